This design comes from an exercise in tuning for small area, a short achievable clock period and few clock cycles on the open sky130 flow, not from production work.
Where RTL was checked, it was by simulation tests only, not by an equivalence proof against the original.
Runs are listed by start time; runs that overlapped did not see each other's results, and the first one shown may already differ from the original design.
The series may have gaps, and a smaller design here may also do less where the tests do not look.
The RTL of runs 1 to 15, 19, 21, 28 and 36 was laid out without a check of its function.
Power figures rest on the tool's default switching activity, not on a simulated workload.

==> flow/run.sh <==
#!/bin/bash
# synth_recipe.tcl (not shown) runs the flow's synth.tcl, then flattens the netlist and writes it again
# the make line also repeats each setting of config.mk as NAME=value (left out here)
make -C /OpenROAD-flow-scripts/flow DESIGN_CONFIG=/design/flow/config.mk WORK_HOME=/design/flow/orfs CLKGATE_MAP_FILE= SYNTH_SCRIPT=/design/flow/synth_recipe.tcl finish
==> flow/config.mk <==
export PLATFORM = sky130hd
export DESIGN_NAME = DCT
export DESIGN_NICKNAME = DCT
export VERILOG_FILES = /design/flow/design.v
export SDC_FILE = /design/flow/constraint.sdc
export NUM_CORES = 4
export LEC_CHECK = 0
export CAP_MARGIN = 20
export CORE_MARGIN = 2
export CORE_UTILIZATION = 40
export SLEW_MARGIN = 20
==> flow/constraint.sdc <==
create_clock -name core_clock -period 10.5 [get_ports {clk}]
set_input_delay 2.1000 -clock core_clock [delete_from_list [all_inputs] [get_ports {clk}]]
set_output_delay 2.1000 -clock core_clock [all_outputs]
set_load 0.01 [all_outputs]
==> flow/design.v <==
module DCT(
	clk,
	rst_n,
	in_valid,
	in_data,
	out_valid,
	out_data
);
input        clk, rst_n, in_valid;
input signed [7:0]in_data;
output logic out_valid;
output logic signed[9:0]out_data;
integer i, j, m, n;
parameter [2:0] IDLE   = 3'd0, 
				INPUT  = 3'd1, 
				MUL1   = 3'd2, 
				MUL2   = 3'd3, 
				OUTPUT = 3'd4;
logic signed [7:0] dctmtx    [0:3][0:3];
logic signed [7:0] inbuffer  [0:3][0:3];
logic signed [9:0] tmpbuffer [0:3][0:3];
logic signed [9:0] outbuffer [0:3][0:3];
logic signed [9:0] buffer_next;
logic signed [31:0] mac [0:3];
logic [3:0] input_cnt, output_cnt;
logic [3:0] mul_cnt;
logic [2:0] state, next_state;
assign dctmtx[0][0] = 8'b01000000;
assign dctmtx[0][1] = 8'b01000000;
assign dctmtx[0][2] = 8'b01000000;
assign dctmtx[0][3] = 8'b01000000;
assign dctmtx[1][0] = 8'b01010011;
assign dctmtx[1][1] = 8'b00100010;
assign dctmtx[1][2] = 8'b11011110;
assign dctmtx[1][3] = 8'b10101101;
assign dctmtx[2][0] = 8'b01000000;
assign dctmtx[2][1] = 8'b11000000;
assign dctmtx[2][2] = 8'b11000000;
assign dctmtx[2][3] = 8'b01000000;
assign dctmtx[3][0] = 8'b00100010;
assign dctmtx[3][1] = 8'b10101101;
assign dctmtx[3][2] = 8'b01010011;
assign dctmtx[3][3] = 8'b11011110;
always_ff @(posedge clk or negedge rst_n) begin
	if(!rst_n)
		state <= IDLE;
	else
		state <= next_state;
end
always_comb begin
	case(state)
		default: 
			next_state = IDLE;
		IDLE: 
			next_state = (in_valid) ? INPUT : IDLE;
		INPUT:
			next_state = (input_cnt == 4'd15) ?  MUL1 : INPUT;
		MUL1:
			next_state = (mul_cnt == 4'd15) ? MUL2 : MUL1;
		MUL2:
			next_state = (mul_cnt == 4'd15) ? OUTPUT : MUL2;
		OUTPUT: 
			next_state = (output_cnt == 4'd15) ? IDLE : OUTPUT;
	endcase
end
always_ff @(posedge clk or negedge rst_n) begin
	if(!rst_n)
		input_cnt <= 4'd0;
	else if(in_valid)
		input_cnt <= input_cnt + 4'd1;
	else
		input_cnt <= 4'd0;
end
always_ff @(posedge clk or negedge rst_n) begin
	if(!rst_n) begin
		for(i = 0; i < 4; i = i + 1)
			for(j = 0; j < 4; j = j + 1)
				inbuffer[i][j] <= 8'd0;
	end
	else if(in_valid)
		inbuffer[input_cnt[3:2]][input_cnt[1:0]] <= in_data;
end
always_ff @(posedge clk or negedge rst_n) begin
	if(!rst_n) begin
		out_valid <= 1'b0;
		out_data  <= 10'd0;
	end
	else if(state == OUTPUT) begin
		out_valid <= 1'b1;
		out_data  <= outbuffer[output_cnt[3:2]][output_cnt[1:0]];
	end
	else begin
		out_valid <= 1'b0;
		out_data  <= 10'd0;
	end
end
always_ff @(posedge clk or negedge rst_n) begin
	if(!rst_n)
		output_cnt <= 4'd0;
	else if(state == OUTPUT)
		output_cnt <= output_cnt + 4'd1;
	else
		output_cnt <= 4'd0;
end
always_ff @(posedge clk or negedge rst_n) begin
	if(!rst_n) begin
		for(m = 0; m < 4; m = m + 1) begin
			for(n = 0; n < 4; n = n + 1) begin
				tmpbuffer[m][n] <= 10'd0;
				outbuffer[m][n] <= 10'd0;
			end
		end
	end
	else begin
		if(state == MUL1)
			tmpbuffer[mul_cnt[3:2]][mul_cnt[1:0]] <= buffer_next;
		else if(state == MUL2)
			outbuffer[mul_cnt[3:2]][mul_cnt[1:0]] <= buffer_next;
	end
end
always_ff @(posedge clk or negedge rst_n) begin
	if(!rst_n)
		mul_cnt <= 4'd0;
	else if(state == MUL1 || state == MUL2)
		mul_cnt <= mul_cnt + 4'd1;
	else
		mul_cnt <= 4'd0;
end
always_comb begin
	mac[0] = 32'sd0;
	mac[1] = 32'sd0;
	mac[2] = 32'sd0;
	mac[3] = 32'sd0;
	if(state == MUL1) begin
		mac[0] = dctmtx[mul_cnt[3:2]][0] * inbuffer[0][mul_cnt[1:0]];
		mac[1] = dctmtx[mul_cnt[3:2]][1] * inbuffer[1][mul_cnt[1:0]];
		mac[2] = dctmtx[mul_cnt[3:2]][2] * inbuffer[2][mul_cnt[1:0]];
		mac[3] = dctmtx[mul_cnt[3:2]][3] * inbuffer[3][mul_cnt[1:0]];
		buffer_next = (mac[0] + mac[1] + mac[2] + mac[3]) / 128;
	end
	else if(state == MUL2) begin
		mac[0] = tmpbuffer[mul_cnt[3:2]][0] * dctmtx[mul_cnt[1:0]][0];
		mac[1] = tmpbuffer[mul_cnt[3:2]][1] * dctmtx[mul_cnt[1:0]][1];
		mac[2] = tmpbuffer[mul_cnt[3:2]][2] * dctmtx[mul_cnt[1:0]][2];
		mac[3] = tmpbuffer[mul_cnt[3:2]][3] * dctmtx[mul_cnt[1:0]][3];
		buffer_next = (mac[0] + mac[1] + mac[2] + mac[3]) / 128;
	end
	else
		buffer_next = 0;
end
endmodule
==> key figures, run 1 <==
Synth
  • Post-synth EDFFs: 0
  • Top_reg_cell synth: dfrtp_1
  • Sequential fraction of the synthesis area: 0.282
  • Synth cell types: 73
  • Netlist Area Pre-Place: ~0.042 mm^2
  • Syn avg cell area: 10.1 um^2
  • Ys async rst share: 1.00
  • Post-Syn Nets: around 5000
  • Synth warn: 6
  • Synth Register Bits: around 470
  • Cells after synthesis: a little over 4000

Power
  • Static leakage: ~24 nW
  • Worst vdd ir: approximately 0.00032 V
  • Pwr Density: approximately 170 mW/mm^2

Worst setup path
  • Crit path capture type: flip-flop
  • Worst setup path start: mul_cnt[2]$_DFF_PN0_
  • Worst r2r src: mul_cnt[2]$_DFF_PN0_
  • WP data required: roughly 11 ns
  • Crit Path Category: reg -> reg
  • Most used cell, CP: fa_1
  • Worst path arrival time: ~11 ns
  • Worst stage delay on the critical path: a little over 0.5 ns
  • Critical Path Source Type: flip-flop
  • Reg-to-reg slack, setup: 0.22 ns
  • Max FO, Critical Path: 8
  • Worst path slowest cell: fa_1

Clocking
  • Clock-pin transition on the worst setup and hold timing paths: around 0.060 ns
  • CTS Root Cell: clkbuf_16
  • H-tree depth: 2
  • TritonCTS Buffers: 48
  • Clk buf depth: 3
  • Worst-skew pair later-pin latency: roughly 0.61 ns
  • Post-CTS Hold Fix Bufs: 0
  • Clock sink total: 474
  • CTS tree: built

Placement
  • Placed cells: approximately 5600
  • GPL Wtd Cong: roughly 0.9
  • Hpwl dp: about 85 mm
  • Area after DPL: roughly 0.046 mm^2
  • Number of port buffers: 21

Flow run
  • Max_cap viols: 0

STA
  • Final hold viol count: 0
  • TNS Setup: 0 ns
  • Finish-stage setup viols: 0
  • Clk_skew: about 0.031 ns
  • Max Freq: a little under 100 MHz
  • Worst-Margin Slew: approximately 1.1 ns
  • Slew Viols, Final: 0
  • Period utilization: 0.979
  • Minimum clock period after layout: between 10 and 15 ns
  • Slew headroom: 0.262
  • Final hold slack: 0.477 ns

Cells and area
  • Reg area: ~0.012 mm^2
  • Fin util: 0.458
  • Footprint of the multi-input gates: between 0.02 and 0.03 mm^2
  • Layout Cells excl Fill: around 5700
  • Final net count: just over 5000
  • Share of cells above drive strength 1: 0.148
  • Filler Cells Inserted: about 9900
  • Area grow syn2layout: 13.3%
  • Fin area: about 0.048 mm^2

Run status
  • Run status: complete, no violations

Global route
  • First-pass GRT wire length: between 150 and 200 mm
  • Initial antenna violation count: 0
  • Total grt overflow: 0
  • Largest net degree at the start of global routing: approximately 180
  • Vias in the first global route: 30300
  • Total GRT Usage: 0.210

Floorplanning
  • Ports: 22
  • Core Area: 0.104 mm^2
  • DIE HEIGHT: between 300 and 400 um
  • Die extent in x: between 300 and 400 um
  • Starting Density: 0.405
  • # rows: around 120
  • DIE AREA: about 0.11 mm^2

Hold path
  • HP Start: outbuffer[11][2]$_DFFE_PN0P_
  • Worst Hold Class: reg -> reg

Detailed routing
  • 1st-pass router iterations: 5
  • Final ANT Viol Nets: 0
  • DR DRC count: 0
  • Final wirelength: approximately 110 mm
  • WL per Instance: around 19 um
  • Vias post-DR: ~29000
  • Via/cell ratio: ~5.1
  • DRT iter0 DRCs: 1952
-- through the flow --
step	setup slack, ns	power, W
after floorplan	0.0905	0.00436
after global placement	-0.0751	0.00658
after detailed placement	-0.236	0.00660
after CTS	0.0322	0.00829
after global routing	-0.0154	0.00883
final	0.216	0.00831
-- registers in the layout (all words and copies together), names as in the netlist --
register,cells
mul_cnt,4
state,3
out_data,10
output_cnt,4
outbuffer,160
out_valid,1
inbuffer,128
tmpbuffer,160
input_cnt,4
-- area by class of cell --
class | instances | share of cell area
Sequential cell | 474 | 0.249
Clock buffer | 71 | 0.0291
Timing Repair Buffer | 291 | 0.0546
Antenna cell | 3 | 0.000158
Clock inverter | 14 | 0.00210
Multi-Input combinational cell | 2672 | 0.564
Tap cell | 1380 | 0.0362
Inverter | 818 | 0.0645
-- cells in the final DEF, fill, tap and decap left out, types with 11 or more instances in the layout --
cell / count
inv_1: 810
clkdlybuf4s50_1: 20
mux2_2: 176
nand2_1: 424
a31oi_1: 46
nand3_1: 60
buf_4: 243
and2_1: 117
buf_12: 23
o21ai_0: 296
or2_2: 19
a222oi_1: 13
a21oi_1: 38
clkbuf_1: 13
xnor2_1: 52
nand2b_1: 24
xor2_1: 17
dfrtp_1: 471
a22oi_1: 146
clkinv_2: 11
ha_1: 283
clkbuf_16: 52
fa_1: 577
nor2_1: 121
mux2i_1: 54
a31oi_2: 17
nor2b_1: 14
-- metal layers --
layer / part of all wire / wire, um / vias up / global-route usage
met3: 0.047 / 5210 / 125 / 0.0249
met4: 0.023 / 2510 / 0 / 0.0514
met2: 0.47 / 52400 / 610 / 0.343
li1: - / - / 13500 / -
met5: 0 / 0 / - / 0
met1: 0.46 / 50300 / 14800 / 0.299
-- power breakdown --
group	leakage, nW	internal, W	switching, W
sequential	5.35	0.00190	0.0000404
clock	0.743	0.000917	0.000734
combinational	18.1	0.00185	0.00287
-- path summary, 6_finish.rpt --
| kind | cells after the start | endpoint |
|---|---|---|
| max in group asynchronous | 2 | mul_cnt[2]$_DFF_PN0_ |
| max reg2reg | 34 | outbuffer[0][9]$_DFFE_PN0P_ |
| min reg2reg | 2 | outbuffer[11][2]$_DFFE_PN0P_ |
| max | 34 | outbuffer[0][9]$_DFFE_PN0P_ |
| min | 2 | outbuffer[11][2]$_DFFE_PN0P_ |
| min in group asynchronous | 1 | out_data[8]$_DFF_PN0_ |
-- logic make-up after synthesis --
kind of cell    Yosys count  share of synthesized area
compound gates          631                     0.0926
other cells               1                  0.0000892
flops                   474                      0.282
buf+inv                1001                     0.0899
simple gates            855                     0.0930
mux                     238                     0.0628
xor+xnor                 74                     0.0166
fa+ha+maj               873                      0.363
-- worst max-delay path: cells and delay by family (launching register included) --
family | cells | cell delay [ns]
multiplexers | 1 | 0.26
XOR/XNOR | 1 | 0.22
AO/OA/AOI/OAI | 6 | 1.63
AND/OR/NAND/NOR | 9 | 2.37
buffers and inverters | 6 | 0.66
adder cells (fa/ha/maj) | 11 | 4.52
flip-flops | 1 | 0.46
-- timing repair --
action / 4_1_cts / 5_1_grt
endpoints found under the hold margin: 0 / 0
gates resized for setup: 8 / 81
setup buffers: 1 / 11
endpoints found under the setup margin: 64 / 319
gates cloned: 0 / 4
pin swaps: 1 / 34
-- Yosys cell counts (5+ instances only) --
master	instances	area share
nand2_1	426	0.038
or3_1	8	0.0012
and2_1	121	0.018
buf_1	20	0.0018
mux2i_1	57	0.014
a31oi_1	67	0.010
a222oi_1	13	0.0031
a21o_1	8	0.0014
nor2_1	136	0.012
nor2b_1	15	0.0022
a22oi_1	146	0.026
a22o_1	7	0.0015
nand2b_1	24	0.0036
xor2_1	17	0.0035
o21ai_0	297	0.035
and3_1	11	0.0016
nor3_1	10	0.0012
nand3_1	60	0.0071
mux2_2	177	0.047
ha_1	295	0.088
xnor2_1	52	0.011
a21oi_1	43	0.0051
clkbuf_1	156	0.014
a221oi_1	5	0.0010
a211oi_1	5	0.00089
inv_1	817	0.073
dfrtp_1	474	0.28
or2_2	20	0.0030
fa_1	578	0.28
==> run 2, diff against run 1 <==
==> flow/design.v (replaced) <==
module DCT(
	input                     clk,
	input                     rst_n,
	input                     in_valid,
	input  signed       [7:0] in_data,
	output logic              out_valid,
	output logic signed [9:0] out_data
);
function signed [9:0] half;
	input signed [10:0] s;
	reg signed [10:0] t;
	begin
		t = s + {10'd0, s[10] & s[0]};
		half = t[10:1];
	end
endfunction
function signed [9:0] odd;
	input signed [10:0] p;
	input signed [10:0] q;
	reg signed [17:0] pp, qq, x, t;
	begin
		pp = p;
		qq = q;
		x = pp * 18'sd83 + qq * 18'sd34;
		t = x + (x[17] ? 18'sd127 : 18'sd0);
		odd = t[16:7];
	end
endfunction
logic [5:0] cnt;
logic [7:0] sr [0:15];
logic signed [8:0] tq [0:2];
logic signed [8:0] bank [0:3];
logic [1:0] trow, ycol;
logic       rot, bank_ld;
always_ff @(posedge clk or negedge rst_n) begin
	if (!rst_n)
		cnt <= 6'd0;
	else if (cnt == 6'd0)
		cnt <= in_valid ? 6'd1 : 6'd0;
	else if (cnt == 6'd32)
		cnt <= 6'd0;
	else
		cnt <= cnt + 6'd1;
end
always_ff @(posedge clk or negedge rst_n) begin
	if (!rst_n)
		out_valid <= 1'b0;
	else
		out_valid <= (cnt >= 6'd17) && (cnt <= 6'd32);
end
logic [5:0] cm12;
assign cm12 = cnt - 6'd12;
always_ff @(posedge clk) begin
	trow    <= cm12[3:2];
	ycol    <= cnt[1:0];
	rot     <= (cnt >= 6'd15) && (cnt <= 6'd27);
	bank_ld <= (cnt == 6'd15) || (cnt == 6'd19) || (cnt == 6'd23) || (cnt == 6'd27);
end
integer j;
always_ff @(posedge clk) begin
	sr[0] <= rot ? sr[15] : in_data;
	for (j = 1; j < 16; j = j + 1)
		sr[j] <= sr[j-1];
end
logic signed [10:0] ta, tb, tc, td, te, tf, tu, tv;
logic signed [9:0] tnew;
assign ta = $signed(sr[0]);
assign tb = $signed(sr[4]);
assign tc = $signed(sr[8]);
assign td = $signed(sr[12]);
assign te = ta + td;
assign tf = tb + tc;
assign tu = ta - tb;
assign tv = td - tc;
always_comb begin
	case (trow)
		2'd0: tnew = half(tf + te);
		2'd1: tnew = odd(tu, tv);
		2'd2: tnew = half(tf - te);
		default: tnew = odd(tu, -tv);
	endcase
end
always_ff @(posedge clk) begin
	tq[0] <= tnew[8:0];
	tq[1] <= tq[0];
	tq[2] <= tq[1];
	if (bank_ld) begin
		bank[0] <= tq[2];
		bank[1] <= tq[1];
		bank[2] <= tq[0];
		bank[3] <= tnew[8:0];
	end
end
logic signed [10:0] e0, e1, o0, o1;
logic signed [9:0] ynew;
assign e0 = bank[0] + bank[3];
assign e1 = bank[1] + bank[2];
assign o0 = bank[0] - bank[3];
assign o1 = bank[1] - bank[2];
always_comb begin
	case (ycol)
		2'd0: ynew = half(e0 + e1);
		2'd1: ynew = odd(o0, o1);
		2'd2: ynew = half(e0 - e1);
		default: ynew = odd(-o1, o0);
	endcase
end
always_ff @(posedge clk)
	out_data <= ynew;
endmodule
==> key figures, run 2 <==
Synth
  • Post-synthesis adder-cell area fraction: 0.329
  • Cells after synthesis: roughly 2200
  • Netlist Area Pre-Place: 0.0202 mm^2
  • Main combinational cell family by area after synthesis: adder cells
  • Top_reg_cell synth: dfxtp_1
  • Post-Syn Nets: ~2700
  • Post-synthesis xor/xnor area fraction: 0.107
  • Syn avg cell area: 9.19 um^2
  • Post-synth EDFFs: 36
  • Sequential fraction of the synthesis area: 0.231
  • Most common cell in the netlist: ha_1
  • Ys async rst share: 0.0327
  • Multiplexer share of the synthesized area: 0.00927
  • Top cells by count, synth: ha_1 (378), inv_1 (329), dfxtp_1 (171), xnor2_1 (171), nor2_1 (153)
  • Synth warn: 4
  • Synth Area in Compound Gates: 0.149
  • Ranking of synthesized cells by area: ha_1 (23%), dfxtp_1 (17%), fa_1 (9.5%), xnor2_1 (7.4%), inv_1 (6.1%)
  • Synth Register Bits: roughly 210
  • Synth cell types: slightly below 90
  • Top-area cell type share of the netlist area: 0.234
  • Simple-Gate Fraction of Synth Area: 0.108
  • Area leader, netlist: ha_1

STA
  • RSZ-0062 raised after global routing: no
  • Final hold viol count: 0
  • PnR worst setup slack: about 0.89 ns
  • Max Freq: 104 MHz
  • Worst-Margin Slew: ~0.95 ns
  • Slew headroom: 0.366
  • Clk_skew: around 0.019 ns
  • Finish-stage setup viols: 0
  • TNS Setup: 0 ns
  • Slew Viols, Final: 0
  • Period utilization: 0.915
  • Minimum clock period after layout: around 9.6 ns

Cells and area
  • Inserted Diodes: 0
  • Most frequent cells in the layout: ha_1 (378), inv_1 (329), dfxtp_1 (171), xnor2_1 (170), nor2_1 (153)
  • Top Registers: sr: 128 flops, bank: 36 flops, tq: 27 flops
  • Largest Register: sr
  • Largest register FFs: 128
  • Fin area: ~0.022 mm^2
  • Layout Cells excl Fill: between 2000 and 3000
  • Final net count: between 2000 and 3000
  • Most common cell after layout, fill and taps aside: ha_1
  • Share of cells above drive strength 1: 0.0379
  • Area grow syn2layout: 8.14%

Placement
  • GPL Wtd Cong: a little under 0.9
  • Number of port buffers: 21
  • Placed cells: around 2900
  • Area after DPL: around 0.021 mm^2
  • DP Worst Slack: about 0.76 ns
  • Hpwl dp: 38.9 mm

Worst setup path
  • WP data required: between 10 and 15 ns
  • Crit path capture type: flip-flop
  • Reg-to-reg slack, setup: approximately 0.89 ns
  • Worst path arrival time: 10.01 ns
  • Worst path slowest cell: fa_1
  • Worst stage delay on the critical path: ~0.48 ns
  • Reg2Reg Capture Point: out_data[6]$_DFF_P_
  • Critical Path Source Type: flip-flop
  • Worst r2r src: bank[0][0]$_DFFE_PP_
  • Most used cell, CP: ha_1
  • Max FO, Critical Path: 7
  • FF-to-FF path depth: 41
  • Crit Path Category: reg -> reg

Global route
  • Total GRT Usage: 0.173
  • Largest net degree at the start of global routing: 37
  • Vias in the first global route: 14700
  • Initial antenna violation count: 0
  • Total grt overflow: 0
  • First-pass GRT wire length: approximately 74 mm

Detailed routing
  • WL per Instance: 15.7 um
  • DRT iter0 DRCs: 690
  • Via/cell ratio: between 5 and 6
  • Vias post-DR: 14700
  • Final wirelength: 45.8 mm
  • DR DRC count: 0
  • Final ANT Viol Nets: 0
  • 1st-pass router iterations: 5

Floorplanning
  • Die extent in x: ~230 um
  • Ports: 22
  • DIE HEIGHT: approximately 230 um
  • DIE AREA: between 0.05 and 0.06 mm^2
  • Core Area: 0.0501 mm^2
  • # rows: 82
  • Starting Density: 0.404

Hold path
  • Endpoint of the worst hold path: sr[12][2]$_DFF_P_
  • HP Start: sr[11][2]$_DFF_P_
  • Worst Hold Class: reg -> reg
  • Hold Path Stages: 0

Clocking
  • CTS Root Cell: clkbuf_16
  • CTS tree: built
  • H-tree depth: 1
  • Clk buf depth: 3
  • Clock-pin transition on the worst setup and hold timing paths: 0.07 ns
  • Clock sink total: ~210
  • Worst-skew pair later-pin latency: ~0.52 ns
  • TritonCTS Buffers: 21

Flow run
  • Max_cap viols: 0

Run status
  • Run status: complete, no violations
## run 2: cell families after synthesis
family | Yosys count
AO/OA/AOI/OAI | 459
multiplexers | 15
adder cells (fa/ha/maj) | 474
XOR/XNOR | 243
AND/OR/NAND/NOR | 441
buffers and inverters | 356
flip-flops | 214
## run 2: what timing repair did
item	4_1_cts	5_1_grt
resized for setup	0	1
buffers inserted	0	0
endpoints found under the setup margin	0	2
hold buffers	0	0
## run 2: how the worst max path moves through the flow
stage	from	endpoint	slack, ns
floorplan	bank[0][0]$_DFFE_PP_	out_data[7]$_DFF_P_	1.66
global route	bank[0][0]$_DFFE_PP_	out_data[6]$_DFF_P_	0.17
global placement	bank[0][0]$_DFFE_PP_	out_data[6]$_DFF_P_	0.94
CTS	bank[0][0]$_DFFE_PP_	out_data[6]$_DFF_P_	0.69
detailed placement	bank[0][0]$_DFFE_PP_	out_data[6]$_DFF_P_	0.76
finish	bank[0][0]$_DFFE_PP_	out_data[6]$_DFF_P_	0.89
## run 2: area by class of cell
| class | count | area (um^2) |
|---|---|---|
| Fill cell | 4948 | 28200 |
| Inverter | 331 | 1240 |
| Tap cell | 672 | 841 |
| Multi-Input combinational cell | 1632 | 14200 |
| Clock inverter | 8 | 72.6 |
| Sequential cell | 214 | 4680 |
| Clock buffer | 30 | 591 |
| Timing Repair Buffer | 27 | 255 |
## run 2: worst max-delay path: cells and delay by family, from the launching register on
family          cells  cell delay (ns)
compound gates     13             2.80
xor+xnor            4             0.93
fa+ha+maj          11             3.88
buf+inv             6             0.45
flops               1             0.39
simple gates        7             1.05
## run 2: stage by stage
stage	util	hold slack (ns)
2_1_floorplan	-	0.310
3_3_place_gp	0.424	0.310
3_5_place_dp	0.424	0.312
4_1_cts	0.437	0.322
5_1_grt	0.437	0.329
6_report	0.437	0.320
## run 2: metal layers
layer	vias to the layer above	routed length, um	track usage
met5	-	0	0
met4	0	1770	0.0625
li1	7540	-	-
met2	184	22600	0.315
met3	73	1320	0.0219
met1	6881	20000	0.208
Power of run 2 is left out: the tool's default activity adds up to more than one toggle a clock period on the data nets, which glitch-free logic cannot reach.
==> run 3, diff against run 2 <==
==> flow/design.v (replaced) <==
module DCT(
	input                     clk,
	input                     rst_n,
	input                     in_valid,
	input  signed       [7:0] in_data,
	output logic              out_valid,
	output logic signed [9:0] out_data
);
logic [5:0] cnt;
always_ff @(posedge clk or negedge rst_n) begin
	if (!rst_n)
		cnt <= 6'd0;
	else if (cnt == 6'd0)
		cnt <= in_valid ? 6'd1 : 6'd0;
	else if (cnt == 6'd34)
		cnt <= 6'd0;
	else
		cnt <= cnt + 6'd1;
end
always_ff @(posedge clk or negedge rst_n) begin
	if (!rst_n)
		out_valid <= 1'b0;
	else
		out_valid <= (cnt >= 6'd19) && (cnt <= 6'd34);
end
logic [5:0] cm12;
logic [1:0] trow;      
logic       rot, bank_ld;
logic [1:0] ysel;      
assign cm12 = cnt - 6'd12;
always_ff @(posedge clk) begin
	trow    <= cm12[3:2];
	rot     <= (cnt >= 6'd15) && (cnt <= 6'd27);
	bank_ld <= (cnt == 6'd17) || (cnt == 6'd21) || (cnt == 6'd25) || (cnt == 6'd29);
	ysel    <= cnt[1:0] + 2'd2;
end
logic signed [7:0] sr [0:15];
integer j;
always_ff @(posedge clk) begin
	sr[0] <= rot ? sr[15] : in_data;
	for (j = 1; j < 16; j = j + 1)
		sr[j] <= sr[j-1];
end
logic signed [7:0] ta, tb, tc, td;
logic signed [7:0] pa, pb, qa, qb;
logic              psub, qsub;
logic signed [8:0] p1, q1;
assign ta = sr[0];
assign tb = sr[4];
assign tc = sr[8];
assign td = sr[12];
always_comb begin
	psub = (trow != 2'd0);
	qsub = (trow != 2'd0);
	pa = (trow == 2'd2) ? tb : ta;
	pb = (trow == 2'd0) ? td : (trow == 2'd2) ? ta : tb;
	qa = (trow == 2'd0) ? tb : (trow == 2'd1) ? td : tc;
	qb = (trow == 2'd0) ? tc : (trow == 2'd1) ? tc : td;
end
logic [9:0] p1w, q1w;
assign p1w = {pa[7], pa, 1'b1} + {pb[7] ^ psub, pb ^ {8{psub}}, psub};
assign q1w = {qa[7], qa, 1'b1} + {qb[7] ^ qsub, qb ^ {8{qsub}}, qsub};
assign p1 = p1w[9:1];
assign q1 = q1w[9:1];
logic signed [8:0] tp, tqv;
logic              teven;
always_ff @(posedge clk) begin
	tp    <= p1;
	tqv   <= q1;
	teven <= ~trow[0];
end
logic signed [15:0] xp, xq, xt1, xt2, xt3, xt4, xt5, xt6, tx;
logic signed [8:0]  ty;
logic               tcb;
assign xp  = tp;
assign xq  = tqv;
assign xt1 = xp <<< 6;
assign xt2 = teven ? (xq <<< 6) : (xq <<< 5);
assign xt3 = teven ? 16'sd0 : (xp <<< 4);
assign xt4 = teven ? 16'sd0 : (xp <<< 1);
assign xt5 = teven ? 16'sd0 : xp;
assign xt6 = teven ? 16'sd0 : (xq <<< 1);
assign tx  = xt1 + xt2 + xt3 + xt4 + xt5 + xt6;
assign ty  = tx[15:7];
assign tcb = tx[15] & (tx[6:0] != 7'd0);
logic signed [8:0] yq [0:3];
logic              cq [0:3];
always_ff @(posedge clk) begin
	yq[0] <= ty;  cq[0] <= tcb;
	yq[1] <= yq[0]; cq[1] <= cq[0];
	yq[2] <= yq[1]; cq[2] <= cq[1];
	yq[3] <= yq[2]; cq[3] <= cq[2];
end
logic signed [10:0] e0, e1, o0, o1, y0s, y2s;
assign e0 = 11'(yq[3]) + 11'(yq[0]) + 11'(cq[3]) + 11'(cq[0]);
assign e1 = 11'(yq[2]) + 11'(yq[1]) + 11'(cq[2]) + 11'(cq[1]);
assign o0 = 11'(yq[3]) - 11'(yq[0]) + 11'(cq[3]) - 11'(cq[0]);
assign o1 = 11'(yq[2]) - 11'(yq[1]) + 11'(cq[2]) - 11'(cq[1]);
logic [12:0] y0w, y2w;
assign y0w = {e0[10], e0, 1'b1} + {e1[10], e1, 1'b0};
assign y2w = {e0[10], e0, 1'b1} + {~e1[10], ~e1, 1'b1};
logic signed [9:0] y0r, y2r, o0r, o1r;
logic              y0f, y2f;
always_ff @(posedge clk) begin
	y0r <= y0w[11:2];
	y0f <= y0w[12] & y0w[1];
	if (bank_ld) begin
		y2r <= y2w[11:2];
		y2f <= y2w[12] & y2w[1];
		o0r <= o0[9:0];
		o1r <= o1[9:0];
	end
end
logic               yodd1;
logic signed [9:0]  m1, m2;
logic signed [16:0] zm1, zm2, z;
assign yodd1 = (ysel[1] == 1'b0);
assign m1 = yodd1 ? o0r : ~o1r;
assign m2 = yodd1 ? o1r : o0r;
assign zm1 = m1;
assign zm2 = m2;
assign z = (zm1 <<< 6) + (zm1 <<< 4) + (zm1 <<< 1) + zm1 + (zm2 <<< 5) + (zm2 <<< 1)
         + (yodd1 ? 17'sd0 : 17'sd83);
logic signed [9:0] zh;
logic              zf;
always_ff @(posedge clk) begin
	zh <= z[16:7];
	zf <= z[16] & (z[6:0] != 7'd0);
end
logic signed [9:0] om;
logic              of;
always_comb begin
	case (ysel)
		2'd0: begin om = y0r; of = y0f; end
		2'd2: begin om = y2r; of = y2f; end
		default: begin om = zh; of = zf; end
	endcase
end
always_ff @(posedge clk)
	out_data <= om + 10'(of);
endmodule
--- a/flow/config.mk
+++ b/flow/config.mk
@@ -8,4 +8,5 @@
 export CAP_MARGIN = 20
 export CORE_MARGIN = 2
 export CORE_UTILIZATION = 40
+export SETUP_SLACK_MARGIN = 5
 export SLEW_MARGIN = 20
==> key figures, run 3 <==
Worst setup path
  • Max FO, Critical Path: 37
  • Reg-to-reg slack, setup: ~5.4 ns
  • Critical Path Source Type: flip-flop
  • WP data required: 10.94 ns
  • Capture point of the worst path: zh[8]$_DFF_P_
  • Worst r2r src: ysel[1]$_DFF_P_
  • Worst setup path start: ysel[1]$_DFF_P_
  • Crit path capture type: flip-flop
  • FF-to-FF path depth: 16
  • Crit Path Category: reg -> reg
  • Worst path arrival time: about 5.5 ns
  • Reg2Reg Capture Point: zh[8]$_DFF_P_

Detailed routing
  • DR DRC count: 0
  • Final ANT Viol Nets: 0
  • 1st-pass router iterations: 4
  • Final wirelength: 27.8 mm
  • Via/cell ratio: between 4 and 5
  • DRT iter0 DRCs: approximately 380
  • Vias post-DR: slightly below 10000
  • WL per Instance: 13.6 um

Cells and area
  • Top Registers: sr: 128 flops, yq: 36 flops
  • Filler Cells Inserted: between 3000 and 4000
  • Share of cells above drive strength 1: 0.0668
  • Inserted Diodes: 0
  • Largest register FFs: between 100 and 150
  • Layout Cells excl Fill: roughly 2000
  • Most frequent cells in the layout: dfxtp_1 (225), inv_1 (207), ha_1 (196), nor2_1 (85), fa_1 (77)
  • Most common cell after layout, fill and taps aside: dfxtp_1
  • Final net count: 1791
  • Area grow syn2layout: 10.7%
  • Largest Register: sr

Clocking
  • Worst-skew pair later-pin latency: 0.55 ns
  • Cells resized by post-CTS repair: 0
  • Clk buf depth: 3
  • Post-CTS Hold Fix Bufs: 0
  • Clock-pin transition on the worst setup and hold timing paths: about 0.06 ns
  • CTS Root Cell: clkbuf_16
  • CTS tree: built
  • H-tree depth: 1
  • TritonCTS Buffers: 28
  • Clock sink total: about 260
  • Post-CTS Setup Bufs: 0

STA
  • TNS Setup: 0 ns
  • RSZ-0062 raised after global routing: no
  • Slew headroom: 0.367
  • Max Freq: between 150 and 200 MHz
  • Slew Viols, Final: 0
  • Period utilization: 0.484
  • Minimum clock period after layout: around 5.1 ns
  • Final hold viol count: 0
  • Clk_skew: approximately 0.018 ns
  • Final hold slack: approximately 0.32 ns
  • Worst-Margin Slew: about 0.95 ns
  • Finish-stage setup viols: 0

Synth
  • Cells after synthesis: around 1500
  • Ranking of synthesized cells by area: dfxtp_1 (30%), ha_1 (16%), fa_1 (10%), edfxtp_1 (6.1%), inv_1 (5.1%)
  • Synth warn: 4
  • Ys async rst share: 0.0266
  • Sequential fraction of the synthesis area: 0.368
  • Top-area cell type share of the netlist area: 0.295
  • Synth Register Bits: 263
  • Synth cell types: 82
  • Netlist Area Pre-Place: 0.0153 mm^2
  • Post-Syn Nets: around 1800
  • Post-synth EDFFs: 31
  • Most common cell in the netlist: dfxtp_1
  • Area leader, netlist: dfxtp_1
  • Top cells by count, synth: dfxtp_1 (225), inv_1 (207), ha_1 (196), nor2_1 (85), fa_1 (77)
  • Top_reg_cell synth: dfxtp_1
  • Syn avg cell area: just over 10 um^2

Floorplanning
  • Die extent in x: between 150 and 200 um
  • Ports: 22
  • DIE AREA: 0.0397 mm^2
  • DIE HEIGHT: roughly 200 um
  • Starting Density: 0.405
  • # rows: between 70 and 80
  • Core Area: around 0.038 mm^2

Placement
  • Number of port buffers: 21
  • Hpwl dp: around 22 mm
  • GPL Wtd Cong: between 0.8 and 0.9
  • Placed cells: between 1500 and 2000

Hold path
  • Worst Hold Class: reg -> reg

Global route
  • Total grt overflow: 0
  • Largest net degree at the start of global routing: a little under 50
  • Total GRT Usage: 0.145
  • First-pass GRT wire length: 47.0 mm
  • Initial antenna violation count: 0
  • Vias in the first global route: between 9000 and 10000

Run status
  • Run status: complete, no violations

Flow run
  • Max_cap viols: 0
[run 3: changes by cell type in the layout (fill, tap and decap cells not counted), sizes merged, moves of 40 or more]
cell and change:
a21oi -75, nor2 -68, xnor2 -110, a21o -45, xor2 -40, inv -121
ha -182, dfxtp +54
[run 3: cell families (layout without fill, tap and decap cells)]
logic type                 after synthesis  after routing  share of synthesized area
and+or+nand+nor                        302            302                      0.101
DFF                                    263            263                      0.368
buffers and inverters                  241            284                     0.0614
adders and majority gates              273            273                      0.262
muxes                                   73             73                     0.0519
AOI/OAI and AO/OA                      240            240                      0.103
xor gates and xnor gates                93             93                     0.0543
[run 3: how the worst min path moves through the flow]
stage	startpoint	end	slack (ns)	cells past startpoint
floorplan	sr[9][0]$_DFF_P_	sr[10][0]$_DFF_P_	0.31	0
detailed placement	sr[14][7]$_DFF_P_	sr[15][7]$_DFF_P_	0.31	0
global placement	sr[7][5]$_DFF_P_	sr[8][5]$_DFF_P_	0.31	0
finish	sr[6][2]$_DFF_P_	sr[7][2]$_DFF_P_	0.32	0
global route	sr[2][3]$_DFF_P_	sr[3][3]$_DFF_P_	0.33	0
CTS	sr[10][1]$_DFF_P_	sr[11][1]$_DFF_P_	0.32	0
[run 3: final cells by class]
type / instances / area (um^2) / share of cell area
Inverter: 208 / 781 / 0.0462
Timing Repair Buffer: 25 / 240 / 0.0142
Sequential cell: 263 / 5610 / 0.332
Clock buffer: 35 / 779 / 0.0461
Tap cell: 511 / 639 / 0.0378
Multi-Input combinational cell: 981 / 8720 / 0.516
Clock inverter: 16 / 134 / 0.00792
[run 3: metal layers]
layer / routed length (um) / track usage / vias up
met5: 0 / 0 / -
met4: 903 / 0.0494 / 0
met3: 731 / 0.0197 / 49
met2: 12700 / 0.249 / 110
met1: 13400 / 0.188 / 4615
li1: - / - / 5073
[run 3: critical path, stage by stage, from the launching register on]
cell     delay (ns)
dfxtp_1        0.31
buf_4          0.42
mux2i_1        0.62
inv_1          0.13
fa_1           0.41
inv_1          0.08
fa_1           0.45
fa_1           0.54
inv_1          0.05
fa_1           0.49
inv_1          0.04
ha_1           0.33
nand2_1        0.07
o21ai_1        0.23
o22ai_2        0.18
and4b_1        0.22
or3_1          0.35
[run 3: stage by stage]
step                worst slack (ns)   util  instance area, um^2
floorplan                       5.55      -                15300
global placement                5.44  0.424                16000
CTS                             5.37  0.449                16900
finish                          5.42  0.449                16900
global route                    5.09  0.449                16900
detailed placement              5.38  0.424                16000
Power of run 3 is left out for the same reason.
==> run 4, diff against run 3 <==
--- a/flow/config.mk
+++ b/flow/config.mk
@@ -8,5 +8,4 @@
 export CAP_MARGIN = 20
 export CORE_MARGIN = 2
 export CORE_UTILIZATION = 40
-export SETUP_SLACK_MARGIN = 5
 export SLEW_MARGIN = 20
==> key figures, run 4 <==
Run status
  • Run status: complete, no violations

Clocking
  • Post-CTS Hold Fix Bufs: 0
  • H-tree depth: 1
  • Post-CTS Setup Bufs: 0
  • Clock sink total: approximately 260
  • Worst-skew pair later-pin latency: approximately 0.55 ns
  • TritonCTS Buffers: 28
  • CTS Root Cell: clkbuf_16
  • Clk buf depth: 3
  • Clock-pin transition on the worst setup and hold timing paths: about 0.060 ns
  • Cells resized by post-CTS repair: 0
  • CTS tree: built

STA
  • Period utilization: 0.484
  • Minimum clock period after layout: between 5 and 6 ns
  • Slew headroom: 0.367
  • Final hold viol count: 0
  • Slew Viols, Final: 0
  • Clk_skew: ~0.018 ns
  • Max Freq: ~200 MHz
  • TNS Setup: 0 ns
  • RSZ-0062 raised after global routing: no
  • Finish-stage setup viols: 0
  • Worst-Margin Slew: 0.948 ns

Worst setup path
  • Worst path arrival time: around 5.5 ns
  • WP data required: 10.94 ns
  • Max FO, Critical Path: 37
  • Reg-to-reg slack, setup: ~5.4 ns
  • Critical Path Source Type: flip-flop
  • Crit path capture type: flip-flop
  • Reg2Reg Capture Point: zh[8]$_DFF_P_
  • Worst r2r src: ysel[1]$_DFF_P_
  • FF-to-FF path depth: 16
  • Crit Path Category: reg -> reg

Global route
  • Total GRT Usage: 0.145
  • Total grt overflow: 0
  • First-pass GRT wire length: approximately 47 mm
  • Largest net degree at the start of global routing: 49
  • Initial antenna violation count: 0
  • Vias in the first global route: slightly below 10000

Flow run
  • Max_cap viols: 0

Cells and area
  • Most frequent cells in the layout: dfxtp_1 (225), inv_1 (207), ha_1 (196), nor2_1 (85), fa_1 (77)
  • Final net count: 1791
  • Largest Register: sr
  • Most common cell after layout, fill and taps aside: dfxtp_1
  • Area grow syn2layout: 10.7%
  • Largest register FFs: approximately 130
  • Inserted Diodes: 0
  • Top Registers: sr: 128 flops, yq: 36 flops
  • Share of cells above drive strength 1: 0.0668

Synth
  • Most common cell in the netlist: dfxtp_1
  • Synth warn: 4
  • Post-Syn Nets: 1769
  • Top cells by count, synth: dfxtp_1 (225), inv_1 (207), ha_1 (196), nor2_1 (85), fa_1 (77)
  • Synth Register Bits: ~260
  • Post-synth EDFFs: 31
  • Synth cell types: a little over 80
  • Ranking of synthesized cells by area: dfxtp_1 (30%), ha_1 (16%), fa_1 (10%), edfxtp_1 (6.1%), inv_1 (5.1%)
  • Top-area cell type share of the netlist area: 0.295
  • Cells after synthesis: 1485
  • Area leader, netlist: dfxtp_1
  • Netlist Area Pre-Place: 0.0153 mm^2
  • Top_reg_cell synth: dfxtp_1
  • Syn avg cell area: 10.3 um^2
  • Ys async rst share: 0.0266
  • Sequential fraction of the synthesis area: 0.368

Floorplanning
  • Core Area: 0.0377 mm^2
  • DIE HEIGHT: between 150 and 200 um
  • Ports: 22
  • DIE AREA: 0.0397 mm^2
  • Starting Density: 0.405
  • # rows: between 70 and 80
  • Die extent in x: between 150 and 200 um

Detailed routing
  • Final wirelength: about 28 mm
  • Final ANT Viol Nets: 0
  • Vias post-DR: between 9000 and 10000
  • Via/cell ratio: between 4 and 5
  • DR DRC count: 0
  • 1st-pass router iterations: 4
  • WL per Instance: 13.6 um
  • DRT iter0 DRCs: between 300 and 400

Placement
  • Number of port buffers: 21
  • GPL Wtd Cong: 0.817
  • Hpwl dp: 21.8 mm

Hold path
  • HP Start: sr[6][2]$_DFF_P_
  • Worst Hold Class: reg -> reg
  • Endpoint of the worst hold path: sr[7][2]$_DFF_P_
  • Hold Path Stages: 0
[run 4: logic make-up (layout without fill, tap and decap cells)]
| kind of cell | after synthesis | count (layout) | synth area share |
|---|---|---|---|
| DFF | 263 | 263 | 0.368 |
| and+or+nand+nor | 302 | 302 | 0.101 |
| buffers and inverters | 241 | 284 | 0.0614 |
| xor gates and xnor gates | 93 | 93 | 0.0543 |
| AOI/OAI and AO/OA | 240 | 240 | 0.103 |
| adders and majority gates | 273 | 273 | 0.262 |
| muxes | 73 | 73 | 0.0519 |
[run 4: how the worst max path moves through the flow]
stage | startpoint | to | slack [ns]
5_1_grt | ysel[1]$_DFF_P_ | zh[8]$_DFF_P_ | 5.09
3_3_place_gp | ysel[1]$_DFF_P_ | zh[8]$_DFF_P_ | 5.44
4_1_cts | ysel[1]$_DFF_P_ | zh[8]$_DFF_P_ | 5.37
2_1_floorplan | ysel[1]$_DFF_P_ | zh[8]$_DFF_P_ | 5.55
3_5_place_dp | ysel[1]$_DFF_P_ | zh[8]$_DFF_P_ | 5.38
6_report | ysel[1]$_DFF_P_ | zh[8]$_DFF_P_ | 5.42
[run 4: routing by layer]
| metal | up-vias | part of all wire | routed length (um) | GRT usage |
|---|---|---|---|---|
| li1 | 5073 | - | - | - |
| met1 | 4615 | 0.48 | 13400 | 0.188 |
| met2 | 110 | 0.46 | 12700 | 0.249 |
| met3 | 49 | 0.026 | 731 | 0.0197 |
| met4 | 0 | 0.032 | 903 | 0.0494 |
| met5 | - | 0 | 0 | 0 |
[run 4: area by class of cell]
cell class	count	area [um^2]
Sequential cell	263	5610
Inverter	208	781
Clock buffer	35	779
Tap cell	511	639
Timing Repair Buffer	25	240
Clock inverter	16	134
Fill cell	3584	20800
Multi-Input combinational cell	981	8720
[run 4: worst max-delay path: stages, from the launching register on]
cell and delay, ns:
dfxtp_1 0.31, buf_4 0.42, mux2i_1 0.62, inv_1 0.13, fa_1 0.41, inv_1 0.08, fa_1 0.45, fa_1 0.54
inv_1 0.05, fa_1 0.49, inv_1 0.04, ha_1 0.33, nand2_1 0.07, o21ai_1 0.23, o22ai_2 0.18, and4b_1 0.22
or3_1 0.35
[run 4: stage by stage]
step | util | worst slack [ns] | std cells | instance area (um^2) | hold WS [ns]
detailed placement | 0.424 | 5.38 | 1988 | 16000 | 0.312
global placement | 0.424 | 5.44 | 1988 | 16000 | 0.310
floorplan | - | 5.55 | 1485 | 15300 | 0.310
finish | 0.449 | 5.42 | 2039 | 16900 | 0.321
CTS | 0.449 | 5.37 | 2039 | 16900 | 0.323
global route | 0.449 | 5.09 | 2039 | 16900 | 0.329
Power of run 4 is left out for the same reason.
==> run 5, diff against run 4 <==
==> flow/design.v (replaced) <==
module DCT(
	input                     clk,
	input                     rst_n,
	input                     in_valid,
	input  signed       [7:0] in_data,
	output logic              out_valid,
	output logic signed [9:0] out_data
);
function [31:0] csa16;
	input [15:0] a, b, c;
	reg [15:0] s, k;
	begin
		s = a ^ b ^ c;
		k = (a & b) | (a & c) | (b & c);
		csa16 = {k[14:0], 1'b0, s};
	end
endfunction
function [33:0] csa17;
	input [16:0] a, b, c;
	reg [16:0] s, k;
	begin
		s = a ^ b ^ c;
		k = (a & b) | (a & c) | (b & c);
		csa17 = {k[15:0], 1'b0, s};
	end
endfunction
logic [5:0] cnt;
always_ff @(posedge clk or negedge rst_n) begin
	if (!rst_n)
		cnt <= 6'd0;
	else if (cnt == 6'd0)
		cnt <= in_valid ? 6'd1 : 6'd0;
	else if (cnt == 6'd35)
		cnt <= 6'd0;
	else
		cnt <= cnt + 6'd1;
end
always_ff @(posedge clk or negedge rst_n) begin
	if (!rst_n)
		out_valid <= 1'b0;
	else
		out_valid <= (cnt >= 6'd20) && (cnt <= 6'd35);
end
logic [5:0] cm12;
logic [1:0] trow;      
logic       rot, bank_ld, m_rot, kf;
logic [1:0] osel;      
assign cm12 = cnt - 6'd12;
always_ff @(posedge clk) begin
	trow    <= cm12[3:2];
	rot     <= (cnt >= 6'd15) && (cnt <= 6'd27);
	bank_ld <= (cnt == 6'd18) || (cnt == 6'd22) || (cnt == 6'd26) || (cnt == 6'd30);
	m_rot   <= (cnt == 6'd20) || (cnt == 6'd24) || (cnt == 6'd28) || (cnt == 6'd32);
	kf      <= (cnt == 6'd21) || (cnt == 6'd25) || (cnt == 6'd29) || (cnt == 6'd33);
	osel    <= cnt[1:0] + 2'd1;
end
logic signed [7:0] sr [0:15];
integer j;
always_ff @(posedge clk) begin
	sr[0] <= rot ? sr[15] : in_data;
	for (j = 1; j < 16; j = j + 1)
		sr[j] <= sr[j-1];
end
logic signed [7:0] ta, tb, tc, td;
logic signed [7:0] pa, pb, qa, qb;
logic              psub, qsub;
assign ta = sr[0];
assign tb = sr[4];
assign tc = sr[8];
assign td = sr[12];
always_comb begin
	psub = (trow != 2'd0);
	qsub = (trow != 2'd0);
	pa = (trow == 2'd2) ? tb : ta;
	pb = (trow == 2'd0) ? td : (trow == 2'd2) ? ta : tb;
	qa = (trow == 2'd0) ? tb : (trow == 2'd1) ? td : tc;
	qb = (trow == 2'd0) ? tc : (trow == 2'd1) ? tc : td;
end
logic [9:0] p1w, q1w;
assign p1w = {pa[7], pa, 1'b1} + {pb[7] ^ psub, pb ^ {8{psub}}, psub};
assign q1w = {qa[7], qa, 1'b1} + {qb[7] ^ qsub, qb ^ {8{qsub}}, qsub};
logic signed [8:0] tp, tqv;
logic              teven;
always_ff @(posedge clk) begin
	tp    <= p1w[9:1];
	tqv   <= q1w[9:1];
	teven <= ~trow[0];
end
logic [15:0] xp, xq, xt1, xt2, xt3, xt4, xt5, xt6;
logic [15:0] xs1, xc1, xs2, xc2, xs3, xc3, xs, xc;
logic [7:0]  xlo;
assign xp  = {{7{tp[8]}}, tp};
assign xq  = {{7{tqv[8]}}, tqv};
assign xt1 = xp << 6;
assign xt2 = teven ? (xq << 6) : (xq << 5);
assign xt3 = teven ? 16'd0 : (xp << 4);
assign xt4 = teven ? 16'd0 : (xp << 1);
assign xt5 = teven ? 16'd0 : xp;
assign xt6 = teven ? 16'd0 : (xq << 1);
assign {xc1, xs1} = csa16(xt1, xt2, xt3);
assign {xc2, xs2} = csa16(xt4, xt5, xt6);
assign {xc3, xs3} = csa16(xs1, xc1, xs2);
assign {xc,  xs}  = csa16(xs3, xc3, xc2);
assign xlo = {1'b0, xs[6:0]} + {1'b0, xc[6:0]};
logic [8:0] ts, tc2;
logic       tc7, tnz;
always_ff @(posedge clk) begin
	ts  <= xs[15:7];
	tc2 <= xc[15:7];
	tc7 <= xlo[7];
	tnz <= (xlo[6:0] != 7'd0);
end
logic [8:0] ty;
assign ty = ts + tc2 + {8'd0, tc7};
logic signed [8:0] yq [0:3];
logic              cq [0:3];
always_ff @(posedge clk) begin
	yq[0] <= ty;  cq[0] <= ty[8] & tnz;
	yq[1] <= yq[0]; cq[1] <= cq[0];
	yq[2] <= yq[1]; cq[2] <= cq[1];
	yq[3] <= yq[2]; cq[3] <= cq[2];
end
logic signed [11:0] s0, s2;
logic signed [10:0] o0, o1;
assign s0 = 12'(yq[3]) + 12'(yq[2]) + 12'(yq[1]) + 12'(yq[0])
          + 12'(cq[3]) + 12'(cq[2]) + 12'(cq[1]) + 12'(cq[0]);
assign s2 = 12'(yq[3]) - 12'(yq[2]) - 12'(yq[1]) + 12'(yq[0])
          + 12'(cq[3]) - 12'(cq[2]) - 12'(cq[1]) + 12'(cq[0]);
assign o0 = 11'(yq[3]) - 11'(yq[0]) + 11'(cq[3]) - 11'(cq[0]);
assign o1 = 11'(yq[2]) - 11'(yq[1]) + 11'(cq[2]) - 11'(cq[1]);
logic signed [9:0] y0r, y2r, m1, m2;
logic              y0f, y2f;
always_ff @(posedge clk) begin
	y0r <= s0[10:1];
	y0f <= s0[11] & s0[0];
	if (bank_ld) begin
		y2r <= s2[10:1];
		y2f <= s2[11] & s2[0];
	end
	if (bank_ld) begin
		m1 <= o0[9:0];
		m2 <= o1[9:0];
	end else if (m_rot) begin
		m1 <= ~m2;
		m2 <= m1;
	end
end
logic [16:0] zm1, zm2;
logic [16:0] zs1, zc1, zs2, zc2, zs3, zc3, zs, zc;
logic [8:0]  zlo;
assign zm1 = {{7{m1[9]}}, m1};
assign zm2 = {{7{m2[9]}}, m2};
assign {zc1, zs1} = csa17(zm1 << 6, zm1 << 4, zm1 << 1);
assign {zc2, zs2} = csa17(zm1, zm2 << 5, zm2 << 1);
assign {zc3, zs3} = csa17(zs1, zc1, zs2);
assign {zc,  zs}  = csa17(zs3, zc3, zc2);
assign zlo = {2'b0, zs[6:0]} + {2'b0, zc[6:0]} + (kf ? 9'd83 : 9'd0);
logic [9:0] zsh, zch;
logic [1:0] zc7;
logic       znz;
always_ff @(posedge clk) begin
	zsh <= zs[16:7];
	zch <= zc[16:7];
	zc7 <= zlo[8:7];
	znz <= (zlo[6:0] != 7'd0);
end
logic [9:0] zh;
logic [9:0] om;
logic       of;
assign zh = zsh + zch + {8'd0, zc7};
always_comb begin
	case (osel)
		2'd0: begin om = y0r; of = y0f; end
		2'd2: begin om = y2r; of = y2f; end
		default: begin om = zh; of = zh[9] & znz; end
	endcase
end
always_ff @(posedge clk)
	out_data <= om + {9'd0, of};
endmodule
==> key figures, run 5 <==
Run status
  • Run status: complete, no violations

Synth
  • Ys async rst share: 0.0236
  • Ranking of synthesized cells by area: dfxtp_1 (32%), fa_1 (16%), ha_1 (14%), edfxtp_1 (5.8%), inv_1 (5.2%)
  • Top cells by count, synth: dfxtp_1 (259), inv_1 (222), ha_1 (185), fa_1 (130), nand2_1 (63)
  • Sequential fraction of the synthesis area: 0.394
  • Post-synth EDFFs: 31
  • Netlist Area Pre-Place: between 0.015 and 0.02 mm^2
  • Most common cell in the netlist: dfxtp_1
  • Top_reg_cell synth: dfxtp_1
  • Synth cell types: between 70 and 80
  • Cells after synthesis: between 1000 and 1500
  • Synth Register Bits: between 200 and 300
  • Top-area cell type share of the netlist area: 0.324
  • Synth warn: 4
  • Post-Syn Nets: 1759
  • Area leader, netlist: dfxtp_1
  • Syn avg cell area: around 11 um^2

Clocking
  • Clock-pin transition on the worst setup and hold timing paths: around 0.06 ns
  • CTS tree: built
  • TritonCTS Buffers: 31
  • Post-CTS Setup Bufs: 0
  • Clock sink total: roughly 300
  • Clk buf depth: 3
  • Worst-skew pair later-pin latency: between 0.5 and 0.6 ns
  • Cells resized by post-CTS repair: 0
  • Post-CTS Hold Fix Bufs: 0
  • H-tree depth: 1
  • CTS Root Cell: clkbuf_16

Worst setup path
  • Crit-path cells: inv_1 -> fa_1 -> fa_1 -> inv_1 -> fa_1 -> fa_1 -> inv_1 -> ha_1 -> a21oi_1 -> o211ai_1 -> o41ai_1 -> o21ai_0 -> xnor2_1 -> and2_1
  • WP data required: 10.83 ns
  • Crit Path Category: reg -> reg
  • Critical Path Source Type: flip-flop
  • Crit-path leading delay family: adder cells
  • Worst path slowest cell: fa_1
  • Worst stage delay on the critical path: around 0.53 ns
  • Worst path arrival time: roughly 4.5 ns
  • Max FO, Critical Path: 4
  • Buf+Inv Stages, Crit Path: 3
  • Crit path capture type: flip-flop
  • Most used cell, CP: fa_1

Placement
  • GPL Wtd Cong: between 0.8 and 0.9
  • Hpwl dp: 22.2 mm
  • Number of port buffers: 21

Flow run
  • Max_cap viols: 0

Global route
  • Vias in the first global route: just under 10000
  • Total grt overflow: 0
  • Initial antenna violation count: 0
  • Largest net degree at the start of global routing: just under 60
  • First-pass GRT wire length: ~48 mm
  • Total GRT Usage: 0.143

Detailed routing
  • Vias post-DR: roughly 9500
  • Via/cell ratio: between 4 and 5
  • 1st-pass router iterations: 5
  • Final ANT Viol Nets: 0
  • DRT iter0 DRCs: approximately 310
  • DR DRC count: 0
  • Final wirelength: between 20 and 30 mm
  • WL per Instance: approximately 14 um

Cells and area
  • Share of cells above drive strength 1: 0.0645
  • Most frequent cells in the layout: dfxtp_1 (257), inv_1 (222), ha_1 (185), fa_1 (130), nand2_1 (63)
  • Inserted Diodes: 0
  • Filler Cells Inserted: about 3600
  • Top Registers: sr: 128 flops, yq: 36 flops
  • Final net count: around 1800
  • Area grow syn2layout: 11.3%
  • Largest Register: sr
  • Fin util: 0.450
  • Most common cell after layout, fill and taps aside: dfxtp_1
  • Largest register FFs: ~130

Floorplanning
  • Starting Density: 0.404
  • # rows: 73
  • DIE AREA: slightly above 0.04 mm^2
  • Die extent in x: ~200 um
  • Core Area: between 0.03 and 0.04 mm^2
  • Ports: 22
  • DIE HEIGHT: 204 um

STA
  • Final hold viol count: 0
  • Slew Viols, Final: 0
  • Worst-Margin Slew: roughly 0.91 ns
  • Slew headroom: 0.394
  • Period utilization: 0.399
  • TNS Setup: 0 ns
  • RSZ-0062 raised after global routing: no
  • Finish-stage setup viols: 0
  • Max Freq: 239 MHz
  • Minimum clock period after layout: about 4.2 ns
  • Clk_skew: around 0.015 ns

Hold path
  • Worst Hold Class: reg -> reg
## run 5: kinds of logic (layout without fill, tap and decap cells)
family | count (synthesis) | in the layout | share of synthesized area
and+or+nand+nor | 238 | 238 | 0.0756
AOI/OAI and AO/OA | 197 | 197 | 0.0811
adders and majority gates | 315 | 315 | 0.308
muxes | 47 | 47 | 0.0323
xor gates and xnor gates | 91 | 91 | 0.0499
DFF | 297 | 297 | 0.394
buffers and inverters | 248 | 303 | 0.0597
## run 5: routing by layer
metal  track usage  part of all wire
met4        0.0472             0.031
met2         0.246              0.47
met5             0                 0
met1         0.185              0.47
met3        0.0206             0.027
## run 5: layout make-up
cell class / instances / area (um^2) / share of cell area
multi-input cells: 888 / 8730 / 0.491
flip-flops and latches: 297 / 6290 / 0.354
clock buffers: 43 / 882 / 0.0496
inverters: 223 / 837 / 0.0471
well taps: 525 / 657 / 0.0369
repair buffers: 24 / 233 / 0.0131
clock inverters: 13 / 148 / 0.00830
## run 5: path summary, 6_finish.rpt
kind / start / endpoint / depth (start not counted) / slack [ns]
max in group asynchronous: rst_n / cnt[1]$_DFF_PN0_ / 1 / 8.45
worst min-delay path: sr[14][3]$_DFF_P_ / sr[15][3]$_DFF_P_ / 0 / 0.32
worst max-delay path: yq[1][0]$_DFF_P_ / y2f$_DFFE_PP_ / 14 / 6.31
worst max register to register: yq[1][0]$_DFF_P_ / y2f$_DFFE_PP_ / 14 / 6.31
worst min register to register: sr[14][3]$_DFF_P_ / sr[15][3]$_DFF_P_ / 0 / 0.32
min in group asynchronous: rst_n / cnt[4]$_DFF_PN0_ / 1 / 1.79
## run 5: per-stage QoR
stage | cell area (um^2) | hold WS [ns] | setup slack [ns] | std cells
2_1_floorplan | 16000 | 0.310 | 6.59 | 1433
3_5_place_dp | 16800 | 0.312 | 6.32 | 1957
6_report | 17800 | 0.324 | 6.31 | 2013
5_1_grt | 17800 | 0.330 | 6.05 | 2013
3_3_place_gp | 16800 | 0.310 | 6.40 | 1957
4_1_cts | 17800 | 0.323 | 6.31 | 2013
Power of run 5 is left out for the same reason.
==> run 6, diff against run 5 <==
==> flow/design.v (replaced) <==
module DCT(
	input                     clk,
	input                     rst_n,
	input                     in_valid,
	input  signed       [7:0] in_data,
	output logic              out_valid,
	output logic signed [9:0] out_data
);
function [31:0] csa16;
	input [15:0] a, b, c;
	reg [15:0] s, k;
	begin
		s = a ^ b ^ c;
		k = (a & b) | (a & c) | (b & c);
		csa16 = {k[14:0], 1'b0, s};
	end
endfunction
function [33:0] csa17;
	input [16:0] a, b, c;
	reg [16:0] s, k;
	begin
		s = a ^ b ^ c;
		k = (a & b) | (a & c) | (b & c);
		csa17 = {k[15:0], 1'b0, s};
	end
endfunction
logic [5:0] cnt;
always_ff @(posedge clk or negedge rst_n) begin
	if (!rst_n)
		cnt <= 6'd0;
	else if (cnt == 6'd0)
		cnt <= in_valid ? 6'd1 : 6'd0;
	else if (cnt == 6'd35)
		cnt <= 6'd0;
	else
		cnt <= cnt + 6'd1;
end
always_ff @(posedge clk or negedge rst_n) begin
	if (!rst_n)
		out_valid <= 1'b0;
	else
		out_valid <= (cnt >= 6'd20) && (cnt <= 6'd35);
end
logic [5:0] cm12;
logic [1:0] trow;      
logic       t1odd, s_pa, s_pbd, s_pba, s_qab, s_qad, s_qbc, t_add;
logic       rot, m2_ld, bank_ld, m_rot, kf;
logic [1:0] osel;      
assign cm12 = cnt - 6'd12;
assign trow = cm12[3:2];
always_ff @(posedge clk) begin
	t1odd   <= trow[0];
	s_pa    <= (trow == 2'd2);
	s_pbd   <= (trow == 2'd0);
	s_pba   <= (trow == 2'd2);
	s_qab   <= (trow == 2'd0);
	s_qad   <= (trow == 2'd1);
	s_qbc   <= (trow == 2'd0) || (trow == 2'd1);
	t_add   <= (trow == 2'd0);
	rot     <= (cnt >= 6'd15) && (cnt <= 6'd27);
	m2_ld   <= (cnt == 6'd17) || (cnt == 6'd21) || (cnt == 6'd25) || (cnt == 6'd29);
	bank_ld <= (cnt == 6'd18) || (cnt == 6'd22) || (cnt == 6'd26) || (cnt == 6'd30);
	m_rot   <= (cnt == 6'd20) || (cnt == 6'd24) || (cnt == 6'd28) || (cnt == 6'd32);
	kf      <= (cnt == 6'd21) || (cnt == 6'd25) || (cnt == 6'd29) || (cnt == 6'd33);
	osel    <= cnt[1:0] + 2'd1;
end
logic signed [7:0] sr [0:15];
integer j;
always_ff @(posedge clk) begin
	sr[0] <= rot ? sr[15] : in_data;
	for (j = 1; j < 16; j = j + 1)
		sr[j] <= sr[j-1];
end
logic [7:0] ta, tb, tc, td;
logic [7:0] pa, pb, qa, qb;
assign ta = sr[0];
assign tb = sr[4];
assign tc = sr[8];
assign td = sr[12];
assign pa = s_pa ? tb : ta;
assign pb = s_pbd ? td : s_pba ? ta : tb;
assign qa = s_qab ? tb : s_qad ? td : tc;
assign qb = s_qbc ? tc : td;
logic [9:0] p1w, q1w;
assign p1w = {pa[7], pa, 1'b1} + {pb[7] ^ ~t_add, pb ^ {8{~t_add}}, ~t_add};
assign q1w = {qa[7], qa, 1'b1} + {qb[7] ^ ~t_add, qb ^ {8{~t_add}}, ~t_add};
logic [8:0] tp, tqv;
logic       teven;
always_ff @(posedge clk) begin
	tp    <= p1w[9:1];
	tqv   <= q1w[9:1];
	teven <= ~t1odd;
end
logic [15:0] xp, xq, xt1, xt2, xt3, xt4, xt5, xt6;
logic [15:0] xs1, xc1, xs2, xc2, xs3, xc3, xs, xc;
assign xp  = {{7{tp[8]}}, tp};
assign xq  = {{7{tqv[8]}}, tqv};
assign xt1 = xp << 6;
assign xt2 = teven ? (xq << 6) : (xq << 5);
assign xt3 = teven ? 16'd0 : (xp << 4);
assign xt4 = teven ? 16'd0 : (xp << 1);
assign xt5 = teven ? 16'd0 : xp;
assign xt6 = teven ? 16'd0 : (xq << 1);
assign {xc1, xs1} = csa16(xt1, xt2, xt3);
assign {xc2, xs2} = csa16(xt4, xt5, xt6);
assign {xc3, xs3} = csa16(xs1, xc1, xs2);
assign {xc,  xs}  = csa16(xs3, xc3, xc2);
logic [15:0] ts, tc2;
always_ff @(posedge clk) begin
	ts  <= xs;
	tc2 <= xc;
end
logic [15:0] tx;
assign tx = ts + tc2;
logic [8:0] yq [0:3];
logic       cq [0:3];
always_ff @(posedge clk) begin
	yq[0] <= tx[15:7];
	cq[0] <= tx[15] & (tx[6:0] != 7'd0);
	yq[1] <= yq[0]; cq[1] <= cq[0];
	yq[2] <= yq[1]; cq[2] <= cq[1];
	yq[3] <= yq[2]; cq[3] <= cq[2];
end
logic signed [10:0] y0e, y1e, y2e, y3e;
assign y0e = {{2{yq[0][8]}}, yq[0]};
assign y1e = {{2{yq[1][8]}}, yq[1]};
assign y3e = {{2{yq[3][8]}}, yq[3]};
logic signed [10:0] e1n, o1n, o0n;
assign e1n = y1e + y0e + 11'(cq[1]) + 11'(cq[0]);
assign o1n = y1e - y0e + 11'(cq[1]) - 11'(cq[0]);
assign o0n = y3e - y0e + 11'(cq[3]) - 11'(cq[0]);
logic signed [10:0] e1r;
always_ff @(posedge clk)
	e1r <= e1n;
logic signed [11:0] s0, s2;
assign s0 = 12'(y3e) + 12'(y0e) + 12'(e1r) + 12'(cq[3]) + 12'(cq[0]);
assign s2 = 12'(y3e) + 12'(y0e) - 12'(e1r) + 12'(cq[3]) + 12'(cq[0]);
logic [9:0] y0r, y2r, m1, m2;
logic       y0f, y2f;
always_ff @(posedge clk) begin
	y0r <= s0[10:1];
	y0f <= s0[11] & s0[0];
	if (bank_ld) begin
		y2r <= s2[10:1];
		y2f <= s2[11] & s2[0];
	end
	if (bank_ld)
		m1 <= o0n[9:0];
	else if (m_rot)
		m1 <= ~m2;
	if (m2_ld)
		m2 <= o1n[9:0];
	else if (m_rot)
		m2 <= m1;
end
logic [16:0] zm1, zm2, zk;
logic [16:0] zs1, zc1, zs2, zc2, zs3, zc3, zs4, zc4, zs, zc;
assign zm1 = {{7{m1[9]}}, m1};
assign zm2 = {{7{m2[9]}}, m2};
assign zk  = kf ? 17'd83 : 17'd0;
assign {zc1, zs1} = csa17(zm1 << 6, zm1 << 4, zm1 << 1);
assign {zc2, zs2} = csa17(zm1, zm2 << 5, zm2 << 1);
assign {zc3, zs3} = csa17(zs1, zc1, zs2);
assign {zc4, zs4} = csa17(zs3, zc3, zc2);
assign {zc,  zs}  = csa17(zs4, zc4, zk);
logic [16:0] zsr, zcr;
always_ff @(posedge clk) begin
	zsr <= zs;
	zcr <= zc;
end
logic [16:0] z;
logic [9:0]  om;
logic        of;
assign z = zsr + zcr;
always_comb begin
	case (osel)
		2'd0: begin om = y0r; of = y0f; end
		2'd2: begin om = y2r; of = y2f; end
		default: begin om = z[16:7]; of = z[16] & (z[6:0] != 7'd0); end
	endcase
end
always_ff @(posedge clk)
	out_data <= om + {9'd0, of};
endmodule
==> key figures, run 6 <==
Run status
  • Run status: complete, no violations

Worst setup path
  • Worst setup path start: yq[0][0]$_DFF_P_
  • Worst path arrival time: roughly 4.2 ns
  • Max FO, Critical Path: 6
  • Critical Path Source Type: flip-flop
  • WP data required: between 10 and 15 ns
  • Crit path capture type: flip-flop
  • Crit Path Category: reg -> reg
  • Worst r2r src: yq[0][0]$_DFF_P_

Cells and area
  • Final net count: between 1500 and 2000
  • Fin area: 0.0186 mm^2
  • Area grow syn2layout: 12.6%
  • Most frequent cells in the layout: dfxtp_1 (292), inv_1 (222), ha_1 (201), fa_1 (89), o21ai_0 (71)
  • Filler Cells Inserted: ~3800
  • Most common cell after layout, fill and taps aside: dfxtp_1
  • Share of cells above drive strength 1: 0.0729
  • Top Registers: sr: 128 flops, yq: 36 flops, zsr: 17 flops
  • Largest register FFs: about 130
  • Layout Cells excl Fill: 2109
  • Largest Register: sr
  • Inserted Diodes: 0

Synth
  • Post-synth EDFFs: 31
  • Most common cell in the netlist: dfxtp_1
  • Top_reg_cell synth: dfxtp_1
  • Syn avg cell area: roughly 11 um^2
  • Top cells by count, synth: dfxtp_1 (292), inv_1 (222), ha_1 (201), fa_1 (89), o21ai_0 (71)
  • Ranking of synthesized cells by area: dfxtp_1 (35%), ha_1 (15%), fa_1 (11%), edfxtp_1 (5.6%), inv_1 (5.0%)
  • Sequential fraction of the synthesis area: 0.421
  • Post-Syn Nets: 1812
  • Cells after synthesis: ~1500
  • Synth Register Bits: between 300 and 400
  • Synth cell types: 70
  • Top-area cell type share of the netlist area: 0.354
  • Area leader, netlist: dfxtp_1
  • Netlist Area Pre-Place: about 0.017 mm^2
  • Synth warn: 4
  • Ys async rst share: 0.0212

Detailed routing
  • DRT iter0 DRCs: 374
  • Final ANT Viol Nets: 0
  • 1st-pass router iterations: 4
  • WL per Instance: ~14 um
  • Vias post-DR: between 9000 and 10000
  • Via/cell ratio: around 4.7
  • DR DRC count: 0
  • Final wirelength: roughly 29 mm

Global route
  • Vias in the first global route: 10200
  • Initial antenna violation count: 0
  • Largest net degree at the start of global routing: 47
  • Total GRT Usage: 0.140
  • Total grt overflow: 0
  • First-pass GRT wire length: between 40 and 50 mm

Floorplanning
  • Die extent in x: a little over 200 um
  • Starting Density: 0.405
  • # rows: 74
  • DIE AREA: 0.0430 mm^2
  • Core Area: just over 0.04 mm^2
  • Ports: 22
  • DIE HEIGHT: 207 um

Placement
  • GPL Wtd Cong: approximately 0.85
  • Number of port buffers: 21
  • Area after DPL: roughly 0.017 mm^2
  • Placed cells: slightly above 2000
  • Hpwl dp: 22.5 mm

STA
  • RSZ-0062 raised after global routing: no
  • Slew headroom: 0.444
  • Slew Viols, Final: 0
  • Period utilization: 0.368
  • Finish-stage setup viols: 0
  • Max Freq: 259 MHz
  • Worst-Margin Slew: 0.833 ns
  • Clk_skew: approximately 0.015 ns
  • Final hold viol count: 0
  • TNS Setup: 0 ns
  • Minimum clock period after layout: a little under 4 ns

Clocking
  • CTS Root Cell: clkbuf_16
  • TritonCTS Buffers: 36
  • Clock-pin transition on the worst setup and hold timing paths: 0.06 ns
  • Clock sink total: 330
  • Worst-skew pair later-pin latency: 0.56 ns
  • Post-CTS Setup Bufs: 0
  • Post-CTS Hold Fix Bufs: 0
  • Cells resized by post-CTS repair: 0
  • H-tree depth: 2
  • Clk buf depth: 3
  • CTS tree: built

Hold path
  • Worst Hold Class: reg -> reg
  • HP Start: sr[3][3]$_DFF_P_

Flow run
  • Max_cap viols: 0
==> run 6: stage by stage <==
stage | util | setup WS (ns) | hold slack, ns
2_1_floorplan | - | 6.99 | 0.310
3_3_place_gp | 0.425 | 6.71 | 0.310
3_5_place_dp | 0.425 | 6.64 | 0.312
4_1_cts | 0.456 | 6.61 | 0.322
5_1_grt | 0.456 | 6.24 | 0.328
6_report | 0.456 | 6.63 | 0.321
==> run 6: final cells by class <==
cell class / count / area [um^2] / share of cell area
Tap cell: 532 / 666 / 0.0358
Clock inverter: 15 / 221 / 0.0119
Clock buffer: 50 / 1050 / 0.0567
Inverter: 222 / 833 / 0.0448
Sequential cell: 330 / 6950 / 0.373
Timing Repair Buffer: 24 / 233 / 0.0125
Multi-Input combinational cell: 936 / 8660 / 0.465
==> run 6: worst max-delay path, cell delays in order (launching register included) <==
cell      delay [ns]
dfxtp_1         0.39
ha_1            0.20
inv_1           0.06
fa_1            0.40
o21bai_1        0.15
a21oi_1         0.11
o21bai_1        0.14
a21o_1          0.17
a21oi_1         0.07
nor2_1          0.09
nor2_1          0.06
xnor2_1         0.21
ha_1            0.29
ha_1            0.38
and3_1          0.17
a21oi_1         0.10
o21ai_0         0.13
o41ai_1         0.35
mux2i_1         0.13
==> run 6: metal layers <==
layer / GRT usage / part of all wire / wire (um)
met4: 0.0596 / 0.037 / 1060
met5: 0 / 0 / 0
met3: 0.0218 / 0.025 / 721
met2: 0.245 / 0.48 / 13900
met1: 0.170 / 0.45 / 13100
==> run 6: logic make-up (layout without fill, tap and decap cells) <==
logic type	count (synthesis)	in the layout	share of synthesized area
flip-flops	330	330	0.421
adder cells (fa/ha/maj)	290	290	0.260
XOR/XNOR	98	98	0.0519
multiplexers	63	63	0.0405
buffers and inverters	245	311	0.0557
AO/OA/AOI/OAI	228	228	0.0902
AND/OR/NAND/NOR	257	257	0.0812
==> run 6: path summary, 6_finish.rpt <==
check                                   endpoint  slack, ns  depth (start not counted)
worst max-delay path               y2f$_DFFE_PP_       6.63                         18
worst min-delay path            sr[4][3]$_DFF_P_       0.32                          0
worst max register to register     y2f$_DFFE_PP_       6.63                         18
worst min register to register  sr[4][3]$_DFF_P_       0.32                          0
max in group asynchronous       cnt[0]$_DFF_PN0_       8.44                          1
min in group asynchronous       cnt[1]$_DFF_PN0_       1.81                          1
Power of run 6 is left out for the same reason.
==> run 7, diff against run 6 <==
==> flow/design.v (replaced) <==
module DCT(
	input                     clk,
	input                     rst_n,
	input                     in_valid,
	input  signed       [7:0] in_data,
	output logic              out_valid,
	output logic signed [9:0] out_data
);
function [35:0] csa;
	input [17:0] a, b, c;
	reg [17:0] s, k;
	begin
		s = a ^ b ^ c;
		k = (a & b) | (a & c) | (b & c);
		csa = {k[16:0], 1'b0, s};
	end
endfunction
function [17:0] padd;
	input [17:0] a, b;
	input        cin;
	reg [17:0] p, g, gg, pp, c;
	integer l, i, m;
	begin
		p = a ^ b;
		g = a & b;
		g[0] = g[0] | (p[0] & cin);
		gg = g;
		pp = p;
		for (l = 0; l < 5; l = l + 1)
			for (i = 0; i < 18; i = i + 1)
				if ((i >> l) & 1) begin
					m = ((i >> l) << l) - 1;
					gg[i] = gg[i] | (pp[i] & gg[m]);
					pp[i] = pp[i] & pp[m];
				end
		c = {gg[16:0], cin};
		padd = p ^ c;
	end
endfunction
logic [5:0] cnt;
always_ff @(posedge clk or negedge rst_n) begin
	if (!rst_n)
		cnt <= 6'd0;
	else if (cnt == 6'd0)
		cnt <= in_valid ? 6'd1 : 6'd0;
	else if (cnt == 6'd35)
		cnt <= 6'd0;
	else
		cnt <= cnt + 6'd1;
end
always_ff @(posedge clk or negedge rst_n) begin
	if (!rst_n)
		out_valid <= 1'b0;
	else
		out_valid <= (cnt >= 6'd20) && (cnt <= 6'd35);
end
logic [5:0] cm12;
logic [1:0] trow;      
logic       t1odd, s_pa, s_pbd, s_pba, s_qab, s_qad, s_qbc, t_add;
logic       rot, m2_ld, bank_ld, m_rot, kf;
logic [1:0] osel;      
assign cm12 = cnt - 6'd12;
assign trow = cm12[3:2];
always_ff @(posedge clk) begin
	t1odd   <= trow[0];
	s_pa    <= (trow == 2'd2);
	s_pbd   <= (trow == 2'd0);
	s_pba   <= (trow == 2'd2);
	s_qab   <= (trow == 2'd0);
	s_qad   <= (trow == 2'd1);
	s_qbc   <= (trow == 2'd0) || (trow == 2'd1);
	t_add   <= (trow == 2'd0);
	rot     <= (cnt >= 6'd15) && (cnt <= 6'd27);
	m2_ld   <= (cnt == 6'd17) || (cnt == 6'd21) || (cnt == 6'd25) || (cnt == 6'd29);
	bank_ld <= (cnt == 6'd18) || (cnt == 6'd22) || (cnt == 6'd26) || (cnt == 6'd30);
	m_rot   <= (cnt == 6'd20) || (cnt == 6'd24) || (cnt == 6'd28) || (cnt == 6'd32);
	kf      <= (cnt == 6'd21) || (cnt == 6'd25) || (cnt == 6'd29) || (cnt == 6'd33);
	osel    <= cnt[1:0] + 2'd1;
end
logic signed [7:0] sr [0:15];
integer j;
always_ff @(posedge clk) begin
	sr[0] <= rot ? sr[15] : in_data;
	for (j = 1; j < 16; j = j + 1)
		sr[j] <= sr[j-1];
end
logic [7:0] ta, tb, tc, td;
logic [7:0] pa, pb, qa, qb;
logic       tsub;
assign ta = sr[0];
assign tb = sr[4];
assign tc = sr[8];
assign td = sr[12];
assign pa = s_pa ? tb : ta;
assign pb = s_pbd ? td : s_pba ? ta : tb;
assign qa = s_qab ? tb : s_qad ? td : tc;
assign qb = s_qbc ? tc : td;
assign tsub = ~t_add;
logic [17:0] p1w, q1w;
assign p1w = padd({{10{pa[7]}}, pa}, {{10{pb[7] ^ tsub}}, pb ^ {8{tsub}}}, tsub);
assign q1w = padd({{10{qa[7]}}, qa}, {{10{qb[7] ^ tsub}}, qb ^ {8{tsub}}}, tsub);
logic [8:0] tp, tqv;
logic       teven;
always_ff @(posedge clk) begin
	tp    <= p1w[8:0];
	tqv   <= q1w[8:0];
	teven <= ~t1odd;
end
logic [17:0] xp, xq, xt1, xt2, xt3, xt4, xt5, xt6;
logic [17:0] xs1, xc1, xs2, xc2, xs3, xc3, xs, xc;
assign xp  = {{9{tp[8]}}, tp};
assign xq  = {{9{tqv[8]}}, tqv};
assign xt1 = xp << 6;
assign xt2 = teven ? (xq << 6) : (xq << 5);
assign xt3 = teven ? 18'd0 : (xp << 4);
assign xt4 = teven ? 18'd0 : (xp << 1);
assign xt5 = teven ? 18'd0 : xp;
assign xt6 = teven ? 18'd0 : (xq << 1);
assign {xc1, xs1} = csa(xt1, xt2, xt3);
assign {xc2, xs2} = csa(xt4, xt5, xt6);
assign {xc3, xs3} = csa(xs1, xc1, xs2);
assign {xc,  xs}  = csa(xs3, xc3, xc2);
logic [15:0] ts, tc2;
always_ff @(posedge clk) begin
	ts  <= xs[15:0];
	tc2 <= xc[15:0];
end
logic [17:0] tx, tt;
assign tx = padd({2'd0, ts}, {2'd0, tc2}, 1'b0);
assign tt = padd({9'd0, tx[15:7]}, 18'd0, tx[15] & (tx[6:0] != 7'd0));
logic [8:0] tq [0:3];
always_ff @(posedge clk) begin
	tq[0] <= tt[8:0];
	tq[1] <= tq[0];
	tq[2] <= tq[1];
	tq[3] <= tq[2];
end
logic [17:0] t0e, t1e, t2e, t3e;
assign t3e = {{9{tq[0][8]}}, tq[0]};
assign t2e = t3e;
assign t1e = {{9{tq[1][8]}}, tq[1]};
assign t0e = {{9{tq[3][8]}}, tq[3]};
logic [17:0] e1n, o1n, o0n;
assign e1n = padd(t1e, t2e, 1'b0);
assign o1n = padd(t1e, ~t2e, 1'b1);
assign o0n = padd(t0e, ~t3e, 1'b1);
logic [10:0] e1r;
always_ff @(posedge clk)
	e1r <= e1n[10:0];
logic [17:0] e1x, as0, ac0, as2, ac2, s0, s2;
assign e1x = {{7{e1r[10]}}, e1r};
assign {ac0, as0} = csa(t0e, t3e, e1x);
assign {ac2, as2} = csa(t0e, t3e, ~e1x);
assign s0 = padd(as0, ac0, 1'b0);
assign s2 = padd(as2, ac2, 1'b1);
logic [9:0] y0r, y2r, m1, m2;
logic       y0f, y2f;
always_ff @(posedge clk) begin
	y0r <= s0[10:1];
	y0f <= s0[11] & s0[0];
	if (bank_ld) begin
		y2r <= s2[10:1];
		y2f <= s2[11] & s2[0];
	end
	if (bank_ld)
		m1 <= o0n[9:0];
	else if (m_rot)
		m1 <= ~m2;
	if (m2_ld)
		m2 <= o1n[9:0];
	else if (m_rot)
		m2 <= m1;
end
logic [17:0] zm1, zm2, zk;
logic [17:0] zs1, zc1, zs2, zc2, zs3, zc3, zs4, zc4, zs, zc;
assign zm1 = {{8{m1[9]}}, m1};
assign zm2 = {{8{m2[9]}}, m2};
assign zk  = kf ? 18'd83 : 18'd0;
assign {zc1, zs1} = csa(zm1 << 6, zm1 << 4, zm1 << 1);
assign {zc2, zs2} = csa(zm1, zm2 << 5, zm2 << 1);
assign {zc3, zs3} = csa(zs1, zc1, zs2);
assign {zc4, zs4} = csa(zs3, zc3, zc2);
assign {zc,  zs}  = csa(zs4, zc4, zk);
logic [16:0] zsr, zcr;
always_ff @(posedge clk) begin
	zsr <= zs[16:0];
	zcr <= zc[16:0];
end
logic [17:0] z, od;
logic [9:0]  om;
logic        of;
assign z = padd({1'b0, zsr}, {1'b0, zcr}, 1'b0);
always_comb begin
	case (osel)
		2'd0: begin om = y0r; of = y0f; end
		2'd2: begin om = y2r; of = y2f; end
		default: begin om = z[16:7]; of = z[16] & (z[6:0] != 7'd0); end
	endcase
end
assign od = padd({8'd0, om}, 18'd0, of);
always_ff @(posedge clk)
	out_data <= od[9:0];
endmodule
==> key figures, run 7 <==
Synth
  • Ranking of synthesized cells by area: dfxtp_1 (38%), fa_1 (17%), ha_1 (11%), edfxtp_1 (6.1%), inv_1 (5.2%)
  • Syn avg cell area: around 12 um^2
  • Top-area cell type share of the netlist area: 0.377
  • Cells after synthesis: about 1300
  • Post-Syn Nets: between 1500 and 2000
  • Top_reg_cell synth: dfxtp_1
  • Netlist Area Pre-Place: roughly 0.015 mm^2
  • Area leader, netlist: dfxtp_1
  • Post-synth EDFFs: 31
  • Synth Register Bits: between 300 and 400
  • Ys async rst share: 0.0215
  • Most common cell in the netlist: dfxtp_1
  • Synth warn: 3
  • Sequential fraction of the synthesis area: 0.449
  • Top cells by count, synth: dfxtp_1 (287), inv_1 (213), ha_1 (131), fa_1 (128), nor2_1 (47)
  • Synth cell types: between 60 and 70

Detailed routing
  • WL per Instance: 12.8 um
  • Vias post-DR: around 8400
  • DR DRC count: 0
  • Final wirelength: about 24 mm
  • DRT iter0 DRCs: 270
  • Via/cell ratio: 4.48
  • 1st-pass router iterations: 4
  • Final ANT Viol Nets: 0

Floorplanning
  • Core Area: between 0.03 and 0.04 mm^2
  • Starting Density: 0.406
  • # rows: 71
  • Ports: 22
  • Die extent in x: 199 um
  • DIE HEIGHT: between 150 and 200 um
  • DIE AREA: approximately 0.040 mm^2

STA
  • Max Freq: roughly 270 MHz
  • Worst-Margin Slew: roughly 0.94 ns
  • Finish-stage setup viols: 0
  • Clk_skew: between 0.02 and 0.03 ns
  • Period utilization: 0.356
  • Slew headroom: 0.375
  • RSZ-0062 raised after global routing: no
  • TNS Setup: 0 ns
  • Final hold viol count: 0
  • Minimum clock period after layout: roughly 3.7 ns
  • Slew Viols, Final: 0

Global route
  • Largest net degree at the start of global routing: 47
  • Total grt overflow: 0
  • Initial antenna violation count: 0
  • Vias in the first global route: 8882
  • First-pass GRT wire length: ~42 mm
  • Total GRT Usage: 0.131

Worst setup path
  • Critical Path Source Type: flip-flop
  • Crit path capture type: flip-flop
  • Crit Path Category: reg -> reg
  • Worst path arrival time: 4.19 ns
  • Max FO, Critical Path: 5
  • WP data required: 10.95 ns

Clocking
  • CTS Root Cell: clkbuf_16
  • Cells resized by post-CTS repair: 0
  • Post-CTS Hold Fix Bufs: 0
  • H-tree depth: 2
  • Clock-pin transition on the worst setup and hold timing paths: 0.06 ns
  • Clock sink total: ~330
  • Post-CTS Setup Bufs: 0
  • CTS tree: built
  • TritonCTS Buffers: 35
  • Worst-skew pair later-pin latency: approximately 0.54 ns
  • Clk buf depth: 3

Cells and area
  • Fin util: 0.457
  • Filler Cells Inserted: 3512
  • Largest register FFs: 128
  • Largest Register: sr
  • Inserted Diodes: 0
  • Share of cells above drive strength 1: 0.0687
  • Area grow syn2layout: 12.6%
  • Final net count: approximately 1600
  • Most common cell after layout, fill and taps aside: dfxtp_1
  • Most frequent cells in the layout: dfxtp_1 (287), inv_1 (213), ha_1 (131), fa_1 (128), nor2_1 (47)
  • Top Registers: sr: 128 flops, tq: 36 flops, zsr: 17 flops

Placement
  • Hpwl dp: 18.8 mm
  • GPL Wtd Cong: just under 0.8
  • Number of port buffers: 21

Hold path
  • Worst Hold Class: reg -> reg

Run status
  • Run status: complete, no violations

Flow run
  • Max_cap viols: 0
[run 7: critical path, cell delays in order (launching register included)]
cell,delay (ns)
dfxtp_1,0.30
ha_1,0.38
nand3_1,0.15
o221ai_2,0.18
a41o_1,0.32
nor4_4,0.05
nor3_2,0.32
a21oi_1,0.13
xnor2_1,0.15
a31oi_1,0.16
ha_1,0.17
ha_1,0.18
nand3_1,0.10
nor3_1,0.26
nand4_2,0.21
a2111oi_2,0.43
xor2_1,0.17
[run 7: kinds of logic (layout without fill, tap and decap cells)]
logic type	after synthesis	count (layout)	share of synthesized area
AOI/OAI and AO/OA	158	158	0.0675
buffers and inverters	237	301	0.0583
adders and majority gates	259	259	0.275
xor gates and xnor gates	82	82	0.0471
muxes	56	56	0.0388
DFF	325	325	0.449
and+or+nand+nor	188	188	0.0639
[run 7: final timing paths]
path | startpoint | end | slack (ns) | depth (start not counted)
max | ts[6]$_DFF_P_ | tq[0][8]$_DFF_P_ | 6.76 | 16
min | sr[7][4]$_DFF_P_ | sr[8][4]$_DFF_P_ | 0.31 | 0
max reg2reg | ts[6]$_DFF_P_ | tq[0][8]$_DFF_P_ | 6.76 | 16
min reg2reg | sr[7][4]$_DFF_P_ | sr[8][4]$_DFF_P_ | 0.31 | 0
max in group asynchronous | rst_n | cnt[1]$_DFF_PN0_ | 8.43 | 1
min in group asynchronous | rst_n | cnt[3]$_DFF_PN0_ | 1.82 | 1
[run 7: per-layer routing]
layer	track usage	share of wire	routed length, um
met5	0	0	0
met4	0.0379	0.019	448
met3	0.0241	0.027	659
met2	0.241	0.51	12400
met1	0.157	0.44	10700
[run 7: area by class of cell]
type                       count  area (um^2)  share of cell area
inverter                     213          800              0.0465
tap                          511          639              0.0372
clock inverter                17          185              0.0108
multi-input combinational    743         7520               0.437
sequential                   325         6850               0.399
clock buffer                  46          948              0.0552
timing repair buffer          25          240              0.0140
[run 7: stage by stage]
stage	hold WS, ns	setup WS [ns]	area [um^2]	std cells
after floorplan	0.310	7.11	15300	1305
after global placement	0.310	6.80	16000	1817
after detailed placement	0.312	6.75	16000	1817
after CTS	0.308	6.72	17200	1880
after global routing	0.313	6.39	17200	1880
final	0.313	6.76	17200	1880
Power of run 7 is left out for the same reason.
==> run 8, diff against run 7 <==
--- a/flow/design.v
+++ b/flow/design.v
@@ -57,7 +57,7 @@
 logic [5:0] cm12;
 logic [1:0] trow;      
 logic       t1odd, s_pa, s_pbd, s_pba, s_qab, s_qad, s_qbc, t_add;
-logic       rot, m2_ld, bank_ld, m_rot, kf;
+logic       rot, m2_ld, bank_ld, y2_ld, m_rot, kf;
 logic [1:0] osel;      
 assign cm12 = cnt - 6'd12;
 assign trow = cm12[3:2];
@@ -73,6 +73,7 @@
 	rot     <= (cnt >= 6'd15) && (cnt <= 6'd27);
 	m2_ld   <= (cnt == 6'd17) || (cnt == 6'd21) || (cnt == 6'd25) || (cnt == 6'd29);
 	bank_ld <= (cnt == 6'd18) || (cnt == 6'd22) || (cnt == 6'd26) || (cnt == 6'd30);
+	y2_ld   <= (cnt == 6'd19) || (cnt == 6'd23) || (cnt == 6'd27) || (cnt == 6'd31);
 	m_rot   <= (cnt == 6'd20) || (cnt == 6'd24) || (cnt == 6'd28) || (cnt == 6'd32);
 	kf      <= (cnt == 6'd21) || (cnt == 6'd25) || (cnt == 6'd29) || (cnt == 6'd33);
 	osel    <= cnt[1:0] + 2'd1;
@@ -125,9 +126,11 @@
 	ts  <= xs[15:0];
 	tc2 <= xc[15:0];
 end
-logic [17:0] tx, tt;
+logic [17:0] tx, txb, tsb, tcb, tt;
 assign tx = padd({2'd0, ts}, {2'd0, tc2}, 1'b0);
-assign tt = padd({9'd0, tx[15:7]}, 18'd0, tx[15] & (tx[6:0] != 7'd0));
+assign {tcb, tsb} = csa({2'd0, ts}, {2'd0, tc2}, 18'd127);
+assign txb = padd(tsb, tcb, 1'b0);
+assign tt = tx[15] ? {9'd0, txb[15:7]} : {9'd0, tx[15:7]};
 logic [8:0] tq [0:3];
 always_ff @(posedge clk) begin
 	tq[0] <= tt[8:0];
@@ -153,14 +156,16 @@
 assign {ac2, as2} = csa(t0e, t3e, ~e1x);
 assign s0 = padd(as0, ac0, 1'b0);
 assign s2 = padd(as2, ac2, 1'b1);
-logic [9:0] y0r, y2r, m1, m2;
-logic       y0f, y2f;
-always_ff @(posedge clk) begin
-	y0r <= s0[10:1];
-	y0f <= s0[11] & s0[0];
-	if (bank_ld) begin
-		y2r <= s2[10:1];
-		y2f <= s2[11] & s2[0];
+logic [9:0] y0r, y2a, y2r, m1, m2;
+logic       y0f, y2af, y2f;
+always_ff @(posedge clk) begin
+	y0r  <= s0[10:1];
+	y0f  <= s0[11] & s0[0];
+	y2a  <= s2[10:1];
+	y2af <= s2[11] & s2[0];
+	if (y2_ld) begin
+		y2r <= y2a;
+		y2f <= y2af;
 	end
 	if (bank_ld)
 		m1 <= o0n[9:0];
==> key figures, run 8 <==
Run status
  • Run status: complete, no violations

Cells and area
  • Inserted Diodes: 0
  • Share of cells above drive strength 1: 0.0639
  • Fin util: 0.456
  • Largest register FFs: between 100 and 150
  • Most frequent cells in the layout: dfxtp_1 (299), inv_1 (229), ha_1 (144), fa_1 (131), xnor2_1 (52)
  • Area grow syn2layout: 11.7%
  • Largest Register: sr
  • Most common cell after layout, fill and taps aside: dfxtp_1
  • Final net count: 1687
  • Top Registers: sr: 128 flops, tq: 36 flops, zsr: 17 flops

Detailed routing
  • WL per Instance: 13.5 um
  • Final ANT Viol Nets: 0
  • DRT iter0 DRCs: around 260
  • DR DRC count: 0
  • 1st-pass router iterations: 4
  • Final wirelength: approximately 26 mm
  • Via/cell ratio: around 4.5
  • Vias post-DR: 8687

Clocking
  • CTS Root Cell: clkbuf_16
  • CTS tree: built
  • H-tree depth: 2
  • Post-CTS Setup Bufs: 0
  • Clock sink total: 337
  • Post-CTS Hold Fix Bufs: 0
  • Clock-pin transition on the worst setup and hold timing paths: about 0.050 ns
  • Worst-skew pair later-pin latency: between 0.5 and 0.6 ns
  • Clk buf depth: 3
  • TritonCTS Buffers: 37
  • Cells resized by post-CTS repair: 0

Floorplanning
  • # rows: slightly above 70
  • Core Area: 0.0389 mm^2
  • Starting Density: 0.408
  • DIE HEIGHT: approximately 200 um
  • Die extent in x: ~200 um
  • DIE AREA: just over 0.04 mm^2
  • Ports: 22

Synth
  • Post-synthesis adder-cell area fraction: 0.279
  • Cells after synthesis: around 1400
  • Synth warn: 3
  • Simple-Gate Fraction of Synth Area: 0.0626
  • Ranking of synthesized cells by area: dfxtp_1 (38%), fa_1 (17%), ha_1 (11%), edfxtp_1 (5.9%), inv_1 (5.4%)
  • Synth Register Bits: around 340
  • Netlist Area Pre-Place: ~0.016 mm^2
  • Top_reg_cell synth: dfxtp_1
  • Top cells by count, synth: dfxtp_1 (299), inv_1 (229), ha_1 (144), fa_1 (131), xnor2_1 (52)
  • Most common cell in the netlist: dfxtp_1
  • Top-area cell type share of the netlist area: 0.377
  • Syn avg cell area: about 12 um^2
  • Area leader, netlist: dfxtp_1
  • Synth Area in Compound Gates: 0.0715
  • Multiplexer share of the synthesized area: 0.0363
  • Sequential fraction of the synthesis area: 0.447
  • Post-Syn Nets: between 1500 and 2000
  • Post-synth EDFFs: 31
  • Ys async rst share: 0.0208
  • Synth cell types: 68
  • Post-synthesis xor/xnor area fraction: 0.0446
  • Main combinational cell family by area after synthesis: adder cells

Worst setup path
  • Crit-path leading delay family: simple AND/OR/NAND/NOR gates
  • Max FO, Critical Path: 2
  • Worst path arrival time: roughly 4.3 ns
  • Worst path slowest cell: nor4_1
  • Worst stage delay on the critical path: roughly 0.61 ns
  • Crit Path Category: reg -> reg
  • Crit path capture type: flip-flop
  • WP data required: roughly 11 ns
  • Buf+Inv Stages, Crit Path: 0
  • Most used cell, CP: ha_1
  • Crit-path cells: ha_1 -> a21o_1 -> nand2_1 -> fa_1 -> or4b_2 -> nor4_1 -> a221oi_1 -> ha_1 -> ha_1 -> nand2_1 -> nor2_1 -> nand4_1 -> nor2_1 -> ha_1 -> xnor2_1
  • Critical Path Source Type: flip-flop

Placement
  • GPL Wtd Cong: approximately 0.78
  • Number of port buffers: 21
  • DP Worst Slack: approximately 6.7 ns
  • Hpwl dp: 20.6 mm

Global route
  • Initial antenna violation count: 0
  • Largest net degree at the start of global routing: 39
  • Total GRT Usage: 0.137
  • Total grt overflow: 0
  • First-pass GRT wire length: 45.9 mm
  • Vias in the first global route: 9655

STA
  • Finish-stage setup viols: 0
  • Period utilization: 0.366
  • PnR worst setup slack: ~6.7 ns
  • Slew headroom: 0.417
  • Slew Viols, Final: 0
  • Final hold viol count: 0
  • Minimum clock period after layout: 3.84 ns
  • TNS Setup: 0 ns
  • Clk_skew: around 0.0095 ns
  • Max Freq: 260 MHz
  • Worst-Margin Slew: slightly below 0.9 ns
  • RSZ-0062 raised after global routing: no

Flow run
  • Max_cap viols: 0

Hold path
  • Worst Hold Class: reg -> reg
run 8: changes by cell type after synthesis, moves of 4 or more:
cell	change
nor3_1	-4
nand2_1	+9
a211oi_1	-5
o31ai_1	+5
inv_1	+16
o21ai_0	+5
nor2b_1	-6
dfxtp_1	+12
a21o_1	+4
xnor2_1	+8
xor2_1	-11
ha_1	+13
clkbuf_1	-6
run 8: final timing paths:
check / start / end / slack [ns] / cells past startpoint
hold reg to reg: tq[2][4]$_DFF_P_ / tq[3][4]$_DFF_P_ / 0.32 / 0
setup reg to reg: zsr[2]$_DFF_P_ / out_data[9]$_DFF_P_ / 6.66 / 15
max in group asynchronous: rst_n / cnt[3]$_DFF_PN0_ / 8.42 / 1
hold / removal: tq[2][4]$_DFF_P_ / tq[3][4]$_DFF_P_ / 0.32 / 0
min in group asynchronous: rst_n / cnt[4]$_DFF_PN0_ / 1.83 / 1
setup / recovery: zsr[2]$_DFF_P_ / out_data[9]$_DFF_P_ / 6.66 / 15
run 8: layer usage:
layer,vias to the layer above,part of all wire,GRT usage
met5,-,0,0
li1,4449,-,-
met4,0,0.038,0.0581
met3,61,0.032,0.0244
met1,4089,0.44,0.157
met2,88,0.49,0.251
run 8: cell type report:
class                           count  area [um^2]
Fill cell                        3593        21200
Multi-Input combinational cell    773         7840
Sequential cell                   337         7090
Clock buffer                       52         1000
Inverter                          230          863
Tap cell                          518          648
Timing Repair Buffer               22          218
Clock inverter                      9         73.8
run 8: logic make-up (layout without fill, tap and decap cells):
family	Yosys count	in the layout
AO/OA/AOI/OAI	168	168
AND/OR/NAND/NOR	195	195
buffers and inverters	251	313
multiplexers	55	55
XOR/XNOR	80	80
adder cells (fa/ha/maj)	275	275
flip-flops	337	337
run 8: worst register-to-register path: stages (launching register included):
cell and delay (ns):
dfxtp_1 0.33, ha_1 0.28, a21o_1 0.13, nand2_1 0.08, fa_1 0.48, or4b_2 0.58, nor4_1 0.61, a221oi_1 0.18
ha_1 0.25, ha_1 0.18, nand2_1 0.09, nor2_1 0.05, nand4_1 0.12, nor2_1 0.05, ha_1 0.19, xnor2_1 0.12
run 8: through the flow:
stage / area [um^2] / instances / hold WS (ns)
after detailed placement: 16700 / 1880 / 0.312
after CTS: 17700 / 1941 / 0.323
final: 17700 / 1941 / 0.320
after floorplan: 15900 / 1361 / 0.310
after global placement: 16700 / 1880 / 0.310
after global routing: 17700 / 1941 / 0.322
Power of run 8 is left out for the same reason.
==> run 9, diff against run 8 <==
--- a/flow/design.v
+++ b/flow/design.v
@@ -156,16 +156,17 @@
 assign {ac2, as2} = csa(t0e, t3e, ~e1x);
 assign s0 = padd(as0, ac0, 1'b0);
 assign s2 = padd(as2, ac2, 1'b1);
-logic [9:0] y0r, y2a, y2r, m1, m2;
-logic       y0f, y2af, y2f;
+logic [9:0]  y0r, y2a, y2r, m1, m2;
+logic        y0f, y2af;
+logic [17:0] y2i;
+assign y2i = padd({8'd0, y2a}, 18'd0, y2af);
 always_ff @(posedge clk) begin
 	y0r  <= s0[10:1];
 	y0f  <= s0[11] & s0[0];
 	y2a  <= s2[10:1];
 	y2af <= s2[11] & s2[0];
 	if (y2_ld) begin
-		y2r <= y2a;
-		y2f <= y2af;
+		y2r <= y2i[9:0];
 	end
 	if (bank_ld)
 		m1 <= o0n[9:0];
@@ -191,18 +192,18 @@
 	zsr <= zs[16:0];
 	zcr <= zc[16:0];
 end
-logic [17:0] z, od;
-logic [9:0]  om;
-logic        of;
+logic [17:0] z, zb, zsb, zcb, y0i;
+logic [9:0]  zt;
 assign z = padd({1'b0, zsr}, {1'b0, zcr}, 1'b0);
-always_comb begin
+assign {zcb, zsb} = csa({1'b0, zsr}, {1'b0, zcr}, 18'd127);
+assign zb = padd(zsb, zcb, 1'b0);
+assign zt = z[16] ? zb[16:7] : z[16:7];
+assign y0i = padd({8'd0, y0r}, 18'd0, y0f);
+always_ff @(posedge clk) begin
 	case (osel)
-		2'd0: begin om = y0r; of = y0f; end
-		2'd2: begin om = y2r; of = y2f; end
-		default: begin om = z[16:7]; of = z[16] & (z[6:0] != 7'd0); end
+		2'd0: out_data <= y0i[9:0];
+		2'd2: out_data <= y2r;
+		default: out_data <= zt;
 	endcase
 end
-assign od = padd({8'd0, om}, 18'd0, of);
-always_ff @(posedge clk)
-	out_data <= od[9:0];
 endmodule
==> key figures, run 9 <==
Global route
  • Largest net degree at the start of global routing: 39
  • Total GRT Usage: 0.138
  • First-pass GRT wire length: approximately 49 mm
  • Vias in the first global route: slightly above 10000
  • Met2 usage: 0.254
  • GR Util met3: 0.0248
  • Total grt overflow: 0
  • Initial antenna violation count: 0
  • Gr busiest metal: met2
  • Met1 global-route usage: 0.160

Cells and area
  • Inserted Diodes: 0
  • Footprint of the multi-input gates: between 0.008 and 0.009 mm^2
  • Share of cells above drive strength 1: 0.0584
  • Largest Register: sr
  • Area grow syn2layout: 11.6%
  • Largest register FFs: 128
  • Top Registers: sr: 128 flops, tq: 36 flops, zsr: 17 flops
  • Final net count: ~1900
  • Layout Cells excl Fill: 2114
  • Reg area: 0.00706 mm^2
  • Filler Cells Inserted: approximately 4000
  • Most frequent cells in the layout: dfxtp_1 (298), inv_1 (288), ha_1 (168), fa_1 (134), xnor2_1 (62)
  • Most common cell after layout, fill and taps aside: dfxtp_1

Worst setup path
  • Crit Path Category: reg -> out
  • Crit path capture type: output port
  • FF-to-FF path depth: 10
  • Worst stage delay on the critical path: between 0.5 and 0.6 ns
  • Crit-path leading delay family: buffers and inverters
  • Buf+Inv Stages, Crit Path: 1
  • Worst path arrival time: 1.36 ns
  • WP data required: between 8 and 9 ns
  • Worst setup path start: out_valid$_DFF_PN0_
  • Crit-path cells: clkdlybuf4s50_1
  • Worst path slowest cell: clkdlybuf4s50_1
  • Max FO, Critical Path: 1
  • Critical Path Source Type: flip-flop
  • Worst r2r src: tq[0][1]$_DFF_P_
  • Levels on crit path: 1

Clocking
  • CTS tree: built
  • Post-CTS Setup Bufs: 0
  • Cells resized by post-CTS repair: 0
  • Clock-pin transition on the worst setup and hold timing paths: approximately 0.050 ns
  • CTS Root Cell: clkbuf_16
  • TritonCTS Buffers: 37
  • Post-CTS Hold Fix Bufs: 0
  • Clk buf depth: 3
  • Worst-skew pair later-pin latency: between 0.5 and 0.6 ns
  • H-tree depth: 2
  • Clock sink total: 336

Placement
  • Hpwl dp: 22.6 mm
  • GPL Wtd Cong: approximately 0.85
  • DP Worst Slack: approximately 7.0 ns
  • Placed cells: 2049
  • Number of port buffers: 21

Floorplanning
  • DIE HEIGHT: 209 um
  • Core Area: roughly 0.042 mm^2
  • Starting Density: 0.403
  • Ports: 22
  • Die extent in x: 209 um
  • DIE AREA: ~0.044 mm^2
  • # rows: 75

Synth
  • Top-area cell type share of the netlist area: 0.356
  • Cells after synthesis: between 1500 and 2000
  • Post-Syn Nets: 1825
  • Most common cell in the netlist: dfxtp_1
  • Top_reg_cell synth: dfxtp_1
  • Area leader, netlist: dfxtp_1
  • Synth Register Bits: 336
  • Post-synth EDFFs: 30
  • Synth cell types: 63
  • Synth warn: 3
  • Syn avg cell area: approximately 11 um^2
  • Top cells by count, synth: dfxtp_1 (299), inv_1 (288), ha_1 (168), fa_1 (134), xnor2_1 (62)
  • Ranking of synthesized cells by area: dfxtp_1 (36%), fa_1 (16%), ha_1 (13%), inv_1 (6.4%), edfxtp_1 (5.4%)
  • Netlist Area Pre-Place: around 0.017 mm^2
  • Ys async rst share: 0.0208
  • Sequential fraction of the synthesis area: 0.420

STA
  • Final hold viol count: 0
  • Slew Viols, Final: 0
  • TNS Setup: 0 ns
  • Worst-Margin Slew: 0.841 ns
  • RSZ-0062 raised after global routing: no
  • Slew headroom: 0.439
  • Max Freq: approximately 290 MHz
  • Clk_skew: approximately 0.018 ns
  • Period utilization: 0.329
  • Finish-stage setup viols: 0
  • Minimum clock period after layout: between 3 and 4 ns
  • PnR worst setup slack: roughly 7.0 ns

Hold path
  • Hold Path Stages: 0
  • Worst Hold Class: reg -> reg
  • HP Start: tq[2][8]$_DFF_P_

Detailed routing
  • Final wirelength: 28.3 mm
  • DRT iter0 DRCs: 390
  • DR DRC count: 0
  • Vias post-DR: 9590
  • Via/cell ratio: between 4 and 5
  • Final ANT Viol Nets: 0
  • 1st-pass router iterations: 7
  • WL per Instance: between 10 and 15 um

Run status
  • Run status: complete, no violations

Flow run
  • Max_cap viols: 0
==> run 9: layer usage <==
layer | vias to the layer above | share of wire
li1 | 4915 | -
met2 | 113 | 0.50
met3 | 56 | 0.031
met5 | - | 0
met1 | 4506 | 0.44
met4 | 0 | 0.030
==> run 9: area by class of cell <==
| class | count | area share |
|---|---|---|
| flip-flops and latches | 336 | 0.376 |
| repair buffers | 21 | 0.0112 |
| multi-input cells | 865 | 0.457 |
| clock inverters | 14 | 0.00787 |
| inverters | 288 | 0.0576 |
| clock buffers | 51 | 0.0538 |
| well taps | 539 | 0.0359 |
==> run 9: worst paths after layout <==
check                                    to  slack, ns
max                               out_valid       7.04
min                        tq[3][8]$_DFF_P_       0.32
max reg2reg                  y2a[8]$_DFF_P_       7.23
min reg2reg                tq[3][8]$_DFF_P_       0.32
max in group asynchronous  cnt[4]$_DFF_PN0_       8.41
min in group asynchronous  cnt[3]$_DFF_PN0_       1.83
==> run 9: logic make-up (layout without fill, tap and decap cells) <==
family                   count (synthesis)  count (layout)  share of synthesized area
AND/OR/NAND/NOR                        221             221                     0.0649
multiplexers                            53              53                     0.0333
buffers and inverters                  311             374                     0.0695
XOR/XNOR                                92              92                     0.0491
adder cells (fa/ha/maj)                302             302                      0.285
flip-flops                             336             336                      0.420
AO/OA/AOI/OAI                          197             197                     0.0783
==> run 9: through the flow <==
| stage | hold WS, ns | util | instance area (um^2) |
|---|---|---|---|
| after global placement | 0.310 | 0.422 | 17600 |
| final | 0.324 | 0.450 | 18800 |
| after floorplan | 0.310 | - | 16800 |
| after CTS | 0.324 | 0.450 | 18800 |
| after global routing | 0.327 | 0.450 | 18800 |
| after detailed placement | 0.312 | 0.422 | 17600 |
Power of run 9 is left out for the same reason.
==> run 10, diff against run 9 <==
--- a/flow/design.v
+++ b/flow/design.v
@@ -109,8 +109,8 @@
 end
 logic [17:0] xp, xq, xt1, xt2, xt3, xt4, xt5, xt6;
 logic [17:0] xs1, xc1, xs2, xc2, xs3, xc3, xs, xc;
-assign xp  = {{9{tp[8]}}, tp};
-assign xq  = {{9{tqv[8]}}, tqv};
+assign xp  = {9'd0, ~tp[8], tp[7:0]};
+assign xq  = {9'd0, ~tqv[8], tqv[7:0]};
 assign xt1 = xp << 6;
 assign xt2 = teven ? (xq << 6) : (xq << 5);
 assign xt3 = teven ? 18'd0 : (xp << 4);
@@ -122,15 +122,20 @@
 assign {xc3, xs3} = csa(xs1, xc1, xs2);
 assign {xc,  xs}  = csa(xs3, xc3, xc2);
 logic [15:0] ts, tc2;
-always_ff @(posedge clk) begin
-	ts  <= xs[15:0];
-	tc2 <= xc[15:0];
-end
-logic [17:0] tx, txb, tsb, tcb, tt;
-assign tx = padd({2'd0, ts}, {2'd0, tc2}, 1'b0);
-assign {tcb, tsb} = csa({2'd0, ts}, {2'd0, tc2}, 18'd127);
+logic        teven2;
+always_ff @(posedge clk) begin
+	ts     <= xs[15:0];
+	tc2    <= xc[15:0];
+	teven2 <= teven;
+end
+logic [17:0] tk, tkb, tsa, tca, tsb, tcb, tx, txb, tt;
+assign tk  = teven2 ? 18'h08000 : 18'h08B00;
+assign tkb = teven2 ? 18'h0807F : 18'h08B7F;
+assign {tca, tsa} = csa({2'd0, ts}, {2'd0, tc2}, tk);
+assign {tcb, tsb} = csa({2'd0, ts}, {2'd0, tc2}, tkb);
+assign tx  = padd(tsa, tca, 1'b0);
 assign txb = padd(tsb, tcb, 1'b0);
-assign tt = tx[15] ? {9'd0, txb[15:7]} : {9'd0, tx[15:7]};
+assign tt  = tx[15] ? {9'd0, txb[15:7]} : {9'd0, tx[15:7]};
 logic [8:0] tq [0:3];
 always_ff @(posedge clk) begin
 	tq[0] <= tt[8:0];
@@ -177,25 +182,29 @@
 	else if (m_rot)
 		m2 <= m1;
 end
-logic [17:0] zm1, zm2, zk;
-logic [17:0] zs1, zc1, zs2, zc2, zs3, zc3, zs4, zc4, zs, zc;
-assign zm1 = {{8{m1[9]}}, m1};
-assign zm2 = {{8{m2[9]}}, m2};
-assign zk  = kf ? 18'd83 : 18'd0;
+logic [17:0] zm1, zm2;
+logic [17:0] zs1, zc1, zs2, zc2, zs3, zc3, zs, zc;
+assign zm1 = {8'd0, ~m1[9], m1[8:0]};
+assign zm2 = {8'd0, ~m2[9], m2[8:0]};
 assign {zc1, zs1} = csa(zm1 << 6, zm1 << 4, zm1 << 1);
 assign {zc2, zs2} = csa(zm1, zm2 << 5, zm2 << 1);
 assign {zc3, zs3} = csa(zs1, zc1, zs2);
-assign {zc4, zs4} = csa(zs3, zc3, zc2);
-assign {zc,  zs}  = csa(zs4, zc4, zk);
+assign {zc,  zs}  = csa(zs3, zc3, zc2);
 logic [16:0] zsr, zcr;
+logic        kf2;
 always_ff @(posedge clk) begin
 	zsr <= zs[16:0];
 	zcr <= zc[16:0];
+	kf2 <= kf;
 end
 logic [17:0] z, zb, zsb, zcb, y0i;
 logic [9:0]  zt;
-assign z = padd({1'b0, zsr}, {1'b0, zcr}, 1'b0);
-assign {zcb, zsb} = csa({1'b0, zsr}, {1'b0, zcr}, 18'd127);
+logic [17:0] zka, zkb, zsa, zca;
+assign zka = kf2 ? 18'h11653 : 18'h11600;
+assign zkb = kf2 ? 18'h116D2 : 18'h1167F;
+assign {zca, zsa} = csa({1'b0, zsr}, {1'b0, zcr}, zka);
+assign {zcb, zsb} = csa({1'b0, zsr}, {1'b0, zcr}, zkb);
+assign z  = padd(zsa, zca, 1'b0);
 assign zb = padd(zsb, zcb, 1'b0);
 assign zt = z[16] ? zb[16:7] : z[16:7];
 assign y0i = padd({8'd0, y0r}, 18'd0, y0f);
==> key figures, run 10 <==
Run status
  • Run status: complete, no violations

Synth
  • Synth warn: 3
  • Post-Syn Nets: around 1600
  • Synth cell types: 66
  • Post-synthesis adder-cell area fraction: 0.282
  • Cells after synthesis: ~1400
  • Top cells by count, synth: dfxtp_1 (299), inv_1 (219), ha_1 (169), fa_1 (116)
  • Ranking of synthesized cells by area: dfxtp_1 (38%), fa_1 (15%), ha_1 (13%), edfxtp_1 (5.7%), inv_1 (5.2%)
  • Simple-Gate Fraction of Synth Area: 0.0567
  • Multiplexer share of the synthesized area: 0.0393
  • Main combinational cell family by area after synthesis: adder cells
  • Top-area cell type share of the netlist area: 0.380
  • Syn avg cell area: between 10 and 15 um^2
  • Synth Area in Compound Gates: 0.0744
  • Netlist Area Pre-Place: ~0.016 mm^2
  • Ys async rst share: 0.0208
  • Most common cell in the netlist: dfxtp_1
  • Area leader, netlist: dfxtp_1
  • Post-synth EDFFs: 30
  • Sequential fraction of the synthesis area: 0.449
  • Post-synthesis xor/xnor area fraction: 0.0406
  • Synth Register Bits: around 340
  • Top_reg_cell synth: dfxtp_1

Placement
  • Hpwl dp: a little over 20 mm
  • DP Worst Slack: between 7 and 8 ns
  • Area after DPL: around 0.017 mm^2
  • Number of port buffers: 21
  • GPL Wtd Cong: 0.814

Clocking
  • TritonCTS Buffers: 37
  • CTS tree: built
  • Clk buf depth: 3
  • Worst-skew pair later-pin latency: 0.55 ns
  • CTS Root Cell: clkbuf_16
  • Cells resized by post-CTS repair: 0
  • Post-CTS Hold Fix Bufs: 0
  • Clock sink total: 336
  • Post-CTS Setup Bufs: 0
  • H-tree depth: 2
  • Clock-pin transition on the worst setup and hold timing paths: about 0.070 ns

STA
  • Slew Viols, Final: 0
  • Period utilization: 0.333
  • Final hold viol count: 0
  • TNS Setup: 0 ns
  • RSZ-0062 raised after global routing: no
  • Finish-stage setup viols: 0
  • Slew headroom: 0.433
  • Minimum clock period after layout: 3.49 ns
  • Worst-Margin Slew: about 0.85 ns
  • Clk_skew: 0.0183 ns
  • Max Freq: between 200 and 300 MHz
  • PnR worst setup slack: 7.01 ns
  • Final hold slack: ~0.32 ns

Floorplanning
  • Die extent in x: slightly above 200 um
  • Core Area: between 0.03 and 0.04 mm^2
  • DIE AREA: around 0.041 mm^2
  • Starting Density: 0.406
  • Ports: 22
  • # rows: slightly above 70
  • DIE HEIGHT: approximately 200 um

Cells and area
  • Top Registers: sr: 128 flops, tq: 36 flops
  • Filler Cells Inserted: 3553
  • Inserted Diodes: 0
  • Most common cell after layout, fill and taps aside: dfxtp_1
  • Fin area: ~0.018 mm^2
  • Most frequent cells in the layout: dfxtp_1 (299), inv_1 (219), ha_1 (169), fa_1 (116)
  • Share of cells above drive strength 1: 0.0713
  • Largest register FFs: around 130
  • Area grow syn2layout: 12.8%
  • Final net count: between 1500 and 2000
  • Largest Register: sr

Worst setup path
  • Reg2Reg Capture Point: y2a[8]$_DFF_P_
  • Worst r2r src: tq[0][0]$_DFF_P_
  • Worst path slowest cell: clkdlybuf4s50_1
  • Crit Path Category: reg -> out
  • Max FO, Critical Path: 1
  • WP data required: roughly 8.4 ns
  • Crit-path cells: clkdlybuf4s50_1
  • FF-to-FF path depth: 11
  • Crit-path leading delay family: buffers and inverters
  • Worst stage delay on the critical path: 0.53 ns
  • Worst path arrival time: between 1 and 1.5 ns
  • Reg-to-reg slack, setup: between 7 and 8 ns
  • Critical Path Source Type: flip-flop
  • Buf+Inv Stages, Crit Path: 1
  • Crit path capture type: output port

Detailed routing
  • Final wirelength: roughly 26 mm
  • Vias post-DR: around 8800
  • Final ANT Viol Nets: 0
  • Via/cell ratio: about 4.5
  • DRT iter0 DRCs: around 260
  • WL per Instance: 13.5 um
  • 1st-pass router iterations: 4
  • DR DRC count: 0

Global route
  • First-pass GRT wire length: about 45 mm
  • Initial antenna violation count: 0
  • Vias in the first global route: around 9100
  • Largest net degree at the start of global routing: 48
  • Total grt overflow: 0
  • Total GRT Usage: 0.136

Hold path
  • HP Start: sr[3][1]$_DFF_P_
  • Worst Hold Class: reg -> reg
  • Endpoint of the worst hold path: sr[4][1]$_DFF_P_
  • Hold Path Stages: 0

Flow run
  • Max_cap viols: 0
run 10: worst max-delay path by stage:
stage	from	end	slack, ns	cells after the start
2_1_floorplan	tq[0][1]$_DFF_P_	y2a[8]$_DFF_P_	7.43	11
3_3_place_gp	tq[0][2]$_DFF_P_	y0r[8]$_DFF_P_	7.23	12
3_5_place_dp	tq[0][1]$_DFF_P_	y2a[8]$_DFF_P_	7.19	11
4_1_cts	out_valid$_DFF_PN0_	out_valid	6.97	1
5_1_grt	tq[0][1]$_DFF_P_	y2a[8]$_DFF_P_	6.93	11
6_report	out_valid$_DFF_PN0_	out_valid	7.01	1
run 10: final cells by class:
class	count	area, um^2	area share
Tap cell	518	648	0.0365
Timing Repair Buffer	22	218	0.0123
Inverter	219	822	0.0463
Sequential cell	336	7060	0.398
Multi-Input combinational cell	773	7760	0.437
Clock inverter	23	251	0.0142
Clock buffer	44	1000	0.0565
run 10: worst reg2reg max path, delay by kind of cell, from the launching register on:
kind | cells | cell delay, ns
DFF | 1 | 0.41
xor gates and xnor gates | 1 | 0.16
buffers and inverters | 1 | 0.12
AOI/OAI and AO/OA | 6 | 1.11
adders and majority gates | 3 | 1.39
run 10: cell families (layout without fill, tap and decap cells):
kind of cell / Yosys count / count (layout)
AOI/OAI and AO/OA: 176 / 176
xor gates and xnor gates: 73 / 73
buffers and inverters: 242 / 308
adders and majority gates: 285 / 285
DFF: 336 / 336
muxes: 59 / 59
and+or+nand+nor: 180 / 180
run 10: per-layer routing:
| metal | up-vias | global-route usage | share of wire | routed length (um) |
|---|---|---|---|---|
| met5 | - | 0 | 0 | 0 |
| met4 | 0 | 0.0472 | 0.030 | 776 |
| met3 | 48 | 0.0229 | 0.028 | 740 |
| met2 | 90 | 0.241 | 0.49 | 12800 |
| met1 | 4147 | 0.166 | 0.45 | 11900 |
| li1 | 4467 | - | - | - |
run 10: per-stage QoR:
stage,util,std cells
floorplan,-,1351
global placement,0.426,1868
detailed placement,0.426,1868
CTS,0.459,1935
global route,0.459,1935
finish,0.459,1935
Power of run 10 is left out for the same reason.
==> run 11, diff against run 10 <==
--- a/flow/design.v
+++ b/flow/design.v
@@ -128,39 +128,39 @@
 	tc2    <= xc[15:0];
 	teven2 <= teven;
 end
-logic [17:0] tk, tkb, tsa, tca, tsb, tcb, tx, txb, tt;
+logic [17:0] tk, tsa, tca, tx;
 assign tk  = teven2 ? 18'h08000 : 18'h08B00;
-assign tkb = teven2 ? 18'h0807F : 18'h08B7F;
 assign {tca, tsa} = csa({2'd0, ts}, {2'd0, tc2}, tk);
-assign {tcb, tsb} = csa({2'd0, ts}, {2'd0, tc2}, tkb);
 assign tx  = padd(tsa, tca, 1'b0);
-assign txb = padd(tsb, tcb, 1'b0);
-assign tt  = tx[15] ? {9'd0, txb[15:7]} : {9'd0, tx[15:7]};
-logic [8:0] tq [0:3];
-always_ff @(posedge clk) begin
-	tq[0] <= tt[8:0];
-	tq[1] <= tq[0];
+logic [8:0]  yn;
+logic        cn;
+logic [8:0]  tq [1:3];
+logic [17:0] ynext;
+assign ynext = padd({9'd0, yn}, 18'd0, cn);
+always_ff @(posedge clk) begin
+	yn    <= tx[15:7];
+	cn    <= tx[15] & (tx[6:0] != 7'd0);
+	tq[1] <= ynext[8:0];
 	tq[2] <= tq[1];
 	tq[3] <= tq[2];
 end
-logic [17:0] t0e, t1e, t2e, t3e;
-assign t3e = {{9{tq[0][8]}}, tq[0]};
-assign t2e = t3e;
+logic [17:0] t0e, t1e, yne;
+assign yne = {{9{yn[8]}}, yn};
 assign t1e = {{9{tq[1][8]}}, tq[1]};
 assign t0e = {{9{tq[3][8]}}, tq[3]};
 logic [17:0] e1n, o1n, o0n;
-assign e1n = padd(t1e, t2e, 1'b0);
-assign o1n = padd(t1e, ~t2e, 1'b1);
-assign o0n = padd(t0e, ~t3e, 1'b1);
+assign e1n = padd(t1e, yne, cn);
+assign o1n = padd(t1e, ~yne, ~cn);
+assign o0n = padd(t0e, ~yne, ~cn);
 logic [10:0] e1r;
 always_ff @(posedge clk)
 	e1r <= e1n[10:0];
 logic [17:0] e1x, as0, ac0, as2, ac2, s0, s2;
 assign e1x = {{7{e1r[10]}}, e1r};
-assign {ac0, as0} = csa(t0e, t3e, e1x);
-assign {ac2, as2} = csa(t0e, t3e, ~e1x);
-assign s0 = padd(as0, ac0, 1'b0);
-assign s2 = padd(as2, ac2, 1'b1);
+assign {ac0, as0} = csa(t0e, yne, e1x);
+assign {ac2, as2} = csa(t0e, yne, ~e1x);
+assign s0 = padd(as0, ac0, cn);
+assign s2 = padd(as2, {ac2[17:1], cn}, 1'b1);
 logic [9:0]  y0r, y2a, y2r, m1, m2;
 logic        y0f, y2af;
 logic [17:0] y2i;
--- a/flow/config.mk
+++ b/flow/config.mk
@@ -8,4 +8,6 @@
 export CAP_MARGIN = 20
 export CORE_MARGIN = 2
 export CORE_UTILIZATION = 40
+export CTS_CLUSTER_DIAMETER = 100
+export CTS_CLUSTER_SIZE = 30
 export SLEW_MARGIN = 20
==> key figures, run 11 <==
Global route
  • First-pass GRT wire length: between 40 and 50 mm
  • Initial antenna violation count: 0
  • Vias in the first global route: between 8000 and 9000
  • Total grt overflow: 0
  • Largest net degree at the start of global routing: between 40 and 50
  • Total GRT Usage: 0.136

Synth
  • Synth Register Bits: ~340
  • Area leader, netlist: dfxtp_1
  • Sequential fraction of the synthesis area: 0.452
  • Ranking of synthesized cells by area: dfxtp_1 (38%), fa_1 (15%), ha_1 (13%), edfxtp_1 (5.7%), inv_1 (5.1%)
  • Ys async rst share: 0.0208
  • Top-area cell type share of the netlist area: 0.383
  • Most common cell in the netlist: dfxtp_1
  • Post-synth EDFFs: 30
  • Synth warn: 3
  • Post-Syn Nets: 1625
  • Syn avg cell area: around 12 um^2
  • Synth cell types: 66
  • Netlist Area Pre-Place: about 0.016 mm^2
  • Top cells by count, synth: dfxtp_1 (300), inv_1 (212), ha_1 (161), fa_1 (119), nand2_1 (46)
  • Top_reg_cell synth: dfxtp_1
  • Cells after synthesis: ~1300

Cells and area
  • Fin area: roughly 0.017 mm^2
  • Most frequent cells in the layout: dfxtp_1 (300), inv_1 (212), ha_1 (161), fa_1 (119), nand2_1 (46)
  • Filler Cells Inserted: ~3500
  • Share of cells above drive strength 1: 0.0464
  • Area grow syn2layout: 8.09%
  • Final net count: ~1600
  • Inserted Diodes: 0
  • Most common cell after layout, fill and taps aside: dfxtp_1
  • Largest Register: sr
  • Top Registers: sr: 128 flops, tq: 27 flops
  • Largest register FFs: between 100 and 150

Clocking
  • Clock-pin transition on the worst setup and hold timing paths: about 0.11 ns
  • TritonCTS Buffers: 16
  • Post-CTS Hold Fix Bufs: 0
  • CTS Root Cell: clkbuf_16
  • H-tree depth: 1
  • Cells resized by post-CTS repair: 0
  • Worst-skew pair later-pin latency: a little over 0.5 ns
  • CTS tree: built
  • Post-CTS Setup Bufs: 0
  • Clock sink total: 337
  • Clk buf depth: 3

STA
  • Finish-stage setup viols: 0
  • Max Freq: ~280 MHz
  • Slew headroom: 0.376
  • TNS Setup: 0 ns
  • Minimum clock period after layout: around 3.5 ns
  • Worst-Margin Slew: slightly above 0.9 ns
  • RSZ-0062 raised after global routing: no
  • Clk_skew: 0.0303 ns
  • Slew Viols, Final: 0
  • Final hold viol count: 0
  • Period utilization: 0.335

Worst setup path
  • Crit-path cells: clkdlybuf4s50_1
  • Worst path slowest cell: clkdlybuf4s50_1
  • Buf+Inv Stages, Crit Path: 1
  • Crit-path leading delay family: buffers and inverters
  • Crit Path Category: reg -> out
  • Worst path arrival time: roughly 1.4 ns
  • WP data required: ~8.4 ns
  • Crit path capture type: output port
  • Worst stage delay on the critical path: 0.54 ns
  • Critical Path Source Type: flip-flop
  • Max FO, Critical Path: 1

Detailed routing
  • WL per Instance: about 14 um
  • Final wirelength: 26.4 mm
  • Final ANT Viol Nets: 0
  • Via/cell ratio: roughly 4.6
  • 1st-pass router iterations: 4
  • DR DRC count: 0
  • Vias post-DR: ~8600
  • DRT iter0 DRCs: roughly 290

Flow run
  • Max_cap viols: 0

Placement
  • GPL Wtd Cong: around 0.8
  • Hpwl dp: about 21 mm
  • Number of port buffers: 21
  • Area after DPL: 0.0164 mm^2

Floorplanning
  • Core Area: 0.0386 mm^2
  • DIE AREA: approximately 0.041 mm^2
  • Die extent in x: between 200 and 250 um
  • # rows: 72
  • DIE HEIGHT: 202 um
  • Starting Density: 0.405
  • Ports: 22

Hold path
  • Worst Hold Class: reg -> reg

Run status
  • Run status: complete, no violations
==> run 11: cell type report <==
| class | count | area [um^2] | area share |
|---|---|---|---|
| Clock buffer | 20 | 437 | 0.0258 |
| Clock inverter | 5 | 66.3 | 0.00391 |
| Inverter | 212 | 796 | 0.0470 |
| Multi-Input combinational cell | 762 | 7690 | 0.454 |
| Sequential cell | 337 | 7080 | 0.418 |
| Tap cell | 518 | 648 | 0.0383 |
| Timing Repair Buffer | 22 | 218 | 0.0129 |
==> run 11: per-layer routing <==
metal  global-route usage  vias up  share of wire
met5                    0        -              0
met2                0.231       76           0.46
li1                     -     4345              -
met4               0.0310        0          0.022
met1                0.185     4178           0.49
met3               0.0160       30          0.024
==> run 11: worst paths after layout <==
check / from / to / slack (ns) / cells past startpoint
setup / recovery: out_data[7]$_DFF_P_ / out_data[7] / 6.99 / 1
hold / removal: sr[11][6]$_DFF_P_ / sr[12][6]$_DFF_P_ / 0.30 / 0
setup reg to reg: yn[1]$_DFF_P_ / y0r[8]$_DFF_P_ / 7.02 / 12
hold reg to reg: sr[11][6]$_DFF_P_ / sr[12][6]$_DFF_P_ / 0.30 / 0
max in group asynchronous: rst_n / cnt[2]$_DFF_PN0_ / 8.39 / 1
min in group asynchronous: rst_n / cnt[1]$_DFF_PN0_ / 1.85 / 1
==> run 11: cell families (layout without fill, tap and decap cells) <==
group	count (synthesis)	count (layout)	synth area share
AOI/OAI and AO/OA	165	165	0.0708
xor gates and xnor gates	72	72	0.0402
adders and majority gates	280	280	0.281
buffers and inverters	235	259	0.0572
DFF	337	337	0.452
muxes	54	54	0.0362
and+or+nand+nor	191	191	0.0631
==> run 11: per-stage QoR <==
step           utilization  hold slack (ns)  worst slack (ns)  cells
2_1_floorplan            -            0.310              7.26   1334
3_3_place_gp         0.425            0.310              7.05   1851
3_5_place_dp         0.425            0.312              7.01   1851
4_1_cts              0.438            0.295              6.92   1876
5_1_grt              0.438            0.296              6.69   1876
6_report             0.438            0.298              6.99   1876
Power of run 11 is left out for the same reason.
==> run 12, diff against run 11 <==
--- a/flow/config.mk
+++ b/flow/config.mk
@@ -8,6 +8,6 @@
 export CAP_MARGIN = 20
 export CORE_MARGIN = 2
 export CORE_UTILIZATION = 40
-export CTS_CLUSTER_DIAMETER = 100
-export CTS_CLUSTER_SIZE = 30
+export CTS_CLUSTER_DIAMETER = 70
+export CTS_CLUSTER_SIZE = 20
 export SLEW_MARGIN = 20
==> key figures, run 12 <==
Worst setup path
  • Worst path slowest cell: clkdlybuf4s50_1
  • Worst setup path start: out_data[7]$_DFF_P_
  • Reg-to-reg slack, setup: between 7 and 8 ns
  • Crit-path cells: clkdlybuf4s50_1
  • Critical Path Source Type: flip-flop
  • Max FO, Critical Path: 1
  • Reg2Reg Capture Point: y0r[8]$_DFF_P_
  • WP data required: about 8.4 ns
  • Worst stage delay on the critical path: roughly 0.54 ns
  • FF-to-FF path depth: 12
  • Crit path capture type: output port
  • Crit-path leading delay family: buffers and inverters
  • Buf+Inv Stages, Crit Path: 1
  • Crit Path Category: reg -> out
  • Worst path arrival time: between 1 and 1.5 ns
  • Worst r2r src: yn[1]$_DFF_P_

STA
  • Slew headroom: 0.373
  • Period utilization: 0.336
  • Worst-Margin Slew: about 0.94 ns
  • TNS Setup: 0 ns
  • Max Freq: roughly 280 MHz
  • Final hold viol count: 0
  • Finish-stage setup viols: 0
  • Minimum clock period after layout: ~3.5 ns
  • RSZ-0062 raised after global routing: no
  • Clk_skew: about 0.021 ns
  • Slew Viols, Final: 0

Detailed routing
  • Final wirelength: between 20 and 30 mm
  • Vias post-DR: between 8000 and 9000
  • DR DRC count: 0
  • WL per Instance: 14.0 um
  • Final ANT Viol Nets: 0
  • DRT iter0 DRCs: roughly 330
  • 1st-pass router iterations: 4
  • Via/cell ratio: 4.58

Synth
  • Syn avg cell area: approximately 12 um^2
  • Top-area cell type share of the netlist area: 0.383
  • Post-synth EDFFs: 30
  • Sequential fraction of the synthesis area: 0.452
  • Netlist Area Pre-Place: roughly 0.016 mm^2
  • Cells after synthesis: about 1300
  • Area leader, netlist: dfxtp_1
  • Synth cell types: 66
  • Ys async rst share: 0.0208
  • Top_reg_cell synth: dfxtp_1
  • Ranking of synthesized cells by area: dfxtp_1 (38%), fa_1 (15%), ha_1 (13%), edfxtp_1 (5.7%), inv_1 (5.1%)
  • Post-Syn Nets: 1625
  • Synth warn: 3
  • Top cells by count, synth: dfxtp_1 (300), inv_1 (212), ha_1 (161), fa_1 (119), nand2_1 (46)
  • Most common cell in the netlist: dfxtp_1
  • Synth Register Bits: roughly 340

Clocking
  • Clock sink total: between 300 and 400
  • CTS Root Cell: clkbuf_16
  • Clk buf depth: 3
  • TritonCTS Buffers: 24
  • Post-CTS Hold Fix Bufs: 0
  • Cells resized by post-CTS repair: 0
  • H-tree depth: 1
  • CTS tree: built
  • Worst-skew pair later-pin latency: between 0.5 and 0.6 ns
  • Clock-pin transition on the worst setup and hold timing paths: ~0.080 ns
  • Post-CTS Setup Bufs: 0

Placement
  • GPL Wtd Cong: between 0.7 and 0.8
  • Number of port buffers: 21
  • Placed cells: 1851
  • Hpwl dp: between 20 and 25 mm

Hold path
  • HP Start: tq[2][3]$_DFF_P_
  • Hold Path Stages: 0
  • Endpoint of the worst hold path: tq[3][3]$_DFF_P_
  • Worst Hold Class: reg -> reg

Global route
  • Total GRT Usage: 0.136
  • First-pass GRT wire length: ~45 mm
  • Largest net degree at the start of global routing: 47
  • Initial antenna violation count: 0
  • Vias in the first global route: ~9000
  • Total grt overflow: 0

Floorplanning
  • Starting Density: 0.405
  • Ports: 22
  • Die extent in x: about 200 um
  • DIE HEIGHT: between 200 and 250 um
  • DIE AREA: approximately 0.041 mm^2
  • # rows: a little over 70
  • Core Area: between 0.03 and 0.04 mm^2

Cells and area
  • Inserted Diodes: 0
  • Top Registers: sr: 128 flops, tq: 27 flops
  • Largest Register: sr
  • Largest register FFs: around 130
  • Area grow syn2layout: 9.79%
  • Final net count: 1650
  • Fin util: 0.445
  • Layout Cells excl Fill: roughly 1900
  • Most common cell after layout, fill and taps aside: dfxtp_1
  • Share of cells above drive strength 1: 0.0568
  • Most frequent cells in the layout: dfxtp_1 (300), inv_1 (212), ha_1 (161), fa_1 (119), nand2_1 (46)

Flow run
  • Max_cap viols: 0

Run status
  • Run status: complete, no violations
run 12: final cells by class:
cell class,instances,area (um^2)
Inverter,212,796
Timing Repair Buffer,22,218
Tap cell,518,648
Clock buffer,31,668
Fill cell,3509,21400
Clock inverter,10,101
Multi-Input combinational cell,762,7690
Sequential cell,337,7080
run 12: cells by family (layout without fill, tap and decap cells):
group / count (synthesis) / count (layout) / share of synthesized area
AND/OR/NAND/NOR: 191 / 191 / 0.0631
XOR/XNOR: 72 / 72 / 0.0402
flip-flops: 337 / 337 / 0.452
buffers and inverters: 235 / 275 / 0.0572
adder cells (fa/ha/maj): 280 / 280 / 0.281
multiplexers: 54 / 54 / 0.0362
AO/OA/AOI/OAI: 165 / 165 / 0.0708
run 12: worst max path at each step:
| stage | end | slack [ns] | depth (start not counted) |
|---|---|---|---|
| after floorplan | y0r[8]$_DFF_P_ | 7.26 | 12 |
| after global placement | y0r[8]$_DFF_P_ | 7.05 | 12 |
| after detailed placement | y0r[8]$_DFF_P_ | 7.01 | 12 |
| after CTS | out_data[7] | 6.92 | 1 |
| after global routing | y2af$_DFF_P_ | 6.72 | 11 |
| final | out_data[7] | 6.97 | 1 |
run 12: worst reg2reg max path: cells and delay by family, from the launching register on:
kind            cells  cell delay, ns
flops               1            0.49
compound gates      6            1.07
xor+xnor            1            0.15
buf+inv             2            0.22
fa+ha+maj           3            1.42
run 12: layer usage:
layer,vias up,global-route usage,share of wire
met4,0,0.0341,0.024
met5,-,0,0
met3,35,0.0173,0.027
met2,85,0.229,0.46
li1,4370,-,-
met1,4179,0.186,0.48
run 12: through the flow:
stage	hold WS [ns]	instance area, um^2	setup WS (ns)
floorplan	0.310	15700	7.26
global placement	0.310	16400	7.05
detailed placement	0.312	16400	7.01
CTS	0.322	17200	6.92
global route	0.330	17200	6.72
finish	0.312	17200	6.97
Power of run 12 is left out for the same reason.
==> run 13, diff against run 12 <==
--- a/flow/config.mk
+++ b/flow/config.mk
@@ -7,7 +7,7 @@
 export LEC_CHECK = 0
 export CAP_MARGIN = 20
 export CORE_MARGIN = 2
-export CORE_UTILIZATION = 40
-export CTS_CLUSTER_DIAMETER = 70
-export CTS_CLUSTER_SIZE = 20
+export CORE_UTILIZATION = 60
+export CTS_CLUSTER_DIAMETER = 100
+export CTS_CLUSTER_SIZE = 30
 export SLEW_MARGIN = 20
==> key figures, run 13 <==
Detailed routing
  • DRT iter0 DRCs: 419
  • WL per Instance: between 15 and 20 um
  • Final wirelength: approximately 26 mm
  • Vias post-DR: between 8000 and 9000
  • DR DRC count: 0
  • Via/cell ratio: 5.04
  • Final ANT Viol Nets: 0
  • 1st-pass router iterations: 4

Global route
  • Total grt overflow: 0
  • Largest net degree at the start of global routing: 47
  • First-pass GRT wire length: about 44 mm
  • Initial antenna violation count: 0
  • Total GRT Usage: 0.200
  • Vias in the first global route: 8804

Floorplanning
  • Ports: 22
  • Core Area: approximately 0.026 mm^2
  • Starting Density: 0.607
  • DIE HEIGHT: around 170 um
  • DIE AREA: 0.0274 mm^2
  • Die extent in x: 166 um
  • # rows: 59

Synth
  • Synth warn: 3
  • Syn avg cell area: 11.7 um^2
  • Ys async rst share: 0.0208
  • Area leader, netlist: dfxtp_1
  • Ranking of synthesized cells by area: dfxtp_1 (38%), fa_1 (15%), ha_1 (13%), edfxtp_1 (5.7%), inv_1 (5.1%)
  • Netlist Area Pre-Place: 0.0157 mm^2
  • Most common cell in the netlist: dfxtp_1
  • Post-synth EDFFs: 30
  • Top_reg_cell synth: dfxtp_1
  • Top-area cell type share of the netlist area: 0.383
  • Synth Register Bits: between 300 and 400
  • Top cells by count, synth: dfxtp_1 (300), inv_1 (212), ha_1 (161), fa_1 (119), nand2_1 (46)
  • Post-Syn Nets: between 1500 and 2000
  • Synth cell types: 66
  • Cells after synthesis: around 1300
  • Sequential fraction of the synthesis area: 0.452

Worst setup path
  • Worst stage delay on the critical path: 0.54 ns
  • Max FO, Critical Path: 1
  • Crit Path Category: reg -> out
  • Crit-path cells: clkdlybuf4s50_1
  • Crit-path leading delay family: buffers and inverters
  • Crit path capture type: output port
  • Worst path arrival time: ~1.4 ns
  • Worst path slowest cell: clkdlybuf4s50_1
  • Critical Path Source Type: flip-flop
  • WP data required: 8.40 ns
  • Buf+Inv Stages, Crit Path: 1

Clocking
  • H-tree depth: 1
  • Cells resized by post-CTS repair: 0
  • Worst-skew pair later-pin latency: between 0.5 and 0.6 ns
  • Post-CTS Hold Fix Bufs: 0
  • TritonCTS Buffers: 15
  • CTS Root Cell: clkbuf_16
  • Post-CTS Setup Bufs: 0
  • Clk buf depth: 3
  • Clock sink total: 337
  • CTS tree: built
  • Clock-pin transition on the worst setup and hold timing paths: approximately 0.11 ns

Cells and area
  • Largest Register: sr
  • Most frequent cells in the layout: dfxtp_1 (300), inv_1 (212), ha_1 (161), fa_1 (119), nand2_1 (46)
  • Inserted Diodes: 0
  • Largest register FFs: 128
  • Final net count: between 1500 and 2000
  • Most common cell after layout, fill and taps aside: dfxtp_1
  • Top Registers: sr: 128 flops, tq: 27 flops
  • Area grow syn2layout: 6.16%
  • Share of cells above drive strength 1: 0.0442

Run status
  • Run status: complete, no violations

STA
  • Final hold viol count: 0
  • Max Freq: 287 MHz
  • Minimum clock period after layout: roughly 3.5 ns
  • Slew headroom: 0.352
  • Worst-Margin Slew: roughly 0.97 ns
  • Slew Viols, Final: 0
  • Period utilization: 0.332
  • RSZ-0062 raised after global routing: no
  • Finish-stage setup viols: 0
  • Clk_skew: approximately 0.028 ns
  • TNS Setup: 0 ns

Placement
  • Hpwl dp: between 20 and 25 mm
  • GPL Wtd Cong: roughly 0.84
  • Number of port buffers: 21

Flow run
  • Max_cap viols: 0

Hold path
  • Worst Hold Class: reg -> reg
## run 13: cell types whose count changed in the layout (fill, tap and decap cells not counted), sizes merged
cell and change:
clkbuf -12, clkinv -3, inv -2, clkinvlp -1
## run 13: layer usage
layer	routed length, um	GRT usage	vias up
met5	0	0	-
met4	370	0.0393	0
met3	576	0.0205	25
met2	12800	0.343	69
met1	12600	0.279	4093
li1	-	-	4338
## run 13: stage by stage
stage,hold slack [ns],std cells,setup WS [ns],utilization,instance area [um^2]
finish,0.323,1691,7.02,0.644,16600
global route,0.334,1691,6.73,0.644,16600
CTS,0.329,1691,6.97,0.644,16600
global placement,0.310,1668,7.11,0.627,16200
floorplan,0.310,1334,7.26,-,15700
detailed placement,0.312,1668,7.01,0.627,16200
## run 13: logic make-up (layout without fill, tap and decap cells)
kind of cell               count (synthesis)  after routing  share of synthesized area
DFF                                      337            337                      0.452
adders and majority gates                280            280                      0.281
buffers and inverters                    235            257                     0.0572
and+or+nand+nor                          191            191                     0.0631
AOI/OAI and AO/OA                        165            165                     0.0708
xor gates and xnor gates                  72             72                     0.0402
muxes                                     54             54                     0.0362
## run 13: final cells by class
class,count,area [um^2]
inverters,212,796
clock inverters,4,40.0
well taps,335,419
multi-input cells,762,7690
repair buffers,22,218
clock buffers,19,390
flip-flops and latches,337,7080
fillers,2082,9200
## run 13: worst paths after layout
path,from,endpoint,slack (ns),depth (start not counted)
min,sr[7][6]$_DFF_P_,sr[8][6]$_DFF_P_,0.32,0
max reg2reg,yn[1]$_DFF_P_,y0r[8]$_DFF_P_,7.04,12
min reg2reg,sr[7][6]$_DFF_P_,sr[8][6]$_DFF_P_,0.32,0
min in group asynchronous,rst_n,cnt[3]$_DFF_PN0_,1.83,1
max,out_data[6]$_DFF_P_,out_data[6],7.02,1
max in group asynchronous,rst_n,cnt[0]$_DFF_PN0_,8.43,1
Power of run 13 is left out for the same reason.
==> run 14, diff against run 13 <==
--- a/flow/design.v
+++ b/flow/design.v
@@ -37,6 +37,27 @@
 		padd = p ^ c;
 	end
 endfunction
+function [35:0] paddc;
+	input [17:0] a, b;
+	reg [17:0] p, g, gg, pp, c0, c1;
+	integer l, i, m;
+	begin
+		p = a ^ b;
+		g = a & b;
+		gg = g;
+		pp = p;
+		for (l = 0; l < 5; l = l + 1)
+			for (i = 0; i < 18; i = i + 1)
+				if ((i >> l) & 1) begin
+					m = ((i >> l) << l) - 1;
+					gg[i] = gg[i] | (pp[i] & gg[m]);
+					pp[i] = pp[i] & pp[m];
+				end
+		c0 = {gg[16:0], 1'b0};
+		c1 = {gg[16:0] | pp[16:0], 1'b1};
+		paddc = {p ^ c1, p ^ c0};
+	end
+endfunction
 logic [5:0] cnt;
 always_ff @(posedge clk or negedge rst_n) begin
 	if (!rst_n)
@@ -190,23 +211,25 @@
 assign {zc2, zs2} = csa(zm1, zm2 << 5, zm2 << 1);
 assign {zc3, zs3} = csa(zs1, zc1, zs2);
 assign {zc,  zs}  = csa(zs3, zc3, zc2);
-logic [16:0] zsr, zcr;
-logic        kf2;
-always_ff @(posedge clk) begin
-	zsr <= zs[16:0];
-	zcr <= zc[16:0];
-	kf2 <= kf;
-end
-logic [17:0] z, zb, zsb, zcb, y0i;
+logic [8:0] zlo;
+assign zlo = {2'd0, zs[6:0]} + {2'd0, zc[6:0]} + (kf ? 9'd83 : 9'd0);
+logic [9:0] zsh, zch;
+logic [1:0] zc7;
+logic       znz;
+always_ff @(posedge clk) begin
+	zsh <= zs[16:7];
+	zch <= zc[16:7];
+	zc7 <= zlo[8:7];
+	znz <= (zlo[6:0] != 7'd0);
+end
+logic [17:0] uk, us, uc;
+logic [35:0] uu;
 logic [9:0]  zt;
-logic [17:0] zka, zkb, zsa, zca;
-assign zka = kf2 ? 18'h11653 : 18'h11600;
-assign zkb = kf2 ? 18'h116D2 : 18'h1167F;
-assign {zca, zsa} = csa({1'b0, zsr}, {1'b0, zcr}, zka);
-assign {zcb, zsb} = csa({1'b0, zsr}, {1'b0, zcr}, zkb);
-assign z  = padd(zsa, zca, 1'b0);
-assign zb = padd(zsb, zcb, 1'b0);
-assign zt = z[16] ? zb[16:7] : z[16:7];
+assign uk = {8'd0, 10'h22C | {8'd0, zc7}};
+assign {uc, us} = csa({8'd0, zsh}, {8'd0, zch}, uk);
+assign uu = paddc(us, uc);
+assign zt = (uu[9] & znz) ? uu[27:18] : uu[9:0];
+logic [17:0] y0i;
 assign y0i = padd({8'd0, y0r}, 18'd0, y0f);
 always_ff @(posedge clk) begin
 	case (osel)
--- a/flow/config.mk
+++ b/flow/config.mk
@@ -7,7 +7,7 @@
 export LEC_CHECK = 0
 export CAP_MARGIN = 20
 export CORE_MARGIN = 2
-export CORE_UTILIZATION = 60
+export CORE_UTILIZATION = 40
 export CTS_CLUSTER_DIAMETER = 100
 export CTS_CLUSTER_SIZE = 30
 export SLEW_MARGIN = 20
==> key figures, run 14 <==
Run status
  • Run status: complete, no violations

Synth
  • Post-synth EDFFs: 30
  • Ys async rst share: 0.0213
  • Sequential fraction of the synthesis area: 0.451
  • Netlist Area Pre-Place: approximately 0.015 mm^2
  • Cells after synthesis: approximately 1300
  • Top-area cell type share of the netlist area: 0.380
  • Post-Syn Nets: approximately 1600
  • Top cells by count, synth: dfxtp_1 (291), inv_1 (205), ha_1 (151), fa_1 (121)
  • Top_reg_cell synth: dfxtp_1
  • Area leader, netlist: dfxtp_1
  • Synth warn: 3
  • Ranking of synthesized cells by area: dfxtp_1 (38%), fa_1 (16%), ha_1 (12%), edfxtp_1 (5.9%), inv_1 (5.0%)
  • Syn avg cell area: about 12 um^2
  • Synth Register Bits: 328
  • Synth cell types: between 60 and 70
  • Most common cell in the netlist: dfxtp_1

Cells and area
  • Area grow syn2layout: 7.87%
  • Layout Cells excl Fill: 1841
  • Most common cell after layout, fill and taps aside: dfxtp_1
  • Final net count: roughly 1600
  • Largest Register: sr
  • Largest register FFs: between 100 and 150
  • Inserted Diodes: 0
  • Top Registers: sr: 128 flops, tq: 27 flops, ts: 16 flops
  • Fin util: 0.439
  • Most frequent cells in the layout: dfxtp_1 (291), inv_1 (205), ha_1 (151), fa_1 (121)
  • Share of cells above drive strength 1: 0.0376

Global route
  • Initial antenna violation count: 0
  • Vias in the first global route: between 8000 and 9000
  • Largest net degree at the start of global routing: 47
  • Total GRT Usage: 0.138
  • First-pass GRT wire length: about 44 mm
  • Total grt overflow: 0

Worst setup path
  • Critical Path Source Type: flip-flop
  • Max FO, Critical Path: 11
  • Worst path arrival time: 4.32 ns
  • WP data required: approximately 11 ns
  • FF-to-FF path depth: 13
  • Crit path capture type: flip-flop
  • Worst path slowest cell: mux2i_1
  • Worst stage delay on the critical path: ~0.74 ns
  • Worst r2r src: zsh[1]$_DFF_P_
  • Crit-path cells: fa_1 -> ha_1 -> nand3_1 -> a21oi_1 -> o21ai_0 -> nand2b_1 -> a21oi_1 -> fa_1 -> nand2b_1 -> mux2i_1 -> a211oi_2 -> a311oi_1 -> o211ai_1
  • Reg2Reg Capture Point: out_data[7]$_DFF_P_
  • Crit Path Category: reg -> reg
  • Reg-to-reg slack, setup: about 6.5 ns

STA
  • RSZ-0062 raised after global routing: no
  • Clk_skew: approximately 0.027 ns
  • Finish-stage setup viols: 0
  • Max Freq: roughly 250 MHz
  • Period utilization: 0.377
  • Slew headroom: 0.320
  • Final hold viol count: 0
  • TNS Setup: 0 ns
  • Minimum clock period after layout: 3.95 ns
  • Slew Viols, Final: 0
  • Worst-Margin Slew: ~1 ns
  • PnR worst setup slack: 6.55 ns

Clocking
  • Cells resized by post-CTS repair: 0
  • Clock-pin transition on the worst setup and hold timing paths: ~0.11 ns
  • Clock sink total: approximately 330
  • CTS Root Cell: clkbuf_16
  • H-tree depth: 1
  • TritonCTS Buffers: 15
  • Clk buf depth: 3
  • Worst-skew pair later-pin latency: around 0.5 ns
  • Post-CTS Hold Fix Bufs: 0
  • Post-CTS Setup Bufs: 0
  • CTS tree: built

Placement
  • GPL Wtd Cong: slightly above 0.8
  • Number of port buffers: 21
  • DP Worst Slack: about 6.6 ns
  • Placed cells: approximately 1800
  • Hpwl dp: a little over 20 mm

Floorplanning
  • Starting Density: 0.407
  • DIE HEIGHT: between 150 and 200 um
  • Die extent in x: 200 um
  • DIE AREA: 0.0399 mm^2
  • # rows: 71
  • Core Area: 0.0377 mm^2
  • Ports: 22

Detailed routing
  • 1st-pass router iterations: 4
  • Via/cell ratio: 4.61
  • DRT iter0 DRCs: approximately 350
  • Final ANT Viol Nets: 0
  • WL per Instance: around 14 um
  • Final wirelength: between 20 and 30 mm
  • DR DRC count: 0
  • Vias post-DR: approximately 8500

Flow run
  • Max_cap viols: 0

Hold path
  • Hold Path Stages: 0
  • HP Start: sr[9][2]$_DFF_P_
  • Endpoint of the worst hold path: sr[10][2]$_DFF_P_
  • Worst Hold Class: reg -> reg
==> run 14: changes by cell type after synthesis, sizes merged, moves of 5 or more <==
cell    delta
a211oi     -5
a21oi     +12
dfxtp      -9
ha        -10
inv        -7
nor2       -6
nor2b      +8
o211ai     +6
o21a       -5
o21bai     -9
==> run 14: how the worst max path moves through the flow <==
stage                     from                   to  cells after the start
3_3_place_gp    zsh[1]$_DFF_P_  out_data[7]$_DFF_P_                     13
2_1_floorplan  m1[5]$_DFFE_PP_          znz$_DFF_P_                     11
6_report        zsh[1]$_DFF_P_  out_data[7]$_DFF_P_                     13
4_1_cts         zsh[1]$_DFF_P_  out_data[7]$_DFF_P_                     13
3_5_place_dp    zsh[1]$_DFF_P_  out_data[7]$_DFF_P_                     13
5_1_grt         zsh[1]$_DFF_P_  out_data[7]$_DFF_P_                     13
==> run 14: layout make-up <==
| type | instances | area (um^2) |
|---|---|---|
| Clock buffer | 19 | 400 |
| Tap cell | 511 | 639 |
| Clock inverter | 4 | 36.3 |
| Sequential cell | 328 | 6900 |
| Inverter | 205 | 769 |
| Fill cell | 3553 | 21100 |
| Multi-Input combinational cell | 752 | 7550 |
| Timing Repair Buffer | 22 | 218 |
==> run 14: per-stage QoR <==
| step | area, um^2 | hold slack (ns) |
|---|---|---|
| after floorplan | 15300 | 0.310 |
| after global placement | 16100 | 0.311 |
| after detailed placement | 16100 | 0.312 |
| after CTS | 16500 | 0.315 |
| after global routing | 16500 | 0.326 |
| final | 16500 | 0.324 |
==> run 14: cells by family after synthesis <==
group,share of synthesized area
XOR/XNOR,0.0451
flip-flops,0.451
multiplexers,0.0359
AND/OR/NAND/NOR,0.0637
AO/OA/AOI/OAI,0.0671
buffers and inverters,0.0560
adder cells (fa/ha/maj),0.282
==> run 14: routing by layer <==
metal	part of all wire	global-route usage
met5	0	0
met4	0.023	0.0370
met3	0.023	0.0176
met2	0.49	0.249
met1	0.46	0.173
==> run 14: worst max-delay path: cells and delay by family, from the launching register on <==
family / cells / cell delay [ns]
AO/OA/AOI/OAI: 6 / 1.07
adder cells (fa/ha/maj): 3 / 1.30
flip-flops: 1 / 0.33
multiplexers: 1 / 0.74
AND/OR/NAND/NOR: 3 / 0.37
Power of run 14 is left out for the same reason.
==> run 15, diff against run 14 <==
--- a/flow/design.v
+++ b/flow/design.v
@@ -37,34 +37,13 @@
 		padd = p ^ c;
 	end
 endfunction
-function [35:0] paddc;
-	input [17:0] a, b;
-	reg [17:0] p, g, gg, pp, c0, c1;
-	integer l, i, m;
-	begin
-		p = a ^ b;
-		g = a & b;
-		gg = g;
-		pp = p;
-		for (l = 0; l < 5; l = l + 1)
-			for (i = 0; i < 18; i = i + 1)
-				if ((i >> l) & 1) begin
-					m = ((i >> l) << l) - 1;
-					gg[i] = gg[i] | (pp[i] & gg[m]);
-					pp[i] = pp[i] & pp[m];
-				end
-		c0 = {gg[16:0], 1'b0};
-		c1 = {gg[16:0] | pp[16:0], 1'b1};
-		paddc = {p ^ c1, p ^ c0};
-	end
-endfunction
 logic [5:0] cnt;
 always_ff @(posedge clk or negedge rst_n) begin
 	if (!rst_n)
 		cnt <= 6'd0;
 	else if (cnt == 6'd0)
 		cnt <= in_valid ? 6'd1 : 6'd0;
-	else if (cnt == 6'd35)
+	else if (cnt == 6'd33)
 		cnt <= 6'd0;
 	else
 		cnt <= cnt + 6'd1;
@@ -73,31 +52,29 @@
 	if (!rst_n)
 		out_valid <= 1'b0;
 	else
-		out_valid <= (cnt >= 6'd20) && (cnt <= 6'd35);
-end
-logic [5:0] cm12;
+		out_valid <= (cnt >= 6'd18) && (cnt <= 6'd33);
+end
+logic [5:0] cm10;
 logic [1:0] trow;      
-logic       t1odd, s_pa, s_pbd, s_pba, s_qab, s_qad, s_qbc, t_add;
-logic       rot, m2_ld, bank_ld, y2_ld, m_rot, kf;
+logic       t1even, s_p, s_qa, s_qb1, s_qb2;
+logic       r0sel, rot, m2_ld, bank_ld, y2_ld, m_rot, kf;
 logic [1:0] osel;      
-assign cm12 = cnt - 6'd12;
-assign trow = cm12[3:2];
-always_ff @(posedge clk) begin
-	t1odd   <= trow[0];
-	s_pa    <= (trow == 2'd2);
-	s_pbd   <= (trow == 2'd0);
-	s_pba   <= (trow == 2'd2);
-	s_qab   <= (trow == 2'd0);
-	s_qad   <= (trow == 2'd1);
-	s_qbc   <= (trow == 2'd0) || (trow == 2'd1);
-	t_add   <= (trow == 2'd0);
-	rot     <= (cnt >= 6'd15) && (cnt <= 6'd27);
-	m2_ld   <= (cnt == 6'd17) || (cnt == 6'd21) || (cnt == 6'd25) || (cnt == 6'd29);
-	bank_ld <= (cnt == 6'd18) || (cnt == 6'd22) || (cnt == 6'd26) || (cnt == 6'd30);
-	y2_ld   <= (cnt == 6'd19) || (cnt == 6'd23) || (cnt == 6'd27) || (cnt == 6'd31);
-	m_rot   <= (cnt == 6'd20) || (cnt == 6'd24) || (cnt == 6'd28) || (cnt == 6'd32);
-	kf      <= (cnt == 6'd21) || (cnt == 6'd25) || (cnt == 6'd29) || (cnt == 6'd33);
-	osel    <= cnt[1:0] + 2'd1;
+assign cm10 = cnt - 6'd10;
+assign trow = cm10[3:2];
+always_ff @(posedge clk) begin
+	t1even  <= (trow == 2'd2);
+	s_p     <= (trow == 2'd2);
+	s_qa    <= (trow == 2'd1);
+	s_qb1   <= (trow == 2'd1);
+	s_qb2   <= (trow == 2'd2);
+	r0sel   <= (cnt >= 6'd12) && (cnt <= 6'd15);
+	rot     <= (cnt >= 6'd15) && (cnt <= 6'd25);
+	m2_ld   <= (cnt == 6'd15) || (cnt == 6'd19) || (cnt == 6'd23) || (cnt == 6'd27);
+	bank_ld <= (cnt == 6'd16) || (cnt == 6'd20) || (cnt == 6'd24) || (cnt == 6'd28);
+	y2_ld   <= (cnt == 6'd17) || (cnt == 6'd21) || (cnt == 6'd25) || (cnt == 6'd29);
+	m_rot   <= (cnt == 6'd18) || (cnt == 6'd22) || (cnt == 6'd26) || (cnt == 6'd30);
+	kf      <= (cnt == 6'd19) || (cnt == 6'd23) || (cnt == 6'd27) || (cnt == 6'd31);
+	osel    <= cnt[1:0] + 2'd3;
 end
 logic signed [7:0] sr [0:15];
 integer j;
@@ -106,27 +83,33 @@
 	for (j = 1; j < 16; j = j + 1)
 		sr[j] <= sr[j-1];
 end
+logic [17:0] r0a, r0b, r0c, r0d, r0s1, r0c1, r0s2, r0c2, r0s;
+assign r0a = {{10{sr[0][7]}}, sr[0]};
+assign r0b = {{10{sr[4][7]}}, sr[4]};
+assign r0c = {{10{sr[8][7]}}, sr[8]};
+assign r0d = {{10{sr[12][7]}}, sr[12]};
+assign {r0c1, r0s1} = csa(r0a, r0b, r0c);
+assign {r0c2, r0s2} = csa(r0s1, r0c1, r0d);
+assign r0s = padd(r0s2, r0c2, 1'b0);
 logic [7:0] ta, tb, tc, td;
 logic [7:0] pa, pb, qa, qb;
-logic       tsub;
-assign ta = sr[0];
-assign tb = sr[4];
-assign tc = sr[8];
-assign td = sr[12];
-assign pa = s_pa ? tb : ta;
-assign pb = s_pbd ? td : s_pba ? ta : tb;
-assign qa = s_qab ? tb : s_qad ? td : tc;
-assign qb = s_qbc ? tc : td;
-assign tsub = ~t_add;
+assign ta = sr[2];
+assign tb = sr[6];
+assign tc = sr[10];
+assign td = sr[14];
+assign pa = s_p ? ta : td;
+assign pb = s_p ? tc : ta;
+assign qa = s_qa ? tc : tb;
+assign qb = s_qb1 ? tb : s_qb2 ? td : tc;
 logic [17:0] p1w, q1w;
-assign p1w = padd({{10{pa[7]}}, pa}, {{10{pb[7] ^ tsub}}, pb ^ {8{tsub}}}, tsub);
-assign q1w = padd({{10{qa[7]}}, qa}, {{10{qb[7] ^ tsub}}, qb ^ {8{tsub}}}, tsub);
+assign p1w = padd({{10{pa[7]}}, pa}, ~{{10{pb[7]}}, pb}, 1'b1);
+assign q1w = padd({{10{qa[7]}}, qa}, ~{{10{qb[7]}}, qb}, 1'b1);
 logic [8:0] tp, tqv;
 logic       teven;
 always_ff @(posedge clk) begin
 	tp    <= p1w[8:0];
 	tqv   <= q1w[8:0];
-	teven <= ~t1odd;
+	teven <= t1even;
 end
 logic [17:0] xp, xq, xt1, xt2, xt3, xt4, xt5, xt6;
 logic [17:0] xs1, xc1, xs2, xc2, xs3, xc3, xs, xc;
@@ -159,8 +142,13 @@
 logic [17:0] ynext;
 assign ynext = padd({9'd0, yn}, 18'd0, cn);
 always_ff @(posedge clk) begin
-	yn    <= tx[15:7];
-	cn    <= tx[15] & (tx[6:0] != 7'd0);
+	if (r0sel) begin
+		yn <= r0s[9:1];
+		cn <= r0s[9] & r0s[0];
+	end else begin
+		yn <= tx[15:7];
+		cn <= tx[15] & (tx[6:0] != 7'd0);
+	end
 	tq[1] <= ynext[8:0];
 	tq[2] <= tq[1];
 	tq[3] <= tq[2];
@@ -211,25 +199,23 @@
 assign {zc2, zs2} = csa(zm1, zm2 << 5, zm2 << 1);
 assign {zc3, zs3} = csa(zs1, zc1, zs2);
 assign {zc,  zs}  = csa(zs3, zc3, zc2);
-logic [8:0] zlo;
-assign zlo = {2'd0, zs[6:0]} + {2'd0, zc[6:0]} + (kf ? 9'd83 : 9'd0);
-logic [9:0] zsh, zch;
-logic [1:0] zc7;
-logic       znz;
-always_ff @(posedge clk) begin
-	zsh <= zs[16:7];
-	zch <= zc[16:7];
-	zc7 <= zlo[8:7];
-	znz <= (zlo[6:0] != 7'd0);
-end
-logic [17:0] uk, us, uc;
-logic [35:0] uu;
+logic [16:0] zsr, zcr;
+logic        kf2;
+always_ff @(posedge clk) begin
+	zsr <= zs[16:0];
+	zcr <= zc[16:0];
+	kf2 <= kf;
+end
+logic [17:0] z, zb, zsb, zcb, y0i;
 logic [9:0]  zt;
-assign uk = {8'd0, 10'h22C | {8'd0, zc7}};
-assign {uc, us} = csa({8'd0, zsh}, {8'd0, zch}, uk);
-assign uu = paddc(us, uc);
-assign zt = (uu[9] & znz) ? uu[27:18] : uu[9:0];
-logic [17:0] y0i;
+logic [17:0] zka, zkb, zsa, zca;
+assign zka = kf2 ? 18'h11653 : 18'h11600;
+assign zkb = kf2 ? 18'h116D2 : 18'h1167F;
+assign {zca, zsa} = csa({1'b0, zsr}, {1'b0, zcr}, zka);
+assign {zcb, zsb} = csa({1'b0, zsr}, {1'b0, zcr}, zkb);
+assign z  = padd(zsa, zca, 1'b0);
+assign zb = padd(zsb, zcb, 1'b0);
+assign zt = z[16] ? zb[16:7] : z[16:7];
 assign y0i = padd({8'd0, y0r}, 18'd0, y0f);
 always_ff @(posedge clk) begin
 	case (osel)
--- a/flow/config.mk
+++ b/flow/config.mk
@@ -7,7 +7,7 @@
 export LEC_CHECK = 0
 export CAP_MARGIN = 20
 export CORE_MARGIN = 2
-export CORE_UTILIZATION = 40
+export CORE_UTILIZATION = 60
 export CTS_CLUSTER_DIAMETER = 100
 export CTS_CLUSTER_SIZE = 30
 export SLEW_MARGIN = 20
==> key figures, run 15 <==
Cells and area
  • Footprint of the multi-input gates: just over 0.008 mm^2
  • Final net count: approximately 1700
  • Inserted Diodes: 0
  • Filler Cells Inserted: around 2100
  • Largest Register: sr
  • Most common cell after layout, fill and taps aside: dfxtp_1
  • Share of cells above drive strength 1: 0.0376
  • Reg area: about 0.007 mm^2
  • Area grow syn2layout: 6.14%
  • Largest register FFs: 128
  • Most frequent cells in the layout: dfxtp_1 (298), inv_1 (213), ha_1 (170), fa_1 (138), nor2_1 (49)
  • Top Registers: sr: 128 flops, tq: 27 flops

Worst setup path
  • Max FO, Critical Path: 2
  • Crit path capture type: flip-flop
  • Crit Path Category: reg -> reg
  • WP data required: about 11 ns
  • Critical Path Source Type: flip-flop
  • Worst path arrival time: between 4 and 5 ns

Floorplanning
  • Die extent in x: between 150 and 200 um
  • Starting Density: 0.614
  • Ports: 22
  • # rows: 59
  • DIE HEIGHT: ~170 um
  • Core Area: 0.0262 mm^2
  • DIE AREA: 0.0281 mm^2

Placement
  • GPL Wtd Cong: ~0.85
  • Number of port buffers: 21
  • Hpwl dp: approximately 23 mm

STA
  • Period utilization: 0.342
  • Final hold viol count: 0
  • Clk_skew: around 0.020 ns
  • RSZ-0062 raised after global routing: no
  • Slew Viols, Final: 0
  • Finish-stage setup viols: 0
  • Worst-Margin Slew: 0.921 ns
  • Slew headroom: 0.385
  • Minimum clock period after layout: 3.59 ns
  • TNS Setup: 0 ns
  • Max Freq: about 280 MHz

Synth
  • Ys async rst share: 0.0209
  • Synth Register Bits: around 340
  • Top cells by count, synth: dfxtp_1 (298), inv_1 (213), ha_1 (170), fa_1 (138), nor2_1 (49)
  • Post-synth EDFFs: 30
  • Synth warn: 3
  • Area leader, netlist: dfxtp_1
  • Sequential fraction of the synthesis area: 0.438
  • Most common cell in the netlist: dfxtp_1
  • Ranking of synthesized cells by area: dfxtp_1 (37%), fa_1 (17%), ha_1 (13%), edfxtp_1 (5.6%), inv_1 (5.0%)
  • Netlist Area Pre-Place: about 0.016 mm^2
  • Top-area cell type share of the netlist area: 0.371
  • Syn avg cell area: 11.8 um^2
  • Cells after synthesis: approximately 1400
  • Top_reg_cell synth: dfxtp_1
  • Post-Syn Nets: between 1500 and 2000
  • Synth cell types: 63

Clocking
  • Clock-pin transition on the worst setup and hold timing paths: about 0.11 ns
  • Clock sink total: between 300 and 400
  • Post-CTS Hold Fix Bufs: 0
  • CTS tree: built
  • Post-CTS Setup Bufs: 0
  • Worst-skew pair later-pin latency: roughly 0.5 ns
  • TritonCTS Buffers: 15
  • H-tree depth: 1
  • CTS Root Cell: clkbuf_16
  • Clk buf depth: 3
  • Cells resized by post-CTS repair: 0

Flow run
  • Max_cap viols: 0

Global route
  • Vias in the first global route: 9088
  • First-pass GRT wire length: 45.7 mm
  • Initial antenna violation count: 1
  • Total GRT Usage: 0.207
  • Total grt overflow: 0
  • Largest net degree at the start of global routing: 32

Detailed routing
  • Via/cell ratio: roughly 5.1
  • 1st-pass router iterations: 4
  • WL per Instance: around 16 um
  • Vias post-DR: ~8800
  • Final ANT Viol Nets: 0
  • Final wirelength: between 20 and 30 mm
  • DRT iter0 DRCs: between 400 and 500
  • DR DRC count: 0

Hold path
  • Worst Hold Class: reg -> reg

Run status
  • Run status: complete, no violations
-- run 15: layout make-up --
cell class	count	share of cell area
clock inverters	3	0.00191
well taps	335	0.0245
clock buffers	20	0.0231
flip-flops and latches	335	0.412
multi-input cells	789	0.478
inverters	214	0.0470
repair buffers	22	0.0127
-- run 15: cell families after synthesis --
group,count (synthesis),share of synthesized area
AOI/OAI and AO/OA,171,0.0729
xor gates and xnor gates,66,0.0359
adders and majority gates,308,0.304
buffers and inverters,234,0.0546
DFF,335,0.438
muxes,53,0.0346
and+or+nand+nor,191,0.0604
-- run 15: per-layer routing --
layer,part of all wire,GRT usage,routed length (um),up-vias
met5,0,0,0,-
met4,0.025,0.0567,701,0
met3,0.025,0.0232,697,35
met2,0.52,0.389,14500,94
met1,0.43,0.252,11800,4191
li1,-,-,-,4449
-- run 15: critical path, stage by stage (launching register included) --
cell,delay (ns)
dfxtp_1,0.34
fa_1,0.56
fa_1,0.44
ha_1,0.31
a21o_1,0.18
a21oi_1,0.22
o21bai_1,0.10
a21o_1,0.21
a21o_1,0.21
a21o_1,0.19
fa_1,0.37
xnor2_1,0.20
nand3_1,0.10
o21ai_0,0.10
-- run 15: path summary, 6_finish.rpt --
path	from	end	slack [ns]	depth (start not counted)
worst max register to register	sr[0][2]$_DFF_P_	cn$_DFF_P_	6.91	13
worst min-delay path	sr[3][3]$_DFF_P_	sr[4][3]$_DFF_P_	0.33	0
min in group asynchronous	rst_n	cnt[0]$_DFF_PN0_	1.85	1
worst min register to register	sr[3][3]$_DFF_P_	sr[4][3]$_DFF_P_	0.33	0
max in group asynchronous	rst_n	cnt[2]$_DFF_PN0_	8.39	1
worst max-delay path	sr[0][2]$_DFF_P_	cn$_DFF_P_	6.91	13
-- run 15: through the flow --
step | hold slack [ns] | area [um^2] | std cells | utilization | setup slack [ns]
5_1_grt | 0.331 | 17100 | 1718 | 0.652 | 6.73
3_5_place_dp | 0.312 | 16600 | 1695 | 0.635 | 6.91
2_1_floorplan | 0.310 | 16100 | 1358 | - | 7.13
3_3_place_gp | 0.310 | 16600 | 1695 | 0.635 | 6.97
4_1_cts | 0.329 | 17100 | 1718 | 0.652 | 6.89
6_report | 0.329 | 17100 | 1718 | 0.652 | 6.91
Power of run 15 is left out for the same reason.
==> run 16, diff against run 15 <==
--- a/flow/design.v
+++ b/flow/design.v
@@ -35,6 +35,27 @@
 				end
 		c = {gg[16:0], cin};
 		padd = p ^ c;
+	end
+endfunction
+function [35:0] paddc;
+	input [17:0] a, b;
+	reg [17:0] p, g, gg, pp, c0, c1;
+	integer l, i, m;
+	begin
+		p = a ^ b;
+		g = a & b;
+		gg = g;
+		pp = p;
+		for (l = 0; l < 5; l = l + 1)
+			for (i = 0; i < 18; i = i + 1)
+				if ((i >> l) & 1) begin
+					m = ((i >> l) << l) - 1;
+					gg[i] = gg[i] | (pp[i] & gg[m]);
+					pp[i] = pp[i] & pp[m];
+				end
+		c0 = {gg[16:0], 1'b0};
+		c1 = {gg[16:0] | pp[16:0], 1'b1};
+		paddc = {p ^ c1, p ^ c0};
 	end
 endfunction
 logic [5:0] cnt;
@@ -199,23 +220,25 @@
 assign {zc2, zs2} = csa(zm1, zm2 << 5, zm2 << 1);
 assign {zc3, zs3} = csa(zs1, zc1, zs2);
 assign {zc,  zs}  = csa(zs3, zc3, zc2);
-logic [16:0] zsr, zcr;
-logic        kf2;
-always_ff @(posedge clk) begin
-	zsr <= zs[16:0];
-	zcr <= zc[16:0];
-	kf2 <= kf;
-end
-logic [17:0] z, zb, zsb, zcb, y0i;
+logic [8:0] zlo;
+assign zlo = {2'd0, zs[6:0]} + {2'd0, zc[6:0]} + (kf ? 9'd83 : 9'd0);
+logic [9:0] zsh, zch;
+logic [1:0] zc7;
+logic       znz;
+always_ff @(posedge clk) begin
+	zsh <= zs[16:7];
+	zch <= zc[16:7];
+	zc7 <= zlo[8:7];
+	znz <= (zlo[6:0] != 7'd0);
+end
+logic [17:0] uk, us, uc;
+logic [35:0] uu;
 logic [9:0]  zt;
-logic [17:0] zka, zkb, zsa, zca;
-assign zka = kf2 ? 18'h11653 : 18'h11600;
-assign zkb = kf2 ? 18'h116D2 : 18'h1167F;
-assign {zca, zsa} = csa({1'b0, zsr}, {1'b0, zcr}, zka);
-assign {zcb, zsb} = csa({1'b0, zsr}, {1'b0, zcr}, zkb);
-assign z  = padd(zsa, zca, 1'b0);
-assign zb = padd(zsb, zcb, 1'b0);
-assign zt = z[16] ? zb[16:7] : z[16:7];
+assign uk = {8'd0, 10'h22C | {8'd0, zc7}};
+assign {uc, us} = csa({8'd0, zsh}, {8'd0, zch}, uk);
+assign uu = paddc(us, uc);
+assign zt = (uu[9] & znz) ? uu[27:18] : uu[9:0];
+logic [17:0] y0i;
 assign y0i = padd({8'd0, y0r}, 18'd0, y0f);
 always_ff @(posedge clk) begin
 	case (osel)
==> key figures, run 16 <==
Cells and area
  • Area grow syn2layout: 6.40%
  • Final net count: between 1500 and 2000
  • Largest Register: sr
  • Inserted Diodes: 0
  • Share of cells above drive strength 1: 0.0422
  • Top Registers: sr: 128 flops, tq: 27 flops, ts: 16 flops
  • Largest register FFs: around 130
  • Most frequent cells in the layout: dfxtp_1 (289), inv_1 (210), ha_1 (160), fa_1 (140), xnor2_1 (57)
  • Most common cell after layout, fill and taps aside: dfxtp_1

Synth
  • Netlist Area Pre-Place: about 0.016 mm^2
  • Synth cell types: 54
  • Syn avg cell area: between 10 and 15 um^2
  • Ys async rst share: 0.0215
  • Top_reg_cell synth: dfxtp_1
  • Synth warn: 3
  • Area leader, netlist: dfxtp_1
  • Sequential fraction of the synthesis area: 0.436
  • Top-area cell type share of the netlist area: 0.368
  • Post-synth EDFFs: 30
  • Post-Syn Nets: 1637
  • Ranking of synthesized cells by area: dfxtp_1 (37%), fa_1 (18%), ha_1 (13%), edfxtp_1 (5.7%), inv_1 (5.0%)
  • Cells after synthesis: about 1300
  • Top cells by count, synth: dfxtp_1 (289), inv_1 (210), ha_1 (160), fa_1 (140), xnor2_1 (57)
  • Most common cell in the netlist: dfxtp_1
  • Synth Register Bits: ~330

Worst setup path
  • Crit-path leading delay family: adder cells
  • Crit Path Category: reg -> reg
  • Most used cell, CP: fa_1
  • Worst path slowest cell: fa_1
  • Worst stage delay on the critical path: about 0.56 ns
  • Crit path capture type: flip-flop
  • Critical Path Source Type: flip-flop
  • Buf+Inv Stages, Crit Path: 0
  • WP data required: 10.93 ns
  • Worst path arrival time: approximately 4 ns
  • Max FO, Critical Path: 2
  • Crit-path cells: fa_1 -> fa_1 -> ha_1 -> a211oi_1 -> o21bai_1 -> a21oi_1 -> o21bai_1 -> a21o_1 -> fa_1 -> xnor2_1 -> xnor2_1 -> nand3_1 -> o21ai_0

STA
  • Max Freq: approximately 280 MHz
  • RSZ-0062 raised after global routing: no
  • TNS Setup: 0 ns
  • Worst-Margin Slew: between 0.8 and 0.9 ns
  • Minimum clock period after layout: roughly 3.6 ns
  • Clk_skew: 0.0165 ns
  • Slew Viols, Final: 0
  • Period utilization: 0.342
  • Finish-stage setup viols: 0
  • Slew headroom: 0.421
  • Final hold viol count: 0

Clocking
  • CTS Root Cell: clkbuf_16
  • CTS tree: built
  • TritonCTS Buffers: 15
  • Clk buf depth: 3
  • Post-CTS Setup Bufs: 0
  • Clock sink total: roughly 330
  • Cells resized by post-CTS repair: 0
  • Clock-pin transition on the worst setup and hold timing paths: 0.10 ns
  • Post-CTS Hold Fix Bufs: 0
  • H-tree depth: 1
  • Worst-skew pair later-pin latency: roughly 0.51 ns

Global route
  • Total grt overflow: 0
  • First-pass GRT wire length: 44.7 mm
  • Vias in the first global route: about 9000
  • Initial antenna violation count: 0
  • Total GRT Usage: 0.204
  • Largest net degree at the start of global routing: 32

Floorplanning
  • Ports: 22
  • DIE HEIGHT: approximately 170 um
  • DIE AREA: 0.0275 mm^2
  • # rows: 59
  • Starting Density: 0.607
  • Core Area: between 0.02 and 0.03 mm^2
  • Die extent in x: between 150 and 200 um

Detailed routing
  • Via/cell ratio: roughly 5
  • DRT iter0 DRCs: between 200 and 300
  • Vias post-DR: between 8000 and 9000
  • Final wirelength: roughly 27 mm
  • WL per Instance: 15.8 um
  • Final ANT Viol Nets: 0
  • 1st-pass router iterations: 5
  • DR DRC count: 0

Placement
  • GPL Wtd Cong: around 0.85
  • Hpwl dp: around 22 mm
  • Number of port buffers: 21

Hold path
  • Worst Hold Class: reg -> reg

Run status
  • Run status: complete, no violations

Flow run
  • Max_cap viols: 0
run 16: cell types whose count changed after synthesis, moves of 5 or more:
| cell | previous run | this run |
|---|---|---|
| nand2_1 | 41 | 48 |
| mux2i_1 | 32 | 38 |
| nor2_1 | 49 | 43 |
| xor2_1 | 18 | 24 |
| or3_1 | 6 | 1 |
| ha_1 | 170 | 160 |
| o21a_1 | 15 | 7 |
| and2_1 | 15 | 9 |
| a21o_1 | 24 | 16 |
| o21ai_0 | 35 | 42 |
| dfxtp_1 | 298 | 289 |
| xnor2_1 | 48 | 57 |
run 16: logic make-up (layout without fill, tap and decap cells):
kind of cell,after synthesis,after routing,share of synthesized area
simple gates,178,178,0.0564
fa+ha+maj,300,300,0.306
compound gates,146,146,0.0577
flops,326,326,0.436
xor+xnor,82,82,0.0467
mux,62,62,0.0416
buf+inv,232,256,0.0555
run 16: layout make-up:
type / count / area (um^2)
clock buffer: 19 / 400
clock inverter: 4 / 45.0
fill: 2035 / 9190
inverter: 210 / 788
multi-input combinational: 768 / 7990
sequential: 326 / 6860
tap: 335 / 419
timing repair buffer: 23 / 225
run 16: through the flow:
stage                     utilization  instances  setup WS (ns)  hold slack (ns)  area, um^2
after global routing            0.646       1685           6.62            0.333       16700
after global placement          0.628       1662           7.01            0.310       16300
after CTS                       0.646       1685           6.91            0.326       16700
after detailed placement        0.628       1662           6.95            0.312       16300
after floorplan                     -       1326           7.13            0.310       15700
final                           0.646       1685           6.91            0.325       16700
run 16: per-layer routing:
layer | track usage | up-vias | share of wire
li1 | - | 4276 | -
met1 | 0.239 | 4043 | 0.42
met2 | 0.392 | 67 | 0.53
met3 | 0.0219 | 32 | 0.017
met4 | 0.0586 | 0 | 0.029
met5 | 0 | - | 0
run 16: worst paths after layout:
kind / depth (start not counted) / endpoint / slack (ns) / start
min in group asynchronous: 1 / cnt[5]$_DFF_PN0_ / 1.84 / rst_n
max: 13 / cn$_DFF_P_ / 6.91 / sr[0][2]$_DFF_P_
min reg2reg: 0 / sr[4][3]$_DFF_P_ / 0.32 / sr[3][3]$_DFF_P_
min: 0 / sr[4][3]$_DFF_P_ / 0.32 / sr[3][3]$_DFF_P_
max in group asynchronous: 1 / cnt[3]$_DFF_PN0_ / 8.42 / rst_n
max reg2reg: 13 / cn$_DFF_P_ / 6.91 / sr[0][2]$_DFF_P_
Testbench counts for the RTL of run 16, summed over its fixed seeds: cycles 8,704.
Power of run 16 is left out for the same reason.
==> run 17, diff against run 16 <==
--- a/flow/design.v
+++ b/flow/design.v
@@ -78,7 +78,7 @@
 logic [5:0] cm10;
 logic [1:0] trow;      
 logic       t1even, s_p, s_qa, s_qb1, s_qb2;
-logic       r0sel, rot, m2_ld, bank_ld, y2_ld, m_rot, kf;
+logic       r0sel, rot, m2_ld, bank_ld, y2_ld, m_rot;
 logic [1:0] osel;      
 assign cm10 = cnt - 6'd10;
 assign trow = cm10[3:2];
@@ -94,7 +94,6 @@
 	bank_ld <= (cnt == 6'd16) || (cnt == 6'd20) || (cnt == 6'd24) || (cnt == 6'd28);
 	y2_ld   <= (cnt == 6'd17) || (cnt == 6'd21) || (cnt == 6'd25) || (cnt == 6'd29);
 	m_rot   <= (cnt == 6'd18) || (cnt == 6'd22) || (cnt == 6'd26) || (cnt == 6'd30);
-	kf      <= (cnt == 6'd19) || (cnt == 6'd23) || (cnt == 6'd27) || (cnt == 6'd31);
 	osel    <= cnt[1:0] + 2'd3;
 end
 logic signed [7:0] sr [0:15];
@@ -104,14 +103,15 @@
 	for (j = 1; j < 16; j = j + 1)
 		sr[j] <= sr[j-1];
 end
-logic [17:0] r0a, r0b, r0c, r0d, r0s1, r0c1, r0s2, r0c2, r0s;
-assign r0a = {{10{sr[0][7]}}, sr[0]};
-assign r0b = {{10{sr[4][7]}}, sr[4]};
-assign r0c = {{10{sr[8][7]}}, sr[8]};
-assign r0d = {{10{sr[12][7]}}, sr[12]};
+logic [17:0] r0a, r0b, r0c, r0d, r0s1, r0c1, r0s2, r0c2, r0u, r0s;
+assign r0a = {10'd0, ~sr[0][7], sr[0][6:0]};
+assign r0b = {10'd0, ~sr[4][7], sr[4][6:0]};
+assign r0c = {10'd0, ~sr[8][7], sr[8][6:0]};
+assign r0d = {10'd0, ~sr[12][7], sr[12][6:0]};
 assign {r0c1, r0s1} = csa(r0a, r0b, r0c);
 assign {r0c2, r0s2} = csa(r0s1, r0c1, r0d);
-assign r0s = padd(r0s2, r0c2, 1'b0);
+assign r0u = padd(r0s2, r0c2, 1'b0);
+assign r0s = {8'd0, ~r0u[9], r0u[8:0]};
 logic [7:0] ta, tb, tc, td;
 logic [7:0] pa, pb, qa, qb;
 assign ta = sr[2];
@@ -193,8 +193,9 @@
 assign s2 = padd(as2, {ac2[17:1], cn}, 1'b1);
 logic [9:0]  y0r, y2a, y2r, m1, m2;
 logic        y0f, y2af;
-logic [17:0] y2i;
+logic [17:0] y2i, m2n;
 assign y2i = padd({8'd0, y2a}, 18'd0, y2af);
+assign m2n = padd({8'd0, ~m2}, 18'd0, 1'b1);
 always_ff @(posedge clk) begin
 	y0r  <= s0[10:1];
 	y0f  <= s0[11] & s0[0];
@@ -206,35 +207,36 @@
 	if (bank_ld)
 		m1 <= o0n[9:0];
 	else if (m_rot)
-		m1 <= ~m2;
+		m1 <= m2n[9:0];
 	if (m2_ld)
 		m2 <= o1n[9:0];
 	else if (m_rot)
 		m2 <= m1;
 end
 logic [17:0] zm1, zm2;
-logic [17:0] zs1, zc1, zs2, zc2, zs3, zc3, zs, zc;
+logic [17:0] zs1, zc1, zs2, zc2, zs3, zc3, zs, zc, zlo;
+logic [6:0]  zor;
 assign zm1 = {8'd0, ~m1[9], m1[8:0]};
 assign zm2 = {8'd0, ~m2[9], m2[8:0]};
 assign {zc1, zs1} = csa(zm1 << 6, zm1 << 4, zm1 << 1);
 assign {zc2, zs2} = csa(zm1, zm2 << 5, zm2 << 1);
 assign {zc3, zs3} = csa(zs1, zc1, zs2);
 assign {zc,  zs}  = csa(zs3, zc3, zc2);
-logic [8:0] zlo;
-assign zlo = {2'd0, zs[6:0]} + {2'd0, zc[6:0]} + (kf ? 9'd83 : 9'd0);
+assign zlo = padd({11'd0, zs[6:0]}, {11'd0, zc[6:0]}, 1'b0);
+assign zor = {zs[5:0] | zc[5:0], 1'b0};
 logic [9:0] zsh, zch;
-logic [1:0] zc7;
+logic       zc7;
 logic       znz;
 always_ff @(posedge clk) begin
 	zsh <= zs[16:7];
 	zch <= zc[16:7];
-	zc7 <= zlo[8:7];
-	znz <= (zlo[6:0] != 7'd0);
+	zc7 <= zlo[7];
+	znz <= ((zs[6:0] ^ zc[6:0]) != zor);
 end
 logic [17:0] uk, us, uc;
 logic [35:0] uu;
 logic [9:0]  zt;
-assign uk = {8'd0, 10'h22C | {8'd0, zc7}};
+assign uk = {8'd0, 10'h22C | {9'd0, zc7}};
 assign {uc, us} = csa({8'd0, zsh}, {8'd0, zch}, uk);
 assign uu = paddc(us, uc);
 assign zt = (uu[9] & znz) ? uu[27:18] : uu[9:0];
==> key figures, run 17 <==
Run status
  • Run status: complete, no violations

Worst setup path
  • Worst path arrival time: around 1.4 ns
  • Levels on crit path: 1
  • Worst r2r src: zsh[2]$_DFF_P_
  • Crit path capture type: output port
  • WP data required: roughly 8.4 ns
  • Reg2Reg Capture Point: out_data[7]$_DFF_P_
  • Critical Path Source Type: flip-flop
  • Worst setup path start: out_data[3]$_DFF_P_
  • Max FO, Critical Path: 1
  • Crit-path cells: clkdlybuf4s50_1
  • Worst stage delay on the critical path: 0.54 ns
  • Reg-to-reg slack, setup: 7.11 ns
  • Capture point of the worst path: out_data[3]
  • FF-to-FF path depth: 16
  • Crit-path leading delay family: buffers and inverters
  • Buf+Inv Stages, Crit Path: 1
  • Worst path slowest cell: clkdlybuf4s50_1
  • Crit Path Category: reg -> out

Detailed routing
  • Final wirelength: 26.7 mm
  • DRT iter0 DRCs: around 320
  • DR DRC count: 0
  • WL met2: 13.9 mm
  • Via/cell ratio: roughly 4.9
  • WL per Instance: about 16 um
  • Final ANT Viol Nets: 0
  • 1st-pass router iterations: 4
  • Max layer used: met4
  • Metal-1 WL: between 10 and 15 mm
  • Met3 WL: 482 um
  • Vias post-DR: 8354

Floorplanning
  • Core Area: 0.0258 mm^2
  • Ports: 22
  • # rows: 59
  • DIE HEIGHT: ~170 um
  • Starting Density: 0.605
  • Die extent in x: roughly 170 um
  • DIE AREA: between 0.02 and 0.03 mm^2

Synth
  • Cells after synthesis: about 1300
  • Netlist Area Pre-Place: roughly 0.016 mm^2
  • Ys async rst share: 0.0216
  • Sequential fraction of the synthesis area: 0.436
  • Post-Syn Nets: about 1600
  • Simple-Gate Fraction of Synth Area: 0.0582
  • Most common cell in the netlist: dfxtp_1
  • Post-synthesis xor/xnor area fraction: 0.0464
  • Main combinational cell family by area after synthesis: adder cells
  • Synth Area in Compound Gates: 0.0605
  • Syn avg cell area: between 10 and 15 um^2
  • Ranking of synthesized cells by area: dfxtp_1 (37%), fa_1 (17%), ha_1 (13%), edfxtp_1 (5.8%), inv_1 (5.4%)
  • Area leader, netlist: dfxtp_1
  • Synth cell types: 58
  • Post-synthesis adder-cell area fraction: 0.304
  • Post-synth EDFFs: 30
  • Top_reg_cell synth: dfxtp_1
  • Synth Register Bits: between 300 and 400
  • Multiplexer share of the synthesized area: 0.0347
  • Synth warn: 3
  • Top-area cell type share of the netlist area: 0.368
  • Top cells by count, synth: dfxtp_1 (287), inv_1 (223), ha_1 (164), fa_1 (135), nor2_1 (53)

Clocking
  • Worst-skew pair later-pin latency: between 0.5 and 0.6 ns
  • TritonCTS Buffers: 15
  • Clock sink total: around 320
  • Clock-pin transition on the worst setup and hold timing paths: 0.11 ns
  • CTS tree: built
  • Post-CTS Hold Fix Bufs: 0
  • H-tree depth: 1
  • Clk buf depth: 3
  • Cells resized by post-CTS repair: 0
  • CTS Root Cell: clkbuf_16
  • Post-CTS Setup Bufs: 0

Cells and area
  • Most common cell after layout, fill and taps aside: dfxtp_1
  • Top Registers: sr: 128 flops, tq: 27 flops, ts: 16 flops
  • Inserted Diodes: 0
  • Area grow syn2layout: 6.40%
  • Most frequent cells in the layout: dfxtp_1 (287), inv_1 (223), ha_1 (164), fa_1 (135), nor2_1 (53)
  • Largest register FFs: between 100 and 150
  • Share of cells above drive strength 1: 0.0487
  • Filler Cells Inserted: ~2100
  • Largest Register: sr
  • Final net count: 1659

STA
  • Period utilization: 0.333
  • Minimum clock period after layout: 3.50 ns
  • Max Freq: ~290 MHz
  • Final hold viol count: 0
  • RSZ-0062 raised after global routing: no
  • TNS Setup: 0 ns
  • Slew Viols, Final: 0
  • Worst-Margin Slew: about 0.87 ns
  • Finish-stage setup viols: 0
  • Slew headroom: 0.422
  • Clk_skew: 0.0163 ns

Placement
  • Number of port buffers: 21
  • Hpwl dp: 21.9 mm
  • GPL Wtd Cong: between 0.8 and 0.9

Flow run
  • Max_cap viols: 0

Global route
  • First-pass GRT wire length: between 40 and 50 mm
  • Largest net degree at the start of global routing: 32
  • Total grt overflow: 0
  • Total GRT Usage: 0.207
  • Initial antenna violation count: 0
  • Vias in the first global route: about 8600

Hold path
  • Worst Hold Class: reg -> reg
[run 17: area by class of cell]
cell class,count,area (um^2),share of cell area
repair buffers,23,225,0.0135
clock buffers,18,397,0.0239
multi-input cells,762,7880,0.474
clock inverters,5,52.6,0.00316
inverters,223,837,0.0503
well taps,335,419,0.0252
flip-flops and latches,324,6820,0.410
[run 17: layer usage]
metal / up-vias / global-route usage
met5: - / 0
met4: 0 / 0.0517
met3: 33 / 0.0215
met2: 77 / 0.399
met1: 3966 / 0.247
li1: 4278 / -
[run 17: cells by family after synthesis]
group	Yosys count
AND/OR/NAND/NOR	181
AO/OA/AOI/OAI	150
multiplexers	51
flip-flops	324
XOR/XNOR	81
buffers and inverters	247
adder cells (fa/ha/maj)	299
[run 17: how the worst min path moves through the flow]
stage	depth (start not counted)	slack, ns	from	to
2_1_floorplan	0	0.31	sr[9][0]$_DFF_P_	sr[10][0]$_DFF_P_
3_3_place_gp	0	0.31	tq[2][0]$_DFF_P_	tq[3][0]$_DFF_P_
3_5_place_dp	0	0.31	sr[1][1]$_DFF_P_	sr[2][1]$_DFF_P_
4_1_cts	0	0.33	sr[7][5]$_DFF_P_	sr[8][5]$_DFF_P_
5_1_grt	0	0.33	sr[7][5]$_DFF_P_	sr[8][5]$_DFF_P_
6_report	0	0.33	sr[7][5]$_DFF_P_	sr[8][5]$_DFF_P_
[run 17: metrics by stage]
stage	std cells	cell area, um^2	hold slack, ns	util	setup slack, ns
2_1_floorplan	1333	15600	0.310	-	7.36
6_report	1690	16600	0.329	0.644	7.00
3_5_place_dp	1667	16200	0.312	0.626	7.11
4_1_cts	1690	16600	0.333	0.644	6.94
5_1_grt	1690	16600	0.334	0.644	6.90
3_3_place_gp	1667	16200	0.310	0.626	7.21
Testbench counts for the RTL of run 17, summed over its fixed seeds: cycles 8,704.
Power of run 17 is left out for the same reason.
==> run 18, diff against run 17 <==
==> flow/flow/run.sh (new file) <==
#!/bin/bash
# Layout: the standard flow (standard.sh, all steps), except that the
# buffers ORFS puts on the input and output ports are buf_2 cells
# (buffer_ports -buffer_cell) instead of its default choice.
# make's full output goes to flow.log here; each step's own log is under orfs/logs/.
set -euo pipefail
export BUFFER_PORTS_ARGS="-buffer_cell sky130_fd_sc_hd__buf_2"
bash standard.sh > flow.log 2>&1
==> flow/standard.sh (new file) <==
#!/bin/bash
# synth_recipe.tcl (not shown) runs the flow's synth.tcl, then flattens the netlist and writes it again
# the make line also repeats each setting of config.mk as NAME=value (left out here)
make -C /OpenROAD-flow-scripts/flow DESIGN_CONFIG=/design/flow/config.mk WORK_HOME=/design/flow/orfs CLKGATE_MAP_FILE= SYNTH_SCRIPT=/design/flow/synth_recipe.tcl "${@:-finish}"
removed: flow/run.sh
==> key figures, run 18 <==
STA
  • Slew Viols, Final: 0
  • Minimum clock period after layout: approximately 3.4 ns
  • TNS Setup: 0 ns
  • RSZ-0062 raised after global routing: no
  • Clk_skew: roughly 0.027 ns
  • Worst-Margin Slew: ~0.87 ns
  • Final hold viol count: 0
  • Slew headroom: 0.418
  • Finish-stage setup viols: 0
  • Final hold slack: between 0.3 and 0.4 ns
  • Max Freq: ~300 MHz
  • Period utilization: 0.326

Floorplanning
  • Core Area: roughly 0.026 mm^2
  • DIE AREA: between 0.02 and 0.03 mm^2
  • # rows: 59
  • Die extent in x: roughly 170 um
  • DIE HEIGHT: 165 um
  • Starting Density: 0.605
  • Ports: 22

Clocking
  • CTS tree: built
  • Worst-skew pair later-pin latency: slightly above 0.5 ns
  • Post-CTS Setup Bufs: 0
  • Clk buf depth: 3
  • TritonCTS Buffers: 15
  • CTS Root Cell: clkbuf_16
  • Clock-pin transition on the worst setup and hold timing paths: 0.10 ns
  • Clock sink total: ~320
  • H-tree depth: 1
  • Cells resized by post-CTS repair: 0
  • Post-CTS Hold Fix Bufs: 0

Worst setup path
  • Crit-path leading delay family: compound AO/OA/AOI/OAI gates
  • Crit path capture type: flip-flop
  • Worst stage delay on the critical path: approximately 0.49 ns
  • Max FO, Critical Path: 5
  • Worst path slowest cell: xor3_2
  • Crit-path cells: inv_1 -> ha_1 -> inv_1 -> ha_1 -> a21oi_1 -> a21o_1 -> nand2_1 -> a21o_1 -> a21oi_1 -> fa_1 -> xor3_2 -> nand4_2 -> nand3_2 -> a21oi_2 -> xnor2_1 -> mux2_4
  • Crit Path Category: reg -> reg
  • Critical Path Source Type: flip-flop
  • WP data required: between 10 and 15 ns
  • Worst path arrival time: 3.82 ns
  • Buf+Inv Stages, Crit Path: 2

Synth
  • Synth Register Bits: 324
  • Netlist Area Pre-Place: about 0.016 mm^2
  • Ys async rst share: 0.0216
  • Top-area cell type share of the netlist area: 0.368
  • Area leader, netlist: dfxtp_1
  • Ranking of synthesized cells by area: dfxtp_1 (37%), fa_1 (17%), ha_1 (13%), edfxtp_1 (5.8%), inv_1 (5.4%)
  • Most common cell in the netlist: dfxtp_1
  • Synth cell types: between 50 and 60
  • Sequential fraction of the synthesis area: 0.436
  • Post-synth EDFFs: 30
  • Synth warn: 3
  • Top cells by count, synth: dfxtp_1 (287), inv_1 (223), ha_1 (164), fa_1 (135), nor2_1 (53)
  • Syn avg cell area: roughly 12 um^2
  • Post-Syn Nets: approximately 1600
  • Cells after synthesis: between 1000 and 1500
  • Top_reg_cell synth: dfxtp_1

Detailed routing
  • DR DRC count: 0
  • 1st-pass router iterations: 4
  • DRT iter0 DRCs: 321
  • Final wirelength: 26.3 mm
  • WL per Instance: 15.5 um
  • Via/cell ratio: 4.95
  • Final ANT Viol Nets: 0
  • Vias post-DR: 8354

Global route
  • First-pass GRT wire length: about 43 mm
  • Vias in the first global route: approximately 8500
  • Total grt overflow: 0
  • Initial antenna violation count: 0
  • Total GRT Usage: 0.204
  • Largest net degree at the start of global routing: 32

Cells and area
  • Top Registers: sr: 128 flops, tq: 27 flops, ts: 16 flops
  • Filler Cells Inserted: between 2000 and 2500
  • Most common cell after layout, fill and taps aside: dfxtp_1
  • Inserted Diodes: 0
  • Most frequent cells in the layout: dfxtp_1 (287), inv_1 (223), ha_1 (164), fa_1 (135), nor2_1 (53)
  • Area grow syn2layout: 5.68%
  • Share of cells above drive strength 1: 0.0620
  • Largest register FFs: approximately 130
  • Footprint of the multi-input gates: about 0.0079 mm^2
  • Final net count: 1659
  • Largest Register: sr
  • Reg area: between 0.006 and 0.007 mm^2

Flow run
  • Max_cap viols: 0

Placement
  • Hpwl dp: 21.5 mm
  • GPL Wtd Cong: 0.838
  • Number of port buffers: 21

Run status
  • Run status: complete, no violations

Hold path
  • Worst Hold Class: reg -> reg
-- run 18: cell counts after synthesis --
No cell type changed its count.
-- run 18: worst paths after layout --
check	start	to	slack (ns)	depth (start not counted)
min	sr[7][3]$_DFF_P_	sr[8][3]$_DFF_P_	0.30	0
max	zch[3]$_DFF_P_	out_data[7]$_DFF_P_	7.07	16
min in group asynchronous	rst_n	cnt[3]$_DFF_PN0_	1.40	1
min reg2reg	sr[7][3]$_DFF_P_	sr[8][3]$_DFF_P_	0.30	0
max reg2reg	zch[3]$_DFF_P_	out_data[7]$_DFF_P_	7.07	16
max in group asynchronous	rst_n	cnt[0]$_DFF_PN0_	8.95	1
-- run 18: routing by layer --
metal,share of wire,vias up,wire length [um],track usage
met5,0,-,0,0
met4,0.033,0,870,0.0600
met2,0.52,74,13600,0.379
met1,0.43,3966,11200,0.249
met3,0.021,39,541,0.0262
li1,-,4275,-,-
-- run 18: cell type report --
| class | count | share of cell area |
|---|---|---|
| multi-input combinational | 762 | 0.477 |
| sequential | 324 | 0.413 |
| inverter | 223 | 0.0507 |
| tap | 335 | 0.0254 |
| clock buffer | 19 | 0.0236 |
| timing repair buffer | 23 | 0.00727 |
| clock inverter | 3 | 0.00303 |
-- run 18: stage by stage --
| stage | area (um^2) | std cells | utilization | setup slack, ns |
|---|---|---|---|---|
| final | 16500 | 1689 | 0.639 | 7.07 |
| after CTS | 16500 | 1689 | 0.639 | 7.09 |
| after global routing | 16500 | 1689 | 0.639 | 6.87 |
| after global placement | 16100 | 1667 | 0.622 | 7.21 |
| after detailed placement | 16100 | 1667 | 0.622 | 7.10 |
| after floorplan | 15600 | 1333 | - | 7.36 |
-- run 18: kinds of logic after synthesis --
group,count (synthesis),synth area share
xor+xnor,81,0.0464
flops,324,0.436
compound gates,150,0.0605
mux,51,0.0347
fa+ha+maj,299,0.304
buf+inv,247,0.0595
simple gates,181,0.0582
Power of run 18 is left out for the same reason.
==> run 19, diff against run 18 <==
--- a/flow/design.v
+++ b/flow/design.v
@@ -16,6 +16,26 @@
 	end
 endfunction
 function [17:0] padd;
+	input [17:0] a, b;
+	input        cin;
+	reg [17:0] p, g, gg, pp, c;
+	integer d, i;
+	begin
+		p = a ^ b;
+		g = a & b;
+		g[0] = g[0] | (p[0] & cin);
+		gg = g;
+		pp = p;
+		for (d = 1; d < 18; d = d * 2)
+			for (i = 17; i >= d; i = i - 1) begin
+				gg[i] = gg[i] | (pp[i] & gg[i-d]);
+				pp[i] = pp[i] & pp[i-d];
+			end
+		c = {gg[16:0], cin};
+		padd = p ^ c;
+	end
+endfunction
+function [17:0] padds;
 	input [17:0] a, b;
 	input        cin;
 	reg [17:0] p, g, gg, pp, c;
@@ -34,25 +54,23 @@
 					pp[i] = pp[i] & pp[m];
 				end
 		c = {gg[16:0], cin};
-		padd = p ^ c;
+		padds = p ^ c;
 	end
 endfunction
 function [35:0] paddc;
 	input [17:0] a, b;
 	reg [17:0] p, g, gg, pp, c0, c1;
-	integer l, i, m;
+	integer d, i;
 	begin
 		p = a ^ b;
 		g = a & b;
 		gg = g;
 		pp = p;
-		for (l = 0; l < 5; l = l + 1)
-			for (i = 0; i < 18; i = i + 1)
-				if ((i >> l) & 1) begin
-					m = ((i >> l) << l) - 1;
-					gg[i] = gg[i] | (pp[i] & gg[m]);
-					pp[i] = pp[i] & pp[m];
-				end
+		for (d = 1; d < 18; d = d * 2)
+			for (i = 17; i >= d; i = i - 1) begin
+				gg[i] = gg[i] | (pp[i] & gg[i-d]);
+				pp[i] = pp[i] & pp[i-d];
+			end
 		c0 = {gg[16:0], 1'b0};
 		c1 = {gg[16:0] | pp[16:0], 1'b1};
 		paddc = {p ^ c1, p ^ c0};
@@ -103,14 +121,17 @@
 	for (j = 1; j < 16; j = j + 1)
 		sr[j] <= sr[j-1];
 end
-logic [17:0] r0a, r0b, r0c, r0d, r0s1, r0c1, r0s2, r0c2, r0u, r0s;
-assign r0a = {10'd0, ~sr[0][7], sr[0][6:0]};
-assign r0b = {10'd0, ~sr[4][7], sr[4][6:0]};
-assign r0c = {10'd0, ~sr[8][7], sr[8][6:0]};
-assign r0d = {10'd0, ~sr[12][7], sr[12][6:0]};
+logic [17:0] r0a, r0b, r0c, r0d, r0s1, r0c1, r0pn, r0u, r0s;
+assign r0a = {10'd0, ~sr[3][7], sr[3][6:0]};
+assign r0b = {10'd0, ~sr[7][7], sr[7][6:0]};
+assign r0c = {10'd0, ~sr[11][7], sr[11][6:0]};
 assign {r0c1, r0s1} = csa(r0a, r0b, r0c);
-assign {r0c2, r0s2} = csa(r0s1, r0c1, r0d);
-assign r0u = padd(r0s2, r0c2, 1'b0);
+assign r0pn = padd(r0s1, r0c1, 1'b0);
+logic [9:0] r0p;
+always_ff @(posedge clk)
+	r0p <= r0pn[9:0];
+assign r0d = {10'd0, ~sr[0][7], sr[0][6:0]};
+assign r0u = padd({8'd0, r0p}, r0d, 1'b0);
 assign r0s = {8'd0, ~r0u[9], r0u[8:0]};
 logic [7:0] ta, tb, tc, td;
 logic [7:0] pa, pb, qa, qb;
@@ -123,8 +144,8 @@
 assign qa = s_qa ? tc : tb;
 assign qb = s_qb1 ? tb : s_qb2 ? td : tc;
 logic [17:0] p1w, q1w;
-assign p1w = padd({{10{pa[7]}}, pa}, ~{{10{pb[7]}}, pb}, 1'b1);
-assign q1w = padd({{10{qa[7]}}, qa}, ~{{10{qb[7]}}, qb}, 1'b1);
+assign p1w = padds({{10{pa[7]}}, pa}, ~{{10{pb[7]}}, pb}, 1'b1);
+assign q1w = padds({{10{qa[7]}}, qa}, ~{{10{qb[7]}}, qb}, 1'b1);
 logic [8:0] tp, tqv;
 logic       teven;
 always_ff @(posedge clk) begin
@@ -161,7 +182,7 @@
 logic        cn;
 logic [8:0]  tq [1:3];
 logic [17:0] ynext;
-assign ynext = padd({9'd0, yn}, 18'd0, cn);
+assign ynext = padds({9'd0, yn}, 18'd0, cn);
 always_ff @(posedge clk) begin
 	if (r0sel) begin
 		yn <= r0s[9:1];
@@ -194,8 +215,8 @@
 logic [9:0]  y0r, y2a, y2r, m1, m2;
 logic        y0f, y2af;
 logic [17:0] y2i, m2n;
-assign y2i = padd({8'd0, y2a}, 18'd0, y2af);
-assign m2n = padd({8'd0, ~m2}, 18'd0, 1'b1);
+assign y2i = padds({8'd0, y2a}, 18'd0, y2af);
+assign m2n = padds({8'd0, ~m2}, 18'd0, 1'b1);
 always_ff @(posedge clk) begin
 	y0r  <= s0[10:1];
 	y0f  <= s0[11] & s0[0];
@@ -222,7 +243,7 @@
 assign {zc2, zs2} = csa(zm1, zm2 << 5, zm2 << 1);
 assign {zc3, zs3} = csa(zs1, zc1, zs2);
 assign {zc,  zs}  = csa(zs3, zc3, zc2);
-assign zlo = padd({11'd0, zs[6:0]}, {11'd0, zc[6:0]}, 1'b0);
+assign zlo = padds({11'd0, zs[6:0]}, {11'd0, zc[6:0]}, 1'b0);
 assign zor = {zs[5:0] | zc[5:0], 1'b0};
 logic [9:0] zsh, zch;
 logic       zc7;
@@ -235,18 +256,15 @@
 end
 logic [17:0] uk, us, uc;
 logic [35:0] uu;
-logic [9:0]  zt;
 assign uk = {8'd0, 10'h22C | {9'd0, zc7}};
 assign {uc, us} = csa({8'd0, zsh}, {8'd0, zch}, uk);
 assign uu = paddc(us, uc);
-assign zt = (uu[9] & znz) ? uu[27:18] : uu[9:0];
 logic [17:0] y0i;
-assign y0i = padd({8'd0, y0r}, 18'd0, y0f);
-always_ff @(posedge clk) begin
-	case (osel)
-		2'd0: out_data <= y0i[9:0];
-		2'd2: out_data <= y2r;
-		default: out_data <= zt;
-	endcase
-end
+logic [9:0]  obase;
+logic        zsel;
+assign y0i   = padds({8'd0, y0r}, 18'd0, y0f);
+assign obase = osel[0] ? uu[9:0] : osel[1] ? y2r : y0i[9:0];
+assign zsel  = osel[0] & znz & uu[9];
+always_ff @(posedge clk)
+	out_data <= zsel ? uu[27:18] : obase;
 endmodule
==> key figures, run 19 <==
Run status
  • Run status: complete, no violations

Floorplanning
  • DIE AREA: 0.0287 mm^2
  • Ports: 22
  • Core Area: about 0.027 mm^2
  • # rows: 60
  • Die extent in x: between 150 and 200 um
  • DIE HEIGHT: about 170 um
  • Starting Density: 0.611

Clocking
  • Clock sink total: 335
  • CTS tree: built
  • CTS Root Cell: clkbuf_16
  • Worst-skew pair later-pin latency: roughly 0.5 ns
  • Cells resized by post-CTS repair: 0
  • Post-CTS Setup Bufs: 0
  • Clock-pin transition on the worst setup and hold timing paths: 0.11 ns
  • Clk buf depth: 3
  • TritonCTS Buffers: 15
  • H-tree depth: 1
  • Post-CTS Hold Fix Bufs: 0

Worst setup path
  • Worst path slowest cell: fa_1
  • Most used cell, CP: o21ai_0
  • Crit path capture type: flip-flop
  • Critical Path Source Type: flip-flop
  • Worst path arrival time: around 3.7 ns
  • Buf+Inv Stages, Crit Path: 2
  • Crit-path cells: inv_1 -> fa_1 -> inv_1 -> fa_1 -> nor2b_1 -> o21ai_0 -> a21boi_0 -> o21ai_0 -> a21oi_1 -> o21ai_0 -> o311ai_0
  • Worst stage delay on the critical path: around 0.66 ns
  • Crit Path Category: reg -> reg
  • Max FO, Critical Path: 6
  • WP data required: ~11 ns
  • Crit-path leading delay family: compound AO/OA/AOI/OAI gates

Placement
  • Area after DPL: ~0.017 mm^2
  • GPL Wtd Cong: roughly 0.86
  • DP Worst Slack: roughly 7.2 ns
  • Hpwl dp: between 20 and 25 mm
  • Number of port buffers: 21

Cells and area
  • Most common cell after layout, fill and taps aside: dfxtp_1
  • Largest register FFs: 128
  • Filler Cells Inserted: 2204
  • Most frequent cells in the layout: dfxtp_1 (298), inv_1 (246), ha_1 (179), fa_1 (109), a21oi_1 (77)
  • Final net count: around 1800
  • Fin area: 0.0173 mm^2
  • Top Registers: sr: 128 flops, tq: 27 flops, ts: 16 flops
  • Inserted Diodes: 0
  • Reg area: a little over 0.007 mm^2
  • Largest Register: sr
  • Share of cells above drive strength 1: 0.0512
  • Footprint of the multi-input gates: between 0.008 and 0.009 mm^2
  • Area grow syn2layout: 5.40%

Global route
  • Total grt overflow: 0
  • Total GRT Usage: 0.213
  • Vias in the first global route: 10000
  • Initial antenna violation count: 1
  • Largest net degree at the start of global routing: 32
  • First-pass GRT wire length: 48.3 mm

Synth
  • Post-synthesis adder-cell area fraction: 0.269
  • Post-synth EDFFs: 30
  • Most common cell in the netlist: dfxtp_1
  • Top-area cell type share of the netlist area: 0.363
  • Multiplexer share of the synthesized area: 0.0368
  • Post-synthesis xor/xnor area fraction: 0.0511
  • Cells after synthesis: between 1500 and 2000
  • Post-Syn Nets: 1800
  • Sequential fraction of the synthesis area: 0.429
  • Main combinational cell family by area after synthesis: adder cells
  • Ranking of synthesized cells by area: dfxtp_1 (36%), ha_1 (14%), fa_1 (13%), inv_1 (5.6%), edfxtp_1 (5.5%)
  • Netlist Area Pre-Place: 0.0164 mm^2
  • Area leader, netlist: dfxtp_1
  • Simple-Gate Fraction of Synth Area: 0.0707
  • Ys async rst share: 0.0209
  • Synth cell types: 54
  • Synth warn: 3
  • Top_reg_cell synth: dfxtp_1
  • Synth Register Bits: 335
  • Synth Area in Compound Gates: 0.0813
  • Syn avg cell area: between 10 and 15 um^2
  • Top cells by count, synth: dfxtp_1 (298), inv_1 (246), ha_1 (179), fa_1 (109), a21oi_1 (77)

Detailed routing
  • Vias post-DR: about 9500
  • 1st-pass router iterations: 5
  • WL per Instance: between 15 and 20 um
  • Final ANT Viol Nets: 0
  • Final wirelength: about 29 mm
  • DR DRC count: 0
  • Via/cell ratio: 5.11
  • DRT iter0 DRCs: 370

STA
  • Slew Viols, Final: 0
  • TNS Setup: 0 ns
  • Minimum clock period after layout: between 3 and 4 ns
  • Period utilization: 0.317
  • PnR worst setup slack: ~7.2 ns
  • Final hold viol count: 0
  • Slew headroom: 0.375
  • Max Freq: between 300 and 400 MHz
  • Worst-Margin Slew: approximately 0.94 ns
  • Clk_skew: approximately 0.02 ns
  • RSZ-0062 raised after global routing: no
  • Finish-stage setup viols: 0

Hold path
  • Worst Hold Class: reg -> reg

Flow run
  • Max_cap viols: 0
==> run 19: layer usage <==
metal	up-vias	share of wire	wire [um]	global-route usage
met3	49	0.021	592	0.0222
li1	4891	-	-	-
met5	-	0.00046	13	0
met2	87	0.52	14800	0.405
met1	4490	0.42	12000	0.247
met4	2	0.038	1080	0.0769
==> run 19: per-stage QoR <==
| step | utilization | std cells | hold WS, ns |
|---|---|---|---|
| after global routing | 0.644 | 1863 | 0.318 |
| after CTS | 0.644 | 1863 | 0.322 |
| after floorplan | - | 1501 | 0.310 |
| after detailed placement | 0.628 | 1840 | 0.312 |
| after global placement | 0.628 | 1840 | 0.310 |
| final | 0.644 | 1863 | 0.321 |
==> run 19: kinds of logic after synthesis <==
| logic type | Yosys count |
|---|---|
| adders and majority gates | 288 |
| and+or+nand+nor | 235 |
| xor gates and xnor gates | 95 |
| DFF | 335 |
| buffers and inverters | 270 |
| muxes | 57 |
| AOI/OAI and AO/OA | 221 |
==> run 19: final cells by class <==
class	instances	area share
Multi-Input combinational cell	896	0.483
Clock inverter	3	0.00195
Inverter	246	0.0534
Timing Repair Buffer	22	0.00651
Clock buffer	20	0.0234
Tap cell	341	0.0247
Sequential cell	335	0.407
==> run 19: worst paths after layout <==
kind,from,end,slack [ns],cells after the start
worst max-delay path,yn[1]$_DFF_P_,y2a[9]$_DFF_P_,7.18,11
worst min-delay path,sr[5][3]$_DFF_P_,sr[6][3]$_DFF_P_,0.32,0
worst max register to register,yn[1]$_DFF_P_,y2a[9]$_DFF_P_,7.18,11
worst min register to register,sr[5][3]$_DFF_P_,sr[6][3]$_DFF_P_,0.32,0
max in group asynchronous,rst_n,cnt[4]$_DFF_PN0_,8.95,1
min in group asynchronous,rst_n,cnt[0]$_DFF_PN0_,1.39,1
Power of run 19 is left out for the same reason.
==> run 20, diff against run 19 <==
--- a/flow/design.v
+++ b/flow/design.v
@@ -121,17 +121,14 @@
 	for (j = 1; j < 16; j = j + 1)
 		sr[j] <= sr[j-1];
 end
-logic [17:0] r0a, r0b, r0c, r0d, r0s1, r0c1, r0pn, r0u, r0s;
-assign r0a = {10'd0, ~sr[3][7], sr[3][6:0]};
-assign r0b = {10'd0, ~sr[7][7], sr[7][6:0]};
-assign r0c = {10'd0, ~sr[11][7], sr[11][6:0]};
+logic [17:0] r0a, r0b, r0c, r0d, r0s1, r0c1, r0s2, r0c2, r0u, r0s;
+assign r0a = {10'd0, ~sr[0][7], sr[0][6:0]};
+assign r0b = {10'd0, ~sr[4][7], sr[4][6:0]};
+assign r0c = {10'd0, ~sr[8][7], sr[8][6:0]};
+assign r0d = {10'd0, ~sr[12][7], sr[12][6:0]};
 assign {r0c1, r0s1} = csa(r0a, r0b, r0c);
-assign r0pn = padd(r0s1, r0c1, 1'b0);
-logic [9:0] r0p;
-always_ff @(posedge clk)
-	r0p <= r0pn[9:0];
-assign r0d = {10'd0, ~sr[0][7], sr[0][6:0]};
-assign r0u = padd({8'd0, r0p}, r0d, 1'b0);
+assign {r0c2, r0s2} = csa(r0s1, r0c1, r0d);
+assign r0u = padd(r0s2, r0c2, 1'b0);
 assign r0s = {8'd0, ~r0u[9], r0u[8:0]};
 logic [7:0] ta, tb, tc, td;
 logic [7:0] pa, pb, qa, qb;
@@ -256,15 +253,18 @@
 end
 logic [17:0] uk, us, uc;
 logic [35:0] uu;
+logic [9:0]  zt;
 assign uk = {8'd0, 10'h22C | {9'd0, zc7}};
 assign {uc, us} = csa({8'd0, zsh}, {8'd0, zch}, uk);
 assign uu = paddc(us, uc);
+assign zt = (uu[9] & znz) ? uu[27:18] : uu[9:0];
 logic [17:0] y0i;
-logic [9:0]  obase;
-logic        zsel;
-assign y0i   = padds({8'd0, y0r}, 18'd0, y0f);
-assign obase = osel[0] ? uu[9:0] : osel[1] ? y2r : y0i[9:0];
-assign zsel  = osel[0] & znz & uu[9];
-always_ff @(posedge clk)
-	out_data <= zsel ? uu[27:18] : obase;
+assign y0i = padds({8'd0, y0r}, 18'd0, y0f);
+always_ff @(posedge clk) begin
+	case (osel)
+		2'd0: out_data <= y0i[9:0];
+		2'd2: out_data <= y2r;
+		default: out_data <= zt;
+	endcase
+end
 endmodule
==> key figures, run 20 <==
Run status
  • Run status: complete, no violations

Cells and area
  • Most frequent cells in the layout: dfxtp_1 (288), inv_1 (212), ha_1 (174), fa_1 (115), nor2_1 (70)
  • Area grow syn2layout: 5.46%
  • Final net count: 1758
  • Most common cell after layout, fill and taps aside: dfxtp_1
  • Largest register FFs: 128
  • Top Registers: sr: 128 flops, tq: 27 flops, ts: 16 flops
  • Layout Cells excl Fill: around 1800
  • Footprint of the multi-input gates: roughly 0.0084 mm^2
  • Reg area: ~0.0068 mm^2
  • Largest Register: sr
  • Share of cells above drive strength 1: 0.0533
  • Fin util: 0.639
  • Filler Cells Inserted: 2157
  • Inserted Diodes: 0

Global route
  • First-pass GRT wire length: ~48 mm
  • Initial antenna violation count: 0
  • Vias in the first global route: 9583
  • Largest net degree at the start of global routing: 32
  • Total GRT Usage: 0.217
  • Total grt overflow: 0

Clocking
  • Clock-pin transition on the worst setup and hold timing paths: between 0.1 and 0.15 ns
  • TritonCTS Buffers: 15
  • Worst-skew pair later-pin latency: ~0.51 ns
  • H-tree depth: 1
  • CTS tree: built
  • Post-CTS Hold Fix Bufs: 0
  • CTS Root Cell: clkbuf_16
  • Post-CTS Setup Bufs: 0
  • Clk buf depth: 3
  • Clock sink total: 325
  • Cells resized by post-CTS repair: 0

STA
  • Minimum clock period after layout: ~3.3 ns
  • Clk_skew: between 0.015 and 0.02 ns
  • Finish-stage setup viols: 0
  • RSZ-0062 raised after global routing: no
  • Final hold slack: approximately 0.32 ns
  • Slew headroom: 0.367
  • Period utilization: 0.313
  • Max Freq: ~300 MHz
  • Final hold viol count: 0
  • Worst-Margin Slew: around 0.95 ns
  • Slew Viols, Final: 0
  • TNS Setup: 0 ns

Hold path
  • Worst Hold Class: reg -> reg
  • Hold Path Stages: 0
  • HP Start: sr[9][6]$_DFF_P_
  • Endpoint of the worst hold path: sr[10][6]$_DFF_P_

Synth
  • Cells after synthesis: approximately 1400
  • Ys async rst share: 0.0215
  • Syn avg cell area: 11.2 um^2
  • Post-Syn Nets: around 1700
  • Top_reg_cell synth: dfxtp_1
  • Most common cell in the netlist: dfxtp_1
  • Sequential fraction of the synthesis area: 0.424
  • Synth warn: 3
  • Netlist Area Pre-Place: ~0.016 mm^2
  • Ranking of synthesized cells by area: dfxtp_1 (36%), fa_1 (14%), ha_1 (13%), edfxtp_1 (5.6%), inv_1 (4.9%)
  • Top-area cell type share of the netlist area: 0.357
  • Post-synth EDFFs: 30
  • Area leader, netlist: dfxtp_1
  • Top cells by count, synth: dfxtp_1 (288), inv_1 (212), ha_1 (174), fa_1 (115), nor2_1 (70)
  • Synth Register Bits: 325
  • Synth cell types: 66

Flow run
  • Max_cap viols: 0

Worst setup path
  • Worst path slowest cell: fa_1
  • Crit Path Category: reg -> reg
  • Worst path arrival time: 3.63 ns
  • Buf+Inv Stages, Crit Path: 1
  • WP data required: around 11 ns
  • Worst stage delay on the critical path: approximately 0.63 ns
  • Reg-to-reg slack, setup: roughly 7.2 ns
  • Worst r2r src: yn[1]$_DFF_P_
  • Critical Path Source Type: flip-flop
  • Max FO, Critical Path: 6
  • Most used cell, CP: fa_1
  • Crit-path leading delay family: compound AO/OA/AOI/OAI gates
  • Crit-path cells: inv_1 -> fa_1 -> fa_1 -> a21o_1 -> a21oi_1 -> nor2b_1 -> o21a_1 -> o41ai_2 -> o311ai_0
  • Crit path capture type: flip-flop
  • FF-to-FF path depth: 9
  • Reg2Reg Capture Point: y2a[9]$_DFF_P_

Detailed routing
  • DRT iter0 DRCs: roughly 340
  • Final ANT Viol Nets: 0
  • WL per Instance: around 16 um
  • Final wirelength: 29.6 mm
  • Via/cell ratio: 5.15
  • DR DRC count: 0
  • Vias post-DR: just over 9000
  • 1st-pass router iterations: 4

Placement
  • GPL Wtd Cong: 0.842
  • Hpwl dp: roughly 24 mm
  • Number of port buffers: 21
  • Placed cells: about 1800

Floorplanning
  • Starting Density: 0.606
  • Die extent in x: between 150 and 200 um
  • Core Area: about 0.027 mm^2
  • DIE AREA: roughly 0.028 mm^2
  • DIE HEIGHT: 168 um
  • Ports: 22
  • # rows: 60
-- run 20: metrics by stage --
step                      worst slack (ns)  area, um^2
after global routing                  6.98       17000
final                                 7.22       17000
after floorplan                       7.49       16100
after detailed placement              7.23       16600
after CTS                             7.17       17000
after global placement                7.30       16600
-- run 20: how the worst max path moves through the flow --
stage	start	end	cells after the start
after floorplan	sr[0][1]$_DFF_P_	cn$_DFF_P_	11
after global placement	yn[1]$_DFF_P_	y2a[9]$_DFF_P_	9
after CTS	yn[1]$_DFF_P_	y2a[9]$_DFF_P_	9
after detailed placement	yn[1]$_DFF_P_	y2a[9]$_DFF_P_	9
final	yn[1]$_DFF_P_	y2a[9]$_DFF_P_	9
after global routing	yn[1]$_DFF_P_	y0r[8]$_DFF_P_	11
-- run 20: layer usage --
metal	global-route usage	wire, um	up-vias
met1	0.257	12500	4435
met4	0.0503	600	0
met3	0.0190	446	28
li1	-	-	4764
met5	0	0	-
met2	0.425	16000	67
-- run 20: cells by family after synthesis --
logic type,share of synthesized area
flops,0.424
xor+xnor,0.0477
buf+inv,0.0551
mux,0.0346
compound gates,0.0869
simple gates,0.0743
fa+ha+maj,0.277
-- run 20: cell type report --
cell class / instances / share of cell area
Multi-Input combinational cell: 882 / 0.494
Sequential cell: 325 / 0.402
Inverter: 212 / 0.0467
Tap cell: 341 / 0.0251
Clock buffer: 18 / 0.0227
Timing Repair Buffer: 22 / 0.00661
Clock inverter: 5 / 0.00294
Testbench counts for the RTL of run 20, summed over its fixed seeds: cycles 8,704.
Power of run 20 is left out for the same reason.
==> run 21, diff against run 20 <==
--- a/flow/design.v
+++ b/flow/design.v
@@ -121,14 +121,17 @@
 	for (j = 1; j < 16; j = j + 1)
 		sr[j] <= sr[j-1];
 end
-logic [17:0] r0a, r0b, r0c, r0d, r0s1, r0c1, r0s2, r0c2, r0u, r0s;
-assign r0a = {10'd0, ~sr[0][7], sr[0][6:0]};
-assign r0b = {10'd0, ~sr[4][7], sr[4][6:0]};
-assign r0c = {10'd0, ~sr[8][7], sr[8][6:0]};
-assign r0d = {10'd0, ~sr[12][7], sr[12][6:0]};
+logic [17:0] r0a, r0b, r0c, r0d, r0s1, r0c1, r0pn, r0u, r0s;
+assign r0a = {10'd0, ~sr[3][7], sr[3][6:0]};
+assign r0b = {10'd0, ~sr[7][7], sr[7][6:0]};
+assign r0c = {10'd0, ~sr[11][7], sr[11][6:0]};
 assign {r0c1, r0s1} = csa(r0a, r0b, r0c);
-assign {r0c2, r0s2} = csa(r0s1, r0c1, r0d);
-assign r0u = padd(r0s2, r0c2, 1'b0);
+assign r0pn = padds(r0s1, r0c1, 1'b0);
+logic [9:0] r0p;
+always_ff @(posedge clk)
+	r0p <= r0pn[9:0];
+assign r0d = {10'd0, ~sr[0][7], sr[0][6:0]};
+assign r0u = padds({8'd0, r0p}, r0d, 1'b0);
 assign r0s = {8'd0, ~r0u[9], r0u[8:0]};
 logic [7:0] ta, tb, tc, td;
 logic [7:0] pa, pb, qa, qb;
@@ -174,32 +177,35 @@
 logic [17:0] tk, tsa, tca, tx;
 assign tk  = teven2 ? 18'h08000 : 18'h08B00;
 assign {tca, tsa} = csa({2'd0, ts}, {2'd0, tc2}, tk);
-assign tx  = padd(tsa, tca, 1'b0);
-logic [8:0]  yn;
+assign tx  = padds(tsa, tca, 1'b0);
+logic [8:0]  yn, ynn;    
 logic        cn;
 logic [8:0]  tq [1:3];
 logic [17:0] ynext;
 assign ynext = padds({9'd0, yn}, 18'd0, cn);
 always_ff @(posedge clk) begin
 	if (r0sel) begin
-		yn <= r0s[9:1];
+		yn  <= r0s[9:1];
+		ynn <= ~r0s[9:1];
 		cn <= r0s[9] & r0s[0];
 	end else begin
-		yn <= tx[15:7];
+		yn  <= tx[15:7];
+		ynn <= ~tx[15:7];
 		cn <= tx[15] & (tx[6:0] != 7'd0);
 	end
 	tq[1] <= ynext[8:0];
 	tq[2] <= tq[1];
 	tq[3] <= tq[2];
 end
-logic [17:0] t0e, t1e, yne;
+logic [17:0] t0e, t1e, yne, ynne;
 assign yne = {{9{yn[8]}}, yn};
+assign ynne = {{9{ynn[8]}}, ynn};
 assign t1e = {{9{tq[1][8]}}, tq[1]};
 assign t0e = {{9{tq[3][8]}}, tq[3]};
 logic [17:0] e1n, o1n, o0n;
-assign e1n = padd(t1e, yne, cn);
-assign o1n = padd(t1e, ~yne, ~cn);
-assign o0n = padd(t0e, ~yne, ~cn);
+assign e1n = padds(t1e, yne, cn);
+assign o1n = padds(t1e, ynne, ~cn);
+assign o0n = padds(t0e, ynne, ~cn);
 logic [10:0] e1r;
 always_ff @(posedge clk)
 	e1r <= e1n[10:0];
@@ -207,7 +213,7 @@
 assign e1x = {{7{e1r[10]}}, e1r};
 assign {ac0, as0} = csa(t0e, yne, e1x);
 assign {ac2, as2} = csa(t0e, yne, ~e1x);
-assign s0 = padd(as0, ac0, cn);
+assign s0 = padd(as0, {ac0[17:1], cn}, 1'b0);
 assign s2 = padd(as2, {ac2[17:1], cn}, 1'b1);
 logic [9:0]  y0r, y2a, y2r, m1, m2;
 logic        y0f, y2af;
@@ -253,18 +259,15 @@
 end
 logic [17:0] uk, us, uc;
 logic [35:0] uu;
-logic [9:0]  zt;
 assign uk = {8'd0, 10'h22C | {9'd0, zc7}};
 assign {uc, us} = csa({8'd0, zsh}, {8'd0, zch}, uk);
 assign uu = paddc(us, uc);
-assign zt = (uu[9] & znz) ? uu[27:18] : uu[9:0];
 logic [17:0] y0i;
-assign y0i = padds({8'd0, y0r}, 18'd0, y0f);
-always_ff @(posedge clk) begin
-	case (osel)
-		2'd0: out_data <= y0i[9:0];
-		2'd2: out_data <= y2r;
-		default: out_data <= zt;
-	endcase
-end
+logic [9:0]  obase;
+logic        zsel;
+assign y0i   = padds({8'd0, y0r}, 18'd0, y0f);
+assign obase = osel[0] ? uu[9:0] : osel[1] ? y2r : y0i[9:0];
+assign zsel  = osel[0] & znz & uu[9];
+always_ff @(posedge clk)
+	out_data <= zsel ? uu[27:18] : obase;
 endmodule
==> key figures, run 21 <==
Run status
  • Run status: complete, no violations

Synth
  • Cells after synthesis: roughly 1400
  • Post-synth EDFFs: 30
  • Sequential fraction of the synthesis area: 0.433
  • Synth Register Bits: about 340
  • Ranking of synthesized cells by area: dfxtp_1 (37%), fa_1 (15%), ha_1 (13%), edfxtp_1 (5.4%), inv_1 (5.2%)
  • Syn avg cell area: between 10 and 15 um^2
  • Most common cell in the netlist: dfxtp_1
  • Synth warn: 3
  • Post-Syn Nets: 1753
  • Netlist Area Pre-Place: approximately 0.017 mm^2
  • Top-area cell type share of the netlist area: 0.369
  • Synth cell types: 68
  • Top cells by count, synth: dfxtp_1 (306), inv_1 (231), ha_1 (175), fa_1 (124), a21oi_1 (60)
  • Ys async rst share: 0.0204
  • Top_reg_cell synth: dfxtp_1
  • Area leader, netlist: dfxtp_1

Cells and area
  • Top Registers: sr: 128 flops, tq: 27 flops, ts: 16 flops
  • Inserted Diodes: 0
  • Area grow syn2layout: 5.32%
  • Most common cell after layout, fill and taps aside: dfxtp_1
  • Largest Register: sr
  • Final net count: 1765
  • Largest register FFs: 128
  • Most frequent cells in the layout: dfxtp_1 (306), inv_1 (231), ha_1 (175), fa_1 (124), a21oi_1 (60)
  • Share of cells above drive strength 1: 0.0610
  • Fin util: 0.646
  • Filler Cells Inserted: about 2200

Detailed routing
  • DR DRC count: 0
  • DRT iter0 DRCs: ~400
  • Final wirelength: approximately 28 mm
  • Via/cell ratio: approximately 5.0
  • Final ANT Viol Nets: 0
  • WL per Instance: between 15 and 20 um
  • Vias post-DR: 9181
  • 1st-pass router iterations: 4

Clocking
  • Clk buf depth: 3
  • TritonCTS Buffers: 15
  • Post-CTS Setup Bufs: 0
  • Post-CTS Hold Fix Bufs: 0
  • Clock sink total: 343
  • CTS Root Cell: clkbuf_16
  • CTS tree: built
  • Worst-skew pair later-pin latency: between 0.5 and 0.6 ns
  • H-tree depth: 1
  • Cells resized by post-CTS repair: 0
  • Clock-pin transition on the worst setup and hold timing paths: around 0.12 ns

Global route
  • Initial antenna violation count: 0
  • Total GRT Usage: 0.209
  • Total grt overflow: 0
  • Vias in the first global route: roughly 9500
  • First-pass GRT wire length: between 40 and 50 mm
  • Largest net degree at the start of global routing: 32

Placement
  • Number of port buffers: 21
  • Hpwl dp: 23.1 mm
  • GPL Wtd Cong: around 0.8

Worst setup path
  • Buf+Inv Stages, Crit Path: 1
  • WP data required: 10.78 ns
  • Crit path capture type: flip-flop
  • Crit-path leading delay family: adder cells
  • Crit Path Category: reg -> reg
  • Worst path slowest cell: fa_1
  • Max FO, Critical Path: 5
  • Most used cell, CP: fa_1
  • Critical Path Source Type: flip-flop
  • Worst stage delay on the critical path: about 0.44 ns
  • Crit-path cells: inv_1 -> fa_1 -> fa_1 -> a21o_1 -> a21oi_1 -> o21ai_0 -> o211ai_1 -> o21bai_1 -> fa_1 -> mux2_2
  • Worst path arrival time: 3.47 ns

STA
  • RSZ-0062 raised after global routing: no
  • Period utilization: 0.304
  • Worst-Margin Slew: approximately 0.99 ns
  • Max Freq: 314 MHz
  • Minimum clock period after layout: about 3.2 ns
  • Final hold viol count: 0
  • TNS Setup: 0 ns
  • Slew headroom: 0.340
  • Clk_skew: approximately 0.019 ns
  • Slew Viols, Final: 0
  • Finish-stage setup viols: 0

Floorplanning
  • Ports: 22
  • Die extent in x: about 170 um
  • DIE AREA: approximately 0.029 mm^2
  • Core Area: roughly 0.027 mm^2
  • Starting Density: 0.613
  • DIE HEIGHT: approximately 170 um
  • # rows: 60

Hold path
  • Worst Hold Class: reg -> reg

Flow run
  • Max_cap viols: 0
-- run 21: worst paths after layout --
| check | from | endpoint | slack, ns | depth (start not counted) |
|---|---|---|---|---|
| min in group asynchronous | rst_n | out_valid$_DFF_PN0_ | 1.39 | 1 |
| max in group asynchronous | rst_n | cnt[4]$_DFF_PN0_ | 8.95 | 1 |
| worst max register to register | cn$_DFF_P_ | m1[8]$_DFFE_PP_ | 7.31 | 10 |
| worst min-delay path | sr[9][1]$_DFF_P_ | sr[10][1]$_DFF_P_ | 0.32 | 0 |
| worst min register to register | sr[9][1]$_DFF_P_ | sr[10][1]$_DFF_P_ | 0.32 | 0 |
| worst max-delay path | cn$_DFF_P_ | m1[8]$_DFFE_PP_ | 7.31 | 10 |
-- run 21: metrics by stage --
stage | hold slack [ns] | cell area, um^2 | worst slack [ns] | std cells
2_1_floorplan | 0.310 | 16600 | 7.54 | 1443
3_3_place_gp | 0.310 | 17100 | 7.35 | 1810
3_5_place_dp | 0.312 | 17100 | 7.29 | 1810
4_1_cts | 0.324 | 17500 | 7.29 | 1832
5_1_grt | 0.331 | 17500 | 7.03 | 1832
6_report | 0.320 | 17500 | 7.31 | 1832
-- run 21: routing by layer --
metal / routed length, um / vias up / global-route usage
met5: 0 / - / 0
met4: 594 / 0 / 0.0494
met3: 605 / 31 / 0.0205
met2: 14700 / 70 / 0.394
met1: 12400 / 4382 / 0.256
li1: - / 4698 / -
-- run 21: worst register-to-register path: cells and delay by family (launching register included) --
| family | cells | cell delay, ns |
|---|---|---|
| adder cells (fa/ha/maj) | 3 | 1.26 |
| multiplexers | 1 | 0.27 |
| flip-flops | 1 | 0.41 |
| AO/OA/AOI/OAI | 5 | 0.87 |
| buffers and inverters | 1 | 0.16 |
-- run 21: area by class of cell --
cell class,count,area [um^2],share of cell area
clock inverters,2,20.0,0.00114
flip-flops and latches,343,7200,0.411
multi-input cells,841,8430,0.482
inverters,231,867,0.0495
repair buffers,23,120,0.00686
clock buffers,20,398,0.0227
well taps,372,465,0.0266
-- run 21: cells by family after synthesis --
family,count (synthesis),synth area share
flops,343,0.433
fa+ha+maj,299,0.281
buf+inv,259,0.0593
simple gates,198,0.0620
compound gates,191,0.0757
xor+xnor,90,0.0486
mux,63,0.0401
Power of run 21 is left out for the same reason.
==> run 22, diff against run 21 <==
--- a/flow/design.v
+++ b/flow/design.v
@@ -178,34 +178,31 @@
 assign tk  = teven2 ? 18'h08000 : 18'h08B00;
 assign {tca, tsa} = csa({2'd0, ts}, {2'd0, tc2}, tk);
 assign tx  = padds(tsa, tca, 1'b0);
-logic [8:0]  yn, ynn;    
+logic [8:0]  yn;
 logic        cn;
 logic [8:0]  tq [1:3];
 logic [17:0] ynext;
 assign ynext = padds({9'd0, yn}, 18'd0, cn);
 always_ff @(posedge clk) begin
 	if (r0sel) begin
-		yn  <= r0s[9:1];
-		ynn <= ~r0s[9:1];
+		yn <= r0s[9:1];
 		cn <= r0s[9] & r0s[0];
 	end else begin
-		yn  <= tx[15:7];
-		ynn <= ~tx[15:7];
+		yn <= tx[15:7];
 		cn <= tx[15] & (tx[6:0] != 7'd0);
 	end
 	tq[1] <= ynext[8:0];
 	tq[2] <= tq[1];
 	tq[3] <= tq[2];
 end
-logic [17:0] t0e, t1e, yne, ynne;
+logic [17:0] t0e, t1e, yne;
 assign yne = {{9{yn[8]}}, yn};
-assign ynne = {{9{ynn[8]}}, ynn};
 assign t1e = {{9{tq[1][8]}}, tq[1]};
 assign t0e = {{9{tq[3][8]}}, tq[3]};
 logic [17:0] e1n, o1n, o0n;
 assign e1n = padds(t1e, yne, cn);
-assign o1n = padds(t1e, ynne, ~cn);
-assign o0n = padds(t0e, ynne, ~cn);
+assign o1n = padds(t1e, ~yne, ~cn);
+assign o0n = padds(t0e, ~yne, ~cn);
 logic [10:0] e1r;
 always_ff @(posedge clk)
 	e1r <= e1n[10:0];
@@ -213,7 +210,7 @@
 assign e1x = {{7{e1r[10]}}, e1r};
 assign {ac0, as0} = csa(t0e, yne, e1x);
 assign {ac2, as2} = csa(t0e, yne, ~e1x);
-assign s0 = padd(as0, {ac0[17:1], cn}, 1'b0);
+assign s0 = padd(as0, ac0, cn);
 assign s2 = padd(as2, {ac2[17:1], cn}, 1'b1);
 logic [9:0]  y0r, y2a, y2r, m1, m2;
 logic        y0f, y2af;
==> key figures, run 22 <==
Run status
  • Run status: complete, no violations

Floorplanning
  • Die extent in x: 168 um
  • # rows: 60
  • DIE AREA: ~0.028 mm^2
  • DIE HEIGHT: approximately 170 um
  • Core Area: 0.0267 mm^2
  • Starting Density: 0.605
  • Ports: 22

Flow run
  • Max_cap viols: 0

Cells and area
  • Largest Register: sr
  • Fin area: 0.0171 mm^2
  • Top Registers: sr: 128 flops, tq: 27 flops, ts: 16 flops
  • Area grow syn2layout: 5.53%
  • Share of cells above drive strength 1: 0.0579
  • Inserted Diodes: 0
  • Most frequent cells in the layout: dfxtp_1 (297), inv_1 (228), ha_1 (174), fa_1 (122), xnor2_1 (58)
  • Most common cell after layout, fill and taps aside: dfxtp_1
  • Largest register FFs: approximately 130
  • Final net count: approximately 1700

Detailed routing
  • Vias post-DR: between 9000 and 10000
  • WL per Instance: 16.0 um
  • 1st-pass router iterations: 4
  • DRT iter0 DRCs: 340
  • Final wirelength: about 28 mm
  • Final ANT Viol Nets: 0
  • DR DRC count: 0
  • Via/cell ratio: approximately 5.2

Global route
  • Largest net degree at the start of global routing: 32
  • First-pass GRT wire length: approximately 47 mm
  • Total grt overflow: 0
  • Initial antenna violation count: 1
  • Total GRT Usage: 0.211
  • Vias in the first global route: between 9000 and 10000

Synth
  • Synth cell types: 63
  • Post-Syn Nets: 1719
  • Netlist Area Pre-Place: around 0.016 mm^2
  • Simple-Gate Fraction of Synth Area: 0.0631
  • Sequential fraction of the synthesis area: 0.434
  • Post-synthesis adder-cell area fraction: 0.286
  • Most common cell in the netlist: dfxtp_1
  • Ranking of synthesized cells by area: dfxtp_1 (37%), fa_1 (15%), ha_1 (13%), edfxtp_1 (5.6%), inv_1 (5.3%)
  • Post-synth EDFFs: 30
  • Cells after synthesis: between 1000 and 1500
  • Top-area cell type share of the netlist area: 0.368
  • Main combinational cell family by area after synthesis: adder cells
  • Ys async rst share: 0.0210
  • Synth Register Bits: 334
  • Synth warn: 3
  • Top_reg_cell synth: dfxtp_1
  • Post-synthesis xor/xnor area fraction: 0.0482
  • Area leader, netlist: dfxtp_1
  • Top cells by count, synth: dfxtp_1 (297), inv_1 (228), ha_1 (174), fa_1 (122), xnor2_1 (58)
  • Synth Area in Compound Gates: 0.0734
  • Syn avg cell area: ~11 um^2
  • Multiplexer share of the synthesized area: 0.0361

Hold path
  • Worst Hold Class: reg -> reg

STA
  • Period utilization: 0.305
  • Final hold viol count: 0
  • TNS Setup: 0 ns
  • Worst-Margin Slew: about 0.95 ns
  • Clk_skew: between 0.02 and 0.03 ns
  • Finish-stage setup viols: 0
  • RSZ-0062 raised after global routing: no
  • Slew Viols, Final: 0
  • Max Freq: between 300 and 400 MHz
  • Minimum clock period after layout: approximately 3.2 ns
  • Slew headroom: 0.369

Placement
  • GPL Wtd Cong: ~0.85
  • Number of port buffers: 21
  • Area after DPL: between 0.015 and 0.02 mm^2
  • Hpwl dp: 23.1 mm

Worst setup path
  • Crit path capture type: flip-flop
  • Worst path arrival time: ~3.7 ns
  • Crit-path cells: inv_1 -> fa_1 -> inv_1 -> fa_1 -> a21oi_1 -> o21ai_0 -> a2111oi_0 -> o31ai_1 -> a21oi_1 -> xnor2_1
  • Worst stage delay on the critical path: 0.63 ns
  • Worst path slowest cell: fa_1
  • Critical Path Source Type: flip-flop
  • Max FO, Critical Path: 5
  • Crit Path Category: reg -> reg
  • WP data required: approximately 11 ns

Clocking
  • Clock sink total: approximately 330
  • H-tree depth: 1
  • Post-CTS Setup Bufs: 0
  • Cells resized by post-CTS repair: 0
  • Clock-pin transition on the worst setup and hold timing paths: roughly 0.10 ns
  • Worst-skew pair later-pin latency: between 0.5 and 0.6 ns
  • TritonCTS Buffers: 15
  • CTS Root Cell: clkbuf_16
  • Post-CTS Hold Fix Bufs: 0
  • Clk buf depth: 3
  • CTS tree: built
==> run 22: cell types whose count changed in the layout (fill, tap and decap cells not counted), moves of 5 or more <==
cell,change
o21ai_1,+6
mux2i_1,-6
a21o_1,-8
xnor2_1,+8
dfxtp_1,-9
o211ai_1,-5
xor2_1,-8
==> run 22: path summary, 6_finish.rpt <==
path | start | end | slack, ns | cells past startpoint
min in group asynchronous | rst_n | out_valid$_DFF_PN0_ | 1.38 | 1
max in group asynchronous | rst_n | cnt[2]$_DFF_PN0_ | 8.97 | 1
max reg2reg | yn[1]$_DFF_P_ | y0r[9]$_DFF_P_ | 7.30 | 10
min | sr[12][2]$_DFF_P_ | sr[13][2]$_DFF_P_ | 0.33 | 0
min reg2reg | sr[12][2]$_DFF_P_ | sr[13][2]$_DFF_P_ | 0.33 | 0
max | yn[1]$_DFF_P_ | y0r[9]$_DFF_P_ | 7.30 | 10
==> run 22: layer usage <==
layer	GRT usage	wire, um	part of all wire	up-vias
met5	0	13	0.00046	-
met4	0.0705	925	0.033	2
met3	0.0202	561	0.020	49
met2	0.420	15300	0.54	81
met1	0.235	11600	0.41	4428
li1	-	-	-	4608
==> run 22: worst max-delay path, delay by kind of cell, from the launching register on <==
kind / cells / cell delay, ns
buffers and inverters: 2 / 0.25
flip-flops: 1 / 0.50
XOR/XNOR: 1 / 0.13
AO/OA/AOI/OAI: 5 / 1.18
adder cells (fa/ha/maj): 2 / 1.09
==> run 22: cells by family (layout without fill, tap and decap cells) <==
| logic type | after synthesis | in the layout |
|---|---|---|
| adders and majority gates | 296 | 296 |
| xor gates and xnor gates | 89 | 89 |
| buffers and inverters | 253 | 274 |
| AOI/OAI and AO/OA | 184 | 184 |
| muxes | 55 | 55 |
| DFF | 334 | 334 |
| and+or+nand+nor | 201 | 201 |
==> run 22: layout make-up <==
type,instances,area (um^2)
clock buffer,21,419
timing repair buffer,22,113
tap,341,427
sequential,334,7020
clock inverter,3,33.8
multi-input combinational,825,8190
fill,2147,9670
inverter,228,856
==> run 22: through the flow <==
step	utilization	hold slack [ns]	cells	worst slack (ns)
final	0.638	0.335	1774	7.30
after floorplan	-	0.310	1412	7.53
after CTS	0.638	0.337	1774	7.29
after detailed placement	0.621	0.312	1750	7.30
after global routing	0.638	0.341	1774	7.05
after global placement	0.621	0.310	1750	7.30
Testbench counts for the RTL of run 22, summed over its fixed seeds: cycles 8,704.
Power of run 22 is left out for the same reason.
==> run 23, diff against run 22 <==
==> flow/flow/run.sh (replaced) <==
#!/bin/bash
# Layout: the standard flow (standard.sh, all steps), except that the
# buffers ORFS puts on the input and output ports are buf_2 cells
# (buffer_ports -buffer_cell), and timing repair aims for 7.4 ns of setup slack.
# make's full output goes to flow.log here; each step's own log is under orfs/logs/.
set -euo pipefail
export BUFFER_PORTS_ARGS="-buffer_cell sky130_fd_sc_hd__buf_2"
export SETUP_SLACK_MARGIN=7.4
bash standard.sh > flow.log 2>&1
==> key figures, run 23 <==
Run status
  • Run status: complete, no violations

Worst setup path
  • Max FO, Critical Path: 1
  • Critical Path Source Type: flip-flop
  • Crit path capture type: output port
  • Crit Path Category: reg -> out
  • Buf+Inv Stages, Crit Path: 1
  • Crit-path leading delay family: flip-flops
  • Crit-path cells: buf_2
  • Worst path slowest cell: dfrtp_1
  • Worst stage delay on the critical path: ~0.37 ns
  • Worst path arrival time: ~1 ns
  • WP data required: about 8.4 ns

Global route
  • Total grt overflow: 0
  • Largest net degree at the start of global routing: 32
  • Vias in the first global route: between 9000 and 10000
  • Initial antenna violation count: 1
  • Total GRT Usage: 0.211
  • First-pass GRT wire length: 47.3 mm

STA
  • Worst-Margin Slew: approximately 0.82 ns
  • PnR worst setup slack: ~7.4 ns
  • Slew Viols, Final: 0
  • TNS Setup: 0 ns
  • Minimum clock period after layout: approximately 3.1 ns
  • Clk_skew: between 0.02 and 0.025 ns
  • Period utilization: 0.298
  • RSZ-0062 raised after global routing: yes
  • Slew headroom: 0.452
  • Finish-stage setup viols: 0
  • Max Freq: ~320 MHz
  • Final hold viol count: 0

Synth
  • Synth Register Bits: 334
  • Synth warn: 3
  • Sequential fraction of the synthesis area: 0.434
  • Area leader, netlist: dfxtp_1
  • Synth cell types: 63
  • Top-area cell type share of the netlist area: 0.368
  • Syn avg cell area: ~11 um^2
  • Ranking of synthesized cells by area: dfxtp_1 (37%), fa_1 (15%), ha_1 (13%), edfxtp_1 (5.6%), inv_1 (5.3%)
  • Post-Syn Nets: around 1700
  • Netlist Area Pre-Place: between 0.015 and 0.02 mm^2
  • Top_reg_cell synth: dfxtp_1
  • Ys async rst share: 0.0210
  • Top cells by count, synth: dfxtp_1 (297), inv_1 (228), ha_1 (174), fa_1 (122), xnor2_1 (58)
  • Cells after synthesis: 1412
  • Most common cell in the netlist: dfxtp_1
  • Post-synth EDFFs: 30

Cells and area
  • Share of cells above drive strength 1: 0.0682
  • Fin area: roughly 0.017 mm^2
  • Area grow syn2layout: 5.87%
  • Largest register FFs: 128
  • Most frequent cells in the layout: dfxtp_1 (289), inv_1 (227), ha_1 (174), fa_1 (122), xnor2_1 (58)
  • Top Registers: sr: 128 flops, tq: 27 flops, ts: 16 flops
  • Largest Register: sr
  • Fin util: 0.640
  • Inserted Diodes: 0
  • Most common cell after layout, fill and taps aside: dfxtp_1
  • Final net count: between 1500 and 2000

Hold path
  • Worst Hold Class: reg -> reg

Clocking
  • Clk buf depth: 3
  • CTS tree: built
  • TritonCTS Buffers: 15
  • Worst-skew pair later-pin latency: approximately 0.53 ns
  • Clock-pin transition on the worst setup and hold timing paths: roughly 0.12 ns
  • H-tree depth: 1
  • Clock sink total: between 300 and 400
  • Post-CTS Hold Fix Bufs: 0
  • CTS Root Cell: clkbuf_16

Detailed routing
  • Final ANT Viol Nets: 0
  • Via/cell ratio: 5.16
  • DR DRC count: 0
  • 1st-pass router iterations: 4
  • Vias post-DR: 9163
  • DRT iter0 DRCs: between 300 and 400
  • WL per Instance: between 15 and 20 um
  • Final wirelength: 28.6 mm

Placement
  • Number of port buffers: 21
  • Hpwl dp: ~23 mm
  • Area after DPL: ~0.017 mm^2
  • DP Worst Slack: about 7.3 ns
  • GPL Wtd Cong: 0.849

Floorplanning
  • # rows: 60
  • Die extent in x: approximately 170 um
  • DIE AREA: 0.0283 mm^2
  • Starting Density: 0.605
  • DIE HEIGHT: 168 um
  • Ports: 22
  • Core Area: between 0.02 and 0.03 mm^2

Flow run
  • Max_cap viols: 0
run 23: per-stage QoR:
step                hold slack, ns  instances
floorplan                    0.310       1412
global placement             0.310       1750
detailed placement           0.312       1750
CTS                          0.337       1774
global route                 0.339       1777
finish                       0.332       1777
run 23: worst paths after layout:
kind	start	to	slack (ns)	cells after the start
setup / recovery	out_valid$_DFF_PN0_	out_valid	7.38	1
hold / removal	tq[2][0]$_DFF_P_	tq[3][0]$_DFF_P_	0.33	0
setup reg to reg	m1[5]$_DFFE_PP_	znz$_DFF_P_	7.53	9
hold reg to reg	tq[2][0]$_DFF_P_	tq[3][0]$_DFF_P_	0.33	0
max in group asynchronous	rst_n	cnt[2]$_DFF_PN0_	8.97	1
min in group asynchronous	rst_n	out_valid$_DFF_PN0_	1.38	1
run 23: cell families (layout without fill, tap and decap cells):
kind of cell / count (synthesis) / count (layout) / synth area share
mux: 55 / 55 / 0.0361
compound gates: 184 / 184 / 0.0734
buf+inv: 253 / 277 / 0.0590
simple gates: 201 / 201 / 0.0631
xor+xnor: 89 / 89 / 0.0482
flops: 334 / 334 / 0.434
fa+ha+maj: 296 / 296 / 0.286
run 23: metal layers:
layer,up-vias,share of wire,track usage
met2,79,0.54,0.420
met4,2,0.032,0.0705
met1,4425,0.41,0.235
met5,-,0.00046,0
met3,46,0.020,0.0202
li1,4611,-,-
run 23: repair_timing:
action	in CTS	in global routing
hold endpoints to repair	0	0
pin swaps	0	1
cloned	0	0
setup endpoints to repair	2	24
gates resized for setup	1	16
setup buffers	0	3
run 23: layout make-up:
| cell class | count | area, um^2 |
|---|---|---|
| well taps | 341 | 427 |
| fillers | 2154 | 9610 |
| flip-flops and latches | 334 | 7030 |
| inverters | 228 | 856 |
| multi-input cells | 825 | 8200 |
| clock inverters | 3 | 33.8 |
| repair buffers | 25 | 141 |
| clock buffers | 21 | 419 |
Power of run 23 is left out for the same reason.
==> run 24, diff against run 23 <==
--- a/flow/design.v
+++ b/flow/design.v
@@ -121,17 +121,14 @@
 	for (j = 1; j < 16; j = j + 1)
 		sr[j] <= sr[j-1];
 end
-logic [17:0] r0a, r0b, r0c, r0d, r0s1, r0c1, r0pn, r0u, r0s;
-assign r0a = {10'd0, ~sr[3][7], sr[3][6:0]};
-assign r0b = {10'd0, ~sr[7][7], sr[7][6:0]};
-assign r0c = {10'd0, ~sr[11][7], sr[11][6:0]};
+logic [17:0] r0a, r0b, r0c, r0d, r0s1, r0c1, r0s2, r0c2, r0u, r0s;
+assign r0a = {10'd0, ~sr[0][7], sr[0][6:0]};
+assign r0b = {10'd0, ~sr[4][7], sr[4][6:0]};
+assign r0c = {10'd0, ~sr[8][7], sr[8][6:0]};
+assign r0d = {10'd0, ~sr[12][7], sr[12][6:0]};
 assign {r0c1, r0s1} = csa(r0a, r0b, r0c);
-assign r0pn = padds(r0s1, r0c1, 1'b0);
-logic [9:0] r0p;
-always_ff @(posedge clk)
-	r0p <= r0pn[9:0];
-assign r0d = {10'd0, ~sr[0][7], sr[0][6:0]};
-assign r0u = padds({8'd0, r0p}, r0d, 1'b0);
+assign {r0c2, r0s2} = csa(r0s1, r0c1, r0d);
+assign r0u = padd(r0s2, r0c2, 1'b0);
 assign r0s = {8'd0, ~r0u[9], r0u[8:0]};
 logic [7:0] ta, tb, tc, td;
 logic [7:0] pa, pb, qa, qb;
@@ -177,7 +174,7 @@
 logic [17:0] tk, tsa, tca, tx;
 assign tk  = teven2 ? 18'h08000 : 18'h08B00;
 assign {tca, tsa} = csa({2'd0, ts}, {2'd0, tc2}, tk);
-assign tx  = padds(tsa, tca, 1'b0);
+assign tx  = padd(tsa, tca, 1'b0);
 logic [8:0]  yn;
 logic        cn;
 logic [8:0]  tq [1:3];
@@ -200,9 +197,9 @@
 assign t1e = {{9{tq[1][8]}}, tq[1]};
 assign t0e = {{9{tq[3][8]}}, tq[3]};
 logic [17:0] e1n, o1n, o0n;
-assign e1n = padds(t1e, yne, cn);
-assign o1n = padds(t1e, ~yne, ~cn);
-assign o0n = padds(t0e, ~yne, ~cn);
+assign e1n = padd(t1e, yne, cn);
+assign o1n = padd(t1e, ~yne, ~cn);
+assign o0n = padd(t0e, ~yne, ~cn);
 logic [10:0] e1r;
 always_ff @(posedge clk)
 	e1r <= e1n[10:0];
@@ -256,15 +253,18 @@
 end
 logic [17:0] uk, us, uc;
 logic [35:0] uu;
+logic [9:0]  zt;
 assign uk = {8'd0, 10'h22C | {9'd0, zc7}};
 assign {uc, us} = csa({8'd0, zsh}, {8'd0, zch}, uk);
 assign uu = paddc(us, uc);
+assign zt = (uu[9] & znz) ? uu[27:18] : uu[9:0];
 logic [17:0] y0i;
-logic [9:0]  obase;
-logic        zsel;
-assign y0i   = padds({8'd0, y0r}, 18'd0, y0f);
-assign obase = osel[0] ? uu[9:0] : osel[1] ? y2r : y0i[9:0];
-assign zsel  = osel[0] & znz & uu[9];
-always_ff @(posedge clk)
-	out_data <= zsel ? uu[27:18] : obase;
+assign y0i = padds({8'd0, y0r}, 18'd0, y0f);
+always_ff @(posedge clk) begin
+	case (osel)
+		2'd0: out_data <= y0i[9:0];
+		2'd2: out_data <= y2r;
+		default: out_data <= zt;
+	endcase
+end
 endmodule
==> key figures, run 24 <==
Run status
  • Run status: complete, no violations

STA
  • Slew Viols, Final: 0
  • TNS Setup: 0 ns
  • Finish-stage setup viols: 0
  • RSZ-0062 raised after global routing: yes
  • Period utilization: 0.296
  • Slew headroom: 0.414
  • Final hold viol count: 0
  • Worst-Margin Slew: approximately 0.88 ns
  • Clk_skew: 0.0208 ns
  • Max Freq: between 300 and 400 MHz
  • Minimum clock period after layout: around 3.1 ns

Synth
  • Area leader, netlist: dfxtp_1
  • Post-synthesis xor/xnor area fraction: 0.0477
  • Netlist Area Pre-Place: 0.0161 mm^2
  • Post-Syn Nets: around 1700
  • Top-area cell type share of the netlist area: 0.357
  • Synth Register Bits: around 330
  • Multiplexer share of the synthesized area: 0.0346
  • Syn avg cell area: 11.2 um^2
  • Post-synthesis adder-cell area fraction: 0.277
  • Ranking of synthesized cells by area: dfxtp_1 (36%), fa_1 (14%), ha_1 (13%), edfxtp_1 (5.6%), inv_1 (4.9%)
  • Top_reg_cell synth: dfxtp_1
  • Most common cell in the netlist: dfxtp_1
  • Sequential fraction of the synthesis area: 0.424
  • Synth warn: 3
  • Synth Area in Compound Gates: 0.0869
  • Top cells by count, synth: dfxtp_1 (288), inv_1 (212), ha_1 (174), fa_1 (115), nor2_1 (70)
  • Cells after synthesis: 1444
  • Synth cell types: between 60 and 70
  • Simple-Gate Fraction of Synth Area: 0.0743
  • Main combinational cell family by area after synthesis: adder cells
  • Ys async rst share: 0.0215
  • Post-synth EDFFs: 30

Floorplanning
  • Ports: 22
  • Die extent in x: 168 um
  • DIE HEIGHT: ~170 um
  • Core Area: 0.0267 mm^2
  • DIE AREA: approximately 0.028 mm^2
  • # rows: 60
  • Starting Density: 0.606

Clocking
  • Post-CTS Hold Fix Bufs: 0
  • TritonCTS Buffers: 15
  • Worst-skew pair later-pin latency: 0.51 ns
  • Clock sink total: 325
  • H-tree depth: 1
  • CTS Root Cell: clkbuf_16
  • Clk buf depth: 3
  • Clock-pin transition on the worst setup and hold timing paths: ~0.1 ns
  • CTS tree: built

Detailed routing
  • Via/cell ratio: slightly above 5
  • DRT iter0 DRCs: 395
  • Final ANT Viol Nets: 0
  • 1st-pass router iterations: 4
  • Final wirelength: approximately 30 mm
  • Vias post-DR: ~9400
  • DR DRC count: 0
  • WL per Instance: 16.5 um

Cells and area
  • Largest register FFs: ~130
  • Share of cells above drive strength 1: 0.0812
  • Area grow syn2layout: 6.86%
  • Filler Cells Inserted: ~2100
  • Most common cell after layout, fill and taps aside: dfxtp_1
  • Largest Register: sr
  • Most frequent cells in the layout: dfxtp_1 (280), inv_1 (207), ha_1 (172), fa_1 (112), nor2_1 (70)
  • Inserted Diodes: 0
  • Final net count: between 1500 and 2000
  • Top Registers: sr: 128 flops, tq: 27 flops, ts: 16 flops

Placement
  • Number of port buffers: 21
  • Hpwl dp: around 24 mm
  • GPL Wtd Cong: ~0.84

Worst setup path
  • Crit path capture type: output port
  • Crit-path cells: buf_2
  • Max FO, Critical Path: 1
  • WP data required: 8.40 ns
  • FF-to-FF path depth: 11
  • Worst setup path start: out_valid$_DFF_PN0_
  • Worst path arrival time: between 1 and 1.5 ns
  • Crit Path Category: reg -> out
  • Buf+Inv Stages, Crit Path: 1
  • Worst path slowest cell: dfrtp_1
  • Reg2Reg Capture Point: cn$_DFF_P_
  • Crit-path leading delay family: flip-flops
  • Worst stage delay on the critical path: roughly 0.37 ns
  • Critical Path Source Type: flip-flop
  • Reg-to-reg slack, setup: about 7.4 ns
  • Worst r2r src: sr[8][1]$_DFF_P_

Global route
  • First-pass GRT wire length: between 40 and 50 mm
  • Gr busiest metal: met2
  • Total grt overflow: 0
  • Total GRT Usage: 0.218
  • Met1 global-route usage: 0.256
  • Initial antenna violation count: 0
  • Met2 usage: 0.427
  • GR Util met3: 0.0190
  • Vias in the first global route: approximately 9600
  • Largest net degree at the start of global routing: 32

Hold path
  • Endpoint of the worst hold path: sr[12][7]$_DFF_P_
  • HP Start: sr[11][7]$_DFF_P_
  • Worst Hold Class: reg -> reg
  • Hold Path Stages: 0

Flow run
  • Max_cap viols: 0
-- run 24: cell types whose count changed in the layout (fill, tap and decap cells not counted), moves of 10 or more --
cell	change
fa_1	-10
inv_1	-20
nor2_1	+17
nor2b_1	+14
buf_4	+10
o21ai_1	+13
-- run 24: cell type report --
cell class / instances / area (um^2) / area share
clock buffers: 18 / 387 / 0.0224
clock inverters: 5 / 50.0 / 0.00290
inverters: 212 / 808 / 0.0469
multi-input cells: 882 / 8490 / 0.492
flip-flops and latches: 325 / 6860 / 0.398
well taps: 341 / 427 / 0.0247
repair buffers: 36 / 234 / 0.0136
-- run 24: worst max path at each step --
stage,end,slack [ns],depth (start not counted)
global placement,y2a[9]$_DFF_P_,7.30,9
CTS,out_valid,7.37,1
global route,cn$_DFF_P_,7.30,11
finish,out_valid,7.39,1
floorplan,cn$_DFF_P_,7.49,11
detailed placement,y2a[9]$_DFF_P_,7.23,9
-- run 24: worst register-to-register path: stages (launching register included) --
cell	delay, ns
dfxtp_2	0.34
fa_1	0.56
fa_1	0.42
ha_2	0.20
fa_2	0.35
a21o_1	0.20
a21oi_2	0.17
nor2b_1	0.08
o31a_1	0.28
o21ai_2	0.12
nand3b_1	0.13
o32ai_2	0.14
-- run 24: through the flow --
| stage | cells | cell area [um^2] | util | worst slack [ns] | hold slack [ns] |
|---|---|---|---|---|---|
| after global placement | 1782 | 16600 | 0.622 | 7.30 | 0.310 |
| after CTS | 1805 | 17100 | 0.640 | 7.37 | 0.317 |
| after detailed placement | 1782 | 16600 | 0.622 | 7.23 | 0.312 |
| after floorplan | 1444 | 16100 | - | 7.49 | 0.310 |
| after global routing | 1819 | 17200 | 0.647 | 7.30 | 0.329 |
| final | 1819 | 17200 | 0.647 | 7.39 | 0.318 |
-- run 24: routing by layer --
metal / share of wire / routed length (um)
met1: 0.42 / 12600
met2: 0.54 / 16300
met3: 0.016 / 491
met4: 0.019 / 561
met5: 0 / 0
-- run 24: repair_timing --
item	CTS	global route
setup endpoints to repair	10	17
gates resized for setup	10	31
setup buffers	0	14
pin swaps	2	12
-- run 24: kinds of logic (layout without fill, tap and decap cells) --
family / count (synthesis) / count (layout)
flip-flops: 325 / 325
adder cells (fa/ha/maj): 289 / 289
buffers and inverters: 237 / 271
AND/OR/NAND/NOR: 232 / 232
AO/OA/AOI/OAI: 220 / 220
XOR/XNOR: 88 / 88
multiplexers: 53 / 53
Testbench counts for the RTL of run 24, summed over its fixed seeds: cycles 8,704.
Power of run 24 is left out for the same reason.
==> run 25, diff against run 24 <==
--- a/flow/design.v
+++ b/flow/design.v
@@ -121,14 +121,17 @@
 	for (j = 1; j < 16; j = j + 1)
 		sr[j] <= sr[j-1];
 end
-logic [17:0] r0a, r0b, r0c, r0d, r0s1, r0c1, r0s2, r0c2, r0u, r0s;
-assign r0a = {10'd0, ~sr[0][7], sr[0][6:0]};
-assign r0b = {10'd0, ~sr[4][7], sr[4][6:0]};
-assign r0c = {10'd0, ~sr[8][7], sr[8][6:0]};
-assign r0d = {10'd0, ~sr[12][7], sr[12][6:0]};
+logic [17:0] r0a, r0b, r0c, r0d, r0s1, r0c1, r0pn, r0u, r0s;
+assign r0a = {10'd0, ~sr[3][7], sr[3][6:0]};
+assign r0b = {10'd0, ~sr[7][7], sr[7][6:0]};
+assign r0c = {10'd0, ~sr[11][7], sr[11][6:0]};
 assign {r0c1, r0s1} = csa(r0a, r0b, r0c);
-assign {r0c2, r0s2} = csa(r0s1, r0c1, r0d);
-assign r0u = padd(r0s2, r0c2, 1'b0);
+assign r0pn = padds(r0s1, r0c1, 1'b0);
+logic [9:0] r0p;
+always_ff @(posedge clk)
+	r0p <= r0pn[9:0];
+assign r0d = {10'd0, ~sr[0][7], sr[0][6:0]};
+assign r0u = padds({8'd0, r0p}, r0d, 1'b0);
 assign r0s = {8'd0, ~r0u[9], r0u[8:0]};
 logic [7:0] ta, tb, tc, td;
 logic [7:0] pa, pb, qa, qb;
@@ -174,7 +177,7 @@
 logic [17:0] tk, tsa, tca, tx;
 assign tk  = teven2 ? 18'h08000 : 18'h08B00;
 assign {tca, tsa} = csa({2'd0, ts}, {2'd0, tc2}, tk);
-assign tx  = padd(tsa, tca, 1'b0);
+assign tx  = padds(tsa, tca, 1'b0);
 logic [8:0]  yn;
 logic        cn;
 logic [8:0]  tq [1:3];
@@ -197,9 +200,9 @@
 assign t1e = {{9{tq[1][8]}}, tq[1]};
 assign t0e = {{9{tq[3][8]}}, tq[3]};
 logic [17:0] e1n, o1n, o0n;
-assign e1n = padd(t1e, yne, cn);
-assign o1n = padd(t1e, ~yne, ~cn);
-assign o0n = padd(t0e, ~yne, ~cn);
+assign e1n = padds(t1e, yne, cn);
+assign o1n = padds(t1e, ~yne, ~cn);
+assign o0n = padds(t0e, ~yne, ~cn);
 logic [10:0] e1r;
 always_ff @(posedge clk)
 	e1r <= e1n[10:0];
@@ -253,18 +256,15 @@
 end
 logic [17:0] uk, us, uc;
 logic [35:0] uu;
-logic [9:0]  zt;
 assign uk = {8'd0, 10'h22C | {9'd0, zc7}};
 assign {uc, us} = csa({8'd0, zsh}, {8'd0, zch}, uk);
 assign uu = paddc(us, uc);
-assign zt = (uu[9] & znz) ? uu[27:18] : uu[9:0];
 logic [17:0] y0i;
-assign y0i = padds({8'd0, y0r}, 18'd0, y0f);
-always_ff @(posedge clk) begin
-	case (osel)
-		2'd0: out_data <= y0i[9:0];
-		2'd2: out_data <= y2r;
-		default: out_data <= zt;
-	endcase
-end
+logic [9:0]  obase;
+logic        zsel;
+assign y0i   = padds({8'd0, y0r}, 18'd0, y0f);
+assign obase = osel[0] ? uu[9:0] : osel[1] ? y2r : y0i[9:0];
+assign zsel  = osel[0] & znz & uu[9];
+always_ff @(posedge clk)
+	out_data <= zsel ? uu[27:18] : obase;
 endmodule
==> flow/flow/run.sh (replaced) <==
#!/bin/bash
# Layout: the standard flow (standard.sh, all steps), except that the
# buffers ORFS puts on the input and output ports are buf_2 cells
# (buffer_ports -buffer_cell), and timing repair aims for 7.45 ns of setup slack.
# make's full output goes to flow.log here; each step's own log is under orfs/logs/.
set -euo pipefail
export BUFFER_PORTS_ARGS="-buffer_cell sky130_fd_sc_hd__buf_2"
export SETUP_SLACK_MARGIN=7.45
bash standard.sh > flow.log 2>&1
--- a/flow/config.mk
+++ b/flow/config.mk
@@ -7,7 +7,7 @@
 export LEC_CHECK = 0
 export CAP_MARGIN = 20
 export CORE_MARGIN = 2
-export CORE_UTILIZATION = 60
+export CORE_UTILIZATION = 70
 export CTS_CLUSTER_DIAMETER = 100
 export CTS_CLUSTER_SIZE = 30
 export SLEW_MARGIN = 20
==> key figures, run 25 <==
STA
  • PnR worst setup slack: between 7 and 8 ns
  • Max Freq: between 300 and 400 MHz
  • Slew Viols, Final: 0
  • Finish-stage setup viols: 0
  • TNS Setup: 0 ns
  • Clk_skew: approximately 0.022 ns
  • Final hold viol count: 0
  • Period utilization: 0.297
  • Slew headroom: 0.537
  • Worst-Margin Slew: between 0.6 and 0.7 ns
  • Minimum clock period after layout: between 3 and 4 ns
  • RSZ-0062 raised after global routing: yes

Cells and area
  • Largest Register: sr
  • Final net count: approximately 1700
  • Share of cells above drive strength 1: 0.0762
  • Largest register FFs: around 130
  • Inserted Diodes: 0
  • Most frequent cells in the layout: dfxtp_1 (287), inv_1 (227), ha_1 (174), fa_1 (122), xnor2_1 (58)
  • Fin util: 0.757
  • Top Registers: sr: 128 flops, tq: 27 flops, ts: 16 flops
  • Most common cell after layout, fill and taps aside: dfxtp_1
  • Area grow syn2layout: 6.02%
  • Fin area: approximately 0.017 mm^2

Synth
  • Ranking of synthesized cells by area: dfxtp_1 (37%), fa_1 (15%), ha_1 (13%), edfxtp_1 (5.6%), inv_1 (5.3%)
  • Post-synth EDFFs: 30
  • Top-area cell type share of the netlist area: 0.368
  • Netlist Area Pre-Place: approximately 0.016 mm^2
  • Most common cell in the netlist: dfxtp_1
  • Syn avg cell area: 11.4 um^2
  • Top cells by count, synth: dfxtp_1 (297), inv_1 (228), ha_1 (174), fa_1 (122), xnor2_1 (58)
  • Sequential fraction of the synthesis area: 0.434
  • Synth warn: 3
  • Area leader, netlist: dfxtp_1
  • Synth cell types: 63
  • Cells after synthesis: between 1000 and 1500
  • Post-Syn Nets: between 1500 and 2000
  • Top_reg_cell synth: dfxtp_1
  • Synth Register Bits: between 300 and 400
  • Ys async rst share: 0.0210

Global route
  • Initial antenna violation count: 0
  • Vias in the first global route: ~10000
  • Largest net degree at the start of global routing: 32
  • First-pass GRT wire length: 47.1 mm
  • Total grt overflow: 0
  • Total GRT Usage: 0.247

Worst setup path
  • Max FO, Critical Path: 1
  • Crit-path leading delay family: flip-flops
  • Crit Path Category: reg -> out
  • Levels on crit path: 1
  • Worst path arrival time: 1.01 ns
  • Crit path capture type: output port
  • Worst path slowest cell: dfrtp_1
  • Crit-path cells: buf_2
  • Worst stage delay on the critical path: about 0.37 ns
  • FF-to-FF path depth: 10
  • Critical Path Source Type: flip-flop
  • Buf+Inv Stages, Crit Path: 1
  • WP data required: 8.40 ns

Detailed routing
  • WL per Instance: between 15 and 20 um
  • Via/cell ratio: between 5 and 6
  • Final wirelength: a little under 30 mm
  • Vias post-DR: 9326
  • 1st-pass router iterations: 5
  • DRT iter0 DRCs: 357
  • Final ANT Viol Nets: 0
  • DR DRC count: 0

Run status
  • Run status: complete, no violations

Placement
  • Number of port buffers: 21
  • GPL Wtd Cong: 0.865
  • Hpwl dp: approximately 23 mm
  • Area after DPL: 0.0165 mm^2
  • DP Worst Slack: 7.29 ns

Floorplanning
  • # rows: 55
  • Starting Density: 0.714
  • Ports: 22
  • Die extent in x: 156 um
  • DIE HEIGHT: 156 um
  • Core Area: between 0.02 and 0.025 mm^2
  • DIE AREA: ~0.024 mm^2

Clocking
  • Post-CTS Hold Fix Bufs: 0
  • Clock sink total: around 330
  • Worst-skew pair later-pin latency: about 0.5 ns
  • Clock-pin transition on the worst setup and hold timing paths: approximately 0.11 ns
  • H-tree depth: 1
  • TritonCTS Buffers: 15
  • CTS tree: built
  • Clk buf depth: 3
  • CTS Root Cell: clkbuf_16

Flow run
  • Max_cap viols: 0

Hold path
  • Hold Path Stages: 0
  • Worst Hold Class: reg -> reg
run 25: changes by cell type in the layout (fill, tap and decap cells not counted), sizes merged, moves of 6 or more:
cell / previous run / this run
a21oi: 66 / 58
dfxtp: 288 / 297
fa: 115 / 122
inv: 214 / 229
nand2: 33 / 42
nand2b: 11 / 17
nor2: 70 / 53
nor2b: 34 / 20
o21a: 16 / 7
o21ai: 54 / 39
xnor2: 66 / 58
xor2: 22 / 31
run 25: worst paths after layout:
kind                                     startpoint                 to  slack, ns
worst max-delay path            out_valid$_DFF_PN0_          out_valid       7.39
worst min-delay path              sr[13][1]$_DFF_P_  sr[14][1]$_DFF_P_       0.32
worst max register to register        yn[1]$_DFF_P_     y0r[9]$_DFF_P_       7.54
worst min register to register    sr[13][1]$_DFF_P_  sr[14][1]$_DFF_P_       0.32
max in group asynchronous                     rst_n   cnt[0]$_DFF_PN0_       8.95
min in group asynchronous                     rst_n   cnt[2]$_DFF_PN0_       1.40
run 25: kinds of logic after synthesis:
group / count (synthesis) / share of synthesized area
AOI/OAI and AO/OA: 184 / 0.0734
xor gates and xnor gates: 89 / 0.0482
adders and majority gates: 296 / 0.286
buffers and inverters: 253 / 0.0590
DFF: 334 / 0.434
muxes: 55 / 0.0361
and+or+nand+nor: 201 / 0.0631
run 25: metal layers:
| metal | vias to the layer above | GRT usage | wire length [um] |
|---|---|---|---|
| li1 | 4625 | - | - |
| met1 | 4524 | 0.275 | 11400 |
| met2 | 121 | 0.495 | 16100 |
| met3 | 56 | 0.0208 | 567 |
| met4 | 0 | 0.0747 | 908 |
| met5 | - | 0 | 0 |
run 25: area by class of cell:
class	instances	area [um^2]
Clock buffer	20	394
Clock inverter	3	45.0
Fill cell	1563	5500
Inverter	228	860
Multi-Input combinational cell	825	8220
Sequential cell	334	7040
Tap cell	285	357
Timing Repair Buffer	33	226
run 25: repair_timing:
action	4_1_cts	5_1_grt
pin swaps	0	4
endpoints found under the setup margin	16	29
resized for setup	6	22
buffers inserted	1	9
run 25: stage by stage:
stage	hold WS, ns	std cells
6_report	0.323	1728
5_1_grt	0.331	1728
4_1_cts	0.328	1719
3_5_place_dp	0.312	1695
3_3_place_gp	0.310	1695
2_1_floorplan	0.310	1412
Testbench counts for the RTL of run 25, summed over its fixed seeds: cycles 8,704.
Power of run 25 is left out for the same reason.
==> run 26, diff against run 25 <==
==> flow/flow/run.sh (replaced) <==
#!/bin/bash
# Layout: the standard flow (standard.sh, all steps), except that the
# buffers ORFS puts on the input and output ports are buf_2 cells
# (buffer_ports -buffer_cell), and timing repair aims for 7.4 ns of setup slack.
# make's full output goes to flow.log here; each step's own log is under orfs/logs/.
set -euo pipefail
export BUFFER_PORTS_ARGS="-buffer_cell sky130_fd_sc_hd__buf_2"
export SETUP_SLACK_MARGIN=7.4
bash standard.sh > flow.log 2>&1
--- a/flow/config.mk
+++ b/flow/config.mk
@@ -5,9 +5,10 @@
 export SDC_FILE = /design/flow/constraint.sdc
 export NUM_CORES = 4
 export LEC_CHECK = 0
+export ABC_AREA = 1
 export CAP_MARGIN = 20
 export CORE_MARGIN = 2
-export CORE_UTILIZATION = 70
+export CORE_UTILIZATION = 60
 export CTS_CLUSTER_DIAMETER = 100
 export CTS_CLUSTER_SIZE = 30
 export SLEW_MARGIN = 20
==> key figures, run 26 <==
Clocking
  • Post-CTS Hold Fix Bufs: 0
  • Worst-skew pair later-pin latency: between 0.5 and 0.6 ns
  • Clock sink total: 334
  • H-tree depth: 1
  • Clock-pin transition on the worst setup and hold timing paths: between 0.1 and 0.15 ns
  • Clk buf depth: 3
  • CTS tree: built
  • TritonCTS Buffers: 15
  • CTS Root Cell: clkbuf_16

Synth
  • Top-area cell type share of the netlist area: 0.360
  • Top_reg_cell synth: dfxtp_1
  • Ys async rst share: 0.0210
  • Synth warn: 3
  • Area leader, netlist: dfxtp_1
  • Post-synth EDFFs: 30
  • Netlist Area Pre-Place: about 0.017 mm^2
  • Most common cell in the netlist: inv_1
  • Cells after synthesis: roughly 1700
  • Ranking of synthesized cells by area: dfxtp_1 (36%), fa_1 (15%), ha_1 (13%), inv_1 (7.3%), nand2_1 (5.7%)
  • Post-Syn Nets: roughly 2000
  • Syn avg cell area: between 9 and 10 um^2
  • Synth cell types: between 40 and 50
  • Sequential fraction of the synthesis area: 0.425
  • Top cells by count, synth: inv_1 (320), dfxtp_1 (297), nand2_1 (253), ha_1 (174), fa_1 (122)
  • Synth Register Bits: 334

Worst setup path
  • Crit path capture type: output port
  • Buf+Inv Stages, Crit Path: 1
  • Crit-path cells: buf_2
  • Worst path arrival time: 1.01 ns
  • Reg-to-reg slack, setup: 7.51 ns
  • WP data required: 8.40 ns
  • Crit Path Category: reg -> out
  • Crit-path leading delay family: flip-flops
  • Critical Path Source Type: flip-flop
  • Max FO, Critical Path: 1
  • Worst path slowest cell: dfrtp_1
  • Worst stage delay on the critical path: about 0.37 ns

Detailed routing
  • WL per Instance: 15.0 um
  • Final ANT Viol Nets: 0
  • Vias post-DR: between 10000 and 15000
  • DR DRC count: 0
  • 1st-pass router iterations: 5
  • Final wirelength: 30.5 mm
  • DRT iter0 DRCs: 401
  • Via/cell ratio: ~5.0

Cells and area
  • Area grow syn2layout: 5.40%
  • Final net count: about 2000
  • Share of cells above drive strength 1: 0.0466
  • Top Registers: sr: 128 flops, tq: 27 flops, ts: 16 flops
  • Largest register FFs: between 100 and 150
  • Inserted Diodes: 0
  • Most common cell after layout, fill and taps aside: inv_1
  • Fin util: 0.645
  • Fin area: 0.0174 mm^2
  • Largest Register: sr
  • Layout Cells excl Fill: about 2000
  • Filler Cells Inserted: about 2300
  • Most frequent cells in the layout: inv_1 (320), dfxtp_1 (296), nand2_1 (253), ha_1 (174), fa_1 (122)

Placement
  • Placed cells: 2012
  • Number of port buffers: 21
  • Hpwl dp: roughly 25 mm
  • GPL Wtd Cong: roughly 0.84
  • Area after DPL: about 0.017 mm^2

STA
  • Worst-Margin Slew: between 0.6 and 0.7 ns
  • Clk_skew: 0.0417 ns
  • Final hold viol count: 0
  • Slew headroom: 0.555
  • TNS Setup: 0 ns
  • Slew Viols, Final: 0
  • Max Freq: 322 MHz
  • RSZ-0062 raised after global routing: yes
  • Finish-stage setup viols: 0
  • Period utilization: 0.296
  • Minimum clock period after layout: 3.11 ns

Floorplanning
  • # rows: 60
  • Die extent in x: between 150 and 200 um
  • Ports: 22
  • Starting Density: 0.612
  • DIE AREA: slightly below 0.03 mm^2
  • Core Area: 0.0270 mm^2
  • DIE HEIGHT: between 150 and 200 um

Global route
  • Initial antenna violation count: 0
  • First-pass GRT wire length: 50.7 mm
  • Total GRT Usage: 0.223
  • Total grt overflow: 0
  • Vias in the first global route: 10600
  • Largest net degree at the start of global routing: 37

Hold path
  • Worst Hold Class: reg -> reg

Run status
  • Run status: complete, no violations

Flow run
  • Max_cap viols: 0
-- run 26: cell types whose count changed in the layout (fill, tap and decap cells not counted), sizes merged, moves of 9 or more --
cell and delta:
inv +93, o21ai +41, nor2 +19, xnor2 -33
mux2i -25, mux2 -18, nand2b -17, buf -9
xor2 +10, nand3 +55, nor2b -20, nand2 +222
a21o -12
-- run 26: worst paths after layout --
path | startpoint | to | cells past startpoint
worst max-delay path | out_valid$_DFF_PN0_ | out_valid | 1
worst min-delay path | sr[8][4]$_DFF_P_ | sr[9][4]$_DFF_P_ | 0
worst max register to register | m1[5]$_DFFE_PP_ | znz$_DFF_P_ | 9
worst min register to register | sr[8][4]$_DFF_P_ | sr[9][4]$_DFF_P_ | 0
max in group asynchronous | rst_n | out_valid$_DFF_PN0_ | 1
min in group asynchronous | rst_n | cnt[1]$_DFF_PN0_ | 1
-- run 26: metal layers --
layer	up-vias	GRT usage	share of wire
li1	5233	-	-
met1	4765	0.251	0.41
met2	146	0.443	0.53
met3	47	0.0226	0.028
met4	0	0.0632	0.026
met5	-	0	0
-- run 26: repair_timing --
action,in CTS,in global routing
setup buffers,0,2
endpoints found under the setup margin,1,4
resized for setup,0,1
gates cloned,0,0
-- run 26: cell type report --
type | instances | area, um^2 | share of cell area
clock buffer | 20 | 394 | 0.0226
clock inverter | 3 | 41.3 | 0.00237
inverter | 322 | 1210 | 0.0695
multi-input combinational | 993 | 8200 | 0.471
timing repair buffer | 24 | 128 | 0.00733
tap | 341 | 427 | 0.0245
sequential | 334 | 7020 | 0.403
-- run 26: cells by family (layout without fill, tap and decap cells) --
| kind of cell | after synthesis | in the layout | share of synthesized area |
|---|---|---|---|
| simple gates | 442 | 442 | 0.114 |
| buf+inv | 343 | 369 | 0.0792 |
| flops | 334 | 334 | 0.425 |
| fa+ha+maj | 296 | 296 | 0.279 |
| compound gates | 177 | 177 | 0.0595 |
| xor+xnor | 66 | 66 | 0.0350 |
| mux | 12 | 12 | 0.00787 |
-- run 26: per-stage QoR --
| step | worst slack [ns] | hold WS (ns) |
|---|---|---|
| finish | 7.39 | 0.322 |
| global route | 7.35 | 0.332 |
| detailed placement | 7.46 | 0.312 |
| CTS | 7.37 | 0.328 |
| global placement | 7.53 | 0.310 |
| floorplan | 7.62 | 0.310 |
Power of run 26 is left out for the same reason.
==> run 27, diff against run 26 <==
--- a/flow/design.v
+++ b/flow/design.v
@@ -96,7 +96,7 @@
 logic [5:0] cm10;
 logic [1:0] trow;      
 logic       t1even, s_p, s_qa, s_qb1, s_qb2;
-logic       r0sel, rot, m2_ld, bank_ld, y2_ld, m_rot;
+logic       r0sel, rot, m2_ld, bank_ld, m_rot;
 logic [1:0] osel;      
 assign cm10 = cnt - 6'd10;
 assign trow = cm10[3:2];
@@ -110,7 +110,6 @@
 	rot     <= (cnt >= 6'd15) && (cnt <= 6'd25);
 	m2_ld   <= (cnt == 6'd15) || (cnt == 6'd19) || (cnt == 6'd23) || (cnt == 6'd27);
 	bank_ld <= (cnt == 6'd16) || (cnt == 6'd20) || (cnt == 6'd24) || (cnt == 6'd28);
-	y2_ld   <= (cnt == 6'd17) || (cnt == 6'd21) || (cnt == 6'd25) || (cnt == 6'd29);
 	m_rot   <= (cnt == 6'd18) || (cnt == 6'd22) || (cnt == 6'd26) || (cnt == 6'd30);
 	osel    <= cnt[1:0] + 2'd3;
 end
@@ -212,18 +211,16 @@
 assign {ac2, as2} = csa(t0e, yne, ~e1x);
 assign s0 = padd(as0, ac0, cn);
 assign s2 = padd(as2, {ac2[17:1], cn}, 1'b1);
-logic [9:0]  y0r, y2a, y2r, m1, m2;
-logic        y0f, y2af;
-logic [17:0] y2i, m2n;
-assign y2i = padds({8'd0, y2a}, 18'd0, y2af);
+logic [9:0]  y0r, y2r, m1, m2;
+logic        y0f, y2f;
+logic [17:0] m2n;
 assign m2n = padds({8'd0, ~m2}, 18'd0, 1'b1);
 always_ff @(posedge clk) begin
 	y0r  <= s0[10:1];
 	y0f  <= s0[11] & s0[0];
-	y2a  <= s2[10:1];
-	y2af <= s2[11] & s2[0];
-	if (y2_ld) begin
-		y2r <= y2i[9:0];
+	if (bank_ld) begin
+		y2r <= s2[10:1];
+		y2f <= s2[11] & s2[0];
 	end
 	if (bank_ld)
 		m1 <= o0n[9:0];
@@ -259,11 +256,11 @@
 assign uk = {8'd0, 10'h22C | {9'd0, zc7}};
 assign {uc, us} = csa({8'd0, zsh}, {8'd0, zch}, uk);
 assign uu = paddc(us, uc);
-logic [17:0] y0i;
+logic [17:0] yi;
 logic [9:0]  obase;
 logic        zsel;
-assign y0i   = padds({8'd0, y0r}, 18'd0, y0f);
-assign obase = osel[0] ? uu[9:0] : osel[1] ? y2r : y0i[9:0];
+assign yi    = padds({8'd0, osel[1] ? y2r : y0r}, 18'd0, osel[1] ? y2f : y0f);
+assign obase = osel[0] ? uu[9:0] : yi[9:0];
 assign zsel  = osel[0] & znz & uu[9];
 always_ff @(posedge clk)
 	out_data <= zsel ? uu[27:18] : obase;
--- a/flow/config.mk
+++ b/flow/config.mk
@@ -5,7 +5,6 @@
 export SDC_FILE = /design/flow/constraint.sdc
 export NUM_CORES = 4
 export LEC_CHECK = 0
-export ABC_AREA = 1
 export CAP_MARGIN = 20
 export CORE_MARGIN = 2
 export CORE_UTILIZATION = 60
==> key figures, run 27 <==
Clocking
  • CTS tree: built
  • Worst-skew pair later-pin latency: approximately 0.5 ns
  • H-tree depth: 1
  • CTS Root Cell: clkbuf_16
  • TritonCTS Buffers: 14
  • Clk buf depth: 3
  • Clock sink total: 323
  • Clock-pin transition on the worst setup and hold timing paths: approximately 0.11 ns

Detailed routing
  • DRT iter0 DRCs: about 270
  • Final ANT Viol Nets: 0
  • WL per Instance: 15.6 um
  • Final wirelength: 27.0 mm
  • 1st-pass router iterations: 4
  • DR DRC count: 0
  • Via/cell ratio: about 5.1
  • Vias post-DR: between 8000 and 9000

Cells and area
  • Share of cells above drive strength 1: 0.0822
  • Most frequent cells in the layout: dfxtp_1 (277), inv_1 (223), ha_1 (169), fa_1 (121), a21oi_1 (54)
  • Largest register FFs: ~130
  • Area grow syn2layout: 6.42%
  • Top Registers: sr: 128 flops, tq: 27 flops, ts: 16 flops
  • Layout Cells excl Fill: 1734
  • Largest Register: sr
  • Most common cell after layout, fill and taps aside: dfxtp_1
  • Final net count: between 1500 and 2000
  • Inserted Diodes: 0

Run status
  • Run status: complete, no violations

Synth
  • Synth cell types: between 60 and 70
  • Top cells by count, synth: dfxtp_1 (285), inv_1 (227), ha_1 (169), fa_1 (122), a21oi_1 (59)
  • Syn avg cell area: between 10 and 15 um^2
  • Top_reg_cell synth: dfxtp_1
  • Sequential fraction of the synthesis area: 0.431
  • Post-Syn Nets: between 1500 and 2000
  • Synth warn: 3
  • Top-area cell type share of the netlist area: 0.361
  • Ys async rst share: 0.0217
  • Post-synth EDFFs: 31
  • Most common cell in the netlist: dfxtp_1
  • Synth Register Bits: around 320
  • Ranking of synthesized cells by area: dfxtp_1 (36%), fa_1 (15%), ha_1 (13%), edfxtp_1 (5.9%), inv_1 (5.4%)
  • Cells after synthesis: 1366
  • Netlist Area Pre-Place: roughly 0.016 mm^2
  • Area leader, netlist: dfxtp_1

Worst setup path
  • WP data required: approximately 8.4 ns
  • Max FO, Critical Path: 1
  • Buf+Inv Stages, Crit Path: 1
  • Crit-path cells: buf_2
  • Crit path capture type: output port
  • Crit-path leading delay family: flip-flops
  • Worst path arrival time: 1.00 ns
  • Critical Path Source Type: flip-flop
  • Worst stage delay on the critical path: about 0.37 ns
  • Crit Path Category: reg -> out
  • Reg-to-reg slack, setup: ~7.5 ns
  • Worst path slowest cell: dfrtp_1

STA
  • Final hold viol count: 0
  • RSZ-0062 raised after global routing: yes
  • Minimum clock period after layout: about 3.1 ns
  • Clk_skew: around 0.013 ns
  • Period utilization: 0.295
  • Slew headroom: 0.478
  • TNS Setup: 0 ns
  • Slew Viols, Final: 0
  • Finish-stage setup viols: 0
  • Max Freq: roughly 320 MHz
  • Worst-Margin Slew: 0.782 ns

Placement
  • Hpwl dp: 22.1 mm
  • Number of port buffers: 21
  • Placed cells: between 1500 and 2000
  • GPL Wtd Cong: a little over 0.8

Floorplanning
  • DIE AREA: ~0.028 mm^2
  • Ports: 22
  • DIE HEIGHT: ~170 um
  • Die extent in x: roughly 170 um
  • Starting Density: 0.608
  • Core Area: about 0.026 mm^2
  • # rows: 59

Global route
  • Initial antenna violation count: 0
  • Largest net degree at the start of global routing: 32
  • First-pass GRT wire length: between 40 and 50 mm
  • Vias in the first global route: approximately 9300
  • Total grt overflow: 0
  • Total GRT Usage: 0.204

Flow run
  • Max_cap viols: 0

Hold path
  • Worst Hold Class: reg -> reg
run 27: cell type report:
class                           instances  area [um^2]
Fill cell                            2099         9180
Multi-Input combinational cell        794         8080
Sequential cell                       323         6830
Inverter                              228          860
Tap cell                              335          419
Clock buffer                           19          412
Timing Repair Buffer                   34          213
Clock inverter                          1         5.00
run 27: repair_timing:
item,CTS,global route
endpoints found under the setup margin,5,17
setup buffers,0,10
hold buffers,0,0
pin swaps,0,5
resized for setup,5,23
run 27: path summary, 6_finish.rpt:
check	from	to	depth (start not counted)
setup / recovery	out_valid$_DFF_PN0_	out_valid	1
hold / removal	sr[12][3]$_DFF_P_	sr[13][3]$_DFF_P_	0
setup reg to reg	yn[1]$_DFF_P_	y0r[9]$_DFF_P_	11
hold reg to reg	sr[12][3]$_DFF_P_	sr[13][3]$_DFF_P_	0
max in group asynchronous	rst_n	cnt[4]$_DFF_PN0_	1
min in group asynchronous	rst_n	cnt[3]$_DFF_PN0_	1
run 27: per-layer routing:
metal / global-route usage / part of all wire / vias up
li1: - / - / 4461
met1: 0.244 / 0.42 / 4218
met2: 0.393 / 0.53 / 88
met3: 0.0212 / 0.024 / 36
met4: 0.0476 / 0.022 / 0
met5: 0 / 0 / -
run 27: per-stage QoR:
stage           util  setup slack [ns]  hold WS, ns  instance area, um^2
6_report       0.647              7.40        0.329                16800
4_1_cts        0.642              7.39        0.330                16700
5_1_grt        0.647              7.36        0.333                16800
2_1_floorplan      -              7.46        0.310                15800
3_3_place_gp   0.626              7.31        0.309                16300
3_5_place_dp   0.626              7.26        0.312                16300
run 27: cells by family (layout without fill, tap and decap cells):
group           after synthesis  count (layout)  share of synthesized area
buf+inv                     249             282                     0.0592
flops                       323             323                      0.431
mux                          64              64                     0.0429
fa+ha+maj                   291             291                      0.288
xor+xnor                     80              80                     0.0455
compound gates              177             177                     0.0729
simple gates                182             182                     0.0598
Testbench counts for the RTL of run 27, summed over its fixed seeds: cycles 8,704.
Power of run 27 is left out for the same reason.
==> run 28, diff against run 27 <==
--- a/flow/design.v
+++ b/flow/design.v
@@ -120,17 +120,14 @@
 	for (j = 1; j < 16; j = j + 1)
 		sr[j] <= sr[j-1];
 end
-logic [17:0] r0a, r0b, r0c, r0d, r0s1, r0c1, r0pn, r0u, r0s;
-assign r0a = {10'd0, ~sr[3][7], sr[3][6:0]};
-assign r0b = {10'd0, ~sr[7][7], sr[7][6:0]};
-assign r0c = {10'd0, ~sr[11][7], sr[11][6:0]};
+logic [17:0] r0a, r0b, r0c, r0d, r0s1, r0c1, r0s2, r0c2, r0u, r0s;
+assign r0a = {10'd0, ~sr[0][7], sr[0][6:0]};
+assign r0b = {10'd0, ~sr[4][7], sr[4][6:0]};
+assign r0c = {10'd0, ~sr[8][7], sr[8][6:0]};
+assign r0d = {10'd0, ~sr[12][7], sr[12][6:0]};
 assign {r0c1, r0s1} = csa(r0a, r0b, r0c);
-assign r0pn = padds(r0s1, r0c1, 1'b0);
-logic [9:0] r0p;
-always_ff @(posedge clk)
-	r0p <= r0pn[9:0];
-assign r0d = {10'd0, ~sr[0][7], sr[0][6:0]};
-assign r0u = padds({8'd0, r0p}, r0d, 1'b0);
+assign {r0c2, r0s2} = csa(r0s1, r0c1, r0d);
+assign r0u = padd(r0s2, r0c2, 1'b0);
 assign r0s = {8'd0, ~r0u[9], r0u[8:0]};
 logic [7:0] ta, tb, tc, td;
 logic [7:0] pa, pb, qa, qb;
==> key figures, run 28 <==
Run status
  • Run status: complete, no violations

Placement
  • Number of port buffers: 21
  • GPL Wtd Cong: 0.856
  • Hpwl dp: between 20 and 25 mm
  • Area after DPL: between 0.015 and 0.02 mm^2

Synth
  • Top cells by count, synth: dfxtp_1 (275), inv_1 (209), ha_1 (162), fa_1 (125), nor2_1 (57)
  • Sequential fraction of the synthesis area: 0.417
  • Post-synth EDFFs: 31
  • Synth warn: 3
  • Syn avg cell area: around 11 um^2
  • Synth Register Bits: around 310
  • Cells after synthesis: ~1400
  • Area leader, netlist: dfxtp_1
  • Top_reg_cell synth: dfxtp_1
  • Post-Syn Nets: roughly 1700
  • Synth cell types: a little over 70
  • Top-area cell type share of the netlist area: 0.348
  • Ranking of synthesized cells by area: dfxtp_1 (35%), fa_1 (16%), ha_1 (13%), edfxtp_1 (5.9%), inv_1 (5.0%)
  • Ys async rst share: 0.0224
  • Netlist Area Pre-Place: about 0.016 mm^2
  • Most common cell in the netlist: dfxtp_1

Cells and area
  • Area grow syn2layout: 6.19%
  • Inserted Diodes: 0
  • Final net count: 1721
  • Largest Register: sr
  • Fin area: roughly 0.017 mm^2
  • Share of cells above drive strength 1: 0.0791
  • Most common cell after layout, fill and taps aside: dfxtp_1
  • Largest register FFs: 128
  • Most frequent cells in the layout: dfxtp_1 (270), inv_1 (208), ha_1 (162), fa_1 (123), nor2_1 (56)
  • Top Registers: sr: 128 flops, tq: 27 flops, ts: 16 flops
  • Fin util: 0.647

Worst setup path
  • Crit path capture type: output port
  • Max FO, Critical Path: 1
  • Levels on crit path: 1
  • Crit-path cells: buf_2
  • Worst stage delay on the critical path: 0.37 ns
  • WP data required: between 8 and 9 ns
  • FF-to-FF path depth: 10
  • Worst path arrival time: slightly above 1 ns
  • Worst path slowest cell: dfrtp_1
  • Crit-path leading delay family: flip-flops
  • Crit Path Category: reg -> out
  • Critical Path Source Type: flip-flop
  • Buf+Inv Stages, Crit Path: 1

Global route
  • Vias in the first global route: approximately 9500
  • Total grt overflow: 0
  • Total GRT Usage: 0.216
  • First-pass GRT wire length: roughly 48 mm
  • Initial antenna violation count: 0
  • Largest net degree at the start of global routing: 32

STA
  • Final hold slack: around 0.33 ns
  • RSZ-0062 raised after global routing: yes
  • Final hold viol count: 0
  • Period utilization: 0.296
  • Minimum clock period after layout: a little over 3 ns
  • Finish-stage setup viols: 0
  • Slew headroom: 0.373
  • Worst-Margin Slew: approximately 0.94 ns
  • Max Freq: 322 MHz
  • Clk_skew: around 0.018 ns
  • Slew Viols, Final: 0
  • TNS Setup: 0 ns

Clocking
  • CTS tree: built
  • H-tree depth: 1
  • Clock sink total: between 300 and 400
  • Clk buf depth: 3
  • Clock-pin transition on the worst setup and hold timing paths: 0.11 ns
  • Worst-skew pair later-pin latency: between 0.5 and 0.6 ns
  • TritonCTS Buffers: 15
  • Post-CTS Hold Fix Bufs: 0
  • CTS Root Cell: clkbuf_16

Detailed routing
  • Vias post-DR: slightly above 9000
  • Final wirelength: ~29 mm
  • Final ANT Viol Nets: 0
  • Via/cell ratio: about 5.2
  • WL per Instance: ~16 um
  • DR DRC count: 0
  • 1st-pass router iterations: 7
  • DRT iter0 DRCs: 411

Floorplanning
  • Die extent in x: 166 um
  • Core Area: around 0.026 mm^2
  • Starting Density: 0.609
  • DIE HEIGHT: between 150 and 200 um
  • Ports: 22
  • # rows: slightly below 60
  • DIE AREA: ~0.028 mm^2

Hold path
  • Hold Path Stages: 0
  • Worst Hold Class: reg -> reg

Flow run
  • Max_cap viols: 0
run 28: what timing repair did:
item | in CTS | in global routing
gates resized for setup | 7 | 14
buffers inserted | 0 | 5
pin swaps | 0 | 2
setup endpoints to repair | 9 | 18
run 28: cells by family (layout without fill, tap and decap cells):
| group | count (synthesis) | after routing | synth area share |
|---|---|---|---|
| buf+inv | 237 | 261 | 0.0564 |
| compound gates | 198 | 198 | 0.0831 |
| flops | 313 | 313 | 0.417 |
| mux | 60 | 60 | 0.0401 |
| xor+xnor | 75 | 75 | 0.0415 |
| fa+ha+maj | 287 | 287 | 0.286 |
| simple gates | 235 | 235 | 0.0755 |
run 28: final timing paths:
path / start / to / slack (ns)
max in group asynchronous: rst_n / cnt[1]$_DFF_PN0_ / 8.94
worst max register to register: sr[0][1]$_DFF_P_ / cn$_DFF_P_ / 7.50
worst min-delay path: tq[2][8]$_DFF_P_ / tq[3][8]$_DFF_P_ / 0.33
min in group asynchronous: rst_n / cnt[2]$_DFF_PN0_ / 1.40
worst max-delay path: out_valid$_DFF_PN0_ / out_valid / 7.39
worst min register to register: tq[2][8]$_DFF_P_ / tq[3][8]$_DFF_P_ / 0.33
run 28: routing by layer:
metal  GRT usage  vias to the layer above  share of wire
li1            -                     4643              -
met1       0.278                     4345           0.45
met2       0.381                      101           0.49
met3      0.0221                       51          0.021
met4      0.0787                        0          0.037
met5           0                        -              0
run 28: stage by stage:
stage	instances	setup WS [ns]
finish	1764	7.39
global route	1764	7.31
CTS	1759	7.37
detailed placement	1736	7.21
global placement	1736	7.23
floorplan	1405	7.42
run 28: layout make-up:
cell class	instances	area (um^2)
sequential	313	6620
timing repair buffer	29	171
multi-input combinational	855	8370
tap	335	419
fill	2149	9170
clock inverter	6	62.6
inverter	209	785
clock buffer	17	393
Power of run 28 is left out for the same reason.
==> run 29, diff against run 28 <==
--- a/flow/design.v
+++ b/flow/design.v
@@ -120,14 +120,17 @@
 	for (j = 1; j < 16; j = j + 1)
 		sr[j] <= sr[j-1];
 end
-logic [17:0] r0a, r0b, r0c, r0d, r0s1, r0c1, r0s2, r0c2, r0u, r0s;
-assign r0a = {10'd0, ~sr[0][7], sr[0][6:0]};
-assign r0b = {10'd0, ~sr[4][7], sr[4][6:0]};
-assign r0c = {10'd0, ~sr[8][7], sr[8][6:0]};
-assign r0d = {10'd0, ~sr[12][7], sr[12][6:0]};
+logic [17:0] r0a, r0b, r0c, r0d, r0s1, r0c1, r0pn, r0u, r0s;
+assign r0a = {10'd0, ~sr[3][7], sr[3][6:0]};
+assign r0b = {10'd0, ~sr[7][7], sr[7][6:0]};
+assign r0c = {10'd0, ~sr[11][7], sr[11][6:0]};
 assign {r0c1, r0s1} = csa(r0a, r0b, r0c);
-assign {r0c2, r0s2} = csa(r0s1, r0c1, r0d);
-assign r0u = padd(r0s2, r0c2, 1'b0);
+assign r0pn = padds(r0s1, r0c1, 1'b0);
+logic [9:0] r0p;
+always_ff @(posedge clk)
+	r0p <= r0pn[9:0];
+assign r0d = {10'd0, ~sr[0][7], sr[0][6:0]};
+assign r0u = padds({8'd0, r0p}, r0d, 1'b0);
 assign r0s = {8'd0, ~r0u[9], r0u[8:0]};
 logic [7:0] ta, tb, tc, td;
 logic [7:0] pa, pb, qa, qb;
--- a/flow/config.mk
+++ b/flow/config.mk
@@ -8,6 +8,7 @@
 export CAP_MARGIN = 20
 export CORE_MARGIN = 2
 export CORE_UTILIZATION = 60
-export CTS_CLUSTER_DIAMETER = 100
-export CTS_CLUSTER_SIZE = 30
+export CTS_BUF_LIST = sky130_fd_sc_hd__clkbuf_8
+export CTS_CLUSTER_DIAMETER = 60
+export CTS_CLUSTER_SIZE = 20
 export SLEW_MARGIN = 20
==> key figures, run 29 <==
Detailed routing
  • Via/cell ratio: about 5.0
  • DRT iter0 DRCs: ~250
  • 1st-pass router iterations: 4
  • DR DRC count: 0
  • Vias post-DR: 8830
  • Final wirelength: between 20 and 30 mm
  • Final ANT Viol Nets: 0
  • WL per Instance: ~16 um

STA
  • Period utilization: 0.301
  • Worst-Margin Slew: between 0.7 and 0.8 ns
  • Final hold slack: ~0.32 ns
  • TNS Setup: 0 ns
  • Clk_skew: 0.0231 ns
  • RSZ-0062 raised after global routing: yes
  • Minimum clock period after layout: roughly 3.2 ns
  • Max Freq: roughly 320 MHz
  • Slew headroom: 0.497
  • Final hold viol count: 0
  • Finish-stage setup viols: 0
  • Slew Viols, Final: 0

Worst setup path
  • Crit Path Category: reg -> out
  • Crit path capture type: output port
  • Worst stage delay on the critical path: 0.37 ns
  • Crit-path cells: buf_2
  • Buf+Inv Stages, Crit Path: 1
  • Worst path slowest cell: dfrtp_1
  • Crit-path leading delay family: flip-flops
  • WP data required: between 8 and 9 ns
  • Worst path arrival time: about 1.1 ns
  • Critical Path Source Type: flip-flop
  • Max FO, Critical Path: 1

Clocking
  • Clock sink total: around 320
  • Clk buf depth: 3
  • CTS tree: built
  • Worst-skew pair later-pin latency: about 0.57 ns
  • CTS Root Cell: clkbuf_8
  • TritonCTS Buffers: 24
  • Clock-pin transition on the worst setup and hold timing paths: roughly 0.11 ns
  • H-tree depth: 1

Synth
  • Synth warn: 3
  • Cells after synthesis: between 1000 and 1500
  • Synth cell types: between 60 and 70
  • Simple-Gate Fraction of Synth Area: 0.0598
  • Synth Register Bits: about 320
  • Top cells by count, synth: dfxtp_1 (285), inv_1 (227), ha_1 (169), fa_1 (122), a21oi_1 (59)
  • Netlist Area Pre-Place: roughly 0.016 mm^2
  • Area leader, netlist: dfxtp_1
  • Ranking of synthesized cells by area: dfxtp_1 (36%), fa_1 (15%), ha_1 (13%), edfxtp_1 (5.9%), inv_1 (5.4%)
  • Post-synthesis adder-cell area fraction: 0.288
  • Ys async rst share: 0.0217
  • Main combinational cell family by area after synthesis: adder cells
  • Multiplexer share of the synthesized area: 0.0429
  • Most common cell in the netlist: dfxtp_1
  • Top-area cell type share of the netlist area: 0.361
  • Sequential fraction of the synthesis area: 0.431
  • Post-Syn Nets: roughly 1700
  • Post-synthesis xor/xnor area fraction: 0.0455
  • Syn avg cell area: 11.6 um^2
  • Post-synth EDFFs: 31
  • Top_reg_cell synth: dfxtp_1
  • Synth Area in Compound Gates: 0.0729

Placement
  • Area after DPL: around 0.016 mm^2
  • Hpwl dp: roughly 22 mm
  • GPL Wtd Cong: between 0.8 and 0.9
  • Number of port buffers: 21

Floorplanning
  • DIE AREA: ~0.028 mm^2
  • Core Area: between 0.02 and 0.03 mm^2
  • Starting Density: 0.608
  • Die extent in x: 166 um
  • Ports: 22
  • # rows: 59
  • DIE HEIGHT: 166 um

Global route
  • Met1 global-route usage: 0.245
  • Total grt overflow: 0
  • Vias in the first global route: between 9000 and 10000
  • Gr busiest metal: met2
  • GR Util met3: 0.0231
  • First-pass GRT wire length: 45.6 mm
  • Initial antenna violation count: 0
  • Largest net degree at the start of global routing: 29
  • Total GRT Usage: 0.206
  • Met2 usage: 0.389

Cells and area
  • Most common cell after layout, fill and taps aside: dfxtp_1
  • Share of cells above drive strength 1: 0.0957
  • Largest Register: sr
  • Final net count: 1707
  • Most frequent cells in the layout: dfxtp_1 (277), inv_1 (227), ha_1 (169), fa_1 (121), a21oi_1 (54)
  • Largest register FFs: between 100 and 150
  • Area grow syn2layout: 7.08%
  • Fin area: between 0.015 and 0.02 mm^2
  • Top Registers: sr: 128 flops, tq: 27 flops, ts: 16 flops
  • Inserted Diodes: 0
  • Filler Cells Inserted: 2102

Flow run
  • Max_cap viols: 0

Run status
  • Run status: complete, no violations

Hold path
  • Worst Hold Class: reg -> reg
[run 29: cell types whose count changed after synthesis, moves of 7 or more]
cell | previous run | this run
dfxtp_1 | 275 | 285
ha_1 | 162 | 169
inv_1 | 209 | 227
nand2_1 | 50 | 39
nand3_1 | 20 | 11
nor2_1 | 57 | 47
nor3_1 | 16 | 7
o211ai_1 | 8 | 1
o21ai_0 | 40 | 31
o31ai_1 | 9 | 1
[run 29: final cells by class]
type                       count  area (um^2)  share of cell area
sequential                   323         6830               0.404
multi-input combinational    794         8080               0.477
inverter                     228          863              0.0510
clock inverter                16          160             0.00947
tap                          335          419              0.0248
clock buffer                  26          358              0.0212
timing repair buffer          34          213              0.0126
[run 29: repair_timing]
action / 4_1_cts / 5_1_grt
gates resized for setup: 3 / 22
buffers inserted: 1 / 9
setup endpoints to repair: 16 / 25
hold buffers: 0 / 0
pin swaps: 0 / 4
[run 29: worst paths after layout]
| check | startpoint | end | slack, ns | depth (start not counted) |
|---|---|---|---|---|
| setup / recovery | out_valid$_DFF_PN0_ | out_valid | 7.34 | 1 |
| min in group asynchronous | rst_n | cnt[0]$_DFF_PN0_ | 1.34 | 1 |
| setup reg to reg | yn[2]$_DFF_P_ | y2f$_DFFE_PP_ | 7.51 | 9 |
| hold reg to reg | sr[12][3]$_DFF_P_ | sr[13][3]$_DFF_P_ | 0.32 | 0 |
| hold / removal | sr[12][3]$_DFF_P_ | sr[13][3]$_DFF_P_ | 0.32 | 0 |
| max in group asynchronous | rst_n | cnt[4]$_DFF_PN0_ | 9.00 | 1 |
[run 29: per-layer routing]
metal	part of all wire	wire length (um)
met3	0.029	791
met2	0.53	14400
met1	0.42	11400
met4	0.026	701
met5	0	0
[run 29: metrics by stage]
step | cells | setup slack, ns | utilization
global placement | 1704 | 7.31 | 0.626
floorplan | 1366 | 7.46 | -
finish | 1756 | 7.34 | 0.651
global route | 1756 | 7.28 | 0.651
detailed placement | 1704 | 7.26 | 0.626
CTS | 1747 | 7.30 | 0.646
[run 29: cells by family after synthesis]
family	after synthesis
AO/OA/AOI/OAI	177
adder cells (fa/ha/maj)	291
AND/OR/NAND/NOR	182
XOR/XNOR	80
buffers and inverters	249
flip-flops	323
multiplexers	64
Testbench counts for the RTL of run 29, summed over its fixed seeds: cycles 8,704.
Power of run 29 is left out for the same reason.
==> run 30, diff against run 29 <==
--- a/flow/config.mk
+++ b/flow/config.mk
@@ -8,7 +8,6 @@
 export CAP_MARGIN = 20
 export CORE_MARGIN = 2
 export CORE_UTILIZATION = 60
-export CTS_BUF_LIST = sky130_fd_sc_hd__clkbuf_8
-export CTS_CLUSTER_DIAMETER = 60
-export CTS_CLUSTER_SIZE = 20
+export CTS_CLUSTER_DIAMETER = 120
+export CTS_CLUSTER_SIZE = 35
 export SLEW_MARGIN = 20
==> key figures, run 30 <==
Run status
  • Run status: complete, no violations

Worst setup path
  • Max FO, Critical Path: 1
  • Critical Path Source Type: flip-flop
  • Crit-path cells: buf_2
  • Crit path capture type: output port
  • Reg-to-reg slack, setup: approximately 7.5 ns
  • Worst path arrival time: 1.01 ns
  • Worst r2r src: ts[4]$_DFF_P_
  • Reg2Reg Capture Point: cn$_DFF_P_
  • Crit Path Category: reg -> out
  • Worst stage delay on the critical path: between 0.3 and 0.4 ns
  • Worst path slowest cell: dfrtp_1
  • Buf+Inv Stages, Crit Path: 1
  • WP data required: between 8 and 9 ns
  • FF-to-FF path depth: 9
  • Crit-path leading delay family: flip-flops

STA
  • Final hold viol count: 0
  • Clk_skew: 0.0225 ns
  • Slew Viols, Final: 0
  • Final hold slack: roughly 0.33 ns
  • Worst-Margin Slew: around 0.73 ns
  • RSZ-0062 raised after global routing: yes
  • Slew headroom: 0.512
  • Period utilization: 0.296
  • Minimum clock period after layout: roughly 3.1 ns
  • Finish-stage setup viols: 0
  • Max Freq: 322 MHz
  • TNS Setup: 0 ns

Global route
  • Initial antenna violation count: 0
  • Largest net degree at the start of global routing: 37
  • Vias in the first global route: 9246
  • Total grt overflow: 0
  • Total GRT Usage: 0.204
  • First-pass GRT wire length: between 40 and 50 mm

Synth
  • Post-Syn Nets: roughly 1700
  • Top cells by count, synth: dfxtp_1 (285), inv_1 (227), ha_1 (169), fa_1 (122), a21oi_1 (59)
  • Top-area cell type share of the netlist area: 0.361
  • Synth Register Bits: ~320
  • Netlist Area Pre-Place: 0.0158 mm^2
  • Synth cell types: 65
  • Syn avg cell area: about 12 um^2
  • Cells after synthesis: approximately 1400
  • Area leader, netlist: dfxtp_1
  • Synth warn: 3
  • Sequential fraction of the synthesis area: 0.431
  • Most common cell in the netlist: dfxtp_1
  • Ys async rst share: 0.0217
  • Ranking of synthesized cells by area: dfxtp_1 (36%), fa_1 (15%), ha_1 (13%), edfxtp_1 (5.9%), inv_1 (5.4%)
  • Post-synth EDFFs: 31
  • Top_reg_cell synth: dfxtp_1

Clocking
  • CTS tree: built
  • Clock-pin transition on the worst setup and hold timing paths: about 0.12 ns
  • TritonCTS Buffers: 13
  • H-tree depth: 1
  • Clock sink total: roughly 320
  • CTS Root Cell: clkbuf_16
  • Clk buf depth: 3
  • Worst-skew pair later-pin latency: just over 0.5 ns

Cells and area
  • Largest register FFs: around 130
  • Share of cells above drive strength 1: 0.0809
  • Inserted Diodes: 0
  • Top Registers: sr: 128 flops, tq: 27 flops, ts: 16 flops
  • Fin util: 0.645
  • Most frequent cells in the layout: dfxtp_1 (277), inv_1 (224), ha_1 (169), fa_1 (121), a21oi_1 (54)
  • Area grow syn2layout: 6.15%
  • Reg area: between 0.006 and 0.007 mm^2
  • Most common cell after layout, fill and taps aside: dfxtp_1
  • Filler Cells Inserted: approximately 2100
  • Footprint of the multi-input gates: 0.00808 mm^2
  • Largest Register: sr
  • Final net count: ~1700

Floorplanning
  • Core Area: approximately 0.026 mm^2
  • Die extent in x: 166 um
  • DIE AREA: 0.0276 mm^2
  • Ports: 22
  • DIE HEIGHT: around 170 um
  • Starting Density: 0.608
  • # rows: 59

Detailed routing
  • Vias post-DR: 8784
  • DRT iter0 DRCs: ~290
  • Final ANT Viol Nets: 0
  • Final wirelength: about 27 mm
  • Via/cell ratio: 5.07
  • DR DRC count: 0
  • WL per Instance: ~16 um
  • 1st-pass router iterations: 4

Hold path
  • HP Start: tq[2][2]$_DFF_P_
  • Worst Hold Class: reg -> reg
  • Endpoint of the worst hold path: tq[3][2]$_DFF_P_
  • Hold Path Stages: 0

Flow run
  • Max_cap viols: 0

Placement
  • Hpwl dp: between 20 and 25 mm
  • GPL Wtd Cong: 0.805
  • Number of port buffers: 21
-- run 30: worst max path at each step --
stage                         from              to  slack, ns  depth (start not counted)
2_1_floorplan       t1even$_DFF_P_   tp[8]$_DFF_P_       7.46                         12
3_3_place_gp         yn[1]$_DFF_P_  y0r[9]$_DFF_P_       7.31                         11
3_5_place_dp         yn[1]$_DFF_P_  y0r[9]$_DFF_P_       7.26                         11
4_1_cts        out_valid$_DFF_PN0_       out_valid       7.37                          1
5_1_grt        out_valid$_DFF_PN0_       out_valid       7.35                          1
6_report       out_valid$_DFF_PN0_       out_valid       7.39                          1
-- run 30: worst reg2reg max path, cell delays in order, from the launching register on --
cell and delay (ns):
dfxtp_1 0.32, ha_1 0.29, ha_1 0.21, fa_1 0.40, fa_1 0.43, or4_1 0.40, o41ai_1 0.44, nand2b_1 0.18
o21bai_1 0.11, nand3_1 0.09
-- run 30: logic make-up after synthesis --
| group | after synthesis | share of synthesized area |
|---|---|---|
| AO/OA/AOI/OAI | 177 | 0.0729 |
| XOR/XNOR | 80 | 0.0455 |
| adder cells (fa/ha/maj) | 291 | 0.288 |
| buffers and inverters | 249 | 0.0592 |
| flip-flops | 323 | 0.431 |
| multiplexers | 64 | 0.0429 |
| AND/OR/NAND/NOR | 182 | 0.0598 |
-- run 30: what timing repair did --
item,in CTS,in global routing
hold buffers,0,0
gates resized for setup,5,23
pin swaps,0,6
setup buffers,1,8
setup endpoints to repair,8,18
-- run 30: final cells by class --
type	instances	area share
multi-input combinational	794	0.482
tap	335	0.0250
clock buffer	16	0.0201
inverter	228	0.0513
timing repair buffer	33	0.0122
clock inverter	3	0.00246
sequential	323	0.407
-- run 30: layer usage --
metal | vias up | global-route usage | wire length, um | share of wire
met5 | - | 0 | 0 | 0
met4 | 0 | 0.0495 | 632 | 0.023
met3 | 32 | 0.0205 | 596 | 0.022
met2 | 75 | 0.394 | 14500 | 0.53
met1 | 4214 | 0.244 | 11400 | 0.42
li1 | 4463 | - | - | -
-- run 30: metrics by stage --
stage,std cells,worst slack (ns),cell area [um^2]
2_1_floorplan,1366,7.46,15800
3_3_place_gp,1704,7.31,16300
3_5_place_dp,1704,7.26,16300
4_1_cts,1724,7.37,16700
5_1_grt,1732,7.35,16800
6_report,1732,7.39,16800
Power of run 30 is left out for the same reason.
==> run 31, diff against run 30 <==
==> flow/flow/run.sh (replaced) <==
#!/bin/bash
# Layout: the standard flow (standard.sh, all steps), except that the
# buffers ORFS puts on the input and output ports are buf_2 cells
# (buffer_ports -buffer_cell), timing repair aims for 7.4 ns of setup slack,
# and the clock tree puts no buffers at its branching points.
# make's full output goes to flow.log here; each step's own log is under orfs/logs/.
set -euo pipefail
export BUFFER_PORTS_ARGS="-buffer_cell sky130_fd_sc_hd__buf_2"
export SETUP_SLACK_MARGIN=7.4
export CTS_ARGS="-sink_clustering_enable -repair_clock_nets -sink_clustering_size 30 -sink_clustering_max_diameter 100 -branching_point_buffers_distance 10000 -distance_between_buffers 10000"
bash standard.sh > flow.log 2>&1
--- a/flow/config.mk
+++ b/flow/config.mk
@@ -8,6 +8,6 @@
 export CAP_MARGIN = 20
 export CORE_MARGIN = 2
 export CORE_UTILIZATION = 60
-export CTS_CLUSTER_DIAMETER = 120
-export CTS_CLUSTER_SIZE = 35
+export CTS_CLUSTER_DIAMETER = 100
+export CTS_CLUSTER_SIZE = 30
 export SLEW_MARGIN = 20
==> key figures, run 31 <==
Worst setup path
  • FF-to-FF path depth: 11
  • Crit-path cells: buf_2
  • Reg2Reg Capture Point: y0r[9]$_DFF_P_
  • Crit path capture type: output port
  • Worst path arrival time: 1.00 ns
  • Reg-to-reg slack, setup: 7.54 ns
  • Critical Path Source Type: flip-flop
  • WP data required: between 8 and 9 ns
  • Worst setup path start: out_valid$_DFF_PN0_
  • Worst stage delay on the critical path: about 0.37 ns
  • Max FO, Critical Path: 1
  • Worst path slowest cell: dfrtp_1
  • Capture point of the worst path: out_valid
  • Buf+Inv Stages, Crit Path: 1
  • Crit Path Category: reg -> out
  • Levels on crit path: 1
  • Worst r2r src: yn[1]$_DFF_P_
  • Crit-path leading delay family: flip-flops

Cells and area
  • Top Registers: sr: 128 flops, tq: 27 flops, ts: 16 flops
  • Most frequent cells in the layout: dfxtp_1 (277), inv_1 (223), ha_1 (169), fa_1 (121), a21oi_1 (54)
  • Final net count: 1697
  • Most common cell after layout, fill and taps aside: dfxtp_1
  • Share of cells above drive strength 1: 0.0822
  • Area grow syn2layout: 6.42%
  • Largest register FFs: approximately 130
  • Inserted Diodes: 0
  • Largest Register: sr

Flow run
  • Max_cap viols: 0

Floorplanning
  • DIE HEIGHT: 166 um
  • # rows: 59
  • Die extent in x: 166 um
  • Ports: 22
  • Starting Density: 0.608
  • Core Area: roughly 0.026 mm^2
  • DIE AREA: 0.0276 mm^2

Clocking
  • H-tree depth: 1
  • Clk buf depth: 3
  • TritonCTS Buffers: 14
  • Clock sink total: 323
  • Worst-skew pair later-pin latency: around 0.50 ns
  • Clock-pin transition on the worst setup and hold timing paths: ~0.11 ns
  • CTS tree: built
  • CTS Root Cell: clkbuf_16

Synth
  • Synth cell types: 65
  • Top cells by count, synth: dfxtp_1 (285), inv_1 (227), ha_1 (169), fa_1 (122), a21oi_1 (59)
  • Synth Register Bits: 323
  • Top-area cell type share of the netlist area: 0.361
  • Area leader, netlist: dfxtp_1
  • Netlist Area Pre-Place: 0.0158 mm^2
  • Most common cell in the netlist: dfxtp_1
  • Syn avg cell area: 11.6 um^2
  • Top_reg_cell synth: dfxtp_1
  • Cells after synthesis: 1366
  • Sequential fraction of the synthesis area: 0.431
  • Post-Syn Nets: approximately 1700
  • Ys async rst share: 0.0217
  • Synth warn: 3
  • Ranking of synthesized cells by area: dfxtp_1 (36%), fa_1 (15%), ha_1 (13%), edfxtp_1 (5.9%), inv_1 (5.4%)
  • Post-synth EDFFs: 31

STA
  • Clk_skew: about 0.013 ns
  • Slew Viols, Final: 0
  • Finish-stage setup viols: 0
  • Period utilization: 0.295
  • RSZ-0062 raised after global routing: yes
  • Final hold viol count: 0
  • TNS Setup: 0 ns
  • Slew headroom: 0.478
  • Max Freq: between 300 and 400 MHz
  • Worst-Margin Slew: between 0.7 and 0.8 ns
  • Minimum clock period after layout: between 3 and 4 ns

Global route
  • Total grt overflow: 0
  • First-pass GRT wire length: between 40 and 50 mm
  • Total GRT Usage: 0.204
  • Initial antenna violation count: 0
  • Vias in the first global route: between 9000 and 10000
  • Largest net degree at the start of global routing: 32

Detailed routing
  • DRT iter0 DRCs: 274
  • Via/cell ratio: 5.08
  • Final wirelength: approximately 27 mm
  • Final ANT Viol Nets: 0
  • WL per Instance: between 15 and 20 um
  • Vias post-DR: between 8000 and 9000
  • 1st-pass router iterations: 4
  • DR DRC count: 0

Placement
  • GPL Wtd Cong: ~0.81
  • Number of port buffers: 21
  • Hpwl dp: roughly 22 mm

Run status
  • Run status: complete, no violations

Hold path
  • HP Start: sr[12][3]$_DFF_P_
  • Worst Hold Class: reg -> reg
run 31: cell type report:
cell class | count | area, um^2
clock inverter | 1 | 5.00
clock buffer | 19 | 412
fill | 2099 | 9180
tap | 335 | 419
timing repair buffer | 34 | 213
inverter | 228 | 860
sequential | 323 | 6830
multi-input combinational | 794 | 8080
run 31: worst min path at each step:
stage,endpoint,cells after the start
finish,sr[13][3]$_DFF_P_,0
global route,sr[2][2]$_DFF_P_,0
CTS,sr[13][3]$_DFF_P_,0
detailed placement,sr[13][0]$_DFF_P_,0
global placement,sr[14][0]$_DFF_P_,0
floorplan,sr[10][0]$_DFF_P_,0
run 31: repair_timing:
action                                  CTS  global route
endpoints found under the setup margin    5            17
hold buffers                              0             0
endpoints found under the hold margin     0             0
resized for setup                         5            23
buffers inserted                          0            10
cloned                                    0             0
pin swaps                                 0             5
run 31: worst register-to-register path, delay by kind of cell, from the launching register on:
kind	cells	cell delay, ns
AOI/OAI and AO/OA	5	0.75
adders and majority gates	2	1.07
buffers and inverters	2	0.17
DFF	1	0.40
and+or+nand+nor	2	0.50
run 31: cell families after synthesis:
| kind of cell | count (synthesis) | share of synthesized area |
|---|---|---|
| AOI/OAI and AO/OA | 177 | 0.0729 |
| adders and majority gates | 291 | 0.288 |
| DFF | 323 | 0.431 |
| muxes | 64 | 0.0429 |
| and+or+nand+nor | 182 | 0.0598 |
| buffers and inverters | 249 | 0.0592 |
| xor gates and xnor gates | 80 | 0.0455 |
run 31: routing by layer:
metal | up-vias | global-route usage | share of wire
met5 | - | 0 | 0
li1 | 4461 | - | -
met2 | 88 | 0.393 | 0.53
met1 | 4218 | 0.244 | 0.42
met4 | 0 | 0.0476 | 0.022
met3 | 36 | 0.0212 | 0.024
run 31: stage by stage:
step	instance area [um^2]	util	std cells	hold slack [ns]	worst slack (ns)
5_1_grt	16800	0.647	1734	0.333	7.36
3_5_place_dp	16300	0.626	1704	0.312	7.26
3_3_place_gp	16300	0.626	1704	0.309	7.31
2_1_floorplan	15800	-	1366	0.310	7.46
6_report	16800	0.647	1734	0.329	7.40
4_1_cts	16700	0.642	1724	0.330	7.39
Power of run 31 is left out for the same reason.
==> run 32, diff against run 31 <==
--- a/flow/design.v
+++ b/flow/design.v
@@ -194,33 +194,42 @@
 	tq[2] <= tq[1];
 	tq[3] <= tq[2];
 end
-logic [17:0] t0e, t1e, yne;
-assign yne = {{9{yn[8]}}, yn};
-assign t1e = {{9{tq[1][8]}}, tq[1]};
-assign t0e = {{9{tq[3][8]}}, tq[3]};
-logic [17:0] e1n, o1n, o0n;
-assign e1n = padds(t1e, yne, cn);
-assign o1n = padds(t1e, ~yne, ~cn);
-assign o0n = padds(t0e, ~yne, ~cn);
-logic [10:0] e1r;
+logic [17:0] t0u, t1u, ynu, ynnu;
+assign t0u  = {9'd0, ~tq[3][8], tq[3][7:0]};
+assign t1u  = {9'd0, ~tq[1][8], tq[1][7:0]};
+assign ynu  = {9'd0, ~yn[8], yn[7:0]};
+assign ynnu = {9'd0, yn[8], ~yn[7:0]};    
+logic [17:0] e1u, o1u, o0u;
+logic [9:0]  e1n, o1n, o0n;
+assign e1u = padds(t1u, ynu, cn);
+assign o1u = padds(t1u, ynnu, ~cn);
+assign o0u = padds(t0u, ynnu, ~cn);
+assign e1n = {~e1u[9], e1u[8:0]};
+assign o1n = {~o1u[9], o1u[8:0]};
+assign o0n = {~o0u[9], o0u[8:0]};
+logic [9:0] e1r;
 always_ff @(posedge clk)
-	e1r <= e1n[10:0];
-logic [17:0] e1x, as0, ac0, as2, ac2, s0, s2;
-assign e1x = {{7{e1r[10]}}, e1r};
-assign {ac0, as0} = csa(t0e, yne, e1x);
-assign {ac2, as2} = csa(t0e, yne, ~e1x);
-assign s0 = padd(as0, ac0, cn);
-assign s2 = padd(as2, {ac2[17:1], cn}, 1'b1);
+	e1r <= e1n;
+logic [17:0] e1p, e1m, as0, ac0, as2, ac2, s0u, s2u;
+logic [10:0] s0, s2;
+assign e1p = {8'd0, ~e1r[9], e1r[8:0]};
+assign e1m = {8'd0, e1r[9], ~e1r[8:0]};
+assign {ac0, as0} = csa(t0u, ynu, e1p);
+assign {ac2, as2} = csa(t0u, ynu, e1m);
+assign s0u = padd(as0, {ac0[17:1], cn}, 1'b0);
+assign s2u = padd(as2, {ac2[17:1], cn}, 1'b1);
+assign s0 = {~s0u[10], s0u[9:0]};
+assign s2 = {~s2u[10], s2u[9:0]};
 logic [9:0]  y0r, y2r, m1, m2;
 logic        y0f, y2f;
 logic [17:0] m2n;
 assign m2n = padds({8'd0, ~m2}, 18'd0, 1'b1);
 always_ff @(posedge clk) begin
 	y0r  <= s0[10:1];
-	y0f  <= s0[11] & s0[0];
+	y0f  <= s0[10] & s0[0];
 	if (bank_ld) begin
 		y2r <= s2[10:1];
-		y2f <= s2[11] & s2[0];
+		y2f <= s2[10] & s2[0];
 	end
 	if (bank_ld)
 		m1 <= o0n[9:0];
==> flow/flow/run.sh (replaced) <==
#!/bin/bash
# Layout: the standard flow (standard.sh, all steps), except that the
# buffers ORFS puts on the input and output ports are buf_2 cells
# (buffer_ports -buffer_cell), and timing repair aims for 7.4 ns of setup slack.
# make's full output goes to flow.log here; each step's own log is under orfs/logs/.
set -euo pipefail
export BUFFER_PORTS_ARGS="-buffer_cell sky130_fd_sc_hd__buf_2"
export SETUP_SLACK_MARGIN=7.4
bash standard.sh > flow.log 2>&1
==> key figures, run 32 <==
STA
  • Clk_skew: around 0.013 ns
  • Finish-stage setup viols: 0
  • Minimum clock period after layout: 3.09 ns
  • Slew Viols, Final: 0
  • Slew headroom: 0.334
  • Max Freq: between 300 and 400 MHz
  • TNS Setup: 0 ns
  • Worst-Margin Slew: between 0.9 and 1 ns
  • PnR worst setup slack: ~7.4 ns
  • Period utilization: 0.295
  • Final hold viol count: 0
  • RSZ-0062 raised after global routing: yes

Placement
  • DP Worst Slack: 7.21 ns
  • GPL Wtd Cong: about 0.9
  • Hpwl dp: roughly 21 mm
  • Number of port buffers: 21

Detailed routing
  • Final ANT Viol Nets: 0
  • Final wirelength: around 27 mm
  • Via/cell ratio: about 5
  • Vias post-DR: 8753
  • DRT iter0 DRCs: between 300 and 400
  • DR DRC count: 0
  • WL per Instance: 15.6 um
  • 1st-pass router iterations: 4

Synth
  • Synth Area in Compound Gates: 0.0756
  • Top_reg_cell synth: dfxtp_1
  • Synth warn: 3
  • Area leader, netlist: dfxtp_1
  • Multiplexer share of the synthesized area: 0.0435
  • Ranking of synthesized cells by area: dfxtp_1 (37%), fa_1 (15%), ha_1 (13%), edfxtp_1 (6.0%), inv_1 (5.2%)
  • Post-synthesis adder-cell area fraction: 0.287
  • Post-Syn Nets: 1643
  • Cells after synthesis: about 1300
  • Main combinational cell family by area after synthesis: adder cells
  • Post-synthesis xor/xnor area fraction: 0.0455
  • Top cells by count, synth: dfxtp_1 (285), inv_1 (216), ha_1 (167), fa_1 (119), a21oi_1 (58)
  • Syn avg cell area: about 12 um^2
  • Top-area cell type share of the netlist area: 0.366
  • Ys async rst share: 0.0217
  • Synth cell types: slightly below 60
  • Sequential fraction of the synthesis area: 0.437
  • Most common cell in the netlist: dfxtp_1
  • Post-synth EDFFs: 31
  • Netlist Area Pre-Place: 0.0156 mm^2
  • Synth Register Bits: ~320
  • Simple-Gate Fraction of Synth Area: 0.0544

Hold path
  • HP Start: sr[13][1]$_DFF_P_
  • Worst Hold Class: reg -> reg

Clocking
  • CTS tree: built
  • Clock sink total: 323
  • H-tree depth: 1
  • Clk buf depth: 3
  • Worst-skew pair later-pin latency: around 0.5 ns
  • TritonCTS Buffers: 15
  • Clock-pin transition on the worst setup and hold timing paths: 0.11 ns
  • CTS Root Cell: clkbuf_16

Global route
  • Met2 usage: 0.388
  • Initial antenna violation count: 0
  • First-pass GRT wire length: ~44 mm
  • Met1 global-route usage: 0.245
  • Vias in the first global route: roughly 9000
  • Largest net degree at the start of global routing: 32
  • Total grt overflow: 0
  • Gr busiest metal: met2
  • Total GRT Usage: 0.207
  • GR Util met3: 0.0262

Cells and area
  • Final net count: ~1700
  • Filler Cells Inserted: roughly 2100
  • Most frequent cells in the layout: dfxtp_1 (275), inv_1 (213), ha_1 (166), fa_1 (117), a21oi_1 (57)
  • Top Registers: sr: 128 flops, tq: 27 flops, ts: 16 flops
  • Most common cell after layout, fill and taps aside: dfxtp_1
  • Area grow syn2layout: 6.40%
  • Largest Register: sr
  • Largest register FFs: 128
  • Share of cells above drive strength 1: 0.0796
  • Inserted Diodes: 0

Floorplanning
  • Core Area: about 0.026 mm^2
  • DIE HEIGHT: around 170 um
  • # rows: between 50 and 60
  • Starting Density: 0.606
  • DIE AREA: approximately 0.027 mm^2
  • Die extent in x: around 170 um
  • Ports: 22

Worst setup path
  • Critical Path Source Type: flip-flop
  • Crit Path Category: reg -> out
  • Buf+Inv Stages, Crit Path: 1
  • Worst path arrival time: 0.99 ns
  • Worst path slowest cell: dfrtp_1
  • Worst r2r src: m1[6]$_DFFE_PP_
  • Crit-path cells: buf_2
  • Crit-path leading delay family: flip-flops
  • Max FO, Critical Path: 1
  • Worst stage delay on the critical path: between 0.3 and 0.4 ns
  • WP data required: around 8.4 ns
  • Worst setup path start: out_valid$_DFF_PN0_
  • Crit path capture type: output port

Run status
  • Run status: complete, no violations

Flow run
  • Max_cap viols: 0
[run 32: changes by cell type after synthesis, sizes merged, moves of 4 or more]
cell    before  now
o31ai        1    6
inv        227  216
a21o        21   25
o211ai       1    7
nor3         7   12
xnor2       50   45
xor2        30   36
o21bai      11    6
nand4        7    1
o21ai       38   29
[run 32: cells by family after synthesis]
logic type | count (synthesis)
flip-flops | 323
buffers and inverters | 240
adder cells (fa/ha/maj) | 286
XOR/XNOR | 81
multiplexers | 64
AND/OR/NAND/NOR | 171
AO/OA/AOI/OAI | 181
[run 32: path summary, 6_finish.rpt]
check / slack [ns] / cells after the start / to
worst max-delay path: 7.41 / 1 / out_valid
worst max register to register: 7.50 / 9 / znz$_DFF_P_
worst min register to register: 0.32 / 0 / sr[14][1]$_DFF_P_
min in group asynchronous: 1.41 / 1 / cnt[3]$_DFF_PN0_
max in group asynchronous: 8.93 / 1 / cnt[0]$_DFF_PN0_
worst min-delay path: 0.32 / 0 / sr[14][1]$_DFF_P_
[run 32: through the flow]
stage | util | std cells | instance area [um^2] | hold slack, ns
floorplan | - | 1346 | 15600 | 0.310
global route | 0.644 | 1705 | 16600 | 0.337
global placement | 0.623 | 1679 | 16000 | 0.310
CTS | 0.640 | 1702 | 16500 | 0.326
detailed placement | 0.623 | 1679 | 16000 | 0.312
finish | 0.644 | 1705 | 16600 | 0.325
[run 32: timing repair]
item,CTS,global route
buffers inserted,1,3
gates resized for setup,7,25
hold buffers,0,0
setup endpoints to repair,5,25
pin swaps,0,11
[run 32: layer usage]
layer / part of all wire / vias up
met1: 0.43 / 4198
met2: 0.52 / 92
met5: 0 / -
met3: 0.025 / 40
met4: 0.032 / 0
li1: - / 4423
[run 32: area by class of cell]
type	count	area, um^2	share of cell area
Clock buffer	18	387	0.0233
Clock inverter	4	45.0	0.00271
Inverter	216	811	0.0488
Multi-Input combinational cell	783	7950	0.479
Sequential cell	323	6830	0.411
Tap cell	335	419	0.0252
Timing Repair Buffer	26	155	0.00935
Testbench counts for the RTL of run 32, summed over its fixed seeds: cycles 8,704.
Power of run 32 is left out for the same reason.
==> run 33, diff against run 32 <==
--- a/flow/design.v
+++ b/flow/design.v
@@ -93,20 +93,13 @@
 	else
 		out_valid <= (cnt >= 6'd18) && (cnt <= 6'd33);
 end
-logic [5:0] cm10;
-logic [1:0] trow;      
-logic       t1even, s_p, s_qa, s_qb1, s_qb2;
-logic       r0sel, rot, m2_ld, bank_ld, m_rot;
+logic       s_q1, r0sel, r0inp, r0inf, rot, m2_ld, bank_ld, m_rot;
 logic [1:0] osel;      
-assign cm10 = cnt - 6'd10;
-assign trow = cm10[3:2];
-always_ff @(posedge clk) begin
-	t1even  <= (trow == 2'd2);
-	s_p     <= (trow == 2'd2);
-	s_qa    <= (trow == 2'd1);
-	s_qb1   <= (trow == 2'd1);
-	s_qb2   <= (trow == 2'd2);
-	r0sel   <= (cnt >= 6'd12) && (cnt <= 6'd15);
+always_ff @(posedge clk) begin
+	s_q1    <= (cnt >= 6'd14) && (cnt <= 6'd17);         
+	r0inp   <= (cnt >= 6'd19) && (cnt <= 6'd22);         
+	r0inf   <= (cnt >= 6'd20) && (cnt <= 6'd23);         
+	r0sel   <= ((cnt >= 6'd12) && (cnt <= 6'd15)) || ((cnt >= 6'd20) && (cnt <= 6'd23));
 	rot     <= (cnt >= 6'd15) && (cnt <= 6'd25);
 	m2_ld   <= (cnt == 6'd15) || (cnt == 6'd19) || (cnt == 6'd23) || (cnt == 6'd27);
 	bank_ld <= (cnt == 6'd16) || (cnt == 6'd20) || (cnt == 6'd24) || (cnt == 6'd28);
@@ -123,58 +116,52 @@
 logic [17:0] r0a, r0b, r0c, r0d, r0s1, r0c1, r0pn, r0u, r0s;
 assign r0a = {10'd0, ~sr[3][7], sr[3][6:0]};
 assign r0b = {10'd0, ~sr[7][7], sr[7][6:0]};
-assign r0c = {10'd0, ~sr[11][7], sr[11][6:0]};
+assign r0c = {10'd0, ~sr[11][7] ^ r0inp, sr[11][6:0] ^ {7{r0inp}}};
 assign {r0c1, r0s1} = csa(r0a, r0b, r0c);
-assign r0pn = padds(r0s1, r0c1, 1'b0);
+assign r0pn = padds(r0s1, r0c1, r0inp);
 logic [9:0] r0p;
 always_ff @(posedge clk)
 	r0p <= r0pn[9:0];
-assign r0d = {10'd0, ~sr[0][7], sr[0][6:0]};
-assign r0u = padds({8'd0, r0p}, r0d, 1'b0);
+assign r0d = {10'd0, ~sr[0][7] ^ r0inf, sr[0][6:0] ^ {7{r0inf}}};
+assign r0u = padds({8'd0, r0p}, r0d, r0inf);
 assign r0s = {8'd0, ~r0u[9], r0u[8:0]};
 logic [7:0] ta, tb, tc, td;
-logic [7:0] pa, pb, qa, qb;
+logic [7:0] qa, qb;
 assign ta = sr[2];
 assign tb = sr[6];
 assign tc = sr[10];
 assign td = sr[14];
-assign pa = s_p ? ta : td;
-assign pb = s_p ? tc : ta;
-assign qa = s_qa ? tc : tb;
-assign qb = s_qb1 ? tb : s_qb2 ? td : tc;
+assign qa = s_q1 ? tc : tb;
+assign qb = s_q1 ? tb : tc;
 logic [17:0] p1w, q1w;
-assign p1w = padds({{10{pa[7]}}, pa}, ~{{10{pb[7]}}, pb}, 1'b1);
+assign p1w = padds({{10{td[7]}}, td}, ~{{10{ta[7]}}, ta}, 1'b1);
 assign q1w = padds({{10{qa[7]}}, qa}, ~{{10{qb[7]}}, qb}, 1'b1);
 logic [8:0] tp, tqv;
-logic       teven;
 always_ff @(posedge clk) begin
 	tp    <= p1w[8:0];
 	tqv   <= q1w[8:0];
-	teven <= t1even;
 end
 logic [17:0] xp, xq, xt1, xt2, xt3, xt4, xt5, xt6;
 logic [17:0] xs1, xc1, xs2, xc2, xs3, xc3, xs, xc;
 assign xp  = {9'd0, ~tp[8], tp[7:0]};
 assign xq  = {9'd0, ~tqv[8], tqv[7:0]};
 assign xt1 = xp << 6;
-assign xt2 = teven ? (xq << 6) : (xq << 5);
-assign xt3 = teven ? 18'd0 : (xp << 4);
-assign xt4 = teven ? 18'd0 : (xp << 1);
-assign xt5 = teven ? 18'd0 : xp;
-assign xt6 = teven ? 18'd0 : (xq << 1);
+assign xt2 = xq << 5;
+assign xt3 = xp << 4;
+assign xt4 = xp << 1;
+assign xt5 = xp;
+assign xt6 = xq << 1;
 assign {xc1, xs1} = csa(xt1, xt2, xt3);
 assign {xc2, xs2} = csa(xt4, xt5, xt6);
 assign {xc3, xs3} = csa(xs1, xc1, xs2);
 assign {xc,  xs}  = csa(xs3, xc3, xc2);
 logic [15:0] ts, tc2;
-logic        teven2;
 always_ff @(posedge clk) begin
 	ts     <= xs[15:0];
 	tc2    <= xc[15:0];
-	teven2 <= teven;
 end
 logic [17:0] tk, tsa, tca, tx;
-assign tk  = teven2 ? 18'h08000 : 18'h08B00;
+assign tk  = 18'h08B00;
 assign {tca, tsa} = csa({2'd0, ts}, {2'd0, tc2}, tk);
 assign tx  = padds(tsa, tca, 1'b0);
 logic [8:0]  yn;
==> key figures, run 33 <==
Run status
  • Run status: complete, no violations

Cells and area
  • Most frequent cells in the layout: dfxtp_1 (272), inv_1 (246), ha_1 (164), fa_1 (113), xnor2_1 (68)
  • Final net count: 1635
  • Inserted Diodes: 0
  • Largest register FFs: ~130
  • Layout Cells excl Fill: between 1500 and 2000
  • Top Registers: sr: 128 flops, tq: 27 flops, ts: 16 flops
  • Share of cells above drive strength 1: 0.0898
  • Most common cell after layout, fill and taps aside: dfxtp_1
  • Area grow syn2layout: 6.89%
  • Largest Register: sr
  • Fin area: 0.0164 mm^2

Worst setup path
  • WP data required: about 8.4 ns
  • Crit-path cells: buf_2
  • Worst r2r src: yn[0]$_DFF_P_
  • Reg2Reg Capture Point: m1[8]$_DFFE_PP_
  • Worst path arrival time: a little under 1 ns
  • Crit path capture type: output port
  • Crit-path leading delay family: flip-flops
  • Reg-to-reg slack, setup: around 7.5 ns
  • Critical Path Source Type: flip-flop
  • Worst stage delay on the critical path: ~0.37 ns
  • Buf+Inv Stages, Crit Path: 1
  • Max FO, Critical Path: 1
  • Worst path slowest cell: dfrtp_1
  • Crit Path Category: reg -> out
  • FF-to-FF path depth: 11

Clocking
  • Clock sink total: about 320
  • Clock-pin transition on the worst setup and hold timing paths: between 0.1 and 0.15 ns
  • Worst-skew pair later-pin latency: about 0.5 ns
  • CTS Root Cell: clkbuf_16
  • H-tree depth: 1
  • Clk buf depth: 3
  • Post-CTS Hold Fix Bufs: 0
  • TritonCTS Buffers: 14
  • CTS tree: built

Placement
  • Number of port buffers: 21
  • Area after DPL: about 0.016 mm^2
  • GPL Wtd Cong: around 0.8
  • Placed cells: 1643
  • Hpwl dp: slightly above 20 mm

Detailed routing
  • Final wirelength: 25.3 mm
  • 1st-pass router iterations: 4
  • WL per Instance: ~15 um
  • Via/cell ratio: a little under 5
  • DR DRC count: 0
  • DRT iter0 DRCs: approximately 260
  • Vias post-DR: between 8000 and 9000
  • Final ANT Viol Nets: 0

STA
  • Clk_skew: roughly 0.019 ns
  • TNS Setup: 0 ns
  • Max Freq: roughly 320 MHz
  • Slew headroom: 0.512
  • Worst-Margin Slew: about 0.73 ns
  • Period utilization: 0.295
  • RSZ-0062 raised after global routing: yes
  • Finish-stage setup viols: 0
  • Minimum clock period after layout: 3.09 ns
  • Slew Viols, Final: 0
  • Final hold viol count: 0

Floorplanning
  • Starting Density: 0.610
  • # rows: 58
  • DIE AREA: ~0.027 mm^2
  • DIE HEIGHT: 164 um
  • Core Area: about 0.025 mm^2
  • Die extent in x: around 160 um
  • Ports: 22

Flow run
  • Max_cap viols: 0

Global route
  • First-pass GRT wire length: 42.6 mm
  • Initial antenna violation count: 0
  • Largest net degree at the start of global routing: 32
  • Total GRT Usage: 0.203
  • Total grt overflow: 0
  • Vias in the first global route: around 8600

Synth
  • Post-Syn Nets: about 1600
  • Top_reg_cell synth: dfxtp_1
  • Ranking of synthesized cells by area: dfxtp_1 (37%), fa_1 (15%), ha_1 (13%), edfxtp_1 (6.1%), inv_1 (6.1%)
  • Netlist Area Pre-Place: 0.0153 mm^2
  • Synth cell types: 58
  • Syn avg cell area: 11.7 um^2
  • Most common cell in the netlist: dfxtp_1
  • Ys async rst share: 0.0217
  • Synth Register Bits: around 320
  • Post-synth EDFFs: 31
  • Top cells by count, synth: dfxtp_1 (284), inv_1 (247), ha_1 (165), fa_1 (116), xnor2_1 (68)
  • Sequential fraction of the synthesis area: 0.443
  • Top-area cell type share of the netlist area: 0.371
  • Synth warn: 3
  • Cells after synthesis: approximately 1300
  • Area leader, netlist: dfxtp_1

Hold path
  • Hold Path Stages: 0
  • Worst Hold Class: reg -> reg
  • HP Start: sr[9][7]$_DFF_P_
  • Endpoint of the worst hold path: sr[10][7]$_DFF_P_
run 33: worst max path at each step:
stage / to / cells past startpoint / from / slack, ns
finish: out_valid / 1 / out_valid$_DFF_PN0_ / 7.41
global route: out_valid / 1 / out_valid$_DFF_PN0_ / 7.36
CTS: out_valid / 1 / out_valid$_DFF_PN0_ / 7.38
detailed placement: y0f$_DFF_P_ / 11 / yn[1]$_DFF_P_ / 7.07
global placement: r0p[8]$_DFF_P_ / 13 / r0inp$_DFF_P_ / 7.10
floorplan: r0p[8]$_DFF_P_ / 14 / r0inp$_DFF_P_ / 7.42
run 33: final cells by class:
class	instances	area (um^2)
Clock buffer	20	394
Sequential cell	322	6820
Multi-Input combinational cell	723	7590
Timing Repair Buffer	35	229
Fill cell	1991	8730
Tap cell	330	413
Clock inverter	1	8.76
Inverter	247	927
run 33: cell families (layout without fill, tap and decap cells):
kind of cell / Yosys count / after routing / share of synthesized area
AND/OR/NAND/NOR: 135 / 135 / 0.0431
multiplexers: 53 / 53 / 0.0369
XOR/XNOR: 106 / 106 / 0.0606
flip-flops: 322 / 322 / 0.443
buffers and inverters: 268 / 303 / 0.0666
AO/OA/AOI/OAI: 146 / 146 / 0.0618
adder cells (fa/ha/maj): 283 / 283 / 0.288
run 33: repair_timing:
item,CTS,global route
pin swaps,1,10
resized for setup,17,21
endpoints found under the setup margin,26,18
buffers inserted,1,13
run 33: layer usage:
layer / track usage / vias to the layer above / share of wire
met3: 0.0194 / 30 / 0.018
met5: 0 / - / 0
li1: - / 4227 / -
met2: 0.384 / 52 / 0.53
met4: 0.0522 / 0 / 0.026
met1: 0.246 / 3938 / 0.43
run 33: through the flow:
step | setup WS, ns | hold WS, ns | utilization
2_1_floorplan | 7.42 | 0.310 | -
3_3_place_gp | 7.10 | 0.310 | 0.627
3_5_place_dp | 7.07 | 0.312 | 0.627
4_1_cts | 7.38 | 0.325 | 0.645
5_1_grt | 7.36 | 0.327 | 0.652
6_report | 7.41 | 0.321 | 0.652
Testbench counts for the RTL of run 33, summed over its fixed seeds: cycles 8,704.
Power of run 33 is left out for the same reason.
==> run 34, diff against run 33 <==
--- a/flow/config.mk
+++ b/flow/config.mk
@@ -8,6 +8,7 @@
 export CAP_MARGIN = 20
 export CORE_MARGIN = 2
 export CORE_UTILIZATION = 60
-export CTS_CLUSTER_DIAMETER = 100
-export CTS_CLUSTER_SIZE = 30
+export CTS_BUF_LIST = sky130_fd_sc_hd__clkbuf_8 sky130_fd_sc_hd__clkbuf_16
+export CTS_CLUSTER_DIAMETER = 80
+export CTS_CLUSTER_SIZE = 25
 export SLEW_MARGIN = 20
==> key figures, run 34 <==
Detailed routing
  • DRT iter0 DRCs: roughly 340
  • Vias post-DR: around 8300
  • Via/cell ratio: a little under 5
  • Final ANT Viol Nets: 0
  • Final wirelength: 25.6 mm
  • 1st-pass router iterations: 4
  • WL per Instance: 15.2 um
  • DR DRC count: 0

Cells and area
  • Most common cell after layout, fill and taps aside: dfxtp_1
  • Inserted Diodes: 0
  • Top Registers: sr: 128 flops, tq: 27 flops, ts: 16 flops
  • Area grow syn2layout: 7.91%
  • Most frequent cells in the layout: dfxtp_1 (272), inv_1 (246), ha_1 (164), fa_1 (113), xnor2_1 (68)
  • Fin area: roughly 0.017 mm^2
  • Largest register FFs: between 100 and 150
  • Share of cells above drive strength 1: 0.0975
  • Largest Register: sr
  • Final net count: between 1500 and 2000

Global route
  • Total grt overflow: 0
  • Met1 global-route usage: 0.246
  • Largest net degree at the start of global routing: 30
  • GR Util met3: 0.0215
  • Total GRT Usage: 0.204
  • Vias in the first global route: 8663
  • Met2 usage: 0.387
  • Initial antenna violation count: 0
  • First-pass GRT wire length: about 43 mm
  • Gr busiest metal: met2

Synth
  • Sequential fraction of the synthesis area: 0.443
  • Ranking of synthesized cells by area: dfxtp_1 (37%), fa_1 (15%), ha_1 (13%), edfxtp_1 (6.1%), inv_1 (6.1%)
  • Top-area cell type share of the netlist area: 0.371
  • Area leader, netlist: dfxtp_1
  • Netlist Area Pre-Place: between 0.015 and 0.02 mm^2
  • Syn avg cell area: approximately 12 um^2
  • Top_reg_cell synth: dfxtp_1
  • Synth cell types: 58
  • Post-synth EDFFs: 31
  • Most common cell in the netlist: dfxtp_1
  • Ys async rst share: 0.0217
  • Post-Syn Nets: 1605
  • Top cells by count, synth: dfxtp_1 (284), inv_1 (247), ha_1 (165), fa_1 (116), xnor2_1 (68)
  • Synth Register Bits: 322
  • Cells after synthesis: between 1000 and 1500
  • Synth warn: 3

STA
  • RSZ-0062 raised after global routing: yes
  • Slew headroom: 0.498
  • TNS Setup: 0 ns
  • Max Freq: ~320 MHz
  • Slew Viols, Final: 0
  • PnR worst setup slack: 7.39 ns
  • Period utilization: 0.296
  • Final hold viol count: 0
  • Minimum clock period after layout: 3.11 ns
  • Clk_skew: ~0.021 ns
  • Finish-stage setup viols: 0
  • Worst-Margin Slew: roughly 0.75 ns

Worst setup path
  • Reg2Reg Capture Point: znz$_DFF_P_
  • WP data required: ~8.4 ns
  • Worst r2r src: m1[5]$_DFFE_PP_
  • Crit-path cells: buf_2
  • Worst path arrival time: just over 1 ns
  • Worst stage delay on the critical path: between 0.3 and 0.4 ns
  • Levels on crit path: 1
  • Crit Path Category: reg -> out
  • Crit path capture type: output port
  • Max FO, Critical Path: 1
  • FF-to-FF path depth: 9
  • Buf+Inv Stages, Crit Path: 1
  • Crit-path leading delay family: flip-flops
  • Worst path slowest cell: dfrtp_1
  • Critical Path Source Type: flip-flop
  • Reg-to-reg slack, setup: approximately 7.5 ns

Clocking
  • H-tree depth: 1
  • Clock sink total: ~320
  • TritonCTS Buffers: 18
  • CTS tree: built
  • Clock-pin transition on the worst setup and hold timing paths: 0.09 ns
  • Worst-skew pair later-pin latency: between 0.5 and 0.6 ns
  • CTS Root Cell: clkbuf_16
  • Clk buf depth: 3
  • Post-CTS Hold Fix Bufs: 0

Floorplanning
  • Starting Density: 0.610
  • Ports: 22
  • Core Area: 0.0251 mm^2
  • # rows: between 50 and 60
  • DIE AREA: ~0.027 mm^2
  • Die extent in x: roughly 160 um
  • DIE HEIGHT: 164 um

Hold path
  • Hold Path Stages: 0
  • HP Start: sr[1][2]$_DFF_P_
  • Worst Hold Class: reg -> reg
  • Endpoint of the worst hold path: sr[2][2]$_DFF_P_

Placement
  • Hpwl dp: between 20 and 25 mm
  • GPL Wtd Cong: ~0.80
  • Area after DPL: roughly 0.016 mm^2
  • Number of port buffers: 21
  • DP Worst Slack: between 7 and 8 ns

Flow run
  • Max_cap viols: 0

Run status
  • Run status: complete, no violations
==> run 34: cell type report <==
cell class	count	area, um^2
well taps	330	413
repair buffers	35	223
clock inverters	7	70.1
multi-input cells	723	7590
fillers	1974	8580
flip-flops and latches	322	6820
clock buffers	20	489
inverters	247	931
==> run 34: worst max path at each step <==
stage	from	end	slack, ns
detailed placement	yn[1]$_DFF_P_	y0f$_DFF_P_	7.07
CTS	yn[1]$_DFF_P_	y0f$_DFF_P_	7.33
global route	out_valid$_DFF_PN0_	out_valid	7.35
finish	out_valid$_DFF_PN0_	out_valid	7.39
floorplan	r0inp$_DFF_P_	r0p[8]$_DFF_P_	7.42
global placement	r0inp$_DFF_P_	r0p[8]$_DFF_P_	7.10
==> run 34: worst register-to-register path, delay by kind of cell (launching register included) <==
family                   cells  cell delay [ns]
adder cells (fa/ha/maj)      4             1.81
flip-flops                   1             0.47
buffers and inverters        3             0.31
XOR/XNOR                     1             0.17
AND/OR/NAND/NOR              1             0.08
==> run 34: stage by stage <==
step           hold WS, ns   util  cells
3_5_place_dp         0.312  0.627   1643
3_3_place_gp         0.310  0.627   1643
4_1_cts              0.311  0.651   1672
5_1_grt              0.327  0.658   1684
2_1_floorplan        0.310      -   1313
6_report             0.320  0.658   1684
==> run 34: cell families after synthesis <==
group,synth area share
adders and majority gates,0.288
muxes,0.0369
and+or+nand+nor,0.0431
xor gates and xnor gates,0.0606
AOI/OAI and AO/OA,0.0618
buffers and inverters,0.0666
DFF,0.443
==> run 34: repair_timing <==
item | 4_1_cts | 5_1_grt
gates resized for setup | 14 | 26
setup endpoints to repair | 26 | 18
pin swaps | 1 | 8
buffers inserted | 2 | 12
==> run 34: layer usage <==
layer,vias to the layer above,share of wire
met5,-,0
met4,0,0.029
met3,31,0.017
met2,66,0.53
met1,3953,0.43
li1,4237,-
Power of run 34 is left out for the same reason.
==> run 35, diff against run 34 <==
==> flow/config.mk (replaced) <==
export PLATFORM = sky130hd
export DESIGN_NAME = DCT
export DESIGN_NICKNAME = DCT
export VERILOG_FILES = /design/flow/design.v
export SDC_FILE = /design/flow/constraint.sdc
export NUM_CORES = 4
export LEC_CHECK = 0
export CAP_MARGIN = 20
export CORE_MARGIN = 2
export CORE_UTILIZATION = 75
export CTS_CLUSTER_DIAMETER = 100
export CTS_CLUSTER_SIZE = 30
export SLEW_MARGIN = 20
==> key figures, run 35 <==
STA
  • Worst-Margin Slew: 0.767 ns
  • Slew headroom: 0.488
  • TNS Setup: 0 ns
  • Minimum clock period after layout: roughly 3.1 ns
  • Period utilization: 0.296
  • Max Freq: ~320 MHz
  • Clk_skew: just over 0.02 ns
  • Slew Viols, Final: 0
  • Finish-stage setup viols: 0
  • RSZ-0062 raised after global routing: yes
  • Final hold viol count: 0

Hold path
  • Worst Hold Class: reg -> reg
  • HP Start: sr[13][2]$_DFF_P_

Clocking
  • Clock sink total: 322
  • Clock-pin transition on the worst setup and hold timing paths: roughly 0.11 ns
  • Clk buf depth: 3
  • CTS tree: built
  • Post-CTS Hold Fix Bufs: 0
  • H-tree depth: 1
  • TritonCTS Buffers: 14
  • Worst-skew pair later-pin latency: around 0.5 ns
  • CTS Root Cell: clkbuf_16

Synth
  • Cells after synthesis: around 1300
  • Sequential fraction of the synthesis area: 0.443
  • Top cells by count, synth: dfxtp_1 (284), inv_1 (247), ha_1 (165), fa_1 (116), xnor2_1 (68)
  • Post-Syn Nets: about 1600
  • Syn avg cell area: 11.7 um^2
  • Synth cell types: 58
  • Post-synth EDFFs: 31
  • Synth warn: 3
  • Top-area cell type share of the netlist area: 0.371
  • Most common cell in the netlist: dfxtp_1
  • Area leader, netlist: dfxtp_1
  • Ys async rst share: 0.0217
  • Netlist Area Pre-Place: between 0.015 and 0.02 mm^2
  • Top_reg_cell synth: dfxtp_1
  • Ranking of synthesized cells by area: dfxtp_1 (37%), fa_1 (15%), ha_1 (13%), edfxtp_1 (6.1%), inv_1 (6.1%)
  • Synth Register Bits: between 300 and 400

Placement
  • Hpwl dp: roughly 21 mm
  • GPL Wtd Cong: about 0.84
  • Number of port buffers: 21

Floorplanning
  • DIE HEIGHT: 147 um
  • Starting Density: 0.760
  • # rows: 52
  • Ports: 22
  • Die extent in x: around 150 um
  • Core Area: roughly 0.020 mm^2
  • DIE AREA: between 0.02 and 0.025 mm^2

Detailed routing
  • DR DRC count: 0
  • Vias post-DR: 8584
  • Via/cell ratio: 5.32
  • WL per Instance: between 15 and 20 um
  • Final ANT Viol Nets: 0
  • DRT iter0 DRCs: around 310
  • 1st-pass router iterations: 4
  • Final wirelength: between 20 and 30 mm

Worst setup path
  • Worst stage delay on the critical path: 0.37 ns
  • Worst setup path start: out_valid$_DFF_PN0_
  • WP data required: approximately 8.4 ns
  • Worst r2r src: r0inp$_DFF_P_
  • Crit-path leading delay family: flip-flops
  • Worst path slowest cell: dfrtp_1
  • Buf+Inv Stages, Crit Path: 1
  • Crit-path cells: buf_2
  • Crit path capture type: output port
  • Critical Path Source Type: flip-flop
  • Max FO, Critical Path: 1
  • Crit Path Category: reg -> out
  • Worst path arrival time: just over 1 ns

Cells and area
  • Largest register FFs: approximately 130
  • Footprint of the multi-input gates: between 0.007 and 0.008 mm^2
  • Inserted Diodes: 0
  • Most frequent cells in the layout: dfxtp_1 (273), inv_1 (244), ha_1 (165), fa_1 (115), xnor2_1 (68)
  • Top Registers: sr: 128 flops, tq: 27 flops, ts: 16 flops
  • Most common cell after layout, fill and taps aside: dfxtp_1
  • Filler Cells Inserted: roughly 1200
  • Largest Register: sr
  • Final net count: ~1600
  • Share of cells above drive strength 1: 0.0856
  • Reg area: between 0.006 and 0.007 mm^2
  • Area grow syn2layout: 6.04%

Global route
  • First-pass GRT wire length: between 40 and 50 mm
  • Vias in the first global route: a little over 9000
  • Initial antenna violation count: 0
  • Total grt overflow: 0
  • Total GRT Usage: 0.255
  • Largest net degree at the start of global routing: 32

Flow run
  • Max_cap viols: 0

Run status
  • Run status: complete, no violations
-- run 35: cell counts after synthesis --
Identical to the previous run, type by type.
-- run 35: kinds of logic after synthesis --
kind of cell,share of synthesized area
AND/OR/NAND/NOR,0.0431
adder cells (fa/ha/maj),0.288
AO/OA/AOI/OAI,0.0618
flip-flops,0.443
multiplexers,0.0369
buffers and inverters,0.0666
XOR/XNOR,0.0606
-- run 35: metal layers --
layer | wire (um) | global-route usage | up-vias
met3 | 568 | 0.0276 | 45
met5 | 0 | 0 | -
met1 | 10600 | 0.286 | 4218
li1 | - | - | 4223
met2 | 14600 | 0.503 | 98
met4 | 852 | 0.0846 | 0
-- run 35: cell type report --
cell class                 instances  area share
tap                              270      0.0208
sequential                       322       0.420
inverter                         247      0.0571
timing repair buffer              30      0.0110
clock inverter                     1    0.000539
clock buffer                      20      0.0243
multi-input combinational        724       0.467
-- run 35: worst paths after layout --
kind | endpoint | slack (ns) | cells after the start
setup / recovery | out_valid | 7.39 | 1
hold / removal | sr[14][2]$_DFF_P_ | 0.33 | 0
min in group asynchronous | cnt[2]$_DFF_PN0_ | 1.40 | 1
hold reg to reg | sr[14][2]$_DFF_P_ | 0.33 | 0
setup reg to reg | r0p[8]$_DFF_P_ | 7.40 | 13
max in group asynchronous | cnt[3]$_DFF_PN0_ | 8.94 | 1
-- run 35: timing repair --
| action | 4_1_cts | 5_1_grt |
|---|---|---|
| setup endpoints to repair | 27 | 16 |
| setup buffers | 1 | 8 |
| gates resized for setup | 15 | 19 |
| cloned | 0 | 1 |
| pin swaps | 1 | 9 |
| endpoints found under the hold margin | 0 | 0 |
-- run 35: metrics by stage --
| stage | hold WS, ns | cell area [um^2] | utilization | std cells | worst slack (ns) |
|---|---|---|---|---|---|
| after global placement | 0.310 | 15700 | 0.777 | 1583 | 7.12 |
| after floorplan | 0.310 | 15300 | - | 1313 | 7.42 |
| final | 0.333 | 16200 | 0.805 | 1614 | 7.39 |
| after CTS | 0.334 | 16100 | 0.799 | 1605 | 7.29 |
| after global routing | 0.337 | 16200 | 0.805 | 1614 | 7.31 |
| after detailed placement | 0.312 | 15700 | 0.777 | 1583 | 7.04 |
Power of run 35 is left out for the same reason.
==> run 36, diff against run 35 <==
--- a/flow/design.v
+++ b/flow/design.v
@@ -93,10 +93,11 @@
 	else
 		out_valid <= (cnt >= 6'd18) && (cnt <= 6'd33);
 end
-logic       s_q1, r0sel, r0inp, r0inf, rot, m2_ld, bank_ld, m_rot;
+logic       neg1, t0_ld, r0sel, r0inp, r0inf, rot, m2_ld, bank_ld, m_rot;
 logic [1:0] osel;      
 always_ff @(posedge clk) begin
-	s_q1    <= (cnt >= 6'd14) && (cnt <= 6'd17);         
+	neg1    <= (cnt >= 6'd22) && (cnt <= 6'd25);         
+	t0_ld   <= (cnt == 6'd15) || (cnt == 6'd19) || (cnt == 6'd23) || (cnt == 6'd27);
 	r0inp   <= (cnt >= 6'd19) && (cnt <= 6'd22);         
 	r0inf   <= (cnt >= 6'd20) && (cnt <= 6'd23);         
 	r0sel   <= ((cnt >= 6'd12) && (cnt <= 6'd15)) || ((cnt >= 6'd20) && (cnt <= 6'd23));
@@ -126,25 +127,25 @@
 assign r0u = padds({8'd0, r0p}, r0d, r0inf);
 assign r0s = {8'd0, ~r0u[9], r0u[8:0]};
 logic [7:0] ta, tb, tc, td;
-logic [7:0] qa, qb;
 assign ta = sr[2];
 assign tb = sr[6];
 assign tc = sr[10];
 assign td = sr[14];
-assign qa = s_q1 ? tc : tb;
-assign qb = s_q1 ? tb : tc;
 logic [17:0] p1w, q1w;
 assign p1w = padds({{10{td[7]}}, td}, ~{{10{ta[7]}}, ta}, 1'b1);
-assign q1w = padds({{10{qa[7]}}, qa}, ~{{10{qb[7]}}, qb}, 1'b1);
+assign q1w = padds({{10{tc[7]}}, tc}, ~{{10{tb[7]}}, tb}, 1'b1);
 logic [8:0] tp, tqv;
+logic       negq, negk;
 always_ff @(posedge clk) begin
 	tp    <= p1w[8:0];
 	tqv   <= q1w[8:0];
+	negq  <= neg1;
+	negk  <= negq;
 end
 logic [17:0] xp, xq, xt1, xt2, xt3, xt4, xt5, xt6;
 logic [17:0] xs1, xc1, xs2, xc2, xs3, xc3, xs, xc;
 assign xp  = {9'd0, ~tp[8], tp[7:0]};
-assign xq  = {9'd0, ~tqv[8], tqv[7:0]};
+assign xq  = {9'd0, ~tqv[8] ^ negq, tqv[7:0] ^ {8{negq}}};
 assign xt1 = xp << 6;
 assign xt2 = xq << 5;
 assign xt3 = xp << 4;
@@ -153,20 +154,20 @@
 assign xt6 = xq << 1;
 assign {xc1, xs1} = csa(xt1, xt2, xt3);
 assign {xc2, xs2} = csa(xt4, xt5, xt6);
-assign {xc3, xs3} = csa(xs1, xc1, xs2);
-assign {xc,  xs}  = csa(xs3, xc3, xc2);
+assign {xc3, xs3} = csa(xs1, xs2, xc2);
+assign {xc,  xs}  = csa(xc1, xs3, xc3);
 logic [15:0] ts, tc2;
 always_ff @(posedge clk) begin
 	ts     <= xs[15:0];
 	tc2    <= xc[15:0];
 end
 logic [17:0] tk, tsa, tca, tx;
-assign tk  = 18'h08B00;
+assign tk  = negk ? 18'h08B22 : 18'h08B00;
 assign {tca, tsa} = csa({2'd0, ts}, {2'd0, tc2}, tk);
 assign tx  = padds(tsa, tca, 1'b0);
 logic [8:0]  yn;
 logic        cn;
-logic [8:0]  tq [1:3];
+logic [8:0]  tq [1:2];
 logic [17:0] ynext;
 assign ynext = padds({9'd0, yn}, 18'd0, cn);
 always_ff @(posedge clk) begin
@@ -179,10 +180,9 @@
 	end
 	tq[1] <= ynext[8:0];
 	tq[2] <= tq[1];
-	tq[3] <= tq[2];
 end
 logic [17:0] t0u, t1u, ynu, ynnu;
-assign t0u  = {9'd0, ~tq[3][8], tq[3][7:0]};
+assign t0u  = {9'd0, ~m1[8], m1[7:0]};
 assign t1u  = {9'd0, ~tq[1][8], tq[1][7:0]};
 assign ynu  = {9'd0, ~yn[8], yn[7:0]};
 assign ynnu = {9'd0, yn[8], ~yn[7:0]};    
@@ -218,7 +218,9 @@
 		y2r <= s2[10:1];
 		y2f <= s2[10] & s2[0];
 	end
-	if (bank_ld)
+	if (t0_ld)
+		m1 <= {tq[2][8], tq[2]};
+	else if (bank_ld)
 		m1 <= o0n[9:0];
 	else if (m_rot)
 		m1 <= m2n[9:0];
@@ -232,10 +234,10 @@
 logic [6:0]  zor;
 assign zm1 = {8'd0, ~m1[9], m1[8:0]};
 assign zm2 = {8'd0, ~m2[9], m2[8:0]};
-assign {zc1, zs1} = csa(zm1 << 6, zm1 << 4, zm1 << 1);
-assign {zc2, zs2} = csa(zm1, zm2 << 5, zm2 << 1);
-assign {zc3, zs3} = csa(zs1, zc1, zs2);
-assign {zc,  zs}  = csa(zs3, zc3, zc2);
+assign {zc1, zs1} = csa(zm1 << 6, zm1 << 4, zm2 << 5);
+assign {zc2, zs2} = csa(zm1 << 1, zm1, zm2 << 1);
+assign {zc3, zs3} = csa(zs1, zs2, zc2);
+assign {zc,  zs}  = csa(zc1, zs3, zc3);
 assign zlo = padds({11'd0, zs[6:0]}, {11'd0, zc[6:0]}, 1'b0);
 assign zor = {zs[5:0] | zc[5:0], 1'b0};
 logic [9:0] zsh, zch;
--- a/flow/config.mk
+++ b/flow/config.mk
@@ -7,7 +7,7 @@
 export LEC_CHECK = 0
 export CAP_MARGIN = 20
 export CORE_MARGIN = 2
-export CORE_UTILIZATION = 75
+export CORE_UTILIZATION = 60
 export CTS_CLUSTER_DIAMETER = 100
 export CTS_CLUSTER_SIZE = 30
 export SLEW_MARGIN = 20
==> key figures, run 36 <==
Detailed routing
  • Final wirelength: 27.5 mm
  • Final ANT Viol Nets: 0
  • WL per Instance: about 16 um
  • 1st-pass router iterations: 5
  • Via/cell ratio: slightly above 5
  • Vias post-DR: 8835
  • DRT iter0 DRCs: 390
  • DR DRC count: 0

STA
  • Period utilization: 0.295
  • Slew headroom: 0.531
  • Minimum clock period after layout: 3.10 ns
  • Worst-Margin Slew: about 0.70 ns
  • TNS Setup: 0 ns
  • Final hold viol count: 0
  • Clk_skew: about 0.018 ns
  • Max Freq: between 300 and 400 MHz
  • Slew Viols, Final: 0
  • Finish-stage setup viols: 0
  • RSZ-0062 raised after global routing: yes

Cells and area
  • Top Registers: sr: 128 flops, tq: 18 flops, ts: 15 flops
  • Footprint of the multi-input gates: just under 0.008 mm^2
  • Share of cells above drive strength 1: 0.0762
  • Largest Register: sr
  • Reg area: approximately 0.0066 mm^2
  • Largest register FFs: roughly 130
  • Inserted Diodes: 0
  • Most common cell after layout, fill and taps aside: dfxtp_1
  • Area grow syn2layout: 6.81%
  • Filler Cells Inserted: about 2100
  • Most frequent cells in the layout: dfxtp_1 (267), inv_1 (257), ha_1 (153), fa_1 (116), xnor2_1 (57)
  • Final net count: roughly 1700

Placement
  • Hpwl dp: about 22 mm
  • Number of port buffers: 21
  • GPL Wtd Cong: approximately 0.88

Synth
  • Cells after synthesis: ~1400
  • Sequential fraction of the synthesis area: 0.431
  • Top_reg_cell synth: dfxtp_1
  • Top-area cell type share of the netlist area: 0.359
  • Ys async rst share: 0.0224
  • Netlist Area Pre-Place: around 0.015 mm^2
  • Syn avg cell area: between 10 and 15 um^2
  • Ranking of synthesized cells by area: dfxtp_1 (36%), fa_1 (15%), ha_1 (13%), inv_1 (6.4%), edfxtp_1 (6.1%)
  • Post-synth EDFFs: 31
  • Top cells by count, synth: dfxtp_1 (275), inv_1 (260), ha_1 (154), fa_1 (118), xnor2_1 (58)
  • Post-Syn Nets: 1653
  • Area leader, netlist: dfxtp_1
  • Synth Register Bits: around 310
  • Synth cell types: 70
  • Most common cell in the netlist: dfxtp_1
  • Synth warn: 3

Global route
  • Total GRT Usage: 0.215
  • Largest net degree at the start of global routing: 35
  • First-pass GRT wire length: around 45 mm
  • Total grt overflow: 0
  • Vias in the first global route: roughly 9000
  • Initial antenna violation count: 0

Clocking
  • Clock sink total: between 300 and 400
  • Clk buf depth: 3
  • Clock-pin transition on the worst setup and hold timing paths: between 0.1 and 0.15 ns
  • Worst-skew pair later-pin latency: roughly 0.5 ns
  • TritonCTS Buffers: 14
  • H-tree depth: 1
  • CTS Root Cell: clkbuf_16
  • CTS tree: built

Worst setup path
  • FF-to-FF path depth: 12
  • Crit-path cells: buf_2
  • Crit path capture type: output port
  • Crit Path Category: reg -> out
  • WP data required: about 8.4 ns
  • Critical Path Source Type: flip-flop
  • Worst path slowest cell: dfrtp_1
  • Crit-path leading delay family: flip-flops
  • Worst path arrival time: 1.00 ns
  • Worst stage delay on the critical path: ~0.37 ns
  • Reg-to-reg slack, setup: between 7 and 8 ns
  • Buf+Inv Stages, Crit Path: 1
  • Worst r2r src: cn$_DFF_P_
  • Max FO, Critical Path: 1
  • Reg2Reg Capture Point: m2[8]$_DFFE_PP_

Flow run
  • Max_cap viols: 0

Run status
  • Run status: complete, no violations

Floorplanning
  • # rows: between 50 and 60
  • Die extent in x: about 160 um
  • Ports: 22
  • DIE HEIGHT: between 150 and 200 um
  • Starting Density: 0.609
  • Core Area: 0.0252 mm^2
  • DIE AREA: ~0.027 mm^2

Hold path
  • HP Start: sr[9][4]$_DFF_P_
  • Hold Path Stages: 0
  • Worst Hold Class: reg -> reg
  • Endpoint of the worst hold path: sr[10][4]$_DFF_P_
## run 36: cell types whose count changed after synthesis, sizes merged, moves of 7 or more
cell	delta
nand2	+32
mux2i	-16
inv	+13
ha	-11
xnor2	-10
dfxtp	-9
nor2	-9
a21o	-8
o211ai	+8
mux2	-7
nor3	+7
o21ai	+7
## run 36: area by class of cell
class / count / area share
clock inverters: 1 / 0.000992
flip-flops and latches: 313 / 0.404
clock buffers: 20 / 0.0260
well taps: 330 / 0.0252
multi-input cells: 774 / 0.470
inverters: 261 / 0.0600
repair buffers: 36 / 0.0137
## run 36: logic make-up (layout without fill, tap and decap cells)
kind of cell               Yosys count  in the layout  synth area share
and+or+nand+nor                    199            199            0.0659
muxes                               30             30            0.0210
AOI/OAI and AO/OA                  178            178            0.0791
adders and majority gates          272            272             0.279
buffers and inverters              283            318            0.0695
xor gates and xnor gates            95             95            0.0542
DFF                                313            313             0.431
## run 36: metal layers
layer,vias up,track usage,wire (um)
li1,4470,-,-
met4,0,0.0574,678
met1,4234,0.258,11500
met3,38,0.0215,628
met5,-,0,0
met2,93,0.410,14600
## run 36: worst max-delay path by stage
| stage | depth (start not counted) | end | slack (ns) | start |
|---|---|---|---|---|
| global route | 12 | m2[8]$_DFFE_PP_ | 7.31 | yn[0]$_DFF_P_ |
| detailed placement | 12 | r0p[8]$_DFF_P_ | 7.03 | r0inp$_DFF_P_ |
| CTS | 12 | r0p[8]$_DFF_P_ | 7.38 | r0inp$_DFF_P_ |
| floorplan | 13 | r0p[8]$_DFF_P_ | 7.41 | r0inp$_DFF_P_ |
| finish | 1 | out_valid | 7.40 | out_valid$_DFF_PN0_ |
| global placement | 12 | r0p[8]$_DFF_P_ | 7.07 | r0inp$_DFF_P_ |
## run 36: stage by stage
stage	hold WS (ns)	util	instances	setup WS, ns	area, um^2
after global placement	0.309	0.627	1701	7.07	15800
after CTS	0.321	0.646	1726	7.38	16300
after global routing	0.330	0.651	1735	7.31	16400
after detailed placement	0.312	0.627	1701	7.03	15800
final	0.325	0.651	1735	7.40	16400
after floorplan	0.310	-	1370	7.41	15400
## run 36: repair_timing
item	4_1_cts	5_1_grt
gates resized for setup	5	20
buffers inserted	4	9
endpoints found under the setup margin	10	20
hold buffers	0	0
pin swaps	0	5
Power of run 36 is left out for the same reason.

## static timing again, ports no longer ideal
Ports are ideal in the flow. The routed layouts listed here were re-timed in OpenROAD.
Step 1: set_driving_cell puts a clkbuf_16 on clk and a buf_2 on each other input, an assumption about the parent block.
Step 2, shift: input delay + t, output delay - t, t = (earliest + latest rising clock arrival at the registers) / 2. This alone moves slack from input paths to output paths.
Three values: no drivers, after step 1, after step 2; two values: the first two.
| run | t (ns) | setup WS [ns] | slew at the worst register clock pin (ns) | cell pins on the clock port's net |
|---|---|---|---|---|
| run 1 | 0.644 | 0.216 / 0.216 / 0.216 | 0.06 / 0.06 | 1 |
| run 2 | 0.562 | 0.893 / 0.893 / 0.893 | 0.07 / 0.07 | 1 |
| run 3 | 0.596 | 5.421 / 5.421 / 5.421 | 0.06 / 0.06 | 1 |
| run 4 | 0.596 | 5.421 / 5.421 / 5.421 | 0.06 / 0.06 | 1 |
| run 5 | 0.621 | 6.314 / 6.314 / 6.314 | 0.06 / 0.06 | 1 |
| run 6 | 0.603 | 6.632 / 6.632 / 6.632 | 0.06 / 0.06 | 1 |
| run 7 | 0.573 | 6.761 / 6.761 / 6.761 | 0.07 / 0.07 | 1 |
| run 8 | 0.575 | 6.658 / 6.658 / 6.658 | 0.06 / 0.06 | 1 |
| run 9 | 0.569 | 7.043 / 6.993 / 7.234 | 0.06 / 0.06 | 1 |
| run 10 | 0.585 | 7.005 / 6.954 / 7.198 | 0.07 / 0.07 | 1 |
| run 11 | 0.548 | 6.987 / 6.936 / 7.022 | 0.11 / 0.11 | 1 |
| run 12 | 0.576 | 6.975 / 6.924 / 7.049 | 0.08 / 0.08 | 1 |
| run 13 | 0.542 | 7.015 / 6.968 / 7.041 | 0.11 / 0.11 | 1 |
| run 14 | 0.550 | 6.547 / 6.547 / 6.547 | 0.12 / 0.12 | 1 |
| run 15 | 0.544 | 6.913 / 6.913 / 6.913 | 0.12 / 0.12 | 1 |
| run 16 | 0.554 | 6.907 / 6.907 / 6.907 | 0.11 / 0.11 | 1 |
| run 17 | 0.546 | 7.005 / 6.955 / 7.110 | 0.11 / 0.11 | 1 |
| run 18 | 0.548 | 7.074 / 7.074 / 7.074 | 0.11 / 0.11 | 1 |
| run 19 | 0.554 | 7.175 / 7.175 / 7.175 | 0.11 / 0.11 | 1 |
| run 20 | 0.550 | 7.216 / 7.216 / 7.216 | 0.11 / 0.11 | 1 |
| run 21 | 0.548 | 7.311 / 7.311 / 7.311 | 0.12 / 0.12 | 1 |
| run 22 | 0.560 | 7.296 / 7.296 / 7.296 | 0.11 / 0.11 | 1 |
| run 23 | 0.562 | 7.375 / 7.327 / 7.534 | 0.12 / 0.12 | 1 |
| run 24 | 0.551 | 7.395 / 7.345 / 7.437 | 0.11 / 0.11 | 1 |
| run 25 | 0.547 | 7.386 / 7.342 / 7.544 | 0.11 / 0.11 | 1 |
| run 26 | 0.553 | 7.391 / 7.343 / 7.513 | 0.12 / 0.12 | 1 |
| run 27 | 0.546 | 7.404 / 7.355 / 7.544 | 0.11 / 0.11 | 1 |
| run 28 | 0.556 | 7.394 / 7.342 / 7.504 | 0.11 / 0.11 | 1 |
| run 29 | 0.603 | 7.345 / 7.301 / 7.508 | 0.12 / 0.12 | 1 |
| run 30 | 0.543 | 7.390 / 7.343 / 7.537 | 0.12 / 0.12 | 1 |
| run 31 | 0.546 | 7.404 / 7.355 / 7.544 | 0.11 / 0.11 | 1 |
| run 32 | 0.540 | 7.406 / 7.358 / 7.496 | 0.11 / 0.11 | 1 |
| run 33 | 0.538 | 7.406 / 7.357 / 7.532 | 0.11 / 0.11 | 1 |
| run 34 | 0.554 | 7.389 / 7.341 / 7.529 | 0.10 / 0.10 | 1 |
| run 35 | 0.540 | 7.392 / 7.345 / 7.396 | 0.11 / 0.11 | 1 |
| run 36 | 0.540 | 7.402 / 7.354 / 7.530 | 0.11 / 0.11 | 1 |
After both steps every run listed still meets setup and hold.
